Source: an optimization exercise on an open RTL-to-GDS flow (aim: small area and a short achievable clock period). Production flows keep margins and buffers that such runs may drop.
Only simulation tests tie the RTL to the original design; equivalence was not proved.
The runs stand in the order in which they began. Some may have run side by side, so a run need not build on the results above it, and the first need not be the original design.
Some runs may be left out. An edit can pass the tests and still lose a function that they never use.

`design.v`:
```
module SLZC(
input        wire      b0,
input        wire      b1,
input        wire      b2,
input        wire      b3,
output       wire	   a,
output       wire      q0,
output       wire      q1
);
assign a =  ~(b0 | b1 | b2 | b3) ;
assign q0 = ((~b3) & b2) | ((~b3) & (~b1));
assign q1 = (~b2) & (~b3);
endmodule
module MUX_6X1(
input         wire     [1:0]       z0,
input         wire     [1:0]       z1,
input         wire     [1:0]       z2,
input         wire     [1:0]       z3,
input         wire     [1:0]       z4,
input         wire     [1:0]       z5,
input         wire     [2:0]       sel,
output        reg      [1:0]       out
);
always@(*)
begin
	case(sel)
		3'b000:begin
			out = z0;
		end
		3'b001:begin
			out = z1;
		end
		3'b010:begin
			out = z2;
		end
		3'b011:begin
			out = z3;
		end
		3'b100:begin
			out = z4;
		end
		3'b101:begin
			out = z5;
		end
		default:begin
                       out = 2'b00;
                end
	endcase
end
endmodule
module MUX_2X1 #(parameter N = 8)(
input       wire       [N-1:0]       A,
input       wire       [N-1:0]       B,
input       wire                     sel,
output      reg        [N-1:0]       OUT
);
always@(*)
begin
	if(sel)
		begin
			OUT = B;
		end
	else
		begin
			OUT = A;
		end
end
endmodule
module LZCE(
input       wire       [5:0]        a,
output      reg        [2:0]        q
);
always@(*)
begin
	casex(a)
		6'b0xxxxx:begin
			q = 3'b000;
		end
		6'b10xxxx:begin
			q = 3'b001;
		end
		6'b110xxx:begin
			q = 3'b010;
		end
		6'b1110xx:begin
			q = 3'b011 ;
		end
		6'b11110x:begin
			q = 3'b100;
		end
		6'b111110:begin
			q = 3'b101;
		end
		default:begin
			q = 3'b000;	
		end	
	endcase
end
endmodule
module reduction_and(
input     wire    [5:0]   a,
output    wire            SEL_MUX_2X1_NLZ
);
assign SEL_MUX_2X1_NLZ = & a;
endmodule
module LZC(
input          wire        [23:0]      result,
output         wire        [4:0]       NUM_LEAD_ZERO           
);
wire        [5:0]        a;
wire        [2:0]        q;
wire        [1:0]        z0;
wire        [1:0]        z1;
wire        [1:0]        z2;
wire        [1:0]        z3;
wire        [1:0]        z4;
wire   	    [1:0]        z5;
wire        [1:0]        z;                     
wire                     SEL_MUX_2X1_NLZ;
reduction_and reduction_and(
.a(a),
.SEL_MUX_2X1_NLZ(SEL_MUX_2X1_NLZ)
);
LZCE LZCE(
.a(a),
.q(q)
);
MUX_2X1 #(5) MUX_2X1_NLZ(
.A({q,z}),
.B(5'd0),
.sel(SEL_MUX_2X1_NLZ),
.OUT(NUM_LEAD_ZERO)
);
MUX_6X1 MUX_6X1(
.z0(z0),
.z1(z1),
.z2(z2),
.z3(z3),
.z4(z4),
.z5(z5),
.sel(q),
.out(z)
);
SLZC SLZC_0(
.b0(result[20]),
.b1(result[21]),
.b2(result[22]),
.b3(result[23]),
.a(a[5]),
.q0(z0[0]),
.q1(z0[1])
);
SLZC SLZC_1(
.b0(result[16]),
.b1(result[17]),
.b2(result[18]),
.b3(result[19]),
.a(a[4]),
.q0(z1[0]),
.q1(z1[1])
);
SLZC SLZC_2(
.b0(result[12]),
.b1(result[13]),
.b2(result[14]),
.b3(result[15]),
.a(a[3]),
.q0(z2[0]),
.q1(z2[1])
);
SLZC SLZC_3(
.b0(result[8]),
.b1(result[9]),
.b2(result[10]),
.b3(result[11]),
.a(a[2]),
.q0(z3[0]),
.q1(z3[1])
);
SLZC SLZC_4(
.b0(result[4]),
.b1(result[5]),
.b2(result[6]),
.b3(result[7]),
.a(a[1]),
.q0(z4[0]),
.q1(z4[1])
);
SLZC SLZC_5(
.b0(result[0]),
.b1(result[1]),
.b2(result[2]),
.b3(result[3]),
.a(a[0]),
.q0(z5[0]),
.q1(z5[1])
);
endmodule
module NORM(
input          wire         [23:0]       result,
input          wire         [7:0]        exponent,
input          wire                      carry,
input          wire         [4:0]        NUM_LEAD_ZERO,   
output         reg          [23:0]       n_result,
output         reg          [7:0]        n_exponent
);
wire           [24:0]      mantissa; 
assign mantissa = {carry,result};
always@(*)
begin
	if(carry)
		begin
			n_result = mantissa >> 1;
			n_exponent = exponent + 1'b1;
		end
	else
		begin
			n_result = mantissa << NUM_LEAD_ZERO;
			n_exponent = exponent - NUM_LEAD_ZERO;
		end
end
endmodule
module pack(
input       wire                             sign,
input       wire     [22:0]                  mantissa,
input       wire     [7:0]                   exponent,
output      wire     [31:0]                  IEEE_FORMAT
);
assign IEEE_FORMAT = {sign,exponent,mantissa};
endmodule
module sign_logic(
input           wire              op,
input           wire              OP_A_S,
input           wire              OP_B_S,
input           wire              swap,
input           wire              equal,
output          reg               sign
);
always@(*)
begin
	if(equal)
		begin
			sign = (OP_A_S & op & ~OP_B_S) | (OP_A_S & ~op & OP_B_S) ;
		end
	else
		begin
			sign = (~swap & OP_A_S) | (swap & ~op & OP_B_S) | (swap & op & ~OP_B_S);                         
		end
end
endmodule
module EOP(
input          wire          sign_a, 
input          wire          sign_b,
input          wire          op,
output         wire          eop 
 );
assign eop = sign_a ^ op ^ sign_b;                    
endmodule
module ALU(
input          wire                    eop,
input          wire       [23:0]       large_m,
input          wire       [23:0]       small_m,
input          wire       [7:0]       large_ex,
input          wire       [7:0]       small_ex,
output         reg        [23:0]       result,
output         reg                     carry
);
always@(*)
begin
	case(eop)
		1'b0 : begin
			if(large_m[22:0]==0 && small_m[22:0]==0 && large_ex == 0 && small_ex == 0) begin
				{carry,result} = {1'b0,1'b0,large_m[22:0]} + {1'b0,1'b0,small_m[22:0]};
		end
		else begin
			{carry,result} = {1'b0,large_m} + {1'b0,small_m};
		end
	end
		1'b1 : begin
			if(large_m[22:0]==0 && small_m[22:0]==0 && large_ex == 0 && small_ex == 0) begin
				{carry,result} = {1'b0,1'b0,large_m[22:0]} - {1'b0,1'b0,small_m[22:0]};
		end
		else begin
			{carry,result} = {1'b0,large_m} - {1'b0,small_m};
		end
	end
	endcase
end
endmodule
module shift_right(
input     wire      [23:0]         mantissa,
input     wire      [7:0]          N_DIFF,
output    wire      [23:0]         N_mantissa         
);
assign N_mantissa = mantissa >> N_DIFF ;
endmodule
module SUB(
input      wire       [7:0]         exponent_A,
input      wire       [7:0]         exponent_B,
output     wire       [7:0]         exponents_diffrence
);
assign exponents_diffrence = exponent_A - exponent_B ;
endmodule
module detect_large(
input         wire          [31:0]           A,
input         wire          [31:0]           B,
output        reg                            equal,                      
output        reg           [7:0]            s_exponent,           
output        reg           [7:0]            l_exponent,           
output        reg           [22:0]           l_mantissa,           
output        reg           [22:0]           s_mantissa,
output        reg                            swap           
);
always@(*)
begin
	if(A[30:23] > B[30:23])
		begin
			equal = 1'b0;
			l_exponent = A[30:23];
			s_exponent = B[30:23];
			l_mantissa = A[22:0];
			s_mantissa = B[22:0];
			swap = 1'b0;
		end
	else if (A[30:23] < B[30:23])
		begin
			equal = 1'b0;
			l_exponent = B[30:23];
			s_exponent = A[30:23];
			l_mantissa = B[22:0];
			s_mantissa = A[22:0] ;
			swap = 1'b1;
		end
	else
		begin
			if(A[22:0] > B[22:0]) begin
			equal = 1'b0;
			l_exponent = A[30:23];
			s_exponent = B[30:23];
			l_mantissa = A[22:0];
			s_mantissa = B[22:0] ;
			swap = 1'b0;
			end
			else if(A[22:0] < B[22:0]) begin
			equal = 1'b0;
			l_exponent = B[30:23];
			s_exponent = A[30:23];
			l_mantissa = B[22:0];
			s_mantissa = A[22:0] ;
			swap = 1'b1;
		    end
			else
			begin
			equal = 1'b1;
			l_exponent = A[30:23];
			s_exponent = B[30:23];
			l_mantissa = A[22:0];
			s_mantissa = B[22:0] ;
			swap = 1'b0;
			end
		end
end
endmodule
module ADDER(
input         wire         [31:0]        OP_A,  
input         wire         [31:0]        OP_B,
input         wire                       OP,
output        wire         [31:0]        IEEE_FORMAT
);
wire                           eop;
wire             [23:0]        result;
wire             [7:0]         DIFF;
wire             [23:0]        sr_mantissa;
wire             [4:0]         NUM_LEAD_ZERO;
wire                           sign;
wire             [7:0]         n_exponent;
wire             [23:0]        n_result;
wire                           carry;
wire           [7:0]            cal_exponent;
wire                     	    equal;                 
wire           [7:0]            s_exponent;           
wire           [7:0]            l_exponent;           
wire           [22:0]           l_mantissa;           
wire           [22:0]           s_mantissa;  
wire                            swap;  
wire                            sel_OUT;      
detect_large detect_large(
.A(OP_A),
.B(OP_B),
.equal(equal),                   
.s_exponent(s_exponent),           
.l_exponent(l_exponent),           
.l_mantissa(l_mantissa),           
.s_mantissa(s_mantissa),
.swap(swap)           
);
SUB SUB(
.exponent_A(l_exponent),
.exponent_B(s_exponent),
.exponents_diffrence(DIFF)
);
shift_right shift_right(
.mantissa({1'b1,s_mantissa}),
.N_DIFF(DIFF),
.N_mantissa(sr_mantissa)         
);
ALU ALU(
.eop(eop),
.large_m({1'b1,l_mantissa}),
.small_m(sr_mantissa),
.large_ex(l_exponent),
.small_ex(s_exponent),
.result(result),
.carry(carry)
);
EOP EOP(
.sign_a(OP_A[31]), 
.sign_b(OP_B[31]),
.op(OP),
.eop(eop) 
 );
sign_logic sign_logic(
.op(OP),
.OP_A_S(OP_A[31]),
.OP_B_S(OP_B[31]),
.equal(equal),
.sign(sign),
.swap(swap)
);
NORM NORM(
.result(result),
.exponent(cal_exponent),
.carry(carry),
.NUM_LEAD_ZERO(NUM_LEAD_ZERO),   
.n_result(n_result),
.n_exponent(n_exponent)
);
LZC LZC(
.result(result),
.NUM_LEAD_ZERO(NUM_LEAD_ZERO)           
);
MUX_2X1 #(8) MUX_2X1_OUT(
.A(l_exponent),
.B(8'd0),
.sel(sel_OUT),
.OUT(cal_exponent)
);
assign sel_OUT = equal & eop;
pack pack(
.sign(sign),
.mantissa(n_result[22:0]),
.exponent(n_exponent),
.IEEE_FORMAT(IEEE_FORMAT)
);
endmodule
module temp_adder (
    input        wire         [31:0]          IEEE_FORMAT,
    input                                     en,
    input                                     rst,
    input                                     clk,
    output        reg         [31:0]          out,
    output        reg         [31:0]          OP_A  
);
reg [31:0] temp;
always @(posedge clk)begin
if(~en & ~rst)begin
    temp = 0;
    OP_A = temp;
end
else if (en & ~rst)begin
    temp = IEEE_FORMAT;
    OP_A = temp; 
    out = IEEE_FORMAT;  
end
else 
begin 
    out = temp;
    temp = 0;
    OP_A = 0;
end
end
endmodule
module top_adder (
    input         wire         [31:0]        OP_B,
    input                                     en,
    input                                     clk,
    input                                     rst,
    output                    [31:0]          out
);
wire [31:0]OP_A , IEEE_FORMAT;
 ADDER add(
    .OP_A               (OP_A),  
    .OP_B               (OP_B),
    .OP                 (1'b0),
    .IEEE_FORMAT        (IEEE_FORMAT)
    );
 temp_adder temp (
    .IEEE_FORMAT         (IEEE_FORMAT),
    .en                  (en),
    .rst                 (rst),
    .clk                 (clk),
    .out                 (out),
    .OP_A                (OP_A) 
    );
endmodule
module Multiplier(A, B,En, Out,Invalid_Num);
  input  [31:0] A, B;
  input         En;
  output wire [31:0] Out;
  output reg Invalid_Num;
  wire A_Sign;
  wire [7:0] A_Exponent;
  wire [23:0] A_Mantissa;
  wire B_Sign;
  wire [7:0] B_Exponent;
  wire [23:0] B_Mantissa;
  reg Result_Sign;
  reg [7:0] Result_Exponent;
  reg [47:0] Result;
  reg [22:0] Result_Mantissa;
assign A_Sign = A[31];
assign B_Sign = B[31];
assign A_Exponent = A[30:23];
assign B_Exponent = B[30:23];
assign A_Mantissa = {1'b1,A[22:0]};
assign B_Mantissa = {1'b1,B[22:0]};
always@(*)begin
     Invalid_Num = 0;
     Result = 48'd0;
     if(En)
       begin
			   if ((A_Exponent == 255 && A_Mantissa != 0) ) begin
				    Result_Sign = A_Sign;
				    Result_Exponent = A_Exponent;
				    Result_Mantissa = A_Mantissa;
            Invalid_Num = 1;
			   end else if ((B_Exponent == 255 && B_Mantissa  != 0) ) begin
				  Result_Sign = B_Sign;
				  Result_Exponent = B_Exponent;
				  Result_Mantissa = B_Mantissa;
          Invalid_Num = 1;
			   end else if ((A_Exponent == 255) || (B_Exponent == 255)) begin
				  Result_Sign = A_Sign ^ B_Sign;
				  Result_Exponent = 255;
				  Result_Mantissa = 0;
          Invalid_Num = 1;
          end
          else if (((A_Exponent == 0) && (A_Mantissa == {1'b1,23'b0})) || ((B_Exponent == 0) && (B_Mantissa == {1'b1,23'b0}) ))begin
            Result_Sign = 0;    
				    Result_Exponent = 0;
				    Result_Mantissa = 0;
				     Invalid_Num = 0;
          end else begin
          Invalid_Num = 0;
          Result_Sign = A_Sign ^ B_Sign;
          Result_Exponent = A_Exponent + B_Exponent - 8'd127;
         Result = A_Mantissa*B_Mantissa;
         if(Result[47] == 1'b1) begin
            Result = Result ;
            Result_Exponent = Result_Exponent + 1;
          end else if (Result[47]== 1'b0) begin
        	   Result = Result << 1 ; 
            Result_Exponent = Result_Exponent  ;
          end if (Result[23] && (Result[22:0] != 0))begin
            Result_Mantissa = Result[46:24]+1'b1;
          end else 
           Result_Mantissa = Result[46:24];
          end
          end
        else
          begin
            Result_Sign = 0;    
				    Result_Exponent = 0;
				    Result_Mantissa = 0;
          end
end
assign Out = {Result_Sign,Result_Exponent,Result_Mantissa};
endmodule
module fp_mac (
    input  wire        clk,
    input  wire [31:0] a,
    input  wire [31:0] b,
    input  wire        en_mult,
    input  wire        en_accuml,
    input  wire        rst_accuml,
    output wire [31:0] acc_out
);
wire [31:0] product;
Multiplier Multi (
    .A           (a),
    .B           (b),
    .En          (en_mult),
    .Out         (product),
    .Invalid_Num ()
);
top_adder adder (
    .OP_B        (product),
    .en          (en_accuml),
    .rst         (rst_accuml),
    .clk         (clk),
    .out         (acc_out)
);
endmodule
```
`run.sh`:
```
#!/bin/bash
# synth_recipe.tcl (not shown) runs the flow's synth.tcl, then flattens the netlist and writes it again
# the make line also repeats each setting of config.mk as NAME=value (left out here)
make -C /OpenROAD-flow-scripts/flow DESIGN_CONFIG=/design/flow/config.mk WORK_HOME=/design/flow/orfs CLKGATE_MAP_FILE= SYNTH_SCRIPT=/design/flow/synth_recipe.tcl finish
```
`config.mk`:
```
export PLATFORM = sky130hd
export DESIGN_NAME = fp_mac
export DESIGN_NICKNAME = fp_mac
export VERILOG_FILES = /design/flow/design.v
export SDC_FILE = /design/flow/constraint.sdc
export NUM_CORES = 4
export LEC_CHECK = 0
export ABC_CLOCK_PERIOD_IN_PS = 12000
export CAP_MARGIN = 20
export CORE_MARGIN = 2
export CORE_UTILIZATION = 40
export PLACE_DENSITY = 0.6
export SLEW_MARGIN = 20
```
`constraint.sdc`:
```
create_clock -name core_clock -period 25.0 [get_ports {clk}]
set_input_delay 5.0000 -clock core_clock [delete_from_list [all_inputs] [get_ports {clk}]]
set_output_delay 5.0000 -clock core_clock [all_outputs]
set_load 0.01 [all_outputs]
```
==> flow_summary.yaml, run 1 <==
synthesis:
  synth_flop_cell: "edfxtp_1"
  syn_area_per_cell_um2: 7.75
  async_reset_ff_frac: 0
  synth_edf_count: 32
  synth_cell_types: 110
  synth_seq_cells: 64
  netlist_area_um2: 33400
  yosysWarnings: 10
  netlist_instances: 4316
  ys_seq_area_frac: 0.0479
setup_path:
  r2r-end: "adder.temp.out[13]"
  critical_path_class: "in -> reg"
  r2r-start: "adder.temp.temp[18]"
  reg2reg_slack_ps: 12940
  arrival_ps: 24640
  crit_top_cell: "buf_4"
  cp_max_fo: 36
  crit_required_ps: 25220
  max_stage_delay_ps: 880
  cp_slowest_cell: "clkdlybuf4s50_1"
  crit_path_start_kind: "input port"
  rr_worst_depth: 58
  cp-end-kind: "flip-flop"
floorplan:
  coreArea_um2: 83200
  die_height_um: 293
  fp-row-count: 106
  die_width_um: 293
  initial_core_util: 0.402
  io_pins: 100
  die_area_um2: 85900
run:
  maxCapViolations: 0
routing:
  antenna_left: 0
  via_count: 34100
  via_per_inst: 5.88
  drc: 0
  drt-pass1-iter-count: 6
  first_iter_violations: 3797
  drt-total-wl_um: 138000
  drt-wirelength-per-cell_um: 23.8
timing:
  finalWorstSetupSlack_ps: 585
  skew_ps: 12.4
  layout_min_cycle_time_ps: 24420
  max_freq_mhz: 41.0
  slew_viol_final: 0
  min_period_over_period: 0.977
  worstMarginPinSlew_ps: 1090
  final_hold_viol_count: 0
  setup_violations: 0
  max-slew-margin-rel: 0.266
global_routing:
  antenna_found_initial: 4
  grt_pass1_wl_um: 209000
  track_usage: 0.318
  grt_pass1_vias: 33500
  grt_max_degree: 61
  grt_overflow: 0
placed_design:
  gp_congestion: 1.05
  io_buffers: 99
  dp_slack_ps: -125
  hpwl_um: 115000
clock_network:
  root_buffer: "clkbuf_16"
  cts_buffer_depth: 2
  cts_buffers: 9
  clkLatencyLatePin_ps: 350
  tritoncts: "built"
  cts_sinks: 64
  clk_pin_slew_ps: 60
  htreeDepth: 3
hold_path:
  hold_depth: 1
  holdCritStartpoint: "adder.temp.temp[31]"
  hold_class: "reg -> reg"
  min_to: "adder.temp.out[31]"
finish:
  final_nets: 5548
  area_growth_syn_to_layout_pct: 20.2
  drive_above_1_share: 0.153
run_status:
  outcome: "complete, no violations"
[worst max-delay path, delay by kind of cell]
family                   cells  cell delay [ps]
AO/OA/AOI/OAI               32             7270
XOR/XNOR                     3              650
buffers and inverters       19             3840
multiplexers                 4              780
AND/OR/NAND/NOR             14             2450
adder cells (fa/ha/maj)     12             4590
[how the worst max path moves through the flow]
stage | from | end | slack (ps) | cells past startpoint
2_1_floorplan | b[3] | adder.temp.out[30] | 5 | 101
3_3_place_gp | b[4] | adder.temp.out[30] | -70 | 88
3_5_place_dp | b[8] | adder.temp.out[30] | -120 | 90
4_1_cts | b[8] | adder.temp.out[30] | 160 | 90
5_1_grt | b[16] | adder.temp.out[30] | -130 | 91
6_report | b[21] | adder.temp.out[13] | 580 | 84
[layout by cell type (no fill, tap or decap), types with 57 or more instances in the layout]
cell type,n
xnor2_1,57
ha_1,279
clkdlybuf4s50_1,88
nor3_1,74
o21ai_0,155
nand2_1,511
a21oi_1,220
inv_1,633
buf_4,480
and2_1,258
nor2_1,286
fa_1,485
nand3_1,70
[layer usage]
layer  up-vias  share of wire  global-route usage
met4         0          0.037              0.0973
met5         -              0                   0
met3       219           0.10              0.0570
met1     16700           0.45               0.483
met2      1778           0.40               0.455
li1      15300              -                   -
[cells in the mapped netlist, types with 19 or more instances]
| master | number | area (um2) |
|---|---|---|
| nand2_1 | 512 | 1920 |
| a21oi_1 | 236 | 1180 |
| o31ai_1 | 29 | 218 |
| nand2b_1 | 20 | 125 |
| a31oi_1 | 48 | 300 |
| inv_1 | 637 | 2390 |
| and3_1 | 31 | 194 |
| nor2_1 | 294 | 1100 |
| edfxtp_1 | 32 | 961 |
| dfxtp_1 | 32 | 641 |
| a21o_1 | 46 | 345 |
| or4_1 | 19 | 143 |
| and2_1 | 258 | 1610 |
| a211oi_1 | 42 | 315 |
| xor2_1 | 28 | 245 |
| a22oi_1 | 25 | 188 |
| or3_1 | 23 | 144 |
| ha_1 | 281 | 3520 |
| nand4_1 | 56 | 350 |
| fa_1 | 487 | 9750 |
| o21ai_0 | 163 | 816 |
| buf_2 | 31 | 155 |
| o21bai_1 | 21 | 158 |
| nor4_1 | 52 | 325 |
| mux2i_1 | 47 | 470 |
| o211ai_1 | 34 | 255 |
| nand3_1 | 75 | 375 |
| o21a_1 | 28 | 210 |
| clkbuf_1 | 189 | 709 |
| xnor2_1 | 64 | 561 |
| nor3_1 | 83 | 415 |
| o21ai_1 | 39 | 195 |
[registers in the layout (all words and copies together), names as in the netlist]
name,cells
adder.temp.temp,32
adder.temp.out,32
[area by class of cell]
type | count | area (um2)
diodes | 2 | 5.00
clock inverters | 3 | 42.5
repair buffers | 620 | 5380
well taps | 1080 | 1350
flip-flops and latches | 64 | 1600
multi-input cells | 3376 | 29100
fillers | 8202 | 43000
clock buffers | 13 | 260
inverters | 641 | 2420
[repair_timing]
| item | CTS | global route |
|---|---|---|
| gates resized for setup | 0 | 139 |
| setup endpoints to repair | 0 | 61 |
| hold endpoints to repair | 0 | 0 |
| buffers inserted | 0 | 28 |
| hold buffers | 0 | 0 |
[per-stage QoR]
step | instances | TNS, ps | area, um2 | utilization | hold WS, ps
after floorplan | 4316 | 0 | 33600 | - | 524
after detailed placement | 5749 | -157 | 39000 | 0.469 | 582
final | 5799 | 0 | 40200 | 0.483 | 590
after CTS | 5765 | 0 | 39300 | 0.472 | 596
after global routing | 5798 | -288 | 40200 | 0.483 | 630
after global placement | 5749 | -73.0 | 39000 | 0.469 | 565
[cell families (layout without fill, tap and decap cells)]
group | Yosys count | count (layout) | synth area share
AOI/OAI and AO/OA | 948 | 948 | 0.191
muxes | 57 | 57 | 0.0174
and+or+nand+nor | 1509 | 1509 | 0.222
buffers and inverters | 876 | 1277 | 0.101
other | 0 | 2 | 0
adders and majority gates | 770 | 770 | 0.397
DFF | 64 | 64 | 0.0479
xor gates and xnor gates | 92 | 92 | 0.0241
Power of run 1 is left out: the tool's default activity adds up to more than one toggle a clock period on the data nets, which glitch-free logic cannot reach.
==> run 2: changes to the inputs <==
==> design.v (replaced) <==
module booth_csa (input wire [23:0] x, input wire [23:0] y,
                  output wire [47:0] ps, output wire [47:0] pc);
wire t1 = y[0] ^ 1'b0;
wire t2 = (y[1] & ~y[0] & ~1'b0) | (~y[1] & y[0] & 1'b0);
wire t3 = ((t1 & x[0])) ^ y[1];
wire t4 = ((t1 & x[1]) | (t2 & x[0])) ^ y[1];
wire t5 = ((t1 & x[2]) | (t2 & x[1])) ^ y[1];
wire t6 = ((t1 & x[3]) | (t2 & x[2])) ^ y[1];
wire t7 = ((t1 & x[4]) | (t2 & x[3])) ^ y[1];
wire t8 = ((t1 & x[5]) | (t2 & x[4])) ^ y[1];
wire t9 = ((t1 & x[6]) | (t2 & x[5])) ^ y[1];
wire t10 = ((t1 & x[7]) | (t2 & x[6])) ^ y[1];
wire t11 = ((t1 & x[8]) | (t2 & x[7])) ^ y[1];
wire t12 = ((t1 & x[9]) | (t2 & x[8])) ^ y[1];
wire t13 = ((t1 & x[10]) | (t2 & x[9])) ^ y[1];
wire t14 = ((t1 & x[11]) | (t2 & x[10])) ^ y[1];
wire t15 = ((t1 & x[12]) | (t2 & x[11])) ^ y[1];
wire t16 = ((t1 & x[13]) | (t2 & x[12])) ^ y[1];
wire t17 = ((t1 & x[14]) | (t2 & x[13])) ^ y[1];
wire t18 = ((t1 & x[15]) | (t2 & x[14])) ^ y[1];
wire t19 = ((t1 & x[16]) | (t2 & x[15])) ^ y[1];
wire t20 = ((t1 & x[17]) | (t2 & x[16])) ^ y[1];
wire t21 = ((t1 & x[18]) | (t2 & x[17])) ^ y[1];
wire t22 = ((t1 & x[19]) | (t2 & x[18])) ^ y[1];
wire t23 = ((t1 & x[20]) | (t2 & x[19])) ^ y[1];
wire t24 = ((t1 & x[21]) | (t2 & x[20])) ^ y[1];
wire t25 = ((t1 & x[22]) | (t2 & x[21])) ^ y[1];
wire t26 = ((t1 & x[23]) | (t2 & x[22])) ^ y[1];
wire t27 = ((t2 & x[23])) ^ y[1];
wire t28 = ~y[1];
wire t29 = y[2] ^ y[1];
wire t30 = (y[3] & ~y[2] & ~y[1]) | (~y[3] & y[2] & y[1]);
wire t31 = ((t29 & x[0])) ^ y[3];
wire t32 = ((t29 & x[1]) | (t30 & x[0])) ^ y[3];
wire t33 = ((t29 & x[2]) | (t30 & x[1])) ^ y[3];
wire t34 = ((t29 & x[3]) | (t30 & x[2])) ^ y[3];
wire t35 = ((t29 & x[4]) | (t30 & x[3])) ^ y[3];
wire t36 = ((t29 & x[5]) | (t30 & x[4])) ^ y[3];
wire t37 = ((t29 & x[6]) | (t30 & x[5])) ^ y[3];
wire t38 = ((t29 & x[7]) | (t30 & x[6])) ^ y[3];
wire t39 = ((t29 & x[8]) | (t30 & x[7])) ^ y[3];
wire t40 = ((t29 & x[9]) | (t30 & x[8])) ^ y[3];
wire t41 = ((t29 & x[10]) | (t30 & x[9])) ^ y[3];
wire t42 = ((t29 & x[11]) | (t30 & x[10])) ^ y[3];
wire t43 = ((t29 & x[12]) | (t30 & x[11])) ^ y[3];
wire t44 = ((t29 & x[13]) | (t30 & x[12])) ^ y[3];
wire t45 = ((t29 & x[14]) | (t30 & x[13])) ^ y[3];
wire t46 = ((t29 & x[15]) | (t30 & x[14])) ^ y[3];
wire t47 = ((t29 & x[16]) | (t30 & x[15])) ^ y[3];
wire t48 = ((t29 & x[17]) | (t30 & x[16])) ^ y[3];
wire t49 = ((t29 & x[18]) | (t30 & x[17])) ^ y[3];
wire t50 = ((t29 & x[19]) | (t30 & x[18])) ^ y[3];
wire t51 = ((t29 & x[20]) | (t30 & x[19])) ^ y[3];
wire t52 = ((t29 & x[21]) | (t30 & x[20])) ^ y[3];
wire t53 = ((t29 & x[22]) | (t30 & x[21])) ^ y[3];
wire t54 = ((t29 & x[23]) | (t30 & x[22])) ^ y[3];
wire t55 = ((t30 & x[23])) ^ y[3];
wire t56 = ~y[3];
wire t57 = y[4] ^ y[3];
wire t58 = (y[5] & ~y[4] & ~y[3]) | (~y[5] & y[4] & y[3]);
wire t59 = ((t57 & x[0])) ^ y[5];
wire t60 = ((t57 & x[1]) | (t58 & x[0])) ^ y[5];
wire t61 = ((t57 & x[2]) | (t58 & x[1])) ^ y[5];
wire t62 = ((t57 & x[3]) | (t58 & x[2])) ^ y[5];
wire t63 = ((t57 & x[4]) | (t58 & x[3])) ^ y[5];
wire t64 = ((t57 & x[5]) | (t58 & x[4])) ^ y[5];
wire t65 = ((t57 & x[6]) | (t58 & x[5])) ^ y[5];
wire t66 = ((t57 & x[7]) | (t58 & x[6])) ^ y[5];
wire t67 = ((t57 & x[8]) | (t58 & x[7])) ^ y[5];
wire t68 = ((t57 & x[9]) | (t58 & x[8])) ^ y[5];
wire t69 = ((t57 & x[10]) | (t58 & x[9])) ^ y[5];
wire t70 = ((t57 & x[11]) | (t58 & x[10])) ^ y[5];
wire t71 = ((t57 & x[12]) | (t58 & x[11])) ^ y[5];
wire t72 = ((t57 & x[13]) | (t58 & x[12])) ^ y[5];
wire t73 = ((t57 & x[14]) | (t58 & x[13])) ^ y[5];
wire t74 = ((t57 & x[15]) | (t58 & x[14])) ^ y[5];
wire t75 = ((t57 & x[16]) | (t58 & x[15])) ^ y[5];
wire t76 = ((t57 & x[17]) | (t58 & x[16])) ^ y[5];
wire t77 = ((t57 & x[18]) | (t58 & x[17])) ^ y[5];
wire t78 = ((t57 & x[19]) | (t58 & x[18])) ^ y[5];
wire t79 = ((t57 & x[20]) | (t58 & x[19])) ^ y[5];
wire t80 = ((t57 & x[21]) | (t58 & x[20])) ^ y[5];
wire t81 = ((t57 & x[22]) | (t58 & x[21])) ^ y[5];
wire t82 = ((t57 & x[23]) | (t58 & x[22])) ^ y[5];
wire t83 = ((t58 & x[23])) ^ y[5];
wire t84 = ~y[5];
wire t85 = y[6] ^ y[5];
wire t86 = (y[7] & ~y[6] & ~y[5]) | (~y[7] & y[6] & y[5]);
wire t87 = ((t85 & x[0])) ^ y[7];
wire t88 = ((t85 & x[1]) | (t86 & x[0])) ^ y[7];
wire t89 = ((t85 & x[2]) | (t86 & x[1])) ^ y[7];
wire t90 = ((t85 & x[3]) | (t86 & x[2])) ^ y[7];
wire t91 = ((t85 & x[4]) | (t86 & x[3])) ^ y[7];
wire t92 = ((t85 & x[5]) | (t86 & x[4])) ^ y[7];
wire t93 = ((t85 & x[6]) | (t86 & x[5])) ^ y[7];
wire t94 = ((t85 & x[7]) | (t86 & x[6])) ^ y[7];
wire t95 = ((t85 & x[8]) | (t86 & x[7])) ^ y[7];
wire t96 = ((t85 & x[9]) | (t86 & x[8])) ^ y[7];
wire t97 = ((t85 & x[10]) | (t86 & x[9])) ^ y[7];
wire t98 = ((t85 & x[11]) | (t86 & x[10])) ^ y[7];
wire t99 = ((t85 & x[12]) | (t86 & x[11])) ^ y[7];
wire t100 = ((t85 & x[13]) | (t86 & x[12])) ^ y[7];
wire t101 = ((t85 & x[14]) | (t86 & x[13])) ^ y[7];
wire t102 = ((t85 & x[15]) | (t86 & x[14])) ^ y[7];
wire t103 = ((t85 & x[16]) | (t86 & x[15])) ^ y[7];
wire t104 = ((t85 & x[17]) | (t86 & x[16])) ^ y[7];
wire t105 = ((t85 & x[18]) | (t86 & x[17])) ^ y[7];
wire t106 = ((t85 & x[19]) | (t86 & x[18])) ^ y[7];
wire t107 = ((t85 & x[20]) | (t86 & x[19])) ^ y[7];
wire t108 = ((t85 & x[21]) | (t86 & x[20])) ^ y[7];
wire t109 = ((t85 & x[22]) | (t86 & x[21])) ^ y[7];
wire t110 = ((t85 & x[23]) | (t86 & x[22])) ^ y[7];
wire t111 = ((t86 & x[23])) ^ y[7];
wire t112 = ~y[7];
wire t113 = y[8] ^ y[7];
wire t114 = (y[9] & ~y[8] & ~y[7]) | (~y[9] & y[8] & y[7]);
wire t115 = ((t113 & x[0])) ^ y[9];
wire t116 = ((t113 & x[1]) | (t114 & x[0])) ^ y[9];
wire t117 = ((t113 & x[2]) | (t114 & x[1])) ^ y[9];
wire t118 = ((t113 & x[3]) | (t114 & x[2])) ^ y[9];
wire t119 = ((t113 & x[4]) | (t114 & x[3])) ^ y[9];
wire t120 = ((t113 & x[5]) | (t114 & x[4])) ^ y[9];
wire t121 = ((t113 & x[6]) | (t114 & x[5])) ^ y[9];
wire t122 = ((t113 & x[7]) | (t114 & x[6])) ^ y[9];
wire t123 = ((t113 & x[8]) | (t114 & x[7])) ^ y[9];
wire t124 = ((t113 & x[9]) | (t114 & x[8])) ^ y[9];
wire t125 = ((t113 & x[10]) | (t114 & x[9])) ^ y[9];
wire t126 = ((t113 & x[11]) | (t114 & x[10])) ^ y[9];
wire t127 = ((t113 & x[12]) | (t114 & x[11])) ^ y[9];
wire t128 = ((t113 & x[13]) | (t114 & x[12])) ^ y[9];
wire t129 = ((t113 & x[14]) | (t114 & x[13])) ^ y[9];
wire t130 = ((t113 & x[15]) | (t114 & x[14])) ^ y[9];
wire t131 = ((t113 & x[16]) | (t114 & x[15])) ^ y[9];
wire t132 = ((t113 & x[17]) | (t114 & x[16])) ^ y[9];
wire t133 = ((t113 & x[18]) | (t114 & x[17])) ^ y[9];
wire t134 = ((t113 & x[19]) | (t114 & x[18])) ^ y[9];
wire t135 = ((t113 & x[20]) | (t114 & x[19])) ^ y[9];
wire t136 = ((t113 & x[21]) | (t114 & x[20])) ^ y[9];
wire t137 = ((t113 & x[22]) | (t114 & x[21])) ^ y[9];
wire t138 = ((t113 & x[23]) | (t114 & x[22])) ^ y[9];
wire t139 = ((t114 & x[23])) ^ y[9];
wire t140 = ~y[9];
wire t141 = y[10] ^ y[9];
wire t142 = (y[11] & ~y[10] & ~y[9]) | (~y[11] & y[10] & y[9]);
wire t143 = ((t141 & x[0])) ^ y[11];
wire t144 = ((t141 & x[1]) | (t142 & x[0])) ^ y[11];
wire t145 = ((t141 & x[2]) | (t142 & x[1])) ^ y[11];
wire t146 = ((t141 & x[3]) | (t142 & x[2])) ^ y[11];
wire t147 = ((t141 & x[4]) | (t142 & x[3])) ^ y[11];
wire t148 = ((t141 & x[5]) | (t142 & x[4])) ^ y[11];
wire t149 = ((t141 & x[6]) | (t142 & x[5])) ^ y[11];
wire t150 = ((t141 & x[7]) | (t142 & x[6])) ^ y[11];
wire t151 = ((t141 & x[8]) | (t142 & x[7])) ^ y[11];
wire t152 = ((t141 & x[9]) | (t142 & x[8])) ^ y[11];
wire t153 = ((t141 & x[10]) | (t142 & x[9])) ^ y[11];
wire t154 = ((t141 & x[11]) | (t142 & x[10])) ^ y[11];
wire t155 = ((t141 & x[12]) | (t142 & x[11])) ^ y[11];
wire t156 = ((t141 & x[13]) | (t142 & x[12])) ^ y[11];
wire t157 = ((t141 & x[14]) | (t142 & x[13])) ^ y[11];
wire t158 = ((t141 & x[15]) | (t142 & x[14])) ^ y[11];
wire t159 = ((t141 & x[16]) | (t142 & x[15])) ^ y[11];
wire t160 = ((t141 & x[17]) | (t142 & x[16])) ^ y[11];
wire t161 = ((t141 & x[18]) | (t142 & x[17])) ^ y[11];
wire t162 = ((t141 & x[19]) | (t142 & x[18])) ^ y[11];
wire t163 = ((t141 & x[20]) | (t142 & x[19])) ^ y[11];
wire t164 = ((t141 & x[21]) | (t142 & x[20])) ^ y[11];
wire t165 = ((t141 & x[22]) | (t142 & x[21])) ^ y[11];
wire t166 = ((t141 & x[23]) | (t142 & x[22])) ^ y[11];
wire t167 = ((t142 & x[23])) ^ y[11];
wire t168 = ~y[11];
wire t169 = y[12] ^ y[11];
wire t170 = (y[13] & ~y[12] & ~y[11]) | (~y[13] & y[12] & y[11]);
wire t171 = ((t169 & x[0])) ^ y[13];
wire t172 = ((t169 & x[1]) | (t170 & x[0])) ^ y[13];
wire t173 = ((t169 & x[2]) | (t170 & x[1])) ^ y[13];
wire t174 = ((t169 & x[3]) | (t170 & x[2])) ^ y[13];
wire t175 = ((t169 & x[4]) | (t170 & x[3])) ^ y[13];
wire t176 = ((t169 & x[5]) | (t170 & x[4])) ^ y[13];
wire t177 = ((t169 & x[6]) | (t170 & x[5])) ^ y[13];
wire t178 = ((t169 & x[7]) | (t170 & x[6])) ^ y[13];
wire t179 = ((t169 & x[8]) | (t170 & x[7])) ^ y[13];
wire t180 = ((t169 & x[9]) | (t170 & x[8])) ^ y[13];
wire t181 = ((t169 & x[10]) | (t170 & x[9])) ^ y[13];
wire t182 = ((t169 & x[11]) | (t170 & x[10])) ^ y[13];
wire t183 = ((t169 & x[12]) | (t170 & x[11])) ^ y[13];
wire t184 = ((t169 & x[13]) | (t170 & x[12])) ^ y[13];
wire t185 = ((t169 & x[14]) | (t170 & x[13])) ^ y[13];
wire t186 = ((t169 & x[15]) | (t170 & x[14])) ^ y[13];
wire t187 = ((t169 & x[16]) | (t170 & x[15])) ^ y[13];
wire t188 = ((t169 & x[17]) | (t170 & x[16])) ^ y[13];
wire t189 = ((t169 & x[18]) | (t170 & x[17])) ^ y[13];
wire t190 = ((t169 & x[19]) | (t170 & x[18])) ^ y[13];
wire t191 = ((t169 & x[20]) | (t170 & x[19])) ^ y[13];
wire t192 = ((t169 & x[21]) | (t170 & x[20])) ^ y[13];
wire t193 = ((t169 & x[22]) | (t170 & x[21])) ^ y[13];
wire t194 = ((t169 & x[23]) | (t170 & x[22])) ^ y[13];
wire t195 = ((t170 & x[23])) ^ y[13];
wire t196 = ~y[13];
wire t197 = y[14] ^ y[13];
wire t198 = (y[15] & ~y[14] & ~y[13]) | (~y[15] & y[14] & y[13]);
wire t199 = ((t197 & x[0])) ^ y[15];
wire t200 = ((t197 & x[1]) | (t198 & x[0])) ^ y[15];
wire t201 = ((t197 & x[2]) | (t198 & x[1])) ^ y[15];
wire t202 = ((t197 & x[3]) | (t198 & x[2])) ^ y[15];
wire t203 = ((t197 & x[4]) | (t198 & x[3])) ^ y[15];
wire t204 = ((t197 & x[5]) | (t198 & x[4])) ^ y[15];
wire t205 = ((t197 & x[6]) | (t198 & x[5])) ^ y[15];
wire t206 = ((t197 & x[7]) | (t198 & x[6])) ^ y[15];
wire t207 = ((t197 & x[8]) | (t198 & x[7])) ^ y[15];
wire t208 = ((t197 & x[9]) | (t198 & x[8])) ^ y[15];
wire t209 = ((t197 & x[10]) | (t198 & x[9])) ^ y[15];
wire t210 = ((t197 & x[11]) | (t198 & x[10])) ^ y[15];
wire t211 = ((t197 & x[12]) | (t198 & x[11])) ^ y[15];
wire t212 = ((t197 & x[13]) | (t198 & x[12])) ^ y[15];
wire t213 = ((t197 & x[14]) | (t198 & x[13])) ^ y[15];
wire t214 = ((t197 & x[15]) | (t198 & x[14])) ^ y[15];
wire t215 = ((t197 & x[16]) | (t198 & x[15])) ^ y[15];
wire t216 = ((t197 & x[17]) | (t198 & x[16])) ^ y[15];
wire t217 = ((t197 & x[18]) | (t198 & x[17])) ^ y[15];
wire t218 = ((t197 & x[19]) | (t198 & x[18])) ^ y[15];
wire t219 = ((t197 & x[20]) | (t198 & x[19])) ^ y[15];
wire t220 = ((t197 & x[21]) | (t198 & x[20])) ^ y[15];
wire t221 = ((t197 & x[22]) | (t198 & x[21])) ^ y[15];
wire t222 = ((t197 & x[23]) | (t198 & x[22])) ^ y[15];
wire t223 = ((t198 & x[23])) ^ y[15];
wire t224 = ~y[15];
wire t225 = y[16] ^ y[15];
wire t226 = (y[17] & ~y[16] & ~y[15]) | (~y[17] & y[16] & y[15]);
wire t227 = ((t225 & x[0])) ^ y[17];
wire t228 = ((t225 & x[1]) | (t226 & x[0])) ^ y[17];
wire t229 = ((t225 & x[2]) | (t226 & x[1])) ^ y[17];
wire t230 = ((t225 & x[3]) | (t226 & x[2])) ^ y[17];
wire t231 = ((t225 & x[4]) | (t226 & x[3])) ^ y[17];
wire t232 = ((t225 & x[5]) | (t226 & x[4])) ^ y[17];
wire t233 = ((t225 & x[6]) | (t226 & x[5])) ^ y[17];
wire t234 = ((t225 & x[7]) | (t226 & x[6])) ^ y[17];
wire t235 = ((t225 & x[8]) | (t226 & x[7])) ^ y[17];
wire t236 = ((t225 & x[9]) | (t226 & x[8])) ^ y[17];
wire t237 = ((t225 & x[10]) | (t226 & x[9])) ^ y[17];
wire t238 = ((t225 & x[11]) | (t226 & x[10])) ^ y[17];
wire t239 = ((t225 & x[12]) | (t226 & x[11])) ^ y[17];
wire t240 = ((t225 & x[13]) | (t226 & x[12])) ^ y[17];
wire t241 = ((t225 & x[14]) | (t226 & x[13])) ^ y[17];
wire t242 = ((t225 & x[15]) | (t226 & x[14])) ^ y[17];
wire t243 = ((t225 & x[16]) | (t226 & x[15])) ^ y[17];
wire t244 = ((t225 & x[17]) | (t226 & x[16])) ^ y[17];
wire t245 = ((t225 & x[18]) | (t226 & x[17])) ^ y[17];
wire t246 = ((t225 & x[19]) | (t226 & x[18])) ^ y[17];
wire t247 = ((t225 & x[20]) | (t226 & x[19])) ^ y[17];
wire t248 = ((t225 & x[21]) | (t226 & x[20])) ^ y[17];
wire t249 = ((t225 & x[22]) | (t226 & x[21])) ^ y[17];
wire t250 = ((t225 & x[23]) | (t226 & x[22])) ^ y[17];
wire t251 = ((t226 & x[23])) ^ y[17];
wire t252 = ~y[17];
wire t253 = y[18] ^ y[17];
wire t254 = (y[19] & ~y[18] & ~y[17]) | (~y[19] & y[18] & y[17]);
wire t255 = ((t253 & x[0])) ^ y[19];
wire t256 = ((t253 & x[1]) | (t254 & x[0])) ^ y[19];
wire t257 = ((t253 & x[2]) | (t254 & x[1])) ^ y[19];
wire t258 = ((t253 & x[3]) | (t254 & x[2])) ^ y[19];
wire t259 = ((t253 & x[4]) | (t254 & x[3])) ^ y[19];
wire t260 = ((t253 & x[5]) | (t254 & x[4])) ^ y[19];
wire t261 = ((t253 & x[6]) | (t254 & x[5])) ^ y[19];
wire t262 = ((t253 & x[7]) | (t254 & x[6])) ^ y[19];
wire t263 = ((t253 & x[8]) | (t254 & x[7])) ^ y[19];
wire t264 = ((t253 & x[9]) | (t254 & x[8])) ^ y[19];
wire t265 = ((t253 & x[10]) | (t254 & x[9])) ^ y[19];
wire t266 = ((t253 & x[11]) | (t254 & x[10])) ^ y[19];
wire t267 = ((t253 & x[12]) | (t254 & x[11])) ^ y[19];
wire t268 = ((t253 & x[13]) | (t254 & x[12])) ^ y[19];
wire t269 = ((t253 & x[14]) | (t254 & x[13])) ^ y[19];
wire t270 = ((t253 & x[15]) | (t254 & x[14])) ^ y[19];
wire t271 = ((t253 & x[16]) | (t254 & x[15])) ^ y[19];
wire t272 = ((t253 & x[17]) | (t254 & x[16])) ^ y[19];
wire t273 = ((t253 & x[18]) | (t254 & x[17])) ^ y[19];
wire t274 = ((t253 & x[19]) | (t254 & x[18])) ^ y[19];
wire t275 = ((t253 & x[20]) | (t254 & x[19])) ^ y[19];
wire t276 = ((t253 & x[21]) | (t254 & x[20])) ^ y[19];
wire t277 = ((t253 & x[22]) | (t254 & x[21])) ^ y[19];
wire t278 = ((t253 & x[23]) | (t254 & x[22])) ^ y[19];
wire t279 = ((t254 & x[23])) ^ y[19];
wire t280 = ~y[19];
wire t281 = y[20] ^ y[19];
wire t282 = (y[21] & ~y[20] & ~y[19]) | (~y[21] & y[20] & y[19]);
wire t283 = ((t281 & x[0])) ^ y[21];
wire t284 = ((t281 & x[1]) | (t282 & x[0])) ^ y[21];
wire t285 = ((t281 & x[2]) | (t282 & x[1])) ^ y[21];
wire t286 = ((t281 & x[3]) | (t282 & x[2])) ^ y[21];
wire t287 = ((t281 & x[4]) | (t282 & x[3])) ^ y[21];
wire t288 = ((t281 & x[5]) | (t282 & x[4])) ^ y[21];
wire t289 = ((t281 & x[6]) | (t282 & x[5])) ^ y[21];
wire t290 = ((t281 & x[7]) | (t282 & x[6])) ^ y[21];
wire t291 = ((t281 & x[8]) | (t282 & x[7])) ^ y[21];
wire t292 = ((t281 & x[9]) | (t282 & x[8])) ^ y[21];
wire t293 = ((t281 & x[10]) | (t282 & x[9])) ^ y[21];
wire t294 = ((t281 & x[11]) | (t282 & x[10])) ^ y[21];
wire t295 = ((t281 & x[12]) | (t282 & x[11])) ^ y[21];
wire t296 = ((t281 & x[13]) | (t282 & x[12])) ^ y[21];
wire t297 = ((t281 & x[14]) | (t282 & x[13])) ^ y[21];
wire t298 = ((t281 & x[15]) | (t282 & x[14])) ^ y[21];
wire t299 = ((t281 & x[16]) | (t282 & x[15])) ^ y[21];
wire t300 = ((t281 & x[17]) | (t282 & x[16])) ^ y[21];
wire t301 = ((t281 & x[18]) | (t282 & x[17])) ^ y[21];
wire t302 = ((t281 & x[19]) | (t282 & x[18])) ^ y[21];
wire t303 = ((t281 & x[20]) | (t282 & x[19])) ^ y[21];
wire t304 = ((t281 & x[21]) | (t282 & x[20])) ^ y[21];
wire t305 = ((t281 & x[22]) | (t282 & x[21])) ^ y[21];
wire t306 = ((t281 & x[23]) | (t282 & x[22])) ^ y[21];
wire t307 = ((t282 & x[23])) ^ y[21];
wire t308 = ~y[21];
wire t309 = y[22] ^ y[21];
wire t310 = (y[23] & ~y[22] & ~y[21]) | (~y[23] & y[22] & y[21]);
wire t311 = ((t309 & x[0])) ^ y[23];
wire t312 = ((t309 & x[1]) | (t310 & x[0])) ^ y[23];
wire t313 = ((t309 & x[2]) | (t310 & x[1])) ^ y[23];
wire t314 = ((t309 & x[3]) | (t310 & x[2])) ^ y[23];
wire t315 = ((t309 & x[4]) | (t310 & x[3])) ^ y[23];
wire t316 = ((t309 & x[5]) | (t310 & x[4])) ^ y[23];
wire t317 = ((t309 & x[6]) | (t310 & x[5])) ^ y[23];
wire t318 = ((t309 & x[7]) | (t310 & x[6])) ^ y[23];
wire t319 = ((t309 & x[8]) | (t310 & x[7])) ^ y[23];
wire t320 = ((t309 & x[9]) | (t310 & x[8])) ^ y[23];
wire t321 = ((t309 & x[10]) | (t310 & x[9])) ^ y[23];
wire t322 = ((t309 & x[11]) | (t310 & x[10])) ^ y[23];
wire t323 = ((t309 & x[12]) | (t310 & x[11])) ^ y[23];
wire t324 = ((t309 & x[13]) | (t310 & x[12])) ^ y[23];
wire t325 = ((t309 & x[14]) | (t310 & x[13])) ^ y[23];
wire t326 = ((t309 & x[15]) | (t310 & x[14])) ^ y[23];
wire t327 = ((t309 & x[16]) | (t310 & x[15])) ^ y[23];
wire t328 = ((t309 & x[17]) | (t310 & x[16])) ^ y[23];
wire t329 = ((t309 & x[18]) | (t310 & x[17])) ^ y[23];
wire t330 = ((t309 & x[19]) | (t310 & x[18])) ^ y[23];
wire t331 = ((t309 & x[20]) | (t310 & x[19])) ^ y[23];
wire t332 = ((t309 & x[21]) | (t310 & x[20])) ^ y[23];
wire t333 = ((t309 & x[22]) | (t310 & x[21])) ^ y[23];
wire t334 = ((t309 & x[23]) | (t310 & x[22])) ^ y[23];
wire t335 = ((t310 & x[23])) ^ y[23];
wire t336 = ~y[23];
wire t337 = x[0] & y[23];
wire t338 = x[1] & y[23];
wire t339 = x[2] & y[23];
wire t340 = x[3] & y[23];
wire t341 = x[4] & y[23];
wire t342 = x[5] & y[23];
wire t343 = x[6] & y[23];
wire t344 = x[7] & y[23];
wire t345 = x[8] & y[23];
wire t346 = x[9] & y[23];
wire t347 = x[10] & y[23];
wire t348 = x[11] & y[23];
wire t349 = x[12] & y[23];
wire t350 = x[13] & y[23];
wire t351 = x[14] & y[23];
wire t352 = x[15] & y[23];
wire t353 = x[16] & y[23];
wire t354 = x[17] & y[23];
wire t355 = x[18] & y[23];
wire t356 = x[19] & y[23];
wire t357 = x[20] & y[23];
wire t358 = x[21] & y[23];
wire t359 = x[22] & y[23];
wire t360 = x[23] & y[23];
wire t361 = 1'b1 ^ t28;
wire t362 = 1'b1 & t28;
wire t363 = 1'b1 ^ t339;
wire t364 = 1'b1 & t339;
wire t365 = y[17] ^ t19;
wire t366 = y[17] & t19;
wire t367 = t20 ^ t46;
wire t368 = t20 & t46;
wire t369 = y[19] ^ t21 ^ t47;
wire t370 = (y[19] & t21) | (y[19] & t47) | (t21 & t47);
wire t371 = t73 ^ t99;
wire t372 = t73 & t99;
wire t373 = t22 ^ t48 ^ t74;
wire t374 = (t22 & t48) | (t22 & t74) | (t48 & t74);
wire t375 = t100 ^ t126;
wire t376 = t100 & t126;
wire t377 = y[21] ^ t23 ^ t49;
wire t378 = (y[21] & t23) | (y[21] & t49) | (t23 & t49);
wire t379 = t75 ^ t101 ^ t127;
wire t380 = (t75 & t101) | (t75 & t127) | (t101 & t127);
wire t381 = t153 ^ t179;
wire t382 = t153 & t179;
wire t383 = t24 ^ t50 ^ t76;
wire t384 = (t24 & t50) | (t24 & t76) | (t50 & t76);
wire t385 = t102 ^ t128 ^ t154;
wire t386 = (t102 & t128) | (t102 & t154) | (t128 & t154);
wire t387 = t180 ^ t206;
wire t388 = t180 & t206;
wire t389 = y[23] ^ t25 ^ t51;
wire t390 = (y[23] & t25) | (y[23] & t51) | (t25 & t51);
wire t391 = t77 ^ t103 ^ t129;
wire t392 = (t77 & t103) | (t77 & t129) | (t103 & t129);
wire t393 = t155 ^ t181 ^ t207;
wire t394 = (t155 & t181) | (t155 & t207) | (t181 & t207);
wire t395 = t233 ^ t259;
wire t396 = t233 & t259;
wire t397 = t26 ^ t52 ^ t78;
wire t398 = (t26 & t52) | (t26 & t78) | (t52 & t78);
wire t399 = t104 ^ t130 ^ t156;
wire t400 = (t104 & t130) | (t104 & t156) | (t130 & t156);
wire t401 = t182 ^ t208 ^ t234;
wire t402 = (t182 & t208) | (t182 & t234) | (t208 & t234);
wire t403 = t260 ^ t286;
wire t404 = t260 & t286;
wire t405 = t337 ^ t27 ^ t53;
wire t406 = (t337 & t27) | (t337 & t53) | (t27 & t53);
wire t407 = t79 ^ t105 ^ t131;
wire t408 = (t79 & t105) | (t79 & t131) | (t105 & t131);
wire t409 = t157 ^ t183 ^ t209;
wire t410 = (t157 & t183) | (t157 & t209) | (t183 & t209);
wire t411 = t235 ^ t261 ^ t287;
wire t412 = (t235 & t261) | (t235 & t287) | (t261 & t287);
wire t413 = t338 ^ t361 ^ t54;
wire t414 = (t338 & t361) | (t338 & t54) | (t361 & t54);
wire t415 = t80 ^ t106 ^ t132;
wire t416 = (t80 & t106) | (t80 & t132) | (t106 & t132);
wire t417 = t158 ^ t184 ^ t210;
wire t418 = (t158 & t184) | (t158 & t210) | (t184 & t210);
wire t419 = t236 ^ t262 ^ t288;
wire t420 = (t236 & t262) | (t236 & t288) | (t262 & t288);
wire t421 = t362 ^ t363 ^ t55;
wire t422 = (t362 & t363) | (t362 & t55) | (t363 & t55);
wire t423 = t81 ^ t107 ^ t133;
wire t424 = (t81 & t107) | (t81 & t133) | (t107 & t133);
wire t425 = t159 ^ t185 ^ t211;
wire t426 = (t159 & t185) | (t159 & t211) | (t185 & t211);
wire t427 = t237 ^ t263 ^ t289;
wire t428 = (t237 & t263) | (t237 & t289) | (t263 & t289);
wire t429 = t56 ^ t340 ^ t364;
wire t430 = (t56 & t340) | (t56 & t364) | (t340 & t364);
wire t431 = t82 ^ t108 ^ t134;
wire t432 = (t82 & t108) | (t82 & t134) | (t108 & t134);
wire t433 = t160 ^ t186 ^ t212;
wire t434 = (t160 & t186) | (t160 & t212) | (t186 & t212);
wire t435 = t238 ^ t264 ^ t290;
wire t436 = (t238 & t264) | (t238 & t290) | (t264 & t290);
wire t437 = 1'b1 ^ t341 ^ t83;
wire t438 = (1'b1 & t341) | (1'b1 & t83) | (t341 & t83);
wire t439 = t109 ^ t135 ^ t161;
wire t440 = (t109 & t135) | (t109 & t161) | (t135 & t161);
wire t441 = t187 ^ t213 ^ t239;
wire t442 = (t187 & t213) | (t187 & t239) | (t213 & t239);
wire t443 = t265 ^ t291;
wire t444 = t265 & t291;
wire t445 = t84 ^ t342 ^ t110;
wire t446 = (t84 & t342) | (t84 & t110) | (t342 & t110);
wire t447 = t136 ^ t162 ^ t188;
wire t448 = (t136 & t162) | (t136 & t188) | (t162 & t188);
wire t449 = t214 ^ t240 ^ t266;
wire t450 = (t214 & t240) | (t214 & t266) | (t240 & t266);
wire t451 = 1'b1 ^ t343 ^ t111;
wire t452 = (1'b1 & t343) | (1'b1 & t111) | (t343 & t111);
wire t453 = t137 ^ t163 ^ t189;
wire t454 = (t137 & t163) | (t137 & t189) | (t163 & t189);
wire t455 = t215 ^ t241;
wire t456 = t215 & t241;
wire t457 = t112 ^ t344 ^ t138;
wire t458 = (t112 & t344) | (t112 & t138) | (t344 & t138);
wire t459 = t164 ^ t190 ^ t216;
wire t460 = (t164 & t190) | (t164 & t216) | (t190 & t216);
wire t461 = 1'b1 ^ t345 ^ t139;
wire t462 = (1'b1 & t345) | (1'b1 & t139) | (t345 & t139);
wire t463 = t165 ^ t191;
wire t464 = t165 & t191;
wire t465 = t140 ^ t346 ^ t166;
wire t466 = (t140 & t346) | (t140 & t166) | (t346 & t166);
wire t467 = 1'b1 ^ t347;
wire t468 = 1'b1 & t347;
wire t469 = y[11] ^ t13;
wire t470 = y[11] & t13;
wire t471 = t14 ^ t40;
wire t472 = t14 & t40;
wire t473 = y[13] ^ t15 ^ t41;
wire t474 = (y[13] & t15) | (y[13] & t41) | (t15 & t41);
wire t475 = t67 ^ t93;
wire t476 = t67 & t93;
wire t477 = t16 ^ t42 ^ t68;
wire t478 = (t16 & t42) | (t16 & t68) | (t42 & t68);
wire t479 = t94 ^ t120;
wire t480 = t94 & t120;
wire t481 = y[15] ^ t17 ^ t43;
wire t482 = (y[15] & t17) | (y[15] & t43) | (t17 & t43);
wire t483 = t69 ^ t95 ^ t121;
wire t484 = (t69 & t95) | (t69 & t121) | (t95 & t121);
wire t485 = t147 ^ t173;
wire t486 = t147 & t173;
wire t487 = t18 ^ t44 ^ t70;
wire t488 = (t18 & t44) | (t18 & t70) | (t44 & t70);
wire t489 = t96 ^ t122 ^ t148;
wire t490 = (t96 & t122) | (t96 & t148) | (t122 & t148);
wire t491 = t174 ^ t200;
wire t492 = t174 & t200;
wire t493 = t45 ^ t71 ^ t97;
wire t494 = (t45 & t71) | (t45 & t97) | (t71 & t97);
wire t495 = t123 ^ t149 ^ t175;
wire t496 = (t123 & t149) | (t123 & t175) | (t149 & t175);
wire t497 = t201 ^ t227 ^ t365;
wire t498 = (t201 & t227) | (t201 & t365) | (t227 & t365);
wire t499 = t72 ^ t98 ^ t124;
wire t500 = (t72 & t98) | (t72 & t124) | (t98 & t124);
wire t501 = t150 ^ t176 ^ t202;
wire t502 = (t150 & t176) | (t150 & t202) | (t176 & t202);
wire t503 = t228 ^ t366 ^ t367;
wire t504 = (t228 & t366) | (t228 & t367) | (t366 & t367);
wire t505 = t125 ^ t151 ^ t177;
wire t506 = (t125 & t151) | (t125 & t177) | (t151 & t177);
wire t507 = t203 ^ t229 ^ t255;
wire t508 = (t203 & t229) | (t203 & t255) | (t229 & t255);
wire t509 = t368 ^ t371 ^ t369;
wire t510 = (t368 & t371) | (t368 & t369) | (t371 & t369);
wire t511 = t152 ^ t178 ^ t204;
wire t512 = (t152 & t178) | (t152 & t204) | (t178 & t204);
wire t513 = t230 ^ t256 ^ t372;
wire t514 = (t230 & t256) | (t230 & t372) | (t256 & t372);
wire t515 = t375 ^ t370 ^ t373;
wire t516 = (t375 & t370) | (t375 & t373) | (t370 & t373);
wire t517 = t205 ^ t231 ^ t257;
wire t518 = (t205 & t231) | (t205 & t257) | (t231 & t257);
wire t519 = t283 ^ t376 ^ t381;
wire t520 = (t283 & t376) | (t283 & t381) | (t376 & t381);
wire t521 = t374 ^ t377 ^ t379;
wire t522 = (t374 & t377) | (t374 & t379) | (t377 & t379);
wire t523 = t232 ^ t258 ^ t284;
wire t524 = (t232 & t258) | (t232 & t284) | (t258 & t284);
wire t525 = t382 ^ t387 ^ t378;
wire t526 = (t382 & t387) | (t382 & t378) | (t387 & t378);
wire t527 = t380 ^ t383 ^ t385;
wire t528 = (t380 & t383) | (t380 & t385) | (t383 & t385);
wire t529 = t285 ^ t311 ^ t388;
wire t530 = (t285 & t311) | (t285 & t388) | (t311 & t388);
wire t531 = t395 ^ t384 ^ t386;
wire t532 = (t395 & t384) | (t395 & t386) | (t384 & t386);
wire t533 = t389 ^ t391 ^ t393;
wire t534 = (t389 & t391) | (t389 & t393) | (t391 & t393);
wire t535 = t312 ^ t396 ^ t403;
wire t536 = (t312 & t396) | (t312 & t403) | (t396 & t403);
wire t537 = t390 ^ t392 ^ t394;
wire t538 = (t390 & t392) | (t390 & t394) | (t392 & t394);
wire t539 = t397 ^ t399 ^ t401;
wire t540 = (t397 & t399) | (t397 & t401) | (t399 & t401);
wire t541 = t313 ^ t404 ^ t398;
wire t542 = (t313 & t404) | (t313 & t398) | (t404 & t398);
wire t543 = t400 ^ t402 ^ t405;
wire t544 = (t400 & t402) | (t400 & t405) | (t402 & t405);
wire t545 = t407 ^ t409 ^ t411;
wire t546 = (t407 & t409) | (t407 & t411) | (t409 & t411);
wire t547 = t314 ^ t406 ^ t408;
wire t548 = (t314 & t406) | (t314 & t408) | (t406 & t408);
wire t549 = t410 ^ t412 ^ t413;
wire t550 = (t410 & t412) | (t410 & t413) | (t412 & t413);
wire t551 = t415 ^ t417 ^ t419;
wire t552 = (t415 & t417) | (t415 & t419) | (t417 & t419);
wire t553 = t315 ^ t414 ^ t416;
wire t554 = (t315 & t414) | (t315 & t416) | (t414 & t416);
wire t555 = t418 ^ t420 ^ t421;
wire t556 = (t418 & t420) | (t418 & t421) | (t420 & t421);
wire t557 = t423 ^ t425 ^ t427;
wire t558 = (t423 & t425) | (t423 & t427) | (t425 & t427);
wire t559 = t316 ^ t429 ^ t422;
wire t560 = (t316 & t429) | (t316 & t422) | (t429 & t422);
wire t561 = t424 ^ t426 ^ t428;
wire t562 = (t424 & t426) | (t424 & t428) | (t426 & t428);
wire t563 = t431 ^ t433 ^ t435;
wire t564 = (t431 & t433) | (t431 & t435) | (t433 & t435);
wire t565 = t317 ^ t430 ^ t443;
wire t566 = (t317 & t430) | (t317 & t443) | (t430 & t443);
wire t567 = t432 ^ t434 ^ t436;
wire t568 = (t432 & t434) | (t432 & t436) | (t434 & t436);
wire t569 = t437 ^ t439 ^ t441;
wire t570 = (t437 & t439) | (t437 & t441) | (t439 & t441);
wire t571 = t292 ^ t318 ^ t444;
wire t572 = (t292 & t318) | (t292 & t444) | (t318 & t444);
wire t573 = t438 ^ t440 ^ t442;
wire t574 = (t438 & t440) | (t438 & t442) | (t440 & t442);
wire t575 = t445 ^ t447 ^ t449;
wire t576 = (t445 & t447) | (t445 & t449) | (t447 & t449);
wire t577 = t267 ^ t293 ^ t319;
wire t578 = (t267 & t293) | (t267 & t319) | (t293 & t319);
wire t579 = t455 ^ t446 ^ t448;
wire t580 = (t455 & t446) | (t455 & t448) | (t446 & t448);
wire t581 = t450 ^ t451 ^ t453;
wire t582 = (t450 & t451) | (t450 & t453) | (t451 & t453);
wire t583 = t242 ^ t268 ^ t294;
wire t584 = (t242 & t268) | (t242 & t294) | (t268 & t294);
wire t585 = t320 ^ t456 ^ t452;
wire t586 = (t320 & t456) | (t320 & t452) | (t456 & t452);
wire t587 = t454 ^ t457 ^ t459;
wire t588 = (t454 & t457) | (t454 & t459) | (t457 & t459);
wire t589 = t217 ^ t243 ^ t269;
wire t590 = (t217 & t243) | (t217 & t269) | (t243 & t269);
wire t591 = t295 ^ t321 ^ t463;
wire t592 = (t295 & t321) | (t295 & t463) | (t321 & t463);
wire t593 = t458 ^ t460 ^ t461;
wire t594 = (t458 & t460) | (t458 & t461) | (t460 & t461);
wire t595 = t192 ^ t218 ^ t244;
wire t596 = (t192 & t218) | (t192 & t244) | (t218 & t244);
wire t597 = t270 ^ t296 ^ t322;
wire t598 = (t270 & t296) | (t270 & t322) | (t296 & t322);
wire t599 = t464 ^ t462 ^ t465;
wire t600 = (t464 & t462) | (t464 & t465) | (t462 & t465);
wire t601 = t467 ^ t167 ^ t193;
wire t602 = (t467 & t167) | (t467 & t193) | (t167 & t193);
wire t603 = t219 ^ t245 ^ t271;
wire t604 = (t219 & t245) | (t219 & t271) | (t245 & t271);
wire t605 = t297 ^ t323 ^ t466;
wire t606 = (t297 & t323) | (t297 & t466) | (t323 & t466);
wire t607 = t168 ^ t348 ^ t468;
wire t608 = (t168 & t348) | (t168 & t468) | (t348 & t468);
wire t609 = t194 ^ t220 ^ t246;
wire t610 = (t194 & t220) | (t194 & t246) | (t220 & t246);
wire t611 = t272 ^ t298 ^ t324;
wire t612 = (t272 & t298) | (t272 & t324) | (t298 & t324);
wire t613 = 1'b1 ^ t349 ^ t195;
wire t614 = (1'b1 & t349) | (1'b1 & t195) | (t349 & t195);
wire t615 = t221 ^ t247 ^ t273;
wire t616 = (t221 & t247) | (t221 & t273) | (t247 & t273);
wire t617 = t299 ^ t325;
wire t618 = t299 & t325;
wire t619 = t196 ^ t350 ^ t222;
wire t620 = (t196 & t350) | (t196 & t222) | (t350 & t222);
wire t621 = t248 ^ t274 ^ t300;
wire t622 = (t248 & t274) | (t248 & t300) | (t274 & t300);
wire t623 = 1'b1 ^ t351 ^ t223;
wire t624 = (1'b1 & t351) | (1'b1 & t223) | (t351 & t223);
wire t625 = t249 ^ t275;
wire t626 = t249 & t275;
wire t627 = t224 ^ t352 ^ t250;
wire t628 = (t224 & t352) | (t224 & t250) | (t352 & t250);
wire t629 = 1'b1 ^ t353;
wire t630 = 1'b1 & t353;
wire t631 = y[7] ^ t9;
wire t632 = y[7] & t9;
wire t633 = t10 ^ t36;
wire t634 = t10 & t36;
wire t635 = y[9] ^ t11 ^ t37;
wire t636 = (y[9] & t11) | (y[9] & t37) | (t11 & t37);
wire t637 = t63 ^ t89;
wire t638 = t63 & t89;
wire t639 = t12 ^ t38 ^ t64;
wire t640 = (t12 & t38) | (t12 & t64) | (t38 & t64);
wire t641 = t90 ^ t116;
wire t642 = t90 & t116;
wire t643 = t39 ^ t65 ^ t91;
wire t644 = (t39 & t65) | (t39 & t91) | (t65 & t91);
wire t645 = t117 ^ t143 ^ t469;
wire t646 = (t117 & t143) | (t117 & t469) | (t143 & t469);
wire t647 = t66 ^ t92 ^ t118;
wire t648 = (t66 & t92) | (t66 & t118) | (t92 & t118);
wire t649 = t144 ^ t470 ^ t471;
wire t650 = (t144 & t470) | (t144 & t471) | (t470 & t471);
wire t651 = t119 ^ t145 ^ t171;
wire t652 = (t119 & t145) | (t119 & t171) | (t145 & t171);
wire t653 = t472 ^ t475 ^ t473;
wire t654 = (t472 & t475) | (t472 & t473) | (t475 & t473);
wire t655 = t146 ^ t172 ^ t476;
wire t656 = (t146 & t172) | (t146 & t476) | (t172 & t476);
wire t657 = t479 ^ t474 ^ t477;
wire t658 = (t479 & t474) | (t479 & t477) | (t474 & t477);
wire t659 = t199 ^ t480 ^ t485;
wire t660 = (t199 & t480) | (t199 & t485) | (t480 & t485);
wire t661 = t478 ^ t481 ^ t483;
wire t662 = (t478 & t481) | (t478 & t483) | (t481 & t483);
wire t663 = t486 ^ t491 ^ t482;
wire t664 = (t486 & t491) | (t486 & t482) | (t491 & t482);
wire t665 = t484 ^ t487 ^ t489;
wire t666 = (t484 & t487) | (t484 & t489) | (t487 & t489);
wire t667 = t492 ^ t488 ^ t490;
wire t668 = (t492 & t488) | (t492 & t490) | (t488 & t490);
wire t669 = t493 ^ t495 ^ t497;
wire t670 = (t493 & t495) | (t493 & t497) | (t495 & t497);
wire t671 = t494 ^ t496 ^ t499;
wire t672 = (t494 & t496) | (t494 & t499) | (t496 & t499);
wire t673 = t501 ^ t498 ^ t503;
wire t674 = (t501 & t498) | (t501 & t503) | (t498 & t503);
wire t675 = t500 ^ t502 ^ t505;
wire t676 = (t500 & t502) | (t500 & t505) | (t502 & t505);
wire t677 = t507 ^ t504 ^ t509;
wire t678 = (t507 & t504) | (t507 & t509) | (t504 & t509);
wire t679 = t506 ^ t508 ^ t511;
wire t680 = (t506 & t508) | (t506 & t511) | (t508 & t511);
wire t681 = t513 ^ t510 ^ t515;
wire t682 = (t513 & t510) | (t513 & t515) | (t510 & t515);
wire t683 = t512 ^ t517 ^ t514;
wire t684 = (t512 & t517) | (t512 & t514) | (t517 & t514);
wire t685 = t519 ^ t516 ^ t521;
wire t686 = (t519 & t516) | (t519 & t521) | (t516 & t521);
wire t687 = t518 ^ t523 ^ t520;
wire t688 = (t518 & t523) | (t518 & t520) | (t523 & t520);
wire t689 = t522 ^ t525 ^ t527;
wire t690 = (t522 & t525) | (t522 & t527) | (t525 & t527);
wire t691 = t524 ^ t529 ^ t526;
wire t692 = (t524 & t529) | (t524 & t526) | (t529 & t526);
wire t693 = t528 ^ t531 ^ t533;
wire t694 = (t528 & t531) | (t528 & t533) | (t531 & t533);
wire t695 = t530 ^ t532 ^ t535;
wire t696 = (t530 & t532) | (t530 & t535) | (t532 & t535);
wire t697 = t534 ^ t537 ^ t539;
wire t698 = (t534 & t537) | (t534 & t539) | (t537 & t539);
wire t699 = t536 ^ t538 ^ t540;
wire t700 = (t536 & t538) | (t536 & t540) | (t538 & t540);
wire t701 = t541 ^ t543 ^ t545;
wire t702 = (t541 & t543) | (t541 & t545) | (t543 & t545);
wire t703 = t542 ^ t544 ^ t546;
wire t704 = (t542 & t544) | (t542 & t546) | (t544 & t546);
wire t705 = t547 ^ t549 ^ t551;
wire t706 = (t547 & t549) | (t547 & t551) | (t549 & t551);
wire t707 = t548 ^ t550 ^ t552;
wire t708 = (t548 & t550) | (t548 & t552) | (t550 & t552);
wire t709 = t553 ^ t555 ^ t557;
wire t710 = (t553 & t555) | (t553 & t557) | (t555 & t557);
wire t711 = t554 ^ t556 ^ t558;
wire t712 = (t554 & t556) | (t554 & t558) | (t556 & t558);
wire t713 = t559 ^ t561 ^ t563;
wire t714 = (t559 & t561) | (t559 & t563) | (t561 & t563);
wire t715 = t560 ^ t562 ^ t565;
wire t716 = (t560 & t562) | (t560 & t565) | (t562 & t565);
wire t717 = t564 ^ t567 ^ t569;
wire t718 = (t564 & t567) | (t564 & t569) | (t567 & t569);
wire t719 = t566 ^ t571 ^ t568;
wire t720 = (t566 & t571) | (t566 & t568) | (t571 & t568);
wire t721 = t570 ^ t573 ^ t575;
wire t722 = (t570 & t573) | (t570 & t575) | (t573 & t575);
wire t723 = t577 ^ t572 ^ t574;
wire t724 = (t577 & t572) | (t577 & t574) | (t572 & t574);
wire t725 = t576 ^ t579 ^ t581;
wire t726 = (t576 & t579) | (t576 & t581) | (t579 & t581);
wire t727 = t578 ^ t583 ^ t580;
wire t728 = (t578 & t583) | (t578 & t580) | (t583 & t580);
wire t729 = t582 ^ t585 ^ t587;
wire t730 = (t582 & t585) | (t582 & t587) | (t585 & t587);
wire t731 = t584 ^ t589 ^ t586;
wire t732 = (t584 & t589) | (t584 & t586) | (t589 & t586);
wire t733 = t591 ^ t588 ^ t593;
wire t734 = (t591 & t588) | (t591 & t593) | (t588 & t593);
wire t735 = t590 ^ t595 ^ t597;
wire t736 = (t590 & t595) | (t590 & t597) | (t595 & t597);
wire t737 = t592 ^ t594 ^ t599;
wire t738 = (t592 & t594) | (t592 & t599) | (t594 & t599);
wire t739 = t596 ^ t598 ^ t601;
wire t740 = (t596 & t598) | (t596 & t601) | (t598 & t601);
wire t741 = t603 ^ t600 ^ t605;
wire t742 = (t603 & t600) | (t603 & t605) | (t600 & t605);
wire t743 = t607 ^ t602 ^ t604;
wire t744 = (t607 & t602) | (t607 & t604) | (t602 & t604);
wire t745 = t609 ^ t611 ^ t606;
wire t746 = (t609 & t611) | (t609 & t606) | (t611 & t606);
wire t747 = t608 ^ t617 ^ t610;
wire t748 = (t608 & t617) | (t608 & t610) | (t617 & t610);
wire t749 = t612 ^ t613 ^ t615;
wire t750 = (t612 & t613) | (t612 & t615) | (t613 & t615);
wire t751 = t326 ^ t618 ^ t614;
wire t752 = (t326 & t618) | (t326 & t614) | (t618 & t614);
wire t753 = t616 ^ t619 ^ t621;
wire t754 = (t616 & t619) | (t616 & t621) | (t619 & t621);
wire t755 = t301 ^ t327 ^ t625;
wire t756 = (t301 & t327) | (t301 & t625) | (t327 & t625);
wire t757 = t620 ^ t622 ^ t623;
wire t758 = (t620 & t622) | (t620 & t623) | (t622 & t623);
wire t759 = t276 ^ t302 ^ t328;
wire t760 = (t276 & t302) | (t276 & t328) | (t302 & t328);
wire t761 = t626 ^ t624 ^ t627;
wire t762 = (t626 & t624) | (t626 & t627) | (t624 & t627);
wire t763 = t629 ^ t251 ^ t277;
wire t764 = (t629 & t251) | (t629 & t277) | (t251 & t277);
wire t765 = t303 ^ t329 ^ t628;
wire t766 = (t303 & t329) | (t303 & t628) | (t329 & t628);
wire t767 = t252 ^ t354 ^ t630;
wire t768 = (t252 & t354) | (t252 & t630) | (t354 & t630);
wire t769 = t278 ^ t304 ^ t330;
wire t770 = (t278 & t304) | (t278 & t330) | (t304 & t330);
wire t771 = 1'b1 ^ t355 ^ t279;
wire t772 = (1'b1 & t355) | (1'b1 & t279) | (t355 & t279);
wire t773 = t305 ^ t331;
wire t774 = t305 & t331;
wire t775 = t280 ^ t356 ^ t306;
wire t776 = (t280 & t356) | (t280 & t306) | (t356 & t306);
wire t777 = 1'b1 ^ t357;
wire t778 = 1'b1 & t357;
wire t779 = y[5] ^ t7;
wire t780 = y[5] & t7;
wire t781 = t8 ^ t34;
wire t782 = t8 & t34;
wire t783 = t35 ^ t61 ^ t87;
wire t784 = (t35 & t61) | (t35 & t87) | (t61 & t87);
wire t785 = t62 ^ t88 ^ t632;
wire t786 = (t62 & t88) | (t62 & t632) | (t88 & t632);
wire t787 = t115 ^ t634 ^ t637;
wire t788 = (t115 & t634) | (t115 & t637) | (t634 & t637);
wire t789 = t638 ^ t641 ^ t636;
wire t790 = (t638 & t641) | (t638 & t636) | (t641 & t636);
wire t791 = t642 ^ t640 ^ t643;
wire t792 = (t642 & t640) | (t642 & t643) | (t640 & t643);
wire t793 = t644 ^ t647 ^ t646;
wire t794 = (t644 & t647) | (t644 & t646) | (t647 & t646);
wire t795 = t648 ^ t651 ^ t650;
wire t796 = (t648 & t651) | (t648 & t650) | (t651 & t650);
wire t797 = t652 ^ t655 ^ t654;
wire t798 = (t652 & t655) | (t652 & t654) | (t655 & t654);
wire t799 = t656 ^ t659 ^ t658;
wire t800 = (t656 & t659) | (t656 & t658) | (t659 & t658);
wire t801 = t660 ^ t662 ^ t663;
wire t802 = (t660 & t662) | (t660 & t663) | (t662 & t663);
wire t803 = t664 ^ t666 ^ t667;
wire t804 = (t664 & t666) | (t664 & t667) | (t666 & t667);
wire t805 = t668 ^ t671 ^ t670;
wire t806 = (t668 & t671) | (t668 & t670) | (t671 & t670);
wire t807 = t672 ^ t675 ^ t674;
wire t808 = (t672 & t675) | (t672 & t674) | (t675 & t674);
wire t809 = t676 ^ t679 ^ t678;
wire t810 = (t676 & t679) | (t676 & t678) | (t679 & t678);
wire t811 = t680 ^ t683 ^ t682;
wire t812 = (t680 & t683) | (t680 & t682) | (t683 & t682);
wire t813 = t684 ^ t687 ^ t686;
wire t814 = (t684 & t687) | (t684 & t686) | (t687 & t686);
wire t815 = t688 ^ t691 ^ t690;
wire t816 = (t688 & t691) | (t688 & t690) | (t691 & t690);
wire t817 = t692 ^ t695 ^ t694;
wire t818 = (t692 & t695) | (t692 & t694) | (t695 & t694);
wire t819 = t696 ^ t698 ^ t699;
wire t820 = (t696 & t698) | (t696 & t699) | (t698 & t699);
wire t821 = t700 ^ t702 ^ t703;
wire t822 = (t700 & t702) | (t700 & t703) | (t702 & t703);
wire t823 = t704 ^ t706 ^ t707;
wire t824 = (t704 & t706) | (t704 & t707) | (t706 & t707);
wire t825 = t708 ^ t710 ^ t711;
wire t826 = (t708 & t710) | (t708 & t711) | (t710 & t711);
wire t827 = t712 ^ t715 ^ t714;
wire t828 = (t712 & t715) | (t712 & t714) | (t715 & t714);
wire t829 = t716 ^ t719 ^ t718;
wire t830 = (t716 & t719) | (t716 & t718) | (t719 & t718);
wire t831 = t720 ^ t723 ^ t722;
wire t832 = (t720 & t723) | (t720 & t722) | (t723 & t722);
wire t833 = t724 ^ t727 ^ t726;
wire t834 = (t724 & t727) | (t724 & t726) | (t727 & t726);
wire t835 = t728 ^ t731 ^ t730;
wire t836 = (t728 & t731) | (t728 & t730) | (t731 & t730);
wire t837 = t735 ^ t732 ^ t734;
wire t838 = (t735 & t732) | (t735 & t734) | (t732 & t734);
wire t839 = t736 ^ t739 ^ t738;
wire t840 = (t736 & t739) | (t736 & t738) | (t739 & t738);
wire t841 = t740 ^ t743 ^ t742;
wire t842 = (t740 & t743) | (t740 & t742) | (t743 & t742);
wire t843 = t744 ^ t747 ^ t749;
wire t844 = (t744 & t747) | (t744 & t749) | (t747 & t749);
wire t845 = t748 ^ t750 ^ t751;
wire t846 = (t748 & t750) | (t748 & t751) | (t750 & t751);
wire t847 = t752 ^ t755 ^ t754;
wire t848 = (t752 & t755) | (t752 & t754) | (t755 & t754);
wire t849 = t759 ^ t756 ^ t758;
wire t850 = (t759 & t756) | (t759 & t758) | (t756 & t758);
wire t851 = t760 ^ t763 ^ t762;
wire t852 = (t760 & t763) | (t760 & t762) | (t763 & t762);
wire t853 = t767 ^ t764 ^ t769;
wire t854 = (t767 & t764) | (t767 & t769) | (t764 & t769);
wire t855 = t768 ^ t773 ^ t770;
wire t856 = (t768 & t773) | (t768 & t770) | (t773 & t770);
wire t857 = t332 ^ t774 ^ t772;
wire t858 = (t332 & t774) | (t332 & t772) | (t774 & t772);
wire t859 = t777 ^ t307 ^ t333;
wire t860 = (t777 & t307) | (t777 & t333) | (t307 & t333);
wire t861 = t308 ^ t358 ^ t778;
wire t862 = (t308 & t358) | (t308 & t778) | (t358 & t778);
wire t863 = 1'b1 ^ t359;
wire t864 = 1'b1 & t359;
wire t865 = y[3] ^ t5;
wire t866 = y[3] & t5;
wire t867 = t6 ^ t32;
wire t868 = t6 & t32;
wire t869 = t33 ^ t59 ^ t779;
wire t870 = (t33 & t59) | (t33 & t779) | (t59 & t779);
wire t871 = t60 ^ t780 ^ t781;
wire t872 = (t60 & t780) | (t60 & t781) | (t780 & t781);
wire t873 = t782 ^ t631 ^ t783;
wire t874 = (t782 & t631) | (t782 & t783) | (t631 & t783);
wire t875 = t633 ^ t784 ^ t785;
wire t876 = (t633 & t784) | (t633 & t785) | (t784 & t785);
wire t877 = t635 ^ t786 ^ t787;
wire t878 = (t635 & t786) | (t635 & t787) | (t786 & t787);
wire t879 = t639 ^ t788 ^ t789;
wire t880 = (t639 & t788) | (t639 & t789) | (t788 & t789);
wire t881 = t790 ^ t645 ^ t791;
wire t882 = (t790 & t645) | (t790 & t791) | (t645 & t791);
wire t883 = t649 ^ t792 ^ t793;
wire t884 = (t649 & t792) | (t649 & t793) | (t792 & t793);
wire t885 = t653 ^ t794 ^ t795;
wire t886 = (t653 & t794) | (t653 & t795) | (t794 & t795);
wire t887 = t657 ^ t796 ^ t797;
wire t888 = (t657 & t796) | (t657 & t797) | (t796 & t797);
wire t889 = t661 ^ t798 ^ t799;
wire t890 = (t661 & t798) | (t661 & t799) | (t798 & t799);
wire t891 = t665 ^ t800 ^ t801;
wire t892 = (t665 & t800) | (t665 & t801) | (t800 & t801);
wire t893 = t802 ^ t669 ^ t803;
wire t894 = (t802 & t669) | (t802 & t803) | (t669 & t803);
wire t895 = t804 ^ t673 ^ t805;
wire t896 = (t804 & t673) | (t804 & t805) | (t673 & t805);
wire t897 = t677 ^ t806 ^ t807;
wire t898 = (t677 & t806) | (t677 & t807) | (t806 & t807);
wire t899 = t681 ^ t808 ^ t809;
wire t900 = (t681 & t808) | (t681 & t809) | (t808 & t809);
wire t901 = t685 ^ t810 ^ t811;
wire t902 = (t685 & t810) | (t685 & t811) | (t810 & t811);
wire t903 = t689 ^ t812 ^ t813;
wire t904 = (t689 & t812) | (t689 & t813) | (t812 & t813);
wire t905 = t693 ^ t814 ^ t815;
wire t906 = (t693 & t814) | (t693 & t815) | (t814 & t815);
wire t907 = t697 ^ t816 ^ t817;
wire t908 = (t697 & t816) | (t697 & t817) | (t816 & t817);
wire t909 = t701 ^ t818 ^ t819;
wire t910 = (t701 & t818) | (t701 & t819) | (t818 & t819);
wire t911 = t705 ^ t820 ^ t821;
wire t912 = (t705 & t820) | (t705 & t821) | (t820 & t821);
wire t913 = t709 ^ t822 ^ t823;
wire t914 = (t709 & t822) | (t709 & t823) | (t822 & t823);
wire t915 = t713 ^ t824 ^ t825;
wire t916 = (t713 & t824) | (t713 & t825) | (t824 & t825);
wire t917 = t717 ^ t826 ^ t827;
wire t918 = (t717 & t826) | (t717 & t827) | (t826 & t827);
wire t919 = t721 ^ t828 ^ t829;
wire t920 = (t721 & t828) | (t721 & t829) | (t828 & t829);
wire t921 = t725 ^ t830 ^ t831;
wire t922 = (t725 & t830) | (t725 & t831) | (t830 & t831);
wire t923 = t729 ^ t832 ^ t833;
wire t924 = (t729 & t832) | (t729 & t833) | (t832 & t833);
wire t925 = t733 ^ t834 ^ t835;
wire t926 = (t733 & t834) | (t733 & t835) | (t834 & t835);
wire t927 = t737 ^ t836 ^ t837;
wire t928 = (t737 & t836) | (t737 & t837) | (t836 & t837);
wire t929 = t741 ^ t838 ^ t839;
wire t930 = (t741 & t838) | (t741 & t839) | (t838 & t839);
wire t931 = t745 ^ t840 ^ t841;
wire t932 = (t745 & t840) | (t745 & t841) | (t840 & t841);
wire t933 = t746 ^ t843 ^ t842;
wire t934 = (t746 & t843) | (t746 & t842) | (t843 & t842);
wire t935 = t753 ^ t844 ^ t845;
wire t936 = (t753 & t844) | (t753 & t845) | (t844 & t845);
wire t937 = t757 ^ t846 ^ t847;
wire t938 = (t757 & t846) | (t757 & t847) | (t846 & t847);
wire t939 = t761 ^ t848 ^ t849;
wire t940 = (t761 & t848) | (t761 & t849) | (t848 & t849);
wire t941 = t765 ^ t850 ^ t851;
wire t942 = (t765 & t850) | (t765 & t851) | (t850 & t851);
wire t943 = t766 ^ t853 ^ t852;
wire t944 = (t766 & t853) | (t766 & t852) | (t853 & t852);
wire t945 = t771 ^ t854 ^ t855;
wire t946 = (t771 & t854) | (t771 & t855) | (t854 & t855);
wire t947 = t775 ^ t856 ^ t857;
wire t948 = (t775 & t856) | (t775 & t857) | (t856 & t857);
wire t949 = t776 ^ t859 ^ t858;
wire t950 = (t776 & t859) | (t776 & t858) | (t859 & t858);
wire t951 = t334 ^ t861 ^ t860;
wire t952 = (t334 & t861) | (t334 & t860) | (t861 & t860);
wire t953 = t863 ^ t335 ^ t862;
wire t954 = (t863 & t335) | (t863 & t862) | (t335 & t862);
wire t955 = t336 ^ t360 ^ t864;
wire t956 = (t336 & t360) | (t336 & t864) | (t360 & t864);
assign ps = {t954, t952, t950, t948, t946, t944, t942, t940, t938, t936, t934, t932, t930, t928, t926, t924, t922, t920, t918, t916, t914, t912, t910, t908, t906, t904, t902, t900, t898, t896, t894, t892, t890, t888, t886, t884, t882, t880, t878, t876, t874, t872, t870, t868, t866, t865, t4, y[1]};
assign pc = {t955, t953, t951, t949, t947, t945, t943, t941, t939, t937, t935, t933, t931, t929, t927, t925, t923, t921, t919, t917, t915, t913, t911, t909, t907, t905, t903, t901, t899, t897, t895, t893, t891, t889, t887, t885, t883, t881, t879, t877, t875, t873, t871, t869, t867, t31, 1'b0, t3};
endmodule
module fp_mac (
    input  wire        clk,
    input  wire [31:0] a,
    input  wire [31:0] b,
    input  wire        en_mult,
    input  wire        en_accuml,
    input  wire        rst_accuml,
    output reg  [31:0] acc_out
);
reg  [31:0] s;                        
wire [31:0] res;
fp_mac_core core (.a(a), .b(b), .en_mult(en_mult), .s(s), .res(res));
always @(posedge clk) begin
    if (rst_accuml) begin
        acc_out <= s;
        s       <= 32'd0;
    end else if (en_accuml) begin
        acc_out <= res;
        s       <= res;
    end else begin
        s       <= 32'd0;
    end
end
endmodule
module fp_mac_core (
    input  wire [31:0] a,
    input  wire [31:0] b,
    input  wire        en_mult,
    input  wire [31:0] s,
    output wire [31:0] res
);
wire [7:0]  ea = a[30:23];
wire [7:0]  eb = b[30:23];
wire        a_spec = &ea;
wire        b_spec = &eb;
wire        p_zero = ~en_mult | (~|a[30:0]) | (~|b[30:0]);
wire        p_pass = ~en_mult | a_spec | b_spec | p_zero;
wire [31:0] p_fix  = (~en_mult) ? 32'd0 : a_spec ? a : b_spec ? b : 32'd0;
wire [47:0] ps, pc;
booth_csa mul (.x({1'b1, a[22:0]}), .y({1'b1, b[22:0]}), .ps(ps), .pc(pc));
wire [22:0] lo = {1'b0, ps[21:0]} + {1'b0, pc[21:0]};
wire [25:0] hi = ps[47:22] + pc[47:22] + {25'd0, lo[22]};
wire        m47 = hi[25] & ~p_pass;
function [4:0] tz23;
    input [22:0] v;
    integer k;
    begin
        tz23 = 5'd23;
        for (k = 22; k >= 0; k = k - 1)
            if (v[k]) tz23 = k[4:0];
    end
endfunction
wire [5:0]  tzs = {1'b0, tz23(a[22:0])} + {1'b0, tz23(b[22:0])};
wire        st1 = tzs <= 6'd22;       
wire        st0 = tzs <= 6'd21;       
wire [22:0] man1 = hi[24:2] + {22'd0, hi[1] & st1};
wire [22:0] man0 = hi[23:1] + {22'd0, hi[0] & st0};
wire [7:0]  pe0 = ea + eb - 8'd127;
wire [7:0]  ye0 = p_pass ? p_fix[30:23] : pe0;
wire [22:0] ym  = p_pass ? p_fix[22:0] : (hi[25] ? man1 : man0);
wire        sy  = p_pass ? p_fix[31] : a[31] ^ b[31];
wire [7:0]  xe = s[30:23];
wire        sx = s[31];
wire        eop = sx ^ sy;
wire [8:0]  dxa = {1'b0, xe} - {1'b0, ye0};
wire [8:0]  dya = {1'b0, ye0} - {1'b0, xe};
wire [7:0]  ye1 = ye0 + 8'd1;
wire [8:0]  dxb = {1'b0, xe} - {1'b0, ye1};
wire [8:0]  dyb = {1'b0, ye1} - {1'b0, xe};
wire [7:0]  ye  = m47 ? ye1 : ye0;
wire        eswap = m47 ? dxb[8] : dxa[8];                   
wire [7:0]  ad    = m47 ? (dxb[8] ? dyb[7:0] : dxb[7:0])
                        : (dxa[8] ? dya[7:0] : dxa[7:0]);    
wire        ad0   = ad == 8'd0;
wire        ad1   = ad == 8'd1;
wire [7:0]  le    = eswap ? ye : xe;
wire [31:0] y = {sy, ye, ym};
wire        equal    = s[30:0] == y[30:0];
wire        bothzero = (~|s[30:0]) & (~|y[30:0]);
wire [23:0] xm = {1'b1, s[22:0]};
wire [23:0] ymf = {1'b1, ym};
wire [23:0] lm = eswap ? ymf : xm;
wire [23:0] sm = eswap ? xm : ymf;
wire [23:0] sr = (ad >= 8'd24) ? 24'd0 : (sm >> ad[4:0]);
wire [24:0] fsum = eop ? ({1'b0, lm} - {1'b0, sr}) : ({1'b0, lm} + {1'b0, sr});
wire [22:0] f_man = fsum[24] ? fsum[23:1] : fsum[23] ? fsum[22:0] : {fsum[21:0], 1'b0};
wire [7:0]  f_exp = fsum[24] ? le + 8'd1 : fsum[23] ? le : le - 8'd1;
wire        f_sign = eswap ? sy : sx;
wire [23:0] na = (ad1 & eswap)  ? {1'b0, xm[23:1]} : xm;
wire [23:0] nb = (ad1 & ~eswap) ? {1'b0, ymf[23:1]} : ymf;
wire [24:0] d1 = {1'b0, na} - {1'b0, nb};
wire [23:0] d2 = nb - na;
wire [23:0] nd = d1[24] ? d2 : d1[23:0];
reg  [4:0]  nlz;
integer i;
always @(*) begin
    nlz = 5'd0;
    for (i = 0; i < 24; i = i + 1)
        if (nd[i]) nlz = 5'd23 - i[4:0];
end
wire [23:0] nsh = nd << nlz;
wire [22:0] n_man = nsh[22:0];
wire [7:0]  n_exp = (equal ? 8'd0 : le) - {3'd0, nlz};
wire        n_sign = d1[24] ? sy : (equal ? 1'b0 : sx);
wire        near = eop & (ad0 | ad1);
assign res = bothzero ? {sx & sy, 31'd0}
           : near     ? {n_sign, n_exp, n_man}
           :            {f_sign, f_exp, f_man};
endmodule
--- a/config.mk
+++ b/config.mk
@@ -5,7 +5,7 @@
 export SDC_FILE = /design/flow/constraint.sdc
 export NUM_CORES = 4
 export LEC_CHECK = 0
-export ABC_CLOCK_PERIOD_IN_PS = 12000
+export ABC_AREA = 1
 export CAP_MARGIN = 20
 export CORE_MARGIN = 2
 export CORE_UTILIZATION = 40
==> run 2 against run 1 <==
  * First-iteration DRC count fell by 7.8%
  * Worst setup slack improved by 3400 ps
  * Cell count shrank 3.9%
  * Global-route usage shrank 1.9 points
  * Synthesized cell count rose by 7.7%
==> flow_summary.yaml, run 2 <==
floorplan:
  die_area_um2: 78300
  io_pins: 100
  die_width_um: 280
  coreArea_um2: 75700
  fp-row-count: 101
  die_height_um: 280
  initial_core_util: 0.402
finish:
  final_common_cell: "nand2_1"
  layout_common_cells: "nand2_1, inv_1, xor2_1"
  area_growth_syn_to_layout_pct: 6.00
  n_antenna_cell: 0
  drive_above_1_share: 0.0523
  final_nets: 5138
timing:
  worstMarginPinSlew_ps: 1190
  min_period_over_period: 0.843
  max-slew-margin-rel: 0.207
  slew_viol_final: 0
  final_hold_viol_count: 0
  max_freq_mhz: 47.5
  setup_violations: 0
  skew_ps: 9.89
  grt_setup_unrepaired: "no"
  fin_tns_setup_ps: 0
  layout_min_cycle_time_ps: 21060
synthesis:
  synth_seq_cells: 64
  synth_top_area_cell: "fa_1"
  netlist_instances: 4649
  synth_top_cells_by_area: "fa_1, nand2_1, xor2_1"
  synthTopCellsByCount: "nand2_1, inv_1, xor2_1"
  ys_seq_area_frac: 0.0526
  async_reset_ff_frac: 0
  yosysWarnings: 2
  syn_area_per_cell_um2: 6.55
  synth_cell_types: 69
  synth_top_area_share: 0.176
  synth_edf_count: 32
  yosysMostFrequentCell: "nand2_1"
  netlist_area_um2: 30400
  synth_flop_cell: "edfxtp_1"
clock_network:
  clkLatencyLatePin_ps: 340
  root_buffer: "clkbuf_16"
  cts_sinks: 64
  clk_pin_slew_ps: 60
  post_cts_buffers: 0
  cts_resized: 0
  cts_buffer_depth: 2
  tritoncts: "built"
  cts_buffers: 9
  cts_hold_buf: 0
  htreeDepth: 3
setup_path:
  r2r-start: "s[23]"
  cp_max_fo: 58
  cp_slowest_cell: "inv_1"
  cp-end-kind: "flip-flop"
  reg2reg_slack_ps: 14030
  arrival_ps: 21160
  critical_path_class: "in -> reg"
  max_stage_delay_ps: 1010
  crit_top_cell: "nand2_1"
  crit_path_start_kind: "input port"
  r2r-end: "acc_out[30]"
  rr_worst_depth: 61
  crit_required_ps: 25090
hold_path:
  min_to: "acc_out[20]"
  holdCritStartpoint: "s[20]"
  hold_depth: 2
  hold_class: "reg -> reg"
routing:
  drt-pass1-iter-count: 6
  drt-total-wl_um: 118000
  drc: 0
  via_count: 31500
  via_per_inst: 5.66
  first_iter_violations: 3501
  antenna_left: 0
  drt-wirelength-per-cell_um: 21.3
global_routing:
  grt_max_degree: 59
  grt_pass1_vias: 30000
  track_usage: 0.299
  grt_pass1_wl_um: 182000
  antenna_found_initial: 0
  grt_overflow: 0
placed_design:
  hpwl_um: 94600
  io_buffers: 99
  gp_congestion: 1.02
run:
  maxCapViolations: 0
run_status:
  outcome: "complete, no violations"
[run 2: cells by family (layout without fill, tap and decap cells)]
| logic type | count (synthesis) | in the layout | synth area share |
|---|---|---|---|
| simple gates | 1857 | 1857 | 0.266 |
| mux | 6 | 6 | 0.00197 |
| compound gates | 868 | 868 | 0.162 |
| fa+ha+maj | 482 | 482 | 0.264 |
| xor+xnor | 436 | 436 | 0.127 |
| flops | 64 | 64 | 0.0526 |
| buf+inv | 936 | 880 | 0.126 |
[run 2: worst max-delay path: cells and delay by family]
family,cells,cell delay [ps]
compound gates,16,3330
xor+xnor,2,600
fa+ha+maj,8,2990
buf+inv,11,4110
simple gates,38,4970
[run 2: final cells by class]
| type | instances | area [um2] |
|---|---|---|
| clock buffers | 9 | 225 |
| clock inverters | 7 | 101 |
| fillers | 8048 | 43400 |
| inverters | 706 | 2660 |
| multi-input cells | 3649 | 25000 |
| flip-flops and latches | 64 | 1600 |
| well taps | 978 | 1220 |
| repair buffers | 158 | 1450 |
[run 2: layer usage]
metal  global-route usage  part of all wire
met3               0.0389             0.092
met2                0.449              0.42
met4                0.115             0.044
met1                0.433              0.44
met5                    0                 0
[run 2: metrics by stage]
step	worst slack, ps	area [um2]	instances	hold WS, ps	utilization
after floorplan	8360	30400	4649	538	-
after global placement	4180	31900	5554	671	0.422
after detailed placement	4000	31900	5554	664	0.422
after CTS	4310	32200	5570	674	0.426
after global routing	2650	32300	5571	701	0.426
final	3940	32300	5571	675	0.426
[run 2: how the worst max path moves through the flow]
stage / from / end / slack (ps)
finish: b[13] / acc_out[30] / 3940
floorplan: b[1] / acc_out[26] / 8360
detailed placement: b[13] / acc_out[30] / 4000
global route: b[13] / acc_out[30] / 2650
CTS: b[5] / acc_out[30] / 4310
global placement: b[13] / acc_out[30] / 4180
Power of run 2 is left out for the same reason.
==> run 3: changes to the inputs <==
==> design.v (replaced) <==
module mul_round (input wire [47:0] ps, input wire [47:0] pc,
                  input wire st1, input wire st0,
                  output wire m47, output wire [22:0] man);
wire g0 = ps[0] & pc[0];
wire p0 = ps[0] ^ pc[0];
wire g1 = ps[1] & pc[1];
wire p1 = ps[1] ^ pc[1];
wire g2 = ps[2] & pc[2];
wire p2 = ps[2] ^ pc[2];
wire g3 = ps[3] & pc[3];
wire p3 = ps[3] ^ pc[3];
wire g4 = ps[4] & pc[4];
wire p4 = ps[4] ^ pc[4];
wire g5 = ps[5] & pc[5];
wire p5 = ps[5] ^ pc[5];
wire g6 = ps[6] & pc[6];
wire p6 = ps[6] ^ pc[6];
wire g7 = ps[7] & pc[7];
wire p7 = ps[7] ^ pc[7];
wire g8 = ps[8] & pc[8];
wire p8 = ps[8] ^ pc[8];
wire g9 = ps[9] & pc[9];
wire p9 = ps[9] ^ pc[9];
wire g10 = ps[10] & pc[10];
wire p10 = ps[10] ^ pc[10];
wire g11 = ps[11] & pc[11];
wire p11 = ps[11] ^ pc[11];
wire g12 = ps[12] & pc[12];
wire p12 = ps[12] ^ pc[12];
wire g13 = ps[13] & pc[13];
wire p13 = ps[13] ^ pc[13];
wire g14 = ps[14] & pc[14];
wire p14 = ps[14] ^ pc[14];
wire g15 = ps[15] & pc[15];
wire p15 = ps[15] ^ pc[15];
wire g16 = ps[16] & pc[16];
wire p16 = ps[16] ^ pc[16];
wire g17 = ps[17] & pc[17];
wire p17 = ps[17] ^ pc[17];
wire g18 = ps[18] & pc[18];
wire p18 = ps[18] ^ pc[18];
wire g19 = ps[19] & pc[19];
wire p19 = ps[19] ^ pc[19];
wire g20 = ps[20] & pc[20];
wire p20 = ps[20] ^ pc[20];
wire g21 = ps[21] & pc[21];
wire p21 = ps[21] ^ pc[21];
wire g22 = ps[22] & pc[22];
wire p22 = ps[22] ^ pc[22];
wire g23 = ps[23] & pc[23];
wire p23 = ps[23] ^ pc[23];
wire g24 = ps[24] & pc[24];
wire p24 = ps[24] ^ pc[24];
wire g25 = ps[25] & pc[25];
wire p25 = ps[25] ^ pc[25];
wire g26 = ps[26] & pc[26];
wire p26 = ps[26] ^ pc[26];
wire g27 = ps[27] & pc[27];
wire p27 = ps[27] ^ pc[27];
wire g28 = ps[28] & pc[28];
wire p28 = ps[28] ^ pc[28];
wire g29 = ps[29] & pc[29];
wire p29 = ps[29] ^ pc[29];
wire g30 = ps[30] & pc[30];
wire p30 = ps[30] ^ pc[30];
wire g31 = ps[31] & pc[31];
wire p31 = ps[31] ^ pc[31];
wire g32 = ps[32] & pc[32];
wire p32 = ps[32] ^ pc[32];
wire g33 = ps[33] & pc[33];
wire p33 = ps[33] ^ pc[33];
wire g34 = ps[34] & pc[34];
wire p34 = ps[34] ^ pc[34];
wire g35 = ps[35] & pc[35];
wire p35 = ps[35] ^ pc[35];
wire g36 = ps[36] & pc[36];
wire p36 = ps[36] ^ pc[36];
wire g37 = ps[37] & pc[37];
wire p37 = ps[37] ^ pc[37];
wire g38 = ps[38] & pc[38];
wire p38 = ps[38] ^ pc[38];
wire g39 = ps[39] & pc[39];
wire p39 = ps[39] ^ pc[39];
wire g40 = ps[40] & pc[40];
wire p40 = ps[40] ^ pc[40];
wire g41 = ps[41] & pc[41];
wire p41 = ps[41] ^ pc[41];
wire g42 = ps[42] & pc[42];
wire p42 = ps[42] ^ pc[42];
wire g43 = ps[43] & pc[43];
wire p43 = ps[43] ^ pc[43];
wire g44 = ps[44] & pc[44];
wire p44 = ps[44] ^ pc[44];
wire g45 = ps[45] & pc[45];
wire p45 = ps[45] ^ pc[45];
wire g46 = ps[46] & pc[46];
wire p46 = ps[46] ^ pc[46];
wire g47 = ps[47] & pc[47];
wire p47 = ps[47] ^ pc[47];
wire lg0_1 = g1 | (p1 & g0);
wire lp0_1 = p1 & p0;
wire lg0_3 = g3 | (p3 & g2);
wire lp0_3 = p3 & p2;
wire lg0_5 = g5 | (p5 & g4);
wire lp0_5 = p5 & p4;
wire lg0_7 = g7 | (p7 & g6);
wire lp0_7 = p7 & p6;
wire lg0_9 = g9 | (p9 & g8);
wire lp0_9 = p9 & p8;
wire lg0_11 = g11 | (p11 & g10);
wire lp0_11 = p11 & p10;
wire lg0_13 = g13 | (p13 & g12);
wire lp0_13 = p13 & p12;
wire lg0_15 = g15 | (p15 & g14);
wire lp0_15 = p15 & p14;
wire lg0_17 = g17 | (p17 & g16);
wire lp0_17 = p17 & p16;
wire lg0_19 = g19 | (p19 & g18);
wire lp0_19 = p19 & p18;
wire lg0_21 = g21 | (p21 & g20);
wire lp0_21 = p21 & p20;
wire lg1_2 = g2 | (p2 & lg0_1);
wire lp1_2 = p2 & lp0_1;
wire lg1_3 = lg0_3 | (lp0_3 & lg0_1);
wire lp1_3 = lp0_3 & lp0_1;
wire lg1_6 = g6 | (p6 & lg0_5);
wire lp1_6 = p6 & lp0_5;
wire lg1_7 = lg0_7 | (lp0_7 & lg0_5);
wire lp1_7 = lp0_7 & lp0_5;
wire lg1_10 = g10 | (p10 & lg0_9);
wire lp1_10 = p10 & lp0_9;
wire lg1_11 = lg0_11 | (lp0_11 & lg0_9);
wire lp1_11 = lp0_11 & lp0_9;
wire lg1_14 = g14 | (p14 & lg0_13);
wire lp1_14 = p14 & lp0_13;
wire lg1_15 = lg0_15 | (lp0_15 & lg0_13);
wire lp1_15 = lp0_15 & lp0_13;
wire lg1_18 = g18 | (p18 & lg0_17);
wire lp1_18 = p18 & lp0_17;
wire lg1_19 = lg0_19 | (lp0_19 & lg0_17);
wire lp1_19 = lp0_19 & lp0_17;
wire lg2_4 = g4 | (p4 & lg1_3);
wire lp2_4 = p4 & lp1_3;
wire lg2_5 = lg0_5 | (lp0_5 & lg1_3);
wire lp2_5 = lp0_5 & lp1_3;
wire lg2_6 = lg1_6 | (lp1_6 & lg1_3);
wire lp2_6 = lp1_6 & lp1_3;
wire lg2_7 = lg1_7 | (lp1_7 & lg1_3);
wire lp2_7 = lp1_7 & lp1_3;
wire lg2_12 = g12 | (p12 & lg1_11);
wire lp2_12 = p12 & lp1_11;
wire lg2_13 = lg0_13 | (lp0_13 & lg1_11);
wire lp2_13 = lp0_13 & lp1_11;
wire lg2_14 = lg1_14 | (lp1_14 & lg1_11);
wire lp2_14 = lp1_14 & lp1_11;
wire lg2_15 = lg1_15 | (lp1_15 & lg1_11);
wire lp2_15 = lp1_15 & lp1_11;
wire lg2_20 = g20 | (p20 & lg1_19);
wire lp2_20 = p20 & lp1_19;
wire lg2_21 = lg0_21 | (lp0_21 & lg1_19);
wire lp2_21 = lp0_21 & lp1_19;
wire lg3_8 = g8 | (p8 & lg2_7);
wire lp3_8 = p8 & lp2_7;
wire lg3_9 = lg0_9 | (lp0_9 & lg2_7);
wire lp3_9 = lp0_9 & lp2_7;
wire lg3_10 = lg1_10 | (lp1_10 & lg2_7);
wire lp3_10 = lp1_10 & lp2_7;
wire lg3_11 = lg1_11 | (lp1_11 & lg2_7);
wire lp3_11 = lp1_11 & lp2_7;
wire lg3_12 = lg2_12 | (lp2_12 & lg2_7);
wire lp3_12 = lp2_12 & lp2_7;
wire lg3_13 = lg2_13 | (lp2_13 & lg2_7);
wire lp3_13 = lp2_13 & lp2_7;
wire lg3_14 = lg2_14 | (lp2_14 & lg2_7);
wire lp3_14 = lp2_14 & lp2_7;
wire lg3_15 = lg2_15 | (lp2_15 & lg2_7);
wire lp3_15 = lp2_15 & lp2_7;
wire lg4_16 = g16 | (p16 & lg3_15);
wire lp4_16 = p16 & lp3_15;
wire lg4_17 = lg0_17 | (lp0_17 & lg3_15);
wire lp4_17 = lp0_17 & lp3_15;
wire lg4_18 = lg1_18 | (lp1_18 & lg3_15);
wire lp4_18 = lp1_18 & lp3_15;
wire lg4_19 = lg1_19 | (lp1_19 & lg3_15);
wire lp4_19 = lp1_19 & lp3_15;
wire lg4_20 = lg2_20 | (lp2_20 & lg3_15);
wire lp4_20 = lp2_20 & lp3_15;
wire lg4_21 = lg2_21 | (lp2_21 & lg3_15);
wire lp4_21 = lp2_21 & lp3_15;
wire c22 = lg4_21;
wire gg22 = g22 | (p22 & c22);
wire hg0_1 = g23 | (p23 & gg22);
wire hp0_1 = p23 & p22;
wire hg0_3 = g25 | (p25 & g24);
wire hp0_3 = p25 & p24;
wire hg0_5 = g27 | (p27 & g26);
wire hp0_5 = p27 & p26;
wire hg0_7 = g29 | (p29 & g28);
wire hp0_7 = p29 & p28;
wire hg0_9 = g31 | (p31 & g30);
wire hp0_9 = p31 & p30;
wire hg0_11 = g33 | (p33 & g32);
wire hp0_11 = p33 & p32;
wire hg0_13 = g35 | (p35 & g34);
wire hp0_13 = p35 & p34;
wire hg0_15 = g37 | (p37 & g36);
wire hp0_15 = p37 & p36;
wire hg0_17 = g39 | (p39 & g38);
wire hp0_17 = p39 & p38;
wire hg0_19 = g41 | (p41 & g40);
wire hp0_19 = p41 & p40;
wire hg0_21 = g43 | (p43 & g42);
wire hp0_21 = p43 & p42;
wire hg0_23 = g45 | (p45 & g44);
wire hp0_23 = p45 & p44;
wire hg1_2 = g24 | (p24 & hg0_1);
wire hp1_2 = p24 & hp0_1;
wire hg1_3 = hg0_3 | (hp0_3 & hg0_1);
wire hp1_3 = hp0_3 & hp0_1;
wire hg1_6 = g28 | (p28 & hg0_5);
wire hp1_6 = p28 & hp0_5;
wire hg1_7 = hg0_7 | (hp0_7 & hg0_5);
wire hp1_7 = hp0_7 & hp0_5;
wire hg1_10 = g32 | (p32 & hg0_9);
wire hp1_10 = p32 & hp0_9;
wire hg1_11 = hg0_11 | (hp0_11 & hg0_9);
wire hp1_11 = hp0_11 & hp0_9;
wire hg1_14 = g36 | (p36 & hg0_13);
wire hp1_14 = p36 & hp0_13;
wire hg1_15 = hg0_15 | (hp0_15 & hg0_13);
wire hp1_15 = hp0_15 & hp0_13;
wire hg1_18 = g40 | (p40 & hg0_17);
wire hp1_18 = p40 & hp0_17;
wire hg1_19 = hg0_19 | (hp0_19 & hg0_17);
wire hp1_19 = hp0_19 & hp0_17;
wire hg1_22 = g44 | (p44 & hg0_21);
wire hp1_22 = p44 & hp0_21;
wire hg1_23 = hg0_23 | (hp0_23 & hg0_21);
wire hp1_23 = hp0_23 & hp0_21;
wire hg2_4 = g26 | (p26 & hg1_3);
wire hp2_4 = p26 & hp1_3;
wire hg2_5 = hg0_5 | (hp0_5 & hg1_3);
wire hp2_5 = hp0_5 & hp1_3;
wire hg2_6 = hg1_6 | (hp1_6 & hg1_3);
wire hp2_6 = hp1_6 & hp1_3;
wire hg2_7 = hg1_7 | (hp1_7 & hg1_3);
wire hp2_7 = hp1_7 & hp1_3;
wire hg2_12 = g34 | (p34 & hg1_11);
wire hp2_12 = p34 & hp1_11;
wire hg2_13 = hg0_13 | (hp0_13 & hg1_11);
wire hp2_13 = hp0_13 & hp1_11;
wire hg2_14 = hg1_14 | (hp1_14 & hg1_11);
wire hp2_14 = hp1_14 & hp1_11;
wire hg2_15 = hg1_15 | (hp1_15 & hg1_11);
wire hp2_15 = hp1_15 & hp1_11;
wire hg2_20 = g42 | (p42 & hg1_19);
wire hp2_20 = p42 & hp1_19;
wire hg2_21 = hg0_21 | (hp0_21 & hg1_19);
wire hp2_21 = hp0_21 & hp1_19;
wire hg2_22 = hg1_22 | (hp1_22 & hg1_19);
wire hp2_22 = hp1_22 & hp1_19;
wire hg2_23 = hg1_23 | (hp1_23 & hg1_19);
wire hp2_23 = hp1_23 & hp1_19;
wire hg3_8 = g30 | (p30 & hg2_7);
wire hp3_8 = p30 & hp2_7;
wire hg3_9 = hg0_9 | (hp0_9 & hg2_7);
wire hp3_9 = hp0_9 & hp2_7;
wire hg3_10 = hg1_10 | (hp1_10 & hg2_7);
wire hp3_10 = hp1_10 & hp2_7;
wire hg3_11 = hg1_11 | (hp1_11 & hg2_7);
wire hp3_11 = hp1_11 & hp2_7;
wire hg3_12 = hg2_12 | (hp2_12 & hg2_7);
wire hp3_12 = hp2_12 & hp2_7;
wire hg3_13 = hg2_13 | (hp2_13 & hg2_7);
wire hp3_13 = hp2_13 & hp2_7;
wire hg3_14 = hg2_14 | (hp2_14 & hg2_7);
wire hp3_14 = hp2_14 & hp2_7;
wire hg3_15 = hg2_15 | (hp2_15 & hg2_7);
wire hp3_15 = hp2_15 & hp2_7;
wire hg3_24 = g46 | (p46 & hg2_23);
wire hp3_24 = p46 & hp2_23;
wire hg4_16 = g38 | (p38 & hg3_15);
wire hp4_16 = p38 & hp3_15;
wire hg4_17 = hg0_17 | (hp0_17 & hg3_15);
wire hp4_17 = hp0_17 & hp3_15;
wire hg4_18 = hg1_18 | (hp1_18 & hg3_15);
wire hp4_18 = hp1_18 & hp3_15;
wire hg4_19 = hg1_19 | (hp1_19 & hg3_15);
wire hp4_19 = hp1_19 & hp3_15;
wire hg4_20 = hg2_20 | (hp2_20 & hg3_15);
wire hp4_20 = hp2_20 & hp3_15;
wire hg4_21 = hg2_21 | (hp2_21 & hg3_15);
wire hp4_21 = hp2_21 & hp3_15;
wire hg4_22 = hg2_22 | (hp2_22 & hg3_15);
wire hp4_22 = hp2_22 & hp3_15;
wire hg4_23 = hg2_23 | (hp2_23 & hg3_15);
wire hp4_23 = hp2_23 & hp3_15;
wire hg4_24 = hg3_24 | (hp3_24 & hg3_15);
wire hp4_24 = hp3_24 & hp3_15;
wire h22 = p22 ^ c22;
wire h23 = p23 ^ gg22;
wire h24 = p24 ^ hg0_1;
wire h25 = p25 ^ hg1_2;
wire h26 = p26 ^ hg1_3;
wire h27 = p27 ^ hg2_4;
wire h28 = p28 ^ hg2_5;
wire h29 = p29 ^ hg2_6;
wire h30 = p30 ^ hg2_7;
wire h31 = p31 ^ hg3_8;
wire h32 = p32 ^ hg3_9;
wire h33 = p33 ^ hg3_10;
wire h34 = p34 ^ hg3_11;
wire h35 = p35 ^ hg3_12;
wire h36 = p36 ^ hg3_13;
wire h37 = p37 ^ hg3_14;
wire h38 = p38 ^ hg3_15;
wire h39 = p39 ^ hg4_16;
wire h40 = p40 ^ hg4_17;
wire h41 = p41 ^ hg4_18;
wire h42 = p42 ^ hg4_19;
wire h43 = p43 ^ hg4_20;
wire h44 = p44 ^ hg4_21;
wire h45 = p45 ^ hg4_22;
wire h46 = p46 ^ hg4_23;
wire h47 = p47 ^ hg4_24;
wire m47w = h47;
wire r1 = h23 & st1;
wire r0 = h22 & st0;
wire a1 = h24;
wire a2 = a1 & h25;
wire a3 = a2 & h26;
wire a4 = a3 & h27;
wire a5 = a4 & h28;
wire a6 = a5 & h29;
wire a7 = a6 & h30;
wire a8 = a7 & h31;
wire a9 = a8 & h32;
wire a10 = a9 & h33;
wire a11 = a10 & h34;
wire a12 = a11 & h35;
wire a13 = a12 & h36;
wire a14 = a13 & h37;
wire a15 = a14 & h38;
wire a16 = a15 & h39;
wire a17 = a16 & h40;
wire a18 = a17 & h41;
wire a19 = a18 & h42;
wire a20 = a19 & h43;
wire a21 = a20 & h44;
wire a22 = a21 & h45;
wire mn1_0 = h24 ^ (r1 & 1'b1);
wire mn0_0 = h23 ^ r0;
wire mn1_1 = h25 ^ (r1 & a1);
wire mn0_1 = h24 ^ (r0 & h23 & 1'b1);
wire mn1_2 = h26 ^ (r1 & a2);
wire mn0_2 = h25 ^ (r0 & h23 & a1);
wire mn1_3 = h27 ^ (r1 & a3);
wire mn0_3 = h26 ^ (r0 & h23 & a2);
wire mn1_4 = h28 ^ (r1 & a4);
wire mn0_4 = h27 ^ (r0 & h23 & a3);
wire mn1_5 = h29 ^ (r1 & a5);
wire mn0_5 = h28 ^ (r0 & h23 & a4);
wire mn1_6 = h30 ^ (r1 & a6);
wire mn0_6 = h29 ^ (r0 & h23 & a5);
wire mn1_7 = h31 ^ (r1 & a7);
wire mn0_7 = h30 ^ (r0 & h23 & a6);
wire mn1_8 = h32 ^ (r1 & a8);
wire mn0_8 = h31 ^ (r0 & h23 & a7);
wire mn1_9 = h33 ^ (r1 & a9);
wire mn0_9 = h32 ^ (r0 & h23 & a8);
wire mn1_10 = h34 ^ (r1 & a10);
wire mn0_10 = h33 ^ (r0 & h23 & a9);
wire mn1_11 = h35 ^ (r1 & a11);
wire mn0_11 = h34 ^ (r0 & h23 & a10);
wire mn1_12 = h36 ^ (r1 & a12);
wire mn0_12 = h35 ^ (r0 & h23 & a11);
wire mn1_13 = h37 ^ (r1 & a13);
wire mn0_13 = h36 ^ (r0 & h23 & a12);
wire mn1_14 = h38 ^ (r1 & a14);
wire mn0_14 = h37 ^ (r0 & h23 & a13);
wire mn1_15 = h39 ^ (r1 & a15);
wire mn0_15 = h38 ^ (r0 & h23 & a14);
wire mn1_16 = h40 ^ (r1 & a16);
wire mn0_16 = h39 ^ (r0 & h23 & a15);
wire mn1_17 = h41 ^ (r1 & a17);
wire mn0_17 = h40 ^ (r0 & h23 & a16);
wire mn1_18 = h42 ^ (r1 & a18);
wire mn0_18 = h41 ^ (r0 & h23 & a17);
wire mn1_19 = h43 ^ (r1 & a19);
wire mn0_19 = h42 ^ (r0 & h23 & a18);
wire mn1_20 = h44 ^ (r1 & a20);
wire mn0_20 = h43 ^ (r0 & h23 & a19);
wire mn1_21 = h45 ^ (r1 & a21);
wire mn0_21 = h44 ^ (r0 & h23 & a20);
wire mn1_22 = h46 ^ (r1 & a22);
wire mn0_22 = h45 ^ (r0 & h23 & a21);
assign m47 = m47w;
assign man = m47w ? {mn1_22, mn1_21, mn1_20, mn1_19, mn1_18, mn1_17, mn1_16, mn1_15, mn1_14, mn1_13, mn1_12, mn1_11, mn1_10, mn1_9, mn1_8, mn1_7, mn1_6, mn1_5, mn1_4, mn1_3, mn1_2, mn1_1, mn1_0}
                  : {mn0_22, mn0_21, mn0_20, mn0_19, mn0_18, mn0_17, mn0_16, mn0_15, mn0_14, mn0_13, mn0_12, mn0_11, mn0_10, mn0_9, mn0_8, mn0_7, mn0_6, mn0_5, mn0_4, mn0_3, mn0_2, mn0_1, mn0_0};
endmodule
module booth_csa (input wire [23:0] x, input wire [23:0] y,
                  output wire [47:0] ps, output wire [47:0] pc);
wire t1 = y[0] ^ 1'b0;
wire t2 = (y[1] & ~y[0] & ~1'b0) | (~y[1] & y[0] & 1'b0);
wire t3 = y[1] & ~(y[0] & 1'b0);
wire t4 = x[0] ^ t3;
wire t5 = x[1] ^ t3;
wire t6 = x[2] ^ t3;
wire t7 = x[3] ^ t3;
wire t8 = x[4] ^ t3;
wire t9 = x[5] ^ t3;
wire t10 = x[6] ^ t3;
wire t11 = x[7] ^ t3;
wire t12 = x[8] ^ t3;
wire t13 = x[9] ^ t3;
wire t14 = x[10] ^ t3;
wire t15 = x[11] ^ t3;
wire t16 = x[12] ^ t3;
wire t17 = x[13] ^ t3;
wire t18 = x[14] ^ t3;
wire t19 = x[15] ^ t3;
wire t20 = x[16] ^ t3;
wire t21 = x[17] ^ t3;
wire t22 = x[18] ^ t3;
wire t23 = x[19] ^ t3;
wire t24 = x[20] ^ t3;
wire t25 = x[21] ^ t3;
wire t26 = x[22] ^ t3;
wire t27 = x[23] ^ t3;
wire t28 = (t1 & t4) | (t2 & t3);
wire t29 = (t1 & t5) | (t2 & t4);
wire t30 = (t1 & t6) | (t2 & t5);
wire t31 = (t1 & t7) | (t2 & t6);
wire t32 = (t1 & t8) | (t2 & t7);
wire t33 = (t1 & t9) | (t2 & t8);
wire t34 = (t1 & t10) | (t2 & t9);
wire t35 = (t1 & t11) | (t2 & t10);
wire t36 = (t1 & t12) | (t2 & t11);
wire t37 = (t1 & t13) | (t2 & t12);
wire t38 = (t1 & t14) | (t2 & t13);
wire t39 = (t1 & t15) | (t2 & t14);
wire t40 = (t1 & t16) | (t2 & t15);
wire t41 = (t1 & t17) | (t2 & t16);
wire t42 = (t1 & t18) | (t2 & t17);
wire t43 = (t1 & t19) | (t2 & t18);
wire t44 = (t1 & t20) | (t2 & t19);
wire t45 = (t1 & t21) | (t2 & t20);
wire t46 = (t1 & t22) | (t2 & t21);
wire t47 = (t1 & t23) | (t2 & t22);
wire t48 = (t1 & t24) | (t2 & t23);
wire t49 = (t1 & t25) | (t2 & t24);
wire t50 = (t1 & t26) | (t2 & t25);
wire t51 = (t1 & t27) | (t2 & t26);
wire t52 = (t1 & t3) | (t2 & t27);
wire t53 = ~t3;
wire t54 = y[2] ^ y[1];
wire t55 = (y[3] & ~y[2] & ~y[1]) | (~y[3] & y[2] & y[1]);
wire t56 = y[3] & ~(y[2] & y[1]);
wire t57 = x[0] ^ t56;
wire t58 = x[1] ^ t56;
wire t59 = x[2] ^ t56;
wire t60 = x[3] ^ t56;
wire t61 = x[4] ^ t56;
wire t62 = x[5] ^ t56;
wire t63 = x[6] ^ t56;
wire t64 = x[7] ^ t56;
wire t65 = x[8] ^ t56;
wire t66 = x[9] ^ t56;
wire t67 = x[10] ^ t56;
wire t68 = x[11] ^ t56;
wire t69 = x[12] ^ t56;
wire t70 = x[13] ^ t56;
wire t71 = x[14] ^ t56;
wire t72 = x[15] ^ t56;
wire t73 = x[16] ^ t56;
wire t74 = x[17] ^ t56;
wire t75 = x[18] ^ t56;
wire t76 = x[19] ^ t56;
wire t77 = x[20] ^ t56;
wire t78 = x[21] ^ t56;
wire t79 = x[22] ^ t56;
wire t80 = x[23] ^ t56;
wire t81 = (t54 & t57) | (t55 & t56);
wire t82 = (t54 & t58) | (t55 & t57);
wire t83 = (t54 & t59) | (t55 & t58);
wire t84 = (t54 & t60) | (t55 & t59);
wire t85 = (t54 & t61) | (t55 & t60);
wire t86 = (t54 & t62) | (t55 & t61);
wire t87 = (t54 & t63) | (t55 & t62);
wire t88 = (t54 & t64) | (t55 & t63);
wire t89 = (t54 & t65) | (t55 & t64);
wire t90 = (t54 & t66) | (t55 & t65);
wire t91 = (t54 & t67) | (t55 & t66);
wire t92 = (t54 & t68) | (t55 & t67);
wire t93 = (t54 & t69) | (t55 & t68);
wire t94 = (t54 & t70) | (t55 & t69);
wire t95 = (t54 & t71) | (t55 & t70);
wire t96 = (t54 & t72) | (t55 & t71);
wire t97 = (t54 & t73) | (t55 & t72);
wire t98 = (t54 & t74) | (t55 & t73);
wire t99 = (t54 & t75) | (t55 & t74);
wire t100 = (t54 & t76) | (t55 & t75);
wire t101 = (t54 & t77) | (t55 & t76);
wire t102 = (t54 & t78) | (t55 & t77);
wire t103 = (t54 & t79) | (t55 & t78);
wire t104 = (t54 & t80) | (t55 & t79);
wire t105 = (t54 & t56) | (t55 & t80);
wire t106 = ~t56;
wire t107 = y[4] ^ y[3];
wire t108 = (y[5] & ~y[4] & ~y[3]) | (~y[5] & y[4] & y[3]);
wire t109 = y[5] & ~(y[4] & y[3]);
wire t110 = x[0] ^ t109;
wire t111 = x[1] ^ t109;
wire t112 = x[2] ^ t109;
wire t113 = x[3] ^ t109;
wire t114 = x[4] ^ t109;
wire t115 = x[5] ^ t109;
wire t116 = x[6] ^ t109;
wire t117 = x[7] ^ t109;
wire t118 = x[8] ^ t109;
wire t119 = x[9] ^ t109;
wire t120 = x[10] ^ t109;
wire t121 = x[11] ^ t109;
wire t122 = x[12] ^ t109;
wire t123 = x[13] ^ t109;
wire t124 = x[14] ^ t109;
wire t125 = x[15] ^ t109;
wire t126 = x[16] ^ t109;
wire t127 = x[17] ^ t109;
wire t128 = x[18] ^ t109;
wire t129 = x[19] ^ t109;
wire t130 = x[20] ^ t109;
wire t131 = x[21] ^ t109;
wire t132 = x[22] ^ t109;
wire t133 = x[23] ^ t109;
wire t134 = (t107 & t110) | (t108 & t109);
wire t135 = (t107 & t111) | (t108 & t110);
wire t136 = (t107 & t112) | (t108 & t111);
wire t137 = (t107 & t113) | (t108 & t112);
wire t138 = (t107 & t114) | (t108 & t113);
wire t139 = (t107 & t115) | (t108 & t114);
wire t140 = (t107 & t116) | (t108 & t115);
wire t141 = (t107 & t117) | (t108 & t116);
wire t142 = (t107 & t118) | (t108 & t117);
wire t143 = (t107 & t119) | (t108 & t118);
wire t144 = (t107 & t120) | (t108 & t119);
wire t145 = (t107 & t121) | (t108 & t120);
wire t146 = (t107 & t122) | (t108 & t121);
wire t147 = (t107 & t123) | (t108 & t122);
wire t148 = (t107 & t124) | (t108 & t123);
wire t149 = (t107 & t125) | (t108 & t124);
wire t150 = (t107 & t126) | (t108 & t125);
wire t151 = (t107 & t127) | (t108 & t126);
wire t152 = (t107 & t128) | (t108 & t127);
wire t153 = (t107 & t129) | (t108 & t128);
wire t154 = (t107 & t130) | (t108 & t129);
wire t155 = (t107 & t131) | (t108 & t130);
wire t156 = (t107 & t132) | (t108 & t131);
wire t157 = (t107 & t133) | (t108 & t132);
wire t158 = (t107 & t109) | (t108 & t133);
wire t159 = ~t109;
wire t160 = y[6] ^ y[5];
wire t161 = (y[7] & ~y[6] & ~y[5]) | (~y[7] & y[6] & y[5]);
wire t162 = y[7] & ~(y[6] & y[5]);
wire t163 = x[0] ^ t162;
wire t164 = x[1] ^ t162;
wire t165 = x[2] ^ t162;
wire t166 = x[3] ^ t162;
wire t167 = x[4] ^ t162;
wire t168 = x[5] ^ t162;
wire t169 = x[6] ^ t162;
wire t170 = x[7] ^ t162;
wire t171 = x[8] ^ t162;
wire t172 = x[9] ^ t162;
wire t173 = x[10] ^ t162;
wire t174 = x[11] ^ t162;
wire t175 = x[12] ^ t162;
wire t176 = x[13] ^ t162;
wire t177 = x[14] ^ t162;
wire t178 = x[15] ^ t162;
wire t179 = x[16] ^ t162;
wire t180 = x[17] ^ t162;
wire t181 = x[18] ^ t162;
wire t182 = x[19] ^ t162;
wire t183 = x[20] ^ t162;
wire t184 = x[21] ^ t162;
wire t185 = x[22] ^ t162;
wire t186 = x[23] ^ t162;
wire t187 = (t160 & t163) | (t161 & t162);
wire t188 = (t160 & t164) | (t161 & t163);
wire t189 = (t160 & t165) | (t161 & t164);
wire t190 = (t160 & t166) | (t161 & t165);
wire t191 = (t160 & t167) | (t161 & t166);
wire t192 = (t160 & t168) | (t161 & t167);
wire t193 = (t160 & t169) | (t161 & t168);
wire t194 = (t160 & t170) | (t161 & t169);
wire t195 = (t160 & t171) | (t161 & t170);
wire t196 = (t160 & t172) | (t161 & t171);
wire t197 = (t160 & t173) | (t161 & t172);
wire t198 = (t160 & t174) | (t161 & t173);
wire t199 = (t160 & t175) | (t161 & t174);
wire t200 = (t160 & t176) | (t161 & t175);
wire t201 = (t160 & t177) | (t161 & t176);
wire t202 = (t160 & t178) | (t161 & t177);
wire t203 = (t160 & t179) | (t161 & t178);
wire t204 = (t160 & t180) | (t161 & t179);
wire t205 = (t160 & t181) | (t161 & t180);
wire t206 = (t160 & t182) | (t161 & t181);
wire t207 = (t160 & t183) | (t161 & t182);
wire t208 = (t160 & t184) | (t161 & t183);
wire t209 = (t160 & t185) | (t161 & t184);
wire t210 = (t160 & t186) | (t161 & t185);
wire t211 = (t160 & t162) | (t161 & t186);
wire t212 = ~t162;
wire t213 = y[8] ^ y[7];
wire t214 = (y[9] & ~y[8] & ~y[7]) | (~y[9] & y[8] & y[7]);
wire t215 = y[9] & ~(y[8] & y[7]);
wire t216 = x[0] ^ t215;
wire t217 = x[1] ^ t215;
wire t218 = x[2] ^ t215;
wire t219 = x[3] ^ t215;
wire t220 = x[4] ^ t215;
wire t221 = x[5] ^ t215;
wire t222 = x[6] ^ t215;
wire t223 = x[7] ^ t215;
wire t224 = x[8] ^ t215;
wire t225 = x[9] ^ t215;
wire t226 = x[10] ^ t215;
wire t227 = x[11] ^ t215;
wire t228 = x[12] ^ t215;
wire t229 = x[13] ^ t215;
wire t230 = x[14] ^ t215;
wire t231 = x[15] ^ t215;
wire t232 = x[16] ^ t215;
wire t233 = x[17] ^ t215;
wire t234 = x[18] ^ t215;
wire t235 = x[19] ^ t215;
wire t236 = x[20] ^ t215;
wire t237 = x[21] ^ t215;
wire t238 = x[22] ^ t215;
wire t239 = x[23] ^ t215;
wire t240 = (t213 & t216) | (t214 & t215);
wire t241 = (t213 & t217) | (t214 & t216);
wire t242 = (t213 & t218) | (t214 & t217);
wire t243 = (t213 & t219) | (t214 & t218);
wire t244 = (t213 & t220) | (t214 & t219);
wire t245 = (t213 & t221) | (t214 & t220);
wire t246 = (t213 & t222) | (t214 & t221);
wire t247 = (t213 & t223) | (t214 & t222);
wire t248 = (t213 & t224) | (t214 & t223);
wire t249 = (t213 & t225) | (t214 & t224);
wire t250 = (t213 & t226) | (t214 & t225);
wire t251 = (t213 & t227) | (t214 & t226);
wire t252 = (t213 & t228) | (t214 & t227);
wire t253 = (t213 & t229) | (t214 & t228);
wire t254 = (t213 & t230) | (t214 & t229);
wire t255 = (t213 & t231) | (t214 & t230);
wire t256 = (t213 & t232) | (t214 & t231);
wire t257 = (t213 & t233) | (t214 & t232);
wire t258 = (t213 & t234) | (t214 & t233);
wire t259 = (t213 & t235) | (t214 & t234);
wire t260 = (t213 & t236) | (t214 & t235);
wire t261 = (t213 & t237) | (t214 & t236);
wire t262 = (t213 & t238) | (t214 & t237);
wire t263 = (t213 & t239) | (t214 & t238);
wire t264 = (t213 & t215) | (t214 & t239);
wire t265 = ~t215;
wire t266 = y[10] ^ y[9];
wire t267 = (y[11] & ~y[10] & ~y[9]) | (~y[11] & y[10] & y[9]);
wire t268 = y[11] & ~(y[10] & y[9]);
wire t269 = x[0] ^ t268;
wire t270 = x[1] ^ t268;
wire t271 = x[2] ^ t268;
wire t272 = x[3] ^ t268;
wire t273 = x[4] ^ t268;
wire t274 = x[5] ^ t268;
wire t275 = x[6] ^ t268;
wire t276 = x[7] ^ t268;
wire t277 = x[8] ^ t268;
wire t278 = x[9] ^ t268;
wire t279 = x[10] ^ t268;
wire t280 = x[11] ^ t268;
wire t281 = x[12] ^ t268;
wire t282 = x[13] ^ t268;
wire t283 = x[14] ^ t268;
wire t284 = x[15] ^ t268;
wire t285 = x[16] ^ t268;
wire t286 = x[17] ^ t268;
wire t287 = x[18] ^ t268;
wire t288 = x[19] ^ t268;
wire t289 = x[20] ^ t268;
wire t290 = x[21] ^ t268;
wire t291 = x[22] ^ t268;
wire t292 = x[23] ^ t268;
wire t293 = (t266 & t269) | (t267 & t268);
wire t294 = (t266 & t270) | (t267 & t269);
wire t295 = (t266 & t271) | (t267 & t270);
wire t296 = (t266 & t272) | (t267 & t271);
wire t297 = (t266 & t273) | (t267 & t272);
wire t298 = (t266 & t274) | (t267 & t273);
wire t299 = (t266 & t275) | (t267 & t274);
wire t300 = (t266 & t276) | (t267 & t275);
wire t301 = (t266 & t277) | (t267 & t276);
wire t302 = (t266 & t278) | (t267 & t277);
wire t303 = (t266 & t279) | (t267 & t278);
wire t304 = (t266 & t280) | (t267 & t279);
wire t305 = (t266 & t281) | (t267 & t280);
wire t306 = (t266 & t282) | (t267 & t281);
wire t307 = (t266 & t283) | (t267 & t282);
wire t308 = (t266 & t284) | (t267 & t283);
wire t309 = (t266 & t285) | (t267 & t284);
wire t310 = (t266 & t286) | (t267 & t285);
wire t311 = (t266 & t287) | (t267 & t286);
wire t312 = (t266 & t288) | (t267 & t287);
wire t313 = (t266 & t289) | (t267 & t288);
wire t314 = (t266 & t290) | (t267 & t289);
wire t315 = (t266 & t291) | (t267 & t290);
wire t316 = (t266 & t292) | (t267 & t291);
wire t317 = (t266 & t268) | (t267 & t292);
wire t318 = ~t268;
wire t319 = y[12] ^ y[11];
wire t320 = (y[13] & ~y[12] & ~y[11]) | (~y[13] & y[12] & y[11]);
wire t321 = y[13] & ~(y[12] & y[11]);
wire t322 = x[0] ^ t321;
wire t323 = x[1] ^ t321;
wire t324 = x[2] ^ t321;
wire t325 = x[3] ^ t321;
wire t326 = x[4] ^ t321;
wire t327 = x[5] ^ t321;
wire t328 = x[6] ^ t321;
wire t329 = x[7] ^ t321;
wire t330 = x[8] ^ t321;
wire t331 = x[9] ^ t321;
wire t332 = x[10] ^ t321;
wire t333 = x[11] ^ t321;
wire t334 = x[12] ^ t321;
wire t335 = x[13] ^ t321;
wire t336 = x[14] ^ t321;
wire t337 = x[15] ^ t321;
wire t338 = x[16] ^ t321;
wire t339 = x[17] ^ t321;
wire t340 = x[18] ^ t321;
wire t341 = x[19] ^ t321;
wire t342 = x[20] ^ t321;
wire t343 = x[21] ^ t321;
wire t344 = x[22] ^ t321;
wire t345 = x[23] ^ t321;
wire t346 = (t319 & t322) | (t320 & t321);
wire t347 = (t319 & t323) | (t320 & t322);
wire t348 = (t319 & t324) | (t320 & t323);
wire t349 = (t319 & t325) | (t320 & t324);
wire t350 = (t319 & t326) | (t320 & t325);
wire t351 = (t319 & t327) | (t320 & t326);
wire t352 = (t319 & t328) | (t320 & t327);
wire t353 = (t319 & t329) | (t320 & t328);
wire t354 = (t319 & t330) | (t320 & t329);
wire t355 = (t319 & t331) | (t320 & t330);
wire t356 = (t319 & t332) | (t320 & t331);
wire t357 = (t319 & t333) | (t320 & t332);
wire t358 = (t319 & t334) | (t320 & t333);
wire t359 = (t319 & t335) | (t320 & t334);
wire t360 = (t319 & t336) | (t320 & t335);
wire t361 = (t319 & t337) | (t320 & t336);
wire t362 = (t319 & t338) | (t320 & t337);
wire t363 = (t319 & t339) | (t320 & t338);
wire t364 = (t319 & t340) | (t320 & t339);
wire t365 = (t319 & t341) | (t320 & t340);
wire t366 = (t319 & t342) | (t320 & t341);
wire t367 = (t319 & t343) | (t320 & t342);
wire t368 = (t319 & t344) | (t320 & t343);
wire t369 = (t319 & t345) | (t320 & t344);
wire t370 = (t319 & t321) | (t320 & t345);
wire t371 = ~t321;
wire t372 = y[14] ^ y[13];
wire t373 = (y[15] & ~y[14] & ~y[13]) | (~y[15] & y[14] & y[13]);
wire t374 = y[15] & ~(y[14] & y[13]);
wire t375 = x[0] ^ t374;
wire t376 = x[1] ^ t374;
wire t377 = x[2] ^ t374;
wire t378 = x[3] ^ t374;
wire t379 = x[4] ^ t374;
wire t380 = x[5] ^ t374;
wire t381 = x[6] ^ t374;
wire t382 = x[7] ^ t374;
wire t383 = x[8] ^ t374;
wire t384 = x[9] ^ t374;
wire t385 = x[10] ^ t374;
wire t386 = x[11] ^ t374;
wire t387 = x[12] ^ t374;
wire t388 = x[13] ^ t374;
wire t389 = x[14] ^ t374;
wire t390 = x[15] ^ t374;
wire t391 = x[16] ^ t374;
wire t392 = x[17] ^ t374;
wire t393 = x[18] ^ t374;
wire t394 = x[19] ^ t374;
wire t395 = x[20] ^ t374;
wire t396 = x[21] ^ t374;
wire t397 = x[22] ^ t374;
wire t398 = x[23] ^ t374;
wire t399 = (t372 & t375) | (t373 & t374);
wire t400 = (t372 & t376) | (t373 & t375);
wire t401 = (t372 & t377) | (t373 & t376);
wire t402 = (t372 & t378) | (t373 & t377);
wire t403 = (t372 & t379) | (t373 & t378);
wire t404 = (t372 & t380) | (t373 & t379);
wire t405 = (t372 & t381) | (t373 & t380);
wire t406 = (t372 & t382) | (t373 & t381);
wire t407 = (t372 & t383) | (t373 & t382);
wire t408 = (t372 & t384) | (t373 & t383);
wire t409 = (t372 & t385) | (t373 & t384);
wire t410 = (t372 & t386) | (t373 & t385);
wire t411 = (t372 & t387) | (t373 & t386);
wire t412 = (t372 & t388) | (t373 & t387);
wire t413 = (t372 & t389) | (t373 & t388);
wire t414 = (t372 & t390) | (t373 & t389);
wire t415 = (t372 & t391) | (t373 & t390);
wire t416 = (t372 & t392) | (t373 & t391);
wire t417 = (t372 & t393) | (t373 & t392);
wire t418 = (t372 & t394) | (t373 & t393);
wire t419 = (t372 & t395) | (t373 & t394);
wire t420 = (t372 & t396) | (t373 & t395);
wire t421 = (t372 & t397) | (t373 & t396);
wire t422 = (t372 & t398) | (t373 & t397);
wire t423 = (t372 & t374) | (t373 & t398);
wire t424 = ~t374;
wire t425 = y[16] ^ y[15];
wire t426 = (y[17] & ~y[16] & ~y[15]) | (~y[17] & y[16] & y[15]);
wire t427 = y[17] & ~(y[16] & y[15]);
wire t428 = x[0] ^ t427;
wire t429 = x[1] ^ t427;
wire t430 = x[2] ^ t427;
wire t431 = x[3] ^ t427;
wire t432 = x[4] ^ t427;
wire t433 = x[5] ^ t427;
wire t434 = x[6] ^ t427;
wire t435 = x[7] ^ t427;
wire t436 = x[8] ^ t427;
wire t437 = x[9] ^ t427;
wire t438 = x[10] ^ t427;
wire t439 = x[11] ^ t427;
wire t440 = x[12] ^ t427;
wire t441 = x[13] ^ t427;
wire t442 = x[14] ^ t427;
wire t443 = x[15] ^ t427;
wire t444 = x[16] ^ t427;
wire t445 = x[17] ^ t427;
wire t446 = x[18] ^ t427;
wire t447 = x[19] ^ t427;
wire t448 = x[20] ^ t427;
wire t449 = x[21] ^ t427;
wire t450 = x[22] ^ t427;
wire t451 = x[23] ^ t427;
wire t452 = (t425 & t428) | (t426 & t427);
wire t453 = (t425 & t429) | (t426 & t428);
wire t454 = (t425 & t430) | (t426 & t429);
wire t455 = (t425 & t431) | (t426 & t430);
wire t456 = (t425 & t432) | (t426 & t431);
wire t457 = (t425 & t433) | (t426 & t432);
wire t458 = (t425 & t434) | (t426 & t433);
wire t459 = (t425 & t435) | (t426 & t434);
wire t460 = (t425 & t436) | (t426 & t435);
wire t461 = (t425 & t437) | (t426 & t436);
wire t462 = (t425 & t438) | (t426 & t437);
wire t463 = (t425 & t439) | (t426 & t438);
wire t464 = (t425 & t440) | (t426 & t439);
wire t465 = (t425 & t441) | (t426 & t440);
wire t466 = (t425 & t442) | (t426 & t441);
wire t467 = (t425 & t443) | (t426 & t442);
wire t468 = (t425 & t444) | (t426 & t443);
wire t469 = (t425 & t445) | (t426 & t444);
wire t470 = (t425 & t446) | (t426 & t445);
wire t471 = (t425 & t447) | (t426 & t446);
wire t472 = (t425 & t448) | (t426 & t447);
wire t473 = (t425 & t449) | (t426 & t448);
wire t474 = (t425 & t450) | (t426 & t449);
wire t475 = (t425 & t451) | (t426 & t450);
wire t476 = (t425 & t427) | (t426 & t451);
wire t477 = ~t427;
wire t478 = y[18] ^ y[17];
wire t479 = (y[19] & ~y[18] & ~y[17]) | (~y[19] & y[18] & y[17]);
wire t480 = y[19] & ~(y[18] & y[17]);
wire t481 = x[0] ^ t480;
wire t482 = x[1] ^ t480;
wire t483 = x[2] ^ t480;
wire t484 = x[3] ^ t480;
wire t485 = x[4] ^ t480;
wire t486 = x[5] ^ t480;
wire t487 = x[6] ^ t480;
wire t488 = x[7] ^ t480;
wire t489 = x[8] ^ t480;
wire t490 = x[9] ^ t480;
wire t491 = x[10] ^ t480;
wire t492 = x[11] ^ t480;
wire t493 = x[12] ^ t480;
wire t494 = x[13] ^ t480;
wire t495 = x[14] ^ t480;
wire t496 = x[15] ^ t480;
wire t497 = x[16] ^ t480;
wire t498 = x[17] ^ t480;
wire t499 = x[18] ^ t480;
wire t500 = x[19] ^ t480;
wire t501 = x[20] ^ t480;
wire t502 = x[21] ^ t480;
wire t503 = x[22] ^ t480;
wire t504 = x[23] ^ t480;
wire t505 = (t478 & t481) | (t479 & t480);
wire t506 = (t478 & t482) | (t479 & t481);
wire t507 = (t478 & t483) | (t479 & t482);
wire t508 = (t478 & t484) | (t479 & t483);
wire t509 = (t478 & t485) | (t479 & t484);
wire t510 = (t478 & t486) | (t479 & t485);
wire t511 = (t478 & t487) | (t479 & t486);
wire t512 = (t478 & t488) | (t479 & t487);
wire t513 = (t478 & t489) | (t479 & t488);
wire t514 = (t478 & t490) | (t479 & t489);
wire t515 = (t478 & t491) | (t479 & t490);
wire t516 = (t478 & t492) | (t479 & t491);
wire t517 = (t478 & t493) | (t479 & t492);
wire t518 = (t478 & t494) | (t479 & t493);
wire t519 = (t478 & t495) | (t479 & t494);
wire t520 = (t478 & t496) | (t479 & t495);
wire t521 = (t478 & t497) | (t479 & t496);
wire t522 = (t478 & t498) | (t479 & t497);
wire t523 = (t478 & t499) | (t479 & t498);
wire t524 = (t478 & t500) | (t479 & t499);
wire t525 = (t478 & t501) | (t479 & t500);
wire t526 = (t478 & t502) | (t479 & t501);
wire t527 = (t478 & t503) | (t479 & t502);
wire t528 = (t478 & t504) | (t479 & t503);
wire t529 = (t478 & t480) | (t479 & t504);
wire t530 = ~t480;
wire t531 = y[20] ^ y[19];
wire t532 = (y[21] & ~y[20] & ~y[19]) | (~y[21] & y[20] & y[19]);
wire t533 = y[21] & ~(y[20] & y[19]);
wire t534 = x[0] ^ t533;
wire t535 = x[1] ^ t533;
wire t536 = x[2] ^ t533;
wire t537 = x[3] ^ t533;
wire t538 = x[4] ^ t533;
wire t539 = x[5] ^ t533;
wire t540 = x[6] ^ t533;
wire t541 = x[7] ^ t533;
wire t542 = x[8] ^ t533;
wire t543 = x[9] ^ t533;
wire t544 = x[10] ^ t533;
wire t545 = x[11] ^ t533;
wire t546 = x[12] ^ t533;
wire t547 = x[13] ^ t533;
wire t548 = x[14] ^ t533;
wire t549 = x[15] ^ t533;
wire t550 = x[16] ^ t533;
wire t551 = x[17] ^ t533;
wire t552 = x[18] ^ t533;
wire t553 = x[19] ^ t533;
wire t554 = x[20] ^ t533;
wire t555 = x[21] ^ t533;
wire t556 = x[22] ^ t533;
wire t557 = x[23] ^ t533;
wire t558 = (t531 & t534) | (t532 & t533);
wire t559 = (t531 & t535) | (t532 & t534);
wire t560 = (t531 & t536) | (t532 & t535);
wire t561 = (t531 & t537) | (t532 & t536);
wire t562 = (t531 & t538) | (t532 & t537);
wire t563 = (t531 & t539) | (t532 & t538);
wire t564 = (t531 & t540) | (t532 & t539);
wire t565 = (t531 & t541) | (t532 & t540);
wire t566 = (t531 & t542) | (t532 & t541);
wire t567 = (t531 & t543) | (t532 & t542);
wire t568 = (t531 & t544) | (t532 & t543);
wire t569 = (t531 & t545) | (t532 & t544);
wire t570 = (t531 & t546) | (t532 & t545);
wire t571 = (t531 & t547) | (t532 & t546);
wire t572 = (t531 & t548) | (t532 & t547);
wire t573 = (t531 & t549) | (t532 & t548);
wire t574 = (t531 & t550) | (t532 & t549);
wire t575 = (t531 & t551) | (t532 & t550);
wire t576 = (t531 & t552) | (t532 & t551);
wire t577 = (t531 & t553) | (t532 & t552);
wire t578 = (t531 & t554) | (t532 & t553);
wire t579 = (t531 & t555) | (t532 & t554);
wire t580 = (t531 & t556) | (t532 & t555);
wire t581 = (t531 & t557) | (t532 & t556);
wire t582 = (t531 & t533) | (t532 & t557);
wire t583 = ~t533;
wire t584 = y[22] ^ y[21];
wire t585 = (y[23] & ~y[22] & ~y[21]) | (~y[23] & y[22] & y[21]);
wire t586 = y[23] & ~(y[22] & y[21]);
wire t587 = x[0] ^ t586;
wire t588 = x[1] ^ t586;
wire t589 = x[2] ^ t586;
wire t590 = x[3] ^ t586;
wire t591 = x[4] ^ t586;
wire t592 = x[5] ^ t586;
wire t593 = x[6] ^ t586;
wire t594 = x[7] ^ t586;
wire t595 = x[8] ^ t586;
wire t596 = x[9] ^ t586;
wire t597 = x[10] ^ t586;
wire t598 = x[11] ^ t586;
wire t599 = x[12] ^ t586;
wire t600 = x[13] ^ t586;
wire t601 = x[14] ^ t586;
wire t602 = x[15] ^ t586;
wire t603 = x[16] ^ t586;
wire t604 = x[17] ^ t586;
wire t605 = x[18] ^ t586;
wire t606 = x[19] ^ t586;
wire t607 = x[20] ^ t586;
wire t608 = x[21] ^ t586;
wire t609 = x[22] ^ t586;
wire t610 = x[23] ^ t586;
wire t611 = (t584 & t587) | (t585 & t586);
wire t612 = (t584 & t588) | (t585 & t587);
wire t613 = (t584 & t589) | (t585 & t588);
wire t614 = (t584 & t590) | (t585 & t589);
wire t615 = (t584 & t591) | (t585 & t590);
wire t616 = (t584 & t592) | (t585 & t591);
wire t617 = (t584 & t593) | (t585 & t592);
wire t618 = (t584 & t594) | (t585 & t593);
wire t619 = (t584 & t595) | (t585 & t594);
wire t620 = (t584 & t596) | (t585 & t595);
wire t621 = (t584 & t597) | (t585 & t596);
wire t622 = (t584 & t598) | (t585 & t597);
wire t623 = (t584 & t599) | (t585 & t598);
wire t624 = (t584 & t600) | (t585 & t599);
wire t625 = (t584 & t601) | (t585 & t600);
wire t626 = (t584 & t602) | (t585 & t601);
wire t627 = (t584 & t603) | (t585 & t602);
wire t628 = (t584 & t604) | (t585 & t603);
wire t629 = (t584 & t605) | (t585 & t604);
wire t630 = (t584 & t606) | (t585 & t605);
wire t631 = (t584 & t607) | (t585 & t606);
wire t632 = (t584 & t608) | (t585 & t607);
wire t633 = (t584 & t609) | (t585 & t608);
wire t634 = (t584 & t610) | (t585 & t609);
wire t635 = (t584 & t586) | (t585 & t610);
wire t636 = ~t586;
wire t637 = x[0] & y[23];
wire t638 = x[1] & y[23];
wire t639 = x[2] & y[23];
wire t640 = x[3] & y[23];
wire t641 = x[4] & y[23];
wire t642 = x[5] & y[23];
wire t643 = x[6] & y[23];
wire t644 = x[7] & y[23];
wire t645 = x[8] & y[23];
wire t646 = x[9] & y[23];
wire t647 = x[10] & y[23];
wire t648 = x[11] & y[23];
wire t649 = x[12] & y[23];
wire t650 = x[13] & y[23];
wire t651 = x[14] & y[23];
wire t652 = x[15] & y[23];
wire t653 = x[16] & y[23];
wire t654 = x[17] & y[23];
wire t655 = x[18] & y[23];
wire t656 = x[19] & y[23];
wire t657 = x[20] & y[23];
wire t658 = x[21] & y[23];
wire t659 = x[22] & y[23];
wire t660 = x[23] & y[23];
wire t661s, t661c;
mul_ha u661 (.a(1'b1), .b(t53), .s(t661s), .co(t661c));
wire t662s, t662c;
mul_ha u662 (.a(1'b1), .b(t639), .s(t662s), .co(t662c));
wire t663s, t663c;
mul_ha u663 (.a(t427), .b(t44), .s(t663s), .co(t663c));
wire t664s, t664c;
mul_ha u664 (.a(t45), .b(t96), .s(t664s), .co(t664c));
wire t665s, t665c;
mul_fa u665 (.a(t480), .b(t46), .c(t97), .s(t665s), .co(t665c));
wire t666s, t666c;
mul_ha u666 (.a(t148), .b(t199), .s(t666s), .co(t666c));
wire t667s, t667c;
mul_fa u667 (.a(t47), .b(t98), .c(t149), .s(t667s), .co(t667c));
wire t668s, t668c;
mul_ha u668 (.a(t200), .b(t251), .s(t668s), .co(t668c));
wire t669s, t669c;
mul_fa u669 (.a(t533), .b(t48), .c(t99), .s(t669s), .co(t669c));
wire t670s, t670c;
mul_fa u670 (.a(t150), .b(t201), .c(t252), .s(t670s), .co(t670c));
wire t671s, t671c;
mul_ha u671 (.a(t303), .b(t354), .s(t671s), .co(t671c));
wire t672s, t672c;
mul_fa u672 (.a(t49), .b(t100), .c(t151), .s(t672s), .co(t672c));
wire t673s, t673c;
mul_fa u673 (.a(t202), .b(t253), .c(t304), .s(t673s), .co(t673c));
wire t674s, t674c;
mul_ha u674 (.a(t355), .b(t406), .s(t674s), .co(t674c));
wire t675s, t675c;
mul_fa u675 (.a(t586), .b(t50), .c(t101), .s(t675s), .co(t675c));
wire t676s, t676c;
mul_fa u676 (.a(t152), .b(t203), .c(t254), .s(t676s), .co(t676c));
wire t677s, t677c;
mul_fa u677 (.a(t305), .b(t356), .c(t407), .s(t677s), .co(t677c));
wire t678s, t678c;
mul_ha u678 (.a(t458), .b(t509), .s(t678s), .co(t678c));
wire t679s, t679c;
mul_fa u679 (.a(t51), .b(t102), .c(t153), .s(t679s), .co(t679c));
wire t680s, t680c;
mul_fa u680 (.a(t204), .b(t255), .c(t306), .s(t680s), .co(t680c));
wire t681s, t681c;
mul_fa u681 (.a(t357), .b(t408), .c(t459), .s(t681s), .co(t681c));
wire t682s, t682c;
mul_ha u682 (.a(t510), .b(t561), .s(t682s), .co(t682c));
wire t683s, t683c;
mul_fa u683 (.a(t637), .b(t52), .c(t103), .s(t683s), .co(t683c));
wire t684s, t684c;
mul_fa u684 (.a(t154), .b(t205), .c(t256), .s(t684s), .co(t684c));
wire t685s, t685c;
mul_fa u685 (.a(t307), .b(t358), .c(t409), .s(t685s), .co(t685c));
wire t686s, t686c;
mul_fa u686 (.a(t460), .b(t511), .c(t562), .s(t686s), .co(t686c));
wire t687s, t687c;
mul_fa u687 (.a(t638), .b(t661s), .c(t104), .s(t687s), .co(t687c));
wire t688s, t688c;
mul_fa u688 (.a(t155), .b(t206), .c(t257), .s(t688s), .co(t688c));
wire t689s, t689c;
mul_fa u689 (.a(t308), .b(t359), .c(t410), .s(t689s), .co(t689c));
wire t690s, t690c;
mul_fa u690 (.a(t461), .b(t512), .c(t563), .s(t690s), .co(t690c));
wire t691s, t691c;
mul_fa u691 (.a(t661c), .b(t662s), .c(t105), .s(t691s), .co(t691c));
wire t692s, t692c;
mul_fa u692 (.a(t156), .b(t207), .c(t258), .s(t692s), .co(t692c));
wire t693s, t693c;
mul_fa u693 (.a(t309), .b(t360), .c(t411), .s(t693s), .co(t693c));
wire t694s, t694c;
mul_fa u694 (.a(t462), .b(t513), .c(t564), .s(t694s), .co(t694c));
wire t695s, t695c;
mul_fa u695 (.a(t106), .b(t640), .c(t662c), .s(t695s), .co(t695c));
wire t696s, t696c;
mul_fa u696 (.a(t157), .b(t208), .c(t259), .s(t696s), .co(t696c));
wire t697s, t697c;
mul_fa u697 (.a(t310), .b(t361), .c(t412), .s(t697s), .co(t697c));
wire t698s, t698c;
mul_fa u698 (.a(t463), .b(t514), .c(t565), .s(t698s), .co(t698c));
wire t699s, t699c;
mul_fa u699 (.a(1'b1), .b(t641), .c(t158), .s(t699s), .co(t699c));
wire t700s, t700c;
mul_fa u700 (.a(t209), .b(t260), .c(t311), .s(t700s), .co(t700c));
wire t701s, t701c;
mul_fa u701 (.a(t362), .b(t413), .c(t464), .s(t701s), .co(t701c));
wire t702s, t702c;
mul_ha u702 (.a(t515), .b(t566), .s(t702s), .co(t702c));
wire t703s, t703c;
mul_fa u703 (.a(t159), .b(t642), .c(t210), .s(t703s), .co(t703c));
wire t704s, t704c;
mul_fa u704 (.a(t261), .b(t312), .c(t363), .s(t704s), .co(t704c));
wire t705s, t705c;
mul_fa u705 (.a(t414), .b(t465), .c(t516), .s(t705s), .co(t705c));
wire t706s, t706c;
mul_fa u706 (.a(1'b1), .b(t643), .c(t211), .s(t706s), .co(t706c));
wire t707s, t707c;
mul_fa u707 (.a(t262), .b(t313), .c(t364), .s(t707s), .co(t707c));
wire t708s, t708c;
mul_ha u708 (.a(t415), .b(t466), .s(t708s), .co(t708c));
wire t709s, t709c;
mul_fa u709 (.a(t212), .b(t644), .c(t263), .s(t709s), .co(t709c));
wire t710s, t710c;
mul_fa u710 (.a(t314), .b(t365), .c(t416), .s(t710s), .co(t710c));
wire t711s, t711c;
mul_fa u711 (.a(1'b1), .b(t645), .c(t264), .s(t711s), .co(t711c));
wire t712s, t712c;
mul_ha u712 (.a(t315), .b(t366), .s(t712s), .co(t712c));
wire t713s, t713c;
mul_fa u713 (.a(t265), .b(t646), .c(t316), .s(t713s), .co(t713c));
wire t714s, t714c;
mul_ha u714 (.a(1'b1), .b(t647), .s(t714s), .co(t714c));
wire t715s, t715c;
mul_ha u715 (.a(t268), .b(t38), .s(t715s), .co(t715c));
wire t716s, t716c;
mul_ha u716 (.a(t39), .b(t90), .s(t716s), .co(t716c));
wire t717s, t717c;
mul_fa u717 (.a(t321), .b(t40), .c(t91), .s(t717s), .co(t717c));
wire t718s, t718c;
mul_ha u718 (.a(t142), .b(t193), .s(t718s), .co(t718c));
wire t719s, t719c;
mul_fa u719 (.a(t41), .b(t92), .c(t143), .s(t719s), .co(t719c));
wire t720s, t720c;
mul_ha u720 (.a(t194), .b(t245), .s(t720s), .co(t720c));
wire t721s, t721c;
mul_fa u721 (.a(t374), .b(t42), .c(t93), .s(t721s), .co(t721c));
wire t722s, t722c;
mul_fa u722 (.a(t144), .b(t195), .c(t246), .s(t722s), .co(t722c));
wire t723s, t723c;
mul_ha u723 (.a(t297), .b(t348), .s(t723s), .co(t723c));
wire t724s, t724c;
mul_fa u724 (.a(t43), .b(t94), .c(t145), .s(t724s), .co(t724c));
wire t725s, t725c;
mul_fa u725 (.a(t196), .b(t247), .c(t298), .s(t725s), .co(t725c));
wire t726s, t726c;
mul_ha u726 (.a(t349), .b(t400), .s(t726s), .co(t726c));
wire t727s, t727c;
mul_fa u727 (.a(t95), .b(t146), .c(t197), .s(t727s), .co(t727c));
wire t728s, t728c;
mul_fa u728 (.a(t248), .b(t299), .c(t350), .s(t728s), .co(t728c));
wire t729s, t729c;
mul_fa u729 (.a(t401), .b(t452), .c(t663s), .s(t729s), .co(t729c));
wire t730s, t730c;
mul_fa u730 (.a(t147), .b(t198), .c(t249), .s(t730s), .co(t730c));
wire t731s, t731c;
mul_fa u731 (.a(t300), .b(t351), .c(t402), .s(t731s), .co(t731c));
wire t732s, t732c;
mul_fa u732 (.a(t453), .b(t663c), .c(t664s), .s(t732s), .co(t732c));
wire t733s, t733c;
mul_fa u733 (.a(t250), .b(t301), .c(t352), .s(t733s), .co(t733c));
wire t734s, t734c;
mul_fa u734 (.a(t403), .b(t454), .c(t505), .s(t734s), .co(t734c));
wire t735s, t735c;
mul_fa u735 (.a(t664c), .b(t666s), .c(t665s), .s(t735s), .co(t735c));
wire t736s, t736c;
mul_fa u736 (.a(t302), .b(t353), .c(t404), .s(t736s), .co(t736c));
wire t737s, t737c;
mul_fa u737 (.a(t455), .b(t506), .c(t666c), .s(t737s), .co(t737c));
wire t738s, t738c;
mul_fa u738 (.a(t668s), .b(t665c), .c(t667s), .s(t738s), .co(t738c));
wire t739s, t739c;
mul_fa u739 (.a(t405), .b(t456), .c(t507), .s(t739s), .co(t739c));
wire t740s, t740c;
mul_fa u740 (.a(t558), .b(t668c), .c(t671s), .s(t740s), .co(t740c));
wire t741s, t741c;
mul_fa u741 (.a(t667c), .b(t669s), .c(t670s), .s(t741s), .co(t741c));
wire t742s, t742c;
mul_fa u742 (.a(t457), .b(t508), .c(t559), .s(t742s), .co(t742c));
wire t743s, t743c;
mul_fa u743 (.a(t671c), .b(t674s), .c(t669c), .s(t743s), .co(t743c));
wire t744s, t744c;
mul_fa u744 (.a(t670c), .b(t672s), .c(t673s), .s(t744s), .co(t744c));
wire t745s, t745c;
mul_fa u745 (.a(t560), .b(t611), .c(t674c), .s(t745s), .co(t745c));
wire t746s, t746c;
mul_fa u746 (.a(t678s), .b(t672c), .c(t673c), .s(t746s), .co(t746c));
wire t747s, t747c;
mul_fa u747 (.a(t675s), .b(t676s), .c(t677s), .s(t747s), .co(t747c));
wire t748s, t748c;
mul_fa u748 (.a(t612), .b(t678c), .c(t682s), .s(t748s), .co(t748c));
wire t749s, t749c;
mul_fa u749 (.a(t675c), .b(t676c), .c(t677c), .s(t749s), .co(t749c));
wire t750s, t750c;
mul_fa u750 (.a(t679s), .b(t680s), .c(t681s), .s(t750s), .co(t750c));
wire t751s, t751c;
mul_fa u751 (.a(t613), .b(t682c), .c(t679c), .s(t751s), .co(t751c));
wire t752s, t752c;
mul_fa u752 (.a(t680c), .b(t681c), .c(t683s), .s(t752s), .co(t752c));
wire t753s, t753c;
mul_fa u753 (.a(t684s), .b(t685s), .c(t686s), .s(t753s), .co(t753c));
wire t754s, t754c;
mul_fa u754 (.a(t614), .b(t683c), .c(t684c), .s(t754s), .co(t754c));
wire t755s, t755c;
mul_fa u755 (.a(t685c), .b(t686c), .c(t687s), .s(t755s), .co(t755c));
wire t756s, t756c;
mul_fa u756 (.a(t688s), .b(t689s), .c(t690s), .s(t756s), .co(t756c));
wire t757s, t757c;
mul_fa u757 (.a(t615), .b(t687c), .c(t688c), .s(t757s), .co(t757c));
wire t758s, t758c;
mul_fa u758 (.a(t689c), .b(t690c), .c(t691s), .s(t758s), .co(t758c));
wire t759s, t759c;
mul_fa u759 (.a(t692s), .b(t693s), .c(t694s), .s(t759s), .co(t759c));
wire t760s, t760c;
mul_fa u760 (.a(t616), .b(t695s), .c(t691c), .s(t760s), .co(t760c));
wire t761s, t761c;
mul_fa u761 (.a(t692c), .b(t693c), .c(t694c), .s(t761s), .co(t761c));
wire t762s, t762c;
mul_fa u762 (.a(t696s), .b(t697s), .c(t698s), .s(t762s), .co(t762c));
wire t763s, t763c;
mul_fa u763 (.a(t617), .b(t695c), .c(t702s), .s(t763s), .co(t763c));
wire t764s, t764c;
mul_fa u764 (.a(t696c), .b(t697c), .c(t698c), .s(t764s), .co(t764c));
wire t765s, t765c;
mul_fa u765 (.a(t699s), .b(t700s), .c(t701s), .s(t765s), .co(t765c));
wire t766s, t766c;
mul_fa u766 (.a(t567), .b(t618), .c(t702c), .s(t766s), .co(t766c));
wire t767s, t767c;
mul_fa u767 (.a(t699c), .b(t700c), .c(t701c), .s(t767s), .co(t767c));
wire t768s, t768c;
mul_fa u768 (.a(t703s), .b(t704s), .c(t705s), .s(t768s), .co(t768c));
wire t769s, t769c;
mul_fa u769 (.a(t517), .b(t568), .c(t619), .s(t769s), .co(t769c));
wire t770s, t770c;
mul_fa u770 (.a(t708s), .b(t703c), .c(t704c), .s(t770s), .co(t770c));
wire t771s, t771c;
mul_fa u771 (.a(t705c), .b(t706s), .c(t707s), .s(t771s), .co(t771c));
wire t772s, t772c;
mul_fa u772 (.a(t467), .b(t518), .c(t569), .s(t772s), .co(t772c));
wire t773s, t773c;
mul_fa u773 (.a(t620), .b(t708c), .c(t706c), .s(t773s), .co(t773c));
wire t774s, t774c;
mul_fa u774 (.a(t707c), .b(t709s), .c(t710s), .s(t774s), .co(t774c));
wire t775s, t775c;
mul_fa u775 (.a(t417), .b(t468), .c(t519), .s(t775s), .co(t775c));
wire t776s, t776c;
mul_fa u776 (.a(t570), .b(t621), .c(t712s), .s(t776s), .co(t776c));
wire t777s, t777c;
mul_fa u777 (.a(t709c), .b(t710c), .c(t711s), .s(t777s), .co(t777c));
wire t778s, t778c;
mul_fa u778 (.a(t367), .b(t418), .c(t469), .s(t778s), .co(t778c));
wire t779s, t779c;
mul_fa u779 (.a(t520), .b(t571), .c(t622), .s(t779s), .co(t779c));
wire t780s, t780c;
mul_fa u780 (.a(t712c), .b(t711c), .c(t713s), .s(t780s), .co(t780c));
wire t781s, t781c;
mul_fa u781 (.a(t714s), .b(t317), .c(t368), .s(t781s), .co(t781c));
wire t782s, t782c;
mul_fa u782 (.a(t419), .b(t470), .c(t521), .s(t782s), .co(t782c));
wire t783s, t783c;
mul_fa u783 (.a(t572), .b(t623), .c(t713c), .s(t783s), .co(t783c));
wire t784s, t784c;
mul_fa u784 (.a(t318), .b(t648), .c(t714c), .s(t784s), .co(t784c));
wire t785s, t785c;
mul_fa u785 (.a(t369), .b(t420), .c(t471), .s(t785s), .co(t785c));
wire t786s, t786c;
mul_fa u786 (.a(t522), .b(t573), .c(t624), .s(t786s), .co(t786c));
wire t787s, t787c;
mul_fa u787 (.a(1'b1), .b(t649), .c(t370), .s(t787s), .co(t787c));
wire t788s, t788c;
mul_fa u788 (.a(t421), .b(t472), .c(t523), .s(t788s), .co(t788c));
wire t789s, t789c;
mul_ha u789 (.a(t574), .b(t625), .s(t789s), .co(t789c));
wire t790s, t790c;
mul_fa u790 (.a(t371), .b(t650), .c(t422), .s(t790s), .co(t790c));
wire t791s, t791c;
mul_fa u791 (.a(t473), .b(t524), .c(t575), .s(t791s), .co(t791c));
wire t792s, t792c;
mul_fa u792 (.a(1'b1), .b(t651), .c(t423), .s(t792s), .co(t792c));
wire t793s, t793c;
mul_ha u793 (.a(t474), .b(t525), .s(t793s), .co(t793c));
wire t794s, t794c;
mul_fa u794 (.a(t424), .b(t652), .c(t475), .s(t794s), .co(t794c));
wire t795s, t795c;
mul_ha u795 (.a(1'b1), .b(t653), .s(t795s), .co(t795c));
wire t796s, t796c;
mul_ha u796 (.a(t162), .b(t34), .s(t796s), .co(t796c));
wire t797s, t797c;
mul_ha u797 (.a(t35), .b(t86), .s(t797s), .co(t797c));
wire t798s, t798c;
mul_fa u798 (.a(t215), .b(t36), .c(t87), .s(t798s), .co(t798c));
wire t799s, t799c;
mul_ha u799 (.a(t138), .b(t189), .s(t799s), .co(t799c));
wire t800s, t800c;
mul_fa u800 (.a(t37), .b(t88), .c(t139), .s(t800s), .co(t800c));
wire t801s, t801c;
mul_ha u801 (.a(t190), .b(t241), .s(t801s), .co(t801c));
wire t802s, t802c;
mul_fa u802 (.a(t89), .b(t140), .c(t191), .s(t802s), .co(t802c));
wire t803s, t803c;
mul_fa u803 (.a(t242), .b(t293), .c(t715s), .s(t803s), .co(t803c));
wire t804s, t804c;
mul_fa u804 (.a(t141), .b(t192), .c(t243), .s(t804s), .co(t804c));
wire t805s, t805c;
mul_fa u805 (.a(t294), .b(t715c), .c(t716s), .s(t805s), .co(t805c));
wire t806s, t806c;
mul_fa u806 (.a(t244), .b(t295), .c(t346), .s(t806s), .co(t806c));
wire t807s, t807c;
mul_fa u807 (.a(t716c), .b(t718s), .c(t717s), .s(t807s), .co(t807c));
wire t808s, t808c;
mul_fa u808 (.a(t296), .b(t347), .c(t718c), .s(t808s), .co(t808c));
wire t809s, t809c;
mul_fa u809 (.a(t720s), .b(t717c), .c(t719s), .s(t809s), .co(t809c));
wire t810s, t810c;
mul_fa u810 (.a(t399), .b(t720c), .c(t723s), .s(t810s), .co(t810c));
wire t811s, t811c;
mul_fa u811 (.a(t719c), .b(t721s), .c(t722s), .s(t811s), .co(t811c));
wire t812s, t812c;
mul_fa u812 (.a(t723c), .b(t726s), .c(t721c), .s(t812s), .co(t812c));
wire t813s, t813c;
mul_fa u813 (.a(t722c), .b(t724s), .c(t725s), .s(t813s), .co(t813c));
wire t814s, t814c;
mul_fa u814 (.a(t726c), .b(t724c), .c(t725c), .s(t814s), .co(t814c));
wire t815s, t815c;
mul_fa u815 (.a(t727s), .b(t728s), .c(t729s), .s(t815s), .co(t815c));
wire t816s, t816c;
mul_fa u816 (.a(t727c), .b(t728c), .c(t730s), .s(t816s), .co(t816c));
wire t817s, t817c;
mul_fa u817 (.a(t731s), .b(t729c), .c(t732s), .s(t817s), .co(t817c));
wire t818s, t818c;
mul_fa u818 (.a(t730c), .b(t731c), .c(t733s), .s(t818s), .co(t818c));
wire t819s, t819c;
mul_fa u819 (.a(t734s), .b(t732c), .c(t735s), .s(t819s), .co(t819c));
wire t820s, t820c;
mul_fa u820 (.a(t733c), .b(t734c), .c(t736s), .s(t820s), .co(t820c));
wire t821s, t821c;
mul_fa u821 (.a(t737s), .b(t735c), .c(t738s), .s(t821s), .co(t821c));
wire t822s, t822c;
mul_fa u822 (.a(t736c), .b(t739s), .c(t737c), .s(t822s), .co(t822c));
wire t823s, t823c;
mul_fa u823 (.a(t740s), .b(t738c), .c(t741s), .s(t823s), .co(t823c));
wire t824s, t824c;
mul_fa u824 (.a(t739c), .b(t742s), .c(t740c), .s(t824s), .co(t824c));
wire t825s, t825c;
mul_fa u825 (.a(t741c), .b(t743s), .c(t744s), .s(t825s), .co(t825c));
wire t826s, t826c;
mul_fa u826 (.a(t742c), .b(t745s), .c(t743c), .s(t826s), .co(t826c));
wire t827s, t827c;
mul_fa u827 (.a(t744c), .b(t746s), .c(t747s), .s(t827s), .co(t827c));
wire t828s, t828c;
mul_fa u828 (.a(t745c), .b(t746c), .c(t748s), .s(t828s), .co(t828c));
wire t829s, t829c;
mul_fa u829 (.a(t747c), .b(t749s), .c(t750s), .s(t829s), .co(t829c));
wire t830s, t830c;
mul_fa u830 (.a(t748c), .b(t749c), .c(t750c), .s(t830s), .co(t830c));
wire t831s, t831c;
mul_fa u831 (.a(t751s), .b(t752s), .c(t753s), .s(t831s), .co(t831c));
wire t832s, t832c;
mul_fa u832 (.a(t751c), .b(t752c), .c(t753c), .s(t832s), .co(t832c));
wire t833s, t833c;
mul_fa u833 (.a(t754s), .b(t755s), .c(t756s), .s(t833s), .co(t833c));
wire t834s, t834c;
mul_fa u834 (.a(t754c), .b(t755c), .c(t756c), .s(t834s), .co(t834c));
wire t835s, t835c;
mul_fa u835 (.a(t757s), .b(t758s), .c(t759s), .s(t835s), .co(t835c));
wire t836s, t836c;
mul_fa u836 (.a(t757c), .b(t758c), .c(t759c), .s(t836s), .co(t836c));
wire t837s, t837c;
mul_fa u837 (.a(t760s), .b(t761s), .c(t762s), .s(t837s), .co(t837c));
wire t838s, t838c;
mul_fa u838 (.a(t760c), .b(t761c), .c(t763s), .s(t838s), .co(t838c));
wire t839s, t839c;
mul_fa u839 (.a(t762c), .b(t764s), .c(t765s), .s(t839s), .co(t839c));
wire t840s, t840c;
mul_fa u840 (.a(t763c), .b(t766s), .c(t764c), .s(t840s), .co(t840c));
wire t841s, t841c;
mul_fa u841 (.a(t765c), .b(t767s), .c(t768s), .s(t841s), .co(t841c));
wire t842s, t842c;
mul_fa u842 (.a(t769s), .b(t766c), .c(t767c), .s(t842s), .co(t842c));
wire t843s, t843c;
mul_fa u843 (.a(t768c), .b(t770s), .c(t771s), .s(t843s), .co(t843c));
wire t844s, t844c;
mul_fa u844 (.a(t769c), .b(t772s), .c(t770c), .s(t844s), .co(t844c));
wire t845s, t845c;
mul_fa u845 (.a(t771c), .b(t773s), .c(t774s), .s(t845s), .co(t845c));
wire t846s, t846c;
mul_fa u846 (.a(t772c), .b(t775s), .c(t773c), .s(t846s), .co(t846c));
wire t847s, t847c;
mul_fa u847 (.a(t776s), .b(t774c), .c(t777s), .s(t847s), .co(t847c));
wire t848s, t848c;
mul_fa u848 (.a(t775c), .b(t778s), .c(t779s), .s(t848s), .co(t848c));
wire t849s, t849c;
mul_fa u849 (.a(t776c), .b(t777c), .c(t780s), .s(t849s), .co(t849c));
wire t850s, t850c;
mul_fa u850 (.a(t778c), .b(t779c), .c(t781s), .s(t850s), .co(t850c));
wire t851s, t851c;
mul_fa u851 (.a(t782s), .b(t780c), .c(t783s), .s(t851s), .co(t851c));
wire t852s, t852c;
mul_fa u852 (.a(t784s), .b(t781c), .c(t782c), .s(t852s), .co(t852c));
wire t853s, t853c;
mul_fa u853 (.a(t785s), .b(t786s), .c(t783c), .s(t853s), .co(t853c));
wire t854s, t854c;
mul_fa u854 (.a(t784c), .b(t789s), .c(t785c), .s(t854s), .co(t854c));
wire t855s, t855c;
mul_fa u855 (.a(t786c), .b(t787s), .c(t788s), .s(t855s), .co(t855c));
wire t856s, t856c;
mul_fa u856 (.a(t626), .b(t789c), .c(t787c), .s(t856s), .co(t856c));
wire t857s, t857c;
mul_fa u857 (.a(t788c), .b(t790s), .c(t791s), .s(t857s), .co(t857c));
wire t858s, t858c;
mul_fa u858 (.a(t576), .b(t627), .c(t793s), .s(t858s), .co(t858c));
wire t859s, t859c;
mul_fa u859 (.a(t790c), .b(t791c), .c(t792s), .s(t859s), .co(t859c));
wire t860s, t860c;
mul_fa u860 (.a(t526), .b(t577), .c(t628), .s(t860s), .co(t860c));
wire t861s, t861c;
mul_fa u861 (.a(t793c), .b(t792c), .c(t794s), .s(t861s), .co(t861c));
wire t862s, t862c;
mul_fa u862 (.a(t795s), .b(t476), .c(t527), .s(t862s), .co(t862c));
wire t863s, t863c;
mul_fa u863 (.a(t578), .b(t629), .c(t794c), .s(t863s), .co(t863c));
wire t864s, t864c;
mul_fa u864 (.a(t477), .b(t654), .c(t795c), .s(t864s), .co(t864c));
wire t865s, t865c;
mul_fa u865 (.a(t528), .b(t579), .c(t630), .s(t865s), .co(t865c));
wire t866s, t866c;
mul_fa u866 (.a(1'b1), .b(t655), .c(t529), .s(t866s), .co(t866c));
wire t867s, t867c;
mul_ha u867 (.a(t580), .b(t631), .s(t867s), .co(t867c));
wire t868s, t868c;
mul_fa u868 (.a(t530), .b(t656), .c(t581), .s(t868s), .co(t868c));
wire t869s, t869c;
mul_ha u869 (.a(1'b1), .b(t657), .s(t869s), .co(t869c));
wire t870s, t870c;
mul_ha u870 (.a(t109), .b(t32), .s(t870s), .co(t870c));
wire t871s, t871c;
mul_ha u871 (.a(t33), .b(t84), .s(t871s), .co(t871c));
wire t872s, t872c;
mul_fa u872 (.a(t85), .b(t136), .c(t187), .s(t872s), .co(t872c));
wire t873s, t873c;
mul_fa u873 (.a(t137), .b(t188), .c(t796c), .s(t873s), .co(t873c));
wire t874s, t874c;
mul_fa u874 (.a(t240), .b(t797c), .c(t799s), .s(t874s), .co(t874c));
wire t875s, t875c;
mul_fa u875 (.a(t799c), .b(t801s), .c(t798c), .s(t875s), .co(t875c));
wire t876s, t876c;
mul_fa u876 (.a(t801c), .b(t800c), .c(t802s), .s(t876s), .co(t876c));
wire t877s, t877c;
mul_fa u877 (.a(t802c), .b(t804s), .c(t803c), .s(t877s), .co(t877c));
wire t878s, t878c;
mul_fa u878 (.a(t804c), .b(t806s), .c(t805c), .s(t878s), .co(t878c));
wire t879s, t879c;
mul_fa u879 (.a(t806c), .b(t808s), .c(t807c), .s(t879s), .co(t879c));
wire t880s, t880c;
mul_fa u880 (.a(t808c), .b(t810s), .c(t809c), .s(t880s), .co(t880c));
wire t881s, t881c;
mul_fa u881 (.a(t810c), .b(t811c), .c(t812s), .s(t881s), .co(t881c));
wire t882s, t882c;
mul_fa u882 (.a(t812c), .b(t813c), .c(t814s), .s(t882s), .co(t882c));
wire t883s, t883c;
mul_fa u883 (.a(t814c), .b(t816s), .c(t815c), .s(t883s), .co(t883c));
wire t884s, t884c;
mul_fa u884 (.a(t816c), .b(t818s), .c(t817c), .s(t884s), .co(t884c));
wire t885s, t885c;
mul_fa u885 (.a(t818c), .b(t820s), .c(t819c), .s(t885s), .co(t885c));
wire t886s, t886c;
mul_fa u886 (.a(t820c), .b(t822s), .c(t821c), .s(t886s), .co(t886c));
wire t887s, t887c;
mul_fa u887 (.a(t822c), .b(t824s), .c(t823c), .s(t887s), .co(t887c));
wire t888s, t888c;
mul_fa u888 (.a(t824c), .b(t826s), .c(t825c), .s(t888s), .co(t888c));
wire t889s, t889c;
mul_fa u889 (.a(t826c), .b(t828s), .c(t827c), .s(t889s), .co(t889c));
wire t890s, t890c;
mul_fa u890 (.a(t828c), .b(t829c), .c(t830s), .s(t890s), .co(t890c));
wire t891s, t891c;
mul_fa u891 (.a(t830c), .b(t831c), .c(t832s), .s(t891s), .co(t891c));
wire t892s, t892c;
mul_fa u892 (.a(t832c), .b(t833c), .c(t834s), .s(t892s), .co(t892c));
wire t893s, t893c;
mul_fa u893 (.a(t834c), .b(t835c), .c(t836s), .s(t893s), .co(t893c));
wire t894s, t894c;
mul_fa u894 (.a(t836c), .b(t838s), .c(t837c), .s(t894s), .co(t894c));
wire t895s, t895c;
mul_fa u895 (.a(t838c), .b(t840s), .c(t839c), .s(t895s), .co(t895c));
wire t896s, t896c;
mul_fa u896 (.a(t840c), .b(t842s), .c(t841c), .s(t896s), .co(t896c));
wire t897s, t897c;
mul_fa u897 (.a(t842c), .b(t844s), .c(t843c), .s(t897s), .co(t897c));
wire t898s, t898c;
mul_fa u898 (.a(t844c), .b(t846s), .c(t845c), .s(t898s), .co(t898c));
wire t899s, t899c;
mul_fa u899 (.a(t848s), .b(t846c), .c(t847c), .s(t899s), .co(t899c));
wire t900s, t900c;
mul_fa u900 (.a(t848c), .b(t850s), .c(t849c), .s(t900s), .co(t900c));
wire t901s, t901c;
mul_fa u901 (.a(t850c), .b(t852s), .c(t851c), .s(t901s), .co(t901c));
wire t902s, t902c;
mul_fa u902 (.a(t852c), .b(t854s), .c(t855s), .s(t902s), .co(t902c));
wire t903s, t903c;
mul_fa u903 (.a(t854c), .b(t855c), .c(t856s), .s(t903s), .co(t903c));
wire t904s, t904c;
mul_fa u904 (.a(t856c), .b(t858s), .c(t857c), .s(t904s), .co(t904c));
wire t905s, t905c;
mul_fa u905 (.a(t860s), .b(t858c), .c(t859c), .s(t905s), .co(t905c));
wire t906s, t906c;
mul_fa u906 (.a(t860c), .b(t862s), .c(t861c), .s(t906s), .co(t906c));
wire t907s, t907c;
mul_fa u907 (.a(t864s), .b(t862c), .c(t865s), .s(t907s), .co(t907c));
wire t908s, t908c;
mul_fa u908 (.a(t864c), .b(t867s), .c(t865c), .s(t908s), .co(t908c));
wire t909s, t909c;
mul_fa u909 (.a(t632), .b(t867c), .c(t866c), .s(t909s), .co(t909c));
wire t910s, t910c;
mul_fa u910 (.a(t869s), .b(t582), .c(t633), .s(t910s), .co(t910c));
wire t911s, t911c;
mul_fa u911 (.a(t583), .b(t658), .c(t869c), .s(t911s), .co(t911c));
wire t912s, t912c;
mul_ha u912 (.a(1'b1), .b(t659), .s(t912s), .co(t912c));
wire t913s, t913c;
mul_ha u913 (.a(t56), .b(t30), .s(t913s), .co(t913c));
wire t914s, t914c;
mul_ha u914 (.a(t31), .b(t82), .s(t914s), .co(t914c));
wire t915s, t915c;
mul_fa u915 (.a(t83), .b(t134), .c(t870s), .s(t915s), .co(t915c));
wire t916s, t916c;
mul_fa u916 (.a(t135), .b(t870c), .c(t871s), .s(t916s), .co(t916c));
wire t917s, t917c;
mul_fa u917 (.a(t871c), .b(t796s), .c(t872s), .s(t917s), .co(t917c));
wire t918s, t918c;
mul_fa u918 (.a(t797s), .b(t872c), .c(t873s), .s(t918s), .co(t918c));
wire t919s, t919c;
mul_fa u919 (.a(t798s), .b(t873c), .c(t874s), .s(t919s), .co(t919c));
wire t920s, t920c;
mul_fa u920 (.a(t800s), .b(t874c), .c(t875s), .s(t920s), .co(t920c));
wire t921s, t921c;
mul_fa u921 (.a(t875c), .b(t803s), .c(t876s), .s(t921s), .co(t921c));
wire t922s, t922c;
mul_fa u922 (.a(t805s), .b(t876c), .c(t877s), .s(t922s), .co(t922c));
wire t923s, t923c;
mul_fa u923 (.a(t807s), .b(t877c), .c(t878s), .s(t923s), .co(t923c));
wire t924s, t924c;
mul_fa u924 (.a(t809s), .b(t878c), .c(t879s), .s(t924s), .co(t924c));
wire t925s, t925c;
mul_fa u925 (.a(t811s), .b(t879c), .c(t880s), .s(t925s), .co(t925c));
wire t926s, t926c;
mul_fa u926 (.a(t813s), .b(t880c), .c(t881s), .s(t926s), .co(t926c));
wire t927s, t927c;
mul_fa u927 (.a(t881c), .b(t815s), .c(t882s), .s(t927s), .co(t927c));
wire t928s, t928c;
mul_fa u928 (.a(t882c), .b(t817s), .c(t883s), .s(t928s), .co(t928c));
wire t929s, t929c;
mul_fa u929 (.a(t819s), .b(t883c), .c(t884s), .s(t929s), .co(t929c));
wire t930s, t930c;
mul_fa u930 (.a(t821s), .b(t884c), .c(t885s), .s(t930s), .co(t930c));
wire t931s, t931c;
mul_fa u931 (.a(t823s), .b(t885c), .c(t886s), .s(t931s), .co(t931c));
wire t932s, t932c;
mul_fa u932 (.a(t825s), .b(t886c), .c(t887s), .s(t932s), .co(t932c));
wire t933s, t933c;
mul_fa u933 (.a(t827s), .b(t887c), .c(t888s), .s(t933s), .co(t933c));
wire t934s, t934c;
mul_fa u934 (.a(t829s), .b(t888c), .c(t889s), .s(t934s), .co(t934c));
wire t935s, t935c;
mul_fa u935 (.a(t831s), .b(t889c), .c(t890s), .s(t935s), .co(t935c));
wire t936s, t936c;
mul_fa u936 (.a(t833s), .b(t890c), .c(t891s), .s(t936s), .co(t936c));
wire t937s, t937c;
mul_fa u937 (.a(t835s), .b(t891c), .c(t892s), .s(t937s), .co(t937c));
wire t938s, t938c;
mul_fa u938 (.a(t837s), .b(t892c), .c(t893s), .s(t938s), .co(t938c));
wire t939s, t939c;
mul_fa u939 (.a(t839s), .b(t893c), .c(t894s), .s(t939s), .co(t939c));
wire t940s, t940c;
mul_fa u940 (.a(t841s), .b(t894c), .c(t895s), .s(t940s), .co(t940c));
wire t941s, t941c;
mul_fa u941 (.a(t843s), .b(t895c), .c(t896s), .s(t941s), .co(t941c));
wire t942s, t942c;
mul_fa u942 (.a(t845s), .b(t896c), .c(t897s), .s(t942s), .co(t942c));
wire t943s, t943c;
mul_fa u943 (.a(t847s), .b(t897c), .c(t898s), .s(t943s), .co(t943c));
wire t944s, t944c;
mul_fa u944 (.a(t849s), .b(t898c), .c(t899s), .s(t944s), .co(t944c));
wire t945s, t945c;
mul_fa u945 (.a(t851s), .b(t899c), .c(t900s), .s(t945s), .co(t945c));
wire t946s, t946c;
mul_fa u946 (.a(t853s), .b(t900c), .c(t901s), .s(t946s), .co(t946c));
wire t947s, t947c;
mul_fa u947 (.a(t853c), .b(t902s), .c(t901c), .s(t947s), .co(t947c));
wire t948s, t948c;
mul_fa u948 (.a(t857s), .b(t902c), .c(t903s), .s(t948s), .co(t948c));
wire t949s, t949c;
mul_fa u949 (.a(t859s), .b(t903c), .c(t904s), .s(t949s), .co(t949c));
wire t950s, t950c;
mul_fa u950 (.a(t861s), .b(t904c), .c(t905s), .s(t950s), .co(t950c));
wire t951s, t951c;
mul_fa u951 (.a(t863s), .b(t905c), .c(t906s), .s(t951s), .co(t951c));
wire t952s, t952c;
mul_fa u952 (.a(t863c), .b(t907s), .c(t906c), .s(t952s), .co(t952c));
wire t953s, t953c;
mul_fa u953 (.a(t866s), .b(t907c), .c(t908s), .s(t953s), .co(t953c));
wire t954s, t954c;
mul_fa u954 (.a(t868s), .b(t908c), .c(t909s), .s(t954s), .co(t954c));
wire t955s, t955c;
mul_fa u955 (.a(t868c), .b(t910s), .c(t909c), .s(t955s), .co(t955c));
wire t956s, t956c;
mul_fa u956 (.a(t634), .b(t911s), .c(t910c), .s(t956s), .co(t956c));
wire t957s, t957c;
mul_fa u957 (.a(t912s), .b(t635), .c(t911c), .s(t957s), .co(t957c));
wire t958s, t958c;
mul_fa u958 (.a(t636), .b(t660), .c(t912c), .s(t958s), .co(t958c));
assign ps = {t957c, t956c, t955c, t954c, t953c, t952c, t951c, t950c, t949c, t948c, t947c, t946c, t945c, t944c, t943c, t942c, t941c, t940c, t939c, t938c, t937c, t936c, t935c, t934c, t933c, t932c, t931c, t930c, t929c, t928c, t927c, t926c, t925c, t924c, t923c, t922c, t921c, t920c, t919c, t918c, t917c, t916c, t915c, t914c, t913c, t913s, t29, t3};
assign pc = {t958s, t957s, t956s, t955s, t954s, t953s, t952s, t951s, t950s, t949s, t948s, t947s, t946s, t945s, t944s, t943s, t942s, t941s, t940s, t939s, t938s, t937s, t936s, t935s, t934s, t933s, t932s, t931s, t930s, t929s, t928s, t927s, t926s, t925s, t924s, t923s, t922s, t921s, t920s, t919s, t918s, t917s, t916s, t915s, t914s, t81, 1'b0, t28};
endmodule
module mul_fa (input wire a, input wire b, input wire c, output wire s, output wire co);
assign s  = a ^ b ^ c;
assign co = (a & b) | (a & c) | (b & c);
endmodule
module mul_ha (input wire a, input wire b, output wire s, output wire co);
assign s  = a ^ b;
assign co = a & b;
endmodule
module fp_mac (
    input  wire        clk,
    input  wire [31:0] a,
    input  wire [31:0] b,
    input  wire        en_mult,
    input  wire        en_accuml,
    input  wire        rst_accuml,
    output reg  [31:0] acc_out
);
reg  [31:0] s;                        
wire [31:0] res;
fp_mac_core core (.a(a), .b(b), .en_mult(en_mult), .s(s), .res(res));
always @(posedge clk) begin
    if (rst_accuml) begin
        acc_out <= s;
        s       <= 32'd0;
    end else if (en_accuml) begin
        acc_out <= res;
        s       <= res;
    end else begin
        s       <= 32'd0;
    end
end
endmodule
module fp_mac_core (
    input  wire [31:0] a,
    input  wire [31:0] b,
    input  wire        en_mult,
    input  wire [31:0] s,
    output wire [31:0] res
);
wire [7:0]  ea = a[30:23];
wire [7:0]  eb = b[30:23];
wire        a_spec = &ea;
wire        b_spec = &eb;
wire        p_zero = ~en_mult | (~|a[30:0]) | (~|b[30:0]);
wire        p_pass = ~en_mult | a_spec | b_spec | p_zero;
wire [31:0] p_fix  = (~en_mult) ? 32'd0 : a_spec ? a : b_spec ? b : 32'd0;
wire [47:0] ps, pc;
booth_csa mul (.x({1'b1, a[22:0]}), .y({1'b1, b[22:0]}), .ps(ps), .pc(pc));
function [4:0] tz23;
    input [22:0] v;
    integer k;
    begin
        tz23 = 5'd23;
        for (k = 22; k >= 0; k = k - 1)
            if (v[k]) tz23 = k[4:0];
    end
endfunction
wire [5:0]  tzs = {1'b0, tz23(a[22:0])} + {1'b0, tz23(b[22:0])};
wire        st1 = tzs <= 6'd22;       
wire        st0 = tzs <= 6'd21;       
wire        m47r;
wire [22:0] man;
mul_round rnd (.ps(ps), .pc(pc), .st1(st1), .st0(st0), .m47(m47r), .man(man));
wire        m47 = m47r & ~p_pass;
wire [7:0]  pe0 = ea + eb - 8'd127;
wire [7:0]  ye0 = p_pass ? p_fix[30:23] : pe0;
wire [22:0] ym  = p_pass ? p_fix[22:0] : man;
wire        sy  = p_pass ? p_fix[31] : a[31] ^ b[31];
wire [7:0]  xe = s[30:23];
wire        sx = s[31];
wire        eop = sx ^ sy;
wire [8:0]  dxa = {1'b0, xe} - {1'b0, ye0};
wire [8:0]  dya = {1'b0, ye0} - {1'b0, xe};
wire [7:0]  ye1 = ye0 + 8'd1;
wire [8:0]  dxb = {1'b0, xe} - {1'b0, ye1};
wire [8:0]  dyb = {1'b0, ye1} - {1'b0, xe};
wire [7:0]  ye  = m47 ? ye1 : ye0;
wire        eswap = m47 ? dxb[8] : dxa[8];                   
wire [7:0]  ad    = m47 ? (dxb[8] ? dyb[7:0] : dxb[7:0])
                        : (dxa[8] ? dya[7:0] : dxa[7:0]);    
wire        ad0   = ad == 8'd0;
wire        ad1   = ad == 8'd1;
wire [7:0]  le    = eswap ? ye : xe;
wire [31:0] y = {sy, ye, ym};
wire        equal    = s[30:0] == y[30:0];
wire        bothzero = (~|s[30:0]) & (~|y[30:0]);
wire [23:0] xm = {1'b1, s[22:0]};
wire [23:0] ymf = {1'b1, ym};
function [25:0] add25;
    input [24:0] a;
    input [24:0] b;
    input        cin;
    reg   [24:0] g, p, t;
    integer l, k, j;
    begin
        g = a & b;
        p = a ^ b;
        t = p;
        g[0] = g[0] | (p[0] & cin);
        for (l = 1; l < 32; l = l * 2)
            for (k = 0; k < 25; k = k + 1)
                if ((k / l) % 2 == 1) begin
                    j = (k / l) * l - 1;
                    g[k] = g[k] | (t[k] & g[j]);
                    t[k] = t[k] & t[j];
                end
        add25 = {g[24], p ^ {g[23:0], cin}};
    end
endfunction
function [4:0] lzc32;
    input [31:0] v;
    reg   [7:0]  z4;
    reg   [15:0] c4;
    reg   [3:0]  z8;
    reg   [11:0] c8;
    reg   [1:0]  z16;
    reg   [7:0]  c16;
    integer k;
    begin
        for (k = 0; k < 8; k = k + 1) begin
            z4[k] = ~|v[4*k +: 4];
            c4[2*k +: 2] = v[4*k+3] ? 2'd0 : v[4*k+2] ? 2'd1 : v[4*k+1] ? 2'd2 : 2'd3;
        end
        for (k = 0; k < 4; k = k + 1) begin
            z8[k] = z4[2*k+1] & z4[2*k];
            c8[3*k +: 3] = z4[2*k+1] ? {1'b1, c4[4*k +: 2]} : {1'b0, c4[4*k+2 +: 2]};
        end
        for (k = 0; k < 2; k = k + 1) begin
            z16[k] = z8[2*k+1] & z8[2*k];
            c16[4*k +: 4] = z8[2*k+1] ? {1'b1, c8[6*k +: 3]} : {1'b0, c8[6*k+3 +: 3]};
        end
        lzc32 = z16[1] ? {1'b1, c16[3:0]} : {1'b0, c16[7:4]};
    end
endfunction
wire [23:0] lm = eswap ? ymf : xm;
wire [23:0] sm = eswap ? xm : ymf;
wire [23:0] sr = (ad >= 8'd24) ? 24'd0 : (sm >> ad[4:0]);
wire [25:0] fadd = add25({1'b0, lm}, {1'b0, sr} ^ {25{eop}}, eop);
wire [24:0] fsum = fadd[24:0];
wire [22:0] f_man = fsum[24] ? fsum[23:1] : fsum[23] ? fsum[22:0] : {fsum[21:0], 1'b0};
wire [7:0]  f_exp = fsum[24] ? le + 8'd1 : fsum[23] ? le : le - 8'd1;
wire        f_sign = eswap ? sy : sx;
wire [23:0] na = (ad1 & eswap)  ? {1'b0, xm[23:1]} : xm;
wire [23:0] nb = (ad1 & ~eswap) ? {1'b0, ymf[23:1]} : ymf;
wire [25:0] d1a = add25({1'b0, na}, ~{1'b0, nb}, 1'b1);
wire [25:0] d2a = add25({1'b0, nb}, ~{1'b0, na}, 1'b1);
wire        d1neg = d1a[24];
wire [23:0] nd = d1neg ? d2a[23:0] : d1a[23:0];
wire [4:0]  nlz = lzc32({nd, 8'hFF});
wire [23:0] nsh = nd << nlz;
wire [22:0] n_man = nsh[22:0];
wire [7:0]  n_exp = equal ? 8'd0 : le - {3'd0, nlz};
wire        n_sign = d1neg ? sy : (equal ? 1'b0 : sx);
wire        near = eop & (ad0 | ad1);
assign res = bothzero ? {sx & sy, 31'd0}
           : near     ? {n_sign, n_exp, n_man}
           :            {f_sign, f_exp, f_man};
endmodule
--- a/config.mk
+++ b/config.mk
@@ -5,9 +5,10 @@
 export SDC_FILE = /design/flow/constraint.sdc
 export NUM_CORES = 4
 export LEC_CHECK = 0
-export ABC_AREA = 1
 export CAP_MARGIN = 20
 export CORE_MARGIN = 2
 export CORE_UTILIZATION = 40
 export PLACE_DENSITY = 0.6
+export SETUP_SLACK_MARGIN = 5
 export SLEW_MARGIN = 20
+export SYNTH_HIERARCHICAL = 1
==> run 3 against run 2 <==
  * Core utilization grew 1.1 points
  * Still clean
  * Via count shrank 6.7%
  * Clock skew grew 9.0 ps
  * Highest routed layer is now met5
==> flow_summary.yaml, run 3 <==
setup_path:
  reg2reg_slack_ps: 14590
  crit_path_start_kind: "input port"
  crit_top_cell: "fa_1"
  max_stage_delay_ps: 520
  crit_required_ps: 25070
  r2r-end: "acc_out[30]"
  cp_slowest_cell: "fa_1"
  path_depth: 61
  cp-end-kind: "flip-flop"
  crit_family: "compound AO/OA/AOI/OAI gates"
  critical_path_class: "in -> reg"
  rr_worst_depth: 42
  cp_max_fo: 18
  path_buf_inv: 4
  r2r-start: "s[23]"
  arrival_ps: 19560
global_routing:
  grt_overflow: 0
  antenna_found_initial: 3
  grt_pass1_wl_um: 174000
  track_usage: 0.281
  grt_pass1_vias: 28500
  grt_max_degree: 66
synthesis:
  ys_seq_area_frac: 0.0518
  syn_area_per_cell_um2: 8.07
  synth_top_area_share: 0.189
  yosysMostFrequentCell: "xnor2_1"
  yosysWarnings: 8
  synth_seq_cells: 64
  synth_edf_count: 32
  synth_top_area_cell: "fa_1"
  netlist_area_um2: 30900
  synth_top_cells_by_area: "fa_1, xnor2_1, ha_1"
  synth_flop_cell: "edfxtp_1"
  netlist_instances: 3827
  synthTopCellsByCount: "xnor2_1, nand2_1, fa_1"
  synth_cell_types: 120
  async_reset_ff_frac: 0
timing:
  layout_min_cycle_time_ps: 19480
  skew_ps: 18.9
  setup_violations: 0
  worstMarginPinSlew_ps: 1170
  max_freq_mhz: 51.3
  slew_viol_final: 0
  grt_setup_unrepaired: "no"
  hold_slack_ps: 643
  min_period_over_period: 0.779
  max-slew-margin-rel: 0.215
  fin_tns_setup_ps: 0
  final_hold_viol_count: 0
floorplan:
  die_width_um: 282
  initial_core_util: 0.406
  io_pins: 100
  die_height_um: 282
  die_area_um2: 79500
  fp-row-count: 101
  coreArea_um2: 76200
routing:
  drt-total-wl_um: 114000
  drt-wirelength-per-cell_um: 23.8
  via_count: 29400
  drc: 0
  via_per_inst: 6.17
  antenna_left: 0
  first_iter_violations: 3352
  drt-pass1-iter-count: 8
finish:
  area_growth_syn_to_layout_pct: 7.75
  drive_above_1_share: 0.121
  final_nets: 4311
  fillers: 7707
  final_common_cell: "xnor2_1"
  final_util: 0.437
  n_antenna_cell: 0
  instances_no_fill: 4771
  layout_common_cells: "xnor2_1, nand2_1, fa_1"
placed_design:
  io_buffers: 99
  hpwl_um: 86000
  gp_congestion: 0.966
  dp.cells: 4687
run:
  maxCapViolations: 0
hold_path:
  holdCritStartpoint: "s[31]"
  hold_depth: 1
  hold_class: "reg -> reg"
  min_to: "acc_out[31]"
run_status:
  outcome: "complete, no violations"
clock_network:
  cts_buffer_depth: 2
  clk_pin_slew_ps: 60
  clkLatencyLatePin_ps: 340
  cts_buffers: 9
  root_buffer: "clkbuf_16"
  htreeDepth: 3
  cts_hold_buf: 0
  cts_sinks: 64
  tritoncts: "built"
-- run 3: cell count changes in the layout (fill, tap and decap cells not counted), moves of 44 or more --
cell	before	now
and3b_1	0	44
o21ai_0	258	199
mux2i_1	6	81
nand3_1	340	71
mux2_2	0	51
xnor2_1	44	357
inv_1	649	148
nand2b_1	0	45
nand2_1	987	329
buf_4	58	120
xor2_1	386	54
nor3_1	26	78
nor2_1	327	218
-- run 3: final cells by class --
class / count / area [um2] / share of cell area
timing repair inverter: 15 / 86.3 / 0.00259
timing repair buffer: 232 / 2030 / 0.0609
sequential: 64 / 1600 / 0.0481
multi-input combinational: 3245 / 27200 / 0.817
clock inverter: 7 / 125 / 0.00376
inverter: 169 / 744 / 0.0224
clock buffer: 9 / 225 / 0.00676
tap: 1030 / 1290 / 0.0387
-- run 3: Yosys stat by module, one instance, submodules excluded --
module / flip-flops and latches / copies in the design / area (um2) / cells
booth_csa: 0 / 1 / 7000 / 994
fp_mac: 64 / 1 / 2380 / 139
fp_mac_core: 0 / 1 / 12800 / 1986
mul_fa: 0 / 264 / 20.0 / 1
mul_ha: 0 / 34 / 12.5 / 1
mul_round: 0 / 1 / 3040 / 410
-- run 3: layer usage --
layer | track usage | vias up | routed length (um)
met5 | 0 | - | 13
met1 | 0.385 | 14100 | 48000
met3 | 0.0460 | 325 | 10500
met4 | 0.112 | 2 | 5500
li1 | - | 13400 | -
met2 | 0.442 | 1547 | 49700
-- run 3: cell families (layout without fill, tap and decap cells) --
kind of cell / after synthesis / after routing / share of synthesized area
AND/OR/NAND/NOR: 1069 / 1069 / 0.176
AO/OA/AOI/OAI: 1065 / 1066 / 0.223
buffers and inverters: 533 / 432 / 0.0917
adder cells (fa/ha/maj): 507 / 507 / 0.276
XOR/XNOR: 426 / 426 / 0.122
multiplexers: 160 / 161 / 0.0588
flip-flops: 64 / 64 / 0.0518
other: 3 / 16 / 0.000364
-- run 3: stage by stage --
stage	worst slack (ps)	area [um2]
3_5_place_dp	1870	31800
4_1_cts	4940	32700
6_report	5520	33300
2_1_floorplan	5010	31000
3_3_place_gp	2150	31800
5_1_grt	4870	33300
-- run 3: worst max path at each step --
stage,startpoint,end,slack [ps]
after detailed placement,b[7],acc_out[30],1870
after floorplan,b[1],acc_out[30],5010
after CTS,b[2],acc_out[30],4940
final,a[18],acc_out[9],5520
after global routing,b[13],acc_out[28],4870
after global placement,b[7],acc_out[30],2150
-- run 3: repair_timing --
| item | in CTS | in global routing |
|---|---|---|
| hold endpoints to repair | 0 | 0 |
| pin swaps | 11 | 22 |
| gates cloned | 10 | 8 |
| setup buffers | 23 | 27 |
| resized for setup | 89 | 113 |
| endpoints found under the setup margin | 62 | 62 |
Power of run 3 is left out for the same reason.
==> run 4: changes to the inputs <==
--- a/design.v
+++ b/design.v
@@ -1803,15 +1803,36 @@
 wire        f_sign = eswap ? sy : sx;
 wire [23:0] na = (ad1 & eswap)  ? {1'b0, xm[23:1]} : xm;
 wire [23:0] nb = (ad1 & ~eswap) ? {1'b0, ymf[23:1]} : ymf;
-wire [25:0] d1a = add25({1'b0, na}, ~{1'b0, nb}, 1'b1);
-wire [25:0] d2a = add25({1'b0, nb}, ~{1'b0, na}, 1'b1);
-wire        d1neg = d1a[24];
-wire [23:0] nd = d1neg ? d2a[23:0] : d1a[23:0];
+function [24:0] eacsub24;
+    input [23:0] a;
+    input [23:0] b;
+    reg   [23:0] g, p, t, gg;
+    reg          co;
+    integer l, k, j;
+    begin
+        g = a & ~b;
+        p = a ^ ~b;
+        t = p;
+        gg = g;
+        for (l = 1; l < 32; l = l * 2)
+            for (k = 0; k < 24; k = k + 1)
+                if ((k / l) % 2 == 1) begin
+                    j = (k / l) * l - 1;
+                    gg[k] = gg[k] | (t[k] & gg[j]);
+                    t[k] = t[k] & t[j];
+                end
+        co = gg[23];
+        eacsub24 = {co, (p ^ ({gg[22:0], 1'b0} | ({t[22:0], 1'b1} & {24{co}}))) ^ {24{~co}}};
+    end
+endfunction
+wire [24:0] nda = eacsub24(na, nb);
+wire        d1neg = ~nda[24];         
+wire [23:0] nd = nda[23:0];
 wire [4:0]  nlz = lzc32({nd, 8'hFF});
 wire [23:0] nsh = nd << nlz;
 wire [22:0] n_man = nsh[22:0];
 wire [7:0]  n_exp = equal ? 8'd0 : le - {3'd0, nlz};
-wire        n_sign = d1neg ? sy : (equal ? 1'b0 : sx);
+wire        n_sign = equal ? 1'b0 : d1neg ? sy : sx;
 wire        near = eop & (ad0 | ad1);
 assign res = bothzero ? {sx & sy, 31'd0}
            : near     ? {n_sign, n_exp, n_man}
==> run 4 against run 3 <==
  * Sequential cell count unchanged
  * Synthesized area shrank 1.7%
  * Hold slack better by 15 ps
  * Global-route usage shrank 0.88 points
  * Die area shrank 1.7%
  * Critical endpoint is now acc_out[22]
  * Largest cell class unchanged
  * Highest routed layer unchanged
==> flow_summary.yaml, run 4 <==
run_status:
  outcome: "complete, no violations"
timing:
  skew_ps: 6.28
  grt_setup_unrepaired: "no"
  max-slew-margin-rel: 0.257
  final_hold_viol_count: 0
  slew_viol_final: 0
  setup_violations: 0
  fin_tns_setup_ps: 0
  layout_min_cycle_time_ps: 19520
  worstMarginPinSlew_ps: 1110
  min_period_over_period: 0.781
  max_freq_mhz: 51.2
setup_path:
  critical_path_class: "in -> reg"
  arrival_ps: 19720
  crit_required_ps: 25190
  crit_top_cell: "fa_1"
  cp_max_fo: 15
  cp_slowest_cell: "clkdlybuf4s50_1"
  cp-end-kind: "flip-flop"
  max_stage_delay_ps: 660
  crit_path_start_kind: "input port"
clock_network:
  cts_hold_buf: 0
  clk_pin_slew_ps: 60
  clkLatencyLatePin_ps: 320
  htreeDepth: 3
  tritoncts: "built"
  root_buffer: "clkbuf_16"
  cts_buffers: 9
  cts_sinks: 64
  cts_buffer_depth: 2
floorplan:
  die_width_um: 280
  die_height_um: 280
  initial_core_util: 0.402
  fp-row-count: 101
  die_area_um2: 78200
  coreArea_um2: 75600
  io_pins: 100
global_routing:
  track_usage: 0.273
  grt_max_degree: 66
  grt_overflow: 0
  antenna_found_initial: 6
  grt_pass1_vias: 26800
  grt_pass1_wl_um: 165000
synthesis:
  synthTopCellsByCount: "xnor2_1, o22ai_1, fa_1"
  async_reset_ff_frac: 0
  synth_top_area_cell: "fa_1"
  synth_top_cells_by_area: "fa_1, xnor2_1, ha_1"
  yosysMostFrequentCell: "xnor2_1"
  synth_edf_count: 32
  synth_top_area_share: 0.186
  synth_seq_cells: 64
  netlist_instances: 3620
  synth_cell_types: 118
  netlist_area_um2: 30400
  yosysWarnings: 8
  ys_seq_area_frac: 0.0527
  synth_flop_cell: "edfxtp_1"
  syn_area_per_cell_um2: 8.39
routing:
  drt-pass1-iter-count: 7
  drt-wirelength-per-cell_um: 24.3
  drc: 0
  via_count: 28000
  drt-total-wl_um: 110000
  antenna_left: 0
  via_per_inst: 6.18
  first_iter_violations: 2727
finish:
  final_nets: 4084
  layout_common_cells: "xnor2_1, o22ai_1, fa_1"
  n_antenna_cell: 0
  final_common_cell: "xnor2_1"
  area_growth_syn_to_layout_pct: 7.54
  drive_above_1_share: 0.130
run:
  maxCapViolations: 0
placed_design:
  io_buffers: 99
  gp_congestion: 0.969
  hpwl_um: 84400
hold_path:
  hold_class: "reg -> reg"
-- run 4: cell count changes after synthesis, moves of 19 or more --
cell,before,now
ha_1,215,194
o21ai_1,12,31
mux4_2,2,23
nand2_1,332,220
clkbuf_1,140,119
nor2_1,227,280
mux2i_1,86,143
o21ai_0,209,140
a21oi_1,197,158
inv_1,156,105
-- run 4: per-stage QoR --
stage	worst slack, ps	hold slack (ps)	std cells	area (um2)	utilization
after floorplan	5030	563	3633	30400	-
after global placement	1860	638	4444	31200	0.412
after detailed placement	1510	621	4444	31200	0.412
after CTS	5010	645	4489	32000	0.423
after global routing	4990	687	4523	32700	0.432
final	5480	658	4523	32700	0.432
-- run 4: cells by family after synthesis --
family	after synthesis	synth area share
AOI/OAI and AO/OA	949	0.206
xor gates and xnor gates	444	0.129
adders and majority gates	476	0.266
buffers and inverters	464	0.0858
DFF	64	0.0527
muxes	233	0.0927
other	3	0.000371
and+or+nand+nor	987	0.168
-- run 4: final cells by class --
| class | count | area (um2) |
|---|---|---|
| sequential | 64 | 1600 |
| inverter | 119 | 629 |
| timing repair buffer | 229 | 1990 |
| multi-input combinational | 3110 | 26900 |
| clock inverter | 7 | 72.6 |
| timing repair inverter | 7 | 43.8 |
| fill | 7587 | 42900 |
| clock buffer | 9 | 225 |
| tap | 978 | 1220 |
-- run 4: final timing paths --
| check | startpoint | end | slack [ps] | cells past startpoint |
|---|---|---|---|---|
| min reg2reg | s[31] | acc_out[31] | 660 | 1 |
| max | a[8] | acc_out[22] | 5480 | 53 |
| max reg2reg | s[23] | acc_out[22] | 14530 | 39 |
| min | s[31] | acc_out[31] | 660 | 1 |
-- run 4: Yosys stat by module (local to each module, per instance) --
| module | area, um2 | flops+latches | cells inside | times used |
|---|---|---|---|---|
| booth_csa | 7000 | 0 | 994 | 1 |
| fp_mac | 2380 | 64 | 139 | 1 |
| fp_mac_core | 12200 | 0 | 1779 | 1 |
| mul_fa | 20.0 | 0 | 1 | 264 |
| mul_ha | 12.5 | 0 | 1 | 34 |
| mul_round | 3040 | 0 | 410 | 1 |
-- run 4: worst max-delay path, delay by kind of cell --
family | cells | cell delay (ps)
compound gates | 24 | 6330
xor+xnor | 1 | 140
fa+ha+maj | 9 | 3770
mux | 6 | 1480
buf+inv | 6 | 1570
simple gates | 7 | 1360
-- run 4: what timing repair did --
item                                    CTS  global route
gates resized for setup                  85           132
endpoints found under the setup margin   62            61
cloned                                    7             7
setup buffers                            22            27
pin swaps                                10            12
-- run 4: layer usage --
| metal | share of wire | routed length (um) | vias to the layer above | global-route usage |
|---|---|---|---|---|
| met5 | 0.00031 | 34 | - | 0 |
| met4 | 0.054 | 5910 | 6 | 0.128 |
| met3 | 0.084 | 9180 | 276 | 0.0349 |
| met2 | 0.45 | 49300 | 1426 | 0.436 |
| met1 | 0.41 | 45400 | 13400 | 0.365 |
| li1 | - | - | 12800 | - |
Power of run 4 is left out for the same reason.
==> run 5: changes to the inputs <==
--- a/config.mk
+++ b/config.mk
@@ -7,8 +7,8 @@
 export LEC_CHECK = 0
 export CAP_MARGIN = 20
 export CORE_MARGIN = 2
-export CORE_UTILIZATION = 40
-export PLACE_DENSITY = 0.6
+export CORE_UTILIZATION = 60
+export PLACE_DENSITY = 0.75
 export SETUP_SLACK_MARGIN = 5
 export SLEW_MARGIN = 20
 export SYNTH_HIERARCHICAL = 1
==> run 5 against run 4 <==
  * Core utilization grew 22 points
  * Synthesized area did not move
  * Cell count fell by 6.7%
  * Highest routed layer unchanged
  * Register-to-register slack improved by 50 ps
  * Non-clock buffer count rose by 2
  * Clock skew is 4.2 ps higher
  * Critical path depth increased by 10
  * Design area fell by 0.67%
  * First-iteration DRC count rose by 13%
  * Routed wire length is 0.96% higher
  * Sequential cell count is the same
==> flow_summary.yaml, run 5 <==
routing:
  drt-total-wl_um: 111000
  first_iter_violations: 3086
  via_per_inst: 6.90
  antenna_left: 0
  drc: 0
  via_count: 29100
  drt-wirelength-per-cell_um: 26.3
  drt-pass1-iter-count: 13
timing:
  slew_viol_final: 0
  max_freq_mhz: 50.9
  max-slew-margin-rel: 0.186
  setup_violations: 0
  final_hold_viol_count: 0
  layout_min_cycle_time_ps: 19630
  fin_tns_setup_ps: 0
  grt_setup_unrepaired: "no"
  min_period_over_period: 0.785
  skew_ps: 10.5
  worstMarginPinSlew_ps: 1220
finish:
  final_common_cell: "xnor2_1"
  n_antenna_cell: 0
  drive_above_1_share: 0.135
  fillers: 4330
  final_nets: 4089
  final_util: 0.648
  instances_no_fill: 4222
  area_growth_syn_to_layout_pct: 6.83
  layout_common_cells: "xnor2_1, o22ai_1, fa_1"
synthesis:
  synth_flop_cell: "edfxtp_1"
  ys_seq_area_frac: 0.0527
  async_reset_ff_frac: 0
  synth_cell_types: 118
  syn_area_per_cell_um2: 8.39
  synth_edf_count: 32
  netlist_instances: 3620
  synth_top_area_cell: "fa_1"
  synthTopCellsByCount: "xnor2_1, o22ai_1, fa_1"
  synth_top_area_share: 0.186
  yosysWarnings: 8
  netlist_area_um2: 30400
  synth_seq_cells: 64
  yosysMostFrequentCell: "xnor2_1"
  synth_top_cells_by_area: "fa_1, xnor2_1, ha_1"
clock_network:
  cts_buffers: 9
  clk_pin_slew_ps: 60
  htreeDepth: 3
  clkLatencyLatePin_ps: 350
  cts_hold_buf: 0
  tritoncts: "built"
  root_buffer: "clkbuf_16"
  cts_sinks: 64
  cts_buffer_depth: 2
global_routing:
  antenna_found_initial: 1
  grt_pass1_wl_um: 168000
  track_usage: 0.410
  grt_overflow: 0
  grt_pass1_vias: 28600
  grt_max_degree: 66
floorplan:
  die_width_um: 229
  fp-row-count: 82
  io_pins: 100
  coreArea_um2: 50100
  die_area_um2: 52500
  initial_core_util: 0.607
  die_height_um: 229
setup_path:
  crit_required_ps: 25100
  cp_max_fo: 26
  arrival_ps: 19730
  cp-end-kind: "flip-flop"
  critical_path_class: "in -> reg"
  crit_path_start_kind: "input port"
  cp_slowest_cell: "fa_1"
  max_stage_delay_ps: 510
placed_design:
  dp.cells: 4134
  io_buffers: 99
  gp_congestion: 1.02
  hpwl_um: 85100
run_status:
  outcome: "complete, no violations"
run:
  maxCapViolations: 0
hold_path:
  hold_class: "reg -> reg"
[run 5: final cells by class]
type,count,area (um2),area share
Multi-Input combinational cell,3106,27100,0.834
Timing Repair inverter,14,83.8,0.00258
Inverter,119,562,0.0173
Sequential cell,64,1600,0.0493
Clock inverter,7,45.0,0.00139
Timing Repair Buffer,231,2030,0.0626
Clock buffer,9,225,0.00694
Tap cell,672,841,0.0259
[run 5: stage by stage]
stage / hold slack, ps / setup slack [ps] / area (um2)
2_1_floorplan: 563 / 5030 / 30400
4_1_cts: 672 / 5010 / 31700
6_report: 673 / 5370 / 32500
5_1_grt: 693 / 4860 / 32500
3_5_place_dp: 646 / 1660 / 30700
3_3_place_gp: 622 / 2190 / 30700
[run 5: logic make-up (layout without fill, tap and decap cells)]
group           count (synthesis)  count (layout)  synth area share
buf+inv                       464             380            0.0858
compound gates                949             949             0.206
xor+xnor                      444             444             0.129
fa+ha+maj                     476             476             0.266
flops                          64              64            0.0527
mux                           233             234            0.0927
simple gates                  987             987             0.168
other cells                     3              16          0.000371
[run 5: per-layer routing]
metal,up-vias,share of wire,track usage
met4,2,0.078,0.261
li1,12800,-,-
met5,-,0.00012,0
met3,501,0.098,0.0688
met2,1844,0.45,0.668
met1,14000,0.37,0.505
[run 5: final timing paths]
kind | cells after the start | to | slack, ps | from
worst min register to register | 1 | acc_out[31] | 670 | s[31]
worst max register to register | 42 | acc_out[30] | 14580 | s[23]
worst max-delay path | 63 | acc_out[30] | 5370 | b[2]
worst min-delay path | 1 | acc_out[31] | 670 | s[31]
[run 5: what timing repair did]
item	CTS	global route
setup buffers	20	36
cloned	13	3
pin swaps	11	16
resized for setup	129	144
endpoints found under the hold margin	0	0
endpoints found under the setup margin	62	62
[run 5: worst max-delay path: cells and delay by family]
kind | cells | cell delay [ps]
multiplexers | 4 | 1130
buffers and inverters | 7 | 1110
adder cells (fa/ha/maj) | 12 | 4630
XOR/XNOR | 3 | 550
AND/OR/NAND/NOR | 15 | 3290
AO/OA/AOI/OAI | 22 | 3960
[run 5: Yosys stat by module, one instance, submodules excluded]
| module | flops+latches | cells inside | cell area, um2 | copies in the design |
|---|---|---|---|---|
| fp_mac_core | 0 | 1779 | 12200 | 1 |
| booth_csa | 0 | 994 | 7000 | 1 |
| mul_round | 0 | 410 | 3040 | 1 |
| fp_mac | 64 | 139 | 2380 | 1 |
| mul_fa | 0 | 1 | 20.0 | 264 |
| mul_ha | 0 | 1 | 12.5 | 34 |
Power of run 5 is left out for the same reason.
==> run 6: changes to the inputs <==
--- a/design.v
+++ b/design.v
@@ -1,102 +1,102 @@
 module mul_round (input wire [47:0] ps, input wire [47:0] pc,
                   input wire st1, input wire st0,
                   output wire m47, output wire [22:0] man);
-wire g0 = ps[0] & pc[0];
-wire p0 = ps[0] ^ pc[0];
-wire g1 = ps[1] & pc[1];
-wire p1 = ps[1] ^ pc[1];
-wire g2 = ps[2] & pc[2];
-wire p2 = ps[2] ^ pc[2];
-wire g3 = ps[3] & pc[3];
-wire p3 = ps[3] ^ pc[3];
-wire g4 = ps[4] & pc[4];
-wire p4 = ps[4] ^ pc[4];
-wire g5 = ps[5] & pc[5];
-wire p5 = ps[5] ^ pc[5];
-wire g6 = ps[6] & pc[6];
-wire p6 = ps[6] ^ pc[6];
-wire g7 = ps[7] & pc[7];
-wire p7 = ps[7] ^ pc[7];
-wire g8 = ps[8] & pc[8];
-wire p8 = ps[8] ^ pc[8];
-wire g9 = ps[9] & pc[9];
-wire p9 = ps[9] ^ pc[9];
-wire g10 = ps[10] & pc[10];
-wire p10 = ps[10] ^ pc[10];
-wire g11 = ps[11] & pc[11];
-wire p11 = ps[11] ^ pc[11];
-wire g12 = ps[12] & pc[12];
-wire p12 = ps[12] ^ pc[12];
-wire g13 = ps[13] & pc[13];
-wire p13 = ps[13] ^ pc[13];
-wire g14 = ps[14] & pc[14];
-wire p14 = ps[14] ^ pc[14];
-wire g15 = ps[15] & pc[15];
-wire p15 = ps[15] ^ pc[15];
-wire g16 = ps[16] & pc[16];
-wire p16 = ps[16] ^ pc[16];
-wire g17 = ps[17] & pc[17];
-wire p17 = ps[17] ^ pc[17];
-wire g18 = ps[18] & pc[18];
-wire p18 = ps[18] ^ pc[18];
-wire g19 = ps[19] & pc[19];
-wire p19 = ps[19] ^ pc[19];
-wire g20 = ps[20] & pc[20];
-wire p20 = ps[20] ^ pc[20];
-wire g21 = ps[21] & pc[21];
-wire p21 = ps[21] ^ pc[21];
-wire g22 = ps[22] & pc[22];
-wire p22 = ps[22] ^ pc[22];
-wire g23 = ps[23] & pc[23];
-wire p23 = ps[23] ^ pc[23];
-wire g24 = ps[24] & pc[24];
-wire p24 = ps[24] ^ pc[24];
-wire g25 = ps[25] & pc[25];
-wire p25 = ps[25] ^ pc[25];
-wire g26 = ps[26] & pc[26];
-wire p26 = ps[26] ^ pc[26];
-wire g27 = ps[27] & pc[27];
-wire p27 = ps[27] ^ pc[27];
-wire g28 = ps[28] & pc[28];
-wire p28 = ps[28] ^ pc[28];
-wire g29 = ps[29] & pc[29];
-wire p29 = ps[29] ^ pc[29];
-wire g30 = ps[30] & pc[30];
-wire p30 = ps[30] ^ pc[30];
-wire g31 = ps[31] & pc[31];
-wire p31 = ps[31] ^ pc[31];
-wire g32 = ps[32] & pc[32];
-wire p32 = ps[32] ^ pc[32];
-wire g33 = ps[33] & pc[33];
-wire p33 = ps[33] ^ pc[33];
-wire g34 = ps[34] & pc[34];
-wire p34 = ps[34] ^ pc[34];
-wire g35 = ps[35] & pc[35];
-wire p35 = ps[35] ^ pc[35];
-wire g36 = ps[36] & pc[36];
-wire p36 = ps[36] ^ pc[36];
-wire g37 = ps[37] & pc[37];
-wire p37 = ps[37] ^ pc[37];
-wire g38 = ps[38] & pc[38];
-wire p38 = ps[38] ^ pc[38];
-wire g39 = ps[39] & pc[39];
-wire p39 = ps[39] ^ pc[39];
-wire g40 = ps[40] & pc[40];
-wire p40 = ps[40] ^ pc[40];
-wire g41 = ps[41] & pc[41];
-wire p41 = ps[41] ^ pc[41];
-wire g42 = ps[42] & pc[42];
-wire p42 = ps[42] ^ pc[42];
-wire g43 = ps[43] & pc[43];
-wire p43 = ps[43] ^ pc[43];
-wire g44 = ps[44] & pc[44];
-wire p44 = ps[44] ^ pc[44];
-wire g45 = ps[45] & pc[45];
-wire p45 = ps[45] ^ pc[45];
-wire g46 = ps[46] & pc[46];
-wire p46 = ps[46] ^ pc[46];
-wire g47 = ps[47] & pc[47];
-wire p47 = ps[47] ^ pc[47];
+wire g0, p0;
+mul_ha hpg0 (.a(ps[0]), .b(pc[0]), .s(p0), .co(g0));
+wire g1, p1;
+mul_ha hpg1 (.a(ps[1]), .b(pc[1]), .s(p1), .co(g1));
+wire g2, p2;
+mul_ha hpg2 (.a(ps[2]), .b(pc[2]), .s(p2), .co(g2));
+wire g3, p3;
+mul_ha hpg3 (.a(ps[3]), .b(pc[3]), .s(p3), .co(g3));
+wire g4, p4;
+mul_ha hpg4 (.a(ps[4]), .b(pc[4]), .s(p4), .co(g4));
+wire g5, p5;
+mul_ha hpg5 (.a(ps[5]), .b(pc[5]), .s(p5), .co(g5));
+wire g6, p6;
+mul_ha hpg6 (.a(ps[6]), .b(pc[6]), .s(p6), .co(g6));
+wire g7, p7;
+mul_ha hpg7 (.a(ps[7]), .b(pc[7]), .s(p7), .co(g7));
+wire g8, p8;
+mul_ha hpg8 (.a(ps[8]), .b(pc[8]), .s(p8), .co(g8));
+wire g9, p9;
+mul_ha hpg9 (.a(ps[9]), .b(pc[9]), .s(p9), .co(g9));
+wire g10, p10;
+mul_ha hpg10 (.a(ps[10]), .b(pc[10]), .s(p10), .co(g10));
+wire g11, p11;
+mul_ha hpg11 (.a(ps[11]), .b(pc[11]), .s(p11), .co(g11));
+wire g12, p12;
+mul_ha hpg12 (.a(ps[12]), .b(pc[12]), .s(p12), .co(g12));
+wire g13, p13;
+mul_ha hpg13 (.a(ps[13]), .b(pc[13]), .s(p13), .co(g13));
+wire g14, p14;
+mul_ha hpg14 (.a(ps[14]), .b(pc[14]), .s(p14), .co(g14));
+wire g15, p15;
+mul_ha hpg15 (.a(ps[15]), .b(pc[15]), .s(p15), .co(g15));
+wire g16, p16;
+mul_ha hpg16 (.a(ps[16]), .b(pc[16]), .s(p16), .co(g16));
+wire g17, p17;
+mul_ha hpg17 (.a(ps[17]), .b(pc[17]), .s(p17), .co(g17));
+wire g18, p18;
+mul_ha hpg18 (.a(ps[18]), .b(pc[18]), .s(p18), .co(g18));
+wire g19, p19;
+mul_ha hpg19 (.a(ps[19]), .b(pc[19]), .s(p19), .co(g19));
+wire g20, p20;
+mul_ha hpg20 (.a(ps[20]), .b(pc[20]), .s(p20), .co(g20));
+wire g21, p21;
+mul_ha hpg21 (.a(ps[21]), .b(pc[21]), .s(p21), .co(g21));
+wire g22, p22;
+mul_ha hpg22 (.a(ps[22]), .b(pc[22]), .s(p22), .co(g22));
+wire g23, p23;
+mul_ha hpg23 (.a(ps[23]), .b(pc[23]), .s(p23), .co(g23));
+wire g24, p24;
+mul_ha hpg24 (.a(ps[24]), .b(pc[24]), .s(p24), .co(g24));
+wire g25, p25;
+mul_ha hpg25 (.a(ps[25]), .b(pc[25]), .s(p25), .co(g25));
+wire g26, p26;
+mul_ha hpg26 (.a(ps[26]), .b(pc[26]), .s(p26), .co(g26));
+wire g27, p27;
+mul_ha hpg27 (.a(ps[27]), .b(pc[27]), .s(p27), .co(g27));
+wire g28, p28;
+mul_ha hpg28 (.a(ps[28]), .b(pc[28]), .s(p28), .co(g28));
+wire g29, p29;
+mul_ha hpg29 (.a(ps[29]), .b(pc[29]), .s(p29), .co(g29));
+wire g30, p30;
+mul_ha hpg30 (.a(ps[30]), .b(pc[30]), .s(p30), .co(g30));
+wire g31, p31;
+mul_ha hpg31 (.a(ps[31]), .b(pc[31]), .s(p31), .co(g31));
+wire g32, p32;
+mul_ha hpg32 (.a(ps[32]), .b(pc[32]), .s(p32), .co(g32));
+wire g33, p33;
+mul_ha hpg33 (.a(ps[33]), .b(pc[33]), .s(p33), .co(g33));
+wire g34, p34;
+mul_ha hpg34 (.a(ps[34]), .b(pc[34]), .s(p34), .co(g34));
+wire g35, p35;
+mul_ha hpg35 (.a(ps[35]), .b(pc[35]), .s(p35), .co(g35));
+wire g36, p36;
+mul_ha hpg36 (.a(ps[36]), .b(pc[36]), .s(p36), .co(g36));
+wire g37, p37;
+mul_ha hpg37 (.a(ps[37]), .b(pc[37]), .s(p37), .co(g37));
+wire g38, p38;
+mul_ha hpg38 (.a(ps[38]), .b(pc[38]), .s(p38), .co(g38));
+wire g39, p39;
+mul_ha hpg39 (.a(ps[39]), .b(pc[39]), .s(p39), .co(g39));
+wire g40, p40;
+mul_ha hpg40 (.a(ps[40]), .b(pc[40]), .s(p40), .co(g40));
+wire g41, p41;
+mul_ha hpg41 (.a(ps[41]), .b(pc[41]), .s(p41), .co(g41));
+wire g42, p42;
+mul_ha hpg42 (.a(ps[42]), .b(pc[42]), .s(p42), .co(g42));
+wire g43, p43;
+mul_ha hpg43 (.a(ps[43]), .b(pc[43]), .s(p43), .co(g43));
+wire g44, p44;
+mul_ha hpg44 (.a(ps[44]), .b(pc[44]), .s(p44), .co(g44));
+wire g45, p45;
+mul_ha hpg45 (.a(ps[45]), .b(pc[45]), .s(p45), .co(g45));
+wire g46, p46;
+mul_ha hpg46 (.a(ps[46]), .b(pc[46]), .s(p46), .co(g46));
+wire g47, p47;
+mul_ha hpg47 (.a(ps[47]), .b(pc[47]), .s(p47), .co(g47));
 wire lg0_1 = g1 | (p1 & g0);
 wire lp0_1 = p1 & p0;
 wire lg0_3 = g3 | (p3 & g2);
@@ -1743,29 +1743,32 @@
 wire        ad1   = ad == 8'd1;
 wire [7:0]  le    = eswap ? ye : xe;
 wire [31:0] y = {sy, ye, ym};
-wire        equal    = s[30:0] == y[30:0];
 wire        bothzero = (~|s[30:0]) & (~|y[30:0]);
 wire [23:0] xm = {1'b1, s[22:0]};
 wire [23:0] ymf = {1'b1, ym};
-function [25:0] add25;
-    input [24:0] a;
-    input [24:0] b;
-    input        cin;
-    reg   [24:0] g, p, t;
+function [24:0] addsub24;
+    input [23:0] a;
+    input [23:0] b;
+    input        sub;
+    reg   [23:0] bb, g, p, t, gg;
+    reg          co, ci;
     integer l, k, j;
     begin
-        g = a & b;
-        p = a ^ b;
+        bb = b ^ {24{sub}};
+        g = a & bb;
+        p = a ^ bb;
         t = p;
-        g[0] = g[0] | (p[0] & cin);
+        gg = g;
         for (l = 1; l < 32; l = l * 2)
-            for (k = 0; k < 25; k = k + 1)
+            for (k = 0; k < 24; k = k + 1)
                 if ((k / l) % 2 == 1) begin
                     j = (k / l) * l - 1;
-                    g[k] = g[k] | (t[k] & g[j]);
+                    gg[k] = gg[k] | (t[k] & gg[j]);
                     t[k] = t[k] & t[j];
                 end
-        add25 = {g[24], p ^ {g[23:0], cin}};
+        co = gg[23];
+        ci = sub & co;
+        addsub24 = {co, (p ^ ({gg[22:0], 1'b0} | ({t[22:0], 1'b1} & {24{ci}}))) ^ {24{sub & ~co}}};
     end
 endfunction
 function [4:0] lzc32;
@@ -1796,43 +1799,18 @@
 wire [23:0] lm = eswap ? ymf : xm;
 wire [23:0] sm = eswap ? xm : ymf;
 wire [23:0] sr = (ad >= 8'd24) ? 24'd0 : (sm >> ad[4:0]);
-wire [25:0] fadd = add25({1'b0, lm}, {1'b0, sr} ^ {25{eop}}, eop);
-wire [24:0] fsum = fadd[24:0];
+wire [24:0] as = addsub24(lm, sr, eop);
+wire [24:0] fsum = {as[24] & ~eop, as[23:0]};
 wire [22:0] f_man = fsum[24] ? fsum[23:1] : fsum[23] ? fsum[22:0] : {fsum[21:0], 1'b0};
 wire [7:0]  f_exp = fsum[24] ? le + 8'd1 : fsum[23] ? le : le - 8'd1;
 wire        f_sign = eswap ? sy : sx;
-wire [23:0] na = (ad1 & eswap)  ? {1'b0, xm[23:1]} : xm;
-wire [23:0] nb = (ad1 & ~eswap) ? {1'b0, ymf[23:1]} : ymf;
-function [24:0] eacsub24;
-    input [23:0] a;
-    input [23:0] b;
-    reg   [23:0] g, p, t, gg;
-    reg          co;
-    integer l, k, j;
-    begin
-        g = a & ~b;
-        p = a ^ ~b;
-        t = p;
-        gg = g;
-        for (l = 1; l < 32; l = l * 2)
-            for (k = 0; k < 24; k = k + 1)
-                if ((k / l) % 2 == 1) begin
-                    j = (k / l) * l - 1;
-                    gg[k] = gg[k] | (t[k] & gg[j]);
-                    t[k] = t[k] & t[j];
-                end
-        co = gg[23];
-        eacsub24 = {co, (p ^ ({gg[22:0], 1'b0} | ({t[22:0], 1'b1} & {24{co}}))) ^ {24{~co}}};
-    end
-endfunction
-wire [24:0] nda = eacsub24(na, nb);
-wire        d1neg = ~nda[24];         
-wire [23:0] nd = nda[23:0];
+wire [23:0] nd = as[23:0];
 wire [4:0]  nlz = lzc32({nd, 8'hFF});
 wire [23:0] nsh = nd << nlz;
 wire [22:0] n_man = nsh[22:0];
-wire [7:0]  n_exp = equal ? 8'd0 : le - {3'd0, nlz};
-wire        n_sign = equal ? 1'b0 : d1neg ? sy : sx;
+wire        nzero = ~|nd;
+wire [7:0]  n_exp = nzero ? 8'd0 : le - {3'd0, nlz};
+wire        n_sign = nzero ? 1'b0 : as[24] ? f_sign : ~f_sign;
 wire        near = eop & (ad0 | ad1);
 assign res = bothzero ? {sx & sy, 31'd0}
            : near     ? {n_sign, n_exp, n_man}
--- a/config.mk
+++ b/config.mk
@@ -7,8 +7,8 @@
 export LEC_CHECK = 0
 export CAP_MARGIN = 20
 export CORE_MARGIN = 2
-export CORE_UTILIZATION = 60
-export PLACE_DENSITY = 0.75
+export CORE_UTILIZATION = 40
+export PLACE_DENSITY = 0.6
 export SETUP_SLACK_MARGIN = 5
 export SLEW_MARGIN = 20
 export SYNTH_HIERARCHICAL = 1
==> run 6 against run 5 <==
  * Core utilization down 17 points
  * Worst setup slack worse by 86 ps
  * Synthesized cell count down 3.4%
==> flow_summary.yaml, run 6 <==
clock_network:
  cts_sinks: 64
  tritoncts: "built"
  cts_buffer_depth: 2
  htreeDepth: 3
  clk_pin_slew_ps: 70
  root_buffer: "clkbuf_16"
  cts_hold_buf: 0
  clkLatencyLatePin_ps: 360
  cts_buffers: 9
setup_path:
  reg2reg_slack_ps: 14810
  r2r-start: "s[28]"
  cp_slowest_cell: "a211oi_1"
  cp-end-kind: "flip-flop"
  crit_required_ps: 25220
  critical_path_class: "in -> reg"
  r2r-end: "acc_out[23]"
  arrival_ps: 19940
  rr_worst_depth: 32
  max_stage_delay_ps: 900
  cp_max_fo: 17
  crit_path_start_kind: "input port"
timing:
  final_hold_viol_count: 0
  max_freq_mhz: 50.7
  worstMarginPinSlew_ps: 1180
  setup_violations: 0
  skew_ps: 12.6
  max-slew-margin-rel: 0.214
  fin_tns_setup_ps: 0
  slew_viol_final: 0
  grt_setup_unrepaired: "yes"
  layout_min_cycle_time_ps: 19720
  min_period_over_period: 0.789
finish:
  final_nets: 4118
  design_area_um2: 34200
  final_common_cell: "xnor2_1"
  drive_above_1_share: 0.207
  area_growth_syn_to_layout_pct: 18.6
  fillers: 6871
  layout_common_cells: "xnor2_1, fa_1, buf_4"
synthesis:
  yosysMostFrequentCell: "xnor2_1"
  netlist_area_um2: 28800
  syn_area_per_cell_um2: 8.24
  async_reset_ff_frac: 0
  yosysWarnings: 8
  synth_edf_count: 32
  synthTopCellsByCount: "xnor2_1, fa_1, o22ai_1"
  synth_seq_cells: 64
  synth_top_area_cell: "fa_1"
  netlist_instances: 3498
  synth_cell_types: 123
  synth_flop_cell: "edfxtp_1"
  synth_top_cells_by_area: "fa_1, xnor2_1, ha_1"
  synth_top_area_share: 0.188
  ys_seq_area_frac: 0.0556
routing:
  first_iter_violations: 3237
  antenna_left: 0
  drt-wirelength-per-cell_um: 26.7
  drt-pass1-iter-count: 7
  drc: 0
  via_count: 29300
  drt-total-wl_um: 122000
  via_per_inst: 6.42
hold_path:
  hold_class: "reg -> reg"
  holdCritStartpoint: "s[1]"
  min_to: "acc_out[1]"
  hold_depth: 1
global_routing:
  grt_util_met2: 0.502
  grt_util_met1: 0.364
  grt_busiest_layer: "met2"
  grt_pass1_vias: 27500
  track_usage: 0.308
  grtUsageMet3: 0.0675
  grt_max_degree: 104
  grt_pass1_wl_um: 174000
  grt_overflow: 0
  antenna_found_initial: 9
placed_design:
  io_buffers: 99
  hpwl_um: 87300
  gp_congestion: 0.992
  dpl_cell_area_um2: 29600
floorplan:
  die_height_um: 272
  io_pins: 100
  die_area_um2: 74200
  die_width_um: 272
  fp-row-count: 98
  coreArea_um2: 71400
  initial_core_util: 0.404
run_status:
  outcome: "complete, no violations"
run:
  maxCapViolations: 0
==> run 6: cell types whose count changed after synthesis, sizes merged, moves of 20 or more <==
cell / before / now
a21oi: 170 / 199
xor2: 68 / 28
inv: 119 / 99
mux4: 23 / 0
nor2: 283 / 214
o21ai: 175 / 230
nor3: 85 / 57
==> run 6: metal layers <==
layer  wire length, um  part of all wire  up-vias
met5                59           0.00049        -
met4             10600             0.087        8
met3             11900             0.098      592
met2             55000              0.45     1774
met1             43900              0.36    14100
li1                  -                 -    12800
==> run 6: cells by family after synthesis <==
logic type,after synthesis,share of synthesized area
DFF,64,0.0556
adders and majority gates,454,0.268
xor gates and xnor gates,393,0.121
and+or+nand+nor,922,0.168
AOI/OAI and AO/OA,1025,0.230
other,3,0.000391
buffers and inverters,451,0.0879
muxes,186,0.0691
==> run 6: final cells by class <==
cell class	count	area, um2	area share
inverters	100	523	0.0153
multi-input cells	2999	26500	0.776
repair buffers	400	3840	0.112
clock buffers	10	239	0.00699
clock inverters	6	115	0.00337
well taps	950	1190	0.0348
repair inverters	22	143	0.00417
diodes	4	10.0	0.000293
flip-flops and latches	64	1600	0.0469
==> run 6: worst max path at each step <==
| stage | start | end | depth (start not counted) | slack [ps] |
|---|---|---|---|---|
| after global placement | b[9] | acc_out[29] | 72 | 1970 |
| after floorplan | b[1] | acc_out[29] | 72 | 5020 |
| after detailed placement | b[9] | acc_out[29] | 72 | 1760 |
| after global routing | b[5] | acc_out[29] | 71 | 4770 |
| final | b[5] | acc_out[23] | 56 | 5280 |
| after CTS | b[15] | acc_out[29] | 73 | 5010 |
==> run 6: worst max-delay path, delay by kind of cell <==
family,cells,cell delay (ps)
AO/OA/AOI/OAI,18,4880
XOR/XNOR,3,580
adder cells (fa/ha/maj),11,3860
buffers and inverters,10,1500
multiplexers,1,320
AND/OR/NAND/NOR,13,3730
==> run 6: metrics by stage <==
stage                     utilization  setup slack [ps]  cells  hold WS (ps)
after floorplan                     -              5020   3511           561
final                           0.479              5280   4555           648
after CTS                       0.442              5010   4406           641
after global routing            0.479              4770   4551           673
after global placement          0.414              1970   4280           637
after detailed placement        0.414              1760   4280           623
==> run 6: modules after synthesis, one instance, submodules excluded <==
module | cell area (um2) | cells inside
fp_mac | 2380 | 139
mul_ha | 12.5 | 1
mul_fa | 20.0 | 1
booth_csa | 7000 | 994
mul_round | 2320 | 350
fp_mac_core | 10800 | 1669
==> run 6: what timing repair did <==
action	4_1_cts	5_1_grt
resized for setup	233	326
buffers inserted	82	138
setup endpoints to repair	64	62
cloned	28	7
pin swaps	32	101
Power of run 6 is left out for the same reason.
==> run 7: changes to the inputs <==
==> flow/run.sh (new file) <==
#!/bin/bash
set -euo pipefail
bash standard.sh synth > synth.log 2>&1
bash standard.sh SETUP_SLACK_MARGIN=8 finish > layout.log 2>&1
==> standard.sh (new file) <==
#!/bin/bash
# synth_recipe.tcl (not shown) runs the flow's synth.tcl, then flattens the netlist and writes it again
# the make line also repeats each setting of config.mk as NAME=value (left out here)
make -C /OpenROAD-flow-scripts/flow DESIGN_CONFIG=/design/flow/config.mk WORK_HOME=/design/flow/orfs CLKGATE_MAP_FILE= SYNTH_SCRIPT=/design/flow/synth_recipe.tcl "${@:-finish}"
--- a/config.mk
+++ b/config.mk
@@ -9,6 +9,5 @@
 export CORE_MARGIN = 2
 export CORE_UTILIZATION = 40
 export PLACE_DENSITY = 0.6
-export SETUP_SLACK_MARGIN = 5
 export SLEW_MARGIN = 20
 export SYNTH_HIERARCHICAL = 1
removed: run.sh
==> run 7 against run 6 <==
  * Design area is 4.8% higher
  * Die area unchanged
  * Register-to-register slack improved by 210 ps
  * Still clean
  * Sequential cell count did not move
  * Critical path depth up 12
==> flow_summary.yaml, run 7 <==
routing:
  via_per_inst: 6.32
  first_iter_violations: 3607
  drt-total-wl_um: 118000
  drt-pass1-iter-count: 6
  drt-wirelength-per-cell_um: 25.7
  drc: 0
  via_count: 29100
  antenna_left: 0
hold_path:
  hold_class: "reg -> reg"
  holdCritStartpoint: "s[31]"
  hold_depth: 1
  min_to: "acc_out[31]"
finish:
  final_nets: 4174
  layout_common_cells: "xnor2_1, buf_4, fa_1"
  drive_above_1_share: 0.257
  fillers: 6625
  multi_input_area_um2: 27700
  instances_no_fill: 4608
  final_util: 0.502
  area_growth_syn_to_layout_pct: 24.3
  seq_area_um2: 1600
  final_common_cell: "xnor2_1"
clock_network:
  htreeDepth: 3
  cts_hold_buf: 0
  cts_buffer_depth: 2
  clk_pin_slew_ps: 60
  clkLatencyLatePin_ps: 330
  tritoncts: "built"
  cts_buffers: 9
  root_buffer: "clkbuf_16"
  cts_sinks: 64
timing:
  skew_ps: 13.4
  slew_viol_final: 0
  final_hold_viol_count: 0
  layout_min_cycle_time_ps: 19530
  worstMarginPinSlew_ps: 1070
  setup_violations: 0
  max-slew-margin-rel: 0.281
  grt_setup_unrepaired: "yes"
  hold_slack_ps: 658
  max_freq_mhz: 51.2
  fin_tns_setup_ps: 0
  min_period_over_period: 0.781
placed_design:
  io_buffers: 99
  dp.cells: 4279
  hpwl_um: 85900
  gp_congestion: 0.993
floorplan:
  fp-row-count: 98
  initial_core_util: 0.404
  die_height_um: 272
  die_width_um: 272
  io_pins: 100
  coreArea_um2: 71400
  die_area_um2: 74200
global_routing:
  grt_overflow: 0
  grt_pass1_wl_um: 176000
  antenna_found_initial: 7
  track_usage: 0.307
  grt_pass1_vias: 28300
  grt_max_degree: 66
setup_path:
  cp_slowest_cell: "fa_1"
  crit_required_ps: 25070
  crit_path_start_kind: "input port"
  reg2reg_slack_ps: 15020
  cp_max_fo: 13
  r2r-start: "s[23]"
  arrival_ps: 19600
  cp-end-kind: "flip-flop"
  critical_path_class: "in -> reg"
  rr_worst_depth: 40
  max_stage_delay_ps: 580
  r2r-end: "acc_out[20]"
synthesis:
  async_reset_ff_frac: 0
  yosysMostFrequentCell: "xnor2_1"
  synth_top_area_cell: "fa_1"
  syn_area_per_cell_um2: 8.24
  netlist_instances: 3498
  synth_cell_types: 123
  ys_seq_area_frac: 0.0556
  synth_flop_cell: "edfxtp_1"
  synth_top_cells_by_area: "fa_1, xnor2_1, ha_1"
  synth_seq_cells: 64
  synth_top_area_share: 0.188
  synth_edf_count: 32
  yosysWarnings: 8
  synthTopCellsByCount: "xnor2_1, fa_1, o22ai_1"
  netlist_area_um2: 28800
run:
  maxCapViolations: 0
run_status:
  outcome: "complete, no violations"
==> run 7: layer usage <==
layer / global-route usage / wire, um / vias up
li1: - / - / 12900
met1: 0.436 / 49600 / 14200
met2: 0.459 / 50400 / 1650
met3: 0.0683 / 13000 / 361
met4: 0.104 / 5160 / 8
met5: 0 / 55 / -
==> run 7: worst max-delay path: cells and delay by family <==
family / cells / cell delay, ps
multiplexers: 5 / 1210
AND/OR/NAND/NOR: 15 / 2780
buffers and inverters: 10 / 1470
XOR/XNOR: 3 / 490
AO/OA/AOI/OAI: 24 / 4840
adder cells (fa/ha/maj): 11 / 3730
==> run 7: what timing repair did <==
item                       in CTS  in global routing
setup endpoints to repair      64                 64
pin swaps                     146                115
gates cloned                   32                  2
gates resized for setup       567                204
hold endpoints to repair        0                  0
buffers inserted              214                 64
==> run 7: layout make-up <==
cell class	instances	area share
sequential	64	0.0447
antenna	1	0.0000699
inverter	100	0.0148
clock buffer	9	0.00629
clock inverter	7	0.00349
timing repair inverter	21	0.00381
timing repair buffer	453	0.121
tap	950	0.0332
multi-input combinational	3003	0.772
==> run 7: worst max-delay path by stage <==
stage / startpoint / to / depth (start not counted)
finish: b[8] / acc_out[20] / 68
global route: b[10] / acc_out[20] / 75
CTS: b[3] / acc_out[14] / 68
detailed placement: b[3] / acc_out[29] / 61
global placement: b[3] / acc_out[29] / 61
floorplan: b[1] / acc_out[29] / 71
==> run 7: through the flow <==
step / setup slack [ps] / instance area [um2]
after floorplan: 5800 / 29400
after CTS: 5820 / 34300
after detailed placement: 1310 / 29900
after global routing: 4950 / 35800
after global placement: 1440 / 29900
final: 5470 / 35800
==> run 7: cell families after synthesis <==
family	share of synthesized area
and+or+nand+nor	0.168
DFF	0.0556
other	0.000391
muxes	0.0691
adders and majority gates	0.268
AOI/OAI and AO/OA	0.230
xor gates and xnor gates	0.121
buffers and inverters	0.0879
==> run 7: per-module statistics from Yosys, one instance, submodules excluded <==
module       flip-flops and latches  area, um2
booth_csa                         0       7000
fp_mac                           64       2380
mul_ha                            0       12.5
mul_round                         0       2320
fp_mac_core                       0      10800
mul_fa                            0       20.0
Power of run 7 is left out for the same reason.
==> run 8: changes to the inputs <==
--- a/design.v
+++ b/design.v
@@ -188,8 +188,7 @@
 wire lg4_21 = lg2_21 | (lp2_21 & lg3_15);
 wire lp4_21 = lp2_21 & lp3_15;
 wire c22 = lg4_21;
-wire gg22 = g22 | (p22 & c22);
-wire hg0_1 = g23 | (p23 & gg22);
+wire hg0_1 = g23 | (p23 & g22);
 wire hp0_1 = p23 & p22;
 wire hg0_3 = g25 | (p25 & g24);
 wire hp0_3 = p25 & p24;
@@ -298,31 +297,31 @@
 wire hg4_24 = hg3_24 | (hp3_24 & hg3_15);
 wire hp4_24 = hp3_24 & hp3_15;
 wire h22 = p22 ^ c22;
-wire h23 = p23 ^ gg22;
-wire h24 = p24 ^ hg0_1;
-wire h25 = p25 ^ hg1_2;
-wire h26 = p26 ^ hg1_3;
-wire h27 = p27 ^ hg2_4;
-wire h28 = p28 ^ hg2_5;
-wire h29 = p29 ^ hg2_6;
-wire h30 = p30 ^ hg2_7;
-wire h31 = p31 ^ hg3_8;
-wire h32 = p32 ^ hg3_9;
-wire h33 = p33 ^ hg3_10;
-wire h34 = p34 ^ hg3_11;
-wire h35 = p35 ^ hg3_12;
-wire h36 = p36 ^ hg3_13;
-wire h37 = p37 ^ hg3_14;
-wire h38 = p38 ^ hg3_15;
-wire h39 = p39 ^ hg4_16;
-wire h40 = p40 ^ hg4_17;
-wire h41 = p41 ^ hg4_18;
-wire h42 = p42 ^ hg4_19;
-wire h43 = p43 ^ hg4_20;
-wire h44 = p44 ^ hg4_21;
-wire h45 = p45 ^ hg4_22;
-wire h46 = p46 ^ hg4_23;
-wire h47 = p47 ^ hg4_24;
+wire h23 = p23 ^ (g22 | (p22 & c22));
+wire h24 = p24 ^ (hg0_1 | (hp0_1 & c22));
+wire h25 = p25 ^ (hg1_2 | (hp1_2 & c22));
+wire h26 = p26 ^ (hg1_3 | (hp1_3 & c22));
+wire h27 = p27 ^ (hg2_4 | (hp2_4 & c22));
+wire h28 = p28 ^ (hg2_5 | (hp2_5 & c22));
+wire h29 = p29 ^ (hg2_6 | (hp2_6 & c22));
+wire h30 = p30 ^ (hg2_7 | (hp2_7 & c22));
+wire h31 = p31 ^ (hg3_8 | (hp3_8 & c22));
+wire h32 = p32 ^ (hg3_9 | (hp3_9 & c22));
+wire h33 = p33 ^ (hg3_10 | (hp3_10 & c22));
+wire h34 = p34 ^ (hg3_11 | (hp3_11 & c22));
+wire h35 = p35 ^ (hg3_12 | (hp3_12 & c22));
+wire h36 = p36 ^ (hg3_13 | (hp3_13 & c22));
+wire h37 = p37 ^ (hg3_14 | (hp3_14 & c22));
+wire h38 = p38 ^ (hg3_15 | (hp3_15 & c22));
+wire h39 = p39 ^ (hg4_16 | (hp4_16 & c22));
+wire h40 = p40 ^ (hg4_17 | (hp4_17 & c22));
+wire h41 = p41 ^ (hg4_18 | (hp4_18 & c22));
+wire h42 = p42 ^ (hg4_19 | (hp4_19 & c22));
+wire h43 = p43 ^ (hg4_20 | (hp4_20 & c22));
+wire h44 = p44 ^ (hg4_21 | (hp4_21 & c22));
+wire h45 = p45 ^ (hg4_22 | (hp4_22 & c22));
+wire h46 = p46 ^ (hg4_23 | (hp4_23 & c22));
+wire h47 = p47 ^ (hg4_24 | (hp4_24 & c22));
 wire m47w = h47;
 wire r1 = h23 & st1;
 wire r0 = h22 & st0;
@@ -1771,6 +1770,26 @@
         addsub24 = {co, (p ^ ({gg[22:0], 1'b0} | ({t[22:0], 1'b1} & {24{ci}}))) ^ {24{sub & ~co}}};
     end
 endfunction
+function [7:0] sub8;
+    input [7:0] a;
+    input [7:0] b;
+    reg   [7:0] g, p, t;
+    integer l, k, j;
+    begin
+        g = a & ~b;
+        p = a ^ ~b;
+        t = p;
+        g[0] = g[0] | p[0];           
+        for (l = 1; l < 8; l = l * 2)
+            for (k = 0; k < 8; k = k + 1)
+                if ((k / l) % 2 == 1) begin
+                    j = (k / l) * l - 1;
+                    g[k] = g[k] | (t[k] & g[j]);
+                    t[k] = t[k] & t[j];
+                end
+        sub8 = p ^ {g[6:0], 1'b1};
+    end
+endfunction
 function [4:0] lzc32;
     input [31:0] v;
     reg   [7:0]  z4;
@@ -1806,10 +1825,14 @@
 wire        f_sign = eswap ? sy : sx;
 wire [23:0] nd = as[23:0];
 wire [4:0]  nlz = lzc32({nd, 8'hFF});
-wire [23:0] nsh = nd << nlz;
+wire [23:0] nsh16 = nlz[4] ? {nd[7:0], 16'd0} : nd;
+wire [23:0] nsh8  = nlz[3] ? {nsh16[15:0], 8'd0} : nsh16;
+wire [23:0] nsh4  = nlz[2] ? {nsh8[19:0], 4'd0} : nsh8;
+wire [23:0] nsh2  = nlz[1] ? {nsh4[21:0], 2'd0} : nsh4;
+wire [23:0] nsh   = nlz[0] ? {nsh2[22:0], 1'd0} : nsh2;
 wire [22:0] n_man = nsh[22:0];
 wire        nzero = ~|nd;
-wire [7:0]  n_exp = nzero ? 8'd0 : le - {3'd0, nlz};
+wire [7:0]  n_exp = nzero ? 8'd0 : sub8(le, {3'd0, nlz});
 wire        n_sign = nzero ? 1'b0 : as[24] ? f_sign : ~f_sign;
 wire        near = eop & (ad0 | ad1);
 assign res = bothzero ? {sx & sy, 31'd0}
==> run.sh (new file) <==
#!/bin/bash
# synth_recipe.tcl (not shown) runs the flow's synth.tcl, then flattens the netlist and writes it again
# the make line also repeats each setting of config.mk as NAME=value (left out here)
make -C /OpenROAD-flow-scripts/flow DESIGN_CONFIG=/design/flow/config.mk WORK_HOME=/design/flow/orfs CLKGATE_MAP_FILE= SYNTH_SCRIPT=/design/flow/synth_recipe.tcl finish
--- a/config.mk
+++ b/config.mk
@@ -9,5 +9,6 @@
 export CORE_MARGIN = 2
 export CORE_UTILIZATION = 40
 export PLACE_DENSITY = 0.6
+export SETUP_SLACK_MARGIN = 5
 export SLEW_MARGIN = 20
 export SYNTH_HIERARCHICAL = 1
removed: flow/run.sh
removed: standard.sh
==> run 8 against run 7 <==
  * Non-clock buffer count down 150
  * Design area down 10%
  * Still clean
  * Die area down 0.52%
  * Worst setup slack worse by 13 ps
  * Routed wire length shrank 3.1%
  * Synthesized area shrank 0.53%
  * Core utilization down 4.9 points
  * Global-route usage is 1.1 points lower
  * Maximum frequency hardly changed
  * Critical endpoint is now acc_out[30]
  * Synthesized cell count shrank 0.66%
==> flow_summary.yaml, run 8 <==
placed_design:
  dpl_cell_area_um2: 29400
  hpwl_um: 86200
  gp_congestion: 0.989
  io_buffers: 99
run:
  maxCapViolations: 0
finish:
  n_antenna_cell: 0
  layout_common_cells: "xnor2_1, fa_1, o22ai_1"
  drive_above_1_share: 0.176
  area_growth_syn_to_layout_pct: 12.4
  design_area_um2: 32200
  final_nets: 3988
  final_common_cell: "xnor2_1"
global_routing:
  antenna_found_initial: 4
  grt_pass1_wl_um: 168000
  grt_pass1_vias: 26400
  grt_overflow: 0
  grt_max_degree: 66
  track_usage: 0.296
synthesis:
  ys_seq_area_frac: 0.0559
  async_reset_ff_frac: 0
  synth_seq_cells: 64
  synth_edf_count: 32
  netlist_instances: 3475
  synth_top_area_cell: "fa_1"
  synth_top_area_share: 0.191
  synthTopCellsByCount: "xnor2_1, fa_1, o22ai_1"
  synth_flop_cell: "edfxtp_1"
  netlist_area_um2: 28700
  yosysWarnings: 8
  synth_top_cells_by_area: "fa_1, xnor2_1, ha_1"
  synth_cell_types: 114
  yosysMostFrequentCell: "xnor2_1"
  syn_area_per_cell_um2: 8.25
clock_network:
  cts_sinks: 64
  tritoncts: "built"
  htreeDepth: 3
  cts_buffer_depth: 2
  cts_hold_buf: 0
  clk_pin_slew_ps: 60
  clkLatencyLatePin_ps: 330
  cts_buffers: 9
  root_buffer: "clkbuf_16"
routing:
  antenna_left: 0
  first_iter_violations: 3847
  via_per_inst: 6.48
  drt-pass1-iter-count: 8
  drt-total-wl_um: 115000
  via_count: 28700
  drt-wirelength-per-cell_um: 25.9
  drc: 0
timing:
  min_period_over_period: 0.782
  layout_min_cycle_time_ps: 19540
  slew_viol_final: 0
  grt_setup_unrepaired: "no"
  setup_violations: 0
  final_hold_viol_count: 0
  max-slew-margin-rel: 0.361
  worstMarginPinSlew_ps: 958
  skew_ps: 8.17
  fin_tns_setup_ps: 0
  max_freq_mhz: 51.2
floorplan:
  initial_core_util: 0.402
  die_width_um: 272
  io_pins: 100
  fp-row-count: 98
  die_area_um2: 73800
  coreArea_um2: 71200
  die_height_um: 272
setup_path:
  crit_required_ps: 25200
  crit_top_cell: "fa_1"
  max_stage_delay_ps: 500
  r2r-start: "s[23]"
  cp_slowest_cell: "fa_1"
  cp_max_fo: 15
  crit_family: "compound AO/OA/AOI/OAI gates"
  crit_path_start_kind: "input port"
  critical_path_class: "in -> reg"
  arrival_ps: 19740
  cp-end-kind: "flip-flop"
  crit_start: "b[16]"
  path_buf_inv: 6
hold_path:
  hold_class: "reg -> reg"
  holdCritStartpoint: "s[31]"
run_status:
  outcome: "complete, no violations"
-- run 8: cell count changes in the layout (fill, tap and decap cells not counted), sizes merged, moves of 25 or more --
cell | before | now
a211oi | 50 | 78
buf | 373 | 214
clkbuf | 15 | 40
mux2i | 137 | 72
nor3 | 57 | 83
o21ai | 230 | 159
-- run 8: through the flow --
step	util	hold WS [ps]	cells	worst slack, ps
6_report	0.452	652	4426	5460
5_1_grt	0.452	678	4426	4960
3_5_place_dp	0.412	635	4261	1610
2_1_floorplan	-	558	3488	5430
4_1_cts	0.431	652	4336	5020
3_3_place_gp	0.412	627	4261	1860
-- run 8: routing by layer --
metal / part of all wire / vias up / GRT usage
met2: 0.40 / 1939 / 0.421
li1: - / 12600 / -
met1: 0.42 / 13800 / 0.430
met4: 0.039 / 4 / 0.0895
met3: 0.14 / 320 / 0.0855
met5: 0.00020 / - / 0
-- run 8: path summary, 6_finish.rpt --
check / end / slack [ps] / cells past startpoint
max: acc_out[30] / 5460 / 59
min reg2reg: acc_out[31] / 650 / 1
min: acc_out[31] / 650 / 1
max reg2reg: acc_out[30] / 14030 / 41
-- run 8: area by class of cell --
| class | count | area (um2) |
|---|---|---|
| fill | 6917 | 39000 |
| multi-input combinational | 2967 | 25800 |
| timing repair buffer | 303 | 2660 |
| sequential | 64 | 1600 |
| tap | 950 | 1190 |
| inverter | 106 | 529 |
| clock buffer | 11 | 243 |
| timing repair inverter | 20 | 140 |
| clock inverter | 5 | 56.3 |
-- run 8: what timing repair did --
item                                   4_1_cts  5_1_grt
pin swaps                                   12       35
gates cloned                                17        7
setup buffers                               42       83
resized for setup                          212      273
endpoints found under the hold margin        0        0
setup endpoints to repair                   62       58
-- run 8: per-module statistics from Yosys, one instance, submodules excluded --
module / copies in the design / cell area, um2 / flip-flops and latches / cells inside
mul_ha: 82 / 12.5 / 0 / 1
fp_mac: 1 / 2380 / 64 / 139
mul_fa: 264 / 20.0 / 0 / 1
mul_round: 1 / 2580 / 0 / 414
fp_mac_core: 1 / 10400 / 0 / 1582
booth_csa: 1 / 7000 / 0 / 994
-- run 8: logic make-up after synthesis --
family	synth area share
simple gates	0.168
mux	0.0583
compound gates	0.236
flops	0.0559
other cells	0.000393
xor+xnor	0.125
buf+inv	0.0897
fa+ha+maj	0.268
-- run 8: worst register-to-register path, delay by kind of cell, from the launching register on --
family	cells	cell delay (ps)
fa+ha+maj	4	1530
xor+xnor	2	640
simple gates	15	3420
buf+inv	4	510
mux	2	510
compound gates	14	3860
flops	1	400
Power of run 8 is left out for the same reason.
==> run 9: changes to the inputs <==
--- a/config.mk
+++ b/config.mk
@@ -9,6 +9,6 @@
 export CORE_MARGIN = 2
 export CORE_UTILIZATION = 40
 export PLACE_DENSITY = 0.6
-export SETUP_SLACK_MARGIN = 5
+export SETUP_SLACK_MARGIN = 4
 export SLEW_MARGIN = 20
 export SYNTH_HIERARCHICAL = 1
==> run 9 against run 8 <==
  * Still clean on timing, DRC and antenna
  * Design area down 4.6%
  * Sequential share of layout area grew 0.24 points
  * Critical path depth decreased by 6
  * Core utilization decreased by 2.1 points
  * Largest cell class unchanged
  * Highest routed layer unchanged
==> flow_summary.yaml, run 9 <==
timing:
  max_freq_mhz: 48.9
  slew_viol_final: 0
  grt_setup_unrepaired: "no"
  final_hold_viol_count: 0
  fin_tns_setup_ps: 0
  setup_violations: 0
  skew_ps: 8.94
  worstMarginPinSlew_ps: 1250
  layout_min_cycle_time_ps: 20430
  hold_slack_ps: 646
  max-slew-margin-rel: 0.167
  min_period_over_period: 0.817
clock_network:
  clkLatencyLatePin_ps: 330
  root_buffer: "clkbuf_16"
  cts_buffers: 9
  clk_pin_slew_ps: 60
  htreeDepth: 3
  tritoncts: "built"
  cts_buffer_depth: 2
  cts_sinks: 64
  cts_hold_buf: 0
setup_path:
  crit_required_ps: 25080
  r2r-start: "s[23]"
  crit_start: "b[9]"
  crit_top_cell: "fa_1"
  cp_slowest_cell: "or4_1"
  critical_path_class: "in -> reg"
  rr_worst_depth: 36
  cp-end-kind: "flip-flop"
  reg2reg_slack_ps: 13530
  crit_path_start_kind: "input port"
  arrival_ps: 20520
  max_stage_delay_ps: 830
  cp_max_fo: 14
synthesis:
  synth_top_area_cell: "fa_1"
  synth_top_cells_by_area: "fa_1, xnor2_1, ha_1"
  synth_seq_cells: 64
  synthMuxAreaShare: 0.0583
  synth_top_area_share: 0.191
  synthTopCellsByCount: "xnor2_1, fa_1, o22ai_1"
  ys_seq_area_frac: 0.0559
  synth_cell_types: 114
  syn_area_per_cell_um2: 8.25
  yosys.area_share.simple: 0.168
  synth-xor-area-share: 0.125
  synth_fa_ha_area_frac: 0.268
  synth_flop_cell: "edfxtp_1"
  synth_top_family_by_area: "adder cells"
  async_reset_ff_frac: 0
  netlist_instances: 3475
  yosysMostFrequentCell: "xnor2_1"
  yosysWarnings: 8
  netlist_area_um2: 28700
  synth-compound-area-share: 0.236
  synth_edf_count: 32
finish:
  final_nets: 3887
  drive_above_1_share: 0.121
  instances_no_fill: 4325
  final_common_cell: "xnor2_1"
  fillers: 7029
  seq_area_um2: 1600
  area_growth_syn_to_layout_pct: 7.31
  multi_input_area_um2: 25200
  n_antenna_cell: 0
  layout_common_cells: "xnor2_1, fa_1, o22ai_1"
routing:
  drt-pass1-iter-count: 9
  via_count: 27900
  drt-wirelength-per-cell_um: 25.8
  via_per_inst: 6.44
  drt-total-wl_um: 112000
  antenna_left: 0
  drc: 0
  first_iter_violations: 3788
hold_path:
  hold_class: "reg -> reg"
  holdCritStartpoint: "s[31]"
  hold_depth: 1
placed_design:
  hpwl_um: 86200
  io_buffers: 99
  dp.cells: 4261
  gp_congestion: 0.989
floorplan:
  fp-row-count: 98
  coreArea_um2: 71200
  io_pins: 100
  die_height_um: 272
  die_area_um2: 73800
  initial_core_util: 0.402
  die_width_um: 272
global_routing:
  antenna_found_initial: 4
  grt_max_degree: 66
  track_usage: 0.288
  grt_overflow: 0
  grt_pass1_vias: 25900
  grt_pass1_wl_um: 164000
run_status:
  outcome: "complete, no violations"
run:
  maxCapViolations: 0
==> run 9: timing repair <==
item / CTS / global route
gates cloned: 3 / 12
gates resized for setup: 99 / 158
pin swaps: 6 / 9
setup endpoints to repair: 62 / 56
setup buffers: 15 / 18
==> run 9: path summary, 6_finish.rpt <==
| kind | to |
|---|---|
| worst max-delay path | acc_out[28] |
| worst min-delay path | acc_out[31] |
| worst max register to register | acc_out[28] |
| worst min register to register | acc_out[31] |
==> run 9: worst max-delay path: cells and delay by family <==
| family | cells | cell delay [ps] |
|---|---|---|
| AOI/OAI and AO/OA | 22 | 5710 |
| buffers and inverters | 3 | 750 |
| and+or+nand+nor | 12 | 3510 |
| muxes | 4 | 860 |
| adders and majority gates | 9 | 4060 |
| xor gates and xnor gates | 3 | 570 |
==> run 9: per-module statistics from Yosys (local to each module, per instance) <==
module / cells inside / cell area, um2
booth_csa: 994 / 7000
fp_mac: 139 / 2380
fp_mac_core: 1582 / 10400
mul_fa: 1 / 20.0
mul_ha: 1 / 12.5
mul_round: 414 / 2580
==> run 9: cells by family (layout without fill, tap and decap cells) <==
logic type,after synthesis,after routing
xor gates and xnor gates,407,407
adders and majority gates,449,449
and+or+nand+nor,936,937
buffers and inverters,459,343
DFF,64,64
other,3,16
AOI/OAI and AO/OA,1023,1025
muxes,134,134
==> run 9: cell type report <==
| cell class | count | share of cell area |
|---|---|---|
| clock buffers | 11 | 0.00789 |
| inverters | 106 | 0.0179 |
| well taps | 950 | 0.0387 |
| multi-input cells | 2968 | 0.819 |
| flip-flops and latches | 64 | 0.0521 |
| clock inverters | 5 | 0.00183 |
| repair buffers | 210 | 0.0598 |
| repair inverters | 11 | 0.00252 |
==> run 9: metal layers <==
| metal | global-route usage | vias up | routed length (um) |
|---|---|---|---|
| met5 | 0 | - | 23 |
| met4 | 0.0756 | 4 | 3630 |
| met3 | 0.0790 | 261 | 15100 |
| met2 | 0.414 | 1716 | 45400 |
| met1 | 0.420 | 13500 | 47300 |
| li1 | - | 12400 | - |
==> run 9: per-stage QoR <==
stage | worst slack (ps) | instance area (um2) | util
after detailed placement | 1610 | 29400 | 0.412
after global placement | 1860 | 29400 | 0.412
after global routing | 3950 | 30800 | 0.432
after CTS | 4000 | 30100 | 0.422
final | 4570 | 30800 | 0.432
after floorplan | 5430 | 28700 | -
Power of run 9 is left out for the same reason.
==> run 10: changes to the inputs <==
--- a/design.v
+++ b/design.v
@@ -1823,7 +1823,9 @@
 wire [22:0] f_man = fsum[24] ? fsum[23:1] : fsum[23] ? fsum[22:0] : {fsum[21:0], 1'b0};
 wire [7:0]  f_exp = fsum[24] ? le + 8'd1 : fsum[23] ? le : le - 8'd1;
 wire        f_sign = eswap ? sy : sx;
-wire [23:0] nd = as[23:0];
+wire [23:0] nb = ad0 ? sm : {1'b0, sm[23:1]};
+wire [24:0] nas = addsub24(lm, nb, 1'b1);
+wire [23:0] nd = nas[23:0];
 wire [4:0]  nlz = lzc32({nd, 8'hFF});
 wire [23:0] nsh16 = nlz[4] ? {nd[7:0], 16'd0} : nd;
 wire [23:0] nsh8  = nlz[3] ? {nsh16[15:0], 8'd0} : nsh16;
@@ -1833,7 +1835,7 @@
 wire [22:0] n_man = nsh[22:0];
 wire        nzero = ~|nd;
 wire [7:0]  n_exp = nzero ? 8'd0 : sub8(le, {3'd0, nlz});
-wire        n_sign = nzero ? 1'b0 : as[24] ? f_sign : ~f_sign;
+wire        n_sign = nzero ? 1'b0 : nas[24] ? f_sign : ~f_sign;
 wire        near = eop & (ad0 | ad1);
 assign res = bothzero ? {sx & sy, 31'd0}
            : near     ? {n_sign, n_exp, n_man}
==> run 10 against run 9 <==
  * Worst setup slack gained 110 ps
  * Routed wire length grew 0.52%
  * Non-clock buffer count shrank 35
  * Design area is essentially flat
  * Clock skew is essentially flat
  * Core utilization shrank 0.94 points
  * Critical path depth grew 4
  * Sequential cell count is the same
  * Global-route usage grew 0.24 points
  * Die area grew 2.6%
  * Sequential share of layout area is essentially flat
  * Synthesized area grew 2.6%
==> flow_summary.yaml, run 10 <==
setup_path:
  cp_max_fo: 36
  cp_slowest_cell: "fa_1"
  crit_required_ps: 25190
  arrival_ps: 20520
  critical_path_class: "in -> reg"
  crit_start: "b[16]"
  cp-end-kind: "flip-flop"
  crit_top_cell: "fa_1"
  max_stage_delay_ps: 640
  crit_path_start_kind: "input port"
  r2r-start: "s[28]"
timing:
  max-slew-margin-rel: 0.275
  fin_tns_setup_ps: 0
  layout_min_cycle_time_ps: 20320
  grt_setup_unrepaired: "no"
  max_freq_mhz: 49.2
  setup_violations: 0
  min_period_over_period: 0.813
  final_hold_viol_count: 0
  worstMarginPinSlew_ps: 1090
  skew_ps: 8.94
  slew_viol_final: 0
placed_design:
  gp_congestion: 1.01
  hpwl_um: 90700
  dpl_cell_area_um2: 30100
  dp.cells: 4396
  io_buffers: 99
finish:
  instances_no_fill: 4424
  final_common_cell: "xnor2_1"
  drive_above_1_share: 0.0815
  design_area_um2: 30800
  area_growth_syn_to_layout_pct: 4.60
  final_nets: 3994
  layout_common_cells: "xnor2_1, o22ai_1, fa_1"
floorplan:
  io_pins: 100
  fp-row-count: 99
  coreArea_um2: 72800
  die_height_um: 275
  die_width_um: 275
  die_area_um2: 75700
  initial_core_util: 0.404
hold_path:
  hold_class: "reg -> reg"
  holdCritStartpoint: "s[5]"
synthesis:
  synth_edf_count: 32
  yosysMostFrequentCell: "xnor2_1"
  synth_flop_cell: "edfxtp_1"
  synth_top_area_share: 0.186
  synth_top_area_cell: "fa_1"
  ys_seq_area_frac: 0.0545
  async_reset_ff_frac: 0
  synth_top_cells_by_area: "fa_1, xnor2_1, ha_1"
  synthTopCellsByCount: "xnor2_1, o22ai_1, fa_1"
  netlist_area_um2: 29400
  synth_cell_types: 115
  netlist_instances: 3598
  syn_area_per_cell_um2: 8.17
  yosysWarnings: 8
  synth_seq_cells: 64
routing:
  drt-total-wl_um: 112000
  drc: 0
  via_count: 27600
  via_per_inst: 6.24
  drt-wirelength-per-cell_um: 25.3
  antenna_left: 0
  drt-pass1-iter-count: 6
  first_iter_violations: 2661
global_routing:
  grt_util_met2: 0.466
  track_usage: 0.290
  grt_pass1_wl_um: 167000
  grt_util_met1: 0.379
  grtUsageMet3: 0.0531
  grt_busiest_layer: "met2"
  grt_overflow: 0
  antenna_found_initial: 3
  grt_max_degree: 66
  grt_pass1_vias: 26200
clock_network:
  tritoncts: "built"
  cts_buffer_depth: 2
  root_buffer: "clkbuf_16"
  htreeDepth: 3
  cts_buffers: 9
  clkLatencyLatePin_ps: 330
  cts_sinks: 64
  clk_pin_slew_ps: 60
  cts_hold_buf: 0
run:
  maxCapViolations: 0
run_status:
  outcome: "complete, no violations"
-- run 10: critical path, delay by kind of cell --
kind            cells  cell delay [ps]
compound gates     24             6100
xor+xnor            3              710
mux                 2              520
fa+ha+maj          10             4180
buf+inv             7             1650
simple gates       11             2300
-- run 10: path summary, 6_finish.rpt --
check / end / slack (ps) / depth (start not counted)
setup reg to reg: acc_out[30] / 13760 / 38
hold / removal: acc_out[5] / 690 / 1
setup / recovery: acc_out[30] / 4680 / 57
hold reg to reg: acc_out[5] / 690 / 1
-- run 10: logic make-up (layout without fill, tap and decap cells) --
family          count (synthesis)  count (layout)  share of synthesized area
other cells                     3              22                   0.000383
compound gates               1078            1079                      0.239
xor+xnor                      435             435                      0.131
buf+inv                       453             300                     0.0860
simple gates                  942             942                      0.163
mux                           151             151                     0.0561
flops                          64              64                     0.0545
fa+ha+maj                     472             472                      0.271
-- run 10: per-layer routing --
metal	up-vias	routed length [um]
met3	275	9490
met5	-	0
met4	0	6280
met1	13400	46300
li1	12700	-
met2	1271	50000
-- run 10: area by class of cell --
cell class	count	area, um2
inverters	109	519
repair buffers	175	1590
fillers	7386	42100
clock buffers	9	225
clock inverters	7	86.3
multi-input cells	3095	25500
diodes	6	15.0
flip-flops and latches	64	1600
well taps	959	1200
-- run 10: repair_timing --
item,4_1_cts,5_1_grt
pin swaps,2,2
cloned,0,1
setup buffers,3,2
gates resized for setup,14,66
setup endpoints to repair,12,15
-- run 10: modules after synthesis, one instance, submodules excluded --
module,cells inside,copies in the design,flip-flops and latches
fp_mac_core,1705,1,0
mul_fa,1,264,0
mul_ha,1,82,0
mul_round,414,1,0
booth_csa,994,1,0
fp_mac,139,1,64
-- run 10: per-stage QoR --
step / hold WS [ps] / utilization / setup slack [ps]
floorplan: 561 / - / 5850
global placement: 684 / 0.413 / 3140
detailed placement: 683 / 0.413 / 2980
CTS: 698 / 0.419 / 4010
global route: 688 / 0.422 / 4000
finish: 695 / 0.422 / 4680
Power of run 10 is left out for the same reason.
==> run 11: changes to the inputs <==
--- a/config.mk
+++ b/config.mk
@@ -9,6 +9,6 @@
 export CORE_MARGIN = 2
 export CORE_UTILIZATION = 40
 export PLACE_DENSITY = 0.6
-export SETUP_SLACK_MARGIN = 4
+export SETUP_SLACK_MARGIN = 5
 export SLEW_MARGIN = 20
 export SYNTH_HIERARCHICAL = 1
==> run 11 against run 10 <==
  * Still clean on timing, DRC and antenna
  * Critical path depth decreased by 3
  * Via count is 0.54% higher
  * First-iteration DRC count up 8.6%
  * Design area grew 1.1%
  * Maximum frequency increased by 3.3%
  * Hold slack worse by 12 ps
  * Routed wire length is 1.5% higher
  * Worst setup slack better by 660 ps
  * Synthesized cell count unchanged
  * Sequential share of layout area down 0.059 points
  * Clock skew decreased by 3.5 ps
  * Non-clock buffer count is 16 higher
  * Largest cell class unchanged
==> flow_summary.yaml, run 11 <==
setup_path:
  r2r-start: "s[28]"
  crit_family: "compound AO/OA/AOI/OAI gates"
  r2r-end: "acc_out[30]"
  path_buf_inv: 9
  reg2reg_slack_ps: 14030
  cp-end-kind: "flip-flop"
  max_stage_delay_ps: 760
  crit_required_ps: 25190
  crit_top_cell: "fa_1"
  arrival_ps: 19860
  cp_slowest_cell: "clkdlybuf4s50_1"
  cp_max_fo: 26
  crit_path_start_kind: "input port"
  rr_worst_depth: 39
  critical_path_class: "in -> reg"
floorplan:
  die_width_um: 275
  initial_core_util: 0.404
  coreArea_um2: 72800
  die_height_um: 275
  io_pins: 100
  die_area_um2: 75700
  fp-row-count: 99
global_routing:
  grt_overflow: 0
  track_usage: 0.291
  grt_max_degree: 66
  grt_pass1_vias: 26300
  grt_pass1_wl_um: 168000
  antenna_found_initial: 2
timing:
  max-slew-margin-rel: 0.360
  worstMarginPinSlew_ps: 950
  grt_setup_unrepaired: "yes"
  skew_ps: 5.44
  setup_violations: 0
  min_period_over_period: 0.787
  layout_min_cycle_time_ps: 19660
  max_freq_mhz: 50.9
  slew_viol_final: 0
  final_hold_viol_count: 0
  fin_tns_setup_ps: 0
synthesis:
  synthMuxAreaShare: 0.0561
  yosys.area_share.simple: 0.163
  netlist_area_um2: 29400
  synthTopCellsByCount: "xnor2_1, o22ai_1, fa_1"
  ys_seq_area_frac: 0.0545
  synth_seq_cells: 64
  netlist_instances: 3598
  synth_top_family_by_area: "adder cells"
  synth_top_area_share: 0.186
  synth_edf_count: 32
  synth_fa_ha_area_frac: 0.271
  syn_area_per_cell_um2: 8.17
  synth-xor-area-share: 0.131
  async_reset_ff_frac: 0
  synth_top_cells_by_area: "fa_1, xnor2_1, ha_1"
  synth_flop_cell: "edfxtp_1"
  synth-compound-area-share: 0.239
  synth_cell_types: 115
  yosysMostFrequentCell: "xnor2_1"
  synth_top_area_cell: "fa_1"
  yosysWarnings: 8
run:
  maxCapViolations: 0
clock_network:
  cts_sinks: 64
  htreeDepth: 3
  root_buffer: "clkbuf_16"
  cts_buffer_depth: 2
  clk_pin_slew_ps: 60
  clkLatencyLatePin_ps: 320
  cts_hold_buf: 0
  tritoncts: "built"
  cts_buffers: 9
finish:
  area_growth_syn_to_layout_pct: 5.80
  final_nets: 4019
  layout_common_cells: "xnor2_1, o22ai_1, fa_1"
  design_area_um2: 31100
  drive_above_1_share: 0.0973
  fillers: 7365
  final_common_cell: "xnor2_1"
routing:
  antenna_left: 0
  first_iter_violations: 2889
  via_per_inst: 6.24
  drc: 0
  drt-pass1-iter-count: 9
  via_count: 27800
  drt-total-wl_um: 114000
  drt-wirelength-per-cell_um: 25.6
hold_path:
  holdCritStartpoint: "s[5]"
  hold_depth: 1
  min_to: "acc_out[5]"
  hold_class: "reg -> reg"
placed_design:
  dpl_cell_area_um2: 30100
  hpwl_um: 90700
  io_buffers: 99
  gp_congestion: 1.01
run_status:
  outcome: "complete, no violations"
-- run 11: changes by cell type in the layout (fill, tap and decap cells not counted), sizes merged, moves of 3 or more --
cell	before	now
clkinvlp	6	11
clkbuf	10	17
clkdlybuf4s50	82	72
buf	78	95
dlygate4sd2	1	5
diode	6	3
-- run 11: repair_timing --
action | in CTS | in global routing
resized for setup | 69 | 83
pin swaps | 5 | 11
buffers inserted | 8 | 13
endpoints found under the setup margin | 54 | 17
cloned | 4 | 6
-- run 11: per-stage QoR --
step	hold WS [ps]	setup WS (ps)	instances	util
6_report	683	5340	4446	0.427
3_5_place_dp	683	2980	4396	0.413
2_1_floorplan	561	5850	3611	-
5_1_grt	688	4890	4445	0.427
3_3_place_gp	684	3140	4396	0.413
4_1_cts	698	5010	4424	0.421
-- run 11: Yosys stat by module, one instance, submodules excluded --
module,cells,area (um2)
fp_mac_core,1705,11100
mul_ha,1,12.5
mul_round,414,2580
fp_mac,139,2380
booth_csa,994,7000
mul_fa,1,20.0
-- run 11: worst register-to-register path, delay by kind of cell, from the launching register on --
family / cells / cell delay (ps)
compound gates: 15 / 3930
mux: 4 / 900
flops: 1 / 720
fa+ha+maj: 4 / 1520
buf+inv: 5 / 910
xor+xnor: 2 / 730
simple gates: 9 / 2130
-- run 11: worst max-delay path by stage --
stage                from           to  slack [ps]  cells after the start
global placement    b[11]  acc_out[30]        3140                     52
CTS                 b[16]  acc_out[30]        5010                     55
global route        b[20]  acc_out[30]        4890                     57
detailed placement  b[11]  acc_out[30]        2980                     52
finish              a[18]  acc_out[30]        5340                     54
floorplan            b[9]  acc_out[30]        5850                     57
-- run 11: metal layers --
metal | vias up | track usage | wire, um
met1 | 13400 | 0.382 | 46700
met2 | 1323 | 0.467 | 50700
met5 | - | 0 | 0
met3 | 290 | 0.0496 | 9840
met4 | 0 | 0.136 | 6560
li1 | 12700 | - | -
-- run 11: area by class of cell --
type | instances | area (um2) | area share
repair buffers | 191 | 1700 | 0.0546
clock buffers | 9 | 225 | 0.00724
clock inverters | 7 | 86.3 | 0.00278
inverters | 109 | 543 | 0.0175
flip-flops and latches | 64 | 1600 | 0.0515
multi-input cells | 3098 | 25700 | 0.826
diodes | 3 | 7.51 | 0.000241
repair inverters | 6 | 35.0 | 0.00113
well taps | 959 | 1200 | 0.0386
-- run 11: cells by family (layout without fill, tap and decap cells) --
logic type / after synthesis / count (layout)
compound gates: 1078 / 1081
simple gates: 942 / 942
fa+ha+maj: 472 / 472
buf+inv: 453 / 322
xor+xnor: 435 / 435
mux: 151 / 152
flops: 64 / 64
other cells: 3 / 19
Power of run 11 is left out for the same reason.
==> run 12: changes to the inputs <==
==> flow/run.sh (new file) <==
#!/bin/bash
set -euo pipefail
bash standard.sh synth > synth.log 2>&1
bash standard.sh SETUP_SLACK_MARGIN=6.5 finish > layout.log 2>&1
==> standard.sh (new file) <==
#!/bin/bash
# synth_recipe.tcl (not shown) runs the flow's synth.tcl, then flattens the netlist and writes it again
# the make line also repeats each setting of config.mk as NAME=value (left out here)
make -C /OpenROAD-flow-scripts/flow DESIGN_CONFIG=/design/flow/config.mk WORK_HOME=/design/flow/orfs CLKGATE_MAP_FILE= SYNTH_SCRIPT=/design/flow/synth_recipe.tcl "${@:-finish}"
--- a/config.mk
+++ b/config.mk
@@ -9,6 +9,5 @@
 export CORE_MARGIN = 2
 export CORE_UTILIZATION = 40
 export PLACE_DENSITY = 0.6
-export SETUP_SLACK_MARGIN = 5
 export SLEW_MARGIN = 20
 export SYNTH_HIERARCHICAL = 1
removed: run.sh
==> run 12 against run 11 <==
  * Still clean on timing, DRC and antenna
  * Design area increased by 9.7%
  * First-iteration DRC count increased by 17%
  * Register-to-register slack improved by 600 ps
  * Routed wire length increased by 5.1%
  * Synthesized area unchanged
  * Cell count increased by 3.1%
  * Count of clock-buffer cells in the layout unchanged
  * Highest routed layer is now met5
==> flow_summary.yaml, run 12 <==
synthesis:
  netlist_instances: 3598
  yosysMostFrequentCell: "xnor2_1"
  async_reset_ff_frac: 0
  yosysWarnings: 8
  synth_flop_cell: "edfxtp_1"
  synth_cell_types: 115
  synth-xor-area-share: 0.131
  synth_seq_cells: 64
  ys_seq_area_frac: 0.0545
  synth-compound-area-share: 0.239
  synthMuxAreaShare: 0.0561
  synth_top_area_cell: "fa_1"
  synth_fa_ha_area_frac: 0.271
  syn_area_per_cell_um2: 8.17
  synth_top_area_share: 0.186
  synth_top_family_by_area: "adder cells"
  yosys.area_share.simple: 0.163
  netlist_area_um2: 29400
  synth_edf_count: 32
  synth_top_cells_by_area: "fa_1, xnor2_1, ha_1"
  synthTopCellsByCount: "xnor2_1, o22ai_1, fa_1"
global_routing:
  grt_pass1_wl_um: 172000
  antenna_found_initial: 7
  grt_overflow: 0
  grt_max_degree: 66
  grt_pass1_vias: 27400
  track_usage: 0.300
routing:
  via_count: 29200
  drc: 0
  via_per_inst: 6.38
  first_iter_violations: 3370
  drt-wirelength-per-cell_um: 26.1
  antenna_left: 0
  drt-pass1-iter-count: 9
  drt-total-wl_um: 120000
setup_path:
  crit_path_start_kind: "input port"
  rr_worst_depth: 40
  cp_slowest_cell: "fa_2"
  critical_path_class: "in -> reg"
  arrival_ps: 18400
  max_stage_delay_ps: 560
  reg2reg_slack_ps: 14630
  cp-end-kind: "flip-flop"
  cp_max_fo: 11
  r2r-start: "s[25]"
  r2r-end: "acc_out[30]"
  crit_top_cell: "fa_1"
  crit_required_ps: 25190
floorplan:
  initial_core_util: 0.404
  die_width_um: 275
  io_pins: 100
  coreArea_um2: 72800
  die_height_um: 275
  fp-row-count: 99
  die_area_um2: 75700
timing:
  skew_ps: 7.95
  max-slew-margin-rel: 0.220
  grt_setup_unrepaired: "no"
  finalWorstSetupSlack_ps: 6790
  hold_slack_ps: 736
  max_freq_mhz: 54.9
  setup_violations: 0
  layout_min_cycle_time_ps: 18210
  worstMarginPinSlew_ps: 1160
  min_period_over_period: 0.728
  final_hold_viol_count: 0
  slew_viol_final: 0
  fin_tns_setup_ps: 0
finish:
  fillers: 7041
  drive_above_1_share: 0.200
  n_antenna_cell: 0
  layout_common_cells: "xnor2_1, nand2_1, fa_1"
  multi_input_area_um2: 27400
  area_growth_syn_to_layout_pct: 16.1
  final_nets: 4159
  final_common_cell: "xnor2_1"
  final_util: 0.469
  seq_area_um2: 1600
clock_network:
  cts_hold_buf: 0
  cts_sinks: 64
  clkLatencyLatePin_ps: 320
  clk_pin_slew_ps: 50
  cts_buffers: 9
  htreeDepth: 3
  tritoncts: "built"
  root_buffer: "clkbuf_16"
  cts_buffer_depth: 2
hold_path:
  hold_class: "reg -> reg"
  min_to: "acc_out[7]"
  holdCritStartpoint: "s[7]"
  hold_depth: 1
placed_design:
  hpwl_um: 90500
  dp_slack_ps: 2550
  gp_congestion: 1.04
  io_buffers: 99
run:
  maxCapViolations: 0
run_status:
  outcome: "complete, no violations"
==> run 12: layout make-up <==
type / count / area share
inverter: 109 / 0.0175
tap: 959 / 0.0351
timing repair inverter: 32 / 0.00678
sequential: 64 / 0.0469
clock buffer: 9 / 0.00660
timing repair buffer: 299 / 0.0819
multi-input combinational: 3104 / 0.803
clock inverter: 7 / 0.00183
==> run 12: kinds of logic (layout without fill, tap and decap cells) <==
logic type | count (synthesis) | in the layout
AND/OR/NAND/NOR | 942 | 945
XOR/XNOR | 435 | 435
multiplexers | 151 | 152
other | 3 | 16
AO/OA/AOI/OAI | 1078 | 1084
buffers and inverters | 453 | 456
flip-flops | 64 | 64
adder cells (fa/ha/maj) | 472 | 472
==> run 12: worst max path at each step <==
stage                     start     endpoint  slack [ps]
after global placement     b[5]  acc_out[30]        2710
after global routing       a[9]  acc_out[30]        6370
after floorplan            b[9]  acc_out[30]        6570
after detailed placement   b[5]  acc_out[30]        2550
after CTS                 b[14]  acc_out[30]        6420
final                     a[10]  acc_out[30]        6790
==> run 12: Yosys stat by module, one instance, submodules excluded <==
module | flops+latches | copies in the design
mul_round | 0 | 1
mul_fa | 0 | 264
fp_mac | 64 | 1
fp_mac_core | 0 | 1
mul_ha | 0 | 82
booth_csa | 0 | 1
==> run 12: what timing repair did <==
| action | in CTS | in global routing |
|---|---|---|
| pin swaps | 23 | 54 |
| buffers inserted | 40 | 99 |
| resized for setup | 271 | 363 |
| endpoints found under the hold margin | 0 | 0 |
| endpoints found under the setup margin | 64 | 62 |
| gates cloned | 32 | 14 |
==> run 12: metal layers <==
layer  vias to the layer above  share of wire  track usage
li1                      13000              -            -
met1                     14100           0.39        0.385
met2                      1648           0.44        0.474
met3                       436           0.10       0.0622
met4                        10          0.073        0.160
met5                         -        0.00057            0
==> run 12: critical path, delay by kind of cell <==
kind | cells | cell delay, ps
AOI/OAI and AO/OA | 20 | 4740
xor gates and xnor gates | 2 | 310
adders and majority gates | 9 | 3560
buffers and inverters | 7 | 1520
muxes | 2 | 530
and+or+nand+nor | 12 | 2710
==> run 12: per-stage QoR <==
step / std cells / cell area (um2)
after floorplan: 3611 / 29500
after global placement: 4382 / 30100
after detailed placement: 4382 / 30000
after CTS: 4470 / 31600
after global routing: 4583 / 34100
final: 4583 / 34100
Power of run 12 is left out for the same reason.
==> run 13: changes to the inputs <==
==> run.sh (new file) <==
#!/bin/bash
# synth_recipe.tcl (not shown) runs the flow's synth.tcl, then flattens the netlist and writes it again
# the make line also repeats each setting of config.mk as NAME=value (left out here)
make -C /OpenROAD-flow-scripts/flow DESIGN_CONFIG=/design/flow/config.mk WORK_HOME=/design/flow/orfs CLKGATE_MAP_FILE= SYNTH_SCRIPT=/design/flow/synth_recipe.tcl finish
--- a/config.mk
+++ b/config.mk
@@ -5,9 +5,10 @@
 export SDC_FILE = /design/flow/constraint.sdc
 export NUM_CORES = 4
 export LEC_CHECK = 0
-export CAP_MARGIN = 20
+export CAP_MARGIN = 5
 export CORE_MARGIN = 2
 export CORE_UTILIZATION = 40
 export PLACE_DENSITY = 0.6
-export SLEW_MARGIN = 20
+export SETUP_SLACK_MARGIN = 5
+export SLEW_MARGIN = 5
 export SYNTH_HIERARCHICAL = 1
removed: flow/run.sh
removed: standard.sh
==> run 13 against run 12 <==
  * Critical path depth is 2 higher
  * Global-route usage decreased by 0.88 points
  * Die area did not move
  * Hold slack worse by 53 ps
  * Worst setup slack worse by 1500 ps
  * Design area down 8.9%
  * Via count shrank 5.0%
  * Critical path type unchanged
  * Core utilization decreased by 4.2 points
==> flow_summary.yaml, run 13 <==
placed_design:
  hpwl_um: 90700
  io_buffers: 99
  gp_congestion: 1.01
clock_network:
  clk_pin_slew_ps: 60
  tritoncts: "built"
  clkLatencyLatePin_ps: 320
  cts_buffer_depth: 2
  root_buffer: "clkbuf_16"
  cts_buffers: 9
  htreeDepth: 3
  cts_sinks: 64
  cts_hold_buf: 0
synthesis:
  synth_top_area_cell: "fa_1"
  synth_seq_cells: 64
  syn_area_per_cell_um2: 8.17
  synth_cell_types: 115
  synth_top_area_share: 0.186
  synth_flop_cell: "edfxtp_1"
  netlist_instances: 3598
  synth_top_cells_by_area: "fa_1, xnor2_1, ha_1"
  yosysWarnings: 8
  synthTopCellsByCount: "xnor2_1, o22ai_1, fa_1"
  netlist_area_um2: 29400
  synth_edf_count: 32
  yosysMostFrequentCell: "xnor2_1"
  ys_seq_area_frac: 0.0545
  async_reset_ff_frac: 0
floorplan:
  coreArea_um2: 72800
  die_width_um: 275
  initial_core_util: 0.404
  io_pins: 100
  die_area_um2: 75700
  die_height_um: 275
  fp-row-count: 99
setup_path:
  rr_worst_depth: 39
  crit_family: "compound AO/OA/AOI/OAI gates"
  endpoint: "acc_out[30]"
  cp_max_fo: 26
  path_depth: 54
  r2r-end: "acc_out[30]"
  crit_top_cell: "fa_1"
  max_stage_delay_ps: 760
  critical_path_class: "in -> reg"
  r2r-start: "s[28]"
  reg2reg_slack_ps: 14030
  crit_start: "a[18]"
  crit_required_ps: 25190
  cp_slowest_cell: "clkdlybuf4s50_1"
  crit_path_start_kind: "input port"
  path_buf_inv: 9
  arrival_ps: 19860
  cp-end-kind: "flip-flop"
timing:
  max-slew-margin-rel: 0.360
  min_period_over_period: 0.787
  fin_tns_setup_ps: 0
  max_freq_mhz: 50.9
  setup_violations: 0
  slew_viol_final: 0
  grt_setup_unrepaired: "yes"
  layout_min_cycle_time_ps: 19660
  skew_ps: 5.44
  worstMarginPinSlew_ps: 950
  final_hold_viol_count: 0
finish:
  drive_above_1_share: 0.0973
  area_growth_syn_to_layout_pct: 5.80
  layout_common_cells: "xnor2_1, o22ai_1, fa_1"
  final_nets: 4019
  final_common_cell: "xnor2_1"
routing:
  drt-total-wl_um: 114000
  drc: 0
  via_count: 27800
  first_iter_violations: 2889
  drt-wirelength-per-cell_um: 25.6
  drt-pass1-iter-count: 9
  via_per_inst: 6.24
  antenna_left: 0
global_routing:
  grt_util_met1: 0.382
  grt_overflow: 0
  grtUsageMet3: 0.0496
  antenna_found_initial: 2
  grt_pass1_vias: 26300
  track_usage: 0.291
  grt_busiest_layer: "met2"
  grt_max_degree: 66
  grt_util_met2: 0.467
  grt_pass1_wl_um: 168000
run:
  maxCapViolations: 0
hold_path:
  hold_class: "reg -> reg"
run_status:
  outcome: "complete, no violations"
## run 13: kinds of logic after synthesis
family,count (synthesis),share of synthesized area
multiplexers,151,0.0561
AND/OR/NAND/NOR,942,0.163
XOR/XNOR,435,0.131
flip-flops,64,0.0545
buffers and inverters,453,0.0860
AO/OA/AOI/OAI,1078,0.239
adder cells (fa/ha/maj),472,0.271
other,3,0.000383
## run 13: worst min path at each step
stage                             end  start  cells past startpoint
final                      acc_out[5]   s[5]                      1
after global routing      acc_out[31]  s[31]                      1
after CTS                  acc_out[5]   s[5]                      1
after detailed placement   acc_out[5]   s[5]                      1
after global placement     acc_out[5]   s[5]                      1
after floorplan           acc_out[31]  s[31]                      1
## run 13: area by class of cell
cell class              instances  area (um2)
diodes                          3        7.51
inverters                     109         543
repair buffers                191        1700
clock buffers                   9         225
well taps                     959        1200
repair inverters                6        35.0
clock inverters                 7        86.3
multi-input cells            3098       25700
flip-flops and latches         64        1600
fillers                      7365       41700
## run 13: layer usage
metal,share of wire,wire length (um)
met1,0.41,46700
met2,0.45,50700
met3,0.086,9840
met4,0.058,6560
met5,0,0
## run 13: what timing repair did
| action | 4_1_cts | 5_1_grt |
|---|---|---|
| gates resized for setup | 69 | 83 |
| gates cloned | 4 | 6 |
| buffers inserted | 8 | 13 |
| endpoints found under the setup margin | 54 | 17 |
| pin swaps | 5 | 11 |
## run 13: per-stage QoR
stage	instance area, um2	worst slack, ps	util	instances	hold WS [ps]
final	31100	5340	0.427	4446	683
after floorplan	29500	5850	-	3611	561
after detailed placement	30100	2980	0.413	4396	683
after global placement	30100	3140	0.413	4396	684
after global routing	31100	4890	0.427	4445	688
after CTS	30700	5010	0.421	4424	698
## run 13: Yosys stat by module (local to each module, per instance)
module | flip-flops and latches | cells inside | area, um2 | copies in the design
mul_fa | 0 | 1 | 20.0 | 264
mul_ha | 0 | 1 | 12.5 | 82
mul_round | 0 | 414 | 2580 | 1
fp_mac_core | 0 | 1705 | 11100 | 1
booth_csa | 0 | 994 | 7000 | 1
fp_mac | 64 | 139 | 2380 | 1
Power of run 13 is left out for the same reason.
==> run 14: changes to the inputs <==
--- a/design.v
+++ b/design.v
@@ -1834,7 +1834,12 @@
 wire [23:0] nsh   = nlz[0] ? {nsh2[22:0], 1'd0} : nsh2;
 wire [22:0] n_man = nsh[22:0];
 wire        nzero = ~|nd;
-wire [7:0]  n_exp = nzero ? 8'd0 : sub8(le, {3'd0, nlz});
+wire [7:0]  le16  = le - 8'd16;
+wire [3:0]  leh1  = le[7:4] - 4'd1;
+wire [3:0]  le16h1 = le16[7:4] - 4'd1;
+wire [4:0]  nel   = {1'b1, nlz[4] ? le16[3:0] : le[3:0]} - {1'b0, nlz[3:0]};
+wire [3:0]  neh   = nlz[4] ? (nel[4] ? le16[7:4] : le16h1) : (nel[4] ? le[7:4] : leh1);
+wire [7:0]  n_exp = nzero ? 8'd0 : {neh, nel[3:0]};
 wire        n_sign = nzero ? 1'b0 : nas[24] ? f_sign : ~f_sign;
 wire        near = eop & (ad0 | ad1);
 assign res = bothzero ? {sx & sy, 31'd0}
--- a/config.mk
+++ b/config.mk
@@ -5,10 +5,10 @@
 export SDC_FILE = /design/flow/constraint.sdc
 export NUM_CORES = 4
 export LEC_CHECK = 0
-export CAP_MARGIN = 5
+export CAP_MARGIN = 20
 export CORE_MARGIN = 2
 export CORE_UTILIZATION = 40
 export PLACE_DENSITY = 0.6
 export SETUP_SLACK_MARGIN = 5
-export SLEW_MARGIN = 5
+export SLEW_MARGIN = 20
 export SYNTH_HIERARCHICAL = 1
==> run 14 against run 13 <==
  * Via count is 2.2% higher
  * Critical path depth did not move
  * Count of clock-buffer cells in the layout grew 2
  * Worst setup slack better by 110 ps
  * Core utilization rose by 0.073 points
  * Global-route usage down 1.0 points
  * Cell count rose by 2.2%
  * First-iteration DRC count increased by 6.6%
  * Sequential share of layout area fell by 0.11 points
==> flow_summary.yaml, run 14 <==
run_status:
  outcome: "complete, no violations"
floorplan:
  die_area_um2: 77000
  fp-row-count: 100
  io_pins: 100
  initial_core_util: 0.403
  die_width_um: 278
  die_height_um: 278
  coreArea_um2: 74300
clock_network:
  htreeDepth: 3
  cts_buffers: 9
  cts_hold_buf: 0
  cts_buffer_depth: 2
  clk_pin_slew_ps: 60
  clkLatencyLatePin_ps: 320
  root_buffer: "clkbuf_16"
  tritoncts: "built"
  cts_sinks: 64
routing:
  wl_met1_um: 49000
  drc: 0
  drt-total-wl_um: 114000
  via_count: 28400
  routed-wl-met3_um: 10600
  first_iter_violations: 3080
  dr.max_layer_used: "met5"
  drt-wirelength-per-cell_um: 25.0
  drt-pass1-iter-count: 6
  via_per_inst: 6.24
  antenna_left: 0
  wl_met2_um: 48400
placed_design:
  hpwl_um: 87600
  io_buffers: 99
  gp_congestion: 0.957
setup_path:
  arrival_ps: 19630
  crit_family: "compound AO/OA/AOI/OAI gates"
  crit_path_start_kind: "input port"
  crit_required_ps: 25070
  cp-end-kind: "flip-flop"
  cp_max_fo: 43
  critical_path_class: "in -> reg"
  path_buf_inv: 9
  cp_slowest_cell: "clkdlybuf4s50_1"
  max_stage_delay_ps: 840
  crit_top_cell: "fa_1"
synthesis:
  synth-compound-area-share: 0.227
  netlist_area_um2: 29900
  synth_top_area_share: 0.181
  synth-xor-area-share: 0.128
  yosysMostFrequentCell: "xnor2_1"
  netlist_instances: 3667
  async_reset_ff_frac: 0
  synth_fa_ha_area_frac: 0.266
  yosysWarnings: 8
  synth_cell_types: 113
  synthMuxAreaShare: 0.0719
  synth_edf_count: 32
  ys_seq_area_frac: 0.0535
  yosys.area_share.simple: 0.166
  synth_top_cells_by_area: "fa_1, xnor2_1, ha_1"
  synthTopCellsByCount: "xnor2_1, nand2_1, o22ai_1"
  synth_flop_cell: "edfxtp_1"
  synth_top_family_by_area: "adder cells"
  syn_area_per_cell_um2: 8.16
  synth_top_area_cell: "fa_1"
  synth_seq_cells: 64
timing:
  final_hold_viol_count: 0
  setup_violations: 0
  max-slew-margin-rel: 0.259
  min_period_over_period: 0.782
  fin_tns_setup_ps: 0
  skew_ps: 8.79
  grt_setup_unrepaired: "yes"
  max_freq_mhz: 51.1
  slew_viol_final: 0
  worstMarginPinSlew_ps: 1100
  layout_min_cycle_time_ps: 19560
run:
  maxCapViolations: 0
hold_path:
  hold_class: "reg -> reg"
global_routing:
  grt_max_degree: 66
  track_usage: 0.281
  grt_pass1_wl_um: 169000
  grt_pass1_vias: 27200
  grt_overflow: 0
  antenna_found_initial: 4
finish:
  fillers: 7620
  area_growth_syn_to_layout_pct: 6.23
  final_common_cell: "xnor2_1"
  final_nets: 4111
  drive_above_1_share: 0.102
  layout_common_cells: "xnor2_1, nand2_1, o22ai_1"
run 14: cell count changes in the layout (fill, tap and decap cells not counted), moves of 12 or more:
cell,delta
mux2i_1,+52
xor2_1,-23
xnor2_1,+29
o31ai_1,+12
nor3_1,+15
o21ai_0,-18
nor2_1,+15
nand2_1,+23
a21oi_1,-54
run 14: cells by family after synthesis:
| group | Yosys count |
|---|---|
| XOR/XNOR | 436 |
| flip-flops | 64 |
| buffers and inverters | 461 |
| AO/OA/AOI/OAI | 1029 |
| adder cells (fa/ha/maj) | 474 |
| multiplexers | 197 |
| AND/OR/NAND/NOR | 1003 |
| other | 3 |
run 14: path summary, 6_finish.rpt:
check	end	from	slack [ps]	cells after the start
max	acc_out[30]	a[18]	5440	54
min	acc_out[31]	s[31]	650	1
max reg2reg	acc_out[30]	s[23]	14130	42
min reg2reg	acc_out[31]	s[31]	650	1
run 14: timing repair:
action,in CTS,in global routing
gates resized for setup,72,83
setup buffers,13,24
cloned,8,13
pin swaps,4,6
setup endpoints to repair,61,52
run 14: per-stage QoR:
step | worst slack (ps) | hold WS, ps | utilization | instances | instance area (um2)
floorplan | 5910 | 561 | - | 3680 | 30000
global placement | 2230 | 620 | 0.412 | 4469 | 30600
detailed placement | 2070 | 640 | 0.412 | 4469 | 30600
CTS | 5030 | 654 | 0.421 | 4506 | 31300
global route | 4930 | 661 | 0.428 | 4543 | 31800
finish | 5440 | 649 | 0.428 | 4544 | 31800
run 14: layout make-up:
type                    instances  area [um2]  area share
diodes                          1        2.50   0.0000787
inverters                     116         567      0.0178
clock buffers                  11         233     0.00732
repair inverters               15         104     0.00327
flip-flops and latches         64        1600      0.0504
clock inverters                 5        33.8     0.00106
multi-input cells            3161       26200       0.825
repair buffers                202        1800      0.0565
well taps                     969        1210      0.0381
run 14: modules after synthesis (local to each module, per instance):
module       copies in the design  flip-flops and latches  area [um2]  cells
fp_mac                          1                      64        2380    139
mul_fa                        264                       0        20.0      1
fp_mac_core                     1                       0       11600   1774
mul_ha                         82                       0        12.5      1
mul_round                       1                       0        2580    414
booth_csa                       1                       0        7000    994
run 14: metal layers:
metal,vias to the layer above,track usage
li1,13000,-
met1,13700,0.391
met2,1397,0.433
met3,271,0.0465
met4,4,0.111
met5,-,0
Power of run 14 is left out for the same reason.
==> run 15: changes to the inputs <==
--- a/design.v
+++ b/design.v
@@ -1745,6 +1745,27 @@
 wire        bothzero = (~|s[30:0]) & (~|y[30:0]);
 wire [23:0] xm = {1'b1, s[22:0]};
 wire [23:0] ymf = {1'b1, ym};
+function [24:0] add24;
+    input [23:0] a;
+    input [23:0] b;
+    input        cin;
+    reg   [23:0] g, p, t;
+    integer l, k, j;
+    begin
+        g = a & b;
+        p = a ^ b;
+        t = p;
+        g[0] = g[0] | (p[0] & cin);
+        for (l = 1; l < 32; l = l * 2)
+            for (k = 0; k < 24; k = k + 1)
+                if ((k / l) % 2 == 1) begin
+                    j = (k / l) * l - 1;
+                    g[k] = g[k] | (t[k] & g[j]);
+                    t[k] = t[k] & t[j];
+                end
+        add24 = {g[23], p ^ {g[22:0], cin}};
+    end
+endfunction
 function [24:0] addsub24;
     input [23:0] a;
     input [23:0] b;
@@ -1818,7 +1839,7 @@
 wire [23:0] lm = eswap ? ymf : xm;
 wire [23:0] sm = eswap ? xm : ymf;
 wire [23:0] sr = (ad >= 8'd24) ? 24'd0 : (sm >> ad[4:0]);
-wire [24:0] as = addsub24(lm, sr, eop);
+wire [24:0] as = add24(lm, sr ^ {24{eop}}, eop);
 wire [24:0] fsum = {as[24] & ~eop, as[23:0]};
 wire [22:0] f_man = fsum[24] ? fsum[23:1] : fsum[23] ? fsum[22:0] : {fsum[21:0], 1'b0};
 wire [7:0]  f_exp = fsum[24] ? le + 8'd1 : fsum[23] ? le : le - 8'd1;
@@ -1834,12 +1855,7 @@
 wire [23:0] nsh   = nlz[0] ? {nsh2[22:0], 1'd0} : nsh2;
 wire [22:0] n_man = nsh[22:0];
 wire        nzero = ~|nd;
-wire [7:0]  le16  = le - 8'd16;
-wire [3:0]  leh1  = le[7:4] - 4'd1;
-wire [3:0]  le16h1 = le16[7:4] - 4'd1;
-wire [4:0]  nel   = {1'b1, nlz[4] ? le16[3:0] : le[3:0]} - {1'b0, nlz[3:0]};
-wire [3:0]  neh   = nlz[4] ? (nel[4] ? le16[7:4] : le16h1) : (nel[4] ? le[7:4] : leh1);
-wire [7:0]  n_exp = nzero ? 8'd0 : {neh, nel[3:0]};
+wire [7:0]  n_exp = nzero ? 8'd0 : sub8(le, {3'd0, nlz});
 wire        n_sign = nzero ? 1'b0 : nas[24] ? f_sign : ~f_sign;
 wire        near = eop & (ad0 | ad1);
 assign res = bothzero ? {sx & sy, 31'd0}
==> run 15 against run 14 <==
  * Global-route usage grew 0.36 points
  * Sequential share of layout area increased by 0.12 points
  * Design area shrank 2.3%
  * Maximum frequency up 0.81%
  * Synthesized cell count is 4.5% lower
  * Still clean on timing, DRC and antenna
  * Highest routed layer unchanged
  * Via count fell by 3.1%
==> flow_summary.yaml, run 15 <==
setup_path:
  max_stage_delay_ps: 600
  cp_max_fo: 39
  arrival_ps: 19490
  cp_slowest_cell: "dlygate4sd2_1"
  critical_path_class: "in -> reg"
  crit_path_start_kind: "input port"
  cp-end-kind: "flip-flop"
  crit_required_ps: 25090
routing:
  first_iter_violations: 3114
  antenna_left: 0
  drt-total-wl_um: 110000
  drt-wirelength-per-cell_um: 25.4
  via_count: 27500
  drc: 0
  via_per_inst: 6.34
  drt-pass1-iter-count: 17
floorplan:
  io_pins: 100
  coreArea_um2: 73100
  die_area_um2: 76000
  die_height_um: 276
  initial_core_util: 0.404
  fp-row-count: 99
  die_width_um: 276
clock_network:
  clkLatencyLatePin_ps: 340
  htreeDepth: 3
  root_buffer: "clkbuf_16"
  cts_sinks: 64
  tritoncts: "built"
  cts_buffers: 9
  cts_buffer_depth: 2
  clk_pin_slew_ps: 70
timing:
  hold_slack_ps: 646
  final_hold_viol_count: 0
  min_period_over_period: 0.776
  max_freq_mhz: 51.5
  fin_tns_setup_ps: 0
  layout_min_cycle_time_ps: 19400
  max-slew-margin-rel: 0.247
  setup_violations: 0
  slew_viol_final: 0
  finalWorstSetupSlack_ps: 5600
  skew_ps: 12.8
  worstMarginPinSlew_ps: 1120
  grt_setup_unrepaired: "no"
synthesis:
  synth_cell_types: 124
  synth_top_area_share: 0.188
  synthTopCellsByCount: "xnor2_1, fa_1, o22ai_1"
  netlist_area_um2: 29500
  netlist_instances: 3503
  synth_top_area_cell: "fa_1"
  synth_top_cells_by_area: "fa_1, xnor2_1, ha_1"
  yosysWarnings: 8
  syn_area_per_cell_um2: 8.43
  yosysMostFrequentCell: "xnor2_1"
  synth_flop_cell: "edfxtp_1"
  ys_seq_area_frac: 0.0542
  async_reset_ff_frac: 0
  synth_edf_count: 32
  synth_seq_cells: 64
finish:
  area_growth_syn_to_layout_pct: 5.19
  final_nets: 3916
  drive_above_1_share: 0.108
  layout_common_cells: "xnor2_1, fa_1, o22ai_1"
  final_common_cell: "xnor2_1"
global_routing:
  grt_overflow: 0
  grt_max_degree: 56
  track_usage: 0.285
  antenna_found_initial: 6
  grt_pass1_wl_um: 166000
  grt_pass1_vias: 26800
run:
  maxCapViolations: 0
hold_path:
  hold_class: "reg -> reg"
placed_design:
  hpwl_um: 85600
  gp_congestion: 0.974
  dp_slack_ps: 3060
  io_buffers: 99
run_status:
  outcome: "complete, no violations"
==> run 15: cell count changes after synthesis, moves of 10 or more <==
cell      change
mux2i_1      -19
xor2_1       +26
nand2_1      -65
mux2_2       +35
o21ai_0      -17
nor2_1       -72
and2_1       -11
xnor2_1      -50
a21oi_1      +14
nor3_1       -13
clkbuf_1     -19
buf_2        +10
==> run 15: critical path: cells and delay by family <==
kind	cells	cell delay [ps]
buffers and inverters	7	1560
AO/OA/AOI/OAI	24	6220
AND/OR/NAND/NOR	8	1440
XOR/XNOR	3	480
adder cells (fa/ha/maj)	10	3960
multiplexers	2	750
==> run 15: cell families after synthesis <==
logic type	after synthesis	share of synthesized area
AO/OA/AOI/OAI	998	0.226
AND/OR/NAND/NOR	884	0.160
adder cells (fa/ha/maj)	475	0.272
buffers and inverters	457	0.0874
XOR/XNOR	411	0.122
multiplexers	211	0.0780
flip-flops	64	0.0542
other	3	0.000381
==> run 15: path summary, 6_finish.rpt <==
path | slack (ps) | endpoint | from | depth (start not counted)
worst max-delay path | 5600 | acc_out[29] | b[12] | 54
worst min-delay path | 650 | acc_out[31] | s[31] | 1
worst max register to register | 14720 | acc_out[29] | s[25] | 36
worst min register to register | 650 | acc_out[31] | s[31] | 1
==> run 15: Yosys stat by module, one instance, submodules excluded <==
module	cells	cell area (um2)	copies in the design
booth_csa	994	7000	1
fp_mac	139	2380	1
fp_mac_core	1610	11300	1
mul_fa	1	20.0	264
mul_ha	1	12.5	82
mul_round	414	2580	1
==> run 15: timing repair <==
item | in CTS | in global routing
setup buffers | 1 | 11
pin swaps | 0 | 6
hold buffers | 0 | 0
gates resized for setup | 47 | 86
setup endpoints to repair | 63 | 62
cloned | 2 | 5
==> run 15: metal layers <==
metal,share of wire,track usage,vias to the layer above
met2,0.45,0.457,1460
li1,-,-,12500
met3,0.087,0.0476,356
met4,0.053,0.117,12
met1,0.41,0.380,13200
met5,0.00067,0,-
==> run 15: stage by stage <==
| step | std cells | utilization | area (um2) |
|---|---|---|---|
| 4_1_cts | 4321 | 0.420 | 30700 |
| 6_report | 4339 | 0.425 | 31100 |
| 3_5_place_dp | 4302 | 0.413 | 30200 |
| 2_1_floorplan | 3516 | - | 29600 |
| 3_3_place_gp | 4302 | 0.413 | 30200 |
| 5_1_grt | 4337 | 0.425 | 31100 |
==> run 15: area by class of cell <==
type	count	area, um2
repair inverters	4	20.0
multi-input cells	2998	25700
inverters	121	602
clock buffers	9	225
diodes	2	5.00
well taps	959	1200
clock inverters	7	125
repair buffers	175	1550
flip-flops and latches	64	1600
fillers	7375	42000
Power of run 15 is left out for the same reason.
==> run 16: changes to the inputs <==
--- a/design.v
+++ b/design.v
@@ -425,7 +425,7 @@
 wire t24 = x[20] ^ t3;
 wire t25 = x[21] ^ t3;
 wire t26 = x[22] ^ t3;
-wire t27 = x[23] ^ t3;
+wire t27 = 1'b1 ^ t3;
 wire t28 = (t1 & t4) | (t2 & t3);
 wire t29 = (t1 & t5) | (t2 & t4);
 wire t30 = (t1 & t6) | (t2 & t5);
@@ -478,7 +478,7 @@
 wire t77 = x[20] ^ t56;
 wire t78 = x[21] ^ t56;
 wire t79 = x[22] ^ t56;
-wire t80 = x[23] ^ t56;
+wire t80 = 1'b1 ^ t56;
 wire t81 = (t54 & t57) | (t55 & t56);
 wire t82 = (t54 & t58) | (t55 & t57);
 wire t83 = (t54 & t59) | (t55 & t58);
@@ -531,7 +531,7 @@
 wire t130 = x[20] ^ t109;
 wire t131 = x[21] ^ t109;
 wire t132 = x[22] ^ t109;
-wire t133 = x[23] ^ t109;
+wire t133 = 1'b1 ^ t109;
 wire t134 = (t107 & t110) | (t108 & t109);
 wire t135 = (t107 & t111) | (t108 & t110);
 wire t136 = (t107 & t112) | (t108 & t111);
@@ -584,7 +584,7 @@
 wire t183 = x[20] ^ t162;
 wire t184 = x[21] ^ t162;
 wire t185 = x[22] ^ t162;
-wire t186 = x[23] ^ t162;
+wire t186 = 1'b1 ^ t162;
 wire t187 = (t160 & t163) | (t161 & t162);
 wire t188 = (t160 & t164) | (t161 & t163);
 wire t189 = (t160 & t165) | (t161 & t164);
@@ -637,7 +637,7 @@
 wire t236 = x[20] ^ t215;
 wire t237 = x[21] ^ t215;
 wire t238 = x[22] ^ t215;
-wire t239 = x[23] ^ t215;
+wire t239 = 1'b1 ^ t215;
 wire t240 = (t213 & t216) | (t214 & t215);
 wire t241 = (t213 & t217) | (t214 & t216);
 wire t242 = (t213 & t218) | (t214 & t217);
@@ -690,7 +690,7 @@
 wire t289 = x[20] ^ t268;
 wire t290 = x[21] ^ t268;
 wire t291 = x[22] ^ t268;
-wire t292 = x[23] ^ t268;
+wire t292 = 1'b1 ^ t268;
 wire t293 = (t266 & t269) | (t267 & t268);
 wire t294 = (t266 & t270) | (t267 & t269);
 wire t295 = (t266 & t271) | (t267 & t270);
@@ -743,7 +743,7 @@
 wire t342 = x[20] ^ t321;
 wire t343 = x[21] ^ t321;
 wire t344 = x[22] ^ t321;
-wire t345 = x[23] ^ t321;
+wire t345 = 1'b1 ^ t321;
 wire t346 = (t319 & t322) | (t320 & t321);
 wire t347 = (t319 & t323) | (t320 & t322);
 wire t348 = (t319 & t324) | (t320 & t323);
@@ -796,7 +796,7 @@
 wire t395 = x[20] ^ t374;
 wire t396 = x[21] ^ t374;
 wire t397 = x[22] ^ t374;
-wire t398 = x[23] ^ t374;
+wire t398 = 1'b1 ^ t374;
 wire t399 = (t372 & t375) | (t373 & t374);
 wire t400 = (t372 & t376) | (t373 & t375);
 wire t401 = (t372 & t377) | (t373 & t376);
@@ -849,7 +849,7 @@
 wire t448 = x[20] ^ t427;
 wire t449 = x[21] ^ t427;
 wire t450 = x[22] ^ t427;
-wire t451 = x[23] ^ t427;
+wire t451 = 1'b1 ^ t427;
 wire t452 = (t425 & t428) | (t426 & t427);
 wire t453 = (t425 & t429) | (t426 & t428);
 wire t454 = (t425 & t430) | (t426 & t429);
@@ -902,7 +902,7 @@
 wire t501 = x[20] ^ t480;
 wire t502 = x[21] ^ t480;
 wire t503 = x[22] ^ t480;
-wire t504 = x[23] ^ t480;
+wire t504 = 1'b1 ^ t480;
 wire t505 = (t478 & t481) | (t479 & t480);
 wire t506 = (t478 & t482) | (t479 & t481);
 wire t507 = (t478 & t483) | (t479 & t482);
@@ -955,7 +955,7 @@
 wire t554 = x[20] ^ t533;
 wire t555 = x[21] ^ t533;
 wire t556 = x[22] ^ t533;
-wire t557 = x[23] ^ t533;
+wire t557 = 1'b1 ^ t533;
 wire t558 = (t531 & t534) | (t532 & t533);
 wire t559 = (t531 & t535) | (t532 & t534);
 wire t560 = (t531 & t536) | (t532 & t535);
@@ -983,8 +983,8 @@
 wire t582 = (t531 & t533) | (t532 & t557);
 wire t583 = ~t533;
 wire t584 = y[22] ^ y[21];
-wire t585 = (y[23] & ~y[22] & ~y[21]) | (~y[23] & y[22] & y[21]);
-wire t586 = y[23] & ~(y[22] & y[21]);
+wire t585 = (1'b1 & ~y[22] & ~y[21]) | (~1'b1 & y[22] & y[21]);
+wire t586 = 1'b1 & ~(y[22] & y[21]);
 wire t587 = x[0] ^ t586;
 wire t588 = x[1] ^ t586;
 wire t589 = x[2] ^ t586;
@@ -1008,7 +1008,7 @@
 wire t607 = x[20] ^ t586;
 wire t608 = x[21] ^ t586;
 wire t609 = x[22] ^ t586;
-wire t610 = x[23] ^ t586;
+wire t610 = 1'b1 ^ t586;
 wire t611 = (t584 & t587) | (t585 & t586);
 wire t612 = (t584 & t588) | (t585 & t587);
 wire t613 = (t584 & t589) | (t585 & t588);
@@ -1035,30 +1035,30 @@
 wire t634 = (t584 & t610) | (t585 & t609);
 wire t635 = (t584 & t586) | (t585 & t610);
 wire t636 = ~t586;
-wire t637 = x[0] & y[23];
-wire t638 = x[1] & y[23];
-wire t639 = x[2] & y[23];
-wire t640 = x[3] & y[23];
-wire t641 = x[4] & y[23];
-wire t642 = x[5] & y[23];
-wire t643 = x[6] & y[23];
-wire t644 = x[7] & y[23];
-wire t645 = x[8] & y[23];
-wire t646 = x[9] & y[23];
-wire t647 = x[10] & y[23];
-wire t648 = x[11] & y[23];
-wire t649 = x[12] & y[23];
-wire t650 = x[13] & y[23];
-wire t651 = x[14] & y[23];
-wire t652 = x[15] & y[23];
-wire t653 = x[16] & y[23];
-wire t654 = x[17] & y[23];
-wire t655 = x[18] & y[23];
-wire t656 = x[19] & y[23];
-wire t657 = x[20] & y[23];
-wire t658 = x[21] & y[23];
-wire t659 = x[22] & y[23];
-wire t660 = x[23] & y[23];
+wire t637 = x[0] & 1'b1;
+wire t638 = x[1] & 1'b1;
+wire t639 = x[2] & 1'b1;
+wire t640 = x[3] & 1'b1;
+wire t641 = x[4] & 1'b1;
+wire t642 = x[5] & 1'b1;
+wire t643 = x[6] & 1'b1;
+wire t644 = x[7] & 1'b1;
+wire t645 = x[8] & 1'b1;
+wire t646 = x[9] & 1'b1;
+wire t647 = x[10] & 1'b1;
+wire t648 = x[11] & 1'b1;
+wire t649 = x[12] & 1'b1;
+wire t650 = x[13] & 1'b1;
+wire t651 = x[14] & 1'b1;
+wire t652 = x[15] & 1'b1;
+wire t653 = x[16] & 1'b1;
+wire t654 = x[17] & 1'b1;
+wire t655 = x[18] & 1'b1;
+wire t656 = x[19] & 1'b1;
+wire t657 = x[20] & 1'b1;
+wire t658 = x[21] & 1'b1;
+wire t659 = x[22] & 1'b1;
+wire t660 = 1'b1 & 1'b1;
 wire t661s, t661c;
 mul_ha u661 (.a(1'b1), .b(t53), .s(t661s), .co(t661c));
 wire t662s, t662c;
@@ -1135,528 +1135,528 @@
 mul_fa u697 (.a(t310), .b(t361), .c(t412), .s(t697s), .co(t697c));
 wire t698s, t698c;
 mul_fa u698 (.a(t463), .b(t514), .c(t565), .s(t698s), .co(t698c));
-wire t699s, t699c;
-mul_fa u699 (.a(1'b1), .b(t641), .c(t158), .s(t699s), .co(t699c));
-wire t700s, t700c;
-mul_fa u700 (.a(t209), .b(t260), .c(t311), .s(t700s), .co(t700c));
+wire t699 = ~(t641 ^ t158);
+wire t700 = t641 | t158;
 wire t701s, t701c;
-mul_fa u701 (.a(t362), .b(t413), .c(t464), .s(t701s), .co(t701c));
+mul_fa u701 (.a(t209), .b(t260), .c(t311), .s(t701s), .co(t701c));
 wire t702s, t702c;
-mul_ha u702 (.a(t515), .b(t566), .s(t702s), .co(t702c));
+mul_fa u702 (.a(t362), .b(t413), .c(t464), .s(t702s), .co(t702c));
 wire t703s, t703c;
-mul_fa u703 (.a(t159), .b(t642), .c(t210), .s(t703s), .co(t703c));
+mul_ha u703 (.a(t515), .b(t566), .s(t703s), .co(t703c));
 wire t704s, t704c;
-mul_fa u704 (.a(t261), .b(t312), .c(t363), .s(t704s), .co(t704c));
+mul_fa u704 (.a(t159), .b(t642), .c(t210), .s(t704s), .co(t704c));
 wire t705s, t705c;
-mul_fa u705 (.a(t414), .b(t465), .c(t516), .s(t705s), .co(t705c));
+mul_fa u705 (.a(t261), .b(t312), .c(t363), .s(t705s), .co(t705c));
 wire t706s, t706c;
-mul_fa u706 (.a(1'b1), .b(t643), .c(t211), .s(t706s), .co(t706c));
-wire t707s, t707c;
-mul_fa u707 (.a(t262), .b(t313), .c(t364), .s(t707s), .co(t707c));
-wire t708s, t708c;
-mul_ha u708 (.a(t415), .b(t466), .s(t708s), .co(t708c));
+mul_fa u706 (.a(t414), .b(t465), .c(t516), .s(t706s), .co(t706c));
+wire t707 = ~(t643 ^ t211);
+wire t708 = t643 | t211;
 wire t709s, t709c;
-mul_fa u709 (.a(t212), .b(t644), .c(t263), .s(t709s), .co(t709c));
+mul_fa u709 (.a(t262), .b(t313), .c(t364), .s(t709s), .co(t709c));
 wire t710s, t710c;
-mul_fa u710 (.a(t314), .b(t365), .c(t416), .s(t710s), .co(t710c));
+mul_ha u710 (.a(t415), .b(t466), .s(t710s), .co(t710c));
 wire t711s, t711c;
-mul_fa u711 (.a(1'b1), .b(t645), .c(t264), .s(t711s), .co(t711c));
+mul_fa u711 (.a(t212), .b(t644), .c(t263), .s(t711s), .co(t711c));
 wire t712s, t712c;
-mul_ha u712 (.a(t315), .b(t366), .s(t712s), .co(t712c));
-wire t713s, t713c;
-mul_fa u713 (.a(t265), .b(t646), .c(t316), .s(t713s), .co(t713c));
-wire t714s, t714c;
-mul_ha u714 (.a(1'b1), .b(t647), .s(t714s), .co(t714c));
+mul_fa u712 (.a(t314), .b(t365), .c(t416), .s(t712s), .co(t712c));
+wire t713 = ~(t645 ^ t264);
+wire t714 = t645 | t264;
 wire t715s, t715c;
-mul_ha u715 (.a(t268), .b(t38), .s(t715s), .co(t715c));
+mul_ha u715 (.a(t315), .b(t366), .s(t715s), .co(t715c));
 wire t716s, t716c;
-mul_ha u716 (.a(t39), .b(t90), .s(t716s), .co(t716c));
+mul_fa u716 (.a(t265), .b(t646), .c(t316), .s(t716s), .co(t716c));
 wire t717s, t717c;
-mul_fa u717 (.a(t321), .b(t40), .c(t91), .s(t717s), .co(t717c));
+mul_ha u717 (.a(1'b1), .b(t647), .s(t717s), .co(t717c));
 wire t718s, t718c;
-mul_ha u718 (.a(t142), .b(t193), .s(t718s), .co(t718c));
+mul_ha u718 (.a(t268), .b(t38), .s(t718s), .co(t718c));
 wire t719s, t719c;
-mul_fa u719 (.a(t41), .b(t92), .c(t143), .s(t719s), .co(t719c));
+mul_ha u719 (.a(t39), .b(t90), .s(t719s), .co(t719c));
 wire t720s, t720c;
-mul_ha u720 (.a(t194), .b(t245), .s(t720s), .co(t720c));
+mul_fa u720 (.a(t321), .b(t40), .c(t91), .s(t720s), .co(t720c));
 wire t721s, t721c;
-mul_fa u721 (.a(t374), .b(t42), .c(t93), .s(t721s), .co(t721c));
+mul_ha u721 (.a(t142), .b(t193), .s(t721s), .co(t721c));
 wire t722s, t722c;
-mul_fa u722 (.a(t144), .b(t195), .c(t246), .s(t722s), .co(t722c));
+mul_fa u722 (.a(t41), .b(t92), .c(t143), .s(t722s), .co(t722c));
 wire t723s, t723c;
-mul_ha u723 (.a(t297), .b(t348), .s(t723s), .co(t723c));
+mul_ha u723 (.a(t194), .b(t245), .s(t723s), .co(t723c));
 wire t724s, t724c;
-mul_fa u724 (.a(t43), .b(t94), .c(t145), .s(t724s), .co(t724c));
+mul_fa u724 (.a(t374), .b(t42), .c(t93), .s(t724s), .co(t724c));
 wire t725s, t725c;
-mul_fa u725 (.a(t196), .b(t247), .c(t298), .s(t725s), .co(t725c));
+mul_fa u725 (.a(t144), .b(t195), .c(t246), .s(t725s), .co(t725c));
 wire t726s, t726c;
-mul_ha u726 (.a(t349), .b(t400), .s(t726s), .co(t726c));
+mul_ha u726 (.a(t297), .b(t348), .s(t726s), .co(t726c));
 wire t727s, t727c;
-mul_fa u727 (.a(t95), .b(t146), .c(t197), .s(t727s), .co(t727c));
+mul_fa u727 (.a(t43), .b(t94), .c(t145), .s(t727s), .co(t727c));
 wire t728s, t728c;
-mul_fa u728 (.a(t248), .b(t299), .c(t350), .s(t728s), .co(t728c));
+mul_fa u728 (.a(t196), .b(t247), .c(t298), .s(t728s), .co(t728c));
 wire t729s, t729c;
-mul_fa u729 (.a(t401), .b(t452), .c(t663s), .s(t729s), .co(t729c));
+mul_ha u729 (.a(t349), .b(t400), .s(t729s), .co(t729c));
 wire t730s, t730c;
-mul_fa u730 (.a(t147), .b(t198), .c(t249), .s(t730s), .co(t730c));
+mul_fa u730 (.a(t95), .b(t146), .c(t197), .s(t730s), .co(t730c));
 wire t731s, t731c;
-mul_fa u731 (.a(t300), .b(t351), .c(t402), .s(t731s), .co(t731c));
+mul_fa u731 (.a(t248), .b(t299), .c(t350), .s(t731s), .co(t731c));
 wire t732s, t732c;
-mul_fa u732 (.a(t453), .b(t663c), .c(t664s), .s(t732s), .co(t732c));
+mul_fa u732 (.a(t401), .b(t452), .c(t663s), .s(t732s), .co(t732c));
 wire t733s, t733c;
-mul_fa u733 (.a(t250), .b(t301), .c(t352), .s(t733s), .co(t733c));
+mul_fa u733 (.a(t147), .b(t198), .c(t249), .s(t733s), .co(t733c));
 wire t734s, t734c;
-mul_fa u734 (.a(t403), .b(t454), .c(t505), .s(t734s), .co(t734c));
+mul_fa u734 (.a(t300), .b(t351), .c(t402), .s(t734s), .co(t734c));
 wire t735s, t735c;
-mul_fa u735 (.a(t664c), .b(t666s), .c(t665s), .s(t735s), .co(t735c));
+mul_fa u735 (.a(t453), .b(t663c), .c(t664s), .s(t735s), .co(t735c));
 wire t736s, t736c;
-mul_fa u736 (.a(t302), .b(t353), .c(t404), .s(t736s), .co(t736c));
+mul_fa u736 (.a(t250), .b(t301), .c(t352), .s(t736s), .co(t736c));
 wire t737s, t737c;
-mul_fa u737 (.a(t455), .b(t506), .c(t666c), .s(t737s), .co(t737c));
+mul_fa u737 (.a(t403), .b(t454), .c(t505), .s(t737s), .co(t737c));
 wire t738s, t738c;
-mul_fa u738 (.a(t668s), .b(t665c), .c(t667s), .s(t738s), .co(t738c));
+mul_fa u738 (.a(t664c), .b(t666s), .c(t665s), .s(t738s), .co(t738c));
 wire t739s, t739c;
-mul_fa u739 (.a(t405), .b(t456), .c(t507), .s(t739s), .co(t739c));
+mul_fa u739 (.a(t302), .b(t353), .c(t404), .s(t739s), .co(t739c));
 wire t740s, t740c;
-mul_fa u740 (.a(t558), .b(t668c), .c(t671s), .s(t740s), .co(t740c));
+mul_fa u740 (.a(t455), .b(t506), .c(t666c), .s(t740s), .co(t740c));
 wire t741s, t741c;
-mul_fa u741 (.a(t667c), .b(t669s), .c(t670s), .s(t741s), .co(t741c));
+mul_fa u741 (.a(t668s), .b(t665c), .c(t667s), .s(t741s), .co(t741c));
 wire t742s, t742c;
-mul_fa u742 (.a(t457), .b(t508), .c(t559), .s(t742s), .co(t742c));
+mul_fa u742 (.a(t405), .b(t456), .c(t507), .s(t742s), .co(t742c));
 wire t743s, t743c;
-mul_fa u743 (.a(t671c), .b(t674s), .c(t669c), .s(t743s), .co(t743c));
+mul_fa u743 (.a(t558), .b(t668c), .c(t671s), .s(t743s), .co(t743c));
 wire t744s, t744c;
-mul_fa u744 (.a(t670c), .b(t672s), .c(t673s), .s(t744s), .co(t744c));
+mul_fa u744 (.a(t667c), .b(t669s), .c(t670s), .s(t744s), .co(t744c));
 wire t745s, t745c;
-mul_fa u745 (.a(t560), .b(t611), .c(t674c), .s(t745s), .co(t745c));
+mul_fa u745 (.a(t457), .b(t508), .c(t559), .s(t745s), .co(t745c));
 wire t746s, t746c;
-mul_fa u746 (.a(t678s), .b(t672c), .c(t673c), .s(t746s), .co(t746c));
+mul_fa u746 (.a(t671c), .b(t674s), .c(t669c), .s(t746s), .co(t746c));
 wire t747s, t747c;
-mul_fa u747 (.a(t675s), .b(t676s), .c(t677s), .s(t747s), .co(t747c));
+mul_fa u747 (.a(t670c), .b(t672s), .c(t673s), .s(t747s), .co(t747c));
 wire t748s, t748c;
-mul_fa u748 (.a(t612), .b(t678c), .c(t682s), .s(t748s), .co(t748c));
+mul_fa u748 (.a(t560), .b(t611), .c(t674c), .s(t748s), .co(t748c));
 wire t749s, t749c;
-mul_fa u749 (.a(t675c), .b(t676c), .c(t677c), .s(t749s), .co(t749c));
+mul_fa u749 (.a(t678s), .b(t672c), .c(t673c), .s(t749s), .co(t749c));
 wire t750s, t750c;
-mul_fa u750 (.a(t679s), .b(t680s), .c(t681s), .s(t750s), .co(t750c));
+mul_fa u750 (.a(t675s), .b(t676s), .c(t677s), .s(t750s), .co(t750c));
 wire t751s, t751c;
-mul_fa u751 (.a(t613), .b(t682c), .c(t679c), .s(t751s), .co(t751c));
+mul_fa u751 (.a(t612), .b(t678c), .c(t682s), .s(t751s), .co(t751c));
 wire t752s, t752c;
-mul_fa u752 (.a(t680c), .b(t681c), .c(t683s), .s(t752s), .co(t752c));
+mul_fa u752 (.a(t675c), .b(t676c), .c(t677c), .s(t752s), .co(t752c));
 wire t753s, t753c;
-mul_fa u753 (.a(t684s), .b(t685s), .c(t686s), .s(t753s), .co(t753c));
+mul_fa u753 (.a(t679s), .b(t680s), .c(t681s), .s(t753s), .co(t753c));
 wire t754s, t754c;
-mul_fa u754 (.a(t614), .b(t683c), .c(t684c), .s(t754s), .co(t754c));
+mul_fa u754 (.a(t613), .b(t682c), .c(t679c), .s(t754s), .co(t754c));
 wire t755s, t755c;
-mul_fa u755 (.a(t685c), .b(t686c), .c(t687s), .s(t755s), .co(t755c));
+mul_fa u755 (.a(t680c), .b(t681c), .c(t683s), .s(t755s), .co(t755c));
 wire t756s, t756c;
-mul_fa u756 (.a(t688s), .b(t689s), .c(t690s), .s(t756s), .co(t756c));
+mul_fa u756 (.a(t684s), .b(t685s), .c(t686s), .s(t756s), .co(t756c));
 wire t757s, t757c;
-mul_fa u757 (.a(t615), .b(t687c), .c(t688c), .s(t757s), .co(t757c));
+mul_fa u757 (.a(t614), .b(t683c), .c(t684c), .s(t757s), .co(t757c));
 wire t758s, t758c;
-mul_fa u758 (.a(t689c), .b(t690c), .c(t691s), .s(t758s), .co(t758c));
+mul_fa u758 (.a(t685c), .b(t686c), .c(t687s), .s(t758s), .co(t758c));
 wire t759s, t759c;
-mul_fa u759 (.a(t692s), .b(t693s), .c(t694s), .s(t759s), .co(t759c));
+mul_fa u759 (.a(t688s), .b(t689s), .c(t690s), .s(t759s), .co(t759c));
 wire t760s, t760c;
-mul_fa u760 (.a(t616), .b(t695s), .c(t691c), .s(t760s), .co(t760c));
+mul_fa u760 (.a(t615), .b(t687c), .c(t688c), .s(t760s), .co(t760c));
 wire t761s, t761c;
-mul_fa u761 (.a(t692c), .b(t693c), .c(t694c), .s(t761s), .co(t761c));
+mul_fa u761 (.a(t689c), .b(t690c), .c(t691s), .s(t761s), .co(t761c));
 wire t762s, t762c;
-mul_fa u762 (.a(t696s), .b(t697s), .c(t698s), .s(t762s), .co(t762c));
+mul_fa u762 (.a(t692s), .b(t693s), .c(t694s), .s(t762s), .co(t762c));
 wire t763s, t763c;
-mul_fa u763 (.a(t617), .b(t695c), .c(t702s), .s(t763s), .co(t763c));
+mul_fa u763 (.a(t616), .b(t695s), .c(t691c), .s(t763s), .co(t763c));
 wire t764s, t764c;
-mul_fa u764 (.a(t696c), .b(t697c), .c(t698c), .s(t764s), .co(t764c));
+mul_fa u764 (.a(t692c), .b(t693c), .c(t694c), .s(t764s), .co(t764c));
 wire t765s, t765c;
-mul_fa u765 (.a(t699s), .b(t700s), .c(t701s), .s(t765s), .co(t765c));
+mul_fa u765 (.a(t696s), .b(t697s), .c(t698s), .s(t765s), .co(t765c));
 wire t766s, t766c;
-mul_fa u766 (.a(t567), .b(t618), .c(t702c), .s(t766s), .co(t766c));
+mul_fa u766 (.a(t617), .b(t695c), .c(t699), .s(t766s), .co(t766c));
 wire t767s, t767c;
-mul_fa u767 (.a(t699c), .b(t700c), .c(t701c), .s(t767s), .co(t767c));
+mul_fa u767 (.a(t703s), .b(t696c), .c(t697c), .s(t767s), .co(t767c));
 wire t768s, t768c;
-mul_fa u768 (.a(t703s), .b(t704s), .c(t705s), .s(t768s), .co(t768c));
+mul_fa u768 (.a(t698c), .b(t701s), .c(t702s), .s(t768s), .co(t768c));
 wire t769s, t769c;
-mul_fa u769 (.a(t517), .b(t568), .c(t619), .s(t769s), .co(t769c));
+mul_fa u769 (.a(t567), .b(t618), .c(t700), .s(t769s), .co(t769c));
 wire t770s, t770c;
-mul_fa u770 (.a(t708s), .b(t703c), .c(t704c), .s(t770s), .co(t770c));
+mul_fa u770 (.a(t703c), .b(t701c), .c(t702c), .s(t770s), .co(t770c));
 wire t771s, t771c;
-mul_fa u771 (.a(t705c), .b(t706s), .c(t707s), .s(t771s), .co(t771c));
+mul_fa u771 (.a(t704s), .b(t705s), .c(t706s), .s(t771s), .co(t771c));
 wire t772s, t772c;
-mul_fa u772 (.a(t467), .b(t518), .c(t569), .s(t772s), .co(t772c));
+mul_fa u772 (.a(t517), .b(t568), .c(t619), .s(t772s), .co(t772c));
 wire t773s, t773c;
-mul_fa u773 (.a(t620), .b(t708c), .c(t706c), .s(t773s), .co(t773c));
+mul_fa u773 (.a(t707), .b(t710s), .c(t704c), .s(t773s), .co(t773c));
 wire t774s, t774c;
-mul_fa u774 (.a(t707c), .b(t709s), .c(t710s), .s(t774s), .co(t774c));
+mul_fa u774 (.a(t705c), .b(t706c), .c(t709s), .s(t774s), .co(t774c));
 wire t775s, t775c;
-mul_fa u775 (.a(t417), .b(t468), .c(t519), .s(t775s), .co(t775c));
+mul_fa u775 (.a(t467), .b(t518), .c(t569), .s(t775s), .co(t775c));
 wire t776s, t776c;
-mul_fa u776 (.a(t570), .b(t621), .c(t712s), .s(t776s), .co(t776c));
+mul_fa u776 (.a(t620), .b(t708), .c(t710c), .s(t776s), .co(t776c));
 wire t777s, t777c;
-mul_fa u777 (.a(t709c), .b(t710c), .c(t711s), .s(t777s), .co(t777c));
+mul_fa u777 (.a(t709c), .b(t711s), .c(t712s), .s(t777s), .co(t777c));
 wire t778s, t778c;
-mul_fa u778 (.a(t367), .b(t418), .c(t469), .s(t778s), .co(t778c));
+mul_fa u778 (.a(t417), .b(t468), .c(t519), .s(t778s), .co(t778c));
 wire t779s, t779c;
-mul_fa u779 (.a(t520), .b(t571), .c(t622), .s(t779s), .co(t779c));
+mul_fa u779 (.a(t570), .b(t621), .c(t713), .s(t779s), .co(t779c));
 wire t780s, t780c;
-mul_fa u780 (.a(t712c), .b(t711c), .c(t713s), .s(t780s), .co(t780c));
+mul_fa u780 (.a(t715s), .b(t711c), .c(t712c), .s(t780s), .co(t780c));
 wire t781s, t781c;
-mul_fa u781 (.a(t714s), .b(t317), .c(t368), .s(t781s), .co(t781c));
+mul_fa u781 (.a(t367), .b(t418), .c(t469), .s(t781s), .co(t781c));
 wire t782s, t782c;
-mul_fa u782 (.a(t419), .b(t470), .c(t521), .s(t782s), .co(t782c));
+mul_fa u782 (.a(t520), .b(t571), .c(t622), .s(t782s), .co(t782c));
 wire t783s, t783c;
-mul_fa u783 (.a(t572), .b(t623), .c(t713c), .s(t783s), .co(t783c));
+mul_fa u783 (.a(t714), .b(t715c), .c(t716s), .s(t783s), .co(t783c));
 wire t784s, t784c;
-mul_fa u784 (.a(t318), .b(t648), .c(t714c), .s(t784s), .co(t784c));
+mul_fa u784 (.a(t717s), .b(t317), .c(t368), .s(t784s), .co(t784c));
 wire t785s, t785c;
-mul_fa u785 (.a(t369), .b(t420), .c(t471), .s(t785s), .co(t785c));
+mul_fa u785 (.a(t419), .b(t470), .c(t521), .s(t785s), .co(t785c));
 wire t786s, t786c;
-mul_fa u786 (.a(t522), .b(t573), .c(t624), .s(t786s), .co(t786c));
+mul_fa u786 (.a(t572), .b(t623), .c(t716c), .s(t786s), .co(t786c));
 wire t787s, t787c;
-mul_fa u787 (.a(1'b1), .b(t649), .c(t370), .s(t787s), .co(t787c));
+mul_fa u787 (.a(t318), .b(t648), .c(t717c), .s(t787s), .co(t787c));
 wire t788s, t788c;
-mul_fa u788 (.a(t421), .b(t472), .c(t523), .s(t788s), .co(t788c));
+mul_fa u788 (.a(t369), .b(t420), .c(t471), .s(t788s), .co(t788c));
 wire t789s, t789c;
-mul_ha u789 (.a(t574), .b(t625), .s(t789s), .co(t789c));
-wire t790s, t790c;
-mul_fa u790 (.a(t371), .b(t650), .c(t422), .s(t790s), .co(t790c));
-wire t791s, t791c;
-mul_fa u791 (.a(t473), .b(t524), .c(t575), .s(t791s), .co(t791c));
+mul_fa u789 (.a(t522), .b(t573), .c(t624), .s(t789s), .co(t789c));
+wire t790 = ~(t649 ^ t370);
+wire t791 = t649 | t370;
 wire t792s, t792c;
-mul_fa u792 (.a(1'b1), .b(t651), .c(t423), .s(t792s), .co(t792c));
+mul_fa u792 (.a(t421), .b(t472), .c(t523), .s(t792s), .co(t792c));
 wire t793s, t793c;
-mul_ha u793 (.a(t474), .b(t525), .s(t793s), .co(t793c));
+mul_ha u793 (.a(t574), .b(t625), .s(t793s), .co(t793c));
 wire t794s, t794c;
-mul_fa u794 (.a(t424), .b(t652), .c(t475), .s(t794s), .co(t794c));
+mul_fa u794 (.a(t371), .b(t650), .c(t422), .s(t794s), .co(t794c));
 wire t795s, t795c;
-mul_ha u795 (.a(1'b1), .b(t653), .s(t795s), .co(t795c));
-wire t796s, t796c;
-mul_ha u796 (.a(t162), .b(t34), .s(t796s), .co(t796c));
-wire t797s, t797c;
-mul_ha u797 (.a(t35), .b(t86), .s(t797s), .co(t797c));
+mul_fa u795 (.a(t473), .b(t524), .c(t575), .s(t795s), .co(t795c));
+wire t796 = ~(t651 ^ t423);
+wire t797 = t651 | t423;
 wire t798s, t798c;
-mul_fa u798 (.a(t215), .b(t36), .c(t87), .s(t798s), .co(t798c));
+mul_ha u798 (.a(t474), .b(t525), .s(t798s), .co(t798c));
 wire t799s, t799c;
-mul_ha u799 (.a(t138), .b(t189), .s(t799s), .co(t799c));
+mul_fa u799 (.a(t424), .b(t652), .c(t475), .s(t799s), .co(t799c));
 wire t800s, t800c;
-mul_fa u800 (.a(t37), .b(t88), .c(t139), .s(t800s), .co(t800c));
+mul_ha u800 (.a(1'b1), .b(t653), .s(t800s), .co(t800c));
 wire t801s, t801c;
-mul_ha u801 (.a(t190), .b(t241), .s(t801s), .co(t801c));
+mul_ha u801 (.a(t162), .b(t34), .s(t801s), .co(t801c));
 wire t802s, t802c;
-mul_fa u802 (.a(t89), .b(t140), .c(t191), .s(t802s), .co(t802c));
+mul_ha u802 (.a(t35), .b(t86), .s(t802s), .co(t802c));
 wire t803s, t803c;
-mul_fa u803 (.a(t242), .b(t293), .c(t715s), .s(t803s), .co(t803c));
+mul_fa u803 (.a(t215), .b(t36), .c(t87), .s(t803s), .co(t803c));
 wire t804s, t804c;
-mul_fa u804 (.a(t141), .b(t192), .c(t243), .s(t804s), .co(t804c));
+mul_ha u804 (.a(t138), .b(t189), .s(t804s), .co(t804c));
 wire t805s, t805c;
-mul_fa u805 (.a(t294), .b(t715c), .c(t716s), .s(t805s), .co(t805c));
+mul_fa u805 (.a(t37), .b(t88), .c(t139), .s(t805s), .co(t805c));
 wire t806s, t806c;
-mul_fa u806 (.a(t244), .b(t295), .c(t346), .s(t806s), .co(t806c));
+mul_ha u806 (.a(t190), .b(t241), .s(t806s), .co(t806c));
 wire t807s, t807c;
-mul_fa u807 (.a(t716c), .b(t718s), .c(t717s), .s(t807s), .co(t807c));
+mul_fa u807 (.a(t89), .b(t140), .c(t191), .s(t807s), .co(t807c));
 wire t808s, t808c;
-mul_fa u808 (.a(t296), .b(t347), .c(t718c), .s(t808s), .co(t808c));
+mul_fa u808 (.a(t242), .b(t293), .c(t718s), .s(t808s), .co(t808c));
 wire t809s, t809c;
-mul_fa u809 (.a(t720s), .b(t717c), .c(t719s), .s(t809s), .co(t809c));
+mul_fa u809 (.a(t141), .b(t192), .c(t243), .s(t809s), .co(t809c));
 wire t810s, t810c;
-mul_fa u810 (.a(t399), .b(t720c), .c(t723s), .s(t810s), .co(t810c));
+mul_fa u810 (.a(t294), .b(t718c), .c(t719s), .s(t810s), .co(t810c));
 wire t811s, t811c;
-mul_fa u811 (.a(t719c), .b(t721s), .c(t722s), .s(t811s), .co(t811c));
+mul_fa u811 (.a(t244), .b(t295), .c(t346), .s(t811s), .co(t811c));
 wire t812s, t812c;
-mul_fa u812 (.a(t723c), .b(t726s), .c(t721c), .s(t812s), .co(t812c));
+mul_fa u812 (.a(t719c), .b(t721s), .c(t720s), .s(t812s), .co(t812c));
 wire t813s, t813c;
-mul_fa u813 (.a(t722c), .b(t724s), .c(t725s), .s(t813s), .co(t813c));
+mul_fa u813 (.a(t296), .b(t347), .c(t721c), .s(t813s), .co(t813c));
 wire t814s, t814c;
-mul_fa u814 (.a(t726c), .b(t724c), .c(t725c), .s(t814s), .co(t814c));
+mul_fa u814 (.a(t723s), .b(t720c), .c(t722s), .s(t814s), .co(t814c));
 wire t815s, t815c;
-mul_fa u815 (.a(t727s), .b(t728s), .c(t729s), .s(t815s), .co(t815c));
+mul_fa u815 (.a(t399), .b(t723c), .c(t726s), .s(t815s), .co(t815c));
 wire t816s, t816c;
-mul_fa u816 (.a(t727c), .b(t728c), .c(t730s), .s(t816s), .co(t816c));
+mul_fa u816 (.a(t722c), .b(t724s), .c(t725s), .s(t816s), .co(t816c));
 wire t817s, t817c;
-mul_fa u817 (.a(t731s), .b(t729c), .c(t732s), .s(t817s), .co(t817c));
+mul_fa u817 (.a(t726c), .b(t729s), .c(t724c), .s(t817s), .co(t817c));
 wire t818s, t818c;
-mul_fa u818 (.a(t730c), .b(t731c), .c(t733s), .s(t818s), .co(t818c));
+mul_fa u818 (.a(t725c), .b(t727s), .c(t728s), .s(t818s), .co(t818c));
 wire t819s, t819c;
-mul_fa u819 (.a(t734s), .b(t732c), .c(t735s), .s(t819s), .co(t819c));
+mul_fa u819 (.a(t729c), .b(t727c), .c(t728c), .s(t819s), .co(t819c));
 wire t820s, t820c;
-mul_fa u820 (.a(t733c), .b(t734c), .c(t736s), .s(t820s), .co(t820c));
+mul_fa u820 (.a(t730s), .b(t731s), .c(t732s), .s(t820s), .co(t820c));
 wire t821s, t821c;
-mul_fa u821 (.a(t737s), .b(t735c), .c(t738s), .s(t821s), .co(t821c));
+mul_fa u821 (.a(t730c), .b(t731c), .c(t733s), .s(t821s), .co(t821c));
 wire t822s, t822c;
-mul_fa u822 (.a(t736c), .b(t739s), .c(t737c), .s(t822s), .co(t822c));
+mul_fa u822 (.a(t734s), .b(t732c), .c(t735s), .s(t822s), .co(t822c));
 wire t823s, t823c;
-mul_fa u823 (.a(t740s), .b(t738c), .c(t741s), .s(t823s), .co(t823c));
+mul_fa u823 (.a(t733c), .b(t734c), .c(t736s), .s(t823s), .co(t823c));
 wire t824s, t824c;
-mul_fa u824 (.a(t739c), .b(t742s), .c(t740c), .s(t824s), .co(t824c));
+mul_fa u824 (.a(t737s), .b(t735c), .c(t738s), .s(t824s), .co(t824c));
 wire t825s, t825c;
-mul_fa u825 (.a(t741c), .b(t743s), .c(t744s), .s(t825s), .co(t825c));
+mul_fa u825 (.a(t736c), .b(t737c), .c(t739s), .s(t825s), .co(t825c));
 wire t826s, t826c;
-mul_fa u826 (.a(t742c), .b(t745s), .c(t743c), .s(t826s), .co(t826c));
+mul_fa u826 (.a(t740s), .b(t738c), .c(t741s), .s(t826s), .co(t826c));
 wire t827s, t827c;
-mul_fa u827 (.a(t744c), .b(t746s), .c(t747s), .s(t827s), .co(t827c));
+mul_fa u827 (.a(t739c), .b(t742s), .c(t740c), .s(t827s), .co(t827c));
 wire t828s, t828c;
-mul_fa u828 (.a(t745c), .b(t746c), .c(t748s), .s(t828s), .co(t828c));
+mul_fa u828 (.a(t743s), .b(t741c), .c(t744s), .s(t828s), .co(t828c));
 wire t829s, t829c;
-mul_fa u829 (.a(t747c), .b(t749s), .c(t750s), .s(t829s), .co(t829c));
+mul_fa u829 (.a(t742c), .b(t745s), .c(t743c), .s(t829s), .co(t829c));
 wire t830s, t830c;
-mul_fa u830 (.a(t748c), .b(t749c), .c(t750c), .s(t830s), .co(t830c));
+mul_fa u830 (.a(t744c), .b(t746s), .c(t747s), .s(t830s), .co(t830c));
 wire t831s, t831c;
-mul_fa u831 (.a(t751s), .b(t752s), .c(t753s), .s(t831s), .co(t831c));
+mul_fa u831 (.a(t745c), .b(t748s), .c(t746c), .s(t831s), .co(t831c));
 wire t832s, t832c;
-mul_fa u832 (.a(t751c), .b(t752c), .c(t753c), .s(t832s), .co(t832c));
+mul_fa u832 (.a(t747c), .b(t749s), .c(t750s), .s(t832s), .co(t832c));
 wire t833s, t833c;
-mul_fa u833 (.a(t754s), .b(t755s), .c(t756s), .s(t833s), .co(t833c));
+mul_fa u833 (.a(t748c), .b(t749c), .c(t751s), .s(t833s), .co(t833c));
 wire t834s, t834c;
-mul_fa u834 (.a(t754c), .b(t755c), .c(t756c), .s(t834s), .co(t834c));
+mul_fa u834 (.a(t750c), .b(t752s), .c(t753s), .s(t834s), .co(t834c));
 wire t835s, t835c;
-mul_fa u835 (.a(t757s), .b(t758s), .c(t759s), .s(t835s), .co(t835c));
+mul_fa u835 (.a(t751c), .b(t752c), .c(t753c), .s(t835s), .co(t835c));
 wire t836s, t836c;
-mul_fa u836 (.a(t757c), .b(t758c), .c(t759c), .s(t836s), .co(t836c));
+mul_fa u836 (.a(t754s), .b(t755s), .c(t756s), .s(t836s), .co(t836c));
 wire t837s, t837c;
-mul_fa u837 (.a(t760s), .b(t761s), .c(t762s), .s(t837s), .co(t837c));
+mul_fa u837 (.a(t754c), .b(t755c), .c(t756c), .s(t837s), .co(t837c));
 wire t838s, t838c;
-mul_fa u838 (.a(t760c), .b(t761c), .c(t763s), .s(t838s), .co(t838c));
+mul_fa u838 (.a(t757s), .b(t758s), .c(t759s), .s(t838s), .co(t838c));
 wire t839s, t839c;
-mul_fa u839 (.a(t762c), .b(t764s), .c(t765s), .s(t839s), .co(t839c));
+mul_fa u839 (.a(t757c), .b(t758c), .c(t759c), .s(t839s), .co(t839c));
 wire t840s, t840c;
-mul_fa u840 (.a(t763c), .b(t766s), .c(t764c), .s(t840s), .co(t840c));
+mul_fa u840 (.a(t760s), .b(t761s), .c(t762s), .s(t840s), .co(t840c));
 wire t841s, t841c;
-mul_fa u841 (.a(t765c), .b(t767s), .c(t768s), .s(t841s), .co(t841c));
+mul_fa u841 (.a(t760c), .b(t761c), .c(t762c), .s(t841s), .co(t841c));
 wire t842s, t842c;
-mul_fa u842 (.a(t769s), .b(t766c), .c(t767c), .s(t842s), .co(t842c));
+mul_fa u842 (.a(t763s), .b(t764s), .c(t765s), .s(t842s), .co(t842c));
 wire t843s, t843c;
-mul_fa u843 (.a(t768c), .b(t770s), .c(t771s), .s(t843s), .co(t843c));
+mul_fa u843 (.a(t763c), .b(t764c), .c(t766s), .s(t843s), .co(t843c));
 wire t844s, t844c;
-mul_fa u844 (.a(t769c), .b(t772s), .c(t770c), .s(t844s), .co(t844c));
+mul_fa u844 (.a(t765c), .b(t767s), .c(t768s), .s(t844s), .co(t844c));
 wire t845s, t845c;
-mul_fa u845 (.a(t771c), .b(t773s), .c(t774s), .s(t845s), .co(t845c));
+mul_fa u845 (.a(t766c), .b(t769s), .c(t767c), .s(t845s), .co(t845c));
 wire t846s, t846c;
-mul_fa u846 (.a(t772c), .b(t775s), .c(t773c), .s(t846s), .co(t846c));
+mul_fa u846 (.a(t768c), .b(t770s), .c(t771s), .s(t846s), .co(t846c));
 wire t847s, t847c;
-mul_fa u847 (.a(t776s), .b(t774c), .c(t777s), .s(t847s), .co(t847c));
+mul_fa u847 (.a(t772s), .b(t769c), .c(t770c), .s(t847s), .co(t847c));
 wire t848s, t848c;
-mul_fa u848 (.a(t775c), .b(t778s), .c(t779s), .s(t848s), .co(t848c));
+mul_fa u848 (.a(t771c), .b(t773s), .c(t774s), .s(t848s), .co(t848c));
 wire t849s, t849c;
-mul_fa u849 (.a(t776c), .b(t777c), .c(t780s), .s(t849s), .co(t849c));
+mul_fa u849 (.a(t772c), .b(t775s), .c(t776s), .s(t849s), .co(t849c));
 wire t850s, t850c;
-mul_fa u850 (.a(t778c), .b(t779c), .c(t781s), .s(t850s), .co(t850c));
+mul_fa u850 (.a(t773c), .b(t774c), .c(t777s), .s(t850s), .co(t850c));
 wire t851s, t851c;
-mul_fa u851 (.a(t782s), .b(t780c), .c(t783s), .s(t851s), .co(t851c));
+mul_fa u851 (.a(t775c), .b(t778s), .c(t776c), .s(t851s), .co(t851c));
 wire t852s, t852c;
-mul_fa u852 (.a(t784s), .b(t781c), .c(t782c), .s(t852s), .co(t852c));
+mul_fa u852 (.a(t779s), .b(t777c), .c(t780s), .s(t852s), .co(t852c));
 wire t853s, t853c;
-mul_fa u853 (.a(t785s), .b(t786s), .c(t783c), .s(t853s), .co(t853c));
+mul_fa u853 (.a(t778c), .b(t781s), .c(t782s), .s(t853s), .co(t853c));
 wire t854s, t854c;
-mul_fa u854 (.a(t784c), .b(t789s), .c(t785c), .s(t854s), .co(t854c));
+mul_fa u854 (.a(t779c), .b(t780c), .c(t783s), .s(t854s), .co(t854c));
 wire t855s, t855c;
-mul_fa u855 (.a(t786c), .b(t787s), .c(t788s), .s(t855s), .co(t855c));
+mul_fa u855 (.a(t781c), .b(t782c), .c(t784s), .s(t855s), .co(t855c));
 wire t856s, t856c;
-mul_fa u856 (.a(t626), .b(t789c), .c(t787c), .s(t856s), .co(t856c));
+mul_fa u856 (.a(t785s), .b(t783c), .c(t786s), .s(t856s), .co(t856c));
 wire t857s, t857c;
-mul_fa u857 (.a(t788c), .b(t790s), .c(t791s), .s(t857s), .co(t857c));
+mul_fa u857 (.a(t787s), .b(t784c), .c(t785c), .s(t857s), .co(t857c));
 wire t858s, t858c;
-mul_fa u858 (.a(t576), .b(t627), .c(t793s), .s(t858s), .co(t858c));
+mul_fa u858 (.a(t788s), .b(t789s), .c(t786c), .s(t858s), .co(t858c));
 wire t859s, t859c;
-mul_fa u859 (.a(t790c), .b(t791c), .c(t792s), .s(t859s), .co(t859c));
+mul_fa u859 (.a(t787c), .b(t790), .c(t793s), .s(t859s), .co(t859c));
 wire t860s, t860c;
-mul_fa u860 (.a(t526), .b(t577), .c(t628), .s(t860s), .co(t860c));
+mul_fa u860 (.a(t788c), .b(t789c), .c(t792s), .s(t860s), .co(t860c));
 wire t861s, t861c;
-mul_fa u861 (.a(t793c), .b(t792c), .c(t794s), .s(t861s), .co(t861c));
+mul_fa u861 (.a(t626), .b(t791), .c(t793c), .s(t861s), .co(t861c));
 wire t862s, t862c;
-mul_fa u862 (.a(t795s), .b(t476), .c(t527), .s(t862s), .co(t862c));
+mul_fa u862 (.a(t792c), .b(t794s), .c(t795s), .s(t862s), .co(t862c));
 wire t863s, t863c;
-mul_fa u863 (.a(t578), .b(t629), .c(t794c), .s(t863s), .co(t863c));
+mul_fa u863 (.a(t576), .b(t627), .c(t796), .s(t863s), .co(t863c));
 wire t864s, t864c;
-mul_fa u864 (.a(t477), .b(t654), .c(t795c), .s(t864s), .co(t864c));
+mul_fa u864 (.a(t798s), .b(t794c), .c(t795c), .s(t864s), .co(t864c));
 wire t865s, t865c;
-mul_fa u865 (.a(t528), .b(t579), .c(t630), .s(t865s), .co(t865c));
+mul_fa u865 (.a(t526), .b(t577), .c(t628), .s(t865s), .co(t865c));
 wire t866s, t866c;
-mul_fa u866 (.a(1'b1), .b(t655), .c(t529), .s(t866s), .co(t866c));
+mul_fa u866 (.a(t797), .b(t798c), .c(t799s), .s(t866s), .co(t866c));
 wire t867s, t867c;
-mul_ha u867 (.a(t580), .b(t631), .s(t867s), .co(t867c));
+mul_fa u867 (.a(t800s), .b(t476), .c(t527), .s(t867s), .co(t867c));
 wire t868s, t868c;
-mul_fa u868 (.a(t530), .b(t656), .c(t581), .s(t868s), .co(t868c));
+mul_fa u868 (.a(t578), .b(t629), .c(t799c), .s(t868s), .co(t868c));
 wire t869s, t869c;
-mul_ha u869 (.a(1'b1), .b(t657), .s(t869s), .co(t869c));
+mul_fa u869 (.a(t477), .b(t654), .c(t800c), .s(t869s), .co(t869c));
 wire t870s, t870c;
-mul_ha u870 (.a(t109), .b(t32), .s(t870s), .co(t870c));
-wire t871s, t871c;
-mul_ha u871 (.a(t33), .b(t84), .s(t871s), .co(t871c));
-wire t872s, t872c;
-mul_fa u872 (.a(t85), .b(t136), .c(t187), .s(t872s), .co(t872c));
+mul_fa u870 (.a(t528), .b(t579), .c(t630), .s(t870s), .co(t870c));
+wire t871 = ~(t655 ^ t529);
+wire t872 = t655 | t529;
 wire t873s, t873c;
-mul_fa u873 (.a(t137), .b(t188), .c(t796c), .s(t873s), .co(t873c));
+mul_ha u873 (.a(t580), .b(t631), .s(t873s), .co(t873c));
 wire t874s, t874c;
-mul_fa u874 (.a(t240), .b(t797c), .c(t799s), .s(t874s), .co(t874c));
+mul_fa u874 (.a(t530), .b(t656), .c(t581), .s(t874s), .co(t874c));
 wire t875s, t875c;
-mul_fa u875 (.a(t799c), .b(t801s), .c(t798c), .s(t875s), .co(t875c));
+mul_ha u875 (.a(1'b1), .b(t657), .s(t875s), .co(t875c));
 wire t876s, t876c;
-mul_fa u876 (.a(t801c), .b(t800c), .c(t802s), .s(t876s), .co(t876c));
+mul_ha u876 (.a(t109), .b(t32), .s(t876s), .co(t876c));
 wire t877s, t877c;
-mul_fa u877 (.a(t802c), .b(t804s), .c(t803c), .s(t877s), .co(t877c));
+mul_ha u877 (.a(t33), .b(t84), .s(t877s), .co(t877c));
 wire t878s, t878c;
-mul_fa u878 (.a(t804c), .b(t806s), .c(t805c), .s(t878s), .co(t878c));
+mul_fa u878 (.a(t85), .b(t136), .c(t187), .s(t878s), .co(t878c));
 wire t879s, t879c;
-mul_fa u879 (.a(t806c), .b(t808s), .c(t807c), .s(t879s), .co(t879c));
+mul_fa u879 (.a(t137), .b(t188), .c(t801c), .s(t879s), .co(t879c));
 wire t880s, t880c;
-mul_fa u880 (.a(t808c), .b(t810s), .c(t809c), .s(t880s), .co(t880c));
+mul_fa u880 (.a(t240), .b(t802c), .c(t804s), .s(t880s), .co(t880c));
 wire t881s, t881c;
-mul_fa u881 (.a(t810c), .b(t811c), .c(t812s), .s(t881s), .co(t881c));
+mul_fa u881 (.a(t804c), .b(t806s), .c(t803c), .s(t881s), .co(t881c));
 wire t882s, t882c;
-mul_fa u882 (.a(t812c), .b(t813c), .c(t814s), .s(t882s), .co(t882c));
+mul_fa u882 (.a(t806c), .b(t805c), .c(t807s), .s(t882s), .co(t882c));
 wire t883s, t883c;
-mul_fa u883 (.a(t814c), .b(t816s), .c(t815c), .s(t883s), .co(t883c));
+mul_fa u883 (.a(t807c), .b(t809s), .c(t808c), .s(t883s), .co(t883c));
 wire t884s, t884c;
-mul_fa u884 (.a(t816c), .b(t818s), .c(t817c), .s(t884s), .co(t884c));
+mul_fa u884 (.a(t809c), .b(t811s), .c(t810c), .s(t884s), .co(t884c));
 wire t885s, t885c;
-mul_fa u885 (.a(t818c), .b(t820s), .c(t819c), .s(t885s), .co(t885c));
+mul_fa u885 (.a(t811c), .b(t813s), .c(t812c), .s(t885s), .co(t885c));
 wire t886s, t886c;
-mul_fa u886 (.a(t820c), .b(t822s), .c(t821c), .s(t886s), .co(t886c));
+mul_fa u886 (.a(t813c), .b(t815s), .c(t814c), .s(t886s), .co(t886c));
 wire t887s, t887c;
-mul_fa u887 (.a(t822c), .b(t824s), .c(t823c), .s(t887s), .co(t887c));
+mul_fa u887 (.a(t815c), .b(t816c), .c(t817s), .s(t887s), .co(t887c));
 wire t888s, t888c;
-mul_fa u888 (.a(t824c), .b(t826s), .c(t825c), .s(t888s), .co(t888c));
+mul_fa u888 (.a(t817c), .b(t818c), .c(t819s), .s(t888s), .co(t888c));
 wire t889s, t889c;
-mul_fa u889 (.a(t826c), .b(t828s), .c(t827c), .s(t889s), .co(t889c));
+mul_fa u889 (.a(t819c), .b(t821s), .c(t820c), .s(t889s), .co(t889c));
 wire t890s, t890c;
-mul_fa u890 (.a(t828c), .b(t829c), .c(t830s), .s(t890s), .co(t890c));
+mul_fa u890 (.a(t821c), .b(t823s), .c(t822c), .s(t890s), .co(t890c));
 wire t891s, t891c;
-mul_fa u891 (.a(t830c), .b(t831c), .c(t832s), .s(t891s), .co(t891c));
+mul_fa u891 (.a(t823c), .b(t825s), .c(t824c), .s(t891s), .co(t891c));
 wire t892s, t892c;
-mul_fa u892 (.a(t832c), .b(t833c), .c(t834s), .s(t892s), .co(t892c));
+mul_fa u892 (.a(t825c), .b(t827s), .c(t826c), .s(t892s), .co(t892c));
 wire t893s, t893c;
-mul_fa u893 (.a(t834c), .b(t835c), .c(t836s), .s(t893s), .co(t893c));
+mul_fa u893 (.a(t827c), .b(t829s), .c(t828c), .s(t893s), .co(t893c));
 wire t894s, t894c;
-mul_fa u894 (.a(t836c), .b(t838s), .c(t837c), .s(t894s), .co(t894c));
+mul_fa u894 (.a(t829c), .b(t831s), .c(t830c), .s(t894s), .co(t894c));
 wire t895s, t895c;
-mul_fa u895 (.a(t838c), .b(t840s), .c(t839c), .s(t895s), .co(t895c));
+mul_fa u895 (.a(t831c), .b(t833s), .c(t832c), .s(t895s), .co(t895c));
 wire t896s, t896c;
-mul_fa u896 (.a(t840c), .b(t842s), .c(t841c), .s(t896s), .co(t896c));
+mul_fa u896 (.a(t833c), .b(t834c), .c(t835s), .s(t896s), .co(t896c));
 wire t897s, t897c;
-mul_fa u897 (.a(t842c), .b(t844s), .c(t843c), .s(t897s), .co(t897c));
+mul_fa u897 (.a(t835c), .b(t836c), .c(t837s), .s(t897s), .co(t897c));
 wire t898s, t898c;
-mul_fa u898 (.a(t844c), .b(t846s), .c(t845c), .s(t898s), .co(t898c));
+mul_fa u898 (.a(t837c), .b(t838c), .c(t839s), .s(t898s), .co(t898c));
 wire t899s, t899c;
-mul_fa u899 (.a(t848s), .b(t846c), .c(t847c), .s(t899s), .co(t899c));
+mul_fa u899 (.a(t839c), .b(t840c), .c(t841s), .s(t899s), .co(t899c));
 wire t900s, t900c;
-mul_fa u900 (.a(t848c), .b(t850s), .c(t849c), .s(t900s), .co(t900c));
+mul_fa u900 (.a(t841c), .b(t843s), .c(t842c), .s(t900s), .co(t900c));
 wire t901s, t901c;
-mul_fa u901 (.a(t850c), .b(t852s), .c(t851c), .s(t901s), .co(t901c));
+mul_fa u901 (.a(t843c), .b(t845s), .c(t844c), .s(t901s), .co(t901c));
 wire t902s, t902c;
-mul_fa u902 (.a(t852c), .b(t854s), .c(t855s), .s(t902s), .co(t902c));
+mul_fa u902 (.a(t845c), .b(t847s), .c(t846c), .s(t902s), .co(t902c));
 wire t903s, t903c;
-mul_fa u903 (.a(t854c), .b(t855c), .c(t856s), .s(t903s), .co(t903c));
+mul_fa u903 (.a(t847c), .b(t849s), .c(t848c), .s(t903s), .co(t903c));
 wire t904s, t904c;
-mul_fa u904 (.a(t856c), .b(t858s), .c(t857c), .s(t904s), .co(t904c));
+mul_fa u904 (.a(t849c), .b(t851s), .c(t850c), .s(t904s), .co(t904c));
 wire t905s, t905c;
-mul_fa u905 (.a(t860s), .b(t858c), .c(t859c), .s(t905s), .co(t905c));
+mul_fa u905 (.a(t853s), .b(t851c), .c(t852c), .s(t905s), .co(t905c));
 wire t906s, t906c;
-mul_fa u906 (.a(t860c), .b(t862s), .c(t861c), .s(t906s), .co(t906c));
+mul_fa u906 (.a(t853c), .b(t855s), .c(t854c), .s(t906s), .co(t906c));
 wire t907s, t907c;
-mul_fa u907 (.a(t864s), .b(t862c), .c(t865s), .s(t907s), .co(t907c));
+mul_fa u907 (.a(t855c), .b(t857s), .c(t856c), .s(t907s), .co(t907c));
 wire t908s, t908c;
-mul_fa u908 (.a(t864c), .b(t867s), .c(t865c), .s(t908s), .co(t908c));
+mul_fa u908 (.a(t857c), .b(t859s), .c(t860s), .s(t908s), .co(t908c));
 wire t909s, t909c;
-mul_fa u909 (.a(t632), .b(t867c), .c(t866c), .s(t909s), .co(t909c));
+mul_fa u909 (.a(t859c), .b(t861s), .c(t860c), .s(t909s), .co(t909c));
 wire t910s, t910c;
-mul_fa u910 (.a(t869s), .b(t582), .c(t633), .s(t910s), .co(t910c));
+mul_fa u910 (.a(t861c), .b(t863s), .c(t862c), .s(t910s), .co(t910c));
 wire t911s, t911c;
-mul_fa u911 (.a(t583), .b(t658), .c(t869c), .s(t911s), .co(t911c));
+mul_fa u911 (.a(t865s), .b(t863c), .c(t864c), .s(t911s), .co(t911c));
 wire t912s, t912c;
-mul_ha u912 (.a(1'b1), .b(t659), .s(t912s), .co(t912c));
+mul_fa u912 (.a(t865c), .b(t867s), .c(t866c), .s(t912s), .co(t912c));
 wire t913s, t913c;
-mul_ha u913 (.a(t56), .b(t30), .s(t913s), .co(t913c));
+mul_fa u913 (.a(t869s), .b(t867c), .c(t870s), .s(t913s), .co(t913c));
 wire t914s, t914c;
-mul_ha u914 (.a(t31), .b(t82), .s(t914s), .co(t914c));
+mul_fa u914 (.a(t869c), .b(t871), .c(t873s), .s(t914s), .co(t914c));
 wire t915s, t915c;
-mul_fa u915 (.a(t83), .b(t134), .c(t870s), .s(t915s), .co(t915c));
+mul_fa u915 (.a(t632), .b(t872), .c(t873c), .s(t915s), .co(t915c));
 wire t916s, t916c;
-mul_fa u916 (.a(t135), .b(t870c), .c(t871s), .s(t916s), .co(t916c));
+mul_fa u916 (.a(t875s), .b(t582), .c(t633), .s(t916s), .co(t916c));
 wire t917s, t917c;
-mul_fa u917 (.a(t871c), .b(t796s), .c(t872s), .s(t917s), .co(t917c));
+mul_fa u917 (.a(t583), .b(t658), .c(t875c), .s(t917s), .co(t917c));
 wire t918s, t918c;
-mul_fa u918 (.a(t797s), .b(t872c), .c(t873s), .s(t918s), .co(t918c));
+mul_ha u918 (.a(1'b1), .b(t659), .s(t918s), .co(t918c));
 wire t919s, t919c;
-mul_fa u919 (.a(t798s), .b(t873c), .c(t874s), .s(t919s), .co(t919c));
+mul_ha u919 (.a(t56), .b(t30), .s(t919s), .co(t919c));
 wire t920s, t920c;
-mul_fa u920 (.a(t800s), .b(t874c), .c(t875s), .s(t920s), .co(t920c));
+mul_ha u920 (.a(t31), .b(t82), .s(t920s), .co(t920c));
 wire t921s, t921c;
-mul_fa u921 (.a(t875c), .b(t803s), .c(t876s), .s(t921s), .co(t921c));
+mul_fa u921 (.a(t83), .b(t134), .c(t876s), .s(t921s), .co(t921c));
 wire t922s, t922c;
-mul_fa u922 (.a(t805s), .b(t876c), .c(t877s), .s(t922s), .co(t922c));
+mul_fa u922 (.a(t135), .b(t876c), .c(t877s), .s(t922s), .co(t922c));
 wire t923s, t923c;
-mul_fa u923 (.a(t807s), .b(t877c), .c(t878s), .s(t923s), .co(t923c));
+mul_fa u923 (.a(t877c), .b(t801s), .c(t878s), .s(t923s), .co(t923c));
 wire t924s, t924c;
-mul_fa u924 (.a(t809s), .b(t878c), .c(t879s), .s(t924s), .co(t924c));
+mul_fa u924 (.a(t802s), .b(t878c), .c(t879s), .s(t924s), .co(t924c));
 wire t925s, t925c;
-mul_fa u925 (.a(t811s), .b(t879c), .c(t880s), .s(t925s), .co(t925c));
+mul_fa u925 (.a(t803s), .b(t879c), .c(t880s), .s(t925s), .co(t925c));
 wire t926s, t926c;
-mul_fa u926 (.a(t813s), .b(t880c), .c(t881s), .s(t926s), .co(t926c));
+mul_fa u926 (.a(t805s), .b(t880c), .c(t881s), .s(t926s), .co(t926c));
 wire t927s, t927c;
-mul_fa u927 (.a(t881c), .b(t815s), .c(t882s), .s(t927s), .co(t927c));
+mul_fa u927 (.a(t881c), .b(t808s), .c(t882s), .s(t927s), .co(t927c));
 wire t928s, t928c;
-mul_fa u928 (.a(t882c), .b(t817s), .c(t883s), .s(t928s), .co(t928c));
+mul_fa u928 (.a(t810s), .b(t882c), .c(t883s), .s(t928s), .co(t928c));
 wire t929s, t929c;
-mul_fa u929 (.a(t819s), .b(t883c), .c(t884s), .s(t929s), .co(t929c));
+mul_fa u929 (.a(t812s), .b(t883c), .c(t884s), .s(t929s), .co(t929c));
 wire t930s, t930c;
-mul_fa u930 (.a(t821s), .b(t884c), .c(t885s), .s(t930s), .co(t930c));
+mul_fa u930 (.a(t814s), .b(t884c), .c(t885s), .s(t930s), .co(t930c));
 wire t931s, t931c;
-mul_fa u931 (.a(t823s), .b(t885c), .c(t886s), .s(t931s), .co(t931c));
+mul_fa u931 (.a(t816s), .b(t885c), .c(t886s), .s(t931s), .co(t931c));
 wire t932s, t932c;
-mul_fa u932 (.a(t825s), .b(t886c), .c(t887s), .s(t932s), .co(t932c));
+mul_fa u932 (.a(t818s), .b(t886c), .c(t887s), .s(t932s), .co(t932c));
 wire t933s, t933c;
-mul_fa u933 (.a(t827s), .b(t887c), .c(t888s), .s(t933s), .co(t933c));
+mul_fa u933 (.a(t887c), .b(t820s), .c(t888s), .s(t933s), .co(t933c));
 wire t934s, t934c;
-mul_fa u934 (.a(t829s), .b(t888c), .c(t889s), .s(t934s), .co(t934c));
+mul_fa u934 (.a(t888c), .b(t822s), .c(t889s), .s(t934s), .co(t934c));
 wire t935s, t935c;
-mul_fa u935 (.a(t831s), .b(t889c), .c(t890s), .s(t935s), .co(t935c));
+mul_fa u935 (.a(t824s), .b(t889c), .c(t890s), .s(t935s), .co(t935c));
 wire t936s, t936c;
-mul_fa u936 (.a(t833s), .b(t890c), .c(t891s), .s(t936s), .co(t936c));
+mul_fa u936 (.a(t826s), .b(t890c), .c(t891s), .s(t936s), .co(t936c));
 wire t937s, t937c;
-mul_fa u937 (.a(t835s), .b(t891c), .c(t892s), .s(t937s), .co(t937c));
+mul_fa u937 (.a(t828s), .b(t891c), .c(t892s), .s(t937s), .co(t937c));
 wire t938s, t938c;
-mul_fa u938 (.a(t837s), .b(t892c), .c(t893s), .s(t938s), .co(t938c));
+mul_fa u938 (.a(t830s), .b(t892c), .c(t893s), .s(t938s), .co(t938c));
 wire t939s, t939c;
-mul_fa u939 (.a(t839s), .b(t893c), .c(t894s), .s(t939s), .co(t939c));
+mul_fa u939 (.a(t832s), .b(t893c), .c(t894s), .s(t939s), .co(t939c));
 wire t940s, t940c;
-mul_fa u940 (.a(t841s), .b(t894c), .c(t895s), .s(t940s), .co(t940c));
+mul_fa u940 (.a(t834s), .b(t894c), .c(t895s), .s(t940s), .co(t940c));
 wire t941s, t941c;
-mul_fa u941 (.a(t843s), .b(t895c), .c(t896s), .s(t941s), .co(t941c));
+mul_fa u941 (.a(t836s), .b(t895c), .c(t896s), .s(t941s), .co(t941c));
 wire t942s, t942c;
-mul_fa u942 (.a(t845s), .b(t896c), .c(t897s), .s(t942s), .co(t942c));
+mul_fa u942 (.a(t838s), .b(t896c), .c(t897s), .s(t942s), .co(t942c));
 wire t943s, t943c;
-mul_fa u943 (.a(t847s), .b(t897c), .c(t898s), .s(t943s), .co(t943c));
+mul_fa u943 (.a(t840s), .b(t897c), .c(t898s), .s(t943s), .co(t943c));
 wire t944s, t944c;
-mul_fa u944 (.a(t849s), .b(t898c), .c(t899s), .s(t944s), .co(t944c));
+mul_fa u944 (.a(t842s), .b(t898c), .c(t899s), .s(t944s), .co(t944c));
 wire t945s, t945c;
-mul_fa u945 (.a(t851s), .b(t899c), .c(t900s), .s(t945s), .co(t945c));
+mul_fa u945 (.a(t844s), .b(t899c), .c(t900s), .s(t945s), .co(t945c));
 wire t946s, t946c;
-mul_fa u946 (.a(t853s), .b(t900c), .c(t901s), .s(t946s), .co(t946c));
+mul_fa u946 (.a(t846s), .b(t900c), .c(t901s), .s(t946s), .co(t946c));
 wire t947s, t947c;
-mul_fa u947 (.a(t853c), .b(t902s), .c(t901c), .s(t947s), .co(t947c));
+mul_fa u947 (.a(t848s), .b(t901c), .c(t902s), .s(t947s), .co(t947c));
 wire t948s, t948c;
-mul_fa u948 (.a(t857s), .b(t902c), .c(t903s), .s(t948s), .co(t948c));
+mul_fa u948 (.a(t850s), .b(t902c), .c(t903s), .s(t948s), .co(t948c));
 wire t949s, t949c;
-mul_fa u949 (.a(t859s), .b(t903c), .c(t904s), .s(t949s), .co(t949c));
+mul_fa u949 (.a(t852s), .b(t903c), .c(t904s), .s(t949s), .co(t949c));
 wire t950s, t950c;
-mul_fa u950 (.a(t861s), .b(t904c), .c(t905s), .s(t950s), .co(t950c));
+mul_fa u950 (.a(t854s), .b(t904c), .c(t905s), .s(t950s), .co(t950c));
 wire t951s, t951c;
-mul_fa u951 (.a(t863s), .b(t905c), .c(t906s), .s(t951s), .co(t951c));
+mul_fa u951 (.a(t856s), .b(t905c), .c(t906s), .s(t951s), .co(t951c));
 wire t952s, t952c;
-mul_fa u952 (.a(t863c), .b(t907s), .c(t906c), .s(t952s), .co(t952c));
+mul_fa u952 (.a(t858s), .b(t906c), .c(t907s), .s(t952s), .co(t952c));
 wire t953s, t953c;
-mul_fa u953 (.a(t866s), .b(t907c), .c(t908s), .s(t953s), .co(t953c));
+mul_fa u953 (.a(t858c), .b(t908s), .c(t907c), .s(t953s), .co(t953c));
 wire t954s, t954c;
-mul_fa u954 (.a(t868s), .b(t908c), .c(t909s), .s(t954s), .co(t954c));
+mul_fa u954 (.a(t862s), .b(t908c), .c(t909s), .s(t954s), .co(t954c));
 wire t955s, t955c;
-mul_fa u955 (.a(t868c), .b(t910s), .c(t909c), .s(t955s), .co(t955c));
+mul_fa u955 (.a(t864s), .b(t909c), .c(t910s), .s(t955s), .co(t955c));
 wire t956s, t956c;
-mul_fa u956 (.a(t634), .b(t911s), .c(t910c), .s(t956s), .co(t956c));
+mul_fa u956 (.a(t866s), .b(t910c), .c(t911s), .s(t956s), .co(t956c));
 wire t957s, t957c;
-mul_fa u957 (.a(t912s), .b(t635), .c(t911c), .s(t957s), .co(t957c));
+mul_fa u957 (.a(t868s), .b(t911c), .c(t912s), .s(t957s), .co(t957c));
 wire t958s, t958c;
-mul_fa u958 (.a(t636), .b(t660), .c(t912c), .s(t958s), .co(t958c));
-assign ps = {t957c, t956c, t955c, t954c, t953c, t952c, t951c, t950c, t949c, t948c, t947c, t946c, t945c, t944c, t943c, t942c, t941c, t940c, t939c, t938c, t937c, t936c, t935c, t934c, t933c, t932c, t931c, t930c, t929c, t928c, t927c, t926c, t925c, t924c, t923c, t922c, t921c, t920c, t919c, t918c, t917c, t916c, t915c, t914c, t913c, t913s, t29, t3};
-assign pc = {t958s, t957s, t956s, t955s, t954s, t953s, t952s, t951s, t950s, t949s, t948s, t947s, t946s, t945s, t944s, t943s, t942s, t941s, t940s, t939s, t938s, t937s, t936s, t935s, t934s, t933s, t932s, t931s, t930s, t929s, t928s, t927s, t926s, t925s, t924s, t923s, t922s, t921s, t920s, t919s, t918s, t917s, t916s, t915s, t914s, t81, 1'b0, t28};
+mul_fa u958 (.a(t868c), .b(t913s), .c(t912c), .s(t958s), .co(t958c));
+wire t959s, t959c;
+mul_fa u959 (.a(t870c), .b(t914s), .c(t913c), .s(t959s), .co(t959c));
+wire t960s, t960c;
+mul_fa u960 (.a(t874s), .b(t914c), .c(t915s), .s(t960s), .co(t960c));
+wire t961s, t961c;
+mul_fa u961 (.a(t874c), .b(t916s), .c(t915c), .s(t961s), .co(t961c));
+wire t962s, t962c;
+mul_fa u962 (.a(t634), .b(t917s), .c(t916c), .s(t962s), .co(t962c));
+wire t963s, t963c;
+mul_fa u963 (.a(t918s), .b(t635), .c(t917c), .s(t963s), .co(t963c));
+wire t964s, t964c;
+mul_fa u964 (.a(t636), .b(t660), .c(t918c), .s(t964s), .co(t964c));
+assign ps = {t963c, t962c, t961c, t960c, t959c, t958c, t957c, t956c, t955c, t954c, t953c, t952c, t951c, t950c, t949c, t948c, t947c, t946c, t945c, t944c, t943c, t942c, t941c, t940c, t939c, t938c, t937c, t936c, t935c, t934c, t933c, t932c, t931c, t930c, t929c, t928c, t927c, t926c, t925c, t924c, t923c, t922c, t921c, t920c, t919c, t919s, t29, t3};
+assign pc = {t964s, t963s, t962s, t961s, t960s, t959s, t958s, t957s, t956s, t955s, t954s, t953s, t952s, t951s, t950s, t949s, t948s, t947s, t946s, t945s, t944s, t943s, t942s, t941s, t940s, t939s, t938s, t937s, t936s, t935s, t934s, t933s, t932s, t931s, t930s, t929s, t928s, t927s, t926s, t925s, t924s, t923s, t922s, t921s, t920s, t81, 1'b0, t28};
 endmodule
 module mul_fa (input wire a, input wire b, input wire c, output wire s, output wire co);
 assign s  = a ^ b ^ c;
==> run 16 against run 15 <==
  * Core utilization grew 0.35 points
  * Largest cell class unchanged
  * Sequential share of layout area hardly changed
  * Routed wire length down 0.83%
  * Maximum frequency down 0.41%
==> flow_summary.yaml, run 16 <==
run_status:
  outcome: "complete, no violations"
timing:
  max-slew-margin-rel: 0.251
  slew_viol_final: 0
  fin_tns_setup_ps: 0
  grt_setup_unrepaired: "yes"
  final_hold_viol_count: 0
  worstMarginPinSlew_ps: 1120
  max_freq_mhz: 51.3
  layout_min_cycle_time_ps: 19480
  setup_violations: 0
  skew_ps: 9.61
  finalWorstSetupSlack_ps: 5520
  min_period_over_period: 0.779
setup_path:
  critical_path_class: "in -> reg"
  cp_slowest_cell: "clkdlybuf4s50_1"
  cp_max_fo: 39
  r2r-end: "acc_out[29]"
  arrival_ps: 19590
  crit_path_start_kind: "input port"
  cp-end-kind: "flip-flop"
  reg2reg_slack_ps: 14800
  max_stage_delay_ps: 590
  crit_required_ps: 25110
  r2r-start: "s[25]"
  crit_top_cell: "fa_1"
  rr_worst_depth: 37
global_routing:
  track_usage: 0.281
  antenna_found_initial: 7
  grt_pass1_wl_um: 163000
  grt_max_degree: 66
  grt_pass1_vias: 26200
  grt_overflow: 0
routing:
  drt-total-wl_um: 109000
  drt-wirelength-per-cell_um: 25.2
  via_per_inst: 6.31
  via_count: 27300
  drc: 0
  antenna_left: 0
  drt-pass1-iter-count: 6
  first_iter_violations: 3060
clock_network:
  clkLatencyLatePin_ps: 360
  clk_pin_slew_ps: 60
  htreeDepth: 3
  tritoncts: "built"
  cts_sinks: 64
  cts_buffers: 9
  cts_buffer_depth: 2
  root_buffer: "clkbuf_16"
finish:
  drive_above_1_share: 0.110
  final_common_cell: "xnor2_1"
  instances_no_fill: 4329
  final_util: 0.429
  area_growth_syn_to_layout_pct: 6.40
  layout_common_cells: "xnor2_1, fa_1, o22ai_1"
  final_nets: 3908
hold_path:
  holdCritStartpoint: "s[31]"
  min_to: "acc_out[31]"
  hold_class: "reg -> reg"
  hold_depth: 1
synthesis:
  syn_area_per_cell_um2: 8.40
  yosysWarnings: 8
  netlist_area_um2: 29300
  netlist_instances: 3494
floorplan:
  die_height_um: 275
  die_width_um: 275
  initial_core_util: 0.403
  die_area_um2: 75500
  coreArea_um2: 72800
  fp-row-count: 99
  io_pins: 100
placed_design:
  gp_congestion: 0.999
  dp.cells: 4286
  dp_slack_ps: 2230
  io_buffers: 99
  hpwl_um: 86800
run:
  maxCapViolations: 0
run 16: what timing repair did:
action,4_1_cts,5_1_grt
endpoints found under the setup margin,64,62
pin swaps,1,8
buffers inserted,1,18
resized for setup,56,76
cloned,1,6
hold buffers,0,0
run 16: cell type report:
type / count / area [um2]
inverter: 156 / 743
tap: 959 / 1200
fill: 7423 / 41600
multi-input combinational: 2945 / 25700
clock buffer: 9 / 225
clock inverter: 7 / 125
antenna: 1 / 2.50
timing repair inverter: 4 / 26.3
timing repair buffer: 184 / 1630
sequential: 64 / 1600
run 16: layer usage:
metal  track usage  wire length [um]
met5             0                75
met4        0.0624              2660
met3        0.0471              9450
met2         0.446             48700
met1         0.399             48500
run 16: worst max path at each step:
stage               startpoint           to  cells past startpoint
finish                    b[1]  acc_out[29]                     53
global placement          b[2]  acc_out[29]                     53
floorplan                 b[9]  acc_out[29]                     62
detailed placement       b[13]  acc_out[29]                     53
global route             b[18]  acc_out[29]                     53
CTS                       b[5]  acc_out[29]                     52
run 16: stage by stage:
| step | hold slack (ps) | instance area [um2] |
|---|---|---|
| 2_1_floorplan | 556 | 29400 |
| 3_5_place_dp | 589 | 30200 |
| 4_1_cts | 606 | 30800 |
| 3_3_place_gp | 594 | 30200 |
| 6_report | 603 | 31200 |
| 5_1_grt | 647 | 31200 |
run 16: critical path: cells and delay by family:
family / cells / cell delay [ps]
AOI/OAI and AO/OA: 21 / 5850
xor gates and xnor gates: 2 / 260
adders and majority gates: 9 / 3770
buffers and inverters: 9 / 2260
muxes: 2 / 640
and+or+nand+nor: 10 / 1720
Power of run 16 is left out for the same reason.
==> run 17: changes to the inputs <==
--- a/design.v
+++ b/design.v
@@ -1791,26 +1791,6 @@
         addsub24 = {co, (p ^ ({gg[22:0], 1'b0} | ({t[22:0], 1'b1} & {24{ci}}))) ^ {24{sub & ~co}}};
     end
 endfunction
-function [7:0] sub8;
-    input [7:0] a;
-    input [7:0] b;
-    reg   [7:0] g, p, t;
-    integer l, k, j;
-    begin
-        g = a & ~b;
-        p = a ^ ~b;
-        t = p;
-        g[0] = g[0] | p[0];           
-        for (l = 1; l < 8; l = l * 2)
-            for (k = 0; k < 8; k = k + 1)
-                if ((k / l) % 2 == 1) begin
-                    j = (k / l) * l - 1;
-                    g[k] = g[k] | (t[k] & g[j]);
-                    t[k] = t[k] & t[j];
-                end
-        sub8 = p ^ {g[6:0], 1'b1};
-    end
-endfunction
 function [4:0] lzc32;
     input [31:0] v;
     reg   [7:0]  z4;
@@ -1855,7 +1835,12 @@
 wire [23:0] nsh   = nlz[0] ? {nsh2[22:0], 1'd0} : nsh2;
 wire [22:0] n_man = nsh[22:0];
 wire        nzero = ~|nd;
-wire [7:0]  n_exp = nzero ? 8'd0 : sub8(le, {3'd0, nlz});
+wire [7:0]  le16   = le - 8'd16;
+wire [3:0]  leh1   = le[7:4] - 4'd1;
+wire [3:0]  le16h1 = le16[7:4] - 4'd1;
+wire [4:0]  nel    = {1'b1, nlz[4] ? le16[3:0] : le[3:0]} - {1'b0, nlz[3:0]};
+wire [3:0]  neh    = nlz[4] ? (nel[4] ? le16[7:4] : le16h1) : (nel[4] ? le[7:4] : leh1);
+wire [7:0]  n_exp  = nzero ? 8'd0 : {neh, nel[3:0]};
 wire        n_sign = nzero ? 1'b0 : nas[24] ? f_sign : ~f_sign;
 wire        near = eop & (ad0 | ad1);
 assign res = bothzero ? {sx & sy, 31'd0}
==> run 17 against run 16 <==
  * Critical path depth fell by 3
  * Non-clock buffer count rose by 23
  * Clock skew fell by 3.1 ps
  * Register-to-register slack got worse by 280 ps
  * Core utilization rose by 0.38 points
  * Via count rose by 0.90%
  * Worst setup slack got worse by 150 ps
  * Count of clock-buffer cells in the layout rose by 3
  * Maximum frequency fell by 0.74%
==> flow_summary.yaml, run 17 <==
clock_network:
  tritoncts: "built"
  cts_hold_buf: 0
  cts_sinks: 64
  cts_buffer_depth: 2
  clkLatencyLatePin_ps: 330
  clk_pin_slew_ps: 50
  root_buffer: "clkbuf_16"
  htreeDepth: 3
  cts_buffers: 9
setup_path:
  crit_required_ps: 25200
  crit_top_cell: "fa_1"
  r2r-end: "acc_out[29]"
  cp-end-kind: "flip-flop"
  crit_path_start_kind: "input port"
  cp_max_fo: 19
  reg2reg_slack_ps: 14520
  max_stage_delay_ps: 1090
  rr_worst_depth: 35
  cp_slowest_cell: "clkdlybuf4s50_1"
  r2r-start: "s[29]"
  arrival_ps: 19830
  critical_path_class: "in -> reg"
finish:
  seq_area_um2: 1600
  drive_above_1_share: 0.114
  fillers: 7294
  final_common_cell: "xnor2_1"
  final_nets: 3942
  multi_input_area_um2: 25700
  area_growth_syn_to_layout_pct: 7.38
  layout_common_cells: "xnor2_1, nor2_1, fa_1"
  final_util: 0.432
timing:
  min_period_over_period: 0.785
  max-slew-margin-rel: 0.215
  worstMarginPinSlew_ps: 1170
  skew_ps: 6.47
  finalWorstSetupSlack_ps: 5370
  grt_setup_unrepaired: "no"
  setup_violations: 0
  fin_tns_setup_ps: 0
  slew_viol_final: 0
  final_hold_viol_count: 0
  max_freq_mhz: 51.0
  layout_min_cycle_time_ps: 19630
placed_design:
  gp_congestion: 1.00
  dp_slack_ps: 1270
  hpwl_um: 87500
  io_buffers: 99
synthesis:
  netlist_area_um2: 29200
  yosysWarnings: 8
  netlist_instances: 3515
  syn_area_per_cell_um2: 8.32
hold_path:
  min_to: "acc_out[31]"
  holdCritStartpoint: "s[31]"
  hold_class: "reg -> reg"
  hold_depth: 1
run:
  maxCapViolations: 0
routing:
  via_count: 27600
  drt-pass1-iter-count: 6
  drt-wirelength-per-cell_um: 24.9
  drc: 0
  first_iter_violations: 3069
  drt-total-wl_um: 109000
  antenna_left: 0
  via_per_inst: 6.32
global_routing:
  grt_max_degree: 66
  grt_pass1_vias: 26000
  grt_overflow: 0
  antenna_found_initial: 6
  grt_pass1_wl_um: 163000
  track_usage: 0.281
floorplan:
  die_height_um: 274
  initial_core_util: 0.403
  die_area_um2: 75200
  fp-row-count: 99
  coreArea_um2: 72600
  io_pins: 100
  die_width_um: 274
run_status:
  outcome: "complete, no violations"
## run 17: how the worst max path moves through the flow
stage                     cells after the start          end  start  slack, ps
after floorplan                              63  acc_out[29]   b[9]       5010
after global placement                       53  acc_out[29]  b[15]       1350
after detailed placement                     53  acc_out[29]  b[15]       1270
after CTS                                    54  acc_out[29]  b[14]       5010
after global routing                         57  acc_out[29]  b[20]       4970
final                                        50  acc_out[29]  a[10]       5370
## run 17: area by class of cell
| class | count | share of cell area |
|---|---|---|
| multi-input cells | 2960 | 0.819 |
| repair buffers | 207 | 0.0590 |
| flip-flops and latches | 64 | 0.0510 |
| well taps | 959 | 0.0382 |
| inverters | 151 | 0.0217 |
| clock buffers | 12 | 0.00785 |
| clock inverters | 4 | 0.00219 |
| repair inverters | 3 | 0.000598 |
| diodes | 4 | 0.000319 |
## run 17: per-stage QoR
| step | area, um2 | hold WS, ps | std cells |
|---|---|---|---|
| after detailed placement | 30200 | 603 | 4312 |
| after global placement | 30200 | 599 | 4312 |
| after global routing | 31400 | 632 | 4362 |
| final | 31400 | 610 | 4364 |
| after floorplan | 29300 | 561 | 3521 |
| after CTS | 30800 | 615 | 4334 |
## run 17: repair_timing
action                                  in CTS  in global routing
buffers inserted                             6                 22
gates resized for setup                     79                106
endpoints found under the setup margin      64                 50
cloned                                       0                  4
pin swaps                                    3                 12
## run 17: metal layers
layer,part of all wire,GRT usage
met1,0.44,0.410
met2,0.43,0.423
met3,0.11,0.0622
met4,0.023,0.0548
met5,0.00038,0
## run 17: critical path, delay by kind of cell
kind | cells | cell delay, ps
AOI/OAI and AO/OA | 19 | 5030
xor gates and xnor gates | 2 | 330
adders and majority gates | 9 | 3860
buffers and inverters | 8 | 2250
muxes | 3 | 810
and+or+nand+nor | 9 | 2490
Power of run 17 is left out for the same reason.
==> run 18: changes to the inputs <==
--- a/design.v
+++ b/design.v
@@ -1766,31 +1766,6 @@
         add24 = {g[23], p ^ {g[22:0], cin}};
     end
 endfunction
-function [24:0] addsub24;
-    input [23:0] a;
-    input [23:0] b;
-    input        sub;
-    reg   [23:0] bb, g, p, t, gg;
-    reg          co, ci;
-    integer l, k, j;
-    begin
-        bb = b ^ {24{sub}};
-        g = a & bb;
-        p = a ^ bb;
-        t = p;
-        gg = g;
-        for (l = 1; l < 32; l = l * 2)
-            for (k = 0; k < 24; k = k + 1)
-                if ((k / l) % 2 == 1) begin
-                    j = (k / l) * l - 1;
-                    gg[k] = gg[k] | (t[k] & gg[j]);
-                    t[k] = t[k] & t[j];
-                end
-        co = gg[23];
-        ci = sub & co;
-        addsub24 = {co, (p ^ ({gg[22:0], 1'b0} | ({t[22:0], 1'b1} & {24{ci}}))) ^ {24{sub & ~co}}};
-    end
-endfunction
 function [4:0] lzc32;
     input [31:0] v;
     reg   [7:0]  z4;
@@ -1825,7 +1800,9 @@
 wire [7:0]  f_exp = fsum[24] ? le + 8'd1 : fsum[23] ? le : le - 8'd1;
 wire        f_sign = eswap ? sy : sx;
 wire [23:0] nb = ad0 ? sm : {1'b0, sm[23:1]};
-wire [24:0] nas = addsub24(lm, nb, 1'b1);
+wire [24:0] nd1 = add24(lm, ~nb, 1'b1);
+wire [24:0] nd2 = add24(nb, ~lm, 1'b1);
+wire [24:0] nas = {nd1[24], nd1[24] ? nd1[23:0] : nd2[23:0]};
 wire [23:0] nd = nas[23:0];
 wire [4:0]  nlz = lzc32({nd, 8'hFF});
 wire [23:0] nsh16 = nlz[4] ? {nd[7:0], 16'd0} : nd;
==> run 18 against run 17 <==
  * Still clean
  * Sequential share of layout area down 0.081 points
  * First-iteration DRC count down 1.1%
  * Global-route usage shrank 0.73 points
  * Critical path depth is 9 higher
  * Via count down 0.55%
  * Design area grew 1.6%
  * Non-clock buffer count shrank 1
  * Clock skew fell by 3.0 ps
  * Count of clock-buffer cells in the layout fell by 1
  * Synthesized cell count increased by 0.68%
  * Worst setup slack gained 42 ps
  * Largest cell class unchanged
==> flow_summary.yaml, run 18 <==
timing:
  worstMarginPinSlew_ps: 1110
  final_hold_viol_count: 0
  min_period_over_period: 0.783
  grt_setup_unrepaired: "no"
  max-slew-margin-rel: 0.254
  setup_violations: 0
  skew_ps: 3.47
  max_freq_mhz: 51.1
  layout_min_cycle_time_ps: 19590
  fin_tns_setup_ps: 0
  slew_viol_final: 0
  hold_slack_ps: 664
clock_network:
  cts_buffer_depth: 2
  tritoncts: "built"
  cts_buffers: 9
  clk_pin_slew_ps: 50
  root_buffer: "clkbuf_16"
  clkLatencyLatePin_ps: 330
  cts_sinks: 64
  cts_hold_buf: 0
  htreeDepth: 3
setup_path:
  crit_path_start_kind: "input port"
  arrival_ps: 19660
  crit_required_ps: 25080
  cp_max_fo: 37
  max_stage_delay_ps: 650
  cp_slowest_cell: "fa_1"
  cp-end-kind: "flip-flop"
  critical_path_class: "in -> reg"
  crit_top_cell: "fa_1"
routing:
  via_count: 27400
  antenna_left: 0
  first_iter_violations: 3035
  via_per_inst: 6.22
  drt-wirelength-per-cell_um: 24.6
  drt-pass1-iter-count: 19
  drt-total-wl_um: 108000
  drc: 0
placed_design:
  gp_congestion: 0.972
  hpwl_um: 84200
  io_buffers: 99
  dpl_cell_area_um2: 30600
run:
  maxCapViolations: 0
global_routing:
  track_usage: 0.274
  grt_max_degree: 66
  grt_overflow: 0
  antenna_found_initial: 1
  grt_pass1_wl_um: 164000
  grt_pass1_vias: 26400
finish:
  area_growth_syn_to_layout_pct: 7.70
  final_util: 0.436
  final_nets: 4021
  drive_above_1_share: 0.119
  layout_common_cells: "xnor2_1, fa_1, nor2_1"
  final_common_cell: "xnor2_1"
  fillers: 7376
  design_area_um2: 31900
floorplan:
  die_area_um2: 76200
  io_pins: 100
  initial_core_util: 0.405
  fp-row-count: 99
  die_height_um: 276
  coreArea_um2: 73100
  die_width_um: 276
hold_path:
  hold_class: "reg -> reg"
synthesis:
  yosysWarnings: 8
  syn_area_per_cell_um2: 8.37
  netlist_area_um2: 29600
  netlist_instances: 3539
run_status:
  outcome: "complete, no violations"
## run 18: repair_timing
action	4_1_cts	5_1_grt
pin swaps	5	20
buffers inserted	7	27
gates resized for setup	104	102
endpoints found under the setup margin	64	62
gates cloned	5	9
## run 18: final timing paths
| kind | to | from | slack (ps) | cells after the start |
|---|---|---|---|---|
| max | acc_out[30] | b[20] | 5410 | 59 |
| min | acc_out[1] | s[1] | 660 | 1 |
| max reg2reg | acc_out[30] | s[23] | 14620 | 42 |
| min reg2reg | acc_out[1] | s[1] | 660 | 1 |
## run 18: cell type report
class | count | area (um2) | area share
multi-input cells | 2962 | 26000 | 0.815
repair buffers | 206 | 1830 | 0.0572
flip-flops and latches | 64 | 1600 | 0.0502
well taps | 959 | 1200 | 0.0376
inverters | 191 | 922 | 0.0289
clock buffers | 11 | 243 | 0.00761
repair inverters | 10 | 68.8 | 0.00216
clock inverters | 5 | 46.3 | 0.00145
diodes | 1 | 2.50 | 0.0000785
## run 18: through the flow
step / worst slack (ps) / cells
5_1_grt: 4940 / 4408
4_1_cts: 4940 / 4372
6_report: 5410 / 4409
3_3_place_gp: 2010 / 4344
2_1_floorplan: 5940 / 3545
3_5_place_dp: 1890 / 4344
## run 18: critical path: cells and delay by family
family,cells,cell delay [ps]
buffers and inverters,9,1970
muxes,1,260
and+or+nand+nor,14,2600
xor gates and xnor gates,2,330
adders and majority gates,10,4040
AOI/OAI and AO/OA,23,5390
## run 18: layer usage
| metal | up-vias | share of wire | wire (um) | global-route usage |
|---|---|---|---|---|
| met2 | 1333 | 0.43 | 46500 | 0.417 |
| li1 | 12500 | - | - | - |
| met1 | 13300 | 0.45 | 48700 | 0.397 |
| met3 | 198 | 0.091 | 9920 | 0.0477 |
| met5 | - | 0.00012 | 13 | 0 |
| met4 | 2 | 0.030 | 3290 | 0.0708 |
Power of run 18 is left out for the same reason.
==> run 19: changes to the inputs <==
==> design.v: back to that of run 15 <==
--- a/config.mk
+++ b/config.mk
@@ -12,3 +12,4 @@
 export SETUP_SLACK_MARGIN = 5
 export SLEW_MARGIN = 20
 export SYNTH_HIERARCHICAL = 1
+export TNS_END_PERCENT = 0
==> run 19 against run 18 <==
  * Largest cell class unchanged
  * Synthesized area down 0.27%
  * Hold slack got worse by 8.7 ps
  * Critical path type unchanged
  * Global-route usage grew 1.1 points
  * Synthesized cell count down 1.0%
  * Sequential cell count is the same
  * Core utilization decreased by 1.2 points
  * Critical path depth fell by 7
==> flow_summary.yaml, run 19 <==
run_status:
  outcome: "complete, no violations"
timing:
  layout_min_cycle_time_ps: 19630
  fin_tns_setup_ps: 0
  setup_violations: 0
  max-slew-margin-rel: 0.255
  slew_viol_final: 0
  worstMarginPinSlew_ps: 1110
  skew_ps: 13.2
  grt_setup_unrepaired: "yes"
  min_period_over_period: 0.785
  max_freq_mhz: 51.0
  hold_slack_ps: 655
  final_hold_viol_count: 0
floorplan:
  coreArea_um2: 73100
  die_height_um: 276
  die_area_um2: 76000
  fp-row-count: 99
  io_pins: 100
  die_width_um: 276
  initial_core_util: 0.404
synthesis:
  synth_cell_types: 124
  syn_area_per_cell_um2: 8.43
  yosysWarnings: 8
  netlist_area_um2: 29500
  netlist_instances: 3503
  synth_seq_cells: 64
  synth_flop_cell: "edfxtp_1"
  synth_top_cells_by_area: "fa_1, xnor2_1, ha_1"
  synth_top_area_share: 0.188
  synth_edf_count: 32
  synth_top_area_cell: "fa_1"
  ys_seq_area_frac: 0.0542
  synthTopCellsByCount: "xnor2_1, fa_1, o22ai_1"
  yosysMostFrequentCell: "xnor2_1"
  async_reset_ff_frac: 0
hold_path:
  holdCritStartpoint: "s[31]"
  hold_class: "reg -> reg"
routing:
  via_count: 27500
  drt-wirelength-per-cell_um: 25.4
  drt-total-wl_um: 110000
  via_per_inst: 6.34
  drt-pass1-iter-count: 18
  drc: 0
  antenna_left: 0
  first_iter_violations: 2915
clock_network:
  tritoncts: "built"
  root_buffer: "clkbuf_16"
  cts_hold_buf: 0
  cts_sinks: 64
  htreeDepth: 3
  clkLatencyLatePin_ps: 340
  cts_buffers: 9
  clk_pin_slew_ps: 70
  cts_buffer_depth: 2
finish:
  final_common_cell: "xnor2_1"
  area_growth_syn_to_layout_pct: 5.09
  drive_above_1_share: 0.105
  final_nets: 3913
  layout_common_cells: "xnor2_1, fa_1, o22ai_1"
setup_path:
  cp-end-kind: "flip-flop"
  cp_slowest_cell: "inv_1"
  critical_path_class: "in -> reg"
  r2r-start: "s[25]"
  max_stage_delay_ps: 620
  crit_required_ps: 25090
  cp_max_fo: 39
  arrival_ps: 19720
  crit_path_start_kind: "input port"
  crit_start: "b[12]"
global_routing:
  track_usage: 0.285
  grt_pass1_vias: 26800
  grt_max_degree: 56
  grt_overflow: 0
  grt_pass1_wl_um: 166000
  antenna_found_initial: 6
placed_design:
  gp_congestion: 0.974
  hpwl_um: 85600
  io_buffers: 99
run:
  maxCapViolations: 0
run 19: per-module statistics from Yosys (local to each module, per instance):
| module | cells inside | area [um2] |
|---|---|---|
| mul_fa | 1 | 20.0 |
| booth_csa | 994 | 7000 |
| mul_round | 414 | 2580 |
| mul_ha | 1 | 12.5 |
| fp_mac_core | 1610 | 11300 |
| fp_mac | 139 | 2380 |
run 19: cell type report:
class	instances	area (um2)
repair inverters	1	5.00
clock buffers	9	225
clock inverters	7	125
inverters	121	586
multi-input cells	2998	25700
flip-flops and latches	64	1600
repair buffers	175	1570
fillers	7371	42000
diodes	1	2.50
well taps	959	1200
run 19: cells by family after synthesis:
family | share of synthesized area
compound gates | 0.226
xor+xnor | 0.122
fa+ha+maj | 0.272
buf+inv | 0.0874
flops | 0.0542
mux | 0.0780
other cells | 0.000381
simple gates | 0.160
run 19: final timing paths:
check	cells after the start	end	slack, ps
setup reg to reg	36	acc_out[29]	14640
hold reg to reg	1	acc_out[31]	660
hold / removal	1	acc_out[31]	660
setup / recovery	52	acc_out[29]	5370
run 19: per-layer routing:
| metal | vias to the layer above | track usage | wire, um |
|---|---|---|---|
| met2 | 1442 | 0.457 | 49500 |
| met3 | 346 | 0.0476 | 9860 |
| met4 | 12 | 0.117 | 5760 |
| met1 | 13300 | 0.380 | 44800 |
| li1 | 12400 | - | - |
| met5 | - | 0 | 74 |
run 19: repair_timing:
action | 4_1_cts | 5_1_grt
buffers inserted | 1 | 11
setup endpoints to repair | 63 | 62
pin swaps | 0 | 6
gates resized for setup | 47 | 57
cloned | 2 | 2
run 19: through the flow:
stage                     worst slack [ps]  std cells  cell area, um2   util
after global routing                  4790       4334           31000  0.425
after detailed placement              3060       4302           30200  0.413
after CTS                             5010       4321           30700  0.420
final                                 5370       4335           31000  0.425
after global placement                3020       4302           30200  0.413
after floorplan                       5910       3516           29600      -
run 19: critical path, delay by kind of cell:
kind / cells / cell delay [ps]
buffers and inverters: 7 / 2070
multiplexers: 2 / 750
AO/OA/AOI/OAI: 24 / 6220
adder cells (fa/ha/maj): 10 / 4090
AND/OR/NAND/NOR: 7 / 1230
XOR/XNOR: 2 / 310
Power of run 19 is left out for the same reason.
==> run 20: changes to the inputs <==
--- a/config.mk
+++ b/config.mk
@@ -9,7 +9,6 @@
 export CORE_MARGIN = 2
 export CORE_UTILIZATION = 40
 export PLACE_DENSITY = 0.6
-export SETUP_SLACK_MARGIN = 5
+export SETUP_SLACK_MARGIN = 4.5
 export SLEW_MARGIN = 20
 export SYNTH_HIERARCHICAL = 1
-export TNS_END_PERCENT = 0
==> run 20 against run 19 <==
  * Worst setup slack lost 240 ps
  * Non-clock buffer count shrank 5
  * Maximum frequency shrank 1.2%
  * Count of clock-buffer cells in the layout is the same
  * Sequential cell count is the same
  * Hold slack lost 7.5 ps
  * Via count shrank 0.17%
  * Synthesized area is the same
  * Cell count shrank 0.16%
  * Design area shrank 0.41%
  * Synthesized cell count is the same
  * Largest cell class unchanged
  * Highest routed layer unchanged
==> flow_summary.yaml, run 20 <==
setup_path:
  crit_start: "b[13]"
  cp_slowest_cell: "dlygate4sd2_1"
  rr_worst_depth: 36
  reg2reg_slack_ps: 14430
  critical_path_class: "in -> reg"
  cp_max_fo: 24
  r2r-end: "acc_out[29]"
  crit_top_cell: "a21o_1"
  max_stage_delay_ps: 740
  arrival_ps: 19950
  crit_required_ps: 25090
  r2r-start: "s[25]"
  cp-end-kind: "flip-flop"
  crit_path_start_kind: "input port"
timing:
  layout_min_cycle_time_ps: 19860
  grt_setup_unrepaired: "no"
  fin_tns_setup_ps: 0
  skew_ps: 11.8
  min_period_over_period: 0.794
  final_hold_viol_count: 0
  max_freq_mhz: 50.3
  setup_violations: 0
  slew_viol_final: 0
  worstMarginPinSlew_ps: 1130
  max-slew-margin-rel: 0.237
routing:
  drt-pass1-iter-count: 18
  antenna_left: 0
  first_iter_violations: 3137
  via_per_inst: 6.34
  drc: 0
  drt-wirelength-per-cell_um: 25.3
  via_count: 27500
  drt-total-wl_um: 109000
synthesis:
  synth_top_area_cell: "fa_1"
  yosysMostFrequentCell: "xnor2_1"
  synth_cell_types: 124
  synth_edf_count: 32
  syn_area_per_cell_um2: 8.43
  synth_flop_cell: "edfxtp_1"
  yosysWarnings: 8
  netlist_instances: 3503
  synth_seq_cells: 64
  netlist_area_um2: 29500
  synth_top_area_share: 0.188
  synth_top_cells_by_area: "fa_1, xnor2_1, ha_1"
  async_reset_ff_frac: 0
  ys_seq_area_frac: 0.0542
  synthTopCellsByCount: "xnor2_1, fa_1, o22ai_1"
floorplan:
  die_area_um2: 76000
  die_width_um: 276
  initial_core_util: 0.404
  io_pins: 100
  fp-row-count: 99
  die_height_um: 276
  coreArea_um2: 73100
global_routing:
  track_usage: 0.284
  antenna_found_initial: 5
  grt_pass1_vias: 26800
  grt_overflow: 0
  grt_max_degree: 56
  grt_pass1_wl_um: 166000
clock_network:
  cts_buffer_depth: 2
  root_buffer: "clkbuf_16"
  cts_sinks: 64
  htreeDepth: 3
  tritoncts: "built"
  clk_pin_slew_ps: 70
  clkLatencyLatePin_ps: 340
  cts_hold_buf: 0
  cts_buffers: 9
run:
  maxCapViolations: 0
placed_design:
  gp_congestion: 0.974
  hpwl_um: 85600
  io_buffers: 99
hold_path:
  hold_class: "reg -> reg"
  hold_depth: 1
  holdCritStartpoint: "s[31]"
  min_to: "acc_out[31]"
finish:
  final_common_cell: "xnor2_1"
  layout_common_cells: "xnor2_1, fa_1, o22ai_1"
  area_growth_syn_to_layout_pct: 4.66
  final_nets: 3906
  fillers: 7383
  drive_above_1_share: 0.100
run_status:
  outcome: "complete, no violations"
==> run 20: cells by family (layout without fill, tap and decap cells) <==
kind of cell             count (synthesis)  after routing  share of synthesized area
buffers and inverters                  457            307                     0.0874
multiplexers                           211            212                     0.0780
other                                    3             17                   0.000381
AO/OA/AOI/OAI                          998            998                      0.226
flip-flops                              64             64                     0.0542
AND/OR/NAND/NOR                        884            885                      0.160
adder cells (fa/ha/maj)                475            475                      0.272
XOR/XNOR                               411            411                      0.122
==> run 20: Yosys stat by module, one instance, submodules excluded <==
module       cell area, um2  cells  flip-flops and latches
booth_csa              7000    994                       0
mul_round              2580    414                       0
fp_mac                 2380    139                      64
mul_fa                 20.0      1                       0
mul_ha                 12.5      1                       0
fp_mac_core           11300   1610                       0
==> run 20: per-stage QoR <==
stage / area, um2 / util / setup WS, ps / hold slack (ps) / instances
floorplan: 29600 / - / 5910 / 556 / 3516
global placement: 30200 / 0.413 / 3020 / 623 / 4302
CTS: 30700 / 0.419 / 4500 / 638 / 4320
global route: 30900 / 0.423 / 4530 / 679 / 4327
finish: 30900 / 0.423 / 5140 / 648 / 4328
detailed placement: 30200 / 0.413 / 3060 / 610 / 4302
==> run 20: final cells by class <==
class                      instances  area [um2]  share of cell area
tap                              959        1200              0.0388
inverter                         121         541              0.0175
timing repair buffer             170        1540              0.0499
clock buffer                       9         225             0.00729
clock inverter                     7         125             0.00405
antenna                            1        2.50           0.0000810
multi-input combinational       2997       25700               0.831
sequential                        64        1600              0.0518
==> run 20: worst max-delay path by stage <==
stage,slack [ps],end,cells past startpoint
after floorplan,5910,acc_out[29],61
after global placement,3020,acc_out[29],49
after detailed placement,3060,acc_out[29],52
after CTS,4500,acc_out[28],51
after global routing,4530,acc_out[29],54
final,5140,acc_out[29],51
==> run 20: routing by layer <==
layer	GRT usage	part of all wire	routed length [um]
met1	0.380	0.41	44600
met2	0.456	0.45	49200
met3	0.0461	0.091	10000
met4	0.114	0.050	5510
met5	0	0.00053	58
==> run 20: what timing repair did <==
item	CTS	global route
setup buffers	1	6
gates resized for setup	19	51
pin swaps	0	5
setup endpoints to repair	58	59
cloned	1	1
==> run 20: critical path, delay by kind of cell <==
family                     cells  cell delay, ps
muxes                          3             970
xor gates and xnor gates       2             460
buffers and inverters          5            1710
AOI/OAI and AO/OA             23            6010
and+or+nand+nor                8            1670
adders and majority gates     10            4080
Power of run 20 is left out for the same reason.
==> run 21: changes to the inputs <==
--- a/design.v
+++ b/design.v
@@ -1745,109 +1745,259 @@
 wire        bothzero = (~|s[30:0]) & (~|y[30:0]);
 wire [23:0] xm = {1'b1, s[22:0]};
 wire [23:0] ymf = {1'b1, ym};
-function [24:0] add24;
-    input [23:0] a;
-    input [23:0] b;
-    input        cin;
-    reg   [23:0] g, p, t;
-    integer l, k, j;
-    begin
-        g = a & b;
-        p = a ^ b;
-        t = p;
-        g[0] = g[0] | (p[0] & cin);
-        for (l = 1; l < 32; l = l * 2)
-            for (k = 0; k < 24; k = k + 1)
-                if ((k / l) % 2 == 1) begin
-                    j = (k / l) * l - 1;
-                    g[k] = g[k] | (t[k] & g[j]);
-                    t[k] = t[k] & t[j];
-                end
-        add24 = {g[23], p ^ {g[22:0], cin}};
-    end
-endfunction
-function [24:0] addsub24;
-    input [23:0] a;
-    input [23:0] b;
-    input        sub;
-    reg   [23:0] bb, g, p, t, gg;
-    reg          co, ci;
-    integer l, k, j;
-    begin
-        bb = b ^ {24{sub}};
-        g = a & bb;
-        p = a ^ bb;
-        t = p;
-        gg = g;
-        for (l = 1; l < 32; l = l * 2)
-            for (k = 0; k < 24; k = k + 1)
-                if ((k / l) % 2 == 1) begin
-                    j = (k / l) * l - 1;
-                    gg[k] = gg[k] | (t[k] & gg[j]);
-                    t[k] = t[k] & t[j];
-                end
-        co = gg[23];
-        ci = sub & co;
-        addsub24 = {co, (p ^ ({gg[22:0], 1'b0} | ({t[22:0], 1'b1} & {24{ci}}))) ^ {24{sub & ~co}}};
-    end
-endfunction
-function [7:0] sub8;
-    input [7:0] a;
-    input [7:0] b;
-    reg   [7:0] g, p, t;
-    integer l, k, j;
-    begin
-        g = a & ~b;
-        p = a ^ ~b;
-        t = p;
-        g[0] = g[0] | p[0];           
-        for (l = 1; l < 8; l = l * 2)
-            for (k = 0; k < 8; k = k + 1)
-                if ((k / l) % 2 == 1) begin
-                    j = (k / l) * l - 1;
-                    g[k] = g[k] | (t[k] & g[j]);
-                    t[k] = t[k] & t[j];
-                end
-        sub8 = p ^ {g[6:0], 1'b1};
-    end
-endfunction
-function [4:0] lzc32;
-    input [31:0] v;
-    reg   [7:0]  z4;
-    reg   [15:0] c4;
-    reg   [3:0]  z8;
-    reg   [11:0] c8;
-    reg   [1:0]  z16;
-    reg   [7:0]  c16;
-    integer k;
-    begin
-        for (k = 0; k < 8; k = k + 1) begin
-            z4[k] = ~|v[4*k +: 4];
-            c4[2*k +: 2] = v[4*k+3] ? 2'd0 : v[4*k+2] ? 2'd1 : v[4*k+1] ? 2'd2 : 2'd3;
-        end
-        for (k = 0; k < 4; k = k + 1) begin
-            z8[k] = z4[2*k+1] & z4[2*k];
-            c8[3*k +: 3] = z4[2*k+1] ? {1'b1, c4[4*k +: 2]} : {1'b0, c4[4*k+2 +: 2]};
-        end
-        for (k = 0; k < 2; k = k + 1) begin
-            z16[k] = z8[2*k+1] & z8[2*k];
-            c16[4*k +: 4] = z8[2*k+1] ? {1'b1, c8[6*k +: 3]} : {1'b0, c8[6*k+3 +: 3]};
-        end
-        lzc32 = z16[1] ? {1'b1, c16[3:0]} : {1'b0, c16[7:4]};
-    end
-endfunction
 wire [23:0] lm = eswap ? ymf : xm;
 wire [23:0] sm = eswap ? xm : ymf;
 wire [23:0] sr = (ad >= 8'd24) ? 24'd0 : (sm >> ad[4:0]);
-wire [24:0] as = add24(lm, sr ^ {24{eop}}, eop);
+wire [23:0] fad_g = (lm) & (sr ^ {24{eop}});
+wire [23:0] fad_p = (lm) ^ (sr ^ {24{eop}});
+wire [23:0] fad_g0 = {fad_g[23:1], fad_g[0] | (fad_p[0] & (eop))};
+wire fad_g0_1 = fad_g0[1] | (fad_p[1] & fad_g0[0]);
+wire fad_t0_1 = fad_p[1] & fad_p[0];
+wire fad_g0_3 = fad_g0[3] | (fad_p[3] & fad_g0[2]);
+wire fad_t0_3 = fad_p[3] & fad_p[2];
+wire fad_g0_5 = fad_g0[5] | (fad_p[5] & fad_g0[4]);
+wire fad_t0_5 = fad_p[5] & fad_p[4];
+wire fad_g0_7 = fad_g0[7] | (fad_p[7] & fad_g0[6]);
+wire fad_t0_7 = fad_p[7] & fad_p[6];
+wire fad_g0_9 = fad_g0[9] | (fad_p[9] & fad_g0[8]);
+wire fad_t0_9 = fad_p[9] & fad_p[8];
+wire fad_g0_11 = fad_g0[11] | (fad_p[11] & fad_g0[10]);
+wire fad_t0_11 = fad_p[11] & fad_p[10];
+wire fad_g0_13 = fad_g0[13] | (fad_p[13] & fad_g0[12]);
+wire fad_t0_13 = fad_p[13] & fad_p[12];
+wire fad_g0_15 = fad_g0[15] | (fad_p[15] & fad_g0[14]);
+wire fad_t0_15 = fad_p[15] & fad_p[14];
+wire fad_g0_17 = fad_g0[17] | (fad_p[17] & fad_g0[16]);
+wire fad_t0_17 = fad_p[17] & fad_p[16];
+wire fad_g0_19 = fad_g0[19] | (fad_p[19] & fad_g0[18]);
+wire fad_t0_19 = fad_p[19] & fad_p[18];
+wire fad_g0_21 = fad_g0[21] | (fad_p[21] & fad_g0[20]);
+wire fad_t0_21 = fad_p[21] & fad_p[20];
+wire fad_g0_23 = fad_g0[23] | (fad_p[23] & fad_g0[22]);
+wire fad_t0_23 = fad_p[23] & fad_p[22];
+wire fad_g1_2 = fad_g0[2] | (fad_p[2] & fad_g0_1);
+wire fad_t1_2 = fad_p[2] & fad_t0_1;
+wire fad_g1_3 = fad_g0_3 | (fad_t0_3 & fad_g0_1);
+wire fad_t1_3 = fad_t0_3 & fad_t0_1;
+wire fad_g1_6 = fad_g0[6] | (fad_p[6] & fad_g0_5);
+wire fad_t1_6 = fad_p[6] & fad_t0_5;
+wire fad_g1_7 = fad_g0_7 | (fad_t0_7 & fad_g0_5);
+wire fad_t1_7 = fad_t0_7 & fad_t0_5;
+wire fad_g1_10 = fad_g0[10] | (fad_p[10] & fad_g0_9);
+wire fad_t1_10 = fad_p[10] & fad_t0_9;
+wire fad_g1_11 = fad_g0_11 | (fad_t0_11 & fad_g0_9);
+wire fad_t1_11 = fad_t0_11 & fad_t0_9;
+wire fad_g1_14 = fad_g0[14] | (fad_p[14] & fad_g0_13);
+wire fad_t1_14 = fad_p[14] & fad_t0_13;
+wire fad_g1_15 = fad_g0_15 | (fad_t0_15 & fad_g0_13);
+wire fad_t1_15 = fad_t0_15 & fad_t0_13;
+wire fad_g1_18 = fad_g0[18] | (fad_p[18] & fad_g0_17);
+wire fad_t1_18 = fad_p[18] & fad_t0_17;
+wire fad_g1_19 = fad_g0_19 | (fad_t0_19 & fad_g0_17);
+wire fad_t1_19 = fad_t0_19 & fad_t0_17;
+wire fad_g1_22 = fad_g0[22] | (fad_p[22] & fad_g0_21);
+wire fad_t1_22 = fad_p[22] & fad_t0_21;
+wire fad_g1_23 = fad_g0_23 | (fad_t0_23 & fad_g0_21);
+wire fad_t1_23 = fad_t0_23 & fad_t0_21;
+wire fad_g2_4 = fad_g0[4] | (fad_p[4] & fad_g1_3);
+wire fad_t2_4 = fad_p[4] & fad_t1_3;
+wire fad_g2_5 = fad_g0_5 | (fad_t0_5 & fad_g1_3);
+wire fad_t2_5 = fad_t0_5 & fad_t1_3;
+wire fad_g2_6 = fad_g1_6 | (fad_t1_6 & fad_g1_3);
+wire fad_t2_6 = fad_t1_6 & fad_t1_3;
+wire fad_g2_7 = fad_g1_7 | (fad_t1_7 & fad_g1_3);
+wire fad_t2_7 = fad_t1_7 & fad_t1_3;
+wire fad_g2_12 = fad_g0[12] | (fad_p[12] & fad_g1_11);
+wire fad_t2_12 = fad_p[12] & fad_t1_11;
+wire fad_g2_13 = fad_g0_13 | (fad_t0_13 & fad_g1_11);
+wire fad_t2_13 = fad_t0_13 & fad_t1_11;
+wire fad_g2_14 = fad_g1_14 | (fad_t1_14 & fad_g1_11);
+wire fad_t2_14 = fad_t1_14 & fad_t1_11;
+wire fad_g2_15 = fad_g1_15 | (fad_t1_15 & fad_g1_11);
+wire fad_t2_15 = fad_t1_15 & fad_t1_11;
+wire fad_g2_20 = fad_g0[20] | (fad_p[20] & fad_g1_19);
+wire fad_t2_20 = fad_p[20] & fad_t1_19;
+wire fad_g2_21 = fad_g0_21 | (fad_t0_21 & fad_g1_19);
+wire fad_t2_21 = fad_t0_21 & fad_t1_19;
+wire fad_g2_22 = fad_g1_22 | (fad_t1_22 & fad_g1_19);
+wire fad_t2_22 = fad_t1_22 & fad_t1_19;
+wire fad_g2_23 = fad_g1_23 | (fad_t1_23 & fad_g1_19);
+wire fad_t2_23 = fad_t1_23 & fad_t1_19;
+wire fad_g3_8 = fad_g0[8] | (fad_p[8] & fad_g2_7);
+wire fad_t3_8 = fad_p[8] & fad_t2_7;
+wire fad_g3_9 = fad_g0_9 | (fad_t0_9 & fad_g2_7);
+wire fad_t3_9 = fad_t0_9 & fad_t2_7;
+wire fad_g3_10 = fad_g1_10 | (fad_t1_10 & fad_g2_7);
+wire fad_t3_10 = fad_t1_10 & fad_t2_7;
+wire fad_g3_11 = fad_g1_11 | (fad_t1_11 & fad_g2_7);
+wire fad_t3_11 = fad_t1_11 & fad_t2_7;
+wire fad_g3_12 = fad_g2_12 | (fad_t2_12 & fad_g2_7);
+wire fad_t3_12 = fad_t2_12 & fad_t2_7;
+wire fad_g3_13 = fad_g2_13 | (fad_t2_13 & fad_g2_7);
+wire fad_t3_13 = fad_t2_13 & fad_t2_7;
+wire fad_g3_14 = fad_g2_14 | (fad_t2_14 & fad_g2_7);
+wire fad_t3_14 = fad_t2_14 & fad_t2_7;
+wire fad_g3_15 = fad_g2_15 | (fad_t2_15 & fad_g2_7);
+wire fad_t3_15 = fad_t2_15 & fad_t2_7;
+wire fad_g4_16 = fad_g0[16] | (fad_p[16] & fad_g3_15);
+wire fad_t4_16 = fad_p[16] & fad_t3_15;
+wire fad_g4_17 = fad_g0_17 | (fad_t0_17 & fad_g3_15);
+wire fad_t4_17 = fad_t0_17 & fad_t3_15;
+wire fad_g4_18 = fad_g1_18 | (fad_t1_18 & fad_g3_15);
+wire fad_t4_18 = fad_t1_18 & fad_t3_15;
+wire fad_g4_19 = fad_g1_19 | (fad_t1_19 & fad_g3_15);
+wire fad_t4_19 = fad_t1_19 & fad_t3_15;
+wire fad_g4_20 = fad_g2_20 | (fad_t2_20 & fad_g3_15);
+wire fad_t4_20 = fad_t2_20 & fad_t3_15;
+wire fad_g4_21 = fad_g2_21 | (fad_t2_21 & fad_g3_15);
+wire fad_t4_21 = fad_t2_21 & fad_t3_15;
+wire fad_g4_22 = fad_g2_22 | (fad_t2_22 & fad_g3_15);
+wire fad_t4_22 = fad_t2_22 & fad_t3_15;
+wire fad_g4_23 = fad_g2_23 | (fad_t2_23 & fad_g3_15);
+wire fad_t4_23 = fad_t2_23 & fad_t3_15;
+wire [23:0] fad_c = {fad_g4_22, fad_g4_21, fad_g4_20, fad_g4_19, fad_g4_18, fad_g4_17, fad_g4_16, fad_g3_15, fad_g3_14, fad_g3_13, fad_g3_12, fad_g3_11, fad_g3_10, fad_g3_9, fad_g3_8, fad_g2_7, fad_g2_6, fad_g2_5, fad_g2_4, fad_g1_3, fad_g1_2, fad_g0_1, fad_g0[0], eop};
+wire [24:0] fad_r = {fad_g4_23, fad_p ^ fad_c};
+wire [24:0] as = fad_r;
 wire [24:0] fsum = {as[24] & ~eop, as[23:0]};
 wire [22:0] f_man = fsum[24] ? fsum[23:1] : fsum[23] ? fsum[22:0] : {fsum[21:0], 1'b0};
 wire [7:0]  f_exp = fsum[24] ? le + 8'd1 : fsum[23] ? le : le - 8'd1;
 wire        f_sign = eswap ? sy : sx;
 wire [23:0] nb = ad0 ? sm : {1'b0, sm[23:1]};
-wire [24:0] nas = addsub24(lm, nb, 1'b1);
+wire [23:0] nad_g = (lm) & ~(nb);
+wire [23:0] nad_p = (lm) ^ ~(nb);
+wire nad_g0_1 = nad_g[1] | (nad_p[1] & nad_g[0]);
+wire nad_t0_1 = nad_p[1] & nad_p[0];
+wire nad_g0_3 = nad_g[3] | (nad_p[3] & nad_g[2]);
+wire nad_t0_3 = nad_p[3] & nad_p[2];
+wire nad_g0_5 = nad_g[5] | (nad_p[5] & nad_g[4]);
+wire nad_t0_5 = nad_p[5] & nad_p[4];
+wire nad_g0_7 = nad_g[7] | (nad_p[7] & nad_g[6]);
+wire nad_t0_7 = nad_p[7] & nad_p[6];
+wire nad_g0_9 = nad_g[9] | (nad_p[9] & nad_g[8]);
+wire nad_t0_9 = nad_p[9] & nad_p[8];
+wire nad_g0_11 = nad_g[11] | (nad_p[11] & nad_g[10]);
+wire nad_t0_11 = nad_p[11] & nad_p[10];
+wire nad_g0_13 = nad_g[13] | (nad_p[13] & nad_g[12]);
+wire nad_t0_13 = nad_p[13] & nad_p[12];
+wire nad_g0_15 = nad_g[15] | (nad_p[15] & nad_g[14]);
+wire nad_t0_15 = nad_p[15] & nad_p[14];
+wire nad_g0_17 = nad_g[17] | (nad_p[17] & nad_g[16]);
+wire nad_t0_17 = nad_p[17] & nad_p[16];
+wire nad_g0_19 = nad_g[19] | (nad_p[19] & nad_g[18]);
+wire nad_t0_19 = nad_p[19] & nad_p[18];
+wire nad_g0_21 = nad_g[21] | (nad_p[21] & nad_g[20]);
+wire nad_t0_21 = nad_p[21] & nad_p[20];
+wire nad_g0_23 = nad_g[23] | (nad_p[23] & nad_g[22]);
+wire nad_t0_23 = nad_p[23] & nad_p[22];
+wire nad_g1_2 = nad_g[2] | (nad_p[2] & nad_g0_1);
+wire nad_t1_2 = nad_p[2] & nad_t0_1;
+wire nad_g1_3 = nad_g0_3 | (nad_t0_3 & nad_g0_1);
+wire nad_t1_3 = nad_t0_3 & nad_t0_1;
+wire nad_g1_6 = nad_g[6] | (nad_p[6] & nad_g0_5);
+wire nad_t1_6 = nad_p[6] & nad_t0_5;
+wire nad_g1_7 = nad_g0_7 | (nad_t0_7 & nad_g0_5);
+wire nad_t1_7 = nad_t0_7 & nad_t0_5;
+wire nad_g1_10 = nad_g[10] | (nad_p[10] & nad_g0_9);
+wire nad_t1_10 = nad_p[10] & nad_t0_9;
+wire nad_g1_11 = nad_g0_11 | (nad_t0_11 & nad_g0_9);
+wire nad_t1_11 = nad_t0_11 & nad_t0_9;
+wire nad_g1_14 = nad_g[14] | (nad_p[14] & nad_g0_13);
+wire nad_t1_14 = nad_p[14] & nad_t0_13;
+wire nad_g1_15 = nad_g0_15 | (nad_t0_15 & nad_g0_13);
+wire nad_t1_15 = nad_t0_15 & nad_t0_13;
+wire nad_g1_18 = nad_g[18] | (nad_p[18] & nad_g0_17);
+wire nad_t1_18 = nad_p[18] & nad_t0_17;
+wire nad_g1_19 = nad_g0_19 | (nad_t0_19 & nad_g0_17);
+wire nad_t1_19 = nad_t0_19 & nad_t0_17;
+wire nad_g1_22 = nad_g[22] | (nad_p[22] & nad_g0_21);
+wire nad_t1_22 = nad_p[22] & nad_t0_21;
+wire nad_g1_23 = nad_g0_23 | (nad_t0_23 & nad_g0_21);
+wire nad_t1_23 = nad_t0_23 & nad_t0_21;
+wire nad_g2_4 = nad_g[4] | (nad_p[4] & nad_g1_3);
+wire nad_t2_4 = nad_p[4] & nad_t1_3;
+wire nad_g2_5 = nad_g0_5 | (nad_t0_5 & nad_g1_3);
+wire nad_t2_5 = nad_t0_5 & nad_t1_3;
+wire nad_g2_6 = nad_g1_6 | (nad_t1_6 & nad_g1_3);
+wire nad_t2_6 = nad_t1_6 & nad_t1_3;
+wire nad_g2_7 = nad_g1_7 | (nad_t1_7 & nad_g1_3);
+wire nad_t2_7 = nad_t1_7 & nad_t1_3;
+wire nad_g2_12 = nad_g[12] | (nad_p[12] & nad_g1_11);
+wire nad_t2_12 = nad_p[12] & nad_t1_11;
+wire nad_g2_13 = nad_g0_13 | (nad_t0_13 & nad_g1_11);
+wire nad_t2_13 = nad_t0_13 & nad_t1_11;
+wire nad_g2_14 = nad_g1_14 | (nad_t1_14 & nad_g1_11);
+wire nad_t2_14 = nad_t1_14 & nad_t1_11;
+wire nad_g2_15 = nad_g1_15 | (nad_t1_15 & nad_g1_11);
+wire nad_t2_15 = nad_t1_15 & nad_t1_11;
+wire nad_g2_20 = nad_g[20] | (nad_p[20] & nad_g1_19);
+wire nad_t2_20 = nad_p[20] & nad_t1_19;
+wire nad_g2_21 = nad_g0_21 | (nad_t0_21 & nad_g1_19);
+wire nad_t2_21 = nad_t0_21 & nad_t1_19;
+wire nad_g2_22 = nad_g1_22 | (nad_t1_22 & nad_g1_19);
+wire nad_t2_22 = nad_t1_22 & nad_t1_19;
+wire nad_g2_23 = nad_g1_23 | (nad_t1_23 & nad_g1_19);
+wire nad_t2_23 = nad_t1_23 & nad_t1_19;
+wire nad_g3_8 = nad_g[8] | (nad_p[8] & nad_g2_7);
+wire nad_t3_8 = nad_p[8] & nad_t2_7;
+wire nad_g3_9 = nad_g0_9 | (nad_t0_9 & nad_g2_7);
+wire nad_t3_9 = nad_t0_9 & nad_t2_7;
+wire nad_g3_10 = nad_g1_10 | (nad_t1_10 & nad_g2_7);
+wire nad_t3_10 = nad_t1_10 & nad_t2_7;
+wire nad_g3_11 = nad_g1_11 | (nad_t1_11 & nad_g2_7);
+wire nad_t3_11 = nad_t1_11 & nad_t2_7;
+wire nad_g3_12 = nad_g2_12 | (nad_t2_12 & nad_g2_7);
+wire nad_t3_12 = nad_t2_12 & nad_t2_7;
+wire nad_g3_13 = nad_g2_13 | (nad_t2_13 & nad_g2_7);
+wire nad_t3_13 = nad_t2_13 & nad_t2_7;
+wire nad_g3_14 = nad_g2_14 | (nad_t2_14 & nad_g2_7);
+wire nad_t3_14 = nad_t2_14 & nad_t2_7;
+wire nad_g3_15 = nad_g2_15 | (nad_t2_15 & nad_g2_7);
+wire nad_t3_15 = nad_t2_15 & nad_t2_7;
+wire nad_g4_16 = nad_g[16] | (nad_p[16] & nad_g3_15);
+wire nad_t4_16 = nad_p[16] & nad_t3_15;
+wire nad_g4_17 = nad_g0_17 | (nad_t0_17 & nad_g3_15);
+wire nad_t4_17 = nad_t0_17 & nad_t3_15;
+wire nad_g4_18 = nad_g1_18 | (nad_t1_18 & nad_g3_15);
+wire nad_t4_18 = nad_t1_18 & nad_t3_15;
+wire nad_g4_19 = nad_g1_19 | (nad_t1_19 & nad_g3_15);
+wire nad_t4_19 = nad_t1_19 & nad_t3_15;
+wire nad_g4_20 = nad_g2_20 | (nad_t2_20 & nad_g3_15);
+wire nad_t4_20 = nad_t2_20 & nad_t3_15;
+wire nad_g4_21 = nad_g2_21 | (nad_t2_21 & nad_g3_15);
+wire nad_t4_21 = nad_t2_21 & nad_t3_15;
+wire nad_g4_22 = nad_g2_22 | (nad_t2_22 & nad_g3_15);
+wire nad_t4_22 = nad_t2_22 & nad_t3_15;
+wire nad_g4_23 = nad_g2_23 | (nad_t2_23 & nad_g3_15);
+wire nad_t4_23 = nad_t2_23 & nad_t3_15;
+wire nad_co = nad_g4_23;
+wire [23:0] nad_gg = {nad_g4_22, nad_g4_21, nad_g4_20, nad_g4_19, nad_g4_18, nad_g4_17, nad_g4_16, nad_g3_15, nad_g3_14, nad_g3_13, nad_g3_12, nad_g3_11, nad_g3_10, nad_g3_9, nad_g3_8, nad_g2_7, nad_g2_6, nad_g2_5, nad_g2_4, nad_g1_3, nad_g1_2, nad_g0_1, nad_g[0], 1'b0};
+wire [23:0] nad_tt = {nad_t4_22, nad_t4_21, nad_t4_20, nad_t4_19, nad_t4_18, nad_t4_17, nad_t4_16, nad_t3_15, nad_t3_14, nad_t3_13, nad_t3_12, nad_t3_11, nad_t3_10, nad_t3_9, nad_t3_8, nad_t2_7, nad_t2_6, nad_t2_5, nad_t2_4, nad_t1_3, nad_t1_2, nad_t0_1, nad_p[0], 1'b1};
+wire [24:0] nad_r = {nad_co, (nad_p ^ (nad_gg | (nad_tt & {24{nad_co}}))) ^ {24{~nad_co}}};
+wire [24:0] nas = nad_r;
 wire [23:0] nd = nas[23:0];
-wire [4:0]  nlz = lzc32({nd, 8'hFF});
+wire [31:0] lzv = {nd, 8'hFF};
+wire [7:0]  lz_z4;
+wire [15:0] lz_c4;
+wire [3:0]  lz_z8;
+wire [11:0] lz_c8;
+wire [1:0]  lz_z16;
+wire [7:0]  lz_c16;
+genvar gk;
+generate
+    for (gk = 0; gk < 8; gk = gk + 1) begin : lz4
+        assign lz_z4[gk] = ~|lzv[4*gk +: 4];
+        assign lz_c4[2*gk +: 2] = lzv[4*gk+3] ? 2'd0 : lzv[4*gk+2] ? 2'd1 : lzv[4*gk+1] ? 2'd2 : 2'd3;
+    end
+    for (gk = 0; gk < 4; gk = gk + 1) begin : lz8
+        assign lz_z8[gk] = lz_z4[2*gk+1] & lz_z4[2*gk];
+        assign lz_c8[3*gk +: 3] = lz_z4[2*gk+1] ? {1'b1, lz_c4[4*gk +: 2]} : {1'b0, lz_c4[4*gk+2 +: 2]};
+    end
+    for (gk = 0; gk < 2; gk = gk + 1) begin : lz16
+        assign lz_z16[gk] = lz_z8[2*gk+1] & lz_z8[2*gk];
+        assign lz_c16[4*gk +: 4] = lz_z8[2*gk+1] ? {1'b1, lz_c8[6*gk +: 3]} : {1'b0, lz_c8[6*gk+3 +: 3]};
+    end
+endgenerate
+wire [4:0]  nlz = lz_z16[1] ? {1'b1, lz_c16[3:0]} : {1'b0, lz_c16[7:4]};
 wire [23:0] nsh16 = nlz[4] ? {nd[7:0], 16'd0} : nd;
 wire [23:0] nsh8  = nlz[3] ? {nsh16[15:0], 8'd0} : nsh16;
 wire [23:0] nsh4  = nlz[2] ? {nsh8[19:0], 4'd0} : nsh8;
@@ -1855,7 +2005,35 @@
 wire [23:0] nsh   = nlz[0] ? {nsh2[22:0], 1'd0} : nsh2;
 wire [22:0] n_man = nsh[22:0];
 wire        nzero = ~|nd;
-wire [7:0]  n_exp = nzero ? 8'd0 : sub8(le, {3'd0, nlz});
+wire [7:0] nex_g = (le) & ~({3'd0, nlz});
+wire [7:0] nex_p = (le) ^ ~({3'd0, nlz});
+wire [7:0] nex_g0 = {nex_g[7:1], nex_g[0] | nex_p[0]};
+wire nex_g0_1 = nex_g0[1] | (nex_p[1] & nex_g0[0]);
+wire nex_t0_1 = nex_p[1] & nex_p[0];
+wire nex_g0_3 = nex_g0[3] | (nex_p[3] & nex_g0[2]);
+wire nex_t0_3 = nex_p[3] & nex_p[2];
+wire nex_g0_5 = nex_g0[5] | (nex_p[5] & nex_g0[4]);
+wire nex_t0_5 = nex_p[5] & nex_p[4];
+wire nex_g0_7 = nex_g0[7] | (nex_p[7] & nex_g0[6]);
+wire nex_t0_7 = nex_p[7] & nex_p[6];
+wire nex_g1_2 = nex_g0[2] | (nex_p[2] & nex_g0_1);
+wire nex_t1_2 = nex_p[2] & nex_t0_1;
+wire nex_g1_3 = nex_g0_3 | (nex_t0_3 & nex_g0_1);
+wire nex_t1_3 = nex_t0_3 & nex_t0_1;
+wire nex_g1_6 = nex_g0[6] | (nex_p[6] & nex_g0_5);
+wire nex_t1_6 = nex_p[6] & nex_t0_5;
+wire nex_g1_7 = nex_g0_7 | (nex_t0_7 & nex_g0_5);
+wire nex_t1_7 = nex_t0_7 & nex_t0_5;
+wire nex_g2_4 = nex_g0[4] | (nex_p[4] & nex_g1_3);
+wire nex_t2_4 = nex_p[4] & nex_t1_3;
+wire nex_g2_5 = nex_g0_5 | (nex_t0_5 & nex_g1_3);
+wire nex_t2_5 = nex_t0_5 & nex_t1_3;
+wire nex_g2_6 = nex_g1_6 | (nex_t1_6 & nex_g1_3);
+wire nex_t2_6 = nex_t1_6 & nex_t1_3;
+wire nex_g2_7 = nex_g1_7 | (nex_t1_7 & nex_g1_3);
+wire nex_t2_7 = nex_t1_7 & nex_t1_3;
+wire [7:0] nex_r = nex_p ^ {nex_g2_6, nex_g2_5, nex_g2_4, nex_g1_3, nex_g1_2, nex_g0_1, nex_g0[0], 1'b1};
+wire [7:0]  n_exp = nzero ? 8'd0 : nex_r;
 wire        n_sign = nzero ? 1'b0 : nas[24] ? f_sign : ~f_sign;
 wire        near = eop & (ad0 | ad1);
 assign res = bothzero ? {sx & sy, 31'd0}
--- a/config.mk
+++ b/config.mk
@@ -9,6 +9,6 @@
 export CORE_MARGIN = 2
 export CORE_UTILIZATION = 40
 export PLACE_DENSITY = 0.6
-export SETUP_SLACK_MARGIN = 4.5
+export SETUP_SLACK_MARGIN = 5
 export SLEW_MARGIN = 20
 export SYNTH_HIERARCHICAL = 1
==> run 21 against run 20 <==
  * Hold slack gained 11 ps
  * Largest cell class unchanged
  * Worst setup slack gained 340 ps
  * Still clean
  * Non-clock buffer count grew 23
==> flow_summary.yaml, run 21 <==
routing:
  drc: 0
  drt-total-wl_um: 112000
  antenna_left: 0
  drt-pass1-iter-count: 6
  drt-wirelength-per-cell_um: 25.1
  via_per_inst: 6.34
  first_iter_violations: 3291
  via_count: 28200
global_routing:
  grt_pass1_vias: 26400
  grt_busiest_layer: "met2"
  grt_pass1_wl_um: 164000
  grtUsageMet3: 0.0426
  grt_util_met1: 0.409
  track_usage: 0.282
  antenna_found_initial: 3
  grt_util_met2: 0.433
  grt_max_degree: 68
  grt_overflow: 0
synthesis:
  synthTopCellsByCount: "xnor2_1, fa_1, o22ai_1"
  netlist_instances: 3594
  synth_top_area_share: 0.190
  synth_seq_cells: 64
  synth_cell_types: 116
  yosysMostFrequentCell: "xnor2_1"
  synth_flop_cell: "edfxtp_1"
  yosysWarnings: 8
  netlist_area_um2: 29300
  async_reset_ff_frac: 0
  ys_seq_area_frac: 0.0547
  synth_top_cells_by_area: "fa_1, xnor2_1, ha_1"
  synth_top_area_cell: "fa_1"
  syn_area_per_cell_um2: 8.15
  synth_edf_count: 32
setup_path:
  reg2reg_slack_ps: 14340
  crit_top_cell: "fa_1"
  max_stage_delay_ps: 660
  cp-end-kind: "flip-flop"
  critical_path_class: "in -> reg"
  r2r-end: "acc_out[30]"
  crit_required_ps: 25070
  crit_path_start_kind: "input port"
  cp_max_fo: 42
  arrival_ps: 19590
  r2r-start: "s[23]"
  rr_worst_depth: 38
  cp_slowest_cell: "or4b_4"
timing:
  max_freq_mhz: 51.2
  setup_violations: 0
  worstMarginPinSlew_ps: 1190
  hold_slack_ps: 659
  skew_ps: 6.20
  min_period_over_period: 0.781
  final_hold_viol_count: 0
  finalWorstSetupSlack_ps: 5480
  layout_min_cycle_time_ps: 19520
  slew_viol_final: 0
  fin_tns_setup_ps: 0
  max-slew-margin-rel: 0.196
  grt_setup_unrepaired: "no"
placed_design:
  hpwl_um: 85100
  dp_slack_ps: 2460
  gp_congestion: 0.989
  io_buffers: 99
finish:
  final_nets: 4032
  layout_common_cells: "xnor2_1, fa_1, o22ai_1"
  multi_input_area_um2: 25700
  drive_above_1_share: 0.106
  area_growth_syn_to_layout_pct: 6.38
  fillers: 7313
  seq_area_um2: 1600
  final_common_cell: "xnor2_1"
floorplan:
  fp-row-count: 99
  io_pins: 100
  coreArea_um2: 72700
  initial_core_util: 0.403
  die_height_um: 275
  die_width_um: 275
  die_area_um2: 75400
clock_network:
  cts_sinks: 64
  tritoncts: "built"
  root_buffer: "clkbuf_16"
  cts_buffers: 9
  cts_buffer_depth: 2
  clk_pin_slew_ps: 50
  clkLatencyLatePin_ps: 330
  htreeDepth: 3
hold_path:
  min_to: "acc_out[31]"
  hold_depth: 1
  hold_class: "reg -> reg"
  holdCritStartpoint: "s[31]"
run:
  maxCapViolations: 0
run_status:
  outcome: "complete, no violations"
run 21: changes by cell type in the layout (fill, tap and decap cells not counted), sizes merged, moves of 12 or more:
cell	delta
mux2i	-40
mux2	-31
o211ai	+18
nand3	+12
nor2	+63
a21oi	+20
clkbuf	+19
clkdlybuf4s50	-22
o21ai	+28
buf	+26
nand2	+44
clkinvlp	+13
run 21: worst max-delay path by stage:
stage | startpoint | end
CTS | b[4] | acc_out[30]
finish | b[21] | acc_out[30]
detailed placement | b[15] | acc_out[30]
floorplan | b[9] | acc_out[29]
global placement | b[5] | acc_out[30]
global route | b[17] | acc_out[30]
run 21: area by class of cell:
cell class | count | area share
Timing Repair Buffer | 193 | 0.0542
Multi-Input combinational cell | 3090 | 0.825
Antenna cell | 1 | 0.0000803
Tap cell | 959 | 0.0385
Inverter | 112 | 0.0174
Timing Repair inverter | 19 | 0.00394
Clock inverter | 3 | 0.00124
Sequential cell | 64 | 0.0514
Clock buffer | 13 | 0.00867
run 21: kinds of logic after synthesis:
family                     Yosys count  synth area share
DFF                                 64            0.0547
AOI/OAI and AO/OA                 1040             0.232
other                                3          0.000384
adders and majority gates          475             0.274
muxes                              142            0.0540
and+or+nand+nor                   1002             0.175
buffers and inverters              462            0.0875
xor gates and xnor gates           406             0.122
run 21: repair_timing:
action | 4_1_cts | 5_1_grt
cloned | 10 | 18
setup endpoints to repair | 64 | 51
resized for setup | 75 | 120
pin swaps | 8 | 6
hold buffers | 0 | 0
buffers inserted | 14 | 16
run 21: stage by stage:
step | instances | util | cell area (um2)
after floorplan | 3607 | - | 29400
after global placement | 4379 | 0.412 | 30000
after detailed placement | 4379 | 0.412 | 30000
after CTS | 4419 | 0.422 | 30700
after global routing | 4454 | 0.429 | 31200
final | 4454 | 0.429 | 31200
run 21: routing by layer:
layer / wire length, um / part of all wire
met1: 47800 / 0.43
met2: 47400 / 0.43
met3: 12700 / 0.11
met4: 3620 / 0.032
met5: 27 / 0.00024
run 21: Yosys stat by module, one instance, submodules excluded:
module       cells  copies in the design  area [um2]  flops+latches
mul_ha           1                    82        12.5              0
fp_mac_core   1701                     1       11000              0
mul_round      414                     1        2580              0
fp_mac         139                     1        2380             64
mul_fa           1                   264        20.0              0
booth_csa      994                     1        7000              0
run 21: critical path, delay by kind of cell:
family / cells / cell delay, ps
compound gates: 21 / 5250
fa+ha+maj: 9 / 3720
simple gates: 12 / 3500
buf+inv: 7 / 1450
xor+xnor: 2 / 330
mux: 1 / 290
Power of run 21 is left out for the same reason.

## port drivers added, routing unchanged
In the flow no input, the clock included, has a driving cell. The finished layouts below were timed again as built, in two steps. Step 1, drivers: a clkbuf_16 drives clk and a buf_2 each remaining input, both assumed. Step 2 moves the port delays by t, midway between the first and last clock arrival at a register: inputs arrive t later, outputs are due t later. That takes back most of the time a late clock gives input paths. Three values: no drivers, after step 1, after step 2; two values: the first two.
| run | t (ns) | setup WS [ns] | hold WS [ns] | clock arrival spread, ns |
|---|---|---|---|---|
| run 1 | 0.379 | 0.585 / 0.555 / 0.176 | 0.590 / 0.590 / 0.590 | 0.013 / 0.012 |
| run 2 | 0.367 | 3.937 / 3.947 / 3.580 | 0.675 / 0.675 / 0.675 | 0.010 / 0.010 |
| run 3 | 0.364 | 5.515 / 5.524 / 5.160 | 0.643 / 0.643 / 0.643 | 0.019 / 0.019 |
| run 4 | 0.358 | 5.477 / 5.483 / 5.125 | 0.658 / 0.658 / 0.658 | 0.007 / 0.007 |
| run 5 | 0.382 | 5.367 / 5.384 / 5.003 | 0.673 / 0.673 / 0.673 | 0.011 / 0.011 |
| run 6 | 0.400 | 5.281 / 5.251 / 4.851 | 0.648 / 0.648 / 0.648 | 0.013 / 0.012 |
| run 7 | 0.356 | 5.470 / 5.409 / 5.053 | 0.658 / 0.658 / 0.658 | 0.013 / 0.014 |
| run 8 | 0.361 | 5.457 / 5.392 / 5.031 | 0.652 / 0.652 / 0.652 | 0.008 / 0.008 |
| run 9 | 0.363 | 4.566 / 4.485 / 4.122 | 0.646 / 0.646 / 0.646 | 0.009 / 0.009 |
| run 10 | 0.352 | 4.678 / 4.681 / 4.328 | 0.695 / 0.695 / 0.695 | 0.009 / 0.009 |
| run 11 | 0.349 | 5.336 / 5.330 / 4.980 | 0.683 / 0.683 / 0.683 | 0.005 / 0.005 |
| run 12 | 0.346 | 6.788 / 6.666 / 6.320 | 0.736 / 0.736 / 0.736 | 0.008 / 0.008 |
| run 13 | 0.349 | 5.336 / 5.330 / 4.980 | 0.683 / 0.683 / 0.683 | 0.005 / 0.005 |
| run 14 | 0.347 | 5.442 / 5.429 / 5.082 | 0.649 / 0.649 / 0.649 | 0.008 / 0.009 |
| run 15 | 0.372 | 5.599 / 5.599 / 5.227 | 0.646 / 0.646 / 0.646 | 0.013 / 0.012 |
| run 16 | 0.396 | 5.519 / 5.512 / 5.116 | 0.603 / 0.603 / 0.603 | 0.010 / 0.010 |
| run 17 | 0.348 | 5.373 / 5.377 / 5.028 | 0.610 / 0.610 / 0.610 | 0.007 / 0.007 |
| run 18 | 0.360 | 5.415 / 5.424 / 5.064 | 0.664 / 0.664 / 0.664 | 0.003 / 0.003 |
| run 19 | 0.371 | 5.373 / 5.389 / 5.017 | 0.655 / 0.655 / 0.655 | 0.013 / 0.013 |
| run 20 | 0.370 | 5.138 / 5.155 / 4.785 | 0.648 / 0.648 / 0.648 | 0.012 / 0.012 |
| run 21 | 0.361 | 5.481 / 5.402 / 5.041 | 0.659 / 0.659 / 0.659 | 0.006 / 0.006 |
After both steps setup and hold are still met in every run listed. The setup slack of run 12, which loses most, moves by -0.122 ns with the drivers and by -0.468 ns with both steps.
